What follows belongs to an exercise in optimizing a design on an open flow for small area; a production flow would make more cautious choices.
Where RTL was checked, it was by simulation tests only, not by an equivalence proof against the original.
Runs are listed by start time; runs that overlapped did not see each other's results, and the first one shown may already differ from the original design.
Not every run is shown, and edits may drop behaviour that the tests do not exercise.
Only the layout flow was run in run 1; the RTL was not checked for function there.

==> design.v <==
`timescale 1ns / 1ps
module clockDivider(clk, rst, maxValue, clk_out, rise);
	input clk, rst;
	input [25:0] maxValue;
	output reg clk_out;
	output wire rise;
	reg [25:0] counter;
	assign rise = ~rst & ~clk_out & (counter == maxValue);
	always @(posedge clk) begin
		if (rst) begin
			counter <= 1;
			clk_out <= 1'b0;
		end
		else begin
			counter <= counter + 1'b1;
			if (counter == maxValue) begin
				clk_out <= ~clk_out;
				counter <= 1;
			end
		end
	end
endmodule
`timescale 1ns / 1ps
module clockPulser(clk, rst, maxValue, clk_out);
	input clk, rst;
	input [31:0] maxValue;
	output reg clk_out;
	reg [31:0] counter;
	always @(posedge clk) begin
		if (rst) begin
			counter <= 1;
			clk_out <= 1'b0;
		end
		else begin
			counter <= counter + 1'b1;
			if (counter == maxValue) begin
				clk_out <= 1;
				counter <= 1;
			end
			else
				clk_out <= 0;
		end
	end
endmodule
`timescale 1ns / 1ps
module debouncer(clk, rst, btnInput, btn_signal
    );
	parameter DIV_BITS = 17;
	input clk, rst, btnInput;
	output reg btn_signal;
	wire [DIV_BITS:0] clk_dv_inc;
	reg [DIV_BITS-1:0] clk_dv;
	reg clk_en;
	reg clk_en_d;
	reg [2:0] step_btn;
    assign clk_dv_inc = clk_dv + 1;
    always @ (posedge clk)
      if (rst)
        begin
           clk_dv   <= 0;
           clk_en   <= 1'b0;
           clk_en_d <= 1'b0;
        end
      else
        begin
           clk_dv   <= clk_dv_inc[DIV_BITS-1:0];
           clk_en   <= clk_dv_inc[DIV_BITS];
           clk_en_d <= clk_en;
        end
   always @ (posedge clk)
     if (rst)
       begin
		  step_btn[2:0]  <= 0;
       end
     else if (clk_en)  
       begin
		  step_btn[2:0] <= {btnInput, step_btn[2:1]};
       end
	wire is_btn_posedge;
    assign is_btn_posedge = ~ step_btn[0] & step_btn[1];
	always @ (posedge clk)
		if (rst)
			begin
				btn_signal <= 1'b0;
			end
		else if (clk_en_d) 
			begin
				btn_signal <= is_btn_posedge;
			end
		else
			begin
				btn_signal <= 1'b0;
			end
endmodule
`timescale 1ns / 1ps
module immuneController(
	clk, pulse_immune, immune, display_player
    );
	input clk,pulse_immune, immune;
	output reg display_player;
	always@(posedge clk)
	begin
		if(immune)
		begin
			if(pulse_immune)
				display_player <= ~display_player;
		end
		else
			display_player <= 1;
	end
endmodule
`timescale 1ns / 1ps
module gameStateHandler(clk, rst, bossHP, playerHP, gameState
    );
	input clk, rst;
	input [9:0] bossHP;
	input [1:0] playerHP;
	output reg [1:0] gameState;
	always @ (posedge clk) begin
		if (rst)
			gameState <= 2'b00;
		else if (bossHP <= 0)
			gameState <= 2'b01;
		else if (playerHP <= 0)
			gameState <= 2'b10;
		else
			gameState <= 2'b00;
	end
endmodule
`timescale 1ns / 1ps
module sevenSegmentDisplayController(
	playerHealth, clk, rst, en_display,
	seg, an
    );
	input [1:0] playerHealth;
	input clk, rst, en_display;
	output reg [7:0] seg;
	output reg [3:0] an;
	parameter stFirst = 2'b00;
	parameter stSecond = 2'b01;
	parameter stThird = 2'b10;
	parameter stFourth = 2'b11;
	parameter fstSeg = 4'b0111;
	parameter sndSeg = 4'b1011;
	parameter thrdSeg = 4'b1101;
	parameter frthSeg = 4'b1110;
	reg [1:0] state;
	function [7:0] getSegment;
		input [3:0] digit;
		begin
			case (digit)
				4'b0000: getSegment = 8'b11000000;
				4'b0001: getSegment = 8'b11111001;
				4'b0010: getSegment = 8'b10100100;
				4'b0011: getSegment = 8'b10110000;
				4'b0100: getSegment = 8'b10011001;
				4'b0101: getSegment = 8'b10010010;
				4'b0110: getSegment = 8'b10000010;
				4'b0111: getSegment = 8'b11111000;
				4'b1000: getSegment = 8'b10000000;
				4'b1001: getSegment = 8'b10010000;
				default: getSegment = 8'b11111111;
			endcase
		end
	endfunction
	always @ (posedge clk) begin
		if (rst)
			state <= stFirst;
		else if (en_display)
		case (state)
			stFirst:
				state <= state + 1;
			stSecond:
				state <= state + 1;
			stThird:
				state <= state + 1;
			stFourth:
				state <= stFirst;
		endcase
	end
	always @ (*) begin
		case (state)
			stFirst: begin
				an = fstSeg;
				seg = getSegment(4'b1111);
				end
			stSecond: begin
				an = sndSeg;
				seg = getSegment(4'b1111);
				end
			stThird: begin
				an = thrdSeg;
				seg = getSegment(4'b1111);
				end
			stFourth: begin
				an = frthSeg;
				seg = getSegment(playerHealth);
				end
		endcase
	end
endmodule
`timescale 1ns / 1ps
module bossController(clk_master, pulse_cycleStep, rst, bossHit, delay,
	bossLocX, bossLocY, bossWidth, bossHeight,
	proj1X, proj1Y,
	proj2X, proj2Y,
	proj3X, proj3Y,
	proj4X, proj4Y,
	proj5X, proj5Y,
	projW, projH,
	bossHP, bossShoot, attackType,
	indicate1, indicate2
    );
	parameter BOSS_HP = 540;
	parameter HIT_DMG = 20;
	input clk_master, pulse_cycleStep, rst, bossHit;
	input [31:0] delay;
	output wire [9:0] bossLocX, bossWidth;
	output wire [8:0] bossLocY, bossHeight;
	output reg [9:0] proj1X, proj2X, proj3X, proj4X, proj5X,
		projW;
	output reg [8:0] proj1Y, proj2Y, proj3Y, proj4Y, proj5Y,
		projH;
	output reg bossShoot;
	output reg [1:0] attackType;
	output reg [9:0] bossHP;
	output reg indicate1, indicate2;
	parameter projAtk = 2'b00;
	parameter beamAtk = 2'b01;
	parameter diagAtk = 2'b10;
	parameter BOSS_X = 264;
	parameter BOSS_Y = 121;
	parameter BOSS_W = 400;
	parameter BOSS_H = 110;
	assign bossLocX = BOSS_X;
	assign bossLocY = BOSS_Y;
	assign bossWidth = BOSS_W;
	assign bossHeight = BOSS_H;
	parameter PROJ_OFFSET = BOSS_W / 4;
	parameter PROJ_Y = BOSS_Y + BOSS_H;
	parameter PROJ_W = 20;
	parameter PROJ_H = 25;
	parameter ATK1_PROJ1_X = BOSS_X - (PROJ_W / 2);
	parameter ATK1_PROJ2_X = ATK1_PROJ1_X + PROJ_OFFSET;
	parameter ATK1_PROJ3_X = ATK1_PROJ2_X + PROJ_OFFSET;
	parameter ATK1_PROJ4_X = ATK1_PROJ3_X + PROJ_OFFSET;
	parameter ATK1_PROJ5_X = ATK1_PROJ4_X + PROJ_OFFSET;
	parameter ATK2_PROJ1_X = BOSS_X + (PROJ_OFFSET / 2) - (PROJ_W / 2);
	parameter ATK2_PROJ2_X = ATK2_PROJ1_X + PROJ_OFFSET;
	parameter ATK2_PROJ3_X = ATK2_PROJ2_X + PROJ_OFFSET;
	parameter ATK2_PROJ4_X = ATK2_PROJ3_X + PROJ_OFFSET;
	parameter BEAM_W = 100;
	parameter BEAM_H = 280;
	parameter ATK3_PROJ1_X = BOSS_X - (BEAM_W / 2);
	parameter ATK3_PROJ2_X = BOSS_X + BOSS_W - (BEAM_W / 2);
	parameter ATK4_PROJ1_X = 144;
	parameter ATK4_PROJ2_X = 464 - (BEAM_W / 2);
	parameter ATK4_PROJ3_X = 783 - BEAM_W;
	parameter ATK5_PROJ_W = 20;
	parameter ATK5_PROJ_H = 20;
	parameter ATK5_PROJ1_X = BOSS_X - ATK5_PROJ_W;
	parameter ATK5_PROJ2_X = BOSS_X + BOSS_W + ATK5_PROJ_W;
	parameter ATK5_PROJ3_X = BOSS_X + BOSS_W/2 - PROJ_W/2;
	reg [2:0] state;
	reg [31:0] timer;
	reg waitSignal;
	always @ (posedge clk_master) begin
		if (rst) begin
			state <= 0;
			bossShoot <= 0;
			waitSignal <= 0;
			indicate1 <= 0;
			indicate2 <= 0;
			bossHP <= BOSS_HP;
			proj1X <= 0;
			proj1Y <= 0;
			proj2X <= 0;
			proj2Y <= 0;
			proj3X <= 0;
			proj3Y <= 0;
			proj4X <= 0;
			proj4Y <= 0;
			proj5X <= 0;
			proj5Y <= 0;
			projW <= 0;
			projH <= 0;
			attackType <= 0;
		end
		else begin
			if (bossHit) begin
				if (bossHP > HIT_DMG)
					bossHP <= bossHP - HIT_DMG;
				else
					bossHP <= 0;
			end
            if (waitSignal) begin
                timer <= timer + 1;
                if (timer == delay) begin
                    indicate1 <= 0;
                    indicate2 <= 0;
                    bossShoot <= 1;
                    waitSignal <= 0;
                end
                else
                    bossShoot <= 0;
            end
			else if (pulse_cycleStep) begin
				case (state)
					0: begin
						waitSignal <= 0;
						state <= state + 1;
					end
					1, 3: begin
						proj1X <= ATK1_PROJ1_X;
						proj1Y <= PROJ_Y;
						proj2X <= ATK1_PROJ2_X;
						proj2Y <= PROJ_Y;
						proj3X <= ATK1_PROJ3_X;
						proj3Y <= PROJ_Y;
						proj4X <= ATK1_PROJ4_X;
						proj4Y <= PROJ_Y;
						proj5X <= ATK1_PROJ5_X;
						proj5Y <= PROJ_Y;
						projW <= PROJ_W;
						projH <= PROJ_H;
						attackType <= projAtk;
						bossShoot <= 1;
						state <= state + 1;
					end
					2, 4: begin
						proj1X <= ATK2_PROJ1_X;
						proj1Y <= PROJ_Y;
						proj2X <= ATK2_PROJ2_X;
						proj2Y <= PROJ_Y;
						proj3X <= ATK2_PROJ3_X;
						proj3Y <= PROJ_Y;
						proj4X <= ATK2_PROJ4_X;
						proj4Y <= PROJ_Y;
						proj5X <= 0;
						proj5Y <= 0;
						projW <= PROJ_W;
						projH <= PROJ_H;
						attackType <= projAtk;
						bossShoot <= 1;
						state <= state + 1;
					end
					5: begin
						proj1X <= ATK3_PROJ1_X;
						proj1Y <= PROJ_Y;
						proj2X <= ATK3_PROJ2_X;
						proj2Y <= PROJ_Y;
						proj3X <= 0;
						proj3Y <= 0;
						proj4X <= 0;
						proj4Y <= 0;
						proj5X <= 0;
						proj5Y <= 0;
						projW <= BEAM_W;
						projH <= BEAM_H;
						attackType <= beamAtk;
						indicate1 <= 1;
						timer <= 1;
						waitSignal <= 1;
						state <= state + 1;
					end
					6: begin
						proj1X <= ATK4_PROJ1_X;
						proj1Y <= PROJ_Y;
						proj2X <= ATK4_PROJ2_X;
						proj2Y <= PROJ_Y;
						proj3X <= ATK4_PROJ3_X;
						proj3Y <= PROJ_Y;
						proj4X <= 0;
						proj4Y <= 0;
						proj5X <= 0;
						proj5Y <= 0;
						projW <= BEAM_W;
						projH <= BEAM_H;
						attackType <= beamAtk;
						indicate2 <= 1;
						timer <= 1;
						waitSignal <= 1;
						state <= state + 1;
					end
					7: begin
						proj1X <= ATK5_PROJ1_X;
						proj1Y <= PROJ_Y;
						proj2X <= ATK5_PROJ2_X;
						proj2Y <= PROJ_Y;
						proj3X <= ATK5_PROJ3_X;
						proj3Y <= PROJ_Y;
						proj4X <= ATK5_PROJ3_X;
						proj4Y <= PROJ_Y;
						proj5X <= 0;
						proj5Y <= 0;
						projW <= ATK5_PROJ_W;
						projH <= ATK5_PROJ_H;
						attackType <= diagAtk;
						bossShoot <= 1;
						state <= 1;
					end
				endcase
			end
			else
				bossShoot <= 0;
		end
	end
endmodule
`timescale 1ns / 1ps
module bossProjHandler(clk, rst, pulse_projSpeed, bossShoot, projHit, collidedProj, attackType, delay,
	proj1X_start, proj1Y_start, proj2X_start, proj2Y_start, proj3X_start, proj3Y_start,
	proj4X_start, proj4Y_start, proj5X_start, proj5Y_start,
	proj1X_out, proj1Y_out, proj2X_out, proj2Y_out, proj3X_out, proj3Y_out,
	proj4X_out, proj4Y_out, proj5X_out, proj5Y_out
    );
	input clk, rst, pulse_projSpeed, bossShoot, projHit;
	input [1:0] attackType;
	input [31:0] delay;
	input [2:0] collidedProj;
	input [9:0] proj1X_start, proj2X_start, proj3X_start, proj4X_start, proj5X_start;
	input [8:0] proj1Y_start, proj2Y_start, proj3Y_start, proj4Y_start, proj5Y_start;
	output reg [9:0] proj1X_out, proj2X_out, proj3X_out, proj4X_out, proj5X_out;
	output reg [8:0] proj1Y_out, proj2Y_out, proj3Y_out, proj4Y_out, proj5Y_out;
	parameter STEP = 1'b1;
	reg [31:0] timer;
    reg waitSignal;
    reg turnOffBeam;
	always @ (posedge clk) begin
		if (rst || turnOffBeam) begin
            if (turnOffBeam == 1)
                turnOffBeam <= 0;
            if (rst)
                timer <= 1;
			proj1X_out <= 0;
			proj1Y_out <= 0;
			proj2X_out <= 0;
			proj2Y_out <= 0;
			proj3X_out <= 0;
			proj3Y_out <= 0;
			proj4X_out <= 0;
			proj4Y_out <= 0;
			proj5X_out <= 0;
			proj5Y_out <= 0;
			waitSignal <= 0;
		end
        else if (waitSignal) begin
			timer <= timer + 1;
			if (timer == delay) begin
				turnOffBeam <= 1;
				waitSignal <= 0;
                timer <= 1;
			end
			else
				turnOffBeam <= 0;
		end
		else if (bossShoot) begin
			if (attackType == 2'b01) begin
				waitSignal <= 1;
			end
			proj1X_out <= proj1X_start;
			proj1Y_out <= proj1Y_start;
			proj2X_out <= proj2X_start;
			proj2Y_out <= proj2Y_start;
			proj3X_out <= proj3X_start;
			proj3Y_out <= proj3Y_start;
			proj4X_out <= proj4X_start;
			proj4Y_out <= proj4Y_start;
			proj5X_out <= proj5X_start;
			proj5Y_out <= proj5Y_start;		
		end
		else if (pulse_projSpeed && attackType == 2'b00) begin
			if (proj1Y_out > 0) proj1Y_out <= proj1Y_out + STEP;
			if (proj2Y_out > 0) proj2Y_out <= proj2Y_out + STEP;
			if (proj3Y_out > 0) proj3Y_out <= proj3Y_out + STEP;
			if (proj4Y_out > 0) proj4Y_out <= proj4Y_out + STEP;
			if (proj5Y_out > 0) proj5Y_out <= proj5Y_out + STEP;
		end
		else if (pulse_projSpeed && attackType == 2'b10) begin
			if (proj1X_out > 0) proj1X_out <= proj1X_out + STEP;
			if (proj1Y_out > 0) proj1Y_out <= proj1Y_out + STEP;
			if (proj2X_out > 0) proj2X_out <= proj2X_out - STEP;
			if (proj2Y_out > 0) proj2Y_out <= proj2Y_out + STEP;
			if (proj3X_out > 0) proj3X_out <= proj3X_out + STEP;
			if (proj3Y_out > 0) proj3Y_out <= proj3Y_out + STEP;
			if (proj4X_out > 0) proj4X_out <= proj4X_out - STEP;
			if (proj4Y_out > 0) proj4Y_out <= proj4Y_out + STEP;
		end
		else if (projHit && (attackType == 2'b00 || attackType == 2'b10)) begin
			if (collidedProj == 1) begin
				proj1X_out <= 0;
				proj1Y_out <= 0;
			end
			if (collidedProj == 2) begin
				proj2X_out <= 0;
				proj2Y_out <= 0;
			end
			if (collidedProj == 3) begin
				proj3X_out <= 0;
				proj3Y_out <= 0;
			end
			if (collidedProj == 4) begin
				proj4X_out <= 0;
				proj4Y_out <= 0;
			end
			if (collidedProj == 5) begin
				proj5X_out <= 0;
				proj5Y_out <= 0;
			end
		end
	end
endmodule
`timescale 1ns / 1ps
module playerController(clk_master, pulse_stepCycle, rst, mvLeft, mvRight, playerHit, delay,
	playerX, playerY, playerW, playerH,
	projW, projH,
	playerHP, immune
    );
	input clk_master, pulse_stepCycle, rst, mvLeft, mvRight, playerHit;
	input [31:0] delay;
	parameter PLAYER_START_X = 449;
	parameter PLAYER_Y = 450;
	parameter PLAYER_W = 30;
	parameter PLAYER_H = 30;
	parameter PROJ_W = 10;
	parameter PROJ_H = 10;
	parameter STEP = 15;
	parameter LEFT_BOUNDARY = 144;
	parameter RIGHT_BOUNDARY = 784;
	parameter MAX_HEALTH = 2'b11;
	parameter MIN_HEALTH = 0;
	parameter HEALTH_LOSS = 1'b1;
	output reg [9:0] playerX;
	output wire [8:0] playerY;
	output wire [9:0] playerW, projW;
	output wire [8:0] playerH, projH;
	output reg [1:0] playerHP;
	output reg immune;
	assign playerW = PLAYER_W;
	assign playerH = PLAYER_H;
	assign playerY = PLAYER_Y;
	assign projW = PROJ_W;
	assign projH = PROJ_H;
	reg [31:0] timer;
	always @(posedge clk_master)
	begin
		if (rst)
		begin
			playerX <= PLAYER_START_X;
			playerHP <= MAX_HEALTH;  
			immune <= 0;
		end
		else
		begin
			if (immune) begin
                timer <= timer + 1;
                if (timer == delay) begin
                    immune <= 0;
                end
            end
			else if(playerHit)
			begin
				if(playerHP > MIN_HEALTH)
				begin
					playerHP <= playerHP-HEALTH_LOSS;
					timer <= 1;
					immune <= 1;
				end
				else
				begin
					playerHP <= MIN_HEALTH;  
				end
			end
			if(mvLeft || mvRight)  
			begin
				if(mvLeft && playerX > (STEP+LEFT_BOUNDARY))
				begin
					playerX <= playerX - STEP;
				end
				else if(mvRight && playerX < (RIGHT_BOUNDARY-STEP-PLAYER_W))
				begin
					playerX <= playerX + STEP;
				end
			end
			else
			begin
				playerX <= playerX;
			end
		end
	end
endmodule
`timescale 1ns / 1ps
module playerProjHandler(clk, rst, pulse_projSpeed, shoot, projHit, collidedProj,
	playerX, playerY, playerW,
	o_proj1X, o_proj1Y, o_proj2X, o_proj2Y, o_proj3X, o_proj3Y
    );
	input clk, rst, pulse_projSpeed, shoot, projHit;
	input [1:0] collidedProj;
	input [9:0] playerX, playerW;
	input [8:0] playerY;
	output reg [9:0] o_proj1X, o_proj2X, o_proj3X;
	output reg [8:0] o_proj1Y, o_proj2Y, o_proj3Y;
	parameter TOP_BOUNDARY = 31;
	parameter STEP = 1;
	always @(posedge clk)
	begin
		if(rst)
		begin
			o_proj1X <= 0;
			o_proj1Y <= 0;
			o_proj2X <= 0;
			o_proj2Y <= 0;
			o_proj3X <= 0;
			o_proj3Y <= 0;
		end
		else if(shoot)  
		begin
			if(o_proj1X==0 && o_proj1Y ==0)
			begin
				o_proj1X <= playerX + playerW/4;
				o_proj1Y <= playerY - playerW;
			end
			else if(o_proj2X==0 && o_proj2Y ==0)
			begin
				o_proj2X <= playerX + playerW/4;
				o_proj2Y <= playerY - playerW;
			end
			else if(o_proj3X==0 && o_proj3Y ==0)
			begin
				o_proj3X <= playerX + playerW/4;
				o_proj3Y <= playerY - playerW;
			end
		end
		if(pulse_projSpeed)  
		begin
			if(((o_proj1Y+STEP)<=TOP_BOUNDARY || (o_proj1X==0 && o_proj1Y==0))) 
			begin
				o_proj1X <= 0;
				o_proj1Y <= 0;
			end
			else
			begin
				o_proj1X <= o_proj1X;
				o_proj1Y <= o_proj1Y-STEP;
			end 
			if(((o_proj2Y+STEP)<=TOP_BOUNDARY || (o_proj2X==0 && o_proj2Y==0))) 
			begin
				o_proj2X <= 0;
				o_proj2Y <= 0;
			end
			else
			begin
				o_proj2X <= o_proj2X;
				o_proj2Y <= o_proj2Y-STEP;
			end
			if(((o_proj3Y+STEP)<=TOP_BOUNDARY || (o_proj3X==0 && o_proj3Y==0))) 
			begin
				o_proj3X <= 0;
				o_proj3Y <= 0;
			end
			else
			begin
				o_proj3X <= o_proj3X;
				o_proj3Y <= o_proj3Y-STEP;
			end
		end
		if (projHit) begin
			case (collidedProj)
				2'b01:
					begin
						o_proj1X <= 0;
						o_proj1Y <= 0;
					end
				2'b10:
					begin
						o_proj2X <= 0;
						o_proj2Y <= 0;
					end
				2'b11:
					begin
						o_proj3X <= 0;
						o_proj3Y <= 0;
					end
			endcase
		end
	end
endmodule
`timescale 1ns / 1ps
module playerCollisionDetector(clk, playerX, playerY, playerW, playerH,
	bossProj1X, bossProj1Y, bossProj2X, bossProj2Y, bossProj3X, bossProj3Y,bossProj4X, bossProj4Y,bossProj5X, bossProj5Y,
	projW, projH,
	playerHit, projHit, collidedProj
    );
	input clk;
	input [9:0] playerX, playerW, bossProj1X, bossProj2X, bossProj3X, bossProj4X, bossProj5X, projW;
	input [8:0] playerY, playerH, bossProj1Y, bossProj2Y, bossProj3Y, bossProj4Y, bossProj5Y, projH;
	output reg playerHit, projHit;
	output reg [2:0] collidedProj;
	always @ (posedge clk) begin
		if ((bossProj1Y + projH > playerY) &&
			(((playerX >= bossProj1X) && (playerX < (bossProj1X + projW))) ||
			((bossProj1X > playerX) && (bossProj1X < (playerX + playerW))))) begin
			playerHit <= 1;
			projHit <= 1;
			collidedProj <= 1;
		end
		else if ((bossProj2Y + projH > playerY) &&
			(((playerX >= bossProj2X) && (playerX < (bossProj2X + projW))) ||
			((bossProj2X > playerX) && (bossProj2X < (playerX + playerW))))) begin
			playerHit <= 1;
			projHit <= 1;
			collidedProj <= 2;
		end
		else if ((bossProj3Y + projH > playerY) &&
			(((playerX >= bossProj3X) && (playerX < (bossProj3X + projW))) ||
			((bossProj3X > playerX) && (bossProj3X < (playerX + playerW))))) begin
			playerHit <= 1;
			projHit <= 1;
			collidedProj <= 3;
		end
		else if ((bossProj4Y + projH > playerY) &&
			(((playerX >= bossProj4X) && (playerX < (bossProj4X + projW))) ||
			((bossProj4X > playerX) && (bossProj4X < (playerX + playerW))))) begin
			playerHit <= 1;
			projHit <= 1;
			collidedProj <= 4;
		end
		else if ((bossProj5Y + projH > playerY) &&
			(((playerX >= bossProj5X) && (playerX < (bossProj5X + projW))) ||
			((bossProj5X > playerX) && (bossProj5X < (playerX + playerW))))) begin
			playerHit <= 1;
			projHit <= 1;
			collidedProj <= 5;
		end
		else begin
			playerHit <= 0;
			projHit <= 0;
		end
	end
endmodule
`timescale 1ns / 1ps
module bossCollisionDetector(clk, rst, bossX, bossY, bossW, bossH,
	playerProj1X, playerProj1Y, playerProj2X, playerProj2Y, playerProj3X, playerProj3Y,
	projW, 
	bossHit, projHit, collidedProj
    );
	input clk,rst;
	input [9:0] bossX, bossW, playerProj1X, playerProj2X, playerProj3X, projW;
	input [8:0] bossY, bossH, playerProj1Y, playerProj2Y, playerProj3Y;
	output reg bossHit, projHit;
	output reg [1:0] collidedProj;
	parameter BORDER = 31;
	always @ (posedge clk) begin
		if (rst)
		begin
			bossHit <= 0;
			projHit <= 0;
			collidedProj <= 0;
		end
		if ((playerProj1Y < (bossY + bossH)) &&
			(((bossX >= playerProj1X) && (bossX < (playerProj1X + projW))) ||
			((playerProj1X >= bossX) && (playerProj1X < (bossX + bossW))))) begin
			bossHit <= 1;
			projHit <= 1;
			collidedProj <= 1;
		end
		else if ((playerProj2Y < (bossY + bossH)) &&
				(((bossX >= playerProj2X) && (bossX < (playerProj2X + projW))) ||
				((playerProj2X >= bossX) && (playerProj2X < (bossX + bossW))))) begin
			bossHit <= 1;
			projHit <= 1;
			collidedProj <= 2;
		end
		else if ((playerProj3Y < (bossY + bossH)) &&
				(((bossX >= playerProj3X) && (bossX < (playerProj3X + projW))) ||
				((playerProj3X >= bossX) && (playerProj3X < (bossX + bossW))))) begin
			bossHit <= 1;
			projHit <= 1;
			collidedProj <= 3;
		end
		else begin
			bossHit <= 0;
			projHit <= 0;
			collidedProj <= 0;
		end
	end
endmodule
`timescale 1ns / 1ps
module vga640x480(
	input wire clk,			 
	input wire dclk_en,		 
	input wire display_player,
	input wire rst,			 
	input wire [9:0] bossX,
	input wire [8:0] bossY,
	input wire [9:0] bossW,
	input wire [8:0] bossH,
	input wire playerImmune,
	input wire indicate1,
	input wire indicate2,
	input wire [9:0] bossProj1X,
	input wire [8:0] bossProj1Y,
	input wire [9:0] bossProj2X,
	input wire [8:0] bossProj2Y,
	input wire [9:0] bossProj3X,
	input wire [8:0] bossProj3Y,
	input wire [9:0] bossProj4X,
	input wire [8:0] bossProj4Y,
	input wire [9:0] bossProj5X,
	input wire [8:0] bossProj5Y,
	input wire [9:0] bossProjW,
	input wire [8:0] bossProjH,
	input wire [9:0] bossHP,
	input wire [9:0] playerX,
	input wire [8:0] playerY,
	input wire [9:0] playerW,
	input wire [8:0] playerH,
	input wire [9:0] playerProj1X,
	input wire [8:0] playerProj1Y,
	input wire [9:0] playerProj2X,
	input wire [8:0] playerProj2Y,
	input wire [9:0] playerProj3X,
	input wire [8:0] playerProj3Y,
	input wire [9:0] playerProjW,
	input wire [8:0] playerProjH,
	input wire [1:0] gameState,
	output wire hsync,		 
	output wire vsync,		 
	output reg [2:0] red,	 
	output reg [2:0] green,  
	output reg [1:0] blue	 
	);
parameter hpixels = 800; 
parameter vlines = 521;  
parameter hpulse = 96; 	 
parameter vpulse = 2; 	 
parameter hbp = 144; 	 
parameter hfp = 784; 	 
parameter vbp = 31; 		 
parameter vfp = 511; 	 
parameter bossHP_Y = 56;
parameter bossHP_H = 40;
parameter bossHP_X = 144 + 50;
parameter PX_PER_BLOCK = 15;
parameter EYE_PX_PER_BLOCK = 10;
parameter VICTORY_Y = 233;
parameter VICTORY_X = 179;
parameter GAMEOVER_X = 314;
parameter GAMEOVER_Y = 189;
parameter LEFT_EYE_X = 334;
parameter LEFT_EYE_Y = 151;
parameter RIGHT_EYE_X = 264+230;
parameter RIGHT_EYE_Y = 151;
parameter INDIC_W = 10;
parameter INDIC_H = 15;
parameter INDIC_Y = 231;
parameter INDIC1_1X = 254;
parameter INDIC1_2X = 664;
parameter INDIC2_1X = 144 + 30;
parameter INDIC2_2X = 464;
parameter INDIC2_3X = 783 - 30;
reg [9:0] hc;
reg [9:0] vc;
always @(posedge clk)
begin
	if (rst == 1)
	begin
		hc <= 0;
		vc <= 0;
	end
	else if (dclk_en)
	begin
		if (hc < hpixels - 1)
			hc <= hc + 1;
		else
		begin
			hc <= 0;
			if (vc < vlines - 1)
				vc <= vc + 1;
			else
				vc <= 0;
		end
	end
end
assign hsync = (hc < hpulse) ? 0:1;
assign vsync = (vc < vpulse) ? 0:1;
always @(*)
begin
	red = 3'b000;
	green = 3'b000;
	blue = 2'b00;
	if (vc >= vbp && vc < vfp)
	begin
		if (gameState == 2'b00) begin
			if (vc >= LEFT_EYE_Y + (2*EYE_PX_PER_BLOCK) && vc <= LEFT_EYE_Y + (4*EYE_PX_PER_BLOCK) &&
				hc >= LEFT_EYE_X + (5*EYE_PX_PER_BLOCK) && hc <= LEFT_EYE_X + (7*EYE_PX_PER_BLOCK))
			begin
				red = 3'b000;
				green = 3'b000;
				blue = 2'b00;
			end
			else if (vc >= LEFT_EYE_Y + EYE_PX_PER_BLOCK && vc <= LEFT_EYE_Y + (2*EYE_PX_PER_BLOCK) &&
				hc >= LEFT_EYE_X + (5*EYE_PX_PER_BLOCK) && hc <= LEFT_EYE_X + (6*EYE_PX_PER_BLOCK))
			begin
				red = 3'b000;
				green = 3'b000;
				blue = 2'b00;
			end
			else if (vc >= LEFT_EYE_Y && vc <= LEFT_EYE_Y + EYE_PX_PER_BLOCK &&
				hc >= LEFT_EYE_X && hc <= LEFT_EYE_X + (3*EYE_PX_PER_BLOCK))
			begin
				red = 3'b111;
				green = 3'b111;
				blue = 2'b11;
			end
			else if (vc >= LEFT_EYE_Y + EYE_PX_PER_BLOCK && vc <= LEFT_EYE_Y + (2*EYE_PX_PER_BLOCK) &&
				hc >= LEFT_EYE_X + EYE_PX_PER_BLOCK && hc <= LEFT_EYE_X + (6*EYE_PX_PER_BLOCK))
			begin
				red = 3'b111;
				green = 3'b111;
				blue = 2'b11;
			end
			else if (vc >= LEFT_EYE_Y + (2*EYE_PX_PER_BLOCK) && vc <= LEFT_EYE_Y + (3*EYE_PX_PER_BLOCK) &&
				hc >= LEFT_EYE_X + EYE_PX_PER_BLOCK && hc <= LEFT_EYE_X + (9*EYE_PX_PER_BLOCK))
			begin
				red = 3'b111;
				green = 3'b111;
				blue = 2'b11;
			end
			else if (vc >= LEFT_EYE_Y + (3*EYE_PX_PER_BLOCK) && vc <= LEFT_EYE_Y + (4*EYE_PX_PER_BLOCK) &&
				hc >= LEFT_EYE_X + (2*EYE_PX_PER_BLOCK) && hc <= LEFT_EYE_X + (9*EYE_PX_PER_BLOCK))
			begin
				red = 3'b111;
				green = 3'b111;
				blue = 2'b11;
			end
			else if (vc >= LEFT_EYE_Y + (4*EYE_PX_PER_BLOCK) && vc <= LEFT_EYE_Y + (5*EYE_PX_PER_BLOCK) &&
				hc >= LEFT_EYE_X + (3*EYE_PX_PER_BLOCK) && hc <= LEFT_EYE_X + (9*EYE_PX_PER_BLOCK))
			begin
				red = 3'b111;
				green = 3'b111;
				blue = 2'b11;
			end
			else if (vc >= LEFT_EYE_Y + (5*EYE_PX_PER_BLOCK) && vc <= LEFT_EYE_Y + (6*EYE_PX_PER_BLOCK) &&
				hc >= LEFT_EYE_X + (4*EYE_PX_PER_BLOCK) && hc <= LEFT_EYE_X + (8*EYE_PX_PER_BLOCK))
			begin
				red = 3'b111;
				green = 3'b111;
				blue = 2'b11;
			end
			else if (vc >= LEFT_EYE_Y - (2*EYE_PX_PER_BLOCK) && vc <= LEFT_EYE_Y - EYE_PX_PER_BLOCK &&
				hc >= LEFT_EYE_X + (3*EYE_PX_PER_BLOCK) && hc <= LEFT_EYE_X + (6*EYE_PX_PER_BLOCK))
			begin
				red = 3'b000;
				green = 3'b000;
				blue = 2'b00;
			end
			else if (vc >= LEFT_EYE_Y - EYE_PX_PER_BLOCK && vc <= LEFT_EYE_Y &&
				hc >= LEFT_EYE_X + (5*EYE_PX_PER_BLOCK) && hc <= LEFT_EYE_X + (8*EYE_PX_PER_BLOCK))
			begin
				red = 3'b000;
				green = 3'b000;
				blue = 2'b00;
			end
			else if (vc >= LEFT_EYE_Y && vc <= LEFT_EYE_Y + EYE_PX_PER_BLOCK &&
				hc >= LEFT_EYE_X + (7*EYE_PX_PER_BLOCK) && hc <= LEFT_EYE_X + (10*EYE_PX_PER_BLOCK))
			begin
				red = 3'b000;
				green = 3'b000;
				blue = 2'b00;
			end
			else if (vc >= RIGHT_EYE_Y + (2*EYE_PX_PER_BLOCK) && vc <= RIGHT_EYE_Y + (4*EYE_PX_PER_BLOCK) &&
				hc >= RIGHT_EYE_X + (2*EYE_PX_PER_BLOCK) && hc <= RIGHT_EYE_X + (4*EYE_PX_PER_BLOCK))
			begin
				red = 3'b000;
				green = 3'b000;
				blue = 2'b00;
			end
			else if (vc >= RIGHT_EYE_Y + EYE_PX_PER_BLOCK && vc <= RIGHT_EYE_Y + (2*EYE_PX_PER_BLOCK) &&
				hc >= RIGHT_EYE_X + (3*EYE_PX_PER_BLOCK) && hc <= RIGHT_EYE_X + (4*EYE_PX_PER_BLOCK))
			begin
				red = 3'b000;
				green = 3'b000;
				blue = 2'b00;
			end
			else if (vc >= RIGHT_EYE_Y && vc <= RIGHT_EYE_Y + EYE_PX_PER_BLOCK &&
				hc >= RIGHT_EYE_X + (6*EYE_PX_PER_BLOCK) && hc <= RIGHT_EYE_X + (9*EYE_PX_PER_BLOCK))
			begin
				red = 3'b111;
				green = 3'b111;
				blue = 2'b11;
			end
			else if (vc >= RIGHT_EYE_Y + EYE_PX_PER_BLOCK && vc <= RIGHT_EYE_Y + (2*EYE_PX_PER_BLOCK) &&
				hc >= RIGHT_EYE_X + (3*EYE_PX_PER_BLOCK) && hc <= RIGHT_EYE_X + (8*EYE_PX_PER_BLOCK))
			begin
				red = 3'b111;
				green = 3'b111;
				blue = 2'b11;
			end
			else if (vc >= RIGHT_EYE_Y + (2*EYE_PX_PER_BLOCK) && vc <= RIGHT_EYE_Y + (3*EYE_PX_PER_BLOCK) &&
				hc >= RIGHT_EYE_X && hc <= RIGHT_EYE_X + (8*EYE_PX_PER_BLOCK))
			begin
				red = 3'b111;
				green = 3'b111;
				blue = 2'b11;
			end
			else if (vc >= RIGHT_EYE_Y + (3*EYE_PX_PER_BLOCK) && vc <= RIGHT_EYE_Y + (4*EYE_PX_PER_BLOCK) &&
				hc >= RIGHT_EYE_X && hc <= RIGHT_EYE_X + (7*EYE_PX_PER_BLOCK))
			begin
				red = 3'b111;
				green = 3'b111;
				blue = 2'b11;
			end
			else if (vc >= RIGHT_EYE_Y + (4*EYE_PX_PER_BLOCK) && vc <= RIGHT_EYE_Y + (5*EYE_PX_PER_BLOCK) &&
				hc >= RIGHT_EYE_X && hc <= RIGHT_EYE_X + (6*EYE_PX_PER_BLOCK))
			begin
				red = 3'b111;
				green = 3'b111;
				blue = 2'b11;
			end
			else if (vc >= RIGHT_EYE_Y + (5*EYE_PX_PER_BLOCK) && vc <= RIGHT_EYE_Y + (6*EYE_PX_PER_BLOCK) &&
				hc >= RIGHT_EYE_X + EYE_PX_PER_BLOCK && hc <= RIGHT_EYE_X + (5*EYE_PX_PER_BLOCK))
			begin
				red = 3'b111;
				green = 3'b111;
				blue = 2'b11;
			end
			else if (vc >= RIGHT_EYE_Y - (2*EYE_PX_PER_BLOCK) && vc <= RIGHT_EYE_Y - EYE_PX_PER_BLOCK &&
				hc >= RIGHT_EYE_X + (3*EYE_PX_PER_BLOCK) && hc <= RIGHT_EYE_X + (6*EYE_PX_PER_BLOCK))
			begin
				red = 3'b000;
				green = 3'b000;
				blue = 2'b00;
			end
			else if (vc >= RIGHT_EYE_Y - EYE_PX_PER_BLOCK && vc <= RIGHT_EYE_Y &&
				hc >= RIGHT_EYE_X + EYE_PX_PER_BLOCK && hc <= RIGHT_EYE_X + (4*EYE_PX_PER_BLOCK))
			begin
				red = 3'b000;
				green = 3'b000;
				blue = 2'b00;
			end
			else if (vc >= RIGHT_EYE_Y && vc <= RIGHT_EYE_Y + EYE_PX_PER_BLOCK &&
				hc >= RIGHT_EYE_X - EYE_PX_PER_BLOCK && hc <= RIGHT_EYE_X + (2*EYE_PX_PER_BLOCK))
			begin
				red = 3'b000;
				green = 3'b000;
				blue = 2'b00;
			end
			else if (vc >= bossY && vc <= bossY + bossH &&
				hc >= bossX && hc <= bossX + bossW)
			begin
				red = 3'b111;
				green = 3'b000;
				blue = 2'b00;
			end
			else if (vc >= bossHP_Y && vc <= (bossHP_Y + bossHP_H) &&
				hc >= bossHP_X && hc <= (bossHP_X + bossHP))
			begin
				if (bossHP > 360) begin
					red = 3'b000;
					green = 3'b111;
					blue = 2'b00;
				end
				else if (bossHP > 180) begin
					red = 3'b111;
					green = 3'b111;
					blue = 2'b00;
				end
				else begin
					red = 3'b111;
					green = 3'b000;
					blue = 2'b00;
				end
			end
			else if (indicate1 && vc >= INDIC_Y && vc <= INDIC_Y + INDIC_H &&
					((hc >= INDIC1_1X && hc <= INDIC1_1X + INDIC_W) ||
					(hc >= INDIC1_2X && hc <= INDIC1_2X + INDIC_W)))
			begin
				red = 3'b111;
				green = 3'b111;
				blue = 2'b00;
			end
			else if (indicate2 && vc >= INDIC_Y && vc <= INDIC_Y + INDIC_H &&
					((hc >= INDIC2_1X && hc <= INDIC2_1X + INDIC_W) ||
					(hc >= INDIC2_2X && hc <= INDIC2_2X + INDIC_W) ||
					(hc >= INDIC2_3X && hc <= INDIC2_3X + INDIC_W)))
			begin
				red = 3'b111;
				green = 3'b111;
				blue = 2'b00;
			end
			else if (bossProj1X >= 144 && bossProj1Y >= 31 &&
				vc >= bossProj1Y && vc <= bossProj1Y + bossProjH &&
				hc >= bossProj1X && hc <= bossProj1X + bossProjW)
			begin
				red = 3'b111;
				green = 3'b000;
				blue = 2'b11;
			end
			else if (bossProj2X >= 144 && bossProj2Y >= 31 &&
				vc >= bossProj2Y && vc <= bossProj2Y + bossProjH &&
				hc >= bossProj2X && hc <= bossProj2X + bossProjW)
			begin
				red = 3'b111;
				green = 3'b000;
				blue = 2'b11;
			end
			else if (bossProj3X >= 144 && bossProj3Y >= 31 &&
				vc >= bossProj3Y && vc <= bossProj3Y + bossProjH &&
				hc >= bossProj3X && hc <= bossProj3X + bossProjW)
			begin
				red = 3'b111;
				green = 3'b000;
				blue = 2'b11;
			end
			else if (bossProj4X >= 144 && bossProj4Y >= 31 &&
				vc >= bossProj4Y && vc <= bossProj4Y + bossProjH &&
				hc >= bossProj4X && hc <= bossProj4X + bossProjW)
			begin
				red = 3'b111;
				green = 3'b000;
				blue = 2'b11;
			end
			else if (bossProj5X >= 144 && bossProj5Y >= 31 &&
				vc >= bossProj5Y && vc <= bossProj5Y + bossProjH &&
				hc >= bossProj5X && hc <= bossProj5X + bossProjW)
			begin
				red = 3'b111;
				green = 3'b000;
				blue = 2'b11;
			end
			else if (  display_player && vc >= playerY && vc <= playerY + playerH &&
				hc >= playerX && hc <= playerX + playerW)
			begin
				red = 3'b000;
				green = 3'b000;
				blue = 2'b11;
			end
			else if (playerProj1X >= 144 && playerProj1Y >= 31 &&
				vc >= playerProj1Y && vc <= playerProj1Y + playerProjH &&
				hc >= playerProj1X && hc <= playerProj1X + playerProjW)
			begin
				red = 3'b000;
				green = 3'b111;
				blue = 2'b11;
			end
			else if (playerProj2X >= 144 && playerProj2Y >= 31 &&
				vc >= playerProj2Y && vc <= playerProj2Y + playerProjH &&
				hc >= playerProj2X && hc <= playerProj2X + playerProjW)
			begin
				red = 3'b000;
				green = 3'b111;
				blue = 2'b11;
			end
			else if (playerProj3X >= 144 && playerProj3Y >= 31 &&
				vc >= playerProj3Y && vc <= playerProj3Y + playerProjH &&
				hc >= playerProj3X && hc <= playerProj3X + playerProjW)
			begin
				red = 3'b000;
				green = 3'b111;
				blue = 2'b11;
			end
			else
			begin
				red = 0;
				green = 0;
				blue = 0;
			end
		end
		else if (gameState == 2'b01) begin
			if (vc >= VICTORY_Y && vc <= VICTORY_Y + (3*PX_PER_BLOCK) &&
				hc >= VICTORY_X && hc <= VICTORY_X + PX_PER_BLOCK)
			begin
				red = 3'b000;
				green = 3'b111;
				blue = 2'b00;
			end
			else if (vc >= VICTORY_Y && vc <= VICTORY_Y + (3*PX_PER_BLOCK) &&
				hc >= VICTORY_X + (4*PX_PER_BLOCK) && hc <= VICTORY_X + (5*PX_PER_BLOCK))
			begin
				red = 3'b000;
				green = 3'b111;
				blue = 2'b00;
			end
			else if (vc >= VICTORY_Y + (3*PX_PER_BLOCK) && vc <= VICTORY_Y + (4*PX_PER_BLOCK) &&
				((hc >= VICTORY_X + PX_PER_BLOCK && hc <= VICTORY_X + (2*PX_PER_BLOCK)) ||
				(hc >= VICTORY_X + (3*PX_PER_BLOCK) && hc <= VICTORY_X + (4*PX_PER_BLOCK))))
			begin
				red = 3'b000;
				green = 3'b111;
				blue = 2'b00;
			end
			else if (vc >= VICTORY_Y + (4*PX_PER_BLOCK) && vc <= VICTORY_Y + (5*PX_PER_BLOCK) &&
				hc >= VICTORY_X + (2*PX_PER_BLOCK) && hc <= VICTORY_X + (3*PX_PER_BLOCK))
			begin
				red = 3'b000;
				green = 3'b111;
				blue = 2'b00;
			end
			else if (vc >= VICTORY_Y && vc <= VICTORY_Y + (5*PX_PER_BLOCK) &&
				hc >= VICTORY_X + (6*PX_PER_BLOCK) && hc <= VICTORY_X + (7*PX_PER_BLOCK))
			begin
				red = 3'b000;
				green = 3'b111;
				blue = 2'b00;
			end
			else if (vc >= VICTORY_Y && vc <= VICTORY_Y + PX_PER_BLOCK &&
				hc >= VICTORY_X + (8*PX_PER_BLOCK) && hc <= VICTORY_X + (12*PX_PER_BLOCK))
			begin
				red = 3'b000;
				green = 3'b111;
				blue = 2'b00;
			end
			else if (vc >= VICTORY_Y && vc <= VICTORY_Y + (5*PX_PER_BLOCK) &&
				hc >= VICTORY_X + (8*PX_PER_BLOCK) && hc <= VICTORY_X + (9*PX_PER_BLOCK))
			begin
				red = 3'b000;
				green = 3'b111;
				blue = 2'b00;
			end
			else if (vc >= VICTORY_Y + (4*PX_PER_BLOCK) && vc <= VICTORY_Y + (5*PX_PER_BLOCK) &&
				hc >= VICTORY_X + (8*PX_PER_BLOCK) && hc <= VICTORY_X + (12*PX_PER_BLOCK))
			begin
				red = 3'b000;
				green = 3'b111;
				blue = 2'b00;
			end
			else if (vc >= VICTORY_Y && vc <= VICTORY_Y + PX_PER_BLOCK &&
				hc >= VICTORY_X + (13*PX_PER_BLOCK) && hc <= VICTORY_X + (18*PX_PER_BLOCK))
			begin
				red = 3'b000;
				green = 3'b111;
				blue = 2'b00;
			end
			else if (vc >= VICTORY_Y && vc <= VICTORY_Y + (5*PX_PER_BLOCK) &&
				hc >= VICTORY_X + (15*PX_PER_BLOCK) && hc <= VICTORY_X + (16*PX_PER_BLOCK))
			begin
				red = 3'b000;
				green = 3'b111;
				blue = 2'b00;
			end
			else if (vc >= VICTORY_Y && vc <= VICTORY_Y + PX_PER_BLOCK &&
				hc >= VICTORY_X + (20*PX_PER_BLOCK) && hc <= VICTORY_X + (22*PX_PER_BLOCK))
			begin
				red = 3'b000;
				green = 3'b111;
				blue = 2'b00;
			end
			else if (vc >= VICTORY_Y + PX_PER_BLOCK && vc <= VICTORY_Y + (4*PX_PER_BLOCK) &&
				hc >= VICTORY_X + (19*PX_PER_BLOCK) && hc <= VICTORY_X + (20*PX_PER_BLOCK))
			begin
				red = 3'b000;
				green = 3'b111;
				blue = 2'b00;
			end
			else if (vc >= VICTORY_Y + PX_PER_BLOCK && vc <= VICTORY_Y + (4*PX_PER_BLOCK) &&
				hc >= VICTORY_X + (22*PX_PER_BLOCK) && hc <= VICTORY_X + (23*PX_PER_BLOCK))
			begin
				red = 3'b000;
				green = 3'b111;
				blue = 2'b00;
			end
			else if (vc >= VICTORY_Y + (4*PX_PER_BLOCK) && vc <= VICTORY_Y + (5*PX_PER_BLOCK) &&
				hc >= VICTORY_X + (20*PX_PER_BLOCK) && hc <= VICTORY_X + (22*PX_PER_BLOCK))
			begin
				red = 3'b000;
				green = 3'b111;
				blue = 2'b00;
			end
			else if (vc >= VICTORY_Y && vc <= VICTORY_Y + PX_PER_BLOCK &&
				hc >= VICTORY_X + (24*PX_PER_BLOCK) && hc <= VICTORY_X + (27*PX_PER_BLOCK))
			begin
				red = 3'b000;
				green = 3'b111;
				blue = 2'b00;
			end
			else if (vc >= VICTORY_Y && vc <= VICTORY_Y + (5*PX_PER_BLOCK) &&
				hc >= VICTORY_X + (24*PX_PER_BLOCK) && hc <= VICTORY_X + (25*PX_PER_BLOCK))
			begin
				red = 3'b000;
				green = 3'b111;
				blue = 2'b00;
			end
			else if (vc >= VICTORY_Y + (2*PX_PER_BLOCK) && vc <= VICTORY_Y + (3*PX_PER_BLOCK) &&
				hc >= VICTORY_X + (24*PX_PER_BLOCK) && hc <= VICTORY_X + (28*PX_PER_BLOCK))
			begin
				red = 3'b000;
				green = 3'b111;
				blue = 2'b00;
			end
			else if (vc >= VICTORY_Y + PX_PER_BLOCK && vc <= VICTORY_Y + (2*PX_PER_BLOCK) &&
				hc >= VICTORY_X + (27*PX_PER_BLOCK) && hc <= VICTORY_X + (28*PX_PER_BLOCK))
			begin
				red = 3'b000;
				green = 3'b111;
				blue = 2'b00;
			end
			else if (vc >= VICTORY_Y + (3*PX_PER_BLOCK) && vc <= VICTORY_Y + (4*PX_PER_BLOCK) &&
				hc >= VICTORY_X + (26*PX_PER_BLOCK) && hc <= VICTORY_X + (27*PX_PER_BLOCK))
			begin
				red = 3'b000;
				green = 3'b111;
				blue = 2'b00;
			end
			else if (vc >= VICTORY_Y + (4*PX_PER_BLOCK) && vc <= VICTORY_Y + (5*PX_PER_BLOCK) &&
				hc >= VICTORY_X + (27*PX_PER_BLOCK) && hc <= VICTORY_X + (28*PX_PER_BLOCK))
			begin
				red = 3'b000;
				green = 3'b111;
				blue = 2'b00;
			end
			else if (vc >= VICTORY_Y && vc <= VICTORY_Y + PX_PER_BLOCK &&
				((hc >= VICTORY_X + (29*PX_PER_BLOCK) && hc <= VICTORY_X + (30*PX_PER_BLOCK)) ||
				(hc >= VICTORY_X + (33*PX_PER_BLOCK) && hc <= VICTORY_X + (34*PX_PER_BLOCK))))
			begin
				red = 3'b000;
				green = 3'b111;
				blue = 2'b00;
			end
			else if (vc >= VICTORY_Y + PX_PER_BLOCK && vc <= VICTORY_Y + (2*PX_PER_BLOCK) &&
				((hc >= VICTORY_X + (30*PX_PER_BLOCK) && hc <= VICTORY_X + (31*PX_PER_BLOCK)) ||
				(hc >= VICTORY_X + (32*PX_PER_BLOCK) && hc <= VICTORY_X + (33*PX_PER_BLOCK))))
			begin
				red = 3'b000;
				green = 3'b111;
				blue = 2'b00;
			end
			else if (vc >= VICTORY_Y + (2*PX_PER_BLOCK) && vc <= VICTORY_Y + (5*PX_PER_BLOCK) &&
				hc >= VICTORY_X + (31*PX_PER_BLOCK) && hc <= VICTORY_X + (32*PX_PER_BLOCK))
			begin
				red = 3'b000;
				green = 3'b111;
				blue = 2'b00;
			end
			else if (vc >= VICTORY_Y && vc <= VICTORY_Y + (3*PX_PER_BLOCK) &&
				hc >= VICTORY_X + (35*PX_PER_BLOCK) && hc <= VICTORY_X + (36*PX_PER_BLOCK))
			begin
				red = 3'b000;
				green = 3'b111;
				blue = 2'b00;
			end
            else if (vc >= VICTORY_Y + (4*PX_PER_BLOCK) && vc <= VICTORY_Y + (5*PX_PER_BLOCK) &&
                hc >= VICTORY_X + (35*PX_PER_BLOCK) && hc <= VICTORY_X + (36*PX_PER_BLOCK))
            begin
                red = 3'b000;
                green = 3'b111;
                blue = 2'b00;
            end
			else
			begin
				red = 0;
				green = 0;
				blue = 0;
			end
		end
		else if (gameState == 2'b10)
		begin
			if (vc >= GAMEOVER_Y && vc <= GAMEOVER_Y + PX_PER_BLOCK &&
				hc >= GAMEOVER_X + PX_PER_BLOCK && hc <= GAMEOVER_X + (4*PX_PER_BLOCK))
			begin
				red = 3'b111;
				green = 3'b111;
				blue = 2'b11;
			end
			else if (vc >= GAMEOVER_Y + PX_PER_BLOCK && vc <= GAMEOVER_Y + (4*PX_PER_BLOCK) &&
				hc >= GAMEOVER_X && hc <= GAMEOVER_X + PX_PER_BLOCK)
			begin
				red = 3'b111;
				green = 3'b111;
				blue = 2'b11;
			end
			else if (vc >= GAMEOVER_Y + (4*PX_PER_BLOCK) && vc <= GAMEOVER_Y + (5*PX_PER_BLOCK) &&
				hc >= GAMEOVER_X + PX_PER_BLOCK && hc <= GAMEOVER_X + (4*PX_PER_BLOCK))
			begin
				red = 3'b111;
				green = 3'b111;
				blue = 2'b11;
			end
			else if (vc >= GAMEOVER_Y + (2*PX_PER_BLOCK) && vc <= GAMEOVER_Y + (5*PX_PER_BLOCK) &&
				hc >= GAMEOVER_X + (3*PX_PER_BLOCK) && hc <= GAMEOVER_X + (4*PX_PER_BLOCK))
			begin
				red = 3'b111;
				green = 3'b111;
				blue = 2'b11;
			end
			else if (vc >= GAMEOVER_Y + (2*PX_PER_BLOCK) && vc <= GAMEOVER_Y + (3*PX_PER_BLOCK) &&
				hc >= GAMEOVER_X + (2*PX_PER_BLOCK) && hc <= GAMEOVER_X + (3*PX_PER_BLOCK))
			begin
				red = 3'b111;
				green = 3'b111;
				blue = 2'b11;
			end
			else if (vc >= GAMEOVER_Y && vc <= GAMEOVER_Y + PX_PER_BLOCK &&
				hc >= GAMEOVER_X + (6*PX_PER_BLOCK) && hc <= GAMEOVER_X + (8*PX_PER_BLOCK))
			begin
				red = 3'b111;
				green = 3'b111;
				blue = 2'b11;
			end
			else if (vc >= GAMEOVER_Y + PX_PER_BLOCK && vc <= GAMEOVER_Y + (5*PX_PER_BLOCK) &&
				hc >= GAMEOVER_X + (5*PX_PER_BLOCK) && hc <= GAMEOVER_X + (6*PX_PER_BLOCK))
			begin
				red = 3'b111;
				green = 3'b111;
				blue = 2'b11;
			end
			else if (vc >= GAMEOVER_Y + PX_PER_BLOCK && vc <= GAMEOVER_Y + (5*PX_PER_BLOCK) &&
				hc >= GAMEOVER_X + (8*PX_PER_BLOCK) && hc <= GAMEOVER_X + (9*PX_PER_BLOCK))
			begin
				red = 3'b111;
				green = 3'b111;
				blue = 2'b11;
			end
			else if (vc >= GAMEOVER_Y + (2*PX_PER_BLOCK) && vc <= GAMEOVER_Y + (3*PX_PER_BLOCK) &&
				hc >= GAMEOVER_X + (6*PX_PER_BLOCK) && hc <= GAMEOVER_X + (8*PX_PER_BLOCK))
			begin
				red = 3'b111;
				green = 3'b111;
				blue = 2'b11;
			end
			else if (vc >= GAMEOVER_Y && vc <= GAMEOVER_Y + (5*PX_PER_BLOCK) &&
				hc >= GAMEOVER_X + (10*PX_PER_BLOCK) && hc <= GAMEOVER_X + (11*PX_PER_BLOCK))
			begin
				red = 3'b111;
				green = 3'b111;
				blue = 2'b11;
			end
			else if (vc >= GAMEOVER_Y + PX_PER_BLOCK && vc <= GAMEOVER_Y + (2*PX_PER_BLOCK) &&
				hc >= GAMEOVER_X + (11*PX_PER_BLOCK) && hc <= GAMEOVER_X + (12*PX_PER_BLOCK))
			begin
				red = 3'b111;
				green = 3'b111;
				blue = 2'b11;
			end
			else if (vc >= GAMEOVER_Y + (2*PX_PER_BLOCK) && vc <= GAMEOVER_Y + (3*PX_PER_BLOCK) &&
				hc >= GAMEOVER_X + (12*PX_PER_BLOCK) && hc <= GAMEOVER_X + (13*PX_PER_BLOCK))
			begin
				red = 3'b111;
				green = 3'b111;
				blue = 2'b11;
			end
			else if (vc >= GAMEOVER_Y + PX_PER_BLOCK && vc <= GAMEOVER_Y + (2*PX_PER_BLOCK) &&
				hc >= GAMEOVER_X + (13*PX_PER_BLOCK) && hc <= GAMEOVER_X + (14*PX_PER_BLOCK))
			begin
				red = 3'b111;
				green = 3'b111;
				blue = 2'b11;
			end
			else if (vc >= GAMEOVER_Y && vc <= GAMEOVER_Y + (5*PX_PER_BLOCK) &&
				hc >= GAMEOVER_X + (14*PX_PER_BLOCK) && hc <= GAMEOVER_X + (15*PX_PER_BLOCK))
			begin
				red = 3'b111;
				green = 3'b111;
				blue = 2'b11;
			end
			else if (vc >= GAMEOVER_Y && vc <= GAMEOVER_Y + PX_PER_BLOCK &&
				hc >= GAMEOVER_X + (17*PX_PER_BLOCK) && hc <= GAMEOVER_X + (20*PX_PER_BLOCK))
			begin
				red = 3'b111;
				green = 3'b111;
				blue = 2'b11;
			end
			else if (vc >= GAMEOVER_Y + (2*PX_PER_BLOCK) && vc <= GAMEOVER_Y + (3*PX_PER_BLOCK) &&
				hc >= GAMEOVER_X + (17*PX_PER_BLOCK) && hc <= GAMEOVER_X + (19*PX_PER_BLOCK))
			begin
				red = 3'b111;
				green = 3'b111;
				blue = 2'b11;
			end
			else if (vc >= GAMEOVER_Y + (4*PX_PER_BLOCK) && vc <= GAMEOVER_Y + (5*PX_PER_BLOCK) &&
				hc >= GAMEOVER_X + (17*PX_PER_BLOCK) && hc <= GAMEOVER_X + (20*PX_PER_BLOCK))
			begin
				red = 3'b111;
				green = 3'b111;
				blue = 2'b11;
			end
			else if (vc >= GAMEOVER_Y && vc <= GAMEOVER_Y + (5*PX_PER_BLOCK) &&
				hc >= GAMEOVER_X + (16*PX_PER_BLOCK) && hc <= GAMEOVER_X + (17*PX_PER_BLOCK))
			begin
				red = 3'b111;
				green = 3'b111;
				blue = 2'b11;
			end
			else if (vc >= GAMEOVER_Y + (6*PX_PER_BLOCK) && vc <= GAMEOVER_Y + (7*PX_PER_BLOCK) &&
				hc >= GAMEOVER_X + PX_PER_BLOCK && hc <= GAMEOVER_X + (3*PX_PER_BLOCK))
			begin
				red = 3'b111;
				green = 3'b111;
				blue = 2'b11;
			end
			else if (vc >= GAMEOVER_Y + (7*PX_PER_BLOCK) && vc <= GAMEOVER_Y + (10*PX_PER_BLOCK) &&
				hc >= GAMEOVER_X && hc <= GAMEOVER_X + PX_PER_BLOCK)
			begin
				red = 3'b111;
				green = 3'b111;
				blue = 2'b11;
			end
			else if (vc >= GAMEOVER_Y + (7*PX_PER_BLOCK) && vc <= GAMEOVER_Y + (10*PX_PER_BLOCK) &&
				hc >= GAMEOVER_X + (3*PX_PER_BLOCK) && hc <= GAMEOVER_X + (4*PX_PER_BLOCK))
			begin
				red = 3'b111;
				green = 3'b111;
				blue = 2'b11;
			end
			else if (vc >= GAMEOVER_Y + (10*PX_PER_BLOCK) && vc <= GAMEOVER_Y + (11*PX_PER_BLOCK) &&
				hc >= GAMEOVER_X + PX_PER_BLOCK && hc <= GAMEOVER_X + (3*PX_PER_BLOCK))
			begin
				red = 3'b111;
				green = 3'b111;
				blue = 2'b11;
			end
			else if (vc >= GAMEOVER_Y + (6*PX_PER_BLOCK) && vc <= GAMEOVER_Y + (9*PX_PER_BLOCK) &&
				hc >= GAMEOVER_X + (5*PX_PER_BLOCK) && hc <= GAMEOVER_X + (6*PX_PER_BLOCK))
			begin
				red = 3'b111;
				green = 3'b111;
				blue = 2'b11;
			end
			else if (vc >= GAMEOVER_Y + (6*PX_PER_BLOCK) && vc <= GAMEOVER_Y + (9*PX_PER_BLOCK) &&
				hc >= GAMEOVER_X + (9*PX_PER_BLOCK) && hc <= GAMEOVER_X + (10*PX_PER_BLOCK))
			begin
				red = 3'b111;
				green = 3'b111;
				blue = 2'b11;
			end
			else if (vc >= GAMEOVER_Y + (9*PX_PER_BLOCK) && vc <= GAMEOVER_Y + (10*PX_PER_BLOCK) &&
				hc >= GAMEOVER_X + (6*PX_PER_BLOCK) && hc <= GAMEOVER_X + (7*PX_PER_BLOCK))
			begin
				red = 3'b111;
				green = 3'b111;
				blue = 2'b11;
			end
			else if (vc >= GAMEOVER_Y + (10*PX_PER_BLOCK) && vc <= GAMEOVER_Y + (11*PX_PER_BLOCK) &&
				hc >= GAMEOVER_X + (7*PX_PER_BLOCK) && hc <= GAMEOVER_X + (8*PX_PER_BLOCK))
			begin
				red = 3'b111;
				green = 3'b111;
				blue = 2'b11;
			end
			else if (vc >= GAMEOVER_Y + (9*PX_PER_BLOCK) && vc <= GAMEOVER_Y + (10*PX_PER_BLOCK) &&
				hc >= GAMEOVER_X + (8*PX_PER_BLOCK) && hc <= GAMEOVER_X + (9*PX_PER_BLOCK))
			begin
				red = 3'b111;
				green = 3'b111;
				blue = 2'b11;
			end
			else if (vc >= GAMEOVER_Y + (6*PX_PER_BLOCK) && vc <= GAMEOVER_Y + (11*PX_PER_BLOCK) &&
				hc >= GAMEOVER_X + (11*PX_PER_BLOCK) && hc <= GAMEOVER_X + (12*PX_PER_BLOCK))
			begin
				red = 3'b111;
				green = 3'b111;
				blue = 2'b11;
			end
			else if (vc >= GAMEOVER_Y + (6*PX_PER_BLOCK) && vc <= GAMEOVER_Y + (7*PX_PER_BLOCK) &&
				hc >= GAMEOVER_X + (12*PX_PER_BLOCK) && hc <= GAMEOVER_X + (15*PX_PER_BLOCK))
			begin
				red = 3'b111;
				green = 3'b111;
				blue = 2'b11;
			end
			else if (vc >= GAMEOVER_Y + (8*PX_PER_BLOCK) && vc <= GAMEOVER_Y + (9*PX_PER_BLOCK) &&
				hc >= GAMEOVER_X + (12*PX_PER_BLOCK) && hc <= GAMEOVER_X + (14*PX_PER_BLOCK))
			begin
				red = 3'b111;
				green = 3'b111;
				blue = 2'b11;
			end
			else if (vc >= GAMEOVER_Y + (10*PX_PER_BLOCK) && vc <= GAMEOVER_Y + (11*PX_PER_BLOCK) &&
				hc >= GAMEOVER_X + (12*PX_PER_BLOCK) && hc <= GAMEOVER_X + (15*PX_PER_BLOCK))
			begin
				red = 3'b111;
				green = 3'b111;
				blue = 2'b11;
			end
			else if (vc >= GAMEOVER_Y + (6*PX_PER_BLOCK) && vc <= GAMEOVER_Y + (11*PX_PER_BLOCK) &&
				hc >= GAMEOVER_X + (16*PX_PER_BLOCK) && hc <= GAMEOVER_X + (17*PX_PER_BLOCK))
			begin
				red = 3'b111;
				green = 3'b111;
				blue = 2'b11;
			end
			else if (vc >= GAMEOVER_Y + (6*PX_PER_BLOCK) && vc <= GAMEOVER_Y + (7*PX_PER_BLOCK) &&
				hc >= GAMEOVER_X + (17*PX_PER_BLOCK) && hc <= GAMEOVER_X + (19*PX_PER_BLOCK))
			begin
				red = 3'b111;
				green = 3'b111;
				blue = 2'b11;
			end
			else if (vc >= GAMEOVER_Y + (8*PX_PER_BLOCK) && vc <= GAMEOVER_Y + (9*PX_PER_BLOCK) &&
				hc >= GAMEOVER_X + (17*PX_PER_BLOCK) && hc <= GAMEOVER_X + (20*PX_PER_BLOCK))
			begin
				red = 3'b111;
				green = 3'b111;
				blue = 2'b11;
			end
			else if (vc >= GAMEOVER_Y + (7*PX_PER_BLOCK) && vc <= GAMEOVER_Y + (8*PX_PER_BLOCK) &&
				hc >= GAMEOVER_X + (19*PX_PER_BLOCK) && hc <= GAMEOVER_X + (20*PX_PER_BLOCK))
			begin
				red = 3'b111;
				green = 3'b111;
				blue = 2'b11;
			end
			else if (vc >= GAMEOVER_Y + (9*PX_PER_BLOCK) && vc <= GAMEOVER_Y + (10*PX_PER_BLOCK) &&
				hc >= GAMEOVER_X + (18*PX_PER_BLOCK) && hc <= GAMEOVER_X + (19*PX_PER_BLOCK))
			begin
				red = 3'b111;
				green = 3'b111;
				blue = 2'b11;
			end
			else if (vc >= GAMEOVER_Y + (10*PX_PER_BLOCK) && vc <= GAMEOVER_Y + (11*PX_PER_BLOCK) &&
				hc >= GAMEOVER_X + (19*PX_PER_BLOCK) && hc <= GAMEOVER_X + (20*PX_PER_BLOCK))
			begin
				red = 3'b111;
				green = 3'b111;
				blue = 2'b11;
			end
			else
			begin
				red = 0;
				green = 0;
				blue = 0;
			end
		end
	end
	else
	begin
		red = 0;
		green = 0;
		blue = 0;
	end
end
endmodule
`timescale 1ns / 1ps
module bossBattleTop(clk, btnRst, btnLeft, btnRight, btnShoot,
	seg, an, vgaRed, vgaGreen, vgaBlue, Hsync, Vsync
    );
	input clk, btnRst, btnLeft, btnRight, btnShoot;
	output [7:0] seg;
	output [3:0] an;
	output [2:0] vgaRed, vgaGreen;
	output [1:0] vgaBlue;
	output Hsync, Vsync;
	wire rst;
	reg [1:0] arst_ff;
	wire arst_i;
	assign arst_i = btnRst;
	assign rst = arst_ff[0];
    always @ (posedge clk or posedge arst_i)
      if (arst_i)
        arst_ff <= 2'b11;
      else
        arst_ff <= {1'b0, arst_ff[1]};
	parameter CYCLES_PER_BOSS_ATTACK = 300000;
	parameter IMMUNE_CYCLES = 150000;
	parameter IMMUNE_BLINK_CYCLES = IMMUNE_CYCLES/10;
	parameter BOSS_PROJ_CYCLES = 400;
	parameter PLAYER_PROJ_CYCLES = 500;
	parameter DISPLAY_HALF_CYCLES = 1000;
	parameter DEBOUNCE_BITS = 8;
	wire clk_vga, en_vga;
	clockDivider gen_clkVga(clk, rst, 26'b0000000000000000000000010, clk_vga, en_vga);
	wire pulse_bossProjSpeed;
	clockPulser gen_pulseBossProjSpeed(clk, rst, BOSS_PROJ_CYCLES, pulse_bossProjSpeed);
	wire pulse_playerProjSpeed;
	clockPulser gen_pulsePlayerProjSpeed(clk, rst, PLAYER_PROJ_CYCLES, pulse_playerProjSpeed);
	wire pulse_cycleStep;
	clockPulser gen_pulseCycleStep(clk, rst, CYCLES_PER_BOSS_ATTACK, pulse_cycleStep);
	wire pulse_immune;
	clockPulser gen_pulseImmune(clk,rst,IMMUNE_BLINK_CYCLES,pulse_immune);
	wire mvLeft;
	wire mvRight;
	wire shoot;
	debouncer #(.DIV_BITS(DEBOUNCE_BITS)) db_btnL(clk, rst, btnLeft, mvLeft);
	debouncer #(.DIV_BITS(DEBOUNCE_BITS)) db_btnR(clk, rst, btnRight, mvRight);
	debouncer #(.DIV_BITS(DEBOUNCE_BITS)) db_btnS(clk, rst, btnShoot, shoot);
	wire [9:0] bossX, bossW, bossProj1X, bossProj2X, bossProj3X, bossProj4X, bossProj5X, bossProjW;
	wire [8:0] bossY, bossH, bossProj1Y, bossProj2Y, bossProj3Y, bossProj4Y, bossProj5Y, bossProjH;
	wire bossHit, bossShoot;
    wire [1:0] atkType;
	wire [9:0] bossHP;
	wire indicate1, indicate2;
	bossController bossCtrl(clk, pulse_cycleStep, rst, bossHit, (CYCLES_PER_BOSS_ATTACK / 2),
		bossX, bossY, bossW, bossH,
		bossProj1X, bossProj1Y, bossProj2X, bossProj2Y, bossProj3X, bossProj3Y, bossProj4X, bossProj4Y,
		bossProj5X, bossProj5Y, bossProjW, bossProjH, bossHP, bossShoot, atkType, indicate1, indicate2);
    wire bossProjHit;
    wire [2:0] bossCollidedProj;
    wire [9:0] bossProj1X_out, bossProj2X_out, bossProj3X_out, bossProj4X_out, bossProj5X_out;
    wire [8:0] bossProj1Y_out, bossProj2Y_out, bossProj3Y_out, bossProj4Y_out, bossProj5Y_out;
    bossProjHandler bossProj(clk, rst, pulse_bossProjSpeed, bossShoot, bossProjHit, bossCollidedProj, atkType,
        (CYCLES_PER_BOSS_ATTACK / 3), bossProj1X, bossProj1Y, bossProj2X, bossProj2Y, bossProj3X, bossProj3Y,
        bossProj4X, bossProj4Y,	bossProj5X, bossProj5Y, bossProj1X_out, bossProj1Y_out, bossProj2X_out,
        bossProj2Y_out, bossProj3X_out, bossProj3Y_out, bossProj4X_out, bossProj4Y_out, bossProj5X_out,
        bossProj5Y_out);
	wire [9:0] playerX, playerW, playerProjW;
	wire [8:0] playerY, playerH, playerProjH;
	wire playerHit;
	wire playerImmune;
	wire [1:0] playerHP;
	playerController playerCtrl(clk, pulse_cycleStep, rst, mvLeft, mvRight, playerHit, IMMUNE_CYCLES,
								playerX, playerY, playerW, playerH, playerProjW, playerProjH,
								playerHP, playerImmune);
	wire playerProjHit;
    wire [1:0] playerCollidedProj;
    wire [9:0] playerProj1X_out, playerProj2X_out, playerProj3X_out;
    wire [8:0] playerProj1Y_out, playerProj2Y_out, playerProj3Y_out;
	playerProjHandler playerProj(clk,rst, pulse_playerProjSpeed, shoot, playerProjHit, playerCollidedProj,
								playerX, playerY, playerW,
								playerProj1X_out, playerProj1Y_out, playerProj2X_out, playerProj2Y_out, playerProj3X_out, playerProj3Y_out
								);
	playerCollisionDetector playerCollisions(clk, playerX, playerY, playerW, playerH,
								bossProj1X_out, bossProj1Y_out, bossProj2X_out, bossProj2Y_out, 
								bossProj3X_out, bossProj3Y_out, bossProj4X_out, bossProj4Y_out, bossProj5X_out, bossProj5Y_out,
								bossProjW, bossProjH, playerHit, bossProjHit, bossCollidedProj);
	bossCollisionDetector bossCollisions(clk, rst, bossX, bossY, bossW, bossH,
	playerProj1X_out, playerProj1Y_out, playerProj2X_out, playerProj2Y_out, playerProj3X_out, playerProj3Y_out,
	playerProjW, bossHit, playerProjHit, playerCollidedProj);
	wire clk_display, en_display;
	clockDivider clkDisplay(clk, rst, DISPLAY_HALF_CYCLES, clk_display, en_display);
	sevenSegmentDisplayController playerHealthDisplay(playerHP,clk,rst,en_display,seg,an);
	wire display_player;
	immuneController immuneHandler(clk,pulse_immune,playerImmune,display_player);
	wire [1:0] gameState;
	gameStateHandler state(clk, rst, bossHP, playerHP, gameState);
    vga640x480 vgaController(clk, en_vga, display_player, rst, bossX, bossY, bossW, bossH,playerImmune, indicate1, indicate2, bossProj1X_out,
        bossProj1Y_out, bossProj2X_out, bossProj2Y_out, bossProj3X_out, bossProj3Y_out, bossProj4X_out,
        bossProj4Y_out,	bossProj5X_out, bossProj5Y_out, bossProjW, bossProjH, bossHP,
        playerX, playerY, playerW, playerH, playerProj1X_out, playerProj1Y_out, playerProj2X_out, playerProj2Y_out, playerProj3X_out, playerProj3Y_out,
		  playerProjW, playerProjH, gameState,
        Hsync, Vsync, vgaRed, vgaGreen, vgaBlue);
endmodule
==> run.sh <==
#!/bin/bash
# synth_recipe.tcl (not shown) runs the flow's synth.tcl, then flattens the netlist and writes it again
# the make line also repeats each setting of config.mk as NAME=value (left out here)
make -C /OpenROAD-flow-scripts/flow DESIGN_CONFIG=/design/flow/config.mk WORK_HOME=/design/flow/orfs CLKGATE_MAP_FILE= SYNTH_SCRIPT=/design/flow/synth_recipe.tcl finish
==> config.mk <==
export PLATFORM = sky130hd
export DESIGN_NAME = bossBattleTop
export DESIGN_NICKNAME = bossBattleTop
export VERILOG_FILES = /design/flow/design.v
export SDC_FILE = /design/flow/constraint.sdc
export NUM_CORES = 4
export LEC_CHECK = 0
export CAP_MARGIN = 20
export CORE_MARGIN = 2
export CORE_UTILIZATION = 40
export SLEW_MARGIN = 20
==> constraint.sdc <==
create_clock -name core_clock -period 10.0 [get_ports {clk}]
set_input_delay 2.0000 -clock core_clock [delete_from_list [all_inputs] [get_ports {clk}]]
set_output_delay 2.0000 -clock core_clock [all_outputs]
set_load 0.01 [all_outputs]
==> results of run 1 <==
## kinds of logic after synthesis
logic type,Yosys count,share of synthesized area (%)
muxes,17,0.395
xor gates and xnor gates,388,7.72
other,2,0.0171
DFF,568,28.0
AOI/OAI and AO/OA,1291,18.8
buffers and inverters,473,4.44
and+or+nand+nor,2091,23.7
adders and majority gates,591,16.8
## layout make-up
cell class	count	area share, %
Multi-Input combinational cell	4380	62.2
Clock inverter	34	0.726
Tap cell	1414	3.69
Clock buffer	90	3.87
Timing Repair Buffer	91	1.57
Sequential cell	568	25.8
Inverter	273	2.14
## Yosys cell counts, types with 36 or more instances
cell	instances
nand2_1	398
nor4_1	72
a31oi_1	42
dfxtp_1	470
xor2_1	182
nor2b_1	78
buf_2	37
nor3_1	131
ha_1	590
o21a_1	36
a22oi_1	59
nand2b_1	44
edfxtp_1	96
nand3_1	217
or3_1	72
inv_1	271
clkbuf_1	129
nand4_1	142
nor2_1	641
and2_1	53
o21ai_0	309
a21oi_1	372
a21o_1	79
and3_1	78
a211oi_1	70
xnor2_1	206
## worst reg2reg max path: stages (launching register included)
cell and delay, ns:
dfxtp_1 0.56, ha_1 0.35, a31o_2 0.26, a21o_1 0.18, a21oi_1 0.24, nor3_1 0.09, xnor2_1 0.28, ha_1 0.30
o2111ai_1 0.11, a21oi_1 0.08, a2111oi_1 0.80, o2111ai_1 0.46, a31o_2 0.35
## layer usage
layer,track usage (%),share of wire [%],up-vias
met4,9.43,4.1,0
met5,0,0,-
li1,-,-,19700
met2,39.2,45,1315
met1,31.3,45,19200
met3,3.65,6.3,306
## final timing paths
path,startpoint,cells past startpoint,endpoint
worst max-delay path,bossCtrl.projH[2],17,vgaGreen[2]
worst min-delay path,arst_ff[1],0,arst_ff[0]
worst max register to register,bossProj.proj1X_out[4],12,playerCollisions.collidedProj[1]
worst min register to register,arst_ff[1],0,arst_ff[0]
max in group asynchronous,btnRst,2,arst_ff[1]
min in group asynchronous,btnRst,2,arst_ff[1]
## registers in the layout (all words and copies together) (netlist names), 10 cells and up
name	count
bossProj.proj3X_out	10
playerProj.o_proj2X	10
bossCtrl.timer	32
playerCtrl.playerX	10
gen_pulseCycleStep.counter	32
bossProj.proj2X_out	10
bossProj.proj4X_out	10
playerCtrl.timer	32
vgaController.vc	10
vgaController.hc	10
bossProj.timer	32
gen_pulseImmune.counter	32
gen_pulseBossProjSpeed.counter	32
playerProj.o_proj1X	10
gen_pulsePlayerProjSpeed.counter	32
gen_clkVga.counter	26
bossProj.proj1X_out	10
clkDisplay.counter	26
playerProj.o_proj3X	10
## metrics by stage
stage	worst slack (ns)	hold slack (ns)
final	1.95	0.357
after global routing	1.83	0.369
after floorplan	4.22	0.345
after global placement	2.91	0.348
after CTS	2.12	0.358
after detailed placement	2.86	0.349
==> flow_metrics.env, run 1 <==
export IMPL_cp_end_kind="output pin"
export IMPL_synth_area_um2=44000
export IMPL_rows=121
export IMPL_cts_made_buffers=69
export IMPL_min_period_over_period_pct=80.5
export IMPL_finalSetupViolCount=0
export IMPL_synth_top_area_cell="dfxtp_1"
export IMPL_final_hold_viol_count=0
export IMPL_drive_above_1_share_pct=5.04
export IMPL_routedWlPerCell_um=20.0
export IMPL_tns_ns=0
export IMPL_synth_distinct_cells=109
export IMPL_cts_resized=0
export IMPL_die_h_um=336
export IMPL_cts_setup_buffers=0
export IMPL_die_area_um2=113000
export IMPL_multiInputGateArea_um2=29800
export IMPL_antenna_left=0
export IMPL_worstSetupStartpointType="register"
export IMPL_worst_pin_slew_ns=1.10
export IMPL_reg2reg_setup_slack_ns=5.84
export IMPL_globalplace_congestion=1.01
export IMPL_ctsLongestPathBuffers=3
export IMPL_routed_via_count=40500
export IMPL_port_buffers=25
export IMPL_clk_latency_ns=0.65
export IMPL_grt_pass1_vias=38400
export IMPL_run_status="complete, no violations"
export IMPL_cp_slowest_stage_delay_ns=0.67
export IMPL_synth_ff_type="dfxtp_1"
export IMPL_syn_avg_cell_area_um2=8.12
export IMPL_rsz0062_at_grt="false"
export IMPL_antenna_cells=0
export IMPL_grt_ovfl_total=0
export IMPL_timing_fmax_mhz=124
export IMPL_drt_iter0_markers=3247
export IMPL_maxCapViolCount=0
export IMPL_cp_arrival_ns=6.05
export IMPL_syn_num_nets=6017
export IMPL_crit_slowest_cell="clkdlybuf4s50_1"
export IMPL_drc_errors=0
export IMPL_cts_reportedPaths_clkPinSlew_ns=0.06
export IMPL_synth_async_sr_flop_share_pct=0.352
export IMPL_core_um2=109000
export IMPL_final_min_clock_period_ns=8.05
export IMPL_final_cell_mix="nor2_1, ha_1, dfxtp_1"
export IMPL_die_w_um=336
export IMPL_yosys_top_cells_area="dfxtp_1, ha_1, edfxtp_1, nor2_1, a21oi_1"
export IMPL_cp_max_fo=11
export IMPL_hold_path_class="reg2reg"
export IMPL_synthCells=5421
export IMPL_cts_tree="built"
export IMPL_ff_latch_area_um2=12400
export IMPL_dpl_instance_area_um2=45700
export IMPL_finalNonFillerCells=6850
export IMPL_crit_chain="buf_4 -> ha_1 -> a31oi_1 -> o21ai_0 -> nand3_1 -> xnor2_1 -> ha_1 -> a21oi_1 -> o21ai_0 -> nand2b_1 -> or3b_2 -> nand4_1 -> o2111ai_1 -> nor3_1 -> a21bo_2 -> a211oi_1 -> clkdlybuf4s50_1"
export IMPL_grt_usage_pct=23.9
export IMPL_area_growth_synth_to_final_pct=8.85
export IMPL_wl_um=137000
export IMPL_nets=5979
export IMPL_n_fill_cell=10900
export IMPL_seq_area_frac_synth_pct=28.0
export IMPL_grt_start_max_net_pins=70
export IMPL_cts_sinks=568
export IMPL_cp_top_family="compound AO/OA/AOI/OAI gates"
export IMPL_fin_area_um2=47900
export IMPL_relSlewSlack_pct=25.6
export IMPL_cts_root_buf="clkbuf_16"
export IMPL_clock_skew_ns=0.0379
export IMPL_yosysWarnings=15
export IMPL_synth_seq_cells=568
export IMPL_postCtsHoldBufs=0
export IMPL_final_common_cell="nor2_1"
export IMPL_synth_edf_count=96
export IMPL_ios=27
export IMPL_antenna_found_initial=1
export IMPL_synth_top_area_share_pct=21.4
export IMPL_dp_cells=6724
export IMPL_cts_htree_levels=3
export IMPL_setup_worst_path_class="reg2out"
export IMPL_worst_ep_required_time_ns=8.00
export IMPL_fin_util_pct=44.0
export IMPL_crit_buf_inv=2
export IMPL_hpwl_um=98800
export IMPL_via_per_inst=5.92
export IMPL_first_pass_iters=6
export IMPL_initial_utilization_pct=40.4
export IMPL_maxSlewViolCount=0
export IMPL_grt_pass1_wl_um=216000
Power of run 1 is not shown: the default activity estimate is doubtful for this run.
==> inputs of run 2 (changes only) <==
==> design.v (replaced) <==
`timescale 1ns / 1ps
module vga640x480(
	input wire clk,
	input wire dclk_en,		 
	input wire rst,			 
	input wire display_player,
	input wire indicate1,
	input wire indicate2,
	input wire [4:0] bossHPk,	 
	input wire [2:0] bossState,	 
	input wire [5:1] bossAlive,	 
	input wire [8:0] bossProjY,	 
	input wire [9:0] playerX,
	input wire [5:0] pq1, pq2, pq3,	 
	input wire [8:0] py1, py2, py3,	 
	input wire [1:0] gameState,
	output wire hsync,
	output wire vsync,
	output reg [2:0] red,
	output reg [2:0] green,
	output reg [1:0] blue
	);
parameter hpixels = 800;
parameter vlines = 521;
parameter hpulse = 96;
parameter vpulse = 2;
parameter vbp = 31;
parameter vfp = 511;
parameter bossHP_Y = 56;
parameter bossHP_H = 40;
parameter bossHP_X = 144 + 50;
parameter PX_PER_BLOCK = 15;
parameter EYE_PX_PER_BLOCK = 10;
parameter VICTORY_Y = 233;
parameter VICTORY_X = 179;
parameter GAMEOVER_X = 314;
parameter GAMEOVER_Y = 189;
parameter LEFT_EYE_X = 334;
parameter LEFT_EYE_Y = 151;
parameter RIGHT_EYE_X = 264+230;
parameter RIGHT_EYE_Y = 151;
parameter INDIC_W = 10;
parameter INDIC_H = 15;
parameter INDIC_Y = 231;
parameter INDIC1_1X = 254;
parameter INDIC1_2X = 664;
parameter INDIC2_1X = 144 + 30;
parameter INDIC2_2X = 464;
parameter INDIC2_3X = 783 - 30;
parameter bossX = 264;
parameter bossY = 121;
parameter bossW = 400;
parameter bossH = 110;
reg [9:0] hc;
reg [9:0] vc;
always @(posedge clk)
begin
	if (rst == 1)
	begin
		hc <= 0;
		vc <= 0;
	end
	else if (dclk_en)
	begin
		if (hc < hpixels - 1)
			hc <= hc + 1;
		else
		begin
			hc <= 0;
			if (vc < vlines - 1)
				vc <= vc + 1;
			else
				vc <= 0;
		end
	end
end
assign hsync = (hc < hpulse) ? 0:1;
assign vsync = (vc < vpulse) ? 0:1;
reg [9:0] bx1, bx2, bx3, bx4, bx5, bw;
reg [8:0] bh;
always @(*) begin
	bx1 = 0; bx2 = 0; bx3 = 0; bx4 = 0; bx5 = 0;
	bw = 20; bh = 25;
	case (bossState)
		3'd2, 3'd4: begin bx1 = 254; bx2 = 354; bx3 = 454; bx4 = 554; bx5 = 654; end
		3'd3, 3'd5: begin bx1 = 304; bx2 = 404; bx3 = 504; bx4 = 604; end
		3'd6: begin bx1 = 214; bx2 = 614; bw = 100; bh = 280; end
		3'd7: begin bx1 = 144; bx2 = 414; bx3 = 683; bw = 100; bh = 280; end
		3'd1: begin
			bx1 = bossProjY + 10'd13;
			bx2 = 10'd915 - bossProjY;
			bx3 = bossProjY + 10'd223;
			bx4 = 10'd685 - bossProjY;
			bh = 20;
		end
		default: ;
	endcase
end
wire [9:0] bossHP = {bossHPk, 4'b0} + {bossHPk, 2'b0};
wire [9:0] ppx1 = 10'd141 + {pq1, 4'b0} - pq1;
wire [9:0] ppx2 = 10'd141 + {pq2, 4'b0} - pq2;
wire [9:0] ppx3 = 10'd141 + {pq3, 4'b0} - pq3;
wire bvy = vc >= bossProjY && vc <= bossProjY + bh;
wire bd1 = bossAlive[1] && bvy && hc >= bx1 && hc <= bx1 + bw;
wire bd2 = bossAlive[2] && bvy && hc >= bx2 && hc <= bx2 + bw;
wire bd3 = bossAlive[3] && bvy && hc >= bx3 && hc <= bx3 + bw;
wire bd4 = bossAlive[4] && bvy && hc >= bx4 && hc <= bx4 + bw;
wire bd5 = bossAlive[5] && bvy && hc >= bx5 && hc <= bx5 + bw;
wire pd1 = pq1 != 0 && py1 >= 31 && vc >= py1 && vc <= py1 + 10 && hc >= ppx1 && hc <= ppx1 + 10;
wire pd2 = pq2 != 0 && py2 >= 31 && vc >= py2 && vc <= py2 + 10 && hc >= ppx2 && hc <= ppx2 + 10;
wire pd3 = pq3 != 0 && py3 >= 31 && vc >= py3 && vc <= py3 + 10 && hc >= ppx3 && hc <= ppx3 + 10;
always @(*)
begin
	red = 3'b000;
	green = 3'b000;
	blue = 2'b00;
	if (vc >= vbp && vc < vfp)
	begin
		if (gameState == 2'b00) begin
			if (vc >= LEFT_EYE_Y + (2*EYE_PX_PER_BLOCK) && vc <= LEFT_EYE_Y + (4*EYE_PX_PER_BLOCK) &&
				hc >= LEFT_EYE_X + (5*EYE_PX_PER_BLOCK) && hc <= LEFT_EYE_X + (7*EYE_PX_PER_BLOCK))
			begin
				red = 3'b000;
				green = 3'b000;
				blue = 2'b00;
			end
			else if (vc >= LEFT_EYE_Y + EYE_PX_PER_BLOCK && vc <= LEFT_EYE_Y + (2*EYE_PX_PER_BLOCK) &&
				hc >= LEFT_EYE_X + (5*EYE_PX_PER_BLOCK) && hc <= LEFT_EYE_X + (6*EYE_PX_PER_BLOCK))
			begin
				red = 3'b000;
				green = 3'b000;
				blue = 2'b00;
			end
			else if (vc >= LEFT_EYE_Y && vc <= LEFT_EYE_Y + EYE_PX_PER_BLOCK &&
				hc >= LEFT_EYE_X && hc <= LEFT_EYE_X + (3*EYE_PX_PER_BLOCK))
			begin
				red = 3'b111;
				green = 3'b111;
				blue = 2'b11;
			end
			else if (vc >= LEFT_EYE_Y + EYE_PX_PER_BLOCK && vc <= LEFT_EYE_Y + (2*EYE_PX_PER_BLOCK) &&
				hc >= LEFT_EYE_X + EYE_PX_PER_BLOCK && hc <= LEFT_EYE_X + (6*EYE_PX_PER_BLOCK))
			begin
				red = 3'b111;
				green = 3'b111;
				blue = 2'b11;
			end
			else if (vc >= LEFT_EYE_Y + (2*EYE_PX_PER_BLOCK) && vc <= LEFT_EYE_Y + (3*EYE_PX_PER_BLOCK) &&
				hc >= LEFT_EYE_X + EYE_PX_PER_BLOCK && hc <= LEFT_EYE_X + (9*EYE_PX_PER_BLOCK))
			begin
				red = 3'b111;
				green = 3'b111;
				blue = 2'b11;
			end
			else if (vc >= LEFT_EYE_Y + (3*EYE_PX_PER_BLOCK) && vc <= LEFT_EYE_Y + (4*EYE_PX_PER_BLOCK) &&
				hc >= LEFT_EYE_X + (2*EYE_PX_PER_BLOCK) && hc <= LEFT_EYE_X + (9*EYE_PX_PER_BLOCK))
			begin
				red = 3'b111;
				green = 3'b111;
				blue = 2'b11;
			end
			else if (vc >= LEFT_EYE_Y + (4*EYE_PX_PER_BLOCK) && vc <= LEFT_EYE_Y + (5*EYE_PX_PER_BLOCK) &&
				hc >= LEFT_EYE_X + (3*EYE_PX_PER_BLOCK) && hc <= LEFT_EYE_X + (9*EYE_PX_PER_BLOCK))
			begin
				red = 3'b111;
				green = 3'b111;
				blue = 2'b11;
			end
			else if (vc >= LEFT_EYE_Y + (5*EYE_PX_PER_BLOCK) && vc <= LEFT_EYE_Y + (6*EYE_PX_PER_BLOCK) &&
				hc >= LEFT_EYE_X + (4*EYE_PX_PER_BLOCK) && hc <= LEFT_EYE_X + (8*EYE_PX_PER_BLOCK))
			begin
				red = 3'b111;
				green = 3'b111;
				blue = 2'b11;
			end
			else if (vc >= LEFT_EYE_Y - (2*EYE_PX_PER_BLOCK) && vc <= LEFT_EYE_Y - EYE_PX_PER_BLOCK &&
				hc >= LEFT_EYE_X + (3*EYE_PX_PER_BLOCK) && hc <= LEFT_EYE_X + (6*EYE_PX_PER_BLOCK))
			begin
				red = 3'b000;
				green = 3'b000;
				blue = 2'b00;
			end
			else if (vc >= LEFT_EYE_Y - EYE_PX_PER_BLOCK && vc <= LEFT_EYE_Y &&
				hc >= LEFT_EYE_X + (5*EYE_PX_PER_BLOCK) && hc <= LEFT_EYE_X + (8*EYE_PX_PER_BLOCK))
			begin
				red = 3'b000;
				green = 3'b000;
				blue = 2'b00;
			end
			else if (vc >= LEFT_EYE_Y && vc <= LEFT_EYE_Y + EYE_PX_PER_BLOCK &&
				hc >= LEFT_EYE_X + (7*EYE_PX_PER_BLOCK) && hc <= LEFT_EYE_X + (10*EYE_PX_PER_BLOCK))
			begin
				red = 3'b000;
				green = 3'b000;
				blue = 2'b00;
			end
			else if (vc >= RIGHT_EYE_Y + (2*EYE_PX_PER_BLOCK) && vc <= RIGHT_EYE_Y + (4*EYE_PX_PER_BLOCK) &&
				hc >= RIGHT_EYE_X + (2*EYE_PX_PER_BLOCK) && hc <= RIGHT_EYE_X + (4*EYE_PX_PER_BLOCK))
			begin
				red = 3'b000;
				green = 3'b000;
				blue = 2'b00;
			end
			else if (vc >= RIGHT_EYE_Y + EYE_PX_PER_BLOCK && vc <= RIGHT_EYE_Y + (2*EYE_PX_PER_BLOCK) &&
				hc >= RIGHT_EYE_X + (3*EYE_PX_PER_BLOCK) && hc <= RIGHT_EYE_X + (4*EYE_PX_PER_BLOCK))
			begin
				red = 3'b000;
				green = 3'b000;
				blue = 2'b00;
			end
			else if (vc >= RIGHT_EYE_Y && vc <= RIGHT_EYE_Y + EYE_PX_PER_BLOCK &&
				hc >= RIGHT_EYE_X + (6*EYE_PX_PER_BLOCK) && hc <= RIGHT_EYE_X + (9*EYE_PX_PER_BLOCK))
			begin
				red = 3'b111;
				green = 3'b111;
				blue = 2'b11;
			end
			else if (vc >= RIGHT_EYE_Y + EYE_PX_PER_BLOCK && vc <= RIGHT_EYE_Y + (2*EYE_PX_PER_BLOCK) &&
				hc >= RIGHT_EYE_X + (3*EYE_PX_PER_BLOCK) && hc <= RIGHT_EYE_X + (8*EYE_PX_PER_BLOCK))
			begin
				red = 3'b111;
				green = 3'b111;
				blue = 2'b11;
			end
			else if (vc >= RIGHT_EYE_Y + (2*EYE_PX_PER_BLOCK) && vc <= RIGHT_EYE_Y + (3*EYE_PX_PER_BLOCK) &&
				hc >= RIGHT_EYE_X && hc <= RIGHT_EYE_X + (8*EYE_PX_PER_BLOCK))
			begin
				red = 3'b111;
				green = 3'b111;
				blue = 2'b11;
			end
			else if (vc >= RIGHT_EYE_Y + (3*EYE_PX_PER_BLOCK) && vc <= RIGHT_EYE_Y + (4*EYE_PX_PER_BLOCK) &&
				hc >= RIGHT_EYE_X && hc <= RIGHT_EYE_X + (7*EYE_PX_PER_BLOCK))
			begin
				red = 3'b111;
				green = 3'b111;
				blue = 2'b11;
			end
			else if (vc >= RIGHT_EYE_Y + (4*EYE_PX_PER_BLOCK) && vc <= RIGHT_EYE_Y + (5*EYE_PX_PER_BLOCK) &&
				hc >= RIGHT_EYE_X && hc <= RIGHT_EYE_X + (6*EYE_PX_PER_BLOCK))
			begin
				red = 3'b111;
				green = 3'b111;
				blue = 2'b11;
			end
			else if (vc >= RIGHT_EYE_Y + (5*EYE_PX_PER_BLOCK) && vc <= RIGHT_EYE_Y + (6*EYE_PX_PER_BLOCK) &&
				hc >= RIGHT_EYE_X + EYE_PX_PER_BLOCK && hc <= RIGHT_EYE_X + (5*EYE_PX_PER_BLOCK))
			begin
				red = 3'b111;
				green = 3'b111;
				blue = 2'b11;
			end
			else if (vc >= RIGHT_EYE_Y - (2*EYE_PX_PER_BLOCK) && vc <= RIGHT_EYE_Y - EYE_PX_PER_BLOCK &&
				hc >= RIGHT_EYE_X + (3*EYE_PX_PER_BLOCK) && hc <= RIGHT_EYE_X + (6*EYE_PX_PER_BLOCK))
			begin
				red = 3'b000;
				green = 3'b000;
				blue = 2'b00;
			end
			else if (vc >= RIGHT_EYE_Y - EYE_PX_PER_BLOCK && vc <= RIGHT_EYE_Y &&
				hc >= RIGHT_EYE_X + EYE_PX_PER_BLOCK && hc <= RIGHT_EYE_X + (4*EYE_PX_PER_BLOCK))
			begin
				red = 3'b000;
				green = 3'b000;
				blue = 2'b00;
			end
			else if (vc >= RIGHT_EYE_Y && vc <= RIGHT_EYE_Y + EYE_PX_PER_BLOCK &&
				hc >= RIGHT_EYE_X - EYE_PX_PER_BLOCK && hc <= RIGHT_EYE_X + (2*EYE_PX_PER_BLOCK))
			begin
				red = 3'b000;
				green = 3'b000;
				blue = 2'b00;
			end
			else if (vc >= bossY && vc <= bossY + bossH &&
				hc >= bossX && hc <= bossX + bossW)
			begin
				red = 3'b111;
				green = 3'b000;
				blue = 2'b00;
			end
			else if (vc >= bossHP_Y && vc <= (bossHP_Y + bossHP_H) &&
				hc >= bossHP_X && hc <= (bossHP_X + bossHP))
			begin
				if (bossHPk > 18) begin
					red = 3'b000;
					green = 3'b111;
					blue = 2'b00;
				end
				else if (bossHPk > 9) begin
					red = 3'b111;
					green = 3'b111;
					blue = 2'b00;
				end
				else begin
					red = 3'b111;
					green = 3'b000;
					blue = 2'b00;
				end
			end
			else if (indicate1 && vc >= INDIC_Y && vc <= INDIC_Y + INDIC_H &&
					((hc >= INDIC1_1X && hc <= INDIC1_1X + INDIC_W) ||
					(hc >= INDIC1_2X && hc <= INDIC1_2X + INDIC_W)))
			begin
				red = 3'b111;
				green = 3'b111;
				blue = 2'b00;
			end
			else if (indicate2 && vc >= INDIC_Y && vc <= INDIC_Y + INDIC_H &&
					((hc >= INDIC2_1X && hc <= INDIC2_1X + INDIC_W) ||
					(hc >= INDIC2_2X && hc <= INDIC2_2X + INDIC_W) ||
					(hc >= INDIC2_3X && hc <= INDIC2_3X + INDIC_W)))
			begin
				red = 3'b111;
				green = 3'b111;
				blue = 2'b00;
			end
			else if (bd1 || bd2 || bd3 || bd4 || bd5)
			begin
				red = 3'b111;
				green = 3'b000;
				blue = 2'b11;
			end
			else if (display_player && vc >= 450 && vc <= 480 &&
				hc >= playerX && hc <= playerX + 30)
			begin
				red = 3'b000;
				green = 3'b000;
				blue = 2'b11;
			end
			else if (pd1 || pd2 || pd3)
			begin
				red = 3'b000;
				green = 3'b111;
				blue = 2'b11;
			end
			else
			begin
				red = 0;
				green = 0;
				blue = 0;
			end
		end
		else if (gameState == 2'b01) begin
			if (vc >= VICTORY_Y && vc <= VICTORY_Y + (3*PX_PER_BLOCK) &&
				hc >= VICTORY_X && hc <= VICTORY_X + PX_PER_BLOCK)
			begin
				red = 3'b000;
				green = 3'b111;
				blue = 2'b00;
			end
			else if (vc >= VICTORY_Y && vc <= VICTORY_Y + (3*PX_PER_BLOCK) &&
				hc >= VICTORY_X + (4*PX_PER_BLOCK) && hc <= VICTORY_X + (5*PX_PER_BLOCK))
			begin
				red = 3'b000;
				green = 3'b111;
				blue = 2'b00;
			end
			else if (vc >= VICTORY_Y + (3*PX_PER_BLOCK) && vc <= VICTORY_Y + (4*PX_PER_BLOCK) &&
				((hc >= VICTORY_X + PX_PER_BLOCK && hc <= VICTORY_X + (2*PX_PER_BLOCK)) ||
				(hc >= VICTORY_X + (3*PX_PER_BLOCK) && hc <= VICTORY_X + (4*PX_PER_BLOCK))))
			begin
				red = 3'b000;
				green = 3'b111;
				blue = 2'b00;
			end
			else if (vc >= VICTORY_Y + (4*PX_PER_BLOCK) && vc <= VICTORY_Y + (5*PX_PER_BLOCK) &&
				hc >= VICTORY_X + (2*PX_PER_BLOCK) && hc <= VICTORY_X + (3*PX_PER_BLOCK))
			begin
				red = 3'b000;
				green = 3'b111;
				blue = 2'b00;
			end
			else if (vc >= VICTORY_Y && vc <= VICTORY_Y + (5*PX_PER_BLOCK) &&
				hc >= VICTORY_X + (6*PX_PER_BLOCK) && hc <= VICTORY_X + (7*PX_PER_BLOCK))
			begin
				red = 3'b000;
				green = 3'b111;
				blue = 2'b00;
			end
			else if (vc >= VICTORY_Y && vc <= VICTORY_Y + PX_PER_BLOCK &&
				hc >= VICTORY_X + (8*PX_PER_BLOCK) && hc <= VICTORY_X + (12*PX_PER_BLOCK))
			begin
				red = 3'b000;
				green = 3'b111;
				blue = 2'b00;
			end
			else if (vc >= VICTORY_Y && vc <= VICTORY_Y + (5*PX_PER_BLOCK) &&
				hc >= VICTORY_X + (8*PX_PER_BLOCK) && hc <= VICTORY_X + (9*PX_PER_BLOCK))
			begin
				red = 3'b000;
				green = 3'b111;
				blue = 2'b00;
			end
			else if (vc >= VICTORY_Y + (4*PX_PER_BLOCK) && vc <= VICTORY_Y + (5*PX_PER_BLOCK) &&
				hc >= VICTORY_X + (8*PX_PER_BLOCK) && hc <= VICTORY_X + (12*PX_PER_BLOCK))
			begin
				red = 3'b000;
				green = 3'b111;
				blue = 2'b00;
			end
			else if (vc >= VICTORY_Y && vc <= VICTORY_Y + PX_PER_BLOCK &&
				hc >= VICTORY_X + (13*PX_PER_BLOCK) && hc <= VICTORY_X + (18*PX_PER_BLOCK))
			begin
				red = 3'b000;
				green = 3'b111;
				blue = 2'b00;
			end
			else if (vc >= VICTORY_Y && vc <= VICTORY_Y + (5*PX_PER_BLOCK) &&
				hc >= VICTORY_X + (15*PX_PER_BLOCK) && hc <= VICTORY_X + (16*PX_PER_BLOCK))
			begin
				red = 3'b000;
				green = 3'b111;
				blue = 2'b00;
			end
			else if (vc >= VICTORY_Y && vc <= VICTORY_Y + PX_PER_BLOCK &&
				hc >= VICTORY_X + (20*PX_PER_BLOCK) && hc <= VICTORY_X + (22*PX_PER_BLOCK))
			begin
				red = 3'b000;
				green = 3'b111;
				blue = 2'b00;
			end
			else if (vc >= VICTORY_Y + PX_PER_BLOCK && vc <= VICTORY_Y + (4*PX_PER_BLOCK) &&
				hc >= VICTORY_X + (19*PX_PER_BLOCK) && hc <= VICTORY_X + (20*PX_PER_BLOCK))
			begin
				red = 3'b000;
				green = 3'b111;
				blue = 2'b00;
			end
			else if (vc >= VICTORY_Y + PX_PER_BLOCK && vc <= VICTORY_Y + (4*PX_PER_BLOCK) &&
				hc >= VICTORY_X + (22*PX_PER_BLOCK) && hc <= VICTORY_X + (23*PX_PER_BLOCK))
			begin
				red = 3'b000;
				green = 3'b111;
				blue = 2'b00;
			end
			else if (vc >= VICTORY_Y + (4*PX_PER_BLOCK) && vc <= VICTORY_Y + (5*PX_PER_BLOCK) &&
				hc >= VICTORY_X + (20*PX_PER_BLOCK) && hc <= VICTORY_X + (22*PX_PER_BLOCK))
			begin
				red = 3'b000;
				green = 3'b111;
				blue = 2'b00;
			end
			else if (vc >= VICTORY_Y && vc <= VICTORY_Y + PX_PER_BLOCK &&
				hc >= VICTORY_X + (24*PX_PER_BLOCK) && hc <= VICTORY_X + (27*PX_PER_BLOCK))
			begin
				red = 3'b000;
				green = 3'b111;
				blue = 2'b00;
			end
			else if (vc >= VICTORY_Y && vc <= VICTORY_Y + (5*PX_PER_BLOCK) &&
				hc >= VICTORY_X + (24*PX_PER_BLOCK) && hc <= VICTORY_X + (25*PX_PER_BLOCK))
			begin
				red = 3'b000;
				green = 3'b111;
				blue = 2'b00;
			end
			else if (vc >= VICTORY_Y + (2*PX_PER_BLOCK) && vc <= VICTORY_Y + (3*PX_PER_BLOCK) &&
				hc >= VICTORY_X + (24*PX_PER_BLOCK) && hc <= VICTORY_X + (28*PX_PER_BLOCK))
			begin
				red = 3'b000;
				green = 3'b111;
				blue = 2'b00;
			end
			else if (vc >= VICTORY_Y + PX_PER_BLOCK && vc <= VICTORY_Y + (2*PX_PER_BLOCK) &&
				hc >= VICTORY_X + (27*PX_PER_BLOCK) && hc <= VICTORY_X + (28*PX_PER_BLOCK))
			begin
				red = 3'b000;
				green = 3'b111;
				blue = 2'b00;
			end
			else if (vc >= VICTORY_Y + (3*PX_PER_BLOCK) && vc <= VICTORY_Y + (4*PX_PER_BLOCK) &&
				hc >= VICTORY_X + (26*PX_PER_BLOCK) && hc <= VICTORY_X + (27*PX_PER_BLOCK))
			begin
				red = 3'b000;
				green = 3'b111;
				blue = 2'b00;
			end
			else if (vc >= VICTORY_Y + (4*PX_PER_BLOCK) && vc <= VICTORY_Y + (5*PX_PER_BLOCK) &&
				hc >= VICTORY_X + (27*PX_PER_BLOCK) && hc <= VICTORY_X + (28*PX_PER_BLOCK))
			begin
				red = 3'b000;
				green = 3'b111;
				blue = 2'b00;
			end
			else if (vc >= VICTORY_Y && vc <= VICTORY_Y + PX_PER_BLOCK &&
				((hc >= VICTORY_X + (29*PX_PER_BLOCK) && hc <= VICTORY_X + (30*PX_PER_BLOCK)) ||
				(hc >= VICTORY_X + (33*PX_PER_BLOCK) && hc <= VICTORY_X + (34*PX_PER_BLOCK))))
			begin
				red = 3'b000;
				green = 3'b111;
				blue = 2'b00;
			end
			else if (vc >= VICTORY_Y + PX_PER_BLOCK && vc <= VICTORY_Y + (2*PX_PER_BLOCK) &&
				((hc >= VICTORY_X + (30*PX_PER_BLOCK) && hc <= VICTORY_X + (31*PX_PER_BLOCK)) ||
				(hc >= VICTORY_X + (32*PX_PER_BLOCK) && hc <= VICTORY_X + (33*PX_PER_BLOCK))))
			begin
				red = 3'b000;
				green = 3'b111;
				blue = 2'b00;
			end
			else if (vc >= VICTORY_Y + (2*PX_PER_BLOCK) && vc <= VICTORY_Y + (5*PX_PER_BLOCK) &&
				hc >= VICTORY_X + (31*PX_PER_BLOCK) && hc <= VICTORY_X + (32*PX_PER_BLOCK))
			begin
				red = 3'b000;
				green = 3'b111;
				blue = 2'b00;
			end
			else if (vc >= VICTORY_Y && vc <= VICTORY_Y + (3*PX_PER_BLOCK) &&
				hc >= VICTORY_X + (35*PX_PER_BLOCK) && hc <= VICTORY_X + (36*PX_PER_BLOCK))
			begin
				red = 3'b000;
				green = 3'b111;
				blue = 2'b00;
			end
            else if (vc >= VICTORY_Y + (4*PX_PER_BLOCK) && vc <= VICTORY_Y + (5*PX_PER_BLOCK) &&
                hc >= VICTORY_X + (35*PX_PER_BLOCK) && hc <= VICTORY_X + (36*PX_PER_BLOCK))
            begin
                red = 3'b000;
                green = 3'b111;
                blue = 2'b00;
            end
			else
			begin
				red = 0;
				green = 0;
				blue = 0;
			end
		end
		else if (gameState == 2'b10)
		begin
			if (vc >= GAMEOVER_Y && vc <= GAMEOVER_Y + PX_PER_BLOCK &&
				hc >= GAMEOVER_X + PX_PER_BLOCK && hc <= GAMEOVER_X + (4*PX_PER_BLOCK))
			begin
				red = 3'b111;
				green = 3'b111;
				blue = 2'b11;
			end
			else if (vc >= GAMEOVER_Y + PX_PER_BLOCK && vc <= GAMEOVER_Y + (4*PX_PER_BLOCK) &&
				hc >= GAMEOVER_X && hc <= GAMEOVER_X + PX_PER_BLOCK)
			begin
				red = 3'b111;
				green = 3'b111;
				blue = 2'b11;
			end
			else if (vc >= GAMEOVER_Y + (4*PX_PER_BLOCK) && vc <= GAMEOVER_Y + (5*PX_PER_BLOCK) &&
				hc >= GAMEOVER_X + PX_PER_BLOCK && hc <= GAMEOVER_X + (4*PX_PER_BLOCK))
			begin
				red = 3'b111;
				green = 3'b111;
				blue = 2'b11;
			end
			else if (vc >= GAMEOVER_Y + (2*PX_PER_BLOCK) && vc <= GAMEOVER_Y + (5*PX_PER_BLOCK) &&
				hc >= GAMEOVER_X + (3*PX_PER_BLOCK) && hc <= GAMEOVER_X + (4*PX_PER_BLOCK))
			begin
				red = 3'b111;
				green = 3'b111;
				blue = 2'b11;
			end
			else if (vc >= GAMEOVER_Y + (2*PX_PER_BLOCK) && vc <= GAMEOVER_Y + (3*PX_PER_BLOCK) &&
				hc >= GAMEOVER_X + (2*PX_PER_BLOCK) && hc <= GAMEOVER_X + (3*PX_PER_BLOCK))
			begin
				red = 3'b111;
				green = 3'b111;
				blue = 2'b11;
			end
			else if (vc >= GAMEOVER_Y && vc <= GAMEOVER_Y + PX_PER_BLOCK &&
				hc >= GAMEOVER_X + (6*PX_PER_BLOCK) && hc <= GAMEOVER_X + (8*PX_PER_BLOCK))
			begin
				red = 3'b111;
				green = 3'b111;
				blue = 2'b11;
			end
			else if (vc >= GAMEOVER_Y + PX_PER_BLOCK && vc <= GAMEOVER_Y + (5*PX_PER_BLOCK) &&
				hc >= GAMEOVER_X + (5*PX_PER_BLOCK) && hc <= GAMEOVER_X + (6*PX_PER_BLOCK))
			begin
				red = 3'b111;
				green = 3'b111;
				blue = 2'b11;
			end
			else if (vc >= GAMEOVER_Y + PX_PER_BLOCK && vc <= GAMEOVER_Y + (5*PX_PER_BLOCK) &&
				hc >= GAMEOVER_X + (8*PX_PER_BLOCK) && hc <= GAMEOVER_X + (9*PX_PER_BLOCK))
			begin
				red = 3'b111;
				green = 3'b111;
				blue = 2'b11;
			end
			else if (vc >= GAMEOVER_Y + (2*PX_PER_BLOCK) && vc <= GAMEOVER_Y + (3*PX_PER_BLOCK) &&
				hc >= GAMEOVER_X + (6*PX_PER_BLOCK) && hc <= GAMEOVER_X + (8*PX_PER_BLOCK))
			begin
				red = 3'b111;
				green = 3'b111;
				blue = 2'b11;
			end
			else if (vc >= GAMEOVER_Y && vc <= GAMEOVER_Y + (5*PX_PER_BLOCK) &&
				hc >= GAMEOVER_X + (10*PX_PER_BLOCK) && hc <= GAMEOVER_X + (11*PX_PER_BLOCK))
			begin
				red = 3'b111;
				green = 3'b111;
				blue = 2'b11;
			end
			else if (vc >= GAMEOVER_Y + PX_PER_BLOCK && vc <= GAMEOVER_Y + (2*PX_PER_BLOCK) &&
				hc >= GAMEOVER_X + (11*PX_PER_BLOCK) && hc <= GAMEOVER_X + (12*PX_PER_BLOCK))
			begin
				red = 3'b111;
				green = 3'b111;
				blue = 2'b11;
			end
			else if (vc >= GAMEOVER_Y + (2*PX_PER_BLOCK) && vc <= GAMEOVER_Y + (3*PX_PER_BLOCK) &&
				hc >= GAMEOVER_X + (12*PX_PER_BLOCK) && hc <= GAMEOVER_X + (13*PX_PER_BLOCK))
			begin
				red = 3'b111;
				green = 3'b111;
				blue = 2'b11;
			end
			else if (vc >= GAMEOVER_Y + PX_PER_BLOCK && vc <= GAMEOVER_Y + (2*PX_PER_BLOCK) &&
				hc >= GAMEOVER_X + (13*PX_PER_BLOCK) && hc <= GAMEOVER_X + (14*PX_PER_BLOCK))
			begin
				red = 3'b111;
				green = 3'b111;
				blue = 2'b11;
			end
			else if (vc >= GAMEOVER_Y && vc <= GAMEOVER_Y + (5*PX_PER_BLOCK) &&
				hc >= GAMEOVER_X + (14*PX_PER_BLOCK) && hc <= GAMEOVER_X + (15*PX_PER_BLOCK))
			begin
				red = 3'b111;
				green = 3'b111;
				blue = 2'b11;
			end
			else if (vc >= GAMEOVER_Y && vc <= GAMEOVER_Y + PX_PER_BLOCK &&
				hc >= GAMEOVER_X + (17*PX_PER_BLOCK) && hc <= GAMEOVER_X + (20*PX_PER_BLOCK))
			begin
				red = 3'b111;
				green = 3'b111;
				blue = 2'b11;
			end
			else if (vc >= GAMEOVER_Y + (2*PX_PER_BLOCK) && vc <= GAMEOVER_Y + (3*PX_PER_BLOCK) &&
				hc >= GAMEOVER_X + (17*PX_PER_BLOCK) && hc <= GAMEOVER_X + (19*PX_PER_BLOCK))
			begin
				red = 3'b111;
				green = 3'b111;
				blue = 2'b11;
			end
			else if (vc >= GAMEOVER_Y + (4*PX_PER_BLOCK) && vc <= GAMEOVER_Y + (5*PX_PER_BLOCK) &&
				hc >= GAMEOVER_X + (17*PX_PER_BLOCK) && hc <= GAMEOVER_X + (20*PX_PER_BLOCK))
			begin
				red = 3'b111;
				green = 3'b111;
				blue = 2'b11;
			end
			else if (vc >= GAMEOVER_Y && vc <= GAMEOVER_Y + (5*PX_PER_BLOCK) &&
				hc >= GAMEOVER_X + (16*PX_PER_BLOCK) && hc <= GAMEOVER_X + (17*PX_PER_BLOCK))
			begin
				red = 3'b111;
				green = 3'b111;
				blue = 2'b11;
			end
			else if (vc >= GAMEOVER_Y + (6*PX_PER_BLOCK) && vc <= GAMEOVER_Y + (7*PX_PER_BLOCK) &&
				hc >= GAMEOVER_X + PX_PER_BLOCK && hc <= GAMEOVER_X + (3*PX_PER_BLOCK))
			begin
				red = 3'b111;
				green = 3'b111;
				blue = 2'b11;
			end
			else if (vc >= GAMEOVER_Y + (7*PX_PER_BLOCK) && vc <= GAMEOVER_Y + (10*PX_PER_BLOCK) &&
				hc >= GAMEOVER_X && hc <= GAMEOVER_X + PX_PER_BLOCK)
			begin
				red = 3'b111;
				green = 3'b111;
				blue = 2'b11;
			end
			else if (vc >= GAMEOVER_Y + (7*PX_PER_BLOCK) && vc <= GAMEOVER_Y + (10*PX_PER_BLOCK) &&
				hc >= GAMEOVER_X + (3*PX_PER_BLOCK) && hc <= GAMEOVER_X + (4*PX_PER_BLOCK))
			begin
				red = 3'b111;
				green = 3'b111;
				blue = 2'b11;
			end
			else if (vc >= GAMEOVER_Y + (10*PX_PER_BLOCK) && vc <= GAMEOVER_Y + (11*PX_PER_BLOCK) &&
				hc >= GAMEOVER_X + PX_PER_BLOCK && hc <= GAMEOVER_X + (3*PX_PER_BLOCK))
			begin
				red = 3'b111;
				green = 3'b111;
				blue = 2'b11;
			end
			else if (vc >= GAMEOVER_Y + (6*PX_PER_BLOCK) && vc <= GAMEOVER_Y + (9*PX_PER_BLOCK) &&
				hc >= GAMEOVER_X + (5*PX_PER_BLOCK) && hc <= GAMEOVER_X + (6*PX_PER_BLOCK))
			begin
				red = 3'b111;
				green = 3'b111;
				blue = 2'b11;
			end
			else if (vc >= GAMEOVER_Y + (6*PX_PER_BLOCK) && vc <= GAMEOVER_Y + (9*PX_PER_BLOCK) &&
				hc >= GAMEOVER_X + (9*PX_PER_BLOCK) && hc <= GAMEOVER_X + (10*PX_PER_BLOCK))
			begin
				red = 3'b111;
				green = 3'b111;
				blue = 2'b11;
			end
			else if (vc >= GAMEOVER_Y + (9*PX_PER_BLOCK) && vc <= GAMEOVER_Y + (10*PX_PER_BLOCK) &&
				hc >= GAMEOVER_X + (6*PX_PER_BLOCK) && hc <= GAMEOVER_X + (7*PX_PER_BLOCK))
			begin
				red = 3'b111;
				green = 3'b111;
				blue = 2'b11;
			end
			else if (vc >= GAMEOVER_Y + (10*PX_PER_BLOCK) && vc <= GAMEOVER_Y + (11*PX_PER_BLOCK) &&
				hc >= GAMEOVER_X + (7*PX_PER_BLOCK) && hc <= GAMEOVER_X + (8*PX_PER_BLOCK))
			begin
				red = 3'b111;
				green = 3'b111;
				blue = 2'b11;
			end
			else if (vc >= GAMEOVER_Y + (9*PX_PER_BLOCK) && vc <= GAMEOVER_Y + (10*PX_PER_BLOCK) &&
				hc >= GAMEOVER_X + (8*PX_PER_BLOCK) && hc <= GAMEOVER_X + (9*PX_PER_BLOCK))
			begin
				red = 3'b111;
				green = 3'b111;
				blue = 2'b11;
			end
			else if (vc >= GAMEOVER_Y + (6*PX_PER_BLOCK) && vc <= GAMEOVER_Y + (11*PX_PER_BLOCK) &&
				hc >= GAMEOVER_X + (11*PX_PER_BLOCK) && hc <= GAMEOVER_X + (12*PX_PER_BLOCK))
			begin
				red = 3'b111;
				green = 3'b111;
				blue = 2'b11;
			end
			else if (vc >= GAMEOVER_Y + (6*PX_PER_BLOCK) && vc <= GAMEOVER_Y + (7*PX_PER_BLOCK) &&
				hc >= GAMEOVER_X + (12*PX_PER_BLOCK) && hc <= GAMEOVER_X + (15*PX_PER_BLOCK))
			begin
				red = 3'b111;
				green = 3'b111;
				blue = 2'b11;
			end
			else if (vc >= GAMEOVER_Y + (8*PX_PER_BLOCK) && vc <= GAMEOVER_Y + (9*PX_PER_BLOCK) &&
				hc >= GAMEOVER_X + (12*PX_PER_BLOCK) && hc <= GAMEOVER_X + (14*PX_PER_BLOCK))
			begin
				red = 3'b111;
				green = 3'b111;
				blue = 2'b11;
			end
			else if (vc >= GAMEOVER_Y + (10*PX_PER_BLOCK) && vc <= GAMEOVER_Y + (11*PX_PER_BLOCK) &&
				hc >= GAMEOVER_X + (12*PX_PER_BLOCK) && hc <= GAMEOVER_X + (15*PX_PER_BLOCK))
			begin
				red = 3'b111;
				green = 3'b111;
				blue = 2'b11;
			end
			else if (vc >= GAMEOVER_Y + (6*PX_PER_BLOCK) && vc <= GAMEOVER_Y + (11*PX_PER_BLOCK) &&
				hc >= GAMEOVER_X + (16*PX_PER_BLOCK) && hc <= GAMEOVER_X + (17*PX_PER_BLOCK))
			begin
				red = 3'b111;
				green = 3'b111;
				blue = 2'b11;
			end
			else if (vc >= GAMEOVER_Y + (6*PX_PER_BLOCK) && vc <= GAMEOVER_Y + (7*PX_PER_BLOCK) &&
				hc >= GAMEOVER_X + (17*PX_PER_BLOCK) && hc <= GAMEOVER_X + (19*PX_PER_BLOCK))
			begin
				red = 3'b111;
				green = 3'b111;
				blue = 2'b11;
			end
			else if (vc >= GAMEOVER_Y + (8*PX_PER_BLOCK) && vc <= GAMEOVER_Y + (9*PX_PER_BLOCK) &&
				hc >= GAMEOVER_X + (17*PX_PER_BLOCK) && hc <= GAMEOVER_X + (20*PX_PER_BLOCK))
			begin
				red = 3'b111;
				green = 3'b111;
				blue = 2'b11;
			end
			else if (vc >= GAMEOVER_Y + (7*PX_PER_BLOCK) && vc <= GAMEOVER_Y + (8*PX_PER_BLOCK) &&
				hc >= GAMEOVER_X + (19*PX_PER_BLOCK) && hc <= GAMEOVER_X + (20*PX_PER_BLOCK))
			begin
				red = 3'b111;
				green = 3'b111;
				blue = 2'b11;
			end
			else if (vc >= GAMEOVER_Y + (9*PX_PER_BLOCK) && vc <= GAMEOVER_Y + (10*PX_PER_BLOCK) &&
				hc >= GAMEOVER_X + (18*PX_PER_BLOCK) && hc <= GAMEOVER_X + (19*PX_PER_BLOCK))
			begin
				red = 3'b111;
				green = 3'b111;
				blue = 2'b11;
			end
			else if (vc >= GAMEOVER_Y + (10*PX_PER_BLOCK) && vc <= GAMEOVER_Y + (11*PX_PER_BLOCK) &&
				hc >= GAMEOVER_X + (19*PX_PER_BLOCK) && hc <= GAMEOVER_X + (20*PX_PER_BLOCK))
			begin
				red = 3'b111;
				green = 3'b111;
				blue = 2'b11;
			end
			else
			begin
				red = 0;
				green = 0;
				blue = 0;
			end
		end
	end
	else
	begin
		red = 0;
		green = 0;
		blue = 0;
	end
end
endmodule
`timescale 1ns / 1ps
module bossBattleTop(clk, btnRst, btnLeft, btnRight, btnShoot,
	seg, an, vgaRed, vgaGreen, vgaBlue, Hsync, Vsync
    );
	input clk, btnRst, btnLeft, btnRight, btnShoot;
	output reg [7:0] seg;
	output [3:0] an;
	output [2:0] vgaRed, vgaGreen;
	output [1:0] vgaBlue;
	output Hsync, Vsync;
	reg [1:0] arst_ff;
	wire rst = arst_ff[0];
	always @ (posedge clk or posedge btnRst)
		if (btnRst)
			arst_ff <= 2'b11;
		else
			arst_ff <= {1'b0, arst_ff[1]};
	reg first;
	always @(posedge clk)
		first <= rst;
	reg [1:0] c4;
	reg [6:0] a;
	reg [1:0] b4;
	reg [4:0] b30;
	reg [4:0] d;
	reg [5:0] e;
	wire c4end = c4 == 2'd3;
	wire aend = c4end && a == 7'd124;
	wire b30end = aend && b30 == 5'd29;
	always @(posedge clk) begin
		if (rst) begin
			c4 <= 0; a <= 0; b4 <= 0; b30 <= 0; d <= 0; e <= 0;
		end
		else begin
			c4 <= c4 + 1'b1;
			if (c4end) begin
				a <= (a == 7'd124) ? 7'd0 : a + 1'b1;
				e <= e + 1'b1;
			end
			if (aend) begin
				b4 <= b4 + 1'b1;
				b30 <= (b30 == 5'd29) ? 5'd0 : b30 + 1'b1;
			end
			if (b30end)
				d <= (d == 5'd19) ? 5'd0 : d + 1'b1;
		end
	end
	wire c0 = c4 == 2'd0;
	wire t500 = c0 && a == 7'd0;				 
	wire pulse_playerProj = t500 && !first;			 
	wire pulse_bossProj = c0 && (					 
		(b4 == 2'd0 && (a == 7'd0 || a == 7'd100)) ||
		(b4 == 2'd1 && a == 7'd75) ||
		(b4 == 2'd2 && a == 7'd50) ||
		(b4 == 2'd3 && a == 7'd25));
	wire pulse_immune = t500 && b30 == 5'd0;		 
	wire phi0 = pulse_immune && d == 5'd0;
	wire pulse_cycleStep = phi0 && !first;			 
	wire phi150000 = pulse_immune && d == 5'd10;		 
	wire phi250002 = c4 == 2'd2 && a == 7'd0 && b30 == 5'd20 && d == 5'd16;
	wire en_vga = c4 == 2'd1;				 
	wire en_display = aend && b4 == 2'd1;			 
	wire deb_en = c0 && e == 6'd0 && !first;		 
	wire deb_out = c4 == 2'd2 && e == 6'd0;			 
	reg [2:0] stepL, stepR, stepS;
	always @(posedge clk)
		if (rst) begin
			stepL <= 0; stepR <= 0; stepS <= 0;
		end
		else if (deb_en) begin
			stepL <= {btnLeft, stepL[2:1]};
			stepR <= {btnRight, stepR[2:1]};
			stepS <= {btnShoot, stepS[2:1]};
		end
	wire mvLeft = deb_out && !stepL[0] && stepL[1];
	wire mvRight = deb_out && !stepR[0] && stepR[1];
	wire shoot = deb_out && !stepS[0] && stepS[1];
	reg [5:0] pj;
	reg [1:0] playerHP;
	reg immune;
	reg [17:0] itimer;
	reg playerHit;
	always @(posedge clk)
		if (rst) begin
			pj <= 6'd20;
			playerHP <= 2'd3;
			immune <= 0;
		end
		else begin
			if (immune) begin
				itimer <= itimer + 1'b1;
				if (itimer == 18'd150000)
					immune <= 0;
			end
			else if (playerHit && playerHP != 0) begin
				playerHP <= playerHP - 1'b1;
				itimer <= 1;
				immune <= 1;
			end
			if (mvLeft && pj != 0)
				pj <= pj - 1'b1;
			else if (mvRight && pj < 6'd40)
				pj <= pj + 1'b1;
		end
	wire [9:0] playerX = 10'd149 + {pj, 4'b0} - pj;
	reg display_player;
	always @(posedge clk)
		if (immune) begin
			if (pulse_immune)
				display_player <= ~display_player;
		end
		else
			display_player <= 1;
	reg [5:0] pq1, pq2, pq3;
	reg [8:0] py1, py2, py3;
	reg bossHit;
	reg [1:0] bossCollided;
	always @(posedge clk) begin
		if (rst) begin
			pq1 <= 0; pq2 <= 0; pq3 <= 0;
		end
		else if (shoot) begin
			if (pq1 == 0) begin
				pq1 <= pj + 1'b1; py1 <= 9'd420;
			end
			else if (pq2 == 0) begin
				pq2 <= pj + 1'b1; py2 <= 9'd420;
			end
			else if (pq3 == 0) begin
				pq3 <= pj + 1'b1; py3 <= 9'd420;
			end
		end
		if (pulse_playerProj) begin
			pq1 <= (pq1 == 0 || py1 <= 9'd30) ? 6'd0 : pq1;
			pq2 <= (pq2 == 0 || py2 <= 9'd30) ? 6'd0 : pq2;
			pq3 <= (pq3 == 0 || py3 <= 9'd30) ? 6'd0 : pq3;
			py1 <= py1 - 1'b1;
			py2 <= py2 - 1'b1;
			py3 <= py3 - 1'b1;
		end
		if (bossHit) begin
			case (bossCollided)
				2'd1: pq1 <= 0;
				2'd2: pq2 <= 0;
				2'd3: pq3 <= 0;
				default: ;
			endcase
		end
	end
	wire bh1 = py1 < 9'd231 && pq1 >= 6'd8 && pq1 <= 6'd34;
	wire bh2 = py2 < 9'd231 && pq2 >= 6'd8 && pq2 <= 6'd34;
	wire bh3 = py3 < 9'd231 && pq3 >= 6'd8 && pq3 <= 6'd34;
	always @(posedge clk) begin
		bossHit <= bh1 || bh2 || bh3;
		bossCollided <= bh1 ? 2'd1 : bh2 ? 2'd2 : 2'd3;
	end
	reg [4:0] bossHPk;
	reg [2:0] bst;
	reg bwait;
	reg bossShoot;
	always @(posedge clk)
		if (rst) begin
			bossHPk <= 5'd27;
			bst <= 0;
			bwait <= 0;
			bossShoot <= 0;
		end
		else begin
			if (bossHit)
				bossHPk <= (bossHPk > 5'd1) ? bossHPk - 1'b1 : 5'd0;
			bossShoot <= (pulse_cycleStep && (bst == 3'd1 || bst == 3'd2 || bst == 3'd3 || bst == 3'd4 || bst == 3'd7)) ||
				(bwait && phi150000);
			if (bwait && phi150000)
				bwait <= 0;
			else if (pulse_cycleStep && (bst == 3'd5 || bst == 3'd6))
				bwait <= 1;
			if (pulse_cycleStep)
				bst <= (bst == 3'd7) ? 3'd1 : bst + 1'b1;
		end
	wire indicate1 = bwait && bst == 3'd6;
	wire indicate2 = bwait && bst == 3'd7;
	wire beamState = bst == 3'd6 || bst == 3'd7;
	reg [5:1] bossAlive;
	reg [8:0] bossProjY;
	reg projHit;
	reg [2:0] projCollided;
	always @(posedge clk)
		if (rst || (beamState && phi250002))
			bossAlive <= 0;
		else if (bossShoot) begin
			bossProjY <= 9'd231;
			case (bst)
				3'd2, 3'd4: bossAlive <= 5'b11111;
				3'd6: bossAlive <= 5'b00011;
				3'd7: bossAlive <= 5'b00111;
				default: bossAlive <= 5'b01111;
			endcase
		end
		else if (pulse_bossProj && !beamState) begin
			bossProjY <= bossProjY + 1'b1;
			if (bossProjY == 9'd511)
				bossAlive <= 0;
		end
		else if (projHit && !beamState) begin
			case (projCollided)
				3'd1: bossAlive[1] <= 0;
				3'd2: bossAlive[2] <= 0;
				3'd3: bossAlive[3] <= 0;
				3'd4: bossAlive[4] <= 0;
				3'd5: bossAlive[5] <= 0;
				default: ;
			endcase
		end
	reg [9:0] bx1, bx2, bx3, bx4, bx5, bw;
	reg [8:0] bh;
	always @(*) begin
		bx1 = 0; bx2 = 0; bx3 = 0; bx4 = 0; bx5 = 0;
		bw = 20; bh = 25;
		case (bst)
			3'd2, 3'd4: begin bx1 = 254; bx2 = 354; bx3 = 454; bx4 = 554; bx5 = 654; end
			3'd3, 3'd5: begin bx1 = 304; bx2 = 404; bx3 = 504; bx4 = 604; end
			3'd6: begin bx1 = 214; bx2 = 614; bw = 100; bh = 280; end
			3'd7: begin bx1 = 144; bx2 = 414; bx3 = 683; bw = 100; bh = 280; end
			3'd1: begin
				bx1 = bossProjY + 10'd13;
				bx2 = 10'd915 - bossProjY;
				bx3 = bossProjY + 10'd223;
				bx4 = 10'd685 - bossProjY;
				bh = 20;
			end
			default: ;
		endcase
	end
	wire [8:0] ybot = bossProjY + bh;
	wire yhit = ybot > 9'd450;
	wire ph1 = bossAlive[1] && yhit && ((playerX >= bx1 && playerX < bx1 + bw) || (bx1 > playerX && bx1 < playerX + 10'd30));
	wire ph2 = bossAlive[2] && yhit && ((playerX >= bx2 && playerX < bx2 + bw) || (bx2 > playerX && bx2 < playerX + 10'd30));
	wire ph3 = bossAlive[3] && yhit && ((playerX >= bx3 && playerX < bx3 + bw) || (bx3 > playerX && bx3 < playerX + 10'd30));
	wire ph4 = bossAlive[4] && yhit && ((playerX >= bx4 && playerX < bx4 + bw) || (bx4 > playerX && bx4 < playerX + 10'd30));
	wire ph5 = bossAlive[5] && yhit && ((playerX >= bx5 && playerX < bx5 + bw) || (bx5 > playerX && bx5 < playerX + 10'd30));
	always @(posedge clk) begin
		playerHit <= ph1 || ph2 || ph3 || ph4 || ph5;
		projHit <= ph1 || ph2 || ph3 || ph4 || ph5;
		projCollided <= ph1 ? 3'd1 : ph2 ? 3'd2 : ph3 ? 3'd3 : ph4 ? 3'd4 : 3'd5;
	end
	reg [1:0] gameState;
	always @(posedge clk)
		if (rst)
			gameState <= 2'b00;
		else if (bossHPk == 0)
			gameState <= 2'b01;
		else if (playerHP == 0)
			gameState <= 2'b10;
		else
			gameState <= 2'b00;
	reg [1:0] digit;
	always @(posedge clk)
		if (rst)
			digit <= 0;
		else if (en_display)
			digit <= digit + 1'b1;
	assign an = ~(4'b1000 >> digit);
	always @(*)
		if (digit != 2'd3)
			seg = 8'b11111111;
		else
			case (playerHP)
				2'd0: seg = 8'b11000000;
				2'd1: seg = 8'b11111001;
				2'd2: seg = 8'b10100100;
				default: seg = 8'b10110000;
			endcase
	vga640x480 vgaController(
		.clk(clk), .dclk_en(en_vga), .rst(rst), .display_player(display_player),
		.indicate1(indicate1), .indicate2(indicate2), .bossHPk(bossHPk),
		.bossState(bst), .bossAlive(bossAlive), .bossProjY(bossProjY),
		.playerX(playerX), .pq1(pq1), .pq2(pq2), .pq3(pq3),
		.py1(py1), .py2(py2), .py3(py3), .gameState(gameState),
		.hsync(Hsync), .vsync(Vsync), .red(vgaRed), .green(vgaGreen), .blue(vgaBlue));
endmodule
==> run 2 against run 1 <==
Compared with the run above: register-to-register slack worse by 1.7 ns; clock-buffer cell count down 73; cell area down 44%; non-clock buffer count down 17.
==> flow_metrics.env, run 2 <==
export IMPL_routedWlPerCell_um=21.0
export IMPL_final_min_clock_period_ns=8.83
export IMPL_cp_max_fo=26
export IMPL_cts_reportedPaths_clkPinSlew_ns=0.09
export IMPL_use_met2_pct=41.1
export IMPL_n_fill_cell=6319
export IMPL_synth_most_common_cell="ha_1"
export IMPL_hpwl_um=63600
export IMPL_rsz0062_at_grt="false"
export IMPL_worst_ep_required_time_ns=8.00
export IMPL_grt_pass1_vias=22600
export IMPL_grt_usage_pct=26.0
export IMPL_globalplace_congestion=1.03
export IMPL_maxCapViolCount=0
export IMPL_first_pass_iters=9
export IMPL_cp_arrival_ns=6.83
export IMPL_routed_via_count=24000
export IMPL_worstSetupStartpointType="register"
export IMPL_grt_use_met1_pct=35.5
export IMPL_tns_ns=0
export IMPL_relSlewSlack_pct=18.5
export IMPL_drc_errors=0
export IMPL_synth_ff_type="dfxtp_1"
export IMPL_busiest_layer="met2"
export IMPL_cts_root_buf="clkbuf_16"
export IMPL_postCtsHoldBufs=0
export IMPL_run_status="complete, no violations"
export IMPL_antenna_cells=0
export IMPL_cts_sinks=167
export IMPL_via_per_inst=6.00
export IMPL_seq_area_frac_synth_pct=15.6
export IMPL_die_h_um=254
export IMPL_synth_async_sr_flop_share_pct=1.20
export IMPL_cp_slowest_stage_delay_ns=0.64
export IMPL_clock_skew_ns=0.0142
export IMPL_wl_um=84100
export IMPL_rows=91
export IMPL_synth_seq_cells=167
export IMPL_yosys_top_cells_area="ha_1, dfxtp_1, edfxtp_1, xnor2_1, a21oi_1"
export IMPL_syn_avg_cell_area_um2=7.84
export IMPL_largest_register_ffs=18
export IMPL_final_common_cell="ha_1"
export IMPL_antenna_left=0
export IMPL_synth_top_area_share_pct=26.8
export IMPL_cts_setup_buffers=0
export IMPL_antenna_found_initial=2
export IMPL_use_met3_pct=3.84
export IMPL_worst_pin_slew_ns=1.21
export IMPL_final_cell_mix="ha_1, nor2_1, inv_1"
export IMPL_port_buffers=25
export IMPL_min_period_over_period_pct=88.3
export IMPL_drive_above_1_share_pct=4.32
export IMPL_hold_path_class="reg2reg"
export IMPL_ctsLongestPathBuffers=2
export IMPL_die_w_um=254
export IMPL_cp_startpoint="bst[1]"
export IMPL_maxSlewViolCount=0
export IMPL_synth_top_area_cell="ha_1"
export IMPL_cp_end_kind="output pin"
export IMPL_area_growth_synth_to_final_pct=7.37
export IMPL_synth_area_um2=25000
export IMPL_die_area_um2=64400
export IMPL_timing_fmax_mhz=113
export IMPL_crit_slowest_cell="inv_1"
export IMPL_core_um2=61700
export IMPL_cts_made_buffers=17
export IMPL_ios=27
export IMPL_r2r_start="pj[1]"
export IMPL_synthCells=3183
export IMPL_clk_latency_ns=0.50
export IMPL_synth_commonest_cells="ha_1, nor2_1, inv_1"
export IMPL_synth_edf_count=54
export IMPL_syn_num_nets=3727
export IMPL_grt_ovfl_total=0
export IMPL_cts_htree_levels=4
export IMPL_nets=3700
export IMPL_cts_tree="built"
export IMPL_max_flop_register="itimer"
export IMPL_final_hold_viol_count=0
export IMPL_grt_start_max_net_pins=50
export IMPL_grt_pass1_wl_um=131000
export IMPL_initial_utilization_pct=40.4
export IMPL_drt_iter0_markers=2421
export IMPL_setup_worst_path_class="reg2out"
export IMPL_hold_start="arst_ff[1]"
export IMPL_largest_registers="itimer: 18 flops, vgaController.hc: 10 flops, vgaController.vc: 10 flops"
export IMPL_yosysWarnings=2
export IMPL_finalSetupViolCount=0
export IMPL_synth_distinct_cells=91
export IMPL_cts_resized=0
run 2: cell types whose count changed in the layout (fill, tap and decap cells not counted), moves of 56 or more:
cell and delta:
nor2_1 -389, dfxtp_1 -350, nand2_1 -171, a21oi_1 -157, xor2_1 -138, o21ai_0 -121, nand3_1 -112, nand4_1 -82
xnor2_1 -63, ha_1 -56
run 2: kinds of logic after synthesis:
logic type	count (synthesis)	synth area share (%)
compound gates	864	22.7
flops	167	15.6
mux	25	1.02
fa+ha+maj	543	27.3
xor+xnor	186	6.58
other cells	2	0.0301
simple gates	1042	21.2
buf+inv	354	5.50
run 2: metal layers:
layer  wire, um  part of all wire, %
met1      38300                   46
met2      37000                   44
met3       5820                  6.9
met4       2930                  3.5
met5         22                0.026
run 2: through the flow:
stage | hold WS [ns] | utilization [%] | setup slack (ns) | area (um^2) | cells
floorplan | 0.345 | - | 2.84 | 25000 | 3183
global placement | 0.351 | 42.4 | 2.08 | 26100 | 3974
global route | 0.366 | 43.4 | 0.795 | 26800 | 4006
detailed placement | 0.347 | 42.4 | 1.96 | 26100 | 3974
CTS | 0.363 | 43.4 | 1.38 | 26800 | 4006
finish | 0.362 | 43.4 | 1.17 | 26800 | 4006
run 2: critical path: cells and delay by family (launching register included):
family                     cells  cell delay (ns)
buffers and inverters          5             1.63
DFF                            1             0.38
and+or+nand+nor                8             1.04
xor gates and xnor gates       1             0.12
adders and majority gates      3             0.96
AOI/OAI and AO/OA              9             2.20
run 2: cell type report:
type / count / area, um^2 / share of cell area, %
multi-input combinational: 2662 / 19700 / 73.5
tap: 837 / 1050 / 3.91
clock buffer: 17 / 425 / 1.59
sequential: 167 / 3910 / 14.6
clock inverter: 15 / 228 / 0.850
timing repair buffer: 74 / 618 / 2.31
inverter: 234 / 878 / 3.28
run 2: path summary, 6_finish.rpt:
kind	end	slack, ns	cells past startpoint
max	vgaGreen[1]	1.17	26
min	arst_ff[0]	0.36	0
max reg2reg	projHit	4.13	20
min reg2reg	arst_ff[0]	0.36	0
max in group asynchronous	arst_ff[0]	8.13	2
min in group asynchronous	arst_ff[1]	1.85	2
Power of run 2 is not shown: the default activity estimate is doubtful for this run.
==> inputs of run 3 (changes only) <==
==> design.v (replaced) <==
`timescale 1ns / 1ps
module vga640x480(
	input wire clk,
	input wire dclk_en,		 
	input wire rst,			 
	input wire display_player,
	input wire indicate1,
	input wire indicate2,
	input wire [4:0] bossHPk,	 
	input wire [2:0] bossState,	 
	input wire [5:1] bossAlive,	 
	input wire [8:0] bossProjY,	 
	input wire [5:0] playerJ,	 
	input wire [9:0] playerX,
	input wire [5:0] pq1, pq2, pq3,	 
	input wire [8:0] py1, py2, py3,	 
	input wire [1:0] gameState,
	output wire hsync,
	output wire vsync,
	output reg [2:0] red,
	output reg [2:0] green,
	output reg [1:0] blue
	);
parameter hpixels = 800;
parameter vlines = 521;
parameter hpulse = 96;
parameter vpulse = 2;
parameter vbp = 31;
parameter vfp = 511;
parameter bossHP_Y = 56;
parameter bossHP_H = 40;
parameter bossHP_X = 144 + 50;
parameter PX_PER_BLOCK = 15;
parameter EYE_PX_PER_BLOCK = 10;
parameter VICTORY_Y = 233;
parameter VICTORY_X = 179;
parameter GAMEOVER_X = 314;
parameter GAMEOVER_Y = 189;
parameter LEFT_EYE_X = 334;
parameter LEFT_EYE_Y = 151;
parameter RIGHT_EYE_X = 264+230;
parameter RIGHT_EYE_Y = 151;
parameter INDIC_W = 10;
parameter INDIC_H = 15;
parameter INDIC_Y = 231;
parameter INDIC1_1X = 254;
parameter INDIC1_2X = 664;
parameter INDIC2_1X = 144 + 30;
parameter INDIC2_2X = 464;
parameter INDIC2_3X = 783 - 30;
parameter bossX = 264;
parameter bossY = 121;
parameter bossW = 400;
parameter bossH = 110;
reg [9:0] hc;
reg [9:0] vc;
reg [5:0] gq;
reg [3:0] gr;
wire hend = hc == hpixels - 1;
always @(posedge clk)
begin
	if (rst == 1)
	begin
		hc <= 0;
		vc <= 0;
		gq <= 1;
		gr <= 9;
	end
	else if (dclk_en)
	begin
		if (!hend)
		begin
			hc <= hc + 1;
			if (gr == 14) begin
				gr <= 0;
				gq <= gq + 1;
			end
			else
				gr <= gr + 1;
		end
		else
		begin
			hc <= 0;
			gq <= 1;
			gr <= 9;
			if (vc < vlines - 1)
				vc <= vc + 1;
			else
				vc <= 0;
		end
	end
end
assign hsync = (hc < hpulse) ? 0:1;
assign vsync = (vc < vpulse) ? 0:1;
function GEc(input [10:0] x, input [10:0] c);
	integer i;
	reg r;
	begin
		r = 1'b1;
		for (i = 0; i < 11; i = i + 1)
			r = c[i] ? (x[i] & r) : (x[i] | r);
		GEc = r;
	end
endfunction
function LEc(input [10:0] x, input [10:0] c);
	integer i;
	reg r;
	begin
		r = 1'b1;
		for (i = 0; i < 11; i = i + 1)
			r = c[i] ? (~x[i] | r) : (~x[i] & r);
		LEc = r;
	end
endfunction
wire [10:0] dv = {1'b0, vc} - {2'b0, bossProjY};		 
wire [10:0] ds = {1'b0, hc} - {2'b0, bossProjY};		 
wire [10:0] dt = {1'b0, hc} + {2'b0, bossProjY};		 
reg bvy;
reg [5:1] bcol;
always @(*) begin
	bvy = LEc(dv, 25);
	bcol = 0;
	case (bossState)
		3'd2, 3'd4: bcol = {GEc(hc, 654) && LEc(hc, 674), GEc(hc, 554) && LEc(hc, 574), GEc(hc, 454) && LEc(hc, 474),
			GEc(hc, 354) && LEc(hc, 374), GEc(hc, 254) && LEc(hc, 274)};
		3'd3, 3'd5: bcol = {1'b0, GEc(hc, 604) && LEc(hc, 624), GEc(hc, 504) && LEc(hc, 524),
			GEc(hc, 404) && LEc(hc, 424), GEc(hc, 304) && LEc(hc, 324)};
		3'd6: begin
			bcol = {3'b0, GEc(hc, 614) && LEc(hc, 714), GEc(hc, 214) && LEc(hc, 314)};
			bvy = LEc(dv, 280);
		end
		3'd7: begin
			bcol = {2'b0, GEc(hc, 683) && LEc(hc, 783), GEc(hc, 414) && LEc(hc, 514), GEc(hc, 144) && LEc(hc, 244)};
			bvy = LEc(dv, 280);
		end
		3'd1: begin
			bcol = {1'b0, GEc(dt, 685) && LEc(dt, 705), GEc(ds, 223) && LEc(ds, 243), GEc(dt, 915) && LEc(dt, 935), GEc(ds, 13) && LEc(ds, 33)};
			bvy = LEc(dv, 20);
		end
		default: ;
	endcase
end
wire bossProjDraw = bvy && |(bcol & bossAlive);
wire [5:0] dq = gq - playerJ;
wire playerDraw = display_player && GEc(vc, 450) && LEc(vc, 480) &&
	((dq == 0 && gr >= 8) || dq == 1 || (dq == 2 && gr <= 8));
wire [9:0] dv1 = vc - py1;
wire [9:0] dv2 = vc - py2;
wire [9:0] dv3 = vc - py3;
wire pcol = gr <= 10;
wire pd1 = pcol && gq == pq1 && GEc(py1, 31) && LEc(dv1, 10);
wire pd2 = pcol && gq == pq2 && GEc(py2, 31) && LEc(dv2, 10);
wire pd3 = pcol && gq == pq3 && GEc(py3, 31) && LEc(dv3, 10);
wire [9:0] bossHP = {bossHPk, 4'b0} + {bossHPk, 2'b0};
always @(*)
begin
	red = 3'b000;
	green = 3'b000;
	blue = 2'b00;
	if (GEc(vc, vbp) && LEc(vc, (vfp) - 1))
	begin
		if (gameState == 2'b00) begin
			if (GEc(vc, LEFT_EYE_Y + (2*EYE_PX_PER_BLOCK)) && LEc(vc, LEFT_EYE_Y + (4*EYE_PX_PER_BLOCK)) &&
				GEc(hc, LEFT_EYE_X + (5*EYE_PX_PER_BLOCK)) && LEc(hc, LEFT_EYE_X + (7*EYE_PX_PER_BLOCK)))
			begin
				red = 3'b000;
				green = 3'b000;
				blue = 2'b00;
			end
			else if (GEc(vc, LEFT_EYE_Y + EYE_PX_PER_BLOCK) && LEc(vc, LEFT_EYE_Y + (2*EYE_PX_PER_BLOCK)) &&
				GEc(hc, LEFT_EYE_X + (5*EYE_PX_PER_BLOCK)) && LEc(hc, LEFT_EYE_X + (6*EYE_PX_PER_BLOCK)))
			begin
				red = 3'b000;
				green = 3'b000;
				blue = 2'b00;
			end
			else if (GEc(vc, LEFT_EYE_Y) && LEc(vc, LEFT_EYE_Y + EYE_PX_PER_BLOCK) &&
				GEc(hc, LEFT_EYE_X) && LEc(hc, LEFT_EYE_X + (3*EYE_PX_PER_BLOCK)))
			begin
				red = 3'b111;
				green = 3'b111;
				blue = 2'b11;
			end
			else if (GEc(vc, LEFT_EYE_Y + EYE_PX_PER_BLOCK) && LEc(vc, LEFT_EYE_Y + (2*EYE_PX_PER_BLOCK)) &&
				GEc(hc, LEFT_EYE_X + EYE_PX_PER_BLOCK) && LEc(hc, LEFT_EYE_X + (6*EYE_PX_PER_BLOCK)))
			begin
				red = 3'b111;
				green = 3'b111;
				blue = 2'b11;
			end
			else if (GEc(vc, LEFT_EYE_Y + (2*EYE_PX_PER_BLOCK)) && LEc(vc, LEFT_EYE_Y + (3*EYE_PX_PER_BLOCK)) &&
				GEc(hc, LEFT_EYE_X + EYE_PX_PER_BLOCK) && LEc(hc, LEFT_EYE_X + (9*EYE_PX_PER_BLOCK)))
			begin
				red = 3'b111;
				green = 3'b111;
				blue = 2'b11;
			end
			else if (GEc(vc, LEFT_EYE_Y + (3*EYE_PX_PER_BLOCK)) && LEc(vc, LEFT_EYE_Y + (4*EYE_PX_PER_BLOCK)) &&
				GEc(hc, LEFT_EYE_X + (2*EYE_PX_PER_BLOCK)) && LEc(hc, LEFT_EYE_X + (9*EYE_PX_PER_BLOCK)))
			begin
				red = 3'b111;
				green = 3'b111;
				blue = 2'b11;
			end
			else if (GEc(vc, LEFT_EYE_Y + (4*EYE_PX_PER_BLOCK)) && LEc(vc, LEFT_EYE_Y + (5*EYE_PX_PER_BLOCK)) &&
				GEc(hc, LEFT_EYE_X + (3*EYE_PX_PER_BLOCK)) && LEc(hc, LEFT_EYE_X + (9*EYE_PX_PER_BLOCK)))
			begin
				red = 3'b111;
				green = 3'b111;
				blue = 2'b11;
			end
			else if (GEc(vc, LEFT_EYE_Y + (5*EYE_PX_PER_BLOCK)) && LEc(vc, LEFT_EYE_Y + (6*EYE_PX_PER_BLOCK)) &&
				GEc(hc, LEFT_EYE_X + (4*EYE_PX_PER_BLOCK)) && LEc(hc, LEFT_EYE_X + (8*EYE_PX_PER_BLOCK)))
			begin
				red = 3'b111;
				green = 3'b111;
				blue = 2'b11;
			end
			else if (GEc(vc, LEFT_EYE_Y - (2*EYE_PX_PER_BLOCK)) && LEc(vc, LEFT_EYE_Y - EYE_PX_PER_BLOCK) &&
				GEc(hc, LEFT_EYE_X + (3*EYE_PX_PER_BLOCK)) && LEc(hc, LEFT_EYE_X + (6*EYE_PX_PER_BLOCK)))
			begin
				red = 3'b000;
				green = 3'b000;
				blue = 2'b00;
			end
			else if (GEc(vc, LEFT_EYE_Y - EYE_PX_PER_BLOCK) && LEc(vc, LEFT_EYE_Y) &&
				GEc(hc, LEFT_EYE_X + (5*EYE_PX_PER_BLOCK)) && LEc(hc, LEFT_EYE_X + (8*EYE_PX_PER_BLOCK)))
			begin
				red = 3'b000;
				green = 3'b000;
				blue = 2'b00;
			end
			else if (GEc(vc, LEFT_EYE_Y) && LEc(vc, LEFT_EYE_Y + EYE_PX_PER_BLOCK) &&
				GEc(hc, LEFT_EYE_X + (7*EYE_PX_PER_BLOCK)) && LEc(hc, LEFT_EYE_X + (10*EYE_PX_PER_BLOCK)))
			begin
				red = 3'b000;
				green = 3'b000;
				blue = 2'b00;
			end
			else if (GEc(vc, RIGHT_EYE_Y + (2*EYE_PX_PER_BLOCK)) && LEc(vc, RIGHT_EYE_Y + (4*EYE_PX_PER_BLOCK)) &&
				GEc(hc, RIGHT_EYE_X + (2*EYE_PX_PER_BLOCK)) && LEc(hc, RIGHT_EYE_X + (4*EYE_PX_PER_BLOCK)))
			begin
				red = 3'b000;
				green = 3'b000;
				blue = 2'b00;
			end
			else if (GEc(vc, RIGHT_EYE_Y + EYE_PX_PER_BLOCK) && LEc(vc, RIGHT_EYE_Y + (2*EYE_PX_PER_BLOCK)) &&
				GEc(hc, RIGHT_EYE_X + (3*EYE_PX_PER_BLOCK)) && LEc(hc, RIGHT_EYE_X + (4*EYE_PX_PER_BLOCK)))
			begin
				red = 3'b000;
				green = 3'b000;
				blue = 2'b00;
			end
			else if (GEc(vc, RIGHT_EYE_Y) && LEc(vc, RIGHT_EYE_Y + EYE_PX_PER_BLOCK) &&
				GEc(hc, RIGHT_EYE_X + (6*EYE_PX_PER_BLOCK)) && LEc(hc, RIGHT_EYE_X + (9*EYE_PX_PER_BLOCK)))
			begin
				red = 3'b111;
				green = 3'b111;
				blue = 2'b11;
			end
			else if (GEc(vc, RIGHT_EYE_Y + EYE_PX_PER_BLOCK) && LEc(vc, RIGHT_EYE_Y + (2*EYE_PX_PER_BLOCK)) &&
				GEc(hc, RIGHT_EYE_X + (3*EYE_PX_PER_BLOCK)) && LEc(hc, RIGHT_EYE_X + (8*EYE_PX_PER_BLOCK)))
			begin
				red = 3'b111;
				green = 3'b111;
				blue = 2'b11;
			end
			else if (GEc(vc, RIGHT_EYE_Y + (2*EYE_PX_PER_BLOCK)) && LEc(vc, RIGHT_EYE_Y + (3*EYE_PX_PER_BLOCK)) &&
				GEc(hc, RIGHT_EYE_X) && LEc(hc, RIGHT_EYE_X + (8*EYE_PX_PER_BLOCK)))
			begin
				red = 3'b111;
				green = 3'b111;
				blue = 2'b11;
			end
			else if (GEc(vc, RIGHT_EYE_Y + (3*EYE_PX_PER_BLOCK)) && LEc(vc, RIGHT_EYE_Y + (4*EYE_PX_PER_BLOCK)) &&
				GEc(hc, RIGHT_EYE_X) && LEc(hc, RIGHT_EYE_X + (7*EYE_PX_PER_BLOCK)))
			begin
				red = 3'b111;
				green = 3'b111;
				blue = 2'b11;
			end
			else if (GEc(vc, RIGHT_EYE_Y + (4*EYE_PX_PER_BLOCK)) && LEc(vc, RIGHT_EYE_Y + (5*EYE_PX_PER_BLOCK)) &&
				GEc(hc, RIGHT_EYE_X) && LEc(hc, RIGHT_EYE_X + (6*EYE_PX_PER_BLOCK)))
			begin
				red = 3'b111;
				green = 3'b111;
				blue = 2'b11;
			end
			else if (GEc(vc, RIGHT_EYE_Y + (5*EYE_PX_PER_BLOCK)) && LEc(vc, RIGHT_EYE_Y + (6*EYE_PX_PER_BLOCK)) &&
				GEc(hc, RIGHT_EYE_X + EYE_PX_PER_BLOCK) && LEc(hc, RIGHT_EYE_X + (5*EYE_PX_PER_BLOCK)))
			begin
				red = 3'b111;
				green = 3'b111;
				blue = 2'b11;
			end
			else if (GEc(vc, RIGHT_EYE_Y - (2*EYE_PX_PER_BLOCK)) && LEc(vc, RIGHT_EYE_Y - EYE_PX_PER_BLOCK) &&
				GEc(hc, RIGHT_EYE_X + (3*EYE_PX_PER_BLOCK)) && LEc(hc, RIGHT_EYE_X + (6*EYE_PX_PER_BLOCK)))
			begin
				red = 3'b000;
				green = 3'b000;
				blue = 2'b00;
			end
			else if (GEc(vc, RIGHT_EYE_Y - EYE_PX_PER_BLOCK) && LEc(vc, RIGHT_EYE_Y) &&
				GEc(hc, RIGHT_EYE_X + EYE_PX_PER_BLOCK) && LEc(hc, RIGHT_EYE_X + (4*EYE_PX_PER_BLOCK)))
			begin
				red = 3'b000;
				green = 3'b000;
				blue = 2'b00;
			end
			else if (GEc(vc, RIGHT_EYE_Y) && LEc(vc, RIGHT_EYE_Y + EYE_PX_PER_BLOCK) &&
				GEc(hc, RIGHT_EYE_X - EYE_PX_PER_BLOCK) && LEc(hc, RIGHT_EYE_X + (2*EYE_PX_PER_BLOCK)))
			begin
				red = 3'b000;
				green = 3'b000;
				blue = 2'b00;
			end
			else if (GEc(vc, bossY) && LEc(vc, bossY + bossH) &&
				GEc(hc, bossX) && LEc(hc, bossX + bossW))
			begin
				red = 3'b111;
				green = 3'b000;
				blue = 2'b00;
			end
			else if (GEc(vc, bossHP_Y) && LEc(vc, (bossHP_Y + bossHP_H)) &&
				GEc(hc, bossHP_X) && LEc(hc, (bossHP_X + bossHP)))
			begin
				if (GEc(bossHPk, (18) + 1)) begin
					red = 3'b000;
					green = 3'b111;
					blue = 2'b00;
				end
				else if (GEc(bossHPk, (9) + 1)) begin
					red = 3'b111;
					green = 3'b111;
					blue = 2'b00;
				end
				else begin
					red = 3'b111;
					green = 3'b000;
					blue = 2'b00;
				end
			end
			else if (indicate1 && GEc(vc, INDIC_Y) && LEc(vc, INDIC_Y + INDIC_H) &&
					((GEc(hc, INDIC1_1X) && LEc(hc, INDIC1_1X + INDIC_W)) ||
					(GEc(hc, INDIC1_2X) && LEc(hc, INDIC1_2X + INDIC_W))))
			begin
				red = 3'b111;
				green = 3'b111;
				blue = 2'b00;
			end
			else if (indicate2 && GEc(vc, INDIC_Y) && LEc(vc, INDIC_Y + INDIC_H) &&
					((GEc(hc, INDIC2_1X) && LEc(hc, INDIC2_1X + INDIC_W)) ||
					(GEc(hc, INDIC2_2X) && LEc(hc, INDIC2_2X + INDIC_W)) ||
					(GEc(hc, INDIC2_3X) && LEc(hc, INDIC2_3X + INDIC_W))))
			begin
				red = 3'b111;
				green = 3'b111;
				blue = 2'b00;
			end
			else if (bossProjDraw)
			begin
				red = 3'b111;
				green = 3'b000;
				blue = 2'b11;
			end
			else if (playerDraw)
			begin
				red = 3'b000;
				green = 3'b000;
				blue = 2'b11;
			end
			else if (pd1 || pd2 || pd3)
			begin
				red = 3'b000;
				green = 3'b111;
				blue = 2'b11;
			end
			else
			begin
				red = 0;
				green = 0;
				blue = 0;
			end
		end
		else if (gameState == 2'b01) begin
			if (GEc(vc, VICTORY_Y) && LEc(vc, VICTORY_Y + (3*PX_PER_BLOCK)) &&
				(GEc(gq, 14) || (gq == 13 && GEc(gr, 8))) && (LEc(gq, 13) || (gq == 14 && LEc(gr, 8))))
			begin
				red = 3'b000;
				green = 3'b111;
				blue = 2'b00;
			end
			else if (GEc(vc, VICTORY_Y) && LEc(vc, VICTORY_Y + (3*PX_PER_BLOCK)) &&
				(GEc(gq, 18) || (gq == 17 && GEc(gr, 8))) && (LEc(gq, 17) || (gq == 18 && LEc(gr, 8))))
			begin
				red = 3'b000;
				green = 3'b111;
				blue = 2'b00;
			end
			else if (GEc(vc, VICTORY_Y + (3*PX_PER_BLOCK)) && LEc(vc, VICTORY_Y + (4*PX_PER_BLOCK)) &&
				(((GEc(gq, 15) || (gq == 14 && GEc(gr, 8))) && (LEc(gq, 14) || (gq == 15 && LEc(gr, 8)))) ||
				((GEc(gq, 17) || (gq == 16 && GEc(gr, 8))) && (LEc(gq, 16) || (gq == 17 && LEc(gr, 8))))))
			begin
				red = 3'b000;
				green = 3'b111;
				blue = 2'b00;
			end
			else if (GEc(vc, VICTORY_Y + (4*PX_PER_BLOCK)) && LEc(vc, VICTORY_Y + (5*PX_PER_BLOCK)) &&
				(GEc(gq, 16) || (gq == 15 && GEc(gr, 8))) && (LEc(gq, 15) || (gq == 16 && LEc(gr, 8))))
			begin
				red = 3'b000;
				green = 3'b111;
				blue = 2'b00;
			end
			else if (GEc(vc, VICTORY_Y) && LEc(vc, VICTORY_Y + (5*PX_PER_BLOCK)) &&
				(GEc(gq, 20) || (gq == 19 && GEc(gr, 8))) && (LEc(gq, 19) || (gq == 20 && LEc(gr, 8))))
			begin
				red = 3'b000;
				green = 3'b111;
				blue = 2'b00;
			end
			else if (GEc(vc, VICTORY_Y) && LEc(vc, VICTORY_Y + PX_PER_BLOCK) &&
				(GEc(gq, 22) || (gq == 21 && GEc(gr, 8))) && (LEc(gq, 24) || (gq == 25 && LEc(gr, 8))))
			begin
				red = 3'b000;
				green = 3'b111;
				blue = 2'b00;
			end
			else if (GEc(vc, VICTORY_Y) && LEc(vc, VICTORY_Y + (5*PX_PER_BLOCK)) &&
				(GEc(gq, 22) || (gq == 21 && GEc(gr, 8))) && (LEc(gq, 21) || (gq == 22 && LEc(gr, 8))))
			begin
				red = 3'b000;
				green = 3'b111;
				blue = 2'b00;
			end
			else if (GEc(vc, VICTORY_Y + (4*PX_PER_BLOCK)) && LEc(vc, VICTORY_Y + (5*PX_PER_BLOCK)) &&
				(GEc(gq, 22) || (gq == 21 && GEc(gr, 8))) && (LEc(gq, 24) || (gq == 25 && LEc(gr, 8))))
			begin
				red = 3'b000;
				green = 3'b111;
				blue = 2'b00;
			end
			else if (GEc(vc, VICTORY_Y) && LEc(vc, VICTORY_Y + PX_PER_BLOCK) &&
				(GEc(gq, 27) || (gq == 26 && GEc(gr, 8))) && (LEc(gq, 30) || (gq == 31 && LEc(gr, 8))))
			begin
				red = 3'b000;
				green = 3'b111;
				blue = 2'b00;
			end
			else if (GEc(vc, VICTORY_Y) && LEc(vc, VICTORY_Y + (5*PX_PER_BLOCK)) &&
				(GEc(gq, 29) || (gq == 28 && GEc(gr, 8))) && (LEc(gq, 28) || (gq == 29 && LEc(gr, 8))))
			begin
				red = 3'b000;
				green = 3'b111;
				blue = 2'b00;
			end
			else if (GEc(vc, VICTORY_Y) && LEc(vc, VICTORY_Y + PX_PER_BLOCK) &&
				(GEc(gq, 34) || (gq == 33 && GEc(gr, 8))) && (LEc(gq, 34) || (gq == 35 && LEc(gr, 8))))
			begin
				red = 3'b000;
				green = 3'b111;
				blue = 2'b00;
			end
			else if (GEc(vc, VICTORY_Y + PX_PER_BLOCK) && LEc(vc, VICTORY_Y + (4*PX_PER_BLOCK)) &&
				(GEc(gq, 33) || (gq == 32 && GEc(gr, 8))) && (LEc(gq, 32) || (gq == 33 && LEc(gr, 8))))
			begin
				red = 3'b000;
				green = 3'b111;
				blue = 2'b00;
			end
			else if (GEc(vc, VICTORY_Y + PX_PER_BLOCK) && LEc(vc, VICTORY_Y + (4*PX_PER_BLOCK)) &&
				(GEc(gq, 36) || (gq == 35 && GEc(gr, 8))) && (LEc(gq, 35) || (gq == 36 && LEc(gr, 8))))
			begin
				red = 3'b000;
				green = 3'b111;
				blue = 2'b00;
			end
			else if (GEc(vc, VICTORY_Y + (4*PX_PER_BLOCK)) && LEc(vc, VICTORY_Y + (5*PX_PER_BLOCK)) &&
				(GEc(gq, 34) || (gq == 33 && GEc(gr, 8))) && (LEc(gq, 34) || (gq == 35 && LEc(gr, 8))))
			begin
				red = 3'b000;
				green = 3'b111;
				blue = 2'b00;
			end
			else if (GEc(vc, VICTORY_Y) && LEc(vc, VICTORY_Y + PX_PER_BLOCK) &&
				(GEc(gq, 38) || (gq == 37 && GEc(gr, 8))) && (LEc(gq, 39) || (gq == 40 && LEc(gr, 8))))
			begin
				red = 3'b000;
				green = 3'b111;
				blue = 2'b00;
			end
			else if (GEc(vc, VICTORY_Y) && LEc(vc, VICTORY_Y + (5*PX_PER_BLOCK)) &&
				(GEc(gq, 38) || (gq == 37 && GEc(gr, 8))) && (LEc(gq, 37) || (gq == 38 && LEc(gr, 8))))
			begin
				red = 3'b000;
				green = 3'b111;
				blue = 2'b00;
			end
			else if (GEc(vc, VICTORY_Y + (2*PX_PER_BLOCK)) && LEc(vc, VICTORY_Y + (3*PX_PER_BLOCK)) &&
				(GEc(gq, 38) || (gq == 37 && GEc(gr, 8))) && (LEc(gq, 40) || (gq == 41 && LEc(gr, 8))))
			begin
				red = 3'b000;
				green = 3'b111;
				blue = 2'b00;
			end
			else if (GEc(vc, VICTORY_Y + PX_PER_BLOCK) && LEc(vc, VICTORY_Y + (2*PX_PER_BLOCK)) &&
				(GEc(gq, 41) || (gq == 40 && GEc(gr, 8))) && (LEc(gq, 40) || (gq == 41 && LEc(gr, 8))))
			begin
				red = 3'b000;
				green = 3'b111;
				blue = 2'b00;
			end
			else if (GEc(vc, VICTORY_Y + (3*PX_PER_BLOCK)) && LEc(vc, VICTORY_Y + (4*PX_PER_BLOCK)) &&
				(GEc(gq, 40) || (gq == 39 && GEc(gr, 8))) && (LEc(gq, 39) || (gq == 40 && LEc(gr, 8))))
			begin
				red = 3'b000;
				green = 3'b111;
				blue = 2'b00;
			end
			else if (GEc(vc, VICTORY_Y + (4*PX_PER_BLOCK)) && LEc(vc, VICTORY_Y + (5*PX_PER_BLOCK)) &&
				(GEc(gq, 41) || (gq == 40 && GEc(gr, 8))) && (LEc(gq, 40) || (gq == 41 && LEc(gr, 8))))
			begin
				red = 3'b000;
				green = 3'b111;
				blue = 2'b00;
			end
			else if (GEc(vc, VICTORY_Y) && LEc(vc, VICTORY_Y + PX_PER_BLOCK) &&
				(((GEc(gq, 43) || (gq == 42 && GEc(gr, 8))) && (LEc(gq, 42) || (gq == 43 && LEc(gr, 8)))) ||
				((GEc(gq, 47) || (gq == 46 && GEc(gr, 8))) && (LEc(gq, 46) || (gq == 47 && LEc(gr, 8))))))
			begin
				red = 3'b000;
				green = 3'b111;
				blue = 2'b00;
			end
			else if (GEc(vc, VICTORY_Y + PX_PER_BLOCK) && LEc(vc, VICTORY_Y + (2*PX_PER_BLOCK)) &&
				(((GEc(gq, 44) || (gq == 43 && GEc(gr, 8))) && (LEc(gq, 43) || (gq == 44 && LEc(gr, 8)))) ||
				((GEc(gq, 46) || (gq == 45 && GEc(gr, 8))) && (LEc(gq, 45) || (gq == 46 && LEc(gr, 8))))))
			begin
				red = 3'b000;
				green = 3'b111;
				blue = 2'b00;
			end
			else if (GEc(vc, VICTORY_Y + (2*PX_PER_BLOCK)) && LEc(vc, VICTORY_Y + (5*PX_PER_BLOCK)) &&
				(GEc(gq, 45) || (gq == 44 && GEc(gr, 8))) && (LEc(gq, 44) || (gq == 45 && LEc(gr, 8))))
			begin
				red = 3'b000;
				green = 3'b111;
				blue = 2'b00;
			end
			else if (GEc(vc, VICTORY_Y) && LEc(vc, VICTORY_Y + (3*PX_PER_BLOCK)) &&
				(GEc(gq, 49) || (gq == 48 && GEc(gr, 8))) && (LEc(gq, 48) || (gq == 49 && LEc(gr, 8))))
			begin
				red = 3'b000;
				green = 3'b111;
				blue = 2'b00;
			end
            else if (GEc(vc, VICTORY_Y + (4*PX_PER_BLOCK)) && LEc(vc, VICTORY_Y + (5*PX_PER_BLOCK)) &&
                (GEc(gq, 49) || (gq == 48 && GEc(gr, 8))) && (LEc(gq, 48) || (gq == 49 && LEc(gr, 8))))
            begin
                red = 3'b000;
                green = 3'b111;
                blue = 2'b00;
            end
			else
			begin
				red = 0;
				green = 0;
				blue = 0;
			end
		end
		else if (gameState == 2'b10)
		begin
			if (GEc(vc, GAMEOVER_Y) && LEc(vc, GAMEOVER_Y + PX_PER_BLOCK) &&
				(GEc(gq, 24) || (gq == 23 && GEc(gr, 8))) && (LEc(gq, 25) || (gq == 26 && LEc(gr, 8))))
			begin
				red = 3'b111;
				green = 3'b111;
				blue = 2'b11;
			end
			else if (GEc(vc, GAMEOVER_Y + PX_PER_BLOCK) && LEc(vc, GAMEOVER_Y + (4*PX_PER_BLOCK)) &&
				(GEc(gq, 23) || (gq == 22 && GEc(gr, 8))) && (LEc(gq, 22) || (gq == 23 && LEc(gr, 8))))
			begin
				red = 3'b111;
				green = 3'b111;
				blue = 2'b11;
			end
			else if (GEc(vc, GAMEOVER_Y + (4*PX_PER_BLOCK)) && LEc(vc, GAMEOVER_Y + (5*PX_PER_BLOCK)) &&
				(GEc(gq, 24) || (gq == 23 && GEc(gr, 8))) && (LEc(gq, 25) || (gq == 26 && LEc(gr, 8))))
			begin
				red = 3'b111;
				green = 3'b111;
				blue = 2'b11;
			end
			else if (GEc(vc, GAMEOVER_Y + (2*PX_PER_BLOCK)) && LEc(vc, GAMEOVER_Y + (5*PX_PER_BLOCK)) &&
				(GEc(gq, 26) || (gq == 25 && GEc(gr, 8))) && (LEc(gq, 25) || (gq == 26 && LEc(gr, 8))))
			begin
				red = 3'b111;
				green = 3'b111;
				blue = 2'b11;
			end
			else if (GEc(vc, GAMEOVER_Y + (2*PX_PER_BLOCK)) && LEc(vc, GAMEOVER_Y + (3*PX_PER_BLOCK)) &&
				(GEc(gq, 25) || (gq == 24 && GEc(gr, 8))) && (LEc(gq, 24) || (gq == 25 && LEc(gr, 8))))
			begin
				red = 3'b111;
				green = 3'b111;
				blue = 2'b11;
			end
			else if (GEc(vc, GAMEOVER_Y) && LEc(vc, GAMEOVER_Y + PX_PER_BLOCK) &&
				(GEc(gq, 29) || (gq == 28 && GEc(gr, 8))) && (LEc(gq, 29) || (gq == 30 && LEc(gr, 8))))
			begin
				red = 3'b111;
				green = 3'b111;
				blue = 2'b11;
			end
			else if (GEc(vc, GAMEOVER_Y + PX_PER_BLOCK) && LEc(vc, GAMEOVER_Y + (5*PX_PER_BLOCK)) &&
				(GEc(gq, 28) || (gq == 27 && GEc(gr, 8))) && (LEc(gq, 27) || (gq == 28 && LEc(gr, 8))))
			begin
				red = 3'b111;
				green = 3'b111;
				blue = 2'b11;
			end
			else if (GEc(vc, GAMEOVER_Y + PX_PER_BLOCK) && LEc(vc, GAMEOVER_Y + (5*PX_PER_BLOCK)) &&
				(GEc(gq, 31) || (gq == 30 && GEc(gr, 8))) && (LEc(gq, 30) || (gq == 31 && LEc(gr, 8))))
			begin
				red = 3'b111;
				green = 3'b111;
				blue = 2'b11;
			end
			else if (GEc(vc, GAMEOVER_Y + (2*PX_PER_BLOCK)) && LEc(vc, GAMEOVER_Y + (3*PX_PER_BLOCK)) &&
				(GEc(gq, 29) || (gq == 28 && GEc(gr, 8))) && (LEc(gq, 29) || (gq == 30 && LEc(gr, 8))))
			begin
				red = 3'b111;
				green = 3'b111;
				blue = 2'b11;
			end
			else if (GEc(vc, GAMEOVER_Y) && LEc(vc, GAMEOVER_Y + (5*PX_PER_BLOCK)) &&
				(GEc(gq, 33) || (gq == 32 && GEc(gr, 8))) && (LEc(gq, 32) || (gq == 33 && LEc(gr, 8))))
			begin
				red = 3'b111;
				green = 3'b111;
				blue = 2'b11;
			end
			else if (GEc(vc, GAMEOVER_Y + PX_PER_BLOCK) && LEc(vc, GAMEOVER_Y + (2*PX_PER_BLOCK)) &&
				(GEc(gq, 34) || (gq == 33 && GEc(gr, 8))) && (LEc(gq, 33) || (gq == 34 && LEc(gr, 8))))
			begin
				red = 3'b111;
				green = 3'b111;
				blue = 2'b11;
			end
			else if (GEc(vc, GAMEOVER_Y + (2*PX_PER_BLOCK)) && LEc(vc, GAMEOVER_Y + (3*PX_PER_BLOCK)) &&
				(GEc(gq, 35) || (gq == 34 && GEc(gr, 8))) && (LEc(gq, 34) || (gq == 35 && LEc(gr, 8))))
			begin
				red = 3'b111;
				green = 3'b111;
				blue = 2'b11;
			end
			else if (GEc(vc, GAMEOVER_Y + PX_PER_BLOCK) && LEc(vc, GAMEOVER_Y + (2*PX_PER_BLOCK)) &&
				(GEc(gq, 36) || (gq == 35 && GEc(gr, 8))) && (LEc(gq, 35) || (gq == 36 && LEc(gr, 8))))
			begin
				red = 3'b111;
				green = 3'b111;
				blue = 2'b11;
			end
			else if (GEc(vc, GAMEOVER_Y) && LEc(vc, GAMEOVER_Y + (5*PX_PER_BLOCK)) &&
				(GEc(gq, 37) || (gq == 36 && GEc(gr, 8))) && (LEc(gq, 36) || (gq == 37 && LEc(gr, 8))))
			begin
				red = 3'b111;
				green = 3'b111;
				blue = 2'b11;
			end
			else if (GEc(vc, GAMEOVER_Y) && LEc(vc, GAMEOVER_Y + PX_PER_BLOCK) &&
				(GEc(gq, 40) || (gq == 39 && GEc(gr, 8))) && (LEc(gq, 41) || (gq == 42 && LEc(gr, 8))))
			begin
				red = 3'b111;
				green = 3'b111;
				blue = 2'b11;
			end
			else if (GEc(vc, GAMEOVER_Y + (2*PX_PER_BLOCK)) && LEc(vc, GAMEOVER_Y + (3*PX_PER_BLOCK)) &&
				(GEc(gq, 40) || (gq == 39 && GEc(gr, 8))) && (LEc(gq, 40) || (gq == 41 && LEc(gr, 8))))
			begin
				red = 3'b111;
				green = 3'b111;
				blue = 2'b11;
			end
			else if (GEc(vc, GAMEOVER_Y + (4*PX_PER_BLOCK)) && LEc(vc, GAMEOVER_Y + (5*PX_PER_BLOCK)) &&
				(GEc(gq, 40) || (gq == 39 && GEc(gr, 8))) && (LEc(gq, 41) || (gq == 42 && LEc(gr, 8))))
			begin
				red = 3'b111;
				green = 3'b111;
				blue = 2'b11;
			end
			else if (GEc(vc, GAMEOVER_Y) && LEc(vc, GAMEOVER_Y + (5*PX_PER_BLOCK)) &&
				(GEc(gq, 39) || (gq == 38 && GEc(gr, 8))) && (LEc(gq, 38) || (gq == 39 && LEc(gr, 8))))
			begin
				red = 3'b111;
				green = 3'b111;
				blue = 2'b11;
			end
			else if (GEc(vc, GAMEOVER_Y + (6*PX_PER_BLOCK)) && LEc(vc, GAMEOVER_Y + (7*PX_PER_BLOCK)) &&
				(GEc(gq, 24) || (gq == 23 && GEc(gr, 8))) && (LEc(gq, 24) || (gq == 25 && LEc(gr, 8))))
			begin
				red = 3'b111;
				green = 3'b111;
				blue = 2'b11;
			end
			else if (GEc(vc, GAMEOVER_Y + (7*PX_PER_BLOCK)) && LEc(vc, GAMEOVER_Y + (10*PX_PER_BLOCK)) &&
				(GEc(gq, 23) || (gq == 22 && GEc(gr, 8))) && (LEc(gq, 22) || (gq == 23 && LEc(gr, 8))))
			begin
				red = 3'b111;
				green = 3'b111;
				blue = 2'b11;
			end
			else if (GEc(vc, GAMEOVER_Y + (7*PX_PER_BLOCK)) && LEc(vc, GAMEOVER_Y + (10*PX_PER_BLOCK)) &&
				(GEc(gq, 26) || (gq == 25 && GEc(gr, 8))) && (LEc(gq, 25) || (gq == 26 && LEc(gr, 8))))
			begin
				red = 3'b111;
				green = 3'b111;
				blue = 2'b11;
			end
			else if (GEc(vc, GAMEOVER_Y + (10*PX_PER_BLOCK)) && LEc(vc, GAMEOVER_Y + (11*PX_PER_BLOCK)) &&
				(GEc(gq, 24) || (gq == 23 && GEc(gr, 8))) && (LEc(gq, 24) || (gq == 25 && LEc(gr, 8))))
			begin
				red = 3'b111;
				green = 3'b111;
				blue = 2'b11;
			end
			else if (GEc(vc, GAMEOVER_Y + (6*PX_PER_BLOCK)) && LEc(vc, GAMEOVER_Y + (9*PX_PER_BLOCK)) &&
				(GEc(gq, 28) || (gq == 27 && GEc(gr, 8))) && (LEc(gq, 27) || (gq == 28 && LEc(gr, 8))))
			begin
				red = 3'b111;
				green = 3'b111;
				blue = 2'b11;
			end
			else if (GEc(vc, GAMEOVER_Y + (6*PX_PER_BLOCK)) && LEc(vc, GAMEOVER_Y + (9*PX_PER_BLOCK)) &&
				(GEc(gq, 32) || (gq == 31 && GEc(gr, 8))) && (LEc(gq, 31) || (gq == 32 && LEc(gr, 8))))
			begin
				red = 3'b111;
				green = 3'b111;
				blue = 2'b11;
			end
			else if (GEc(vc, GAMEOVER_Y + (9*PX_PER_BLOCK)) && LEc(vc, GAMEOVER_Y + (10*PX_PER_BLOCK)) &&
				(GEc(gq, 29) || (gq == 28 && GEc(gr, 8))) && (LEc(gq, 28) || (gq == 29 && LEc(gr, 8))))
			begin
				red = 3'b111;
				green = 3'b111;
				blue = 2'b11;
			end
			else if (GEc(vc, GAMEOVER_Y + (10*PX_PER_BLOCK)) && LEc(vc, GAMEOVER_Y + (11*PX_PER_BLOCK)) &&
				(GEc(gq, 30) || (gq == 29 && GEc(gr, 8))) && (LEc(gq, 29) || (gq == 30 && LEc(gr, 8))))
			begin
				red = 3'b111;
				green = 3'b111;
				blue = 2'b11;
			end
			else if (GEc(vc, GAMEOVER_Y + (9*PX_PER_BLOCK)) && LEc(vc, GAMEOVER_Y + (10*PX_PER_BLOCK)) &&
				(GEc(gq, 31) || (gq == 30 && GEc(gr, 8))) && (LEc(gq, 30) || (gq == 31 && LEc(gr, 8))))
			begin
				red = 3'b111;
				green = 3'b111;
				blue = 2'b11;
			end
			else if (GEc(vc, GAMEOVER_Y + (6*PX_PER_BLOCK)) && LEc(vc, GAMEOVER_Y + (11*PX_PER_BLOCK)) &&
				(GEc(gq, 34) || (gq == 33 && GEc(gr, 8))) && (LEc(gq, 33) || (gq == 34 && LEc(gr, 8))))
			begin
				red = 3'b111;
				green = 3'b111;
				blue = 2'b11;
			end
			else if (GEc(vc, GAMEOVER_Y + (6*PX_PER_BLOCK)) && LEc(vc, GAMEOVER_Y + (7*PX_PER_BLOCK)) &&
				(GEc(gq, 35) || (gq == 34 && GEc(gr, 8))) && (LEc(gq, 36) || (gq == 37 && LEc(gr, 8))))
			begin
				red = 3'b111;
				green = 3'b111;
				blue = 2'b11;
			end
			else if (GEc(vc, GAMEOVER_Y + (8*PX_PER_BLOCK)) && LEc(vc, GAMEOVER_Y + (9*PX_PER_BLOCK)) &&
				(GEc(gq, 35) || (gq == 34 && GEc(gr, 8))) && (LEc(gq, 35) || (gq == 36 && LEc(gr, 8))))
			begin
				red = 3'b111;
				green = 3'b111;
				blue = 2'b11;
			end
			else if (GEc(vc, GAMEOVER_Y + (10*PX_PER_BLOCK)) && LEc(vc, GAMEOVER_Y + (11*PX_PER_BLOCK)) &&
				(GEc(gq, 35) || (gq == 34 && GEc(gr, 8))) && (LEc(gq, 36) || (gq == 37 && LEc(gr, 8))))
			begin
				red = 3'b111;
				green = 3'b111;
				blue = 2'b11;
			end
			else if (GEc(vc, GAMEOVER_Y + (6*PX_PER_BLOCK)) && LEc(vc, GAMEOVER_Y + (11*PX_PER_BLOCK)) &&
				(GEc(gq, 39) || (gq == 38 && GEc(gr, 8))) && (LEc(gq, 38) || (gq == 39 && LEc(gr, 8))))
			begin
				red = 3'b111;
				green = 3'b111;
				blue = 2'b11;
			end
			else if (GEc(vc, GAMEOVER_Y + (6*PX_PER_BLOCK)) && LEc(vc, GAMEOVER_Y + (7*PX_PER_BLOCK)) &&
				(GEc(gq, 40) || (gq == 39 && GEc(gr, 8))) && (LEc(gq, 40) || (gq == 41 && LEc(gr, 8))))
			begin
				red = 3'b111;
				green = 3'b111;
				blue = 2'b11;
			end
			else if (GEc(vc, GAMEOVER_Y + (8*PX_PER_BLOCK)) && LEc(vc, GAMEOVER_Y + (9*PX_PER_BLOCK)) &&
				(GEc(gq, 40) || (gq == 39 && GEc(gr, 8))) && (LEc(gq, 41) || (gq == 42 && LEc(gr, 8))))
			begin
				red = 3'b111;
				green = 3'b111;
				blue = 2'b11;
			end
			else if (GEc(vc, GAMEOVER_Y + (7*PX_PER_BLOCK)) && LEc(vc, GAMEOVER_Y + (8*PX_PER_BLOCK)) &&
				(GEc(gq, 42) || (gq == 41 && GEc(gr, 8))) && (LEc(gq, 41) || (gq == 42 && LEc(gr, 8))))
			begin
				red = 3'b111;
				green = 3'b111;
				blue = 2'b11;
			end
			else if (GEc(vc, GAMEOVER_Y + (9*PX_PER_BLOCK)) && LEc(vc, GAMEOVER_Y + (10*PX_PER_BLOCK)) &&
				(GEc(gq, 41) || (gq == 40 && GEc(gr, 8))) && (LEc(gq, 40) || (gq == 41 && LEc(gr, 8))))
			begin
				red = 3'b111;
				green = 3'b111;
				blue = 2'b11;
			end
			else if (GEc(vc, GAMEOVER_Y + (10*PX_PER_BLOCK)) && LEc(vc, GAMEOVER_Y + (11*PX_PER_BLOCK)) &&
				(GEc(gq, 42) || (gq == 41 && GEc(gr, 8))) && (LEc(gq, 41) || (gq == 42 && LEc(gr, 8))))
			begin
				red = 3'b111;
				green = 3'b111;
				blue = 2'b11;
			end
			else
			begin
				red = 0;
				green = 0;
				blue = 0;
			end
		end
	end
	else
	begin
		red = 0;
		green = 0;
		blue = 0;
	end
end
endmodule
`timescale 1ns / 1ps
module bossBattleTop(clk, btnRst, btnLeft, btnRight, btnShoot,
	seg, an, vgaRed, vgaGreen, vgaBlue, Hsync, Vsync
    );
	input clk, btnRst, btnLeft, btnRight, btnShoot;
	output reg [7:0] seg;
	output [3:0] an;
	output [2:0] vgaRed, vgaGreen;
	output [1:0] vgaBlue;
	output Hsync, Vsync;
	reg [1:0] arst_ff;
	wire rst = arst_ff[0];
	always @ (posedge clk or posedge btnRst)
		if (btnRst)
			arst_ff <= 2'b11;
		else
			arst_ff <= {1'b0, arst_ff[1]};
	reg first;
	always @(posedge clk)
		first <= rst;
	reg [1:0] c4;
	reg [6:0] a;
	reg [1:0] b4;
	reg [4:0] b30;
	reg [4:0] d;
	reg [5:0] e;
	wire c4end = c4 == 2'd3;
	wire aend = c4end && a == 7'd124;
	wire b30end = aend && b30 == 5'd29;
	always @(posedge clk) begin
		if (rst) begin
			c4 <= 0; a <= 0; b4 <= 0; b30 <= 0; d <= 0; e <= 0;
		end
		else begin
			c4 <= c4 + 1'b1;
			if (c4end) begin
				a <= (a == 7'd124) ? 7'd0 : a + 1'b1;
				e <= e + 1'b1;
			end
			if (aend) begin
				b4 <= b4 + 1'b1;
				b30 <= (b30 == 5'd29) ? 5'd0 : b30 + 1'b1;
			end
			if (b30end)
				d <= (d == 5'd19) ? 5'd0 : d + 1'b1;
		end
	end
	wire c0 = c4 == 2'd0;
	wire t500 = c0 && a == 7'd0;				 
	wire pulse_playerProj = t500 && !first;			 
	wire pulse_bossProj = c0 && (					 
		(b4 == 2'd0 && (a == 7'd0 || a == 7'd100)) ||
		(b4 == 2'd1 && a == 7'd75) ||
		(b4 == 2'd2 && a == 7'd50) ||
		(b4 == 2'd3 && a == 7'd25));
	wire pulse_immune = t500 && b30 == 5'd0;		 
	wire phi0 = pulse_immune && d == 5'd0;
	wire pulse_cycleStep = phi0 && !first;			 
	wire phi150000 = pulse_immune && d == 5'd10;		 
	wire phi250002 = c4 == 2'd2 && a == 7'd0 && b30 == 5'd20 && d == 5'd16;
	wire en_vga = c4 == 2'd1;				 
	wire en_display = aend && b4 == 2'd1;			 
	wire deb_en = c0 && e == 6'd0 && !first;		 
	wire deb_out = c4 == 2'd2 && e == 6'd0;			 
	reg [2:0] stepL, stepR, stepS;
	always @(posedge clk)
		if (rst) begin
			stepL <= 0; stepR <= 0; stepS <= 0;
		end
		else if (deb_en) begin
			stepL <= {btnLeft, stepL[2:1]};
			stepR <= {btnRight, stepR[2:1]};
			stepS <= {btnShoot, stepS[2:1]};
		end
	wire mvLeft = deb_out && !stepL[0] && stepL[1];
	wire mvRight = deb_out && !stepR[0] && stepR[1];
	wire shoot = deb_out && !stepS[0] && stepS[1];
	reg [5:0] pJ;
	reg [1:0] playerHP;
	reg immune;
	reg [17:0] itimer;	 
	reg playerHit;
	always @(posedge clk)
		if (rst) begin
			pJ <= 6'd31;
			playerHP <= 2'd3;
			immune <= 0;
		end
		else begin
			if (immune) begin
				itimer <= {itimer[16:0], itimer[17] ^ itimer[10]};
				if (itimer == 18'h08d32)
					immune <= 0;
			end
			else if (playerHit && playerHP != 0) begin
				playerHP <= playerHP - 1'b1;
				itimer <= 18'd1;
				immune <= 1;
			end
			if (mvLeft && pJ != 6'd11)
				pJ <= pJ - 1'b1;
			else if (mvRight && pJ != 6'd51)
				pJ <= pJ + 1'b1;
		end
	wire [9:0] playerX = {pJ, 4'b0} - pJ - 10'd16;
	reg display_player;
	always @(posedge clk)
		if (immune) begin
			if (pulse_immune)
				display_player <= ~display_player;
		end
		else
			display_player <= 1;
	reg [5:0] pq1, pq2, pq3;
	reg [8:0] py1, py2, py3;
	reg bossHit;
	reg [1:0] bossCollided;
	always @(posedge clk) begin
		if (rst) begin
			pq1 <= 0; pq2 <= 0; pq3 <= 0;
		end
		else if (shoot) begin
			if (pq1 == 0) begin
				pq1 <= pJ + 1'b1; py1 <= 9'd420;
			end
			else if (pq2 == 0) begin
				pq2 <= pJ + 1'b1; py2 <= 9'd420;
			end
			else if (pq3 == 0) begin
				pq3 <= pJ + 1'b1; py3 <= 9'd420;
			end
		end
		if (pulse_playerProj) begin
			pq1 <= (pq1 == 0 || py1 <= 9'd30) ? 6'd0 : pq1;
			pq2 <= (pq2 == 0 || py2 <= 9'd30) ? 6'd0 : pq2;
			pq3 <= (pq3 == 0 || py3 <= 9'd30) ? 6'd0 : pq3;
			py1 <= py1 - 1'b1;
			py2 <= py2 - 1'b1;
			py3 <= py3 - 1'b1;
		end
		if (bossHit) begin
			case (bossCollided)
				2'd1: pq1 <= 0;
				2'd2: pq2 <= 0;
				2'd3: pq3 <= 0;
				default: ;
			endcase
		end
	end
	wire bh1 = py1 < 9'd231 && pq1 >= 6'd19 && pq1 <= 6'd45;
	wire bh2 = py2 < 9'd231 && pq2 >= 6'd19 && pq2 <= 6'd45;
	wire bh3 = py3 < 9'd231 && pq3 >= 6'd19 && pq3 <= 6'd45;
	always @(posedge clk) begin
		bossHit <= bh1 || bh2 || bh3;
		bossCollided <= bh1 ? 2'd1 : bh2 ? 2'd2 : 2'd3;
	end
	reg [4:0] bossHPk;
	reg [2:0] bst;
	reg bwait;
	reg bossShoot;
	always @(posedge clk)
		if (rst) begin
			bossHPk <= 5'd27;
			bst <= 0;
			bwait <= 0;
			bossShoot <= 0;
		end
		else begin
			if (bossHit)
				bossHPk <= (bossHPk > 5'd1) ? bossHPk - 1'b1 : 5'd0;
			bossShoot <= (pulse_cycleStep && (bst == 3'd1 || bst == 3'd2 || bst == 3'd3 || bst == 3'd4 || bst == 3'd7)) ||
				(bwait && phi150000);
			if (bwait && phi150000)
				bwait <= 0;
			else if (pulse_cycleStep && (bst == 3'd5 || bst == 3'd6))
				bwait <= 1;
			if (pulse_cycleStep)
				bst <= (bst == 3'd7) ? 3'd1 : bst + 1'b1;
		end
	wire indicate1 = bwait && bst == 3'd6;
	wire indicate2 = bwait && bst == 3'd7;
	wire beamState = bst == 3'd6 || bst == 3'd7;
	reg [5:1] bossAlive;
	reg [8:0] bossProjY;
	reg projHit;
	reg [2:0] projCollided;
	always @(posedge clk)
		if (rst || (beamState && phi250002))
			bossAlive <= 0;
		else if (bossShoot) begin
			bossProjY <= 9'd231;
			case (bst)
				3'd2, 3'd4: bossAlive <= 5'b11111;
				3'd6: bossAlive <= 5'b00011;
				3'd7: bossAlive <= 5'b00111;
				default: bossAlive <= 5'b01111;
			endcase
		end
		else if (pulse_bossProj && !beamState) begin
			bossProjY <= bossProjY + 1'b1;
			if (bossProjY == 9'd511)
				bossAlive <= 0;
		end
		else if (projHit && !beamState) begin
			case (projCollided)
				3'd1: bossAlive[1] <= 0;
				3'd2: bossAlive[2] <= 0;
				3'd3: bossAlive[3] <= 0;
				3'd4: bossAlive[4] <= 0;
				3'd5: bossAlive[5] <= 0;
				default: ;
			endcase
		end
	wire [10:0] cm = {1'b0, playerX} - {2'b0, bossProjY};	 
	wire [10:0] cp = {1'b0, playerX} + {2'b0, bossProjY};	 
	reg [5:1] ccol;
	reg yhit;
	always @(*) begin
		ccol = 0;
		yhit = bossProjY >= 9'd426 && bossProjY <= 9'd486;
		case (bst)
			3'd2, 3'd4: ccol = {pJ >= 43 && pJ <= 45, pJ >= 37 && pJ <= 39, pJ >= 30 && pJ <= 32,
				pJ >= 23 && pJ <= 25, pJ >= 17 && pJ <= 19};
			3'd3, 3'd5: ccol = {1'b0, pJ >= 40 && pJ <= 42, pJ >= 33 && pJ <= 35,
				pJ >= 27 && pJ <= 29, pJ >= 20 && pJ <= 22};
			3'd6: begin
				ccol = {3'b0, pJ >= 41 && pJ <= 48, pJ >= 14 && pJ <= 21};
				yhit = bossProjY >= 9'd171 && bossProjY <= 9'd231;
			end
			3'd7: begin
				ccol = {2'b0, pJ >= 45 && pJ <= 51, pJ >= 27 && pJ <= 35, pJ >= 11 && pJ <= 17};
				yhit = bossProjY >= 9'd171 && bossProjY <= 9'd231;
			end
			3'd1: begin
				ccol = {1'b0, cp >= 656 && cp <= 704, cm >= 194 && cm <= 242,
					cp >= 886 && cp <= 934, cm <= 32 || cm >= 11'h7f0};
				yhit = bossProjY >= 9'd431 && bossProjY <= 9'd491;
			end
			default: ;
		endcase
	end
	wire [5:1] ph = (yhit ? ccol : 5'b0) & bossAlive;
	always @(posedge clk) begin
		playerHit <= |ph;
		projHit <= |ph;
		projCollided <= ph[1] ? 3'd1 : ph[2] ? 3'd2 : ph[3] ? 3'd3 : ph[4] ? 3'd4 : 3'd5;
	end
	reg [1:0] gameState;
	always @(posedge clk)
		if (rst)
			gameState <= 2'b00;
		else if (bossHPk == 0)
			gameState <= 2'b01;
		else if (playerHP == 0)
			gameState <= 2'b10;
		else
			gameState <= 2'b00;
	reg [1:0] digit;
	always @(posedge clk)
		if (rst)
			digit <= 0;
		else if (en_display)
			digit <= digit + 1'b1;
	assign an = ~(4'b1000 >> digit);
	always @(*)
		if (digit != 2'd3)
			seg = 8'b11111111;
		else
			case (playerHP)
				2'd0: seg = 8'b11000000;
				2'd1: seg = 8'b11111001;
				2'd2: seg = 8'b10100100;
				default: seg = 8'b10110000;
			endcase
	vga640x480 vgaController(
		.clk(clk), .dclk_en(en_vga), .rst(rst), .display_player(display_player),
		.indicate1(indicate1), .indicate2(indicate2), .bossHPk(bossHPk),
		.bossState(bst), .bossAlive(bossAlive), .bossProjY(bossProjY),
		.playerJ(pJ), .playerX(playerX), .pq1(pq1), .pq2(pq2), .pq3(pq3),
		.py1(py1), .py2(py2), .py3(py3), .gameState(gameState),
		.hsync(Hsync), .vsync(Vsync), .red(vgaRed), .green(vgaGreen), .blue(vgaBlue));
endmodule
==> run 3 against run 2 <==
Compared with the run above: register-to-register slack better by 0.83 ns; sequential share of layout area is 6.9 points higher; maximum frequency is 24% higher; final cell count is 28% lower; first-iteration DRC count is 29% lower; critical path depth is 13 lower; clock-buffer cell count is 1 higher; global-route usage is 1.9 points lower.
==> flow_metrics.env, run 3 <==
export IMPL_final_hold_viol_count=0
export IMPL_ctsLongestPathBuffers=2
export IMPL_reg2reg_setup_slack_ns=4.96
export IMPL_routedWlPerCell_um=19.7
export IMPL_syn_avg_cell_area_um2=7.72
export IMPL_die_area_um2=46400
export IMPL_max_flop_register="itimer"
export IMPL_finalNonFillerCells=2872
export IMPL_yosysWarnings=2
export IMPL_fin_area_um2=19100
export IMPL_min_period_over_period_pct=71.1
export IMPL_die_h_um=215
export IMPL_timing_rr_end="projCollided[0]"
export IMPL_syn_num_nets=2496
export IMPL_initial_utilization_pct=40.5
export IMPL_rr_worst_depth=18
export IMPL_synth_ff_type="dfxtp_1"
export IMPL_cp_top_family="compound AO/OA/AOI/OAI gates"
export IMPL_nets=2447
export IMPL_cts_tree="built"
export IMPL_antenna_left=0
export IMPL_hpwl_um=42000
export IMPL_synth_top_area_cell="dfxtp_1"
export IMPL_run_status="complete, no violations"
export IMPL_drive_above_1_share_pct=5.09
export IMPL_yosys_top_cells_area="dfxtp_1, ha_1, edfxtp_1, nor2_1, xnor2_1"
export IMPL_hold_depth=0
export IMPL_grt_usage_pct=24.1
export IMPL_hold_start="arst_ff[1]"
export IMPL_cp_slowest_stage_delay_ns=0.68
export IMPL_via_per_inst=6.08
export IMPL_final_min_clock_period_ns=7.11
export IMPL_synth_area_um2=17900
export IMPL_hold_end="arst_ff[0]"
export IMPL_clock_skew_ns=0.0171
export IMPL_finalSetupViolCount=0
export IMPL_routed_via_count=17500
export IMPL_synth_async_sr_flop_share_pct=1.13
export IMPL_relSlewSlack_pct=28.2
export IMPL_rows=77
export IMPL_largest_register_ffs=18
export IMPL_cts_setup_buffers=0
export IMPL_tns_ns=0
export IMPL_grt_pass1_vias=16400
export IMPL_worstSetupStartpointType="register"
export IMPL_setup_worst_path_class="reg2out"
export IMPL_area_growth_synth_to_final_pct=6.75
export IMPL_grt_start_max_net_pins=52
export IMPL_synthCells=2316
export IMPL_timing_fmax_mhz=141
export IMPL_globalplace_congestion=1.01
export IMPL_crit_chain="inv_1 -> ha_1 -> nand2b_4 -> nor2b_1 -> o41ai_1 -> o2111ai_1 -> and4_1 -> o2111a_1 -> o21ai_1 -> a311o_1 -> nand4_1 -> a211oi_1 -> clkdlybuf4s50_1"
export IMPL_cts_made_buffers=17
export IMPL_antenna_cells=0
export IMPL_core_um2=44100
export IMPL_postCtsHoldBufs=0
export IMPL_cp_arrival_ns=5.11
export IMPL_grt_ovfl_total=0
export IMPL_cts_sinks=177
export IMPL_drt_iter0_markers=1729
export IMPL_ios=27
export IMPL_final_common_cell="nor2_1"
export IMPL_dpl_instance_area_um2=18500
export IMPL_cp_end_kind="output pin"
export IMPL_first_pass_iters=8
export IMPL_cts_htree_levels=4
export IMPL_synth_commonest_cells="nor2_1, nand2_1, ha_1"
export IMPL_synth_top_area_share_pct=13.5
export IMPL_port_buffers=25
export IMPL_fin_util_pct=43.3
export IMPL_antenna_found_initial=0
export IMPL_die_w_um=215
export IMPL_wl_um=56400
export IMPL_crit_slowest_cell="clkdlybuf4s50_1"
export IMPL_synth_seq_cells=177
export IMPL_seq_area_frac_synth_pct=22.9
export IMPL_cp_max_fo=11
export IMPL_hold_path_class="reg2reg"
export IMPL_cts_resized=0
export IMPL_cts_reportedPaths_clkPinSlew_ns=0.08
export IMPL_maxSlewViolCount=0
export IMPL_clk_latency_ns=0.47
export IMPL_worst_ep_required_time_ns=8.00
export IMPL_maxCapViolCount=0
export IMPL_cts_root_buf="clkbuf_16"
export IMPL_crit_buf_inv=2
export IMPL_synth_edf_count=54
export IMPL_grt_pass1_wl_um=90500
export IMPL_rsz0062_at_grt="false"
export IMPL_final_cell_mix="nor2_1, nand2_1, ha_1"
export IMPL_largest_registers="itimer: 18 flops, vgaController.hc: 10 flops, vgaController.vc: 10 flops"
export IMPL_dp_cells=2840
export IMPL_r2r_start="pJ[1]"
export IMPL_drc_errors=0
export IMPL_synth_most_common_cell="nor2_1"
export IMPL_synth_distinct_cells=104
export IMPL_worst_pin_slew_ns=1.07
run 3: kinds of logic after synthesis:
group | Yosys count | share of synthesized area, %
fa+ha+maj | 176 | 12.7
buf+inv | 262 | 6.43
other cells | 2 | 0.0420
flops | 177 | 22.9
compound gates | 606 | 22.9
mux | 33 | 1.88
xor+xnor | 140 | 6.90
simple gates | 920 | 26.2
run 3: worst max-delay path by stage:
stage                       from  depth (start not counted)          end
floorplan           bossProjY[2]                         15   vgaBlue[1]
global placement    bossProjY[2]                         13   vgaBlue[0]
detailed placement  bossProjY[2]                         13    vgaRed[1]
CTS                 bossProjY[2]                         13    vgaRed[1]
global route        bossProjY[1]                         13    vgaRed[0]
finish              bossProjY[2]                         13  vgaGreen[1]
run 3: layout make-up:
| class | count | area (um^2) |
|---|---|---|
| clock buffer | 18 | 450 |
| clock inverter | 14 | 168 |
| fill | 4513 | 25000 |
| inverter | 140 | 526 |
| multi-input combinational | 1877 | 12600 |
| sequential | 177 | 4100 |
| tap | 592 | 741 |
| timing repair buffer | 54 | 468 |
run 3: worst reg2reg max path, stage by stage (launching register included):
cell	delay [ns]
dfxtp_1	0.57
inv_1	0.30
ha_1	0.36
inv_1	0.04
ha_1	0.32
nor3b_1	0.24
nor2_1	0.08
xnor2_1	0.20
ha_1	0.26
or2_2	0.31
a2111oi_2	0.44
o21ai_0	0.14
or3_1	0.34
a2111oi_2	0.31
a31oi_1	0.10
nor4b_1	0.45
o211a_1	0.25
o2bb2ai_1	0.13
nand2_1	0.08
run 3: routing by layer:
| metal | GRT usage, % | share of wire, % | vias to the layer above |
|---|---|---|---|
| met3 | 2.99 | 6.9 | 124 |
| li1 | - | - | 8322 |
| met5 | 0 | 0 | - |
| met2 | 38.1 | 44 | 754 |
| met1 | 33.6 | 46 | 8256 |
| met4 | 8.67 | 2.8 | 0 |
run 3: per-stage QoR:
stage          hold WS, ns  setup slack (ns)
2_1_floorplan        0.345              4.30
3_3_place_gp         0.347              3.46
3_5_place_dp         0.349              3.39
4_1_cts              0.361              2.86
5_1_grt              0.367              2.55
6_report             0.360              2.89
Power of run 3 is not shown: the default activity estimate is doubtful for this run.
==> inputs of run 4 (changes only) <==
--- a/design.v
+++ b/design.v
@@ -57,5 +57,5 @@
 reg [5:0] gq;
 reg [3:0] gr;
-wire hend = hc == hpixels - 1;
+wire hend = GEc(hc, hpixels - 1);
 always @(posedge clk)
 begin
@@ -71,11 +71,11 @@
 		if (!hend)
 		begin
-			hc <= hc + 1;
+			hc <= INCr(hc);
 			if (gr == 14) begin
 				gr <= 0;
-				gq <= gq + 1;
+				gq <= INCr(gq);
 			end
 			else
-				gr <= gr + 1;
+				gr <= INCr(gr);
 		end
 		else
@@ -84,6 +84,6 @@
 			gq <= 1;
 			gr <= 9;
-			if (vc < vlines - 1)
-				vc <= vc + 1;
+			if (LEc(vc, vlines - 2))
+				vc <= INCr(vc);
 			else
 				vc <= 0;
@@ -91,6 +91,50 @@
 	end
 end
-assign hsync = (hc < hpulse) ? 0:1;
-assign vsync = (vc < vpulse) ? 0:1;
+assign hsync = GEc(hc, hpulse);
+assign vsync = GEc(vc, vpulse);
+function [10:0] ADDr(input [10:0] a, input [10:0] b);
+	integer i;
+	reg c;
+	begin
+		c = 1'b0;
+		for (i = 0; i < 11; i = i + 1) begin
+			ADDr[i] = a[i] ^ b[i] ^ c;
+			c = (a[i] & b[i]) | (c & (a[i] ^ b[i]));
+		end
+	end
+endfunction
+function [10:0] SUBr(input [10:0] a, input [10:0] b);
+	integer i;
+	reg c;
+	begin
+		c = 1'b1;
+		for (i = 0; i < 11; i = i + 1) begin
+			SUBr[i] = a[i] ^ ~b[i] ^ c;
+			c = (a[i] & ~b[i]) | (c & (a[i] ^ ~b[i]));
+		end
+	end
+endfunction
+function [10:0] INCr(input [10:0] a);
+	integer i;
+	reg c;
+	begin
+		c = 1'b1;
+		for (i = 0; i < 11; i = i + 1) begin
+			INCr[i] = a[i] ^ c;
+			c = c & a[i];
+		end
+	end
+endfunction
+function [10:0] DECr(input [10:0] a);
+	integer i;
+	reg c;
+	begin
+		c = 1'b1;
+		for (i = 0; i < 11; i = i + 1) begin
+			DECr[i] = a[i] ^ c;
+			c = c & ~a[i];
+		end
+	end
+endfunction
 function GEc(input [10:0] x, input [10:0] c);
 	integer i;
@@ -113,7 +157,7 @@
 	end
 endfunction
-wire [10:0] dv = {1'b0, vc} - {2'b0, bossProjY};		 
-wire [10:0] ds = {1'b0, hc} - {2'b0, bossProjY};		 
-wire [10:0] dt = {1'b0, hc} + {2'b0, bossProjY};		 
+wire [10:0] dv = SUBr(vc, bossProjY);		 
+wire [10:0] ds = SUBr(hc, bossProjY);		 
+wire [10:0] dt = ADDr(hc, bossProjY);		 
 reg bvy;
 reg [5:1] bcol;
@@ -142,15 +186,15 @@
 end
 wire bossProjDraw = bvy && |(bcol & bossAlive);
-wire [5:0] dq = gq - playerJ;
+wire [5:0] dq = SUBr(gq, playerJ);
 wire playerDraw = display_player && GEc(vc, 450) && LEc(vc, 480) &&
-	((dq == 0 && gr >= 8) || dq == 1 || (dq == 2 && gr <= 8));
-wire [9:0] dv1 = vc - py1;
-wire [9:0] dv2 = vc - py2;
-wire [9:0] dv3 = vc - py3;
-wire pcol = gr <= 10;
+	((dq == 0 && GEc(gr, 8)) || dq == 1 || (dq == 2 && LEc(gr, 8)));
+wire [9:0] dv1 = SUBr(vc, py1);
+wire [9:0] dv2 = SUBr(vc, py2);
+wire [9:0] dv3 = SUBr(vc, py3);
+wire pcol = LEc(gr, 10);
 wire pd1 = pcol && gq == pq1 && GEc(py1, 31) && LEc(dv1, 10);
 wire pd2 = pcol && gq == pq2 && GEc(py2, 31) && LEc(dv2, 10);
 wire pd3 = pcol && gq == pq3 && GEc(py3, 31) && LEc(dv3, 10);
-wire [9:0] bossHP = {bossHPk, 4'b0} + {bossHPk, 2'b0};
+wire [9:0] bossHPend = ADDr(ADDr({bossHPk, 4'b0}, {bossHPk, 2'b0}), bossHP_X);
 always @(*)
 begin
@@ -323,5 +367,5 @@
 			end
 			else if (GEc(vc, bossHP_Y) && LEc(vc, (bossHP_Y + bossHP_H)) &&
-				GEc(hc, bossHP_X) && LEc(hc, (bossHP_X + bossHP)))
+				GEc(hc, bossHP_X) && LEc(hc, bossHPend))
 			begin
 				if (GEc(bossHPk, (18) + 1)) begin
@@ -856,4 +900,68 @@
 	output [1:0] vgaBlue;
 	output Hsync, Vsync;
+	function [10:0] ADDr(input [10:0] a, input [10:0] b);
+		integer i;
+		reg c;
+		begin
+			c = 1'b0;
+			for (i = 0; i < 11; i = i + 1) begin
+				ADDr[i] = a[i] ^ b[i] ^ c;
+				c = (a[i] & b[i]) | (c & (a[i] ^ b[i]));
+			end
+		end
+	endfunction
+	function [10:0] SUBr(input [10:0] a, input [10:0] b);
+		integer i;
+		reg c;
+		begin
+			c = 1'b1;
+			for (i = 0; i < 11; i = i + 1) begin
+				SUBr[i] = a[i] ^ ~b[i] ^ c;
+				c = (a[i] & ~b[i]) | (c & (a[i] ^ ~b[i]));
+			end
+		end
+	endfunction
+	function [10:0] INCr(input [10:0] a);
+		integer i;
+		reg c;
+		begin
+			c = 1'b1;
+			for (i = 0; i < 11; i = i + 1) begin
+				INCr[i] = a[i] ^ c;
+				c = c & a[i];
+			end
+		end
+	endfunction
+	function [10:0] DECr(input [10:0] a);
+		integer i;
+		reg c;
+		begin
+			c = 1'b1;
+			for (i = 0; i < 11; i = i + 1) begin
+				DECr[i] = a[i] ^ c;
+				c = c & ~a[i];
+			end
+		end
+	endfunction
+	function GEc(input [10:0] x, input [10:0] c);
+		integer i;
+		reg r;
+		begin
+			r = 1'b1;
+			for (i = 0; i < 11; i = i + 1)
+				r = c[i] ? (x[i] & r) : (x[i] | r);
+			GEc = r;
+		end
+	endfunction
+	function LEc(input [10:0] x, input [10:0] c);
+		integer i;
+		reg r;
+		begin
+			r = 1'b1;
+			for (i = 0; i < 11; i = i + 1)
+				r = c[i] ? (~x[i] | r) : (~x[i] & r);
+			LEc = r;
+		end
+	endfunction
 	reg [1:0] arst_ff;
 	wire rst = arst_ff[0];
@@ -880,15 +988,15 @@
 		end
 		else begin
-			c4 <= c4 + 1'b1;
+			c4 <= INCr(c4);
 			if (c4end) begin
-				a <= (a == 7'd124) ? 7'd0 : a + 1'b1;
-				e <= e + 1'b1;
+				a <= (a == 7'd124) ? 7'd0 : INCr(a);
+				e <= INCr(e);
 			end
 			if (aend) begin
-				b4 <= b4 + 1'b1;
-				b30 <= (b30 == 5'd29) ? 5'd0 : b30 + 1'b1;
+				b4 <= INCr(b4);
+				b30 <= (b30 == 5'd29) ? 5'd0 : INCr(b30);
 			end
 			if (b30end)
-				d <= (d == 5'd19) ? 5'd0 : d + 1'b1;
+				d <= (d == 5'd19) ? 5'd0 : INCr(d);
 		end
 	end
@@ -941,14 +1049,14 @@
 			end
 			else if (playerHit && playerHP != 0) begin
-				playerHP <= playerHP - 1'b1;
+				playerHP <= DECr(playerHP);
 				itimer <= 18'd1;
 				immune <= 1;
 			end
 			if (mvLeft && pJ != 6'd11)
-				pJ <= pJ - 1'b1;
+				pJ <= DECr(pJ);
 			else if (mvRight && pJ != 6'd51)
-				pJ <= pJ + 1'b1;
+				pJ <= INCr(pJ);
 		end
-	wire [9:0] playerX = {pJ, 4'b0} - pJ - 10'd16;
+	wire [9:0] playerX = SUBr(SUBr({pJ, 4'b0}, pJ), 16);
 	reg display_player;
 	always @(posedge clk)
@@ -969,20 +1077,20 @@
 		else if (shoot) begin
 			if (pq1 == 0) begin
-				pq1 <= pJ + 1'b1; py1 <= 9'd420;
+				pq1 <= INCr(pJ); py1 <= 9'd420;
 			end
 			else if (pq2 == 0) begin
-				pq2 <= pJ + 1'b1; py2 <= 9'd420;
+				pq2 <= INCr(pJ); py2 <= 9'd420;
 			end
 			else if (pq3 == 0) begin
-				pq3 <= pJ + 1'b1; py3 <= 9'd420;
+				pq3 <= INCr(pJ); py3 <= 9'd420;
 			end
 		end
 		if (pulse_playerProj) begin
-			pq1 <= (pq1 == 0 || py1 <= 9'd30) ? 6'd0 : pq1;
-			pq2 <= (pq2 == 0 || py2 <= 9'd30) ? 6'd0 : pq2;
-			pq3 <= (pq3 == 0 || py3 <= 9'd30) ? 6'd0 : pq3;
-			py1 <= py1 - 1'b1;
-			py2 <= py2 - 1'b1;
-			py3 <= py3 - 1'b1;
+			pq1 <= (pq1 == 0 || LEc(py1, 9'd30)) ? 6'd0 : pq1;
+			pq2 <= (pq2 == 0 || LEc(py2, 9'd30)) ? 6'd0 : pq2;
+			pq3 <= (pq3 == 0 || LEc(py3, 9'd30)) ? 6'd0 : pq3;
+			py1 <= DECr(py1);
+			py2 <= DECr(py2);
+			py3 <= DECr(py3);
 		end
 		if (bossHit) begin
@@ -995,7 +1103,7 @@
 		end
 	end
-	wire bh1 = py1 < 9'd231 && pq1 >= 6'd19 && pq1 <= 6'd45;
-	wire bh2 = py2 < 9'd231 && pq2 >= 6'd19 && pq2 <= 6'd45;
-	wire bh3 = py3 < 9'd231 && pq3 >= 6'd19 && pq3 <= 6'd45;
+	wire bh1 = LEc(py1, (9'd231) - 1) && GEc(pq1, 6'd19) && LEc(pq1, 6'd45);
+	wire bh2 = LEc(py2, (9'd231) - 1) && GEc(pq2, 6'd19) && LEc(pq2, 6'd45);
+	wire bh3 = LEc(py3, (9'd231) - 1) && GEc(pq3, 6'd19) && LEc(pq3, 6'd45);
 	always @(posedge clk) begin
 		bossHit <= bh1 || bh2 || bh3;
@@ -1015,5 +1123,5 @@
 		else begin
 			if (bossHit)
-				bossHPk <= (bossHPk > 5'd1) ? bossHPk - 1'b1 : 5'd0;
+				bossHPk <= GEc(bossHPk, 2) ? DECr(bossHPk) : 5'd0;
 			bossShoot <= (pulse_cycleStep && (bst == 3'd1 || bst == 3'd2 || bst == 3'd3 || bst == 3'd4 || bst == 3'd7)) ||
 				(bwait && phi150000);
@@ -1023,5 +1131,5 @@
 				bwait <= 1;
 			if (pulse_cycleStep)
-				bst <= (bst == 3'd7) ? 3'd1 : bst + 1'b1;
+				bst <= (bst == 3'd7) ? 3'd1 : INCr(bst);
 		end
 	wire indicate1 = bwait && bst == 3'd6;
@@ -1045,5 +1153,5 @@
 		end
 		else if (pulse_bossProj && !beamState) begin
-			bossProjY <= bossProjY + 1'b1;
+			bossProjY <= INCr(bossProjY);
 			if (bossProjY == 9'd511)
 				bossAlive <= 0;
@@ -1059,28 +1167,28 @@
 			endcase
 		end
-	wire [10:0] cm = {1'b0, playerX} - {2'b0, bossProjY};	 
-	wire [10:0] cp = {1'b0, playerX} + {2'b0, bossProjY};	 
+	wire [10:0] cm = SUBr(playerX, bossProjY);	 
+	wire [10:0] cp = ADDr(playerX, bossProjY);	 
 	reg [5:1] ccol;
 	reg yhit;
 	always @(*) begin
 		ccol = 0;
-		yhit = bossProjY >= 9'd426 && bossProjY <= 9'd486;
+		yhit = GEc(bossProjY, 9'd426) && LEc(bossProjY, 9'd486);
 		case (bst)
-			3'd2, 3'd4: ccol = {pJ >= 43 && pJ <= 45, pJ >= 37 && pJ <= 39, pJ >= 30 && pJ <= 32,
-				pJ >= 23 && pJ <= 25, pJ >= 17 && pJ <= 19};
-			3'd3, 3'd5: ccol = {1'b0, pJ >= 40 && pJ <= 42, pJ >= 33 && pJ <= 35,
-				pJ >= 27 && pJ <= 29, pJ >= 20 && pJ <= 22};
+			3'd2, 3'd4: ccol = {GEc(pJ, 43) && LEc(pJ, 45), GEc(pJ, 37) && LEc(pJ, 39), GEc(pJ, 30) && LEc(pJ, 32),
+				GEc(pJ, 23) && LEc(pJ, 25), GEc(pJ, 17) && LEc(pJ, 19)};
+			3'd3, 3'd5: ccol = {1'b0, GEc(pJ, 40) && LEc(pJ, 42), GEc(pJ, 33) && LEc(pJ, 35),
+				GEc(pJ, 27) && LEc(pJ, 29), GEc(pJ, 20) && LEc(pJ, 22)};
 			3'd6: begin
-				ccol = {3'b0, pJ >= 41 && pJ <= 48, pJ >= 14 && pJ <= 21};
-				yhit = bossProjY >= 9'd171 && bossProjY <= 9'd231;
+				ccol = {3'b0, GEc(pJ, 41) && LEc(pJ, 48), GEc(pJ, 14) && LEc(pJ, 21)};
+				yhit = GEc(bossProjY, 9'd171) && LEc(bossProjY, 9'd231);
 			end
 			3'd7: begin
-				ccol = {2'b0, pJ >= 45 && pJ <= 51, pJ >= 27 && pJ <= 35, pJ >= 11 && pJ <= 17};
-				yhit = bossProjY >= 9'd171 && bossProjY <= 9'd231;
+				ccol = {2'b0, GEc(pJ, 45) && LEc(pJ, 51), GEc(pJ, 27) && LEc(pJ, 35), GEc(pJ, 11) && LEc(pJ, 17)};
+				yhit = GEc(bossProjY, 9'd171) && LEc(bossProjY, 9'd231);
 			end
 			3'd1: begin
-				ccol = {1'b0, cp >= 656 && cp <= 704, cm >= 194 && cm <= 242,
-					cp >= 886 && cp <= 934, cm <= 32 || cm >= 11'h7f0};
-				yhit = bossProjY >= 9'd431 && bossProjY <= 9'd491;
+				ccol = {1'b0, GEc(cp, 656) && LEc(cp, 704), GEc(cm, 194) && LEc(cm, 242),
+					GEc(cp, 886) && LEc(cp, 934), LEc(cm, 32) || GEc(cm, 11'h7f0)};
+				yhit = GEc(bossProjY, 9'd431) && LEc(bossProjY, 9'd491);
 			end
 			default: ;
@@ -1108,5 +1216,5 @@
 			digit <= 0;
 		else if (en_display)
-			digit <= digit + 1'b1;
+			digit <= INCr(digit);
 	assign an = ~(4'b1000 >> digit);
 	always @(*)
==> run 4 against run 3 <==
Compared with the run above: still clean on timing, DRC and antenna; sequential share of layout area grew 2.0 points; sequential cell count is the same; critical path depth is 9 higher; global-route usage fell by 0.51 points; clock skew down 0.0043 ns; synthesized area shrank 9.2%; highest routed layer is now met5; hold slack worse by 0.00083 ns; synthesized cell count down 17%; largest cell class unchanged; register-to-register slack worse by 0.94 ns; worst setup slack got worse by 2.3 ns; non-clock buffer count shrank 3.
==> flow_metrics.env, run 4 <==
export IMPL_synthCells=1929
export IMPL_max_flop_register="itimer"
export IMPL_cp_arrival_ns=7.37
export IMPL_antenna_cells=0
export IMPL_synth_adder_area_share_pct=21.6
export IMPL_setup_worst_path_class="reg2out"
export IMPL_clock_skew_ns=0.0128
export IMPL_cts_sinks=177
export IMPL_crit_slowest_cell="clkdlybuf4s50_1"
export IMPL_largest_register_ffs=18
export IMPL_globalplace_congestion=0.924
export IMPL_run_status="complete, no violations"
export IMPL_synth_most_common_cell="inv_1"
export IMPL_ctsLongestPathBuffers=2
export IMPL_antenna_left=0
export IMPL_die_h_um=205
export IMPL_synth_commonest_cells="inv_1, nor2_1, ha_1"
export IMPL_hold_ws_ns=0.359
export IMPL_initial_utilization_pct=40.7
export IMPL_ios=27
export IMPL_cp_slowest_stage_delay_ns=0.66
export IMPL_grt_ovfl_total=0
export IMPL_largest_registers="itimer: 18 flops, vgaController.hc: 10 flops, vgaController.vc: 10 flops"
export IMPL_fin_ws_ns=0.635
export IMPL_yosysWarnings=2
export IMPL_yosys_top_cells_area="dfxtp_1, ha_1, edfxtp_1, fa_1, inv_1"
export IMPL_synth_seq_cells=177
export IMPL_postCtsHoldBufs=0
export IMPL_timing_fmax_mhz=107
export IMPL_via_per_inst=5.96
export IMPL_synth_top_area_share_pct=14.9
export IMPL_yosys_area_share_simple_pct=22.4
export IMPL_finalSetupViolCount=0
export IMPL_grt_pass1_vias=14000
export IMPL_final_common_cell="inv_1"
export IMPL_crit_chain="inv_1 -> fa_1 -> fa_1 -> fa_1 -> fa_1 -> inv_1 -> fa_1 -> inv_1 -> fa_1 -> fa_1 -> inv_1 -> fa_1 -> ha_1 -> nor2b_1 -> a31oi_1 -> a2111oi_0 -> nor4_1 -> a21boi_1 -> o41ai_2 -> a41oi_1 -> a211oi_2 -> clkdlybuf4s50_1"
export IMPL_cts_made_buffers=17
export IMPL_antenna_found_initial=1
export IMPL_final_cell_mix="inv_1, nor2_1, ha_1"
export IMPL_cts_setup_buffers=0
export IMPL_maxCapViolCount=0
export IMPL_seq_area_frac_synth_pct=25.2
export IMPL_port_buffers=25
export IMPL_synth_async_sr_flop_share_pct=1.13
export IMPL_dpl_instance_area_um2=16900
export IMPL_cts_root_buf="clkbuf_16"
export IMPL_synth_compound_area_share_pct=19.3
export IMPL_cp_end_kind="output pin"
export IMPL_worst_pin_slew_ns=0.918
export IMPL_hpwl_um=36900
export IMPL_first_pass_iters=6
export IMPL_routed_via_count=14500
export IMPL_dp_slack_ns=1.12
export IMPL_drive_above_1_share_pct=5.25
export IMPL_synthXorXnorAreaFrac_pct=2.54
export IMPL_routedWlPerCell_um=19.9
export IMPL_worst_ep_required_time_ns=8.00
export IMPL_cts_tree="built"
export IMPL_drt_iter0_markers=1297
export IMPL_final_min_clock_period_ns=9.37
export IMPL_rsz0062_at_grt="false"
export IMPL_cpMostUsedCell="fa_1"
export IMPL_syn_num_nets=2171
export IMPL_cts_reportedPaths_clkPinSlew_ns=0.08
export IMPL_grt_start_max_net_pins=49
export IMPL_final_hold_viol_count=0
export IMPL_synth_mux_area_fraction_pct=1.77
export IMPL_nets=2135
export IMPL_synth_area_um2=16200
export IMPL_syn_avg_cell_area_um2=8.42
export IMPL_clk_latency_ns=0.46
export IMPL_area_growth_synth_to_final_pct=7.72
export IMPL_tns_ns=0
export IMPL_core_um2=39900
export IMPL_hold_path_class="reg2reg"
export IMPL_cts_htree_levels=4
export IMPL_die_area_um2=42200
export IMPL_fin_area_um2=17500
export IMPL_synth_top_family_by_area="simple AND/OR/NAND/NOR gates"
export IMPL_drc_errors=0
export IMPL_min_period_over_period_pct=93.7
export IMPL_n_fill_cell=3951
export IMPL_worstSetupStartpointType="register"
export IMPL_synth_ff_type="dfxtp_1"
export IMPL_cts_resized=0
export IMPL_maxSlewViolCount=0
export IMPL_rows=73
export IMPL_relSlewSlack_pct=38.0
export IMPL_synth_top_area_cell="dfxtp_1"
export IMPL_wl_um=48300
export IMPL_synth_distinct_cells=95
export IMPL_die_w_um=205
export IMPL_grt_pass1_wl_um=77900
export IMPL_synth_edf_count=54
export IMPL_grt_usage_pct=23.6
export IMPL_cp_max_fo=13
[run 4: layer usage]
metal / track usage, % / routed length [um] / vias up
met4: 7.58 / 1030 / 2
li1: - / - / 6860
met3: 4.10 / 2620 / 78
met2: 38.2 / 22500 / 470
met1: 31.8 / 22200 / 7071
met5: 0 / 9 / -
[run 4: cell type report]
type                            instances  area (um^2)  area share, %
Tap cell                              525          657           3.76
Clock buffer                           20          462           2.64
Clock inverter                         12          138          0.787
Timing Repair Buffer                   51          445           2.55
Multi-Input combinational cell       1461        11000           62.9
Sequential cell                       177         4100           23.4
Inverter                              185          694           3.97
[run 4: cell families (layout without fill, tap and decap cells)]
logic type	Yosys count	after routing
fa+ha+maj	237	237
compound gates	455	455
xor+xnor	47	47
simple gates	692	692
mux	28	28
buf+inv	291	268
other cells	2	2
flops	177	177
[run 4: critical path, delay by kind of cell (launching register included)]
kind	cells	cell delay, ns
fa+ha+maj	9	2.97
flops	1	0.61
buf+inv	5	1.03
compound gates	6	1.79
simple gates	2	0.53
[run 4: stage by stage]
stage	cells	utilization, %
after CTS	2431	43.8
final	2431	43.8
after global placement	2399	42.3
after floorplan	1929	-
after detailed placement	2399	42.3
after global routing	2431	43.8
[run 4: path summary, 6_finish.rpt]
path                                      from     endpoint  slack (ns)  cells after the start
min reg2reg                         arst_ff[1]   arst_ff[0]        0.36                      0
min                                 arst_ff[1]   arst_ff[0]        0.36                      0
max                        vgaController.hc[1]  vgaGreen[0]        0.63                     22
max in group asynchronous               btnRst   arst_ff[0]        8.13                      2
max reg2reg                              pJ[0]    playerHit        4.02                     22
min in group asynchronous               btnRst   arst_ff[1]        1.85                      2
Power of run 4 is not shown: the default activity estimate is doubtful for this run.
==> inputs of run 5 (changes only) <==
==> design.v (replaced) <==
`timescale 1ns / 1ps
module vga640x480(
	input wire clk,
	input wire dclk_en,		 
	input wire rst,			 
	input wire display_player,
	input wire indicate1,
	input wire indicate2,
	input wire [4:0] bossHPk,	 
	input wire [2:0] bossState,	 
	input wire [5:1] bossAlive,	 
	input wire [8:0] bossProjY,	 
	input wire [5:0] playerJ,	 
	input wire [9:0] playerX,
	input wire [5:0] pq1, pq2, pq3,	 
	input wire [8:0] py1, py2, py3,	 
	input wire [1:0] gameState,
	output wire hsync,
	output wire vsync,
	output reg [2:0] red,
	output reg [2:0] green,
	output reg [1:0] blue
	);
parameter hpixels = 800;
parameter vlines = 521;
parameter hpulse = 96;
parameter vpulse = 2;
parameter vbp = 31;
parameter vfp = 511;
parameter bossHP_Y = 56;
parameter bossHP_H = 40;
parameter bossHP_X = 144 + 50;
parameter PX_PER_BLOCK = 15;
parameter EYE_PX_PER_BLOCK = 10;
parameter VICTORY_Y = 233;
parameter VICTORY_X = 179;
parameter GAMEOVER_X = 314;
parameter GAMEOVER_Y = 189;
parameter LEFT_EYE_X = 334;
parameter LEFT_EYE_Y = 151;
parameter RIGHT_EYE_X = 264+230;
parameter RIGHT_EYE_Y = 151;
parameter INDIC_W = 10;
parameter INDIC_H = 15;
parameter INDIC_Y = 231;
parameter INDIC1_1X = 254;
parameter INDIC1_2X = 664;
parameter INDIC2_1X = 144 + 30;
parameter INDIC2_2X = 464;
parameter INDIC2_3X = 783 - 30;
parameter bossX = 264;
parameter bossY = 121;
parameter bossW = 400;
parameter bossH = 110;
reg [9:0] hc;
reg [9:0] vc;
reg [5:0] gq;
reg [3:0] gr;
wire hend = GEc(hc, hpixels - 1);
always @(posedge clk)
begin
	if (rst == 1)
	begin
		hc <= 0;
		vc <= 0;
		gq <= 1;
		gr <= 9;
	end
	else if (dclk_en)
	begin
		if (!hend)
		begin
			hc <= INCr(hc);
			if (gr == 14) begin
				gr <= 0;
				gq <= INCr(gq);
			end
			else
				gr <= INCr(gr);
		end
		else
		begin
			hc <= 0;
			gq <= 1;
			gr <= 9;
			if (LEc(vc, vlines - 2))
				vc <= INCr(vc);
			else
				vc <= 0;
		end
	end
end
assign hsync = GEc(hc, hpulse);
assign vsync = GEc(vc, vpulse);
function [10:0] ADDr(input [10:0] a, input [10:0] b);
	integer i;
	reg c;
	begin
		c = 1'b0;
		for (i = 0; i < 11; i = i + 1) begin
			ADDr[i] = a[i] ^ b[i] ^ c;
			c = (a[i] & b[i]) | (c & (a[i] ^ b[i]));
		end
	end
endfunction
function [10:0] SUBr(input [10:0] a, input [10:0] b);
	integer i;
	reg c;
	begin
		c = 1'b1;
		for (i = 0; i < 11; i = i + 1) begin
			SUBr[i] = a[i] ^ ~b[i] ^ c;
			c = (a[i] & ~b[i]) | (c & (a[i] ^ ~b[i]));
		end
	end
endfunction
function [10:0] INCr(input [10:0] a);
	integer i;
	reg c;
	begin
		c = 1'b1;
		for (i = 0; i < 11; i = i + 1) begin
			INCr[i] = a[i] ^ c;
			c = c & a[i];
		end
	end
endfunction
function [10:0] DECr(input [10:0] a);
	integer i;
	reg c;
	begin
		c = 1'b1;
		for (i = 0; i < 11; i = i + 1) begin
			DECr[i] = a[i] ^ c;
			c = c & ~a[i];
		end
	end
endfunction
function GEc(input [10:0] x, input [10:0] c);
	integer i;
	reg r;
	begin
		r = 1'b1;
		for (i = 0; i < 11; i = i + 1)
			r = c[i] ? (x[i] & r) : (x[i] | r);
		GEc = r;
	end
endfunction
function LEc(input [10:0] x, input [10:0] c);
	integer i;
	reg r;
	begin
		r = 1'b1;
		for (i = 0; i < 11; i = i + 1)
			r = c[i] ? (~x[i] | r) : (~x[i] & r);
		LEc = r;
	end
endfunction
wire [10:0] dv = SUBr(vc, bossProjY);		 
wire [10:0] ds = SUBr(hc, bossProjY);		 
wire [10:0] dt = ADDr(hc, bossProjY);		 
reg bvy;
reg [5:1] bcol;
always @(*) begin
	bvy = LEc(dv, 25);
	bcol = 0;
	case (bossState)
		3'd2, 3'd4: bcol = {GEc(hc, 654) && LEc(hc, 674), GEc(hc, 554) && LEc(hc, 574), GEc(hc, 454) && LEc(hc, 474),
			GEc(hc, 354) && LEc(hc, 374), GEc(hc, 254) && LEc(hc, 274)};
		3'd3, 3'd5: bcol = {1'b0, GEc(hc, 604) && LEc(hc, 624), GEc(hc, 504) && LEc(hc, 524),
			GEc(hc, 404) && LEc(hc, 424), GEc(hc, 304) && LEc(hc, 324)};
		3'd6: begin
			bcol = {3'b0, GEc(hc, 614) && LEc(hc, 714), GEc(hc, 214) && LEc(hc, 314)};
			bvy = LEc(dv, 280);
		end
		3'd7: begin
			bcol = {2'b0, GEc(hc, 683) && LEc(hc, 783), GEc(hc, 414) && LEc(hc, 514), GEc(hc, 144) && LEc(hc, 244)};
			bvy = LEc(dv, 280);
		end
		3'd1: begin
			bcol = {1'b0, GEc(dt, 685) && LEc(dt, 705), GEc(ds, 223) && LEc(ds, 243), GEc(dt, 915) && LEc(dt, 935), GEc(ds, 13) && LEc(ds, 33)};
			bvy = LEc(dv, 20);
		end
		default: ;
	endcase
end
wire bossProjDraw = bvy && |(bcol & bossAlive);
wire [5:0] dq = SUBr(gq, playerJ);
wire playerDraw = display_player && GEc(vc, 450) && LEc(vc, 480) &&
	((dq == 0 && GEc(gr, 8)) || dq == 1 || (dq == 2 && LEc(gr, 8)));
wire [9:0] dv1 = SUBr(vc, py1);
wire [9:0] dv2 = SUBr(vc, py2);
wire [9:0] dv3 = SUBr(vc, py3);
wire pcol = LEc(gr, 10);
wire pd1 = pcol && gq == pq1 && GEc(py1, 31) && LEc(dv1, 10);
wire pd2 = pcol && gq == pq2 && GEc(py2, 31) && LEc(dv2, 10);
wire pd3 = pcol && gq == pq3 && GEc(py3, 31) && LEc(dv3, 10);
wire [9:0] bossHPend = ADDr(ADDr({bossHPk, 4'b0}, {bossHPk, 2'b0}), bossHP_X);
wire dc0 = GEc(vc, vbp) && LEc(vc, (vfp) - 1);
wire dc1 = GEc(vc, LEFT_EYE_Y + (2*EYE_PX_PER_BLOCK)) && LEc(vc, LEFT_EYE_Y + (4*EYE_PX_PER_BLOCK)) && GEc(hc, LEFT_EYE_X + (5*EYE_PX_PER_BLOCK)) && LEc(hc, LEFT_EYE_X + (7*EYE_PX_PER_BLOCK));
wire dc2 = GEc(vc, LEFT_EYE_Y + EYE_PX_PER_BLOCK) && LEc(vc, LEFT_EYE_Y + (2*EYE_PX_PER_BLOCK)) && GEc(hc, LEFT_EYE_X + (5*EYE_PX_PER_BLOCK)) && LEc(hc, LEFT_EYE_X + (6*EYE_PX_PER_BLOCK));
wire dc3 = GEc(vc, LEFT_EYE_Y) && LEc(vc, LEFT_EYE_Y + EYE_PX_PER_BLOCK) && GEc(hc, LEFT_EYE_X) && LEc(hc, LEFT_EYE_X + (3*EYE_PX_PER_BLOCK));
wire dc4 = GEc(vc, LEFT_EYE_Y + EYE_PX_PER_BLOCK) && LEc(vc, LEFT_EYE_Y + (2*EYE_PX_PER_BLOCK)) && GEc(hc, LEFT_EYE_X + EYE_PX_PER_BLOCK) && LEc(hc, LEFT_EYE_X + (6*EYE_PX_PER_BLOCK));
wire dc5 = GEc(vc, LEFT_EYE_Y + (2*EYE_PX_PER_BLOCK)) && LEc(vc, LEFT_EYE_Y + (3*EYE_PX_PER_BLOCK)) && GEc(hc, LEFT_EYE_X + EYE_PX_PER_BLOCK) && LEc(hc, LEFT_EYE_X + (9*EYE_PX_PER_BLOCK));
wire dc6 = GEc(vc, LEFT_EYE_Y + (3*EYE_PX_PER_BLOCK)) && LEc(vc, LEFT_EYE_Y + (4*EYE_PX_PER_BLOCK)) && GEc(hc, LEFT_EYE_X + (2*EYE_PX_PER_BLOCK)) && LEc(hc, LEFT_EYE_X + (9*EYE_PX_PER_BLOCK));
wire dc7 = GEc(vc, LEFT_EYE_Y + (4*EYE_PX_PER_BLOCK)) && LEc(vc, LEFT_EYE_Y + (5*EYE_PX_PER_BLOCK)) && GEc(hc, LEFT_EYE_X + (3*EYE_PX_PER_BLOCK)) && LEc(hc, LEFT_EYE_X + (9*EYE_PX_PER_BLOCK));
wire dc8 = GEc(vc, LEFT_EYE_Y + (5*EYE_PX_PER_BLOCK)) && LEc(vc, LEFT_EYE_Y + (6*EYE_PX_PER_BLOCK)) && GEc(hc, LEFT_EYE_X + (4*EYE_PX_PER_BLOCK)) && LEc(hc, LEFT_EYE_X + (8*EYE_PX_PER_BLOCK));
wire dc9 = GEc(vc, LEFT_EYE_Y - (2*EYE_PX_PER_BLOCK)) && LEc(vc, LEFT_EYE_Y - EYE_PX_PER_BLOCK) && GEc(hc, LEFT_EYE_X + (3*EYE_PX_PER_BLOCK)) && LEc(hc, LEFT_EYE_X + (6*EYE_PX_PER_BLOCK));
wire dc10 = GEc(vc, LEFT_EYE_Y - EYE_PX_PER_BLOCK) && LEc(vc, LEFT_EYE_Y) && GEc(hc, LEFT_EYE_X + (5*EYE_PX_PER_BLOCK)) && LEc(hc, LEFT_EYE_X + (8*EYE_PX_PER_BLOCK));
wire dc11 = GEc(vc, LEFT_EYE_Y) && LEc(vc, LEFT_EYE_Y + EYE_PX_PER_BLOCK) && GEc(hc, LEFT_EYE_X + (7*EYE_PX_PER_BLOCK)) && LEc(hc, LEFT_EYE_X + (10*EYE_PX_PER_BLOCK));
wire dc12 = GEc(vc, RIGHT_EYE_Y + (2*EYE_PX_PER_BLOCK)) && LEc(vc, RIGHT_EYE_Y + (4*EYE_PX_PER_BLOCK)) && GEc(hc, RIGHT_EYE_X + (2*EYE_PX_PER_BLOCK)) && LEc(hc, RIGHT_EYE_X + (4*EYE_PX_PER_BLOCK));
wire dc13 = GEc(vc, RIGHT_EYE_Y + EYE_PX_PER_BLOCK) && LEc(vc, RIGHT_EYE_Y + (2*EYE_PX_PER_BLOCK)) && GEc(hc, RIGHT_EYE_X + (3*EYE_PX_PER_BLOCK)) && LEc(hc, RIGHT_EYE_X + (4*EYE_PX_PER_BLOCK));
wire dc14 = GEc(vc, RIGHT_EYE_Y) && LEc(vc, RIGHT_EYE_Y + EYE_PX_PER_BLOCK) && GEc(hc, RIGHT_EYE_X + (6*EYE_PX_PER_BLOCK)) && LEc(hc, RIGHT_EYE_X + (9*EYE_PX_PER_BLOCK));
wire dc15 = GEc(vc, RIGHT_EYE_Y + EYE_PX_PER_BLOCK) && LEc(vc, RIGHT_EYE_Y + (2*EYE_PX_PER_BLOCK)) && GEc(hc, RIGHT_EYE_X + (3*EYE_PX_PER_BLOCK)) && LEc(hc, RIGHT_EYE_X + (8*EYE_PX_PER_BLOCK));
wire dc16 = GEc(vc, RIGHT_EYE_Y + (2*EYE_PX_PER_BLOCK)) && LEc(vc, RIGHT_EYE_Y + (3*EYE_PX_PER_BLOCK)) && GEc(hc, RIGHT_EYE_X) && LEc(hc, RIGHT_EYE_X + (8*EYE_PX_PER_BLOCK));
wire dc17 = GEc(vc, RIGHT_EYE_Y + (3*EYE_PX_PER_BLOCK)) && LEc(vc, RIGHT_EYE_Y + (4*EYE_PX_PER_BLOCK)) && GEc(hc, RIGHT_EYE_X) && LEc(hc, RIGHT_EYE_X + (7*EYE_PX_PER_BLOCK));
wire dc18 = GEc(vc, RIGHT_EYE_Y + (4*EYE_PX_PER_BLOCK)) && LEc(vc, RIGHT_EYE_Y + (5*EYE_PX_PER_BLOCK)) && GEc(hc, RIGHT_EYE_X) && LEc(hc, RIGHT_EYE_X + (6*EYE_PX_PER_BLOCK));
wire dc19 = GEc(vc, RIGHT_EYE_Y + (5*EYE_PX_PER_BLOCK)) && LEc(vc, RIGHT_EYE_Y + (6*EYE_PX_PER_BLOCK)) && GEc(hc, RIGHT_EYE_X + EYE_PX_PER_BLOCK) && LEc(hc, RIGHT_EYE_X + (5*EYE_PX_PER_BLOCK));
wire dc20 = GEc(vc, RIGHT_EYE_Y - (2*EYE_PX_PER_BLOCK)) && LEc(vc, RIGHT_EYE_Y - EYE_PX_PER_BLOCK) && GEc(hc, RIGHT_EYE_X + (3*EYE_PX_PER_BLOCK)) && LEc(hc, RIGHT_EYE_X + (6*EYE_PX_PER_BLOCK));
wire dc21 = GEc(vc, RIGHT_EYE_Y - EYE_PX_PER_BLOCK) && LEc(vc, RIGHT_EYE_Y) && GEc(hc, RIGHT_EYE_X + EYE_PX_PER_BLOCK) && LEc(hc, RIGHT_EYE_X + (4*EYE_PX_PER_BLOCK));
wire dc22 = GEc(vc, RIGHT_EYE_Y) && LEc(vc, RIGHT_EYE_Y + EYE_PX_PER_BLOCK) && GEc(hc, RIGHT_EYE_X - EYE_PX_PER_BLOCK) && LEc(hc, RIGHT_EYE_X + (2*EYE_PX_PER_BLOCK));
wire dc23 = GEc(vc, bossY) && LEc(vc, bossY + bossH) && GEc(hc, bossX) && LEc(hc, bossX + bossW);
wire dc24 = GEc(vc, bossHP_Y) && LEc(vc, (bossHP_Y + bossHP_H)) && GEc(hc, bossHP_X) && LEc(hc, bossHPend);
wire dc25 = GEc(bossHPk, (18) + 1);
wire dc26 = GEc(bossHPk, (9) + 1);
wire dc27 = indicate1 && GEc(vc, INDIC_Y) && LEc(vc, INDIC_Y + INDIC_H) && ((GEc(hc, INDIC1_1X) && LEc(hc, INDIC1_1X + INDIC_W)) || (GEc(hc, INDIC1_2X) && LEc(hc, INDIC1_2X + INDIC_W)));
wire dc28 = indicate2 && GEc(vc, INDIC_Y) && LEc(vc, INDIC_Y + INDIC_H) && ((GEc(hc, INDIC2_1X) && LEc(hc, INDIC2_1X + INDIC_W)) || (GEc(hc, INDIC2_2X) && LEc(hc, INDIC2_2X + INDIC_W)) || (GEc(hc, INDIC2_3X) && LEc(hc, INDIC2_3X + INDIC_W)));
wire dc29 = GEc(vc, VICTORY_Y) && LEc(vc, VICTORY_Y + (3*PX_PER_BLOCK)) && (GEc(gq, 14) || (gq == 13 && GEc(gr, 8))) && (LEc(gq, 13) || (gq == 14 && LEc(gr, 8)));
wire dc30 = GEc(vc, VICTORY_Y) && LEc(vc, VICTORY_Y + (3*PX_PER_BLOCK)) && (GEc(gq, 18) || (gq == 17 && GEc(gr, 8))) && (LEc(gq, 17) || (gq == 18 && LEc(gr, 8)));
wire dc31 = GEc(vc, VICTORY_Y + (3*PX_PER_BLOCK)) && LEc(vc, VICTORY_Y + (4*PX_PER_BLOCK)) && (((GEc(gq, 15) || (gq == 14 && GEc(gr, 8))) && (LEc(gq, 14) || (gq == 15 && LEc(gr, 8)))) || ((GEc(gq, 17) || (gq == 16 && GEc(gr, 8))) && (LEc(gq, 16) || (gq == 17 && LEc(gr, 8)))));
wire dc32 = GEc(vc, VICTORY_Y + (4*PX_PER_BLOCK)) && LEc(vc, VICTORY_Y + (5*PX_PER_BLOCK)) && (GEc(gq, 16) || (gq == 15 && GEc(gr, 8))) && (LEc(gq, 15) || (gq == 16 && LEc(gr, 8)));
wire dc33 = GEc(vc, VICTORY_Y) && LEc(vc, VICTORY_Y + (5*PX_PER_BLOCK)) && (GEc(gq, 20) || (gq == 19 && GEc(gr, 8))) && (LEc(gq, 19) || (gq == 20 && LEc(gr, 8)));
wire dc34 = GEc(vc, VICTORY_Y) && LEc(vc, VICTORY_Y + PX_PER_BLOCK) && (GEc(gq, 22) || (gq == 21 && GEc(gr, 8))) && (LEc(gq, 24) || (gq == 25 && LEc(gr, 8)));
wire dc35 = GEc(vc, VICTORY_Y) && LEc(vc, VICTORY_Y + (5*PX_PER_BLOCK)) && (GEc(gq, 22) || (gq == 21 && GEc(gr, 8))) && (LEc(gq, 21) || (gq == 22 && LEc(gr, 8)));
wire dc36 = GEc(vc, VICTORY_Y + (4*PX_PER_BLOCK)) && LEc(vc, VICTORY_Y + (5*PX_PER_BLOCK)) && (GEc(gq, 22) || (gq == 21 && GEc(gr, 8))) && (LEc(gq, 24) || (gq == 25 && LEc(gr, 8)));
wire dc37 = GEc(vc, VICTORY_Y) && LEc(vc, VICTORY_Y + PX_PER_BLOCK) && (GEc(gq, 27) || (gq == 26 && GEc(gr, 8))) && (LEc(gq, 30) || (gq == 31 && LEc(gr, 8)));
wire dc38 = GEc(vc, VICTORY_Y) && LEc(vc, VICTORY_Y + (5*PX_PER_BLOCK)) && (GEc(gq, 29) || (gq == 28 && GEc(gr, 8))) && (LEc(gq, 28) || (gq == 29 && LEc(gr, 8)));
wire dc39 = GEc(vc, VICTORY_Y) && LEc(vc, VICTORY_Y + PX_PER_BLOCK) && (GEc(gq, 34) || (gq == 33 && GEc(gr, 8))) && (LEc(gq, 34) || (gq == 35 && LEc(gr, 8)));
wire dc40 = GEc(vc, VICTORY_Y + PX_PER_BLOCK) && LEc(vc, VICTORY_Y + (4*PX_PER_BLOCK)) && (GEc(gq, 33) || (gq == 32 && GEc(gr, 8))) && (LEc(gq, 32) || (gq == 33 && LEc(gr, 8)));
wire dc41 = GEc(vc, VICTORY_Y + PX_PER_BLOCK) && LEc(vc, VICTORY_Y + (4*PX_PER_BLOCK)) && (GEc(gq, 36) || (gq == 35 && GEc(gr, 8))) && (LEc(gq, 35) || (gq == 36 && LEc(gr, 8)));
wire dc42 = GEc(vc, VICTORY_Y + (4*PX_PER_BLOCK)) && LEc(vc, VICTORY_Y + (5*PX_PER_BLOCK)) && (GEc(gq, 34) || (gq == 33 && GEc(gr, 8))) && (LEc(gq, 34) || (gq == 35 && LEc(gr, 8)));
wire dc43 = GEc(vc, VICTORY_Y) && LEc(vc, VICTORY_Y + PX_PER_BLOCK) && (GEc(gq, 38) || (gq == 37 && GEc(gr, 8))) && (LEc(gq, 39) || (gq == 40 && LEc(gr, 8)));
wire dc44 = GEc(vc, VICTORY_Y) && LEc(vc, VICTORY_Y + (5*PX_PER_BLOCK)) && (GEc(gq, 38) || (gq == 37 && GEc(gr, 8))) && (LEc(gq, 37) || (gq == 38 && LEc(gr, 8)));
wire dc45 = GEc(vc, VICTORY_Y + (2*PX_PER_BLOCK)) && LEc(vc, VICTORY_Y + (3*PX_PER_BLOCK)) && (GEc(gq, 38) || (gq == 37 && GEc(gr, 8))) && (LEc(gq, 40) || (gq == 41 && LEc(gr, 8)));
wire dc46 = GEc(vc, VICTORY_Y + PX_PER_BLOCK) && LEc(vc, VICTORY_Y + (2*PX_PER_BLOCK)) && (GEc(gq, 41) || (gq == 40 && GEc(gr, 8))) && (LEc(gq, 40) || (gq == 41 && LEc(gr, 8)));
wire dc47 = GEc(vc, VICTORY_Y + (3*PX_PER_BLOCK)) && LEc(vc, VICTORY_Y + (4*PX_PER_BLOCK)) && (GEc(gq, 40) || (gq == 39 && GEc(gr, 8))) && (LEc(gq, 39) || (gq == 40 && LEc(gr, 8)));
wire dc48 = GEc(vc, VICTORY_Y + (4*PX_PER_BLOCK)) && LEc(vc, VICTORY_Y + (5*PX_PER_BLOCK)) && (GEc(gq, 41) || (gq == 40 && GEc(gr, 8))) && (LEc(gq, 40) || (gq == 41 && LEc(gr, 8)));
wire dc49 = GEc(vc, VICTORY_Y) && LEc(vc, VICTORY_Y + PX_PER_BLOCK) && (((GEc(gq, 43) || (gq == 42 && GEc(gr, 8))) && (LEc(gq, 42) || (gq == 43 && LEc(gr, 8)))) || ((GEc(gq, 47) || (gq == 46 && GEc(gr, 8))) && (LEc(gq, 46) || (gq == 47 && LEc(gr, 8)))));
wire dc50 = GEc(vc, VICTORY_Y + PX_PER_BLOCK) && LEc(vc, VICTORY_Y + (2*PX_PER_BLOCK)) && (((GEc(gq, 44) || (gq == 43 && GEc(gr, 8))) && (LEc(gq, 43) || (gq == 44 && LEc(gr, 8)))) || ((GEc(gq, 46) || (gq == 45 && GEc(gr, 8))) && (LEc(gq, 45) || (gq == 46 && LEc(gr, 8)))));
wire dc51 = GEc(vc, VICTORY_Y + (2*PX_PER_BLOCK)) && LEc(vc, VICTORY_Y + (5*PX_PER_BLOCK)) && (GEc(gq, 45) || (gq == 44 && GEc(gr, 8))) && (LEc(gq, 44) || (gq == 45 && LEc(gr, 8)));
wire dc52 = GEc(vc, VICTORY_Y) && LEc(vc, VICTORY_Y + (3*PX_PER_BLOCK)) && (GEc(gq, 49) || (gq == 48 && GEc(gr, 8))) && (LEc(gq, 48) || (gq == 49 && LEc(gr, 8)));
wire dc53 = GEc(vc, VICTORY_Y + (4*PX_PER_BLOCK)) && LEc(vc, VICTORY_Y + (5*PX_PER_BLOCK)) && (GEc(gq, 49) || (gq == 48 && GEc(gr, 8))) && (LEc(gq, 48) || (gq == 49 && LEc(gr, 8)));
wire dc54 = GEc(vc, GAMEOVER_Y) && LEc(vc, GAMEOVER_Y + PX_PER_BLOCK) && (GEc(gq, 24) || (gq == 23 && GEc(gr, 8))) && (LEc(gq, 25) || (gq == 26 && LEc(gr, 8)));
wire dc55 = GEc(vc, GAMEOVER_Y + PX_PER_BLOCK) && LEc(vc, GAMEOVER_Y + (4*PX_PER_BLOCK)) && (GEc(gq, 23) || (gq == 22 && GEc(gr, 8))) && (LEc(gq, 22) || (gq == 23 && LEc(gr, 8)));
wire dc56 = GEc(vc, GAMEOVER_Y + (4*PX_PER_BLOCK)) && LEc(vc, GAMEOVER_Y + (5*PX_PER_BLOCK)) && (GEc(gq, 24) || (gq == 23 && GEc(gr, 8))) && (LEc(gq, 25) || (gq == 26 && LEc(gr, 8)));
wire dc57 = GEc(vc, GAMEOVER_Y + (2*PX_PER_BLOCK)) && LEc(vc, GAMEOVER_Y + (5*PX_PER_BLOCK)) && (GEc(gq, 26) || (gq == 25 && GEc(gr, 8))) && (LEc(gq, 25) || (gq == 26 && LEc(gr, 8)));
wire dc58 = GEc(vc, GAMEOVER_Y + (2*PX_PER_BLOCK)) && LEc(vc, GAMEOVER_Y + (3*PX_PER_BLOCK)) && (GEc(gq, 25) || (gq == 24 && GEc(gr, 8))) && (LEc(gq, 24) || (gq == 25 && LEc(gr, 8)));
wire dc59 = GEc(vc, GAMEOVER_Y) && LEc(vc, GAMEOVER_Y + PX_PER_BLOCK) && (GEc(gq, 29) || (gq == 28 && GEc(gr, 8))) && (LEc(gq, 29) || (gq == 30 && LEc(gr, 8)));
wire dc60 = GEc(vc, GAMEOVER_Y + PX_PER_BLOCK) && LEc(vc, GAMEOVER_Y + (5*PX_PER_BLOCK)) && (GEc(gq, 28) || (gq == 27 && GEc(gr, 8))) && (LEc(gq, 27) || (gq == 28 && LEc(gr, 8)));
wire dc61 = GEc(vc, GAMEOVER_Y + PX_PER_BLOCK) && LEc(vc, GAMEOVER_Y + (5*PX_PER_BLOCK)) && (GEc(gq, 31) || (gq == 30 && GEc(gr, 8))) && (LEc(gq, 30) || (gq == 31 && LEc(gr, 8)));
wire dc62 = GEc(vc, GAMEOVER_Y + (2*PX_PER_BLOCK)) && LEc(vc, GAMEOVER_Y + (3*PX_PER_BLOCK)) && (GEc(gq, 29) || (gq == 28 && GEc(gr, 8))) && (LEc(gq, 29) || (gq == 30 && LEc(gr, 8)));
wire dc63 = GEc(vc, GAMEOVER_Y) && LEc(vc, GAMEOVER_Y + (5*PX_PER_BLOCK)) && (GEc(gq, 33) || (gq == 32 && GEc(gr, 8))) && (LEc(gq, 32) || (gq == 33 && LEc(gr, 8)));
wire dc64 = GEc(vc, GAMEOVER_Y + PX_PER_BLOCK) && LEc(vc, GAMEOVER_Y + (2*PX_PER_BLOCK)) && (GEc(gq, 34) || (gq == 33 && GEc(gr, 8))) && (LEc(gq, 33) || (gq == 34 && LEc(gr, 8)));
wire dc65 = GEc(vc, GAMEOVER_Y + (2*PX_PER_BLOCK)) && LEc(vc, GAMEOVER_Y + (3*PX_PER_BLOCK)) && (GEc(gq, 35) || (gq == 34 && GEc(gr, 8))) && (LEc(gq, 34) || (gq == 35 && LEc(gr, 8)));
wire dc66 = GEc(vc, GAMEOVER_Y + PX_PER_BLOCK) && LEc(vc, GAMEOVER_Y + (2*PX_PER_BLOCK)) && (GEc(gq, 36) || (gq == 35 && GEc(gr, 8))) && (LEc(gq, 35) || (gq == 36 && LEc(gr, 8)));
wire dc67 = GEc(vc, GAMEOVER_Y) && LEc(vc, GAMEOVER_Y + (5*PX_PER_BLOCK)) && (GEc(gq, 37) || (gq == 36 && GEc(gr, 8))) && (LEc(gq, 36) || (gq == 37 && LEc(gr, 8)));
wire dc68 = GEc(vc, GAMEOVER_Y) && LEc(vc, GAMEOVER_Y + PX_PER_BLOCK) && (GEc(gq, 40) || (gq == 39 && GEc(gr, 8))) && (LEc(gq, 41) || (gq == 42 && LEc(gr, 8)));
wire dc69 = GEc(vc, GAMEOVER_Y + (2*PX_PER_BLOCK)) && LEc(vc, GAMEOVER_Y + (3*PX_PER_BLOCK)) && (GEc(gq, 40) || (gq == 39 && GEc(gr, 8))) && (LEc(gq, 40) || (gq == 41 && LEc(gr, 8)));
wire dc70 = GEc(vc, GAMEOVER_Y + (4*PX_PER_BLOCK)) && LEc(vc, GAMEOVER_Y + (5*PX_PER_BLOCK)) && (GEc(gq, 40) || (gq == 39 && GEc(gr, 8))) && (LEc(gq, 41) || (gq == 42 && LEc(gr, 8)));
wire dc71 = GEc(vc, GAMEOVER_Y) && LEc(vc, GAMEOVER_Y + (5*PX_PER_BLOCK)) && (GEc(gq, 39) || (gq == 38 && GEc(gr, 8))) && (LEc(gq, 38) || (gq == 39 && LEc(gr, 8)));
wire dc72 = GEc(vc, GAMEOVER_Y + (6*PX_PER_BLOCK)) && LEc(vc, GAMEOVER_Y + (7*PX_PER_BLOCK)) && (GEc(gq, 24) || (gq == 23 && GEc(gr, 8))) && (LEc(gq, 24) || (gq == 25 && LEc(gr, 8)));
wire dc73 = GEc(vc, GAMEOVER_Y + (7*PX_PER_BLOCK)) && LEc(vc, GAMEOVER_Y + (10*PX_PER_BLOCK)) && (GEc(gq, 23) || (gq == 22 && GEc(gr, 8))) && (LEc(gq, 22) || (gq == 23 && LEc(gr, 8)));
wire dc74 = GEc(vc, GAMEOVER_Y + (7*PX_PER_BLOCK)) && LEc(vc, GAMEOVER_Y + (10*PX_PER_BLOCK)) && (GEc(gq, 26) || (gq == 25 && GEc(gr, 8))) && (LEc(gq, 25) || (gq == 26 && LEc(gr, 8)));
wire dc75 = GEc(vc, GAMEOVER_Y + (10*PX_PER_BLOCK)) && LEc(vc, GAMEOVER_Y + (11*PX_PER_BLOCK)) && (GEc(gq, 24) || (gq == 23 && GEc(gr, 8))) && (LEc(gq, 24) || (gq == 25 && LEc(gr, 8)));
wire dc76 = GEc(vc, GAMEOVER_Y + (6*PX_PER_BLOCK)) && LEc(vc, GAMEOVER_Y + (9*PX_PER_BLOCK)) && (GEc(gq, 28) || (gq == 27 && GEc(gr, 8))) && (LEc(gq, 27) || (gq == 28 && LEc(gr, 8)));
wire dc77 = GEc(vc, GAMEOVER_Y + (6*PX_PER_BLOCK)) && LEc(vc, GAMEOVER_Y + (9*PX_PER_BLOCK)) && (GEc(gq, 32) || (gq == 31 && GEc(gr, 8))) && (LEc(gq, 31) || (gq == 32 && LEc(gr, 8)));
wire dc78 = GEc(vc, GAMEOVER_Y + (9*PX_PER_BLOCK)) && LEc(vc, GAMEOVER_Y + (10*PX_PER_BLOCK)) && (GEc(gq, 29) || (gq == 28 && GEc(gr, 8))) && (LEc(gq, 28) || (gq == 29 && LEc(gr, 8)));
wire dc79 = GEc(vc, GAMEOVER_Y + (10*PX_PER_BLOCK)) && LEc(vc, GAMEOVER_Y + (11*PX_PER_BLOCK)) && (GEc(gq, 30) || (gq == 29 && GEc(gr, 8))) && (LEc(gq, 29) || (gq == 30 && LEc(gr, 8)));
wire dc80 = GEc(vc, GAMEOVER_Y + (9*PX_PER_BLOCK)) && LEc(vc, GAMEOVER_Y + (10*PX_PER_BLOCK)) && (GEc(gq, 31) || (gq == 30 && GEc(gr, 8))) && (LEc(gq, 30) || (gq == 31 && LEc(gr, 8)));
wire dc81 = GEc(vc, GAMEOVER_Y + (6*PX_PER_BLOCK)) && LEc(vc, GAMEOVER_Y + (11*PX_PER_BLOCK)) && (GEc(gq, 34) || (gq == 33 && GEc(gr, 8))) && (LEc(gq, 33) || (gq == 34 && LEc(gr, 8)));
wire dc82 = GEc(vc, GAMEOVER_Y + (6*PX_PER_BLOCK)) && LEc(vc, GAMEOVER_Y + (7*PX_PER_BLOCK)) && (GEc(gq, 35) || (gq == 34 && GEc(gr, 8))) && (LEc(gq, 36) || (gq == 37 && LEc(gr, 8)));
wire dc83 = GEc(vc, GAMEOVER_Y + (8*PX_PER_BLOCK)) && LEc(vc, GAMEOVER_Y + (9*PX_PER_BLOCK)) && (GEc(gq, 35) || (gq == 34 && GEc(gr, 8))) && (LEc(gq, 35) || (gq == 36 && LEc(gr, 8)));
wire dc84 = GEc(vc, GAMEOVER_Y + (10*PX_PER_BLOCK)) && LEc(vc, GAMEOVER_Y + (11*PX_PER_BLOCK)) && (GEc(gq, 35) || (gq == 34 && GEc(gr, 8))) && (LEc(gq, 36) || (gq == 37 && LEc(gr, 8)));
wire dc85 = GEc(vc, GAMEOVER_Y + (6*PX_PER_BLOCK)) && LEc(vc, GAMEOVER_Y + (11*PX_PER_BLOCK)) && (GEc(gq, 39) || (gq == 38 && GEc(gr, 8))) && (LEc(gq, 38) || (gq == 39 && LEc(gr, 8)));
wire dc86 = GEc(vc, GAMEOVER_Y + (6*PX_PER_BLOCK)) && LEc(vc, GAMEOVER_Y + (7*PX_PER_BLOCK)) && (GEc(gq, 40) || (gq == 39 && GEc(gr, 8))) && (LEc(gq, 40) || (gq == 41 && LEc(gr, 8)));
wire dc87 = GEc(vc, GAMEOVER_Y + (8*PX_PER_BLOCK)) && LEc(vc, GAMEOVER_Y + (9*PX_PER_BLOCK)) && (GEc(gq, 40) || (gq == 39 && GEc(gr, 8))) && (LEc(gq, 41) || (gq == 42 && LEc(gr, 8)));
wire dc88 = GEc(vc, GAMEOVER_Y + (7*PX_PER_BLOCK)) && LEc(vc, GAMEOVER_Y + (8*PX_PER_BLOCK)) && (GEc(gq, 42) || (gq == 41 && GEc(gr, 8))) && (LEc(gq, 41) || (gq == 42 && LEc(gr, 8)));
wire dc89 = GEc(vc, GAMEOVER_Y + (9*PX_PER_BLOCK)) && LEc(vc, GAMEOVER_Y + (10*PX_PER_BLOCK)) && (GEc(gq, 41) || (gq == 40 && GEc(gr, 8))) && (LEc(gq, 40) || (gq == 41 && LEc(gr, 8)));
wire dc90 = GEc(vc, GAMEOVER_Y + (10*PX_PER_BLOCK)) && LEc(vc, GAMEOVER_Y + (11*PX_PER_BLOCK)) && (GEc(gq, 42) || (gq == 41 && GEc(gr, 8))) && (LEc(gq, 41) || (gq == 42 && LEc(gr, 8)));
always @(*)
begin
	red = 3'b000;
	green = 3'b000;
	blue = 2'b00;
	if (dc0)
	begin
		if (gameState == 2'b00) begin
			if (dc1)
			begin
				red = 3'b000;
				green = 3'b000;
				blue = 2'b00;
			end
			else if (dc2)
			begin
				red = 3'b000;
				green = 3'b000;
				blue = 2'b00;
			end
			else if (dc3)
			begin
				red = 3'b111;
				green = 3'b111;
				blue = 2'b11;
			end
			else if (dc4)
			begin
				red = 3'b111;
				green = 3'b111;
				blue = 2'b11;
			end
			else if (dc5)
			begin
				red = 3'b111;
				green = 3'b111;
				blue = 2'b11;
			end
			else if (dc6)
			begin
				red = 3'b111;
				green = 3'b111;
				blue = 2'b11;
			end
			else if (dc7)
			begin
				red = 3'b111;
				green = 3'b111;
				blue = 2'b11;
			end
			else if (dc8)
			begin
				red = 3'b111;
				green = 3'b111;
				blue = 2'b11;
			end
			else if (dc9)
			begin
				red = 3'b000;
				green = 3'b000;
				blue = 2'b00;
			end
			else if (dc10)
			begin
				red = 3'b000;
				green = 3'b000;
				blue = 2'b00;
			end
			else if (dc11)
			begin
				red = 3'b000;
				green = 3'b000;
				blue = 2'b00;
			end
			else if (dc12)
			begin
				red = 3'b000;
				green = 3'b000;
				blue = 2'b00;
			end
			else if (dc13)
			begin
				red = 3'b000;
				green = 3'b000;
				blue = 2'b00;
			end
			else if (dc14)
			begin
				red = 3'b111;
				green = 3'b111;
				blue = 2'b11;
			end
			else if (dc15)
			begin
				red = 3'b111;
				green = 3'b111;
				blue = 2'b11;
			end
			else if (dc16)
			begin
				red = 3'b111;
				green = 3'b111;
				blue = 2'b11;
			end
			else if (dc17)
			begin
				red = 3'b111;
				green = 3'b111;
				blue = 2'b11;
			end
			else if (dc18)
			begin
				red = 3'b111;
				green = 3'b111;
				blue = 2'b11;
			end
			else if (dc19)
			begin
				red = 3'b111;
				green = 3'b111;
				blue = 2'b11;
			end
			else if (dc20)
			begin
				red = 3'b000;
				green = 3'b000;
				blue = 2'b00;
			end
			else if (dc21)
			begin
				red = 3'b000;
				green = 3'b000;
				blue = 2'b00;
			end
			else if (dc22)
			begin
				red = 3'b000;
				green = 3'b000;
				blue = 2'b00;
			end
			else if (dc23)
			begin
				red = 3'b111;
				green = 3'b000;
				blue = 2'b00;
			end
			else if (dc24)
			begin
				if (dc25) begin
					red = 3'b000;
					green = 3'b111;
					blue = 2'b00;
				end
				else if (dc26) begin
					red = 3'b111;
					green = 3'b111;
					blue = 2'b00;
				end
				else begin
					red = 3'b111;
					green = 3'b000;
					blue = 2'b00;
				end
			end
			else if (dc27)
			begin
				red = 3'b111;
				green = 3'b111;
				blue = 2'b00;
			end
			else if (dc28)
			begin
				red = 3'b111;
				green = 3'b111;
				blue = 2'b00;
			end
			else if (bossProjDraw)
			begin
				red = 3'b111;
				green = 3'b000;
				blue = 2'b11;
			end
			else if (playerDraw)
			begin
				red = 3'b000;
				green = 3'b000;
				blue = 2'b11;
			end
			else if (pd1 || pd2 || pd3)
			begin
				red = 3'b000;
				green = 3'b111;
				blue = 2'b11;
			end
			else
			begin
				red = 0;
				green = 0;
				blue = 0;
			end
		end
		else if (gameState == 2'b01) begin
			if (dc29)
			begin
				red = 3'b000;
				green = 3'b111;
				blue = 2'b00;
			end
			else if (dc30)
			begin
				red = 3'b000;
				green = 3'b111;
				blue = 2'b00;
			end
			else if (dc31)
			begin
				red = 3'b000;
				green = 3'b111;
				blue = 2'b00;
			end
			else if (dc32)
			begin
				red = 3'b000;
				green = 3'b111;
				blue = 2'b00;
			end
			else if (dc33)
			begin
				red = 3'b000;
				green = 3'b111;
				blue = 2'b00;
			end
			else if (dc34)
			begin
				red = 3'b000;
				green = 3'b111;
				blue = 2'b00;
			end
			else if (dc35)
			begin
				red = 3'b000;
				green = 3'b111;
				blue = 2'b00;
			end
			else if (dc36)
			begin
				red = 3'b000;
				green = 3'b111;
				blue = 2'b00;
			end
			else if (dc37)
			begin
				red = 3'b000;
				green = 3'b111;
				blue = 2'b00;
			end
			else if (dc38)
			begin
				red = 3'b000;
				green = 3'b111;
				blue = 2'b00;
			end
			else if (dc39)
			begin
				red = 3'b000;
				green = 3'b111;
				blue = 2'b00;
			end
			else if (dc40)
			begin
				red = 3'b000;
				green = 3'b111;
				blue = 2'b00;
			end
			else if (dc41)
			begin
				red = 3'b000;
				green = 3'b111;
				blue = 2'b00;
			end
			else if (dc42)
			begin
				red = 3'b000;
				green = 3'b111;
				blue = 2'b00;
			end
			else if (dc43)
			begin
				red = 3'b000;
				green = 3'b111;
				blue = 2'b00;
			end
			else if (dc44)
			begin
				red = 3'b000;
				green = 3'b111;
				blue = 2'b00;
			end
			else if (dc45)
			begin
				red = 3'b000;
				green = 3'b111;
				blue = 2'b00;
			end
			else if (dc46)
			begin
				red = 3'b000;
				green = 3'b111;
				blue = 2'b00;
			end
			else if (dc47)
			begin
				red = 3'b000;
				green = 3'b111;
				blue = 2'b00;
			end
			else if (dc48)
			begin
				red = 3'b000;
				green = 3'b111;
				blue = 2'b00;
			end
			else if (dc49)
			begin
				red = 3'b000;
				green = 3'b111;
				blue = 2'b00;
			end
			else if (dc50)
			begin
				red = 3'b000;
				green = 3'b111;
				blue = 2'b00;
			end
			else if (dc51)
			begin
				red = 3'b000;
				green = 3'b111;
				blue = 2'b00;
			end
			else if (dc52)
			begin
				red = 3'b000;
				green = 3'b111;
				blue = 2'b00;
			end
            else if (dc53)
            begin
                red = 3'b000;
                green = 3'b111;
                blue = 2'b00;
            end
			else
			begin
				red = 0;
				green = 0;
				blue = 0;
			end
		end
		else if (gameState == 2'b10)
		begin
			if (dc54)
			begin
				red = 3'b111;
				green = 3'b111;
				blue = 2'b11;
			end
			else if (dc55)
			begin
				red = 3'b111;
				green = 3'b111;
				blue = 2'b11;
			end
			else if (dc56)
			begin
				red = 3'b111;
				green = 3'b111;
				blue = 2'b11;
			end
			else if (dc57)
			begin
				red = 3'b111;
				green = 3'b111;
				blue = 2'b11;
			end
			else if (dc58)
			begin
				red = 3'b111;
				green = 3'b111;
				blue = 2'b11;
			end
			else if (dc59)
			begin
				red = 3'b111;
				green = 3'b111;
				blue = 2'b11;
			end
			else if (dc60)
			begin
				red = 3'b111;
				green = 3'b111;
				blue = 2'b11;
			end
			else if (dc61)
			begin
				red = 3'b111;
				green = 3'b111;
				blue = 2'b11;
			end
			else if (dc62)
			begin
				red = 3'b111;
				green = 3'b111;
				blue = 2'b11;
			end
			else if (dc63)
			begin
				red = 3'b111;
				green = 3'b111;
				blue = 2'b11;
			end
			else if (dc64)
			begin
				red = 3'b111;
				green = 3'b111;
				blue = 2'b11;
			end
			else if (dc65)
			begin
				red = 3'b111;
				green = 3'b111;
				blue = 2'b11;
			end
			else if (dc66)
			begin
				red = 3'b111;
				green = 3'b111;
				blue = 2'b11;
			end
			else if (dc67)
			begin
				red = 3'b111;
				green = 3'b111;
				blue = 2'b11;
			end
			else if (dc68)
			begin
				red = 3'b111;
				green = 3'b111;
				blue = 2'b11;
			end
			else if (dc69)
			begin
				red = 3'b111;
				green = 3'b111;
				blue = 2'b11;
			end
			else if (dc70)
			begin
				red = 3'b111;
				green = 3'b111;
				blue = 2'b11;
			end
			else if (dc71)
			begin
				red = 3'b111;
				green = 3'b111;
				blue = 2'b11;
			end
			else if (dc72)
			begin
				red = 3'b111;
				green = 3'b111;
				blue = 2'b11;
			end
			else if (dc73)
			begin
				red = 3'b111;
				green = 3'b111;
				blue = 2'b11;
			end
			else if (dc74)
			begin
				red = 3'b111;
				green = 3'b111;
				blue = 2'b11;
			end
			else if (dc75)
			begin
				red = 3'b111;
				green = 3'b111;
				blue = 2'b11;
			end
			else if (dc76)
			begin
				red = 3'b111;
				green = 3'b111;
				blue = 2'b11;
			end
			else if (dc77)
			begin
				red = 3'b111;
				green = 3'b111;
				blue = 2'b11;
			end
			else if (dc78)
			begin
				red = 3'b111;
				green = 3'b111;
				blue = 2'b11;
			end
			else if (dc79)
			begin
				red = 3'b111;
				green = 3'b111;
				blue = 2'b11;
			end
			else if (dc80)
			begin
				red = 3'b111;
				green = 3'b111;
				blue = 2'b11;
			end
			else if (dc81)
			begin
				red = 3'b111;
				green = 3'b111;
				blue = 2'b11;
			end
			else if (dc82)
			begin
				red = 3'b111;
				green = 3'b111;
				blue = 2'b11;
			end
			else if (dc83)
			begin
				red = 3'b111;
				green = 3'b111;
				blue = 2'b11;
			end
			else if (dc84)
			begin
				red = 3'b111;
				green = 3'b111;
				blue = 2'b11;
			end
			else if (dc85)
			begin
				red = 3'b111;
				green = 3'b111;
				blue = 2'b11;
			end
			else if (dc86)
			begin
				red = 3'b111;
				green = 3'b111;
				blue = 2'b11;
			end
			else if (dc87)
			begin
				red = 3'b111;
				green = 3'b111;
				blue = 2'b11;
			end
			else if (dc88)
			begin
				red = 3'b111;
				green = 3'b111;
				blue = 2'b11;
			end
			else if (dc89)
			begin
				red = 3'b111;
				green = 3'b111;
				blue = 2'b11;
			end
			else if (dc90)
			begin
				red = 3'b111;
				green = 3'b111;
				blue = 2'b11;
			end
			else
			begin
				red = 0;
				green = 0;
				blue = 0;
			end
		end
	end
	else
	begin
		red = 0;
		green = 0;
		blue = 0;
	end
end
endmodule
`timescale 1ns / 1ps
module bossBattleTop(clk, btnRst, btnLeft, btnRight, btnShoot,
	seg, an, vgaRed, vgaGreen, vgaBlue, Hsync, Vsync
    );
	input clk, btnRst, btnLeft, btnRight, btnShoot;
	output reg [7:0] seg;
	output [3:0] an;
	output [2:0] vgaRed, vgaGreen;
	output [1:0] vgaBlue;
	output Hsync, Vsync;
	function [10:0] ADDr(input [10:0] a, input [10:0] b);
		integer i;
		reg c;
		begin
			c = 1'b0;
			for (i = 0; i < 11; i = i + 1) begin
				ADDr[i] = a[i] ^ b[i] ^ c;
				c = (a[i] & b[i]) | (c & (a[i] ^ b[i]));
			end
		end
	endfunction
	function [10:0] SUBr(input [10:0] a, input [10:0] b);
		integer i;
		reg c;
		begin
			c = 1'b1;
			for (i = 0; i < 11; i = i + 1) begin
				SUBr[i] = a[i] ^ ~b[i] ^ c;
				c = (a[i] & ~b[i]) | (c & (a[i] ^ ~b[i]));
			end
		end
	endfunction
	function [10:0] INCr(input [10:0] a);
		integer i;
		reg c;
		begin
			c = 1'b1;
			for (i = 0; i < 11; i = i + 1) begin
				INCr[i] = a[i] ^ c;
				c = c & a[i];
			end
		end
	endfunction
	function [10:0] DECr(input [10:0] a);
		integer i;
		reg c;
		begin
			c = 1'b1;
			for (i = 0; i < 11; i = i + 1) begin
				DECr[i] = a[i] ^ c;
				c = c & ~a[i];
			end
		end
	endfunction
	function GEc(input [10:0] x, input [10:0] c);
		integer i;
		reg r;
		begin
			r = 1'b1;
			for (i = 0; i < 11; i = i + 1)
				r = c[i] ? (x[i] & r) : (x[i] | r);
			GEc = r;
		end
	endfunction
	function LEc(input [10:0] x, input [10:0] c);
		integer i;
		reg r;
		begin
			r = 1'b1;
			for (i = 0; i < 11; i = i + 1)
				r = c[i] ? (~x[i] | r) : (~x[i] & r);
			LEc = r;
		end
	endfunction
	reg [1:0] arst_ff;
	wire rst = arst_ff[0];
	always @ (posedge clk or posedge btnRst)
		if (btnRst)
			arst_ff <= 2'b11;
		else
			arst_ff <= {1'b0, arst_ff[1]};
	reg first;
	always @(posedge clk)
		first <= rst;
	reg [1:0] c4;
	reg [6:0] a;
	reg [1:0] b4;
	reg [4:0] b30;
	reg [4:0] d;
	reg [5:0] e;
	wire c0 = c4 == 2'b00;
	wire c1 = c4 == 2'b01;
	wire c2 = c4 == 2'b11;
	wire c3 = c4 == 2'b10;
	wire a0 = a == 7'b0000000;
	wire a25 = a == 7'b0101110;
	wire a50 = a == 7'b1010110;
	wire a75 = a == 7'b1011001;
	wire a100 = a == 7'b0010110;
	wire a124 = a == 7'b1010000;
	wire b30_0 = b30 == 5'b00000;
	wire b30_20 = b30 == 5'b11011;
	wire b30_29 = b30 == 5'b11000;
	wire d0 = d == 5'b00000;
	wire d10 = d == 5'b10001;
	wire d16 = d == 5'b10111;
	wire d19 = d == 5'b11101;
	wire e0 = e == 6'b000000;
	wire aend = c3 && a124;
	wire b30end = aend && b30_29;
	always @(posedge clk) begin
		if (rst) begin
			c4 <= 0; a <= 0; b4 <= 0; b30 <= 0; d <= 0; e <= 0;
		end
		else begin
			c4 <= {c4[0], ~c4[1]};
			if (c3) begin
				a <= a124 ? 7'd0 : {a[5:0], ~(a[6] ^ a[5])};
				e <= {e[4:0], e[5] ^ e[4] ^ (e[4:0] == 5'b00000)};
			end
			if (aend) begin
				b4 <= {b4[0], ~b4[1]};
				b30 <= b30_29 ? 5'd0 : {b30[3:0], ~(b30[4] ^ b30[2])};
			end
			if (b30end)
				d <= d19 ? 5'd0 : {d[3:0], ~(d[4] ^ d[2])};
		end
	end
	wire t500 = c0 && a0;					 
	wire pulse_playerProj = t500 && !first;			 
	wire pulse_bossProj = c0 && (					 
		(b4 == 2'b00 && (a0 || a100)) ||
		(b4 == 2'b01 && a75) ||
		(b4 == 2'b11 && a50) ||
		(b4 == 2'b10 && a25));
	wire pulse_immune = t500 && b30_0;			 
	wire phi0 = pulse_immune && d0;
	wire pulse_cycleStep = phi0 && !first;			 
	wire phi150000 = pulse_immune && d10;			 
	wire phi250002 = c2 && a0 && b30_20 && d16;		 
	wire en_vga = c1;					 
	wire en_display = aend && b4 == 2'b01;			 
	wire deb_en = c0 && e0 && !first;			 
	wire deb_out = c2 && e0;				 
	reg [2:0] stepL, stepR, stepS;
	always @(posedge clk)
		if (rst) begin
			stepL <= 0; stepR <= 0; stepS <= 0;
		end
		else if (deb_en) begin
			stepL <= {btnLeft, stepL[2:1]};
			stepR <= {btnRight, stepR[2:1]};
			stepS <= {btnShoot, stepS[2:1]};
		end
	wire mvLeft = deb_out && !stepL[0] && stepL[1];
	wire mvRight = deb_out && !stepR[0] && stepR[1];
	wire shoot = deb_out && !stepS[0] && stepS[1];
	reg [5:0] pJ;
	reg [1:0] playerHP;
	reg immune;
	reg [17:0] itimer;	 
	reg playerHit;
	always @(posedge clk)
		if (rst) begin
			pJ <= 6'd31;
			playerHP <= 2'd3;
			immune <= 0;
		end
		else begin
			if (immune) begin
				itimer <= {itimer[16:0], itimer[17] ^ itimer[10]};
				if (itimer == 18'h08d32)
					immune <= 0;
			end
			else if (playerHit && playerHP != 0) begin
				playerHP <= DECr(playerHP);
				itimer <= 18'd1;
				immune <= 1;
			end
			if (mvLeft && pJ != 6'd11)
				pJ <= DECr(pJ);
			else if (mvRight && pJ != 6'd51)
				pJ <= INCr(pJ);
		end
	wire [9:0] playerX = SUBr(SUBr({pJ, 4'b0}, pJ), 16);
	reg display_player;
	always @(posedge clk)
		if (immune) begin
			if (pulse_immune)
				display_player <= ~display_player;
		end
		else
			display_player <= 1;
	reg [5:0] pq1, pq2, pq3;
	reg [8:0] py1, py2, py3;
	reg bossHit;
	reg [1:0] bossCollided;
	always @(posedge clk) begin
		if (rst) begin
			pq1 <= 0; pq2 <= 0; pq3 <= 0;
		end
		else if (shoot) begin
			if (pq1 == 0) begin
				pq1 <= INCr(pJ); py1 <= 9'd420;
			end
			else if (pq2 == 0) begin
				pq2 <= INCr(pJ); py2 <= 9'd420;
			end
			else if (pq3 == 0) begin
				pq3 <= INCr(pJ); py3 <= 9'd420;
			end
		end
		if (pulse_playerProj) begin
			pq1 <= (pq1 == 0 || LEc(py1, 9'd30)) ? 6'd0 : pq1;
			pq2 <= (pq2 == 0 || LEc(py2, 9'd30)) ? 6'd0 : pq2;
			pq3 <= (pq3 == 0 || LEc(py3, 9'd30)) ? 6'd0 : pq3;
			py1 <= DECr(py1);
			py2 <= DECr(py2);
			py3 <= DECr(py3);
		end
		if (bossHit) begin
			case (bossCollided)
				2'd1: pq1 <= 0;
				2'd2: pq2 <= 0;
				2'd3: pq3 <= 0;
				default: ;
			endcase
		end
	end
	wire bh1 = LEc(py1, (9'd231) - 1) && GEc(pq1, 6'd19) && LEc(pq1, 6'd45);
	wire bh2 = LEc(py2, (9'd231) - 1) && GEc(pq2, 6'd19) && LEc(pq2, 6'd45);
	wire bh3 = LEc(py3, (9'd231) - 1) && GEc(pq3, 6'd19) && LEc(pq3, 6'd45);
	always @(posedge clk) begin
		bossHit <= bh1 || bh2 || bh3;
		bossCollided <= bh1 ? 2'd1 : bh2 ? 2'd2 : 2'd3;
	end
	reg [4:0] bossHPk;
	reg [2:0] bst;
	reg bwait;
	reg bossShoot;
	always @(posedge clk)
		if (rst) begin
			bossHPk <= 5'd27;
			bst <= 0;
			bwait <= 0;
			bossShoot <= 0;
		end
		else begin
			if (bossHit)
				bossHPk <= GEc(bossHPk, 2) ? DECr(bossHPk) : 5'd0;
			bossShoot <= (pulse_cycleStep && (bst == 3'd1 || bst == 3'd2 || bst == 3'd3 || bst == 3'd4 || bst == 3'd7)) ||
				(bwait && phi150000);
			if (bwait && phi150000)
				bwait <= 0;
			else if (pulse_cycleStep && (bst == 3'd5 || bst == 3'd6))
				bwait <= 1;
			if (pulse_cycleStep)
				bst <= (bst == 3'd7) ? 3'd1 : INCr(bst);
		end
	wire indicate1 = bwait && bst == 3'd6;
	wire indicate2 = bwait && bst == 3'd7;
	wire beamState = bst == 3'd6 || bst == 3'd7;
	reg [5:1] bossAlive;
	reg [8:0] bossProjY;
	wire projHit = playerHit;
	reg [2:0] projCollided;
	always @(posedge clk)
		if (rst || (beamState && phi250002))
			bossAlive <= 0;
		else if (bossShoot) begin
			bossProjY <= 9'd231;
			case (bst)
				3'd2, 3'd4: bossAlive <= 5'b11111;
				3'd6: bossAlive <= 5'b00011;
				3'd7: bossAlive <= 5'b00111;
				default: bossAlive <= 5'b01111;
			endcase
		end
		else if (pulse_bossProj && !beamState) begin
			bossProjY <= INCr(bossProjY);
			if (bossProjY == 9'd511)
				bossAlive <= 0;
		end
		else if (projHit && !beamState) begin
			case (projCollided)
				3'd1: bossAlive[1] <= 0;
				3'd2: bossAlive[2] <= 0;
				3'd3: bossAlive[3] <= 0;
				3'd4: bossAlive[4] <= 0;
				3'd5: bossAlive[5] <= 0;
				default: ;
			endcase
		end
	wire [10:0] cm = SUBr(playerX, bossProjY);	 
	wire [10:0] cp = ADDr(playerX, bossProjY);	 
	reg [5:1] ccol;
	reg yhit;
	always @(*) begin
		ccol = 0;
		yhit = GEc(bossProjY, 9'd426) && LEc(bossProjY, 9'd486);
		case (bst)
			3'd2, 3'd4: ccol = {GEc(pJ, 43) && LEc(pJ, 45), GEc(pJ, 37) && LEc(pJ, 39), GEc(pJ, 30) && LEc(pJ, 32),
				GEc(pJ, 23) && LEc(pJ, 25), GEc(pJ, 17) && LEc(pJ, 19)};
			3'd3, 3'd5: ccol = {1'b0, GEc(pJ, 40) && LEc(pJ, 42), GEc(pJ, 33) && LEc(pJ, 35),
				GEc(pJ, 27) && LEc(pJ, 29), GEc(pJ, 20) && LEc(pJ, 22)};
			3'd6: begin
				ccol = {3'b0, GEc(pJ, 41) && LEc(pJ, 48), GEc(pJ, 14) && LEc(pJ, 21)};
				yhit = GEc(bossProjY, 9'd171) && LEc(bossProjY, 9'd231);
			end
			3'd7: begin
				ccol = {2'b0, GEc(pJ, 45) && LEc(pJ, 51), GEc(pJ, 27) && LEc(pJ, 35), GEc(pJ, 11) && LEc(pJ, 17)};
				yhit = GEc(bossProjY, 9'd171) && LEc(bossProjY, 9'd231);
			end
			3'd1: begin
				ccol = {1'b0, GEc(cp, 656) && LEc(cp, 704), GEc(cm, 194) && LEc(cm, 242),
					GEc(cp, 886) && LEc(cp, 934), LEc(cm, 32) || GEc(cm, 11'h7f0)};
				yhit = GEc(bossProjY, 9'd431) && LEc(bossProjY, 9'd491);
			end
			default: ;
		endcase
	end
	wire [5:1] ph = (yhit ? ccol : 5'b0) & bossAlive;
	always @(posedge clk) begin
		playerHit <= |ph;
		projCollided <= ph[1] ? 3'd1 : ph[2] ? 3'd2 : ph[3] ? 3'd3 : ph[4] ? 3'd4 : 3'd5;
	end
	reg [1:0] gameState;
	always @(posedge clk)
		if (rst)
			gameState <= 2'b00;
		else if (bossHPk == 0)
			gameState <= 2'b01;
		else if (playerHP == 0)
			gameState <= 2'b10;
		else
			gameState <= 2'b00;
	reg [1:0] digit;
	always @(posedge clk)
		if (rst)
			digit <= 0;
		else if (en_display)
			digit <= {digit[0], ~digit[1]};
	assign an = {digit != 2'b00, digit != 2'b01, digit != 2'b11, digit != 2'b10};
	always @(*)
		if (digit != 2'b10)
			seg = 8'b11111111;
		else
			case (playerHP)
				2'd0: seg = 8'b11000000;
				2'd1: seg = 8'b11111001;
				2'd2: seg = 8'b10100100;
				default: seg = 8'b10110000;
			endcase
	vga640x480 vgaController(
		.clk(clk), .dclk_en(en_vga), .rst(rst), .display_player(display_player),
		.indicate1(indicate1), .indicate2(indicate2), .bossHPk(bossHPk),
		.bossState(bst), .bossAlive(bossAlive), .bossProjY(bossProjY),
		.playerJ(pJ), .playerX(playerX), .pq1(pq1), .pq2(pq2), .pq3(pq3),
		.py1(py1), .py2(py2), .py3(py3), .gameState(gameState),
		.hsync(Hsync), .vsync(Vsync), .red(vgaRed), .green(vgaGreen), .blue(vgaBlue));
endmodule
==> run 5 against run 4 <==
Compared with the run above: largest cell class unchanged; via count decreased by 1.2%; still clean; sequential cell count unchanged; register-to-register slack got worse by 0.08 ns; non-clock buffer count decreased by 7; die area decreased by 3.7%; synthesized area decreased by 3.8%; clock skew decreased by 0.0011 ns; critical path depth increased by 2; sequential share of layout area increased by 0.91 points; maximum frequency increased by 7.1%; clock-buffer cell count decreased by 2.
==> flow_metrics.env, run 5 <==
export IMPL_run_status="complete, no violations"
export IMPL_grt_pass1_vias=13900
export IMPL_via_per_inst=5.93
export IMPL_setup_worst_path_class="reg2out"
export IMPL_largest_registers="itimer: 18 flops, vgaController.hc: 10 flops, vgaController.vc: 10 flops"
export IMPL_synth_ff_type="dfxtp_1"
export IMPL_max_flop_register="itimer"
export IMPL_timing_fmax_mhz=114
export IMPL_antenna_cells=0
export IMPL_yosysWarnings=2
export IMPL_drt_iter0_markers=1162
export IMPL_routed_via_count=14300
export IMPL_use_met3_pct=3.21
export IMPL_busiest_layer="met2"
export IMPL_first_pass_iters=5
export IMPL_ios=27
export IMPL_syn_avg_cell_area_um2=8.14
export IMPL_nets=2093
export IMPL_antenna_found_initial=0
export IMPL_initial_utilization_pct=40.5
export IMPL_syn_num_nets=2131
export IMPL_drc_errors=0
export IMPL_dp_cells=2381
export IMPL_use_met2_pct=38.1
export IMPL_synth_async_sr_flop_share_pct=1.13
export IMPL_area_growth_synth_to_final_pct=7.75
export IMPL_wl_um=47600
export IMPL_worst_pin_slew_ns=1.13
export IMPL_tns_ns=0
export IMPL_die_area_um2=40600
export IMPL_hpwl_um=35700
export IMPL_cp_end_kind="output pin"
export IMPL_port_buffers=25
export IMPL_cts_made_buffers=17
export IMPL_largest_register_ffs=18
export IMPL_cts_resized=0
export IMPL_cts_setup_buffers=0
export IMPL_drive_above_1_share_pct=4.96
export IMPL_clk_latency_ns=0.45
export IMPL_routedWlPerCell_um=19.7
export IMPL_cp_max_fo=7
export IMPL_final_hold_viol_count=0
export IMPL_grt_usage_pct=23.5
export IMPL_ctsLongestPathBuffers=2
export IMPL_seq_area_frac_synth_pct=26.2
export IMPL_die_h_um=202
export IMPL_grt_start_max_net_pins=68
export IMPL_worst_ep_required_time_ns=8.00
export IMPL_synth_area_um2=15600
export IMPL_globalplace_congestion=0.942
export IMPL_synth_commonest_cells="nand2_1, inv_1, nor2_1"
export IMPL_die_w_um=202
export IMPL_grt_ovfl_total=0
export IMPL_synth_top_area_share_pct=15.5
export IMPL_synth_top_area_cell="dfxtp_1"
export IMPL_postCtsHoldBufs=0
export IMPL_rsz0062_at_grt="false"
export IMPL_rows=72
export IMPL_grt_use_met1_pct=31.8
export IMPL_maxSlewViolCount=0
export IMPL_synthCells=1920
export IMPL_hold_ws_ns=0.361
export IMPL_cts_root_buf="clkbuf_16"
export IMPL_synth_seq_cells=177
export IMPL_worstSetupStartpointType="register"
export IMPL_min_period_over_period_pct=87.4
export IMPL_final_cell_mix="nand2_1, inv_1, nor2_1"
export IMPL_core_um2=38600
export IMPL_final_min_clock_period_ns=8.74
export IMPL_finalSetupViolCount=0
export IMPL_grt_pass1_wl_um=76300
export IMPL_cts_htree_levels=4
export IMPL_maxCapViolCount=0
export IMPL_yosys_top_cells_area="dfxtp_1, ha_1, edfxtp_1, fa_1, nand2_1"
export IMPL_antenna_left=0
export IMPL_cts_tree="built"
export IMPL_synth_edf_count=54
export IMPL_relSlewSlack_pct=22.7
export IMPL_cp_arrival_ns=6.74
export IMPL_reg2reg_setup_slack_ns=3.94
export IMPL_clock_skew_ns=0.0117
export IMPL_synth_most_common_cell="nand2_1"
export IMPL_finalNonFillerCells=2413
export IMPL_hold_path_class="reg2reg"
export IMPL_cts_reportedPaths_clkPinSlew_ns=0.08
export IMPL_cts_sinks=177
export IMPL_synth_distinct_cells=89
export IMPL_final_common_cell="nand2_1"
## run 5: kinds of logic after synthesis
group / share of synthesized area, %
AND/OR/NAND/NOR: 23.0
AO/OA/AOI/OAI: 19.6
buffers and inverters: 7.15
adder cells (fa/ha/maj): 20.0
flip-flops: 26.2
XOR/XNOR: 2.24
multiplexers: 1.76
other: 0.0481
## run 5: path summary, 6_finish.rpt
kind,depth (start not counted),endpoint,from
max in group asynchronous,2,arst_ff[0],btnRst
worst max register to register,22,projCollided[1],pJ[0]
worst max-delay path,24,vgaGreen[1],bossProjY[0]
worst min-delay path,0,arst_ff[0],arst_ff[1]
worst min register to register,0,arst_ff[0],arst_ff[1]
min in group asynchronous,2,arst_ff[1],btnRst
## run 5: per-layer routing
layer / vias to the layer above / wire length [um]
li1: 6750 / -
met1: 6860 / 20900
met2: 600 / 22100
met3: 104 / 3210
met4: 0 / 1430
met5: - / 0
## run 5: layout make-up
class / instances / area [um^2]
clock buffers: 18 / 450
clock inverters: 14 / 156
fillers: 3925 / 21700
inverters: 180 / 676
multi-input cells: 1462 / 10400
flip-flops and latches: 177 / 4100
well taps: 518 / 648
repair buffers: 44 / 393
## run 5: per-stage QoR
step | instance area (um^2) | util (%) | worst slack (ns)
after floorplan | 15600 | - | 2.55
after global placement | 16200 | 42.1 | 1.84
after detailed placement | 16200 | 42.1 | 1.79
after CTS | 16800 | 43.6 | 1.26
after global routing | 16800 | 43.7 | 0.945
final | 16800 | 43.7 | 1.26
## run 5: critical path: stages (launching register included)
cell and delay [ns]:
edfxtp_1 0.52, ha_1 0.19, inv_1 0.04, fa_1 0.37, fa_1 0.40, fa_1 0.39, fa_1 0.38, inv_1 0.08
fa_1 0.16, inv_1 0.05, fa_1 0.39, fa_1 0.38, inv_1 0.08, fa_1 0.20, ha_1 0.26, nor2b_1 0.15
nand2_1 0.08, o21bai_1 0.07, nor4b_1 0.15, o41a_1 0.41, a31oi_1 0.17, a41o_1 0.31, a311oi_1 0.12, nor3b_1 0.31
clkdlybuf4s50_1 0.61
Power of run 5 is not shown: the default activity estimate is doubtful for this run.
==> inputs of run 6 (changes only) <==
--- a/design.v
+++ b/design.v
@@ -3,4 +3,6 @@
 	input wire clk,
 	input wire dclk_en,		 
+	input wire [9:0] hc,		 
+	input wire hend,		 
 	input wire rst,			 
 	input wire display_player,
@@ -53,50 +55,42 @@
 parameter bossW = 400;
 parameter bossH = 110;
-reg [9:0] hc;
 reg [9:0] vc;
 reg [5:0] gq;
 reg [3:0] gr;
-wire hend = GEc(hc, hpixels - 1);
 always @(posedge clk)
 begin
 	if (rst == 1)
 	begin
-		hc <= 0;
 		vc <= 0;
 		gq <= 1;
 		gr <= 9;
 	end
+	else if (hend)
+	begin
+		gq <= 1;
+		gr <= 9;
+		if (LEc(vc, vlines - 2))
+			vc <= INCr(vc);
+		else
+			vc <= 0;
+	end
 	else if (dclk_en)
 	begin
-		if (!hend)
-		begin
-			hc <= INCr(hc);
-			if (gr == 14) begin
-				gr <= 0;
-				gq <= INCr(gq);
-			end
-			else
-				gr <= INCr(gr);
+		if (gr == 14) begin
+			gr <= 0;
+			gq <= INCr(gq);
 		end
 		else
-		begin
-			hc <= 0;
-			gq <= 1;
-			gr <= 9;
-			if (LEc(vc, vlines - 2))
-				vc <= INCr(vc);
-			else
-				vc <= 0;
-		end
+			gr <= INCr(gr);
 	end
 end
 assign hsync = GEc(hc, hpulse);
 assign vsync = GEc(vc, vpulse);
-function [10:0] ADDr(input [10:0] a, input [10:0] b);
+function [11:0] ADDr(input [11:0] a, input [11:0] b);
 	integer i;
 	reg c;
 	begin
 		c = 1'b0;
-		for (i = 0; i < 11; i = i + 1) begin
+		for (i = 0; i < 12; i = i + 1) begin
 			ADDr[i] = a[i] ^ b[i] ^ c;
 			c = (a[i] & b[i]) | (c & (a[i] ^ b[i]));
@@ -104,10 +98,10 @@
 	end
 endfunction
-function [10:0] SUBr(input [10:0] a, input [10:0] b);
+function [11:0] SUBr(input [11:0] a, input [11:0] b);
 	integer i;
 	reg c;
 	begin
 		c = 1'b1;
-		for (i = 0; i < 11; i = i + 1) begin
+		for (i = 0; i < 12; i = i + 1) begin
 			SUBr[i] = a[i] ^ ~b[i] ^ c;
 			c = (a[i] & ~b[i]) | (c & (a[i] ^ ~b[i]));
@@ -115,10 +109,10 @@
 	end
 endfunction
-function [10:0] INCr(input [10:0] a);
+function [11:0] INCr(input [11:0] a);
 	integer i;
 	reg c;
 	begin
 		c = 1'b1;
-		for (i = 0; i < 11; i = i + 1) begin
+		for (i = 0; i < 12; i = i + 1) begin
 			INCr[i] = a[i] ^ c;
 			c = c & a[i];
@@ -126,10 +120,10 @@
 	end
 endfunction
-function [10:0] DECr(input [10:0] a);
+function [11:0] DECr(input [11:0] a);
 	integer i;
 	reg c;
 	begin
 		c = 1'b1;
-		for (i = 0; i < 11; i = i + 1) begin
+		for (i = 0; i < 12; i = i + 1) begin
 			DECr[i] = a[i] ^ c;
 			c = c & ~a[i];
@@ -137,20 +131,20 @@
 	end
 endfunction
-function GEc(input [10:0] x, input [10:0] c);
+function GEc(input [11:0] x, input [11:0] c);
 	integer i;
 	reg r;
 	begin
 		r = 1'b1;
-		for (i = 0; i < 11; i = i + 1)
+		for (i = 0; i < 12; i = i + 1)
 			r = c[i] ? (x[i] & r) : (x[i] | r);
 		GEc = r;
 	end
 endfunction
-function LEc(input [10:0] x, input [10:0] c);
+function LEc(input [11:0] x, input [11:0] c);
 	integer i;
 	reg r;
 	begin
 		r = 1'b1;
-		for (i = 0; i < 11; i = i + 1)
+		for (i = 0; i < 12; i = i + 1)
 			r = c[i] ? (~x[i] | r) : (~x[i] & r);
 		LEc = r;
@@ -897,10 +891,10 @@
 	output [1:0] vgaBlue;
 	output Hsync, Vsync;
-	function [10:0] ADDr(input [10:0] a, input [10:0] b);
+	function [11:0] ADDr(input [11:0] a, input [11:0] b);
 		integer i;
 		reg c;
 		begin
 			c = 1'b0;
-			for (i = 0; i < 11; i = i + 1) begin
+			for (i = 0; i < 12; i = i + 1) begin
 				ADDr[i] = a[i] ^ b[i] ^ c;
 				c = (a[i] & b[i]) | (c & (a[i] ^ b[i]));
@@ -908,10 +902,10 @@
 		end
 	endfunction
-	function [10:0] SUBr(input [10:0] a, input [10:0] b);
+	function [11:0] SUBr(input [11:0] a, input [11:0] b);
 		integer i;
 		reg c;
 		begin
 			c = 1'b1;
-			for (i = 0; i < 11; i = i + 1) begin
+			for (i = 0; i < 12; i = i + 1) begin
 				SUBr[i] = a[i] ^ ~b[i] ^ c;
 				c = (a[i] & ~b[i]) | (c & (a[i] ^ ~b[i]));
@@ -919,10 +913,10 @@
 		end
 	endfunction
-	function [10:0] INCr(input [10:0] a);
+	function [11:0] INCr(input [11:0] a);
 		integer i;
 		reg c;
 		begin
 			c = 1'b1;
-			for (i = 0; i < 11; i = i + 1) begin
+			for (i = 0; i < 12; i = i + 1) begin
 				INCr[i] = a[i] ^ c;
 				c = c & a[i];
@@ -930,10 +924,10 @@
 		end
 	endfunction
-	function [10:0] DECr(input [10:0] a);
+	function [11:0] DECr(input [11:0] a);
 		integer i;
 		reg c;
 		begin
 			c = 1'b1;
-			for (i = 0; i < 11; i = i + 1) begin
+			for (i = 0; i < 12; i = i + 1) begin
 				DECr[i] = a[i] ^ c;
 				c = c & ~a[i];
@@ -941,20 +935,20 @@
 		end
 	endfunction
-	function GEc(input [10:0] x, input [10:0] c);
+	function GEc(input [11:0] x, input [11:0] c);
 		integer i;
 		reg r;
 		begin
 			r = 1'b1;
-			for (i = 0; i < 11; i = i + 1)
+			for (i = 0; i < 12; i = i + 1)
 				r = c[i] ? (x[i] & r) : (x[i] | r);
 			GEc = r;
 		end
 	endfunction
-	function LEc(input [10:0] x, input [10:0] c);
+	function LEc(input [11:0] x, input [11:0] c);
 		integer i;
 		reg r;
 		begin
 			r = 1'b1;
-			for (i = 0; i < 11; i = i + 1)
+			for (i = 0; i < 12; i = i + 1)
 				r = c[i] ? (~x[i] | r) : (~x[i] & r);
 			LEc = r;
@@ -971,20 +965,22 @@
 	always @(posedge clk)
 		first <= rst;
-	reg [1:0] c4;
-	reg [6:0] a;
+	reg [11:0] u;
+	reg [8:0] a;
 	reg [1:0] b4;
 	reg [4:0] b30;
 	reg [4:0] d;
 	reg [5:0] e;
-	wire c0 = c4 == 2'b00;
-	wire c1 = c4 == 2'b01;
-	wire c2 = c4 == 2'b11;
-	wire c3 = c4 == 2'b10;
-	wire a0 = a == 7'b0000000;
-	wire a25 = a == 7'b0101110;
-	wire a50 = a == 7'b1010110;
-	wire a75 = a == 7'b1011001;
-	wire a100 = a == 7'b0010110;
-	wire a124 = a == 7'b1010000;
+	wire c0 = u[1:0] == 2'd2;				 
+	wire c1 = u[1:0] == 2'd3;
+	wire c2 = u[1:0] == 2'd0;
+	wire c3 = u[1:0] == 2'd1;
+	wire uend = u == 12'd3199;
+	wire a0 = a == 9'b000000000;
+	wire a2 = a == 9'b000000011;
+	wire a100 = a == 9'b100100101;
+	wire a200 = a == 9'b111010100;
+	wire a300 = a == 9'b110100111;
+	wire a400 = a == 9'b101010000;
+	wire aend = a == 9'b000100001;				 
 	wire b30_0 = b30 == 5'b00000;
 	wire b30_20 = b30 == 5'b11011;
@@ -995,16 +991,14 @@
 	wire d19 = d == 5'b11101;
 	wire e0 = e == 6'b000000;
-	wire aend = c3 && a124;
 	wire b30end = aend && b30_29;
 	always @(posedge clk) begin
 		if (rst) begin
-			c4 <= 0; a <= 0; b4 <= 0; b30 <= 0; d <= 0; e <= 0;
+			u <= 12'd2; a <= 0; b4 <= 0; b30 <= 0; d <= 0; e <= 0;
 		end
 		else begin
-			c4 <= {c4[0], ~c4[1]};
-			if (c3) begin
-				a <= a124 ? 7'd0 : {a[5:0], ~(a[6] ^ a[5])};
+			u <= uend ? 12'd0 : INCr(u);
+			a <= aend ? 9'd0 : {a[7:0], ~(a[8] ^ a[4])};
+			if (c3)
 				e <= {e[4:0], e[5] ^ e[4] ^ (e[4:0] == 5'b00000)};
-			end
 			if (aend) begin
 				b4 <= {b4[0], ~b4[1]};
@@ -1015,16 +1009,16 @@
 		end
 	end
-	wire t500 = c0 && a0;					 
+	wire t500 = a0;						 
 	wire pulse_playerProj = t500 && !first;			 
-	wire pulse_bossProj = c0 && (					 
-		(b4 == 2'b00 && (a0 || a100)) ||
-		(b4 == 2'b01 && a75) ||
-		(b4 == 2'b11 && a50) ||
-		(b4 == 2'b10 && a25));
+	wire pulse_bossProj =					 
+		(b4 == 2'b00 && (a0 || a400)) ||
+		(b4 == 2'b01 && a300) ||
+		(b4 == 2'b11 && a200) ||
+		(b4 == 2'b10 && a100);
 	wire pulse_immune = t500 && b30_0;			 
 	wire phi0 = pulse_immune && d0;
 	wire pulse_cycleStep = phi0 && !first;			 
 	wire phi150000 = pulse_immune && d10;			 
-	wire phi250002 = c2 && a0 && b30_20 && d16;		 
+	wire phi250002 = a2 && b30_20 && d16;			 
 	wire en_vga = c1;					 
 	wire en_display = aend && b4 == 2'b01;			 
@@ -1057,5 +1051,4 @@
 		else begin
 			if (immune) begin
-				itimer <= {itimer[16:0], itimer[17] ^ itimer[10]};
 				if (itimer == 18'h08d32)
 					immune <= 0;
@@ -1063,5 +1056,4 @@
 			else if (playerHit && playerHP != 0) begin
 				playerHP <= DECr(playerHP);
-				itimer <= 18'd1;
 				immune <= 1;
 			end
@@ -1071,4 +1063,9 @@
 				pJ <= INCr(pJ);
 		end
+	always @(posedge clk)
+		if (!immune && playerHit && playerHP != 0)
+			itimer <= 18'd1;
+		else
+			itimer <= {itimer[16:0], itimer[17] ^ itimer[10]};
 	wire [9:0] playerX = SUBr(SUBr({pJ, 4'b0}, pJ), 16);
 	reg display_player;
@@ -1241,5 +1238,5 @@
 			endcase
 	vga640x480 vgaController(
-		.clk(clk), .dclk_en(en_vga), .rst(rst), .display_player(display_player),
+		.clk(clk), .dclk_en(en_vga), .hc(u[11:2]), .hend(uend), .rst(rst), .display_player(display_player),
 		.indicate1(indicate1), .indicate2(indicate2), .bossHPk(bossHPk),
 		.bossState(bst), .bossAlive(bossAlive), .bossProjY(bossProjY),
==> run 6 against run 5 <==
Compared with the run above: still clean on timing, DRC and antenna; clock-buffer cell count did not move; final cell count shrank 3.7%; hold slack got worse by 0.0025 ns; worst setup slack better by 0.0090 ns; maximum frequency grew 0.10%; clock skew is 0.0018 ns higher; sequential share of layout area fell by 0.43 points; critical path depth shrank 3; global-route usage up 0.51 points; critical path type unchanged.
==> flow_metrics.env, run 6 <==
export IMPL_cts_setup_buffers=0
export IMPL_grt_ovfl_total=0
export IMPL_fin_ws_ns=1.27
export IMPL_cts_htree_levels=4
export IMPL_maxSlewViolCount=0
export IMPL_crit_buf_inv=5
export IMPL_port_buffers=25
export IMPL_synth_ff_type="dfxtp_1"
export IMPL_yosysWarnings=2
export IMPL_cts_tree="built"
export IMPL_cp_slowest_stage_delay_ns=0.77
export IMPL_cts_made_buffers=17
export IMPL_clk_latency_ns=0.46
export IMPL_grt_usage_pct=24.0
export IMPL_ctsLongestPathBuffers=2
export IMPL_fin_area_um2=16500
export IMPL_antenna_left=0
export IMPL_max_flop_register="itimer"
export IMPL_cp_top_family="adder cells"
export IMPL_first_pass_iters=6
export IMPL_syn_avg_cell_area_um2=8.40
export IMPL_synth_most_common_cell="inv_1"
export IMPL_synth_area_um2=15300
export IMPL_timing_fmax_mhz=114
export IMPL_grt_pass1_vias=12900
export IMPL_maxCapViolCount=0
export IMPL_syn_num_nets=2031
export IMPL_rsz0062_at_grt="false"
export IMPL_synth_commonest_cells="inv_1, nor2_1, dfxtp_1"
export IMPL_synth_async_sr_flop_share_pct=1.12
export IMPL_wl_um=46700
export IMPL_dpl_instance_area_um2=16000
export IMPL_antenna_found_initial=0
export IMPL_globalplace_congestion=0.949
export IMPL_drc_errors=0
export IMPL_synth_top_area_cell="dfxtp_1"
export IMPL_tns_ns=0
export IMPL_final_hold_viol_count=0
export IMPL_area_growth_synth_to_final_pct=8.08
export IMPL_largest_register_ffs=18
export IMPL_final_common_cell="inv_1"
export IMPL_dp_slack_ns=1.75
export IMPL_routed_via_count=13600
export IMPL_crit_slowest_cell="dfxtp_1"
export IMPL_synth_distinct_cells=95
export IMPL_synth_top_area_share_pct=18.4
export IMPL_dp_cells=2291
export IMPL_via_per_inst=5.87
export IMPL_core_um2=37700
export IMPL_cts_root_buf="clkbuf_16"
export IMPL_cp_arrival_ns=6.73
export IMPL_relSlewSlack_pct=30.4
export IMPL_largest_registers="itimer: 18 flops, u: 12 flops, vgaController.vc: 10 flops"
export IMPL_initial_utilization_pct=40.6
export IMPL_synthCells=1823
export IMPL_setup_worst_path_class="reg2out"
export IMPL_cts_resized=0
export IMPL_final_min_clock_period_ns=8.73
export IMPL_final_cell_mix="inv_1, nor2_1, dfxtp_1"
export IMPL_crit_chain="inv_1 -> fa_1 -> fa_1 -> fa_1 -> fa_1 -> inv_1 -> fa_1 -> inv_1 -> fa_1 -> fa_1 -> inv_1 -> fa_1 -> ha_1 -> nand2b_1 -> o31a_1 -> a32oi_1 -> a41oi_1 -> o31a_1 -> nand4b_1 -> a211oi_1 -> clkdlybuf4s50_1"
export IMPL_finalSetupViolCount=0
export IMPL_rows=71
export IMPL_yosys_top_cells_area="dfxtp_1, ha_1, fa_1, edfxtp_1, inv_1"
export IMPL_die_h_um=200
export IMPL_worst_ep_required_time_ns=8.00
export IMPL_worstSetupStartpointType="register"
export IMPL_seq_area_frac_synth_pct=25.8
export IMPL_antenna_cells=0
export IMPL_worst_pin_slew_ns=1.03
export IMPL_hold_path_class="reg2reg"
export IMPL_cts_sinks=179
export IMPL_die_area_um2=39800
export IMPL_run_status="complete, no violations"
export IMPL_hpwl_um=35200
export IMPL_die_w_um=200
export IMPL_cpMostUsedCell="fa_1"
export IMPL_cp_max_fo=18
export IMPL_min_period_over_period_pct=87.3
export IMPL_drive_above_1_share_pct=5.68
export IMPL_synth_seq_cells=179
export IMPL_nets=2007
export IMPL_ios=27
export IMPL_drt_iter0_markers=1317
export IMPL_finalNonFillerCells=2323
export IMPL_grt_pass1_wl_um=74100
export IMPL_synth_edf_count=36
export IMPL_routedWlPerCell_um=20.1
export IMPL_postCtsHoldBufs=0
export IMPL_cp_end_kind="output pin"
export IMPL_cts_reportedPaths_clkPinSlew_ns=0.08
export IMPL_clock_skew_ns=0.0135
export IMPL_grt_start_max_net_pins=50
run 6: cell types whose count changed after synthesis, moves of 18 or more:
cell,previous run,this run
a21oi_1,120,78
clkbuf_1,65,40
dfxtp_1,121,141
edfxtp_1,54,36
nand2_1,201,140
nor2b_1,24,47
run 6: worst paths after layout:
check	endpoint	cells after the start	from	slack (ns)
setup / recovery	vgaGreen[1]	21	u[3]	1.27
hold / removal	arst_ff[0]	0	arst_ff[1]	0.36
setup reg to reg	playerHit	22	pJ[0]	3.86
hold reg to reg	arst_ff[0]	0	arst_ff[1]	0.36
max in group asynchronous	arst_ff[0]	2	btnRst	8.12
min in group asynchronous	arst_ff[1]	2	btnRst	1.86
run 6: logic make-up after synthesis:
logic type / Yosys count / synth area share, %
other: 2 / 0.0491
buffers and inverters: 266 / 6.96
and+or+nand+nor: 682 / 23.5
xor gates and xnor gates: 43 / 2.46
muxes: 35 / 2.32
adders and majority gates: 203 / 20.2
DFF: 179 / 25.8
AOI/OAI and AO/OA: 413 / 18.6
run 6: per-stage QoR:
step	hold WS, ns	util [%]
floorplan	0.345	-
global placement	0.347	42.3
detailed placement	0.349	42.3
CTS	0.360	43.9
global route	0.366	43.9
finish	0.359	43.9
run 6: cell type report:
type / instances / area [um^2]
Clock inverter: 14 / 164
Inverter: 180 / 676
Tap cell: 511 / 639
Multi-Input combinational cell: 1378 / 10300
Sequential cell: 179 / 3960
Clock buffer: 18 / 429
Fill cell: 3804 / 21100
Timing Repair Buffer: 43 / 385
run 6: routing by layer:
layer / vias up / global-route usage [%] / share of wire, %
li1: 6466 / - / -
met1: 6516 / 33.5 / 46
met2: 563 / 37.7 / 45
met3: 98 / 2.89 / 6.0
met4: 0 / 9.14 / 3.3
met5: - / 0 / 0
Power of run 6 is not shown: the default activity estimate is doubtful for this run.
==> inputs of run 7 (changes only) <==
==> flow/run.sh (new file) <==
#!/bin/bash
# Layout flow: the standard flow (standard.sh, unchanged synthesis and steps), with one
# change: clock tree synthesis adds no dummy loads to balance the tree.
set -euo pipefail
export CTS_ARGS="-sink_clustering_enable -repair_clock_nets -dont_use_dummy_load"
bash standard.sh 2>&1 | tee standard.log
==> standard.sh (new file) <==
#!/bin/bash
# synth_recipe.tcl (not shown) runs the flow's synth.tcl, then flattens the netlist and writes it again
# the make line also repeats each setting of config.mk as NAME=value (left out here)
make -C /OpenROAD-flow-scripts/flow DESIGN_CONFIG=/design/flow/config.mk WORK_HOME=/design/flow/orfs CLKGATE_MAP_FILE= SYNTH_SCRIPT=/design/flow/synth_recipe.tcl "${@:-finish}"
removed: run.sh
==> run 7 against run 6 <==
Compared with the run above: still clean on timing, DRC and antenna; sequential share of layout area increased by 0.24 points; critical path depth is the same; clock skew increased by 0.014 ns; register-to-register slack got worse by 0.05 ns; maximum frequency increased by 0.15%; hold slack lost 0.0014 ns; critical path type unchanged.
==> flow_metrics.env, run 7 <==
export IMPL_final_hold_viol_count=0
export IMPL_final_cell_mix="inv_1, nor2_1, dfxtp_1"
export IMPL_synth_area_um2=15300
export IMPL_top_layer="met4"
export IMPL_via_per_inst=5.91
export IMPL_cts_setup_buffers=0
export IMPL_synth_most_common_cell="inv_1"
export IMPL_ctsLongestPathBuffers=2
export IMPL_grt_pass1_wl_um=74000
export IMPL_cts_reportedPaths_clkPinSlew_ns=0.06
export IMPL_rows=71
export IMPL_run_status="complete, no violations"
export IMPL_drc_errors=0
export IMPL_synth_distinct_cells=95
export IMPL_seq_area_frac_synth_pct=25.8
export IMPL_synth_edf_count=36
export IMPL_synth_commonest_cells="inv_1, nor2_1, dfxtp_1"
export IMPL_largest_register_ffs=18
export IMPL_clk_latency_ns=0.46
export IMPL_antenna_cells=0
export IMPL_worstSetupStartpointType="register"
export IMPL_synth_top_area_cell="dfxtp_1"
export IMPL_maxSlewViolCount=0
export IMPL_worst_pin_slew_ns=1.02
export IMPL_grt_usage_pct=24.0
export IMPL_cts_tree="built"
export IMPL_setup_worst_path_class="reg2out"
export IMPL_drive_above_1_share_pct=4.95
export IMPL_die_h_um=200
export IMPL_dp_slack_ns=1.75
export IMPL_final_common_cell="inv_1"
export IMPL_clock_skew_ns=0.0279
export IMPL_grt_ovfl_total=0
export IMPL_ios=27
export IMPL_synth_top_area_share_pct=18.4
export IMPL_min_period_over_period_pct=87.2
export IMPL_finalSetupViolCount=0
export IMPL_hpwl_um=35200
export IMPL_hold_ws_ns=0.357
export IMPL_crit_chain="inv_1 -> fa_1 -> fa_1 -> fa_1 -> fa_1 -> inv_1 -> fa_1 -> inv_1 -> fa_1 -> fa_1 -> inv_1 -> fa_1 -> ha_1 -> nand2b_1 -> o31a_1 -> a32oi_1 -> a41oi_1 -> o31a_1 -> nand4b_1 -> a211oi_1 -> clkdlybuf4s50_1"
export IMPL_rsz0062_at_grt="false"
export IMPL_syn_num_nets=2031
export IMPL_drt_iter0_markers=1336
export IMPL_cpMostUsedCell="fa_1"
export IMPL_timing_fmax_mhz=115
export IMPL_cts_sinks=179
export IMPL_core_um2=37700
export IMPL_cp_slowest_stage_delay_ns=0.75
export IMPL_final_min_clock_period_ns=8.72
export IMPL_die_w_um=200
export IMPL_antenna_found_initial=0
export IMPL_wl_met3_um=2840
export IMPL_route_met2_wl_um=21100
export IMPL_die_area_um2=39800
export IMPL_grt_start_max_net_pins=50
export IMPL_largest_registers="itimer: 18 flops, u: 12 flops, vgaController.vc: 10 flops"
export IMPL_max_flop_register="itimer"
export IMPL_postCtsHoldBufs=0
export IMPL_synthCells=1823
export IMPL_antenna_left=0
export IMPL_initial_utilization_pct=40.6
export IMPL_multiInputGateArea_um2=10300
export IMPL_grt_pass1_vias=12900
export IMPL_port_buffers=25
export IMPL_cp_max_fo=18
export IMPL_relSlewSlack_pct=32.0
export IMPL_first_pass_iters=5
export IMPL_fin_ws_ns=1.28
export IMPL_routedWlPerCell_um=20.2
export IMPL_syn_avg_cell_area_um2=8.40
export IMPL_n_fill_cell=3820
export IMPL_cts_htree_levels=4
export IMPL_cts_root_buf="clkbuf_16"
export IMPL_worst_ep_required_time_ns=8.00
export IMPL_wl_um=46700
export IMPL_crit_slowest_cell="dfxtp_1"
export IMPL_met1Wirelength_um=21300
export IMPL_globalplace_congestion=0.949
export IMPL_yosysWarnings=2
export IMPL_cp_arrival_ns=6.72
export IMPL_synth_async_sr_flop_share_pct=1.12
export IMPL_cp_end_kind="output pin"
export IMPL_cts_resized=0
export IMPL_nets=2007
export IMPL_cts_made_buffers=17
export IMPL_maxCapViolCount=0
export IMPL_tns_ns=0
export IMPL_hold_path_class="reg2reg"
export IMPL_area_growth_synth_to_final_pct=6.99
export IMPL_synth_seq_cells=179
export IMPL_synth_ff_type="dfxtp_1"
export IMPL_routed_via_count=13600
export IMPL_yosys_top_cells_area="dfxtp_1, ha_1, fa_1, edfxtp_1, inv_1"
export IMPL_ff_latch_area_um2=3960
-- run 7: through the flow --
stage               area [um^2]  utilization [%]  instances
floorplan                 15300                -       1823
global placement          16000             42.3       2291
detailed placement        16000             42.3       2291
CTS                       16400             43.5       2308
global route              16400             43.5       2308
finish                    16400             43.5       2308
-- run 7: final cells by class --
cell class              count  share of cell area (%)
repair buffers             43                    2.35
flip-flops and latches    179                    24.2
clock buffers              17                    2.60
inverters                 180                    4.13
multi-input cells        1378                    62.9
well taps                 511                    3.90
-- run 7: cells by family after synthesis --
logic type	count (synthesis)	synth area share, %
AND/OR/NAND/NOR	682	23.5
AO/OA/AOI/OAI	413	18.6
buffers and inverters	266	6.96
adder cells (fa/ha/maj)	203	20.2
flip-flops	179	25.8
XOR/XNOR	43	2.46
multiplexers	35	2.32
other	2	0.0491
-- run 7: path summary, 6_finish.rpt --
path                                 start     endpoint  slack, ns  cells past startpoint
min in group asynchronous           btnRst   arst_ff[0]       1.87                      2
worst max register to register       pJ[0]    playerHit       3.81                     22
worst min-delay path            arst_ff[1]   arst_ff[0]       0.36                      0
max in group asynchronous           btnRst   arst_ff[1]       8.11                      2
worst max-delay path                  u[3]  vgaGreen[1]       1.28                     21
worst min register to register  arst_ff[1]   arst_ff[0]       0.36                      0
-- run 7: per-layer routing --
| metal | up-vias | global-route usage [%] |
|---|---|---|
| met3 | 93 | 3.43 |
| met5 | - | 0 |
| met1 | 6560 | 33.4 |
| met2 | 546 | 37.8 |
| met4 | 0 | 8.78 |
| li1 | 6450 | - |
-- run 7: worst max-delay path, delay by kind of cell, from the launching register on --
family	cells	cell delay, ns
adders and majority gates	9	2.84
AOI/OAI and AO/OA	5	1.35
buffers and inverters	5	0.98
DFF	1	0.75
and+or+nand+nor	2	0.30
Power of run 7 is not shown: the default activity estimate is doubtful for this run.
==> inputs of run 8 (changes only) <==
--- a/design.v
+++ b/design.v
@@ -166,9 +166,9 @@
 		3'd6: begin
 			bcol = {3'b0, GEc(hc, 614) && LEc(hc, 714), GEc(hc, 214) && LEc(hc, 314)};
-			bvy = LEc(dv, 280);
+			bvy = GEc(vc, 231) && LEc(vc, 511);	 
 		end
 		3'd7: begin
 			bcol = {2'b0, GEc(hc, 683) && LEc(hc, 783), GEc(hc, 414) && LEc(hc, 514), GEc(hc, 144) && LEc(hc, 244)};
-			bvy = LEc(dv, 280);
+			bvy = GEc(vc, 231) && LEc(vc, 511);	 
 		end
 		3'd1: begin
@@ -1191,9 +1191,9 @@
 			3'd6: begin
 				ccol = {3'b0, GEc(pJ, 41) && LEc(pJ, 48), GEc(pJ, 14) && LEc(pJ, 21)};
-				yhit = GEc(bossProjY, 9'd171) && LEc(bossProjY, 9'd231);
+				yhit = 1'b1;	 
 			end
 			3'd7: begin
 				ccol = {2'b0, GEc(pJ, 45) && LEc(pJ, 51), GEc(pJ, 27) && LEc(pJ, 35), GEc(pJ, 11) && LEc(pJ, 17)};
-				yhit = GEc(bossProjY, 9'd171) && LEc(bossProjY, 9'd231);
+				yhit = 1'b1;	 
 			end
 			3'd1: begin
==> run 8 against run 7 <==
Compared with the run above: clock skew is 0.0081 ns lower; sequential cell count stayed put; hold slack gained 0.0024 ns; still clean; wire length is 4.6% lower.
==> flow_metrics.env, run 8 <==
export IMPL_postCtsHoldBufs=0
export IMPL_drc_errors=0
export IMPL_largest_registers="itimer: 18 flops, u: 12 flops, vgaController.vc: 10 flops"
export IMPL_die_h_um=201
export IMPL_synth_edf_count=36
export IMPL_routedWlPerCell_um=19.1
export IMPL_globalplace_congestion=0.997
export IMPL_synth_top_area_share_pct=18.3
export IMPL_seq_area_frac_synth_pct=25.6
export IMPL_final_hold_viol_count=0
export IMPL_cts_setup_buffers=0
export IMPL_clock_skew_ns=0.0197
export IMPL_fin_area_um2=16500
export IMPL_yosys_top_cells_area="dfxtp_1, ha_1, fa_1, edfxtp_1, nor2_1"
export IMPL_die_area_um2=40300
export IMPL_ctsLongestPathBuffers=2
export IMPL_maxSlewViolCount=0
export IMPL_grt_pass1_wl_um=71800
export IMPL_rows=72
export IMPL_cts_root_buf="clkbuf_16"
export IMPL_initial_utilization_pct=40.3
export IMPL_yosys_area_share_simple_pct=24.3
export IMPL_synth_compound_area_share_pct=17.5
export IMPL_cts_made_buffers=17
export IMPL_synth_most_common_cell="nor2_1"
export IMPL_die_w_um=201
export IMPL_cts_reportedPaths_clkPinSlew_ns=0.07
export IMPL_max_flop_register="itimer"
export IMPL_antenna_found_initial=1
export IMPL_worst_pin_slew_ns=1.13
export IMPL_nets=2023
export IMPL_final_min_clock_period_ns=9.01
export IMPL_hold_path_class="reg2reg"
export IMPL_cp_max_fo=18
export IMPL_synth_mux_area_fraction_pct=2.65
export IMPL_cts_tree="built"
export IMPL_worstSetupStartpointType="register"
export IMPL_grt_usage_pct=22.0
export IMPL_largest_register_ffs=18
export IMPL_rsz0062_at_grt="false"
export IMPL_synth_async_sr_flop_share_pct=1.12
export IMPL_antenna_cells=0
export IMPL_grt_start_max_net_pins=65
export IMPL_maxCapViolCount=0
export IMPL_cp_end_kind="output pin"
export IMPL_synthCells=1847
export IMPL_dpl_instance_area_um2=16100
export IMPL_cts_resized=0
export IMPL_synth_seq_cells=179
export IMPL_routed_via_count=13700
export IMPL_port_buffers=25
export IMPL_grt_ovfl_total=0
export IMPL_n_fill_cell=3837
export IMPL_timing_fmax_mhz=111
export IMPL_final_common_cell="nor2_1"
export IMPL_final_cell_mix="nor2_1, inv_1, nand2_1"
export IMPL_worst_ep_required_time_ns=8.00
export IMPL_synthXorXnorAreaFrac_pct=2.49
export IMPL_first_pass_iters=5
export IMPL_tns_ns=0
export IMPL_wl_um=44500
export IMPL_syn_avg_cell_area_um2=8.37
export IMPL_finalSetupViolCount=0
export IMPL_min_period_over_period_pct=90.1
export IMPL_synth_top_area_cell="dfxtp_1"
export IMPL_synth_ff_type="dfxtp_1"
export IMPL_via_per_inst=5.89
export IMPL_synth_adder_area_share_pct=20.1
export IMPL_run_status="complete, no violations"
export IMPL_syn_num_nets=2054
export IMPL_drive_above_1_share_pct=5.07
export IMPL_grt_pass1_vias=13000
export IMPL_synth_area_um2=15500
export IMPL_cp_arrival_ns=7.01
export IMPL_synth_commonest_cells="nor2_1, inv_1, nand2_1"
export IMPL_antenna_left=0
export IMPL_drt_iter0_markers=1300
export IMPL_clk_latency_ns=0.43
export IMPL_core_um2=38400
export IMPL_area_growth_synth_to_final_pct=6.59
export IMPL_cts_htree_levels=4
export IMPL_setup_worst_path_class="reg2out"
export IMPL_hpwl_um=33400
export IMPL_yosysWarnings=2
export IMPL_synth_distinct_cells=101
export IMPL_ios=27
export IMPL_synth_top_family_by_area="simple AND/OR/NAND/NOR gates"
export IMPL_cts_sinks=179
export IMPL_relSlewSlack_pct=24.8
## run 8: cell types whose count changed after synthesis, moves of 8 or more
cell	delta
a22oi_1	+9
nand2_1	+9
buf_2	+11
nor3_1	+10
nand4_1	+14
inv_1	-12
o22ai_1	+9
o21ai_1	+8
nor2b_1	+10
o31ai_1	-10
and3_1	+10
a21oi_1	+10
o21ai_0	-13
## run 8: worst paths after layout
path | from | to | slack (ns) | depth (start not counted)
max in group asynchronous | btnRst | arst_ff[0] | 8.10 | 2
min reg2reg | arst_ff[1] | arst_ff[0] | 0.36 | 0
max | u[3] | vgaRed[0] | 0.99 | 21
min in group asynchronous | btnRst | arst_ff[1] | 1.88 | 2
max reg2reg | pJ[0] | playerHit | 4.00 | 22
min | arst_ff[1] | arst_ff[0] | 0.36 | 0
## run 8: area by class of cell
class / count / area, um^2 / area share (%)
clock buffer: 17 / 425 / 2.58
sequential: 179 / 3960 / 24.0
multi-input combinational: 1401 / 10400 / 63.0
tap: 518 / 648 / 3.93
timing repair buffer: 50 / 438 / 2.66
inverter: 167 / 627 / 3.80
## run 8: routing by layer
| metal | vias up | GRT usage (%) | routed length [um] |
|---|---|---|---|
| met1 | 6487 | 31.1 | 20200 |
| met3 | 101 | 2.35 | 3180 |
| li1 | 6519 | - | - |
| met2 | 619 | 35.0 | 19900 |
| met5 | - | 0 | 0 |
| met4 | 0 | 7.75 | 1270 |
## run 8: cells by family (layout without fill, tap and decap cells)
| logic type | after synthesis | in the layout |
|---|---|---|
| DFF | 179 | 179 |
| buffers and inverters | 267 | 234 |
| and+or+nand+nor | 713 | 713 |
| adders and majority gates | 205 | 205 |
| muxes | 40 | 40 |
| xor gates and xnor gates | 44 | 44 |
| AOI/OAI and AO/OA | 397 | 397 |
| other | 2 | 2 |
## run 8: worst max-delay path, stage by stage, from the launching register on
cell and delay [ns]:
dfxtp_1 0.79, inv_2 0.12, fa_1 0.46, fa_1 0.39
fa_1 0.40, fa_1 0.37, inv_1 0.07, fa_1 0.15
inv_1 0.05, fa_1 0.37, fa_1 0.37, inv_1 0.08
fa_1 0.20, ha_1 0.15, nand2b_1 0.10, o31a_1 0.29
nor4_1 0.30, o41a_1 0.26, o31ai_4 0.10, a221o_1 0.37
a2111oi_1 0.55, clkdlybuf4s50_1 0.64
## run 8: per-stage QoR
| stage | hold WS (ns) | instances | utilization [%] | setup slack, ns |
|---|---|---|---|---|
| 3_5_place_dp | 0.350 | 2315 | 41.8 | 1.43 |
| 3_3_place_gp | 0.347 | 2315 | 41.8 | 1.63 |
| 5_1_grt | 0.361 | 2332 | 43.0 | 0.470 |
| 6_report | 0.359 | 2332 | 43.0 | 0.995 |
| 4_1_cts | 0.360 | 2332 | 43.0 | 0.966 |
| 2_1_floorplan | 0.345 | 1847 | - | 2.15 |
Power of run 8 is not shown: the default activity estimate is doubtful for this run.
==> inputs of run 9 (changes only) <==
--- a/design.v
+++ b/design.v
@@ -14,5 +14,4 @@
 	input wire [8:0] bossProjY,	 
 	input wire [5:0] playerJ,	 
-	input wire [9:0] playerX,
 	input wire [5:0] pq1, pq2, pq3,	 
 	input wire [8:0] py1, py2, py3,	 
@@ -1068,5 +1067,5 @@
 		else
 			itimer <= {itimer[16:0], itimer[17] ^ itimer[10]};
-	wire [9:0] playerX = SUBr(SUBr({pJ, 4'b0}, pJ), 16);
+	wire [9:0] pJ15 = SUBr({pJ, 4'b0}, pJ);	 
 	reg display_player;
 	always @(posedge clk)
@@ -1177,6 +1176,6 @@
 			endcase
 		end
-	wire [10:0] cm = SUBr(playerX, bossProjY);	 
-	wire [10:0] cp = ADDr(playerX, bossProjY);	 
+	wire [9:0] cm = SUBr(pJ15, bossProjY[6:0]);
+	wire [9:0] cp = ADDr(pJ15, bossProjY[6:0]);
 	reg [5:1] ccol;
 	reg yhit;
@@ -1198,6 +1197,6 @@
 			end
 			3'd1: begin
-				ccol = {1'b0, GEc(cp, 656) && LEc(cp, 704), GEc(cm, 194) && LEc(cm, 242),
-					GEc(cp, 886) && LEc(cp, 934), LEc(cm, 32) || GEc(cm, 11'h7f0)};
+				ccol = {1'b0, GEc(cp, 288) && LEc(cp, 336), GEc(cm, 594) && LEc(cm, 642),
+					GEc(cp, 518) && LEc(cp, 566), GEc(cm, 384) && LEc(cm, 432)};
 				yhit = GEc(bossProjY, 9'd431) && LEc(bossProjY, 9'd491);
 			end
@@ -1241,5 +1240,5 @@
 		.indicate1(indicate1), .indicate2(indicate2), .bossHPk(bossHPk),
 		.bossState(bst), .bossAlive(bossAlive), .bossProjY(bossProjY),
-		.playerJ(pJ), .playerX(playerX), .pq1(pq1), .pq2(pq2), .pq3(pq3),
+		.playerJ(pJ), .pq1(pq1), .pq2(pq2), .pq3(pq3),
 		.py1(py1), .py2(py2), .py3(py3), .gameState(gameState),
 		.hsync(Hsync), .vsync(Vsync), .red(vgaRed), .green(vgaGreen), .blue(vgaBlue));
==> run 9 against run 8 <==
Compared with the run above: worst setup slack worse by 0.20 ns; highest routed layer unchanged; synthesized area down 1.1%; clock skew down 0.0027 ns; sequential share of layout area up 0.21 points; core utilization up 0.44 points; first-iteration DRC count down 1.9%; wire length up 6.6%; non-clock buffer count down 4; die area down 1.1%; synthesized cell count up 0.87%; hold slack worse by 0.0027 ns; final cell count up 0.13%.
==> flow_metrics.env, run 9 <==
export IMPL_grt_pass1_vias=13500
export IMPL_timing_fmax_mhz=109
export IMPL_dp_cells=2318
export IMPL_postCtsHoldBufs=0
export IMPL_final_common_cell="nand2_1"
export IMPL_clk_latency_ns=0.45
export IMPL_final_min_clock_period_ns=9.20
export IMPL_yosys_top_cells_area="dfxtp_1, ha_1, fa_1, edfxtp_1, nand2_1"
export IMPL_tns_ns=0
export IMPL_setup_worst_path_class="reg2out"
export IMPL_wl_um=47500
export IMPL_largest_register_ffs=18
export IMPL_syn_num_nets=2064
export IMPL_maxSlewViolCount=0
export IMPL_fin_area_um2=16300
export IMPL_synth_async_sr_flop_share_pct=1.12
export IMPL_fin_ws_ns=0.795
export IMPL_seq_area_frac_synth_pct=25.9
export IMPL_synth_distinct_cells=91
export IMPL_globalplace_congestion=1.00
export IMPL_via_per_inst=5.96
export IMPL_clock_skew_ns=0.0171
export IMPL_n_fill_cell=3834
export IMPL_synthCells=1863
export IMPL_synth_ff_type="dfxtp_1"
export IMPL_first_pass_iters=6
export IMPL_ff_latch_area_um2=3960
export IMPL_synth_most_common_cell="nand2_1"
export IMPL_cp_max_fo=16
export IMPL_cts_root_buf="clkbuf_16"
export IMPL_max_flop_register="itimer"
export IMPL_drt_iter0_markers=1275
export IMPL_min_period_over_period_pct=92.0
export IMPL_worstSetupStartpointType="register"
export IMPL_final_hold_viol_count=0
export IMPL_cts_reportedPaths_clkPinSlew_ns=0.07
export IMPL_grt_pass1_wl_um=75100
export IMPL_hpwl_um=35700
export IMPL_grt_ovfl_total=0
export IMPL_port_buffers=25
export IMPL_dp_slack_ns=1.31
export IMPL_finalNonFillerCells=2335
export IMPL_antenna_left=0
export IMPL_antenna_cells=0
export IMPL_syn_avg_cell_area_um2=8.21
export IMPL_dpl_instance_area_um2=15900
export IMPL_cp_arrival_ns=7.20
export IMPL_cts_htree_levels=4
export IMPL_ios=27
export IMPL_die_h_um=200
export IMPL_synth_edf_count=36
export IMPL_core_um2=37700
export IMPL_finalSetupViolCount=0
export IMPL_synth_top_area_share_pct=18.5
export IMPL_die_area_um2=39800
export IMPL_rsz0062_at_grt="false"
export IMPL_cts_made_buffers=17
export IMPL_antenna_found_initial=0
export IMPL_grt_start_max_net_pins=62
export IMPL_synth_top_area_cell="dfxtp_1"
export IMPL_worst_ep_required_time_ns=8.00
export IMPL_hold_path_class="reg2reg"
export IMPL_multiInputGateArea_um2=10300
export IMPL_rows=71
export IMPL_yosysWarnings=2
export IMPL_drc_errors=0
export IMPL_cts_setup_buffers=0
export IMPL_area_growth_synth_to_final_pct=6.83
export IMPL_grt_usage_pct=24.4
export IMPL_worst_pin_slew_ns=1.03
export IMPL_final_cell_mix="nand2_1, inv_1, nor2_1"
export IMPL_routed_via_count=13900
export IMPL_cts_resized=0
export IMPL_synth_commonest_cells="nand2_1, inv_1, nor2_1"
export IMPL_run_status="complete, no violations"
export IMPL_largest_registers="itimer: 18 flops, u: 12 flops, vgaController.vc: 10 flops"
export IMPL_die_w_um=200
export IMPL_synth_area_um2=15300
export IMPL_cts_tree="built"
export IMPL_cts_sinks=179
export IMPL_relSlewSlack_pct=31.2
export IMPL_nets=2027
export IMPL_maxCapViolCount=0
export IMPL_ctsLongestPathBuffers=2
export IMPL_reg2reg_setup_slack_ns=4.07
export IMPL_cp_end_kind="output pin"
export IMPL_initial_utilization_pct=40.6
export IMPL_routedWlPerCell_um=20.3
export IMPL_synth_seq_cells=179
export IMPL_drive_above_1_share_pct=4.55
==> run 9: cell count changes in the layout (fill, tap and decap cells not counted), moves of 6 or more <==
cell       before  now
nand2_1       149  174
mux2i_1        35   22
o21a_1          5   17
o21ai_0        75   87
nor2_1        163  153
nor2b_1        57   48
o21bai_1        1    9
a2111oi_0       3   10
and2_1         19   12
a21oi_1        88   94
nand3b_1        6   12
nand4_1        42   36
==> run 9: through the flow <==
step                hold slack [ns]  util [%]
detailed placement            0.348      42.3
global route                  0.363      43.4
global placement              0.347      42.3
floorplan                     0.345         -
finish                        0.357      43.4
CTS                           0.357      43.4
==> run 9: critical path, stage by stage, from the launching register on <==
cell             delay [ns]
dfxtp_1                0.68
inv_1                  0.14
fa_1                   0.45
fa_1                   0.38
fa_1                   0.39
fa_1                   0.36
inv_1                  0.07
fa_1                   0.15
inv_1                  0.05
fa_1                   0.37
fa_1                   0.37
inv_1                  0.07
fa_1                   0.45
and4b_1                0.22
a311o_1                0.31
o211ai_1               0.10
o41ai_1                0.10
o31ai_1                0.34
a41oi_1                0.37
nor4bb_1               0.40
nor3b_1                0.08
o21ai_0                0.29
clkdlybuf4s50_1        0.60
==> run 9: path summary, 6_finish.rpt <==
check	start	endpoint	depth (start not counted)
setup / recovery	u[3]	vgaGreen[1]	22
hold / removal	arst_ff[1]	arst_ff[0]	0
setup reg to reg	pJ[0]	playerHit	20
hold reg to reg	arst_ff[1]	arst_ff[0]	0
max in group asynchronous	btnRst	arst_ff[0]	2
min in group asynchronous	btnRst	arst_ff[1]	2
==> run 9: cell families after synthesis <==
| family | after synthesis | synth area share (%) |
|---|---|---|
| flip-flops | 179 | 25.9 |
| adder cells (fa/ha/maj) | 196 | 19.4 |
| multiplexers | 26 | 1.73 |
| buffers and inverters | 259 | 6.68 |
| AO/OA/AOI/OAI | 441 | 19.5 |
| other | 2 | 0.0491 |
| AND/OR/NAND/NOR | 716 | 24.3 |
| XOR/XNOR | 44 | 2.52 |
==> run 9: area by class of cell <==
cell class / count / share of cell area [%]
clock buffer: 17 / 2.60
inverter: 157 / 3.61
multi-input combinational: 1425 / 63.2
sequential: 179 / 24.2
tap: 511 / 3.91
timing repair buffer: 46 / 2.50
==> run 9: per-layer routing <==
layer | GRT usage, % | share of wire [%] | vias up
met4 | 8.72 | 2.8 | 0
met1 | 32.3 | 44 | 6730
li1 | - | - | 6585
met3 | 4.02 | 6.4 | 94
met5 | 0 | 0 | -
met2 | 40.1 | 47 | 505
Power of run 9 is not shown: the default activity estimate is doubtful for this run.
==> inputs of run 10 (changes only) <==
--- a/config.mk
+++ b/config.mk
@@ -9,3 +9,4 @@
 export CORE_MARGIN = 2
 export CORE_UTILIZATION = 40
+export GPL_TIMING_DRIVEN = 0
 export SLEW_MARGIN = 20
==> run 10 against run 9 <==
Compared with the run above: cell area up 1.7%; sequential cell count is the same; critical path depth increased by 2; synthesized area unchanged; clock skew up 0.0050 ns; global-route usage up 1.5 points; clock-buffer cell count unchanged; non-clock buffer count increased by 81; register-to-register slack gained 0.05 ns; final cell count is 3.5% higher; hold slack worse by 0.0012 ns; synthesized cell count unchanged; critical endpoint unchanged; largest cell class unchanged.
==> flow_metrics.env, run 10 <==
export IMPL_final_hold_viol_count=0
export IMPL_min_period_over_period_pct=94.4
export IMPL_final_common_cell="nand2_1"
export IMPL_maxSlewViolCount=0
export IMPL_antenna_found_initial=0
export IMPL_rsz0062_at_grt="false"
export IMPL_antenna_cells=0
export IMPL_grt_ovfl_total=0
export IMPL_yosysWarnings=2
export IMPL_seq_area_frac_synth_pct=25.9
export IMPL_cp_max_fo=10
export IMPL_area_growth_synth_to_final_pct=8.60
export IMPL_drc_errors=0
export IMPL_grt_start_max_net_pins=18
export IMPL_routed_via_count=14500
export IMPL_crit_chain="buf_2 -> inv_1 -> fa_1 -> fa_1 -> fa_1 -> fa_1 -> inv_1 -> fa_1 -> inv_1 -> fa_1 -> fa_1 -> inv_1 -> fa_1 -> and4b_1 -> a311o_1 -> o211ai_1 -> o41ai_1 -> o31ai_1 -> a41oi_1 -> nor4bb_1 -> nor3b_1 -> o21ai_0 -> buf_4 -> clkdlybuf4s50_1"
export IMPL_synth_distinct_cells=91
export IMPL_wl_um=50500
export IMPL_dp_slack_ns=1.07
export IMPL_die_area_um2=39800
export IMPL_largest_register_ffs=18
export IMPL_synth_most_common_cell="nand2_1"
export IMPL_worst_ep_required_time_ns=8.00
export IMPL_syn_num_nets=2064
export IMPL_cts_root_buf="clkbuf_16"
export IMPL_cpMostUsedCell="fa_1"
export IMPL_synth_commonest_cells="nand2_1, inv_1, nor2_1"
export IMPL_nets=2108
export IMPL_relSlewSlack_pct=25.2
export IMPL_rows=71
export IMPL_synth_ff_type="dfxtp_1"
export IMPL_crit_buf_inv=7
export IMPL_synthCells=1863
export IMPL_cts_reportedPaths_clkPinSlew_ns=0.06
export IMPL_grt_pass1_vias=14000
export IMPL_maxCapViolCount=0
export IMPL_clk_latency_ns=0.44
export IMPL_tns_ns=0
export IMPL_fin_ws_ns=0.558
export IMPL_cts_made_buffers=17
export IMPL_cts_tree="built"
export IMPL_finalSetupViolCount=0
export IMPL_yosys_top_cells_area="dfxtp_1, ha_1, fa_1, edfxtp_1, nand2_1"
export IMPL_die_w_um=200
export IMPL_cp_end_kind="output pin"
export IMPL_synth_async_sr_flop_share_pct=1.12
export IMPL_synth_edf_count=36
export IMPL_synth_top_area_cell="dfxtp_1"
export IMPL_timing_fmax_mhz=106
export IMPL_synth_top_area_share_pct=18.5
export IMPL_via_per_inst=5.99
export IMPL_final_cell_mix="nand2_1, inv_1, nor2_1"
export IMPL_final_min_clock_period_ns=9.44
export IMPL_core_um2=37700
export IMPL_cts_htree_levels=4
export IMPL_hold_ws_ns=0.356
export IMPL_clock_skew_ns=0.0221
export IMPL_synth_area_um2=15300
export IMPL_run_status="complete, no violations"
export IMPL_syn_avg_cell_area_um2=8.21
export IMPL_worst_pin_slew_ns=1.11
export IMPL_max_flop_register="itimer"
export IMPL_port_buffers=25
export IMPL_cp_arrival_ns=7.44
export IMPL_drive_above_1_share_pct=4.46
export IMPL_cp_top_family="adder cells"
export IMPL_crit_slowest_cell="dfxtp_1"
export IMPL_cts_resized=0
export IMPL_grt_usage_pct=25.9
export IMPL_first_pass_iters=8
export IMPL_largest_registers="itimer: 18 flops, u: 12 flops, vgaController.vc: 10 flops"
export IMPL_grt_pass1_wl_um=79200
export IMPL_die_h_um=200
export IMPL_antenna_left=0
export IMPL_hold_path_class="reg2reg"
export IMPL_cp_slowest_stage_delay_ns=0.52
export IMPL_routedWlPerCell_um=20.9
export IMPL_ctsLongestPathBuffers=2
export IMPL_synth_seq_cells=179
export IMPL_cts_sinks=179
export IMPL_ios=27
export IMPL_setup_worst_path_class="reg2out"
export IMPL_cts_setup_buffers=0
export IMPL_drt_iter0_markers=1539
export IMPL_postCtsHoldBufs=0
export IMPL_globalplace_congestion=0.977
export IMPL_worstSetupStartpointType="register"
export IMPL_initial_utilization_pct=40.6
export IMPL_hpwl_um=39100
run 10: cell counts after synthesis:
No cell type changed its count.
run 10: kinds of logic (layout without fill, tap and decap cells):
group	count (synthesis)	after routing	share of synthesized area [%]
AOI/OAI and AO/OA	441	441	19.5
muxes	26	26	1.73
DFF	179	179	25.9
xor gates and xnor gates	44	44	2.52
adders and majority gates	196	196	19.4
buffers and inverters	259	301	6.68
other	2	2	0.0491
and+or+nand+nor	716	716	24.3
run 10: layout make-up:
class	instances	area [um^2]
repair buffers	25	250
inverters	157	589
well taps	511	639
plain buffers	102	433
flip-flops and latches	179	3960
multi-input cells	1425	10300
clock buffers	17	425
fillers	3805	21100
run 10: layer usage:
metal	track usage, %	wire, um
met2	42.3	23200
met1	35.3	22000
met3	3.58	3960
met4	8.04	1260
met5	0	0
run 10: path summary, 6_finish.rpt:
check	end	slack [ns]	depth (start not counted)	startpoint
worst max-delay path	vgaGreen[1]	0.56	24	u[3]
worst min-delay path	arst_ff[0]	0.36	0	arst_ff[1]
worst max register to register	playerHit	4.12	20	pJ[0]
worst min register to register	arst_ff[0]	0.36	0	arst_ff[1]
max in group asynchronous	arst_ff[0]	8.05	2	btnRst
min in group asynchronous	arst_ff[1]	1.93	2	btnRst
run 10: per-stage QoR:
stage / util, % / cells / instance area, um^2
3_5_place_dp: 43.0 / 2399 / 16200
3_3_place_gp: 43.0 / 2399 / 16200
5_1_grt: 44.1 / 2416 / 16600
2_1_floorplan: - / 1863 / 15300
6_report: 44.1 / 2416 / 16600
4_1_cts: 44.1 / 2416 / 16600
Power of run 10 is not shown: the default activity estimate is doubtful for this run.
==> inputs of run 11 (changes only) <==
==> flow/run.sh (replaced) <==
#!/bin/bash
# Layout flow: the standard flow (standard.sh, unchanged synthesis and steps), with two
# changes: the port buffers are the smallest buffer cell, and clock tree synthesis adds no
# dummy loads to balance the tree.
set -euo pipefail
export BUFFER_PORTS_ARGS="-buffer_cell sky130_fd_sc_hd__buf_1"
export CTS_ARGS="-sink_clustering_enable -repair_clock_nets -dont_use_dummy_load"
bash standard.sh 2>&1 | tee standard.log
==> run 11 against run 10 <==
Compared with the run above: maximum frequency increased by 3.8%; still clean on timing, DRC and antenna; cell area decreased by 0.94%; core utilization shrank 0.42 points; wire length down 0.15%; sequential share of layout area increased by 0.23 points; global-route usage decreased by 0.17 points; critical path type unchanged; critical path depth unchanged; synthesized cell count stayed put; clock-buffer cell count is the same.
==> flow_metrics.env, run 11 <==
export IMPL_max_flop_register="itimer"
export IMPL_cts_reportedPaths_clkPinSlew_ns=0.06
export IMPL_grt_ovfl_total=0
export IMPL_routed_via_count=14500
export IMPL_grt_start_max_net_pins=17
export IMPL_antenna_found_initial=0
export IMPL_synth_distinct_cells=91
export IMPL_largest_register_ffs=18
export IMPL_drc_errors=0
export IMPL_run_status="complete, no violations"
export IMPL_routedWlPerCell_um=20.9
export IMPL_antenna_left=0
export IMPL_grt_pass1_vias=13700
export IMPL_yosysWarnings=2
export IMPL_postCtsHoldBufs=0
export IMPL_nets=2108
export IMPL_synth_top_area_cell="dfxtp_1"
export IMPL_ios=27
export IMPL_min_period_over_period_pct=91.0
export IMPL_tns_ns=0
export IMPL_relSlewSlack_pct=27.8
export IMPL_synth_top_area_share_pct=18.5
export IMPL_synth_area_um2=15300
export IMPL_syn_avg_cell_area_um2=8.21
export IMPL_die_area_um2=39800
export IMPL_first_pass_iters=6
export IMPL_maxSlewViolCount=0
export IMPL_die_w_um=200
export IMPL_syn_num_nets=2064
export IMPL_area_growth_synth_to_final_pct=7.57
export IMPL_worstSetupStartpointType="register"
export IMPL_hpwl_um=39100
export IMPL_core_um2=37700
export IMPL_yosys_top_cells_area="dfxtp_1, ha_1, fa_1, edfxtp_1, nand2_1"
export IMPL_synthCells=1863
export IMPL_synth_seq_cells=179
export IMPL_globalplace_congestion=0.967
export IMPL_cts_root_buf="clkbuf_16"
export IMPL_final_min_clock_period_ns=9.10
export IMPL_cp_arrival_ns=7.10
export IMPL_setup_worst_path_class="reg2out"
export IMPL_rr_worst_depth=20
export IMPL_hold_path_class="reg2reg"
export IMPL_largest_registers="itimer: 18 flops, u: 12 flops, vgaController.vc: 10 flops"
export IMPL_die_h_um=200
export IMPL_synth_commonest_cells="nand2_1, inv_1, nor2_1"
export IMPL_initial_utilization_pct=40.6
export IMPL_drt_iter0_markers=1696
export IMPL_drive_above_1_share_pct=4.46
export IMPL_timing_fmax_mhz=110
export IMPL_hold_depth=0
export IMPL_cts_made_buffers=17
export IMPL_final_cell_mix="nand2_1, inv_1, nor2_1"
export IMPL_final_common_cell="nand2_1"
export IMPL_worst_pin_slew_ns=1.07
export IMPL_synth_most_common_cell="nand2_1"
export IMPL_finalSetupViolCount=0
export IMPL_final_hold_viol_count=0
export IMPL_rows=71
export IMPL_cp_max_fo=10
export IMPL_via_per_inst=5.98
export IMPL_seq_area_frac_synth_pct=25.9
export IMPL_worst_ep_required_time_ns=8.00
export IMPL_synth_ff_type="dfxtp_1"
export IMPL_rsz0062_at_grt="false"
export IMPL_maxCapViolCount=0
export IMPL_clock_skew_ns=0.0194
export IMPL_antenna_cells=0
export IMPL_port_buffers=25
export IMPL_cp_end_kind="output pin"
export IMPL_cts_tree="built"
export IMPL_synth_async_sr_flop_share_pct=1.12
export IMPL_cts_resized=0
export IMPL_ctsLongestPathBuffers=2
export IMPL_grt_usage_pct=25.7
export IMPL_cts_htree_levels=4
export IMPL_cts_sinks=179
export IMPL_synth_edf_count=36
export IMPL_grt_pass1_wl_um=78700
export IMPL_clk_latency_ns=0.44
export IMPL_cts_setup_buffers=0
export IMPL_wl_um=50400
-- run 11: path summary, 6_finish.rpt --
kind / slack, ns / to / startpoint
worst min register to register: 0.35 / arst_ff[0] / arst_ff[1]
worst min-delay path: 0.35 / arst_ff[0] / arst_ff[1]
min in group asynchronous: 1.58 / arst_ff[1] / btnRst
max in group asynchronous: 8.40 / arst_ff[0] / btnRst
worst max-delay path: 0.90 / vgaGreen[1] / u[3]
worst max register to register: 4.05 / playerHit / pJ[0]
-- run 11: cells by family (layout without fill, tap and decap cells) --
group	after synthesis	count (layout)	share of synthesized area, %
other	2	2	0.0491
XOR/XNOR	44	44	2.52
multiplexers	26	26	1.73
buffers and inverters	259	301	6.68
flip-flops	179	179	25.9
AO/OA/AOI/OAI	441	441	19.5
adder cells (fa/ha/maj)	196	196	19.4
AND/OR/NAND/NOR	716	716	24.3
-- run 11: layout make-up --
| cell class | instances | area (um^2) |
|---|---|---|
| sequential | 179 | 3960 |
| timing repair buffer | 25 | 93.8 |
| tap | 511 | 639 |
| clock buffer | 17 | 425 |
| inverter | 157 | 589 |
| buffer | 102 | 433 |
| fill | 3798 | 21200 |
| multi-input combinational | 1425 | 10300 |
-- run 11: layer usage --
layer  track usage [%]  part of all wire [%]  wire length (um)
met4              8.89                   2.8              1410
met5                 0                     0                 0
met3              2.65                   7.0              3530
met1              36.5                    45             22900
met2              40.5                    45             22600
-- run 11: metrics by stage --
stage,hold WS (ns),instances,utilization (%),setup slack (ns),instance area [um^2]
finish,0.353,2416,43.7,0.901,16500
global route,0.358,2416,43.7,0.440,16500
CTS,0.355,2416,43.7,0.901,16500
detailed placement,0.347,2399,42.6,1.38,16000
floorplan,0.345,1863,-,2.25,15300
global placement,0.346,2399,42.6,1.46,16000
-- run 11: worst max-delay path, cell delays in order, from the launching register on --
cell      delay (ns)
dfxtp_1         0.55
buf_2           0.30
inv_1           0.09
fa_1            0.44
fa_1            0.39
fa_1            0.39
fa_1            0.37
inv_1           0.07
fa_1            0.15
inv_1           0.05
fa_1            0.37
fa_1            0.36
inv_1           0.08
fa_1            0.45
and4b_1         0.21
a311o_1         0.31
o211ai_1        0.17
o41ai_1         0.16
o31ai_1         0.32
a41oi_1         0.27
nor4bb_1        0.34
nor3b_1         0.12
o21ai_0         0.38
buf_4           0.18
buf_1           0.14
Power of run 11 is not shown: the default activity estimate is doubtful for this run.
==> inputs of run 12 (changes only) <==
--- a/config.mk
+++ b/config.mk
@@ -9,4 +9,3 @@
 export CORE_MARGIN = 2
 export CORE_UTILIZATION = 40
-export GPL_TIMING_DRIVEN = 0
 export SLEW_MARGIN = 20
==> run 12 against run 11 <==
Compared with the run above: wire length fell by 8.0%; worst setup slack improved by 0.33 ns; clock skew increased by 0.00077 ns; via count shrank 4.4%; sequential cell count unchanged; hold slack gained 0.0027 ns; register-to-register slack better by 0.08 ns.
==> flow_metrics.env, run 12 <==
export IMPL_yosys_top_cells_area="dfxtp_1, ha_1, fa_1, edfxtp_1, nand2_1"
export IMPL_r2r_start="pJ[0]"
export IMPL_rows=71
export IMPL_finalSetupViolCount=0
export IMPL_clk_latency_ns=0.45
export IMPL_drt_iter0_markers=1322
export IMPL_grt_start_max_net_pins=62
export IMPL_antenna_left=0
export IMPL_dpl_instance_area_um2=15800
export IMPL_initial_utilization_pct=40.6
export IMPL_synth_async_sr_flop_share_pct=1.12
export IMPL_synth_commonest_cells="nand2_1, inv_1, nor2_1"
export IMPL_die_area_um2=39800
export IMPL_syn_avg_cell_area_um2=8.21
export IMPL_final_min_clock_period_ns=8.77
export IMPL_area_growth_synth_to_final_pct=5.92
export IMPL_antenna_found_initial=1
export IMPL_n_fill_cell=3837
export IMPL_cts_tree="built"
export IMPL_tns_ns=0
export IMPL_run_status="complete, no violations"
export IMPL_fin_util_pct=43.0
export IMPL_ff_latch_area_um2=3960
export IMPL_synth_seq_cells=179
export IMPL_hpwl_um=34700
export IMPL_drc_errors=0
export IMPL_hold_end="arst_ff[0]"
export IMPL_final_hold_viol_count=0
export IMPL_largest_registers="itimer: 18 flops, u: 12 flops, vgaController.vc: 10 flops"
export IMPL_cts_sinks=179
export IMPL_cts_made_buffers=17
export IMPL_relSlewSlack_pct=34.3
export IMPL_clock_skew_ns=0.0202
export IMPL_cts_setup_buffers=0
export IMPL_maxCapViolCount=0
export IMPL_cts_root_buf="clkbuf_16"
export IMPL_cp_end_kind="output pin"
export IMPL_final_common_cell="nand2_1"
export IMPL_ctsLongestPathBuffers=2
export IMPL_worst_pin_slew_ns=0.984
export IMPL_cts_htree_levels=4
export IMPL_routed_via_count=13800
export IMPL_largest_register_ffs=18
export IMPL_timing_fmax_mhz=114
export IMPL_min_period_over_period_pct=87.7
export IMPL_grt_pass1_vias=13300
export IMPL_cp_max_fo=16
export IMPL_grt_ovfl_total=0
export IMPL_synth_ff_type="dfxtp_1"
export IMPL_synth_top_area_cell="dfxtp_1"
export IMPL_reg2reg_setup_slack_ns=4.13
export IMPL_setup_worst_path_class="reg2out"
export IMPL_final_cell_mix="nand2_1, inv_1, nor2_1"
export IMPL_grt_pass1_wl_um=74400
export IMPL_hold_path_class="reg2reg"
export IMPL_rr_worst_depth=20
export IMPL_synth_distinct_cells=91
export IMPL_synth_most_common_cell="nand2_1"
export IMPL_cp_arrival_ns=6.77
export IMPL_wl_um=46400
export IMPL_max_flop_register="itimer"
export IMPL_worstSetupStartpointType="register"
export IMPL_rsz0062_at_grt="false"
export IMPL_worst_ep_required_time_ns=8.00
export IMPL_yosysWarnings=2
export IMPL_first_pass_iters=6
export IMPL_port_buffers=25
export IMPL_die_h_um=200
export IMPL_multiInputGateArea_um2=10300
export IMPL_timing_rr_end="playerHit"
export IMPL_fin_area_um2=16200
export IMPL_cts_resized=0
export IMPL_synthCells=1863
export IMPL_globalplace_congestion=0.956
export IMPL_maxSlewViolCount=0
export IMPL_synth_top_area_share_pct=18.5
export IMPL_hold_depth=0
export IMPL_synth_area_um2=15300
export IMPL_syn_num_nets=2064
export IMPL_hold_start="arst_ff[1]"
export IMPL_via_per_inst=5.91
export IMPL_nets=2029
export IMPL_drive_above_1_share_pct=4.65
export IMPL_grt_usage_pct=23.9
export IMPL_core_um2=37700
export IMPL_postCtsHoldBufs=0
export IMPL_seq_area_frac_synth_pct=25.9
export IMPL_cts_reportedPaths_clkPinSlew_ns=0.07
export IMPL_ios=27
export IMPL_routedWlPerCell_um=19.8
export IMPL_die_w_um=200
export IMPL_hold_ws_ns=0.356
export IMPL_synth_edf_count=36
[run 12: cell families (layout without fill, tap and decap cells)]
| logic type | after synthesis | after routing | synth area share (%) |
|---|---|---|---|
| AO/OA/AOI/OAI | 441 | 441 | 19.5 |
| other | 2 | 3 | 0.0491 |
| adder cells (fa/ha/maj) | 196 | 196 | 19.4 |
| XOR/XNOR | 44 | 44 | 2.52 |
| buffers and inverters | 259 | 222 | 6.68 |
| AND/OR/NAND/NOR | 716 | 716 | 24.3 |
| multiplexers | 26 | 26 | 1.73 |
| flip-flops | 179 | 179 | 25.9 |
[run 12: final cells by class]
class	instances	share of cell area [%]
Sequential cell	179	24.4
Inverter	157	3.64
Multi-Input combinational cell	1425	63.7
Antenna cell	1	0.0154
Timing Repair Buffer	48	1.64
Tap cell	511	3.95
Clock buffer	17	2.63
[run 12: metal layers]
layer	GRT usage, %	wire, um
met5	0	0
met4	7.93	1250
met3	3.97	2980
met2	39.2	21500
met1	32.1	20700
[run 12: worst max-delay path by stage]
stage / end / startpoint / cells after the start / slack (ns)
final: vgaGreen[0] / u[3] / 22 / 1.23
after global routing: vgaGreen[2] / u[3] / 22 / 0.82
after CTS: vgaGreen[2] / u[3] / 22 / 1.29
after detailed placement: vgaGreen[2] / u[3] / 22 / 1.79
after global placement: vgaGreen[0] / u[3] / 22 / 1.97
after floorplan: vgaGreen[1] / u[3] / 23 / 2.25
[run 12: stage by stage]
stage / setup slack, ns / std cells
2_1_floorplan: 2.25 / 1863
6_report: 1.23 / 2338
4_1_cts: 1.29 / 2337
3_3_place_gp: 1.97 / 2320
3_5_place_dp: 1.79 / 2320
5_1_grt: 0.822 / 2337
[run 12: critical path, cell delays in order (launching register included)]
cell and delay, ns:
dfxtp_1 0.68, inv_1 0.13, fa_1 0.45, fa_1 0.39, fa_1 0.39, fa_1 0.37
inv_1 0.08, fa_1 0.15, inv_1 0.05, fa_1 0.37, fa_1 0.36, inv_1 0.08
fa_1 0.45, and4b_1 0.22, a311o_1 0.32, o211ai_1 0.15, o41ai_1 0.13, o31ai_1 0.29
a41oi_1 0.32, nor4bb_1 0.36, nor3b_1 0.08, o21ai_0 0.30, buf_1 0.19
Power of run 12 is not shown: the default activity estimate is doubtful for this run.
==> inputs of run 13 (changes only) <==
--- a/config.mk
+++ b/config.mk
@@ -8,4 +8,4 @@
 export CAP_MARGIN = 20
 export CORE_MARGIN = 2
-export CORE_UTILIZATION = 40
+export CORE_UTILIZATION = 60
 export SLEW_MARGIN = 20
==> run 13 against run 12 <==
Compared with the run above: highest routed layer unchanged; still clean on timing, DRC and antenna; first-iteration DRC count rose by 5.9%; critical path depth stayed put; clock skew increased by 0.017 ns; core utilization increased by 20 points; clock-buffer cell count stayed put; worst setup slack improved by 0.11 ns; global-route usage rose by 9.9 points; sequential share of layout area rose by 0.39 points; wire length decreased by 3.4%; non-clock buffer count shrank 7.
==> flow_metrics.env, run 13 <==
export IMPL_run_status="complete, no violations"
export IMPL_worst_pin_slew_ns=0.893
export IMPL_syn_avg_cell_area_um2=8.21
export IMPL_maxSlewViolCount=0
export IMPL_synth_seq_cells=179
export IMPL_via_per_inst=6.49
export IMPL_final_hold_viol_count=0
export IMPL_synth_commonest_cells="nand2_1, inv_1, nor2_1"
export IMPL_dp_cells=2132
export IMPL_clk_latency_ns=0.44
export IMPL_wl_um=44800
export IMPL_setup_worst_path_class="reg2out"
export IMPL_synth_async_sr_flop_share_pct=1.12
export IMPL_tns_ns=0
export IMPL_largest_registers="itimer: 18 flops, u: 12 flops, vgaController.vc: 10 flops"
export IMPL_synth_distinct_cells=91
export IMPL_syn_num_nets=2064
export IMPL_worstSetupStartpointType="register"
export IMPL_largest_register_ffs=18
export IMPL_cp_max_fo=16
export IMPL_cpMostUsedCell="fa_1"
export IMPL_final_common_cell="nand2_1"
export IMPL_drt_iter0_markers=1400
export IMPL_grt_start_max_net_pins=61
export IMPL_globalplace_congestion=0.955
export IMPL_die_w_um=164
export IMPL_hpwl_um=33400
export IMPL_die_area_um2=26800
export IMPL_cts_reportedPaths_clkPinSlew_ns=0.07
export IMPL_synth_most_common_cell="nand2_1"
export IMPL_ctsLongestPathBuffers=2
export IMPL_rows=58
export IMPL_grt_pass1_wl_um=71400
export IMPL_cts_htree_levels=4
export IMPL_cp_end_kind="output pin"
export IMPL_n_fill_cell=2246
export IMPL_synth_edf_count=36
export IMPL_crit_chain="inv_1 -> fa_1 -> fa_1 -> fa_1 -> fa_1 -> inv_1 -> fa_1 -> inv_1 -> fa_1 -> fa_1 -> inv_1 -> fa_1 -> and4b_1 -> a311o_1 -> o211ai_1 -> o41ai_1 -> o31ai_1 -> a41oi_1 -> nor4bb_1 -> nor3b_1 -> o21ai_0 -> buf_1"
export IMPL_routedWlPerCell_um=20.8
export IMPL_synth_top_area_share_pct=18.5
export IMPL_cts_tree="built"
export IMPL_rsz0062_at_grt="false"
export IMPL_dpl_instance_area_um2=15500
export IMPL_clock_skew_ns=0.0367
export IMPL_yosys_top_cells_area="dfxtp_1, ha_1, fa_1, edfxtp_1, nand2_1"
export IMPL_min_period_over_period_pct=86.5
export IMPL_final_min_clock_period_ns=8.65
export IMPL_initial_utilization_pct=60.9
export IMPL_core_um2=25100
export IMPL_seq_area_frac_synth_pct=25.9
export IMPL_synth_area_um2=15300
export IMPL_nets=2022
export IMPL_hold_path_class="reg2reg"
export IMPL_fin_area_um2=15900
export IMPL_cts_resized=0
export IMPL_cts_sinks=179
export IMPL_ios=27
export IMPL_cts_made_buffers=17
export IMPL_cp_arrival_ns=6.65
export IMPL_port_buffers=25
export IMPL_cts_setup_buffers=0
export IMPL_finalSetupViolCount=0
export IMPL_crit_slowest_cell="dfxtp_1"
export IMPL_timing_fmax_mhz=116
export IMPL_relSlewSlack_pct=38.9
export IMPL_cp_slowest_stage_delay_ns=0.65
export IMPL_antenna_found_initial=1
export IMPL_yosysWarnings=2
export IMPL_grt_ovfl_total=0
export IMPL_routed_via_count=13900
export IMPL_drive_above_1_share_pct=4.40
export IMPL_max_flop_register="itimer"
export IMPL_maxCapViolCount=0
export IMPL_final_cell_mix="nand2_1, inv_1, nor2_1"
export IMPL_synth_ff_type="dfxtp_1"
export IMPL_die_h_um=164
export IMPL_area_growth_synth_to_final_pct=4.24
export IMPL_synthCells=1863
export IMPL_grt_usage_pct=33.8
export IMPL_grt_pass1_vias=13100
export IMPL_first_pass_iters=8
export IMPL_postCtsHoldBufs=0
export IMPL_synth_top_area_cell="dfxtp_1"
export IMPL_antenna_left=0
export IMPL_finalNonFillerCells=2150
export IMPL_worst_ep_required_time_ns=8.00
export IMPL_cts_root_buf="clkbuf_16"
export IMPL_drc_errors=0
==> run 13: cell type report <==
class,instances,area (um^2),area share (%)
Sequential cell,179,3960,24.8
Tap cell,330,413,2.59
Antenna cell,1,2.50,0.0157
Inverter,157,589,3.70
Timing Repair Buffer,41,214,1.34
Multi-Input combinational cell,1425,10300,64.9
Clock buffer,17,425,2.67
==> run 13: cells by family (layout without fill, tap and decap cells) <==
logic type                 count (synthesis)  count (layout)  synth area share (%)
AOI/OAI and AO/OA                        441             441                  19.5
xor gates and xnor gates                  44              44                  2.52
adders and majority gates                196             196                  19.4
buffers and inverters                    259             215                  6.68
DFF                                      179             179                  25.9
muxes                                     26              26                  1.73
other                                      2               3                0.0491
and+or+nand+nor                          716             716                  24.3
==> run 13: worst max-delay path: cells and delay by family, from the launching register on <==
family	cells	cell delay, ns
DFF	1	0.65
buffers and inverters	5	0.51
adders and majority gates	8	2.96
AOI/OAI and AO/OA	6	1.44
and+or+nand+nor	3	0.68
==> run 13: routing by layer <==
| metal | routed length, um | GRT usage, % |
|---|---|---|
| met1 | 19400 | 46.2 |
| met2 | 20700 | 54.4 |
| met3 | 3430 | 5.15 |
| met4 | 1340 | 12.4 |
| met5 | 0 | 0 |
==> run 13: worst paths after layout <==
check | cells after the start | slack [ns] | endpoint | startpoint
min in group asynchronous | 2 | 1.55 | arst_ff[1] | btnRst
worst min-delay path | 0 | 0.37 | arst_ff[0] | arst_ff[1]
worst min register to register | 0 | 0.37 | arst_ff[0] | arst_ff[1]
worst max-delay path | 22 | 1.35 | vgaGreen[2] | u[3]
worst max register to register | 20 | 4.08 | playerHit | pJ[0]
max in group asynchronous | 2 | 8.43 | arst_ff[0] | btnRst
==> run 13: stage by stage <==
step                      utilization [%]  setup WS, ns  hold WS [ns]
final                                63.5          1.35         0.368
after global routing                 63.5         0.963         0.373
after CTS                            63.4          1.40         0.367
after detailed placement             61.7          1.83         0.352
after global placement               61.7          1.96         0.350
after floorplan                         -          2.25         0.345
Power of run 13 is not shown: the default activity estimate is doubtful for this run.
==> inputs of run 14 (changes only) <==
--- a/design.v
+++ b/design.v
@@ -190,4 +190,53 @@
 wire pd3 = pcol && gq == pq3 && GEc(py3, 31) && LEc(dv3, 10);
 wire [9:0] bossHPend = ADDr(ADDr({bossHPk, 4'b0}, {bossHPk, 2'b0}), bossHP_X);
+wire gr_ge8 = GEc(gr, 8);
+wire gr_le8 = LEc(gr, 8);
+localparam [63:0] vic_A0 = 64'h000144e67dea2000;
+localparam [63:0] vic_B0 = 64'h000289ccfbd44000;
+wire vic_r0 = GEc(vc, 233) && LEc(vc, 248) && ((gr_ge8 && vic_A0[gq]) || (gr_le8 && vic_B0[gq]));
+localparam [63:0] vic_A1 = 64'h00012929102a2000;
+localparam [63:0] vic_B1 = 64'h0002525220544000;
+wire vic_r1 = GEc(vc, 248) && LEc(vc, 263) && ((gr_ge8 && vic_A1[gq]) || (gr_le8 && vic_B1[gq]));
+localparam [63:0] vic_A2 = 64'h000111e9102a2000;
+localparam [63:0] vic_B2 = 64'h000223d220544000;
+wire vic_r2 = GEc(vc, 263) && LEc(vc, 278) && ((gr_ge8 && vic_A2[gq]) || (gr_le8 && vic_B2[gq]));
+localparam [63:0] vic_A3 = 64'h000010a910294000;
+localparam [63:0] vic_B3 = 64'h0000215220528000;
+wire vic_r3 = GEc(vc, 278) && LEc(vc, 293) && ((gr_ge8 && vic_A3[gq]) || (gr_le8 && vic_B3[gq]));
+localparam [63:0] vic_A4 = 64'h0001112611e88000;
+localparam [63:0] vic_B4 = 64'h0002224c23d10000;
+wire vic_r4 = GEc(vc, 293) && LEc(vc, 308) && ((gr_ge8 && vic_A4[gq]) || (gr_le8 && vic_B4[gq]));
+localparam [63:0] gov_A0 = 64'h000003d133800000;
+localparam [63:0] gov_B0 = 64'h000007a267000000;
+wire gov_r0 = GEc(vc, 189) && LEc(vc, 204) && ((gr_ge8 && gov_A0[gq]) || (gr_le8 && gov_B0[gq]));
+localparam [63:0] gov_A1 = 64'h0000005b48400000;
+localparam [63:0] gov_B1 = 64'h000000b690800000;
+wire gov_r1 = GEc(vc, 204) && LEc(vc, 219) && ((gr_ge8 && gov_A1[gq]) || (gr_le8 && gov_B1[gq]));
+localparam [63:0] gov_A2 = 64'h000001d57b400000;
+localparam [63:0] gov_B2 = 64'h000003aaf6800000;
+wire gov_r2 = GEc(vc, 219) && LEc(vc, 234) && ((gr_ge8 && gov_A2[gq]) || (gr_le8 && gov_B2[gq]));
+localparam [63:0] gov_A3 = 64'h000000514a400000;
+localparam [63:0] gov_B3 = 64'h000000a294800000;
+wire gov_r3 = GEc(vc, 234) && LEc(vc, 249) && ((gr_ge8 && gov_A3[gq]) || (gr_le8 && gov_B3[gq]));
+localparam [63:0] gov_A4 = 64'h000003d14b800000;
+localparam [63:0] gov_B4 = 64'h000007a297000000;
+wire gov_r4 = GEc(vc, 249) && LEc(vc, 264) && ((gr_ge8 && gov_A4[gq]) || (gr_le8 && gov_B4[gq]));
+localparam [63:0] gov_A6 = 64'h000001de89800000;
+localparam [63:0] gov_B6 = 64'h000003bd13000000;
+wire gov_r6 = GEc(vc, 279) && LEc(vc, 294) && ((gr_ge8 && gov_A6[gq]) || (gr_le8 && gov_B6[gq]));
+localparam [63:0] gov_A7 = 64'h000002428a400000;
+localparam [63:0] gov_B7 = 64'h0000048514800000;
+wire gov_r7 = GEc(vc, 294) && LEc(vc, 309) && ((gr_ge8 && gov_A7[gq]) || (gr_le8 && gov_B7[gq]));
+localparam [63:0] gov_A8 = 64'h000003ce8a400000;
+localparam [63:0] gov_B8 = 64'h0000079d14800000;
+wire gov_r8 = GEc(vc, 309) && LEc(vc, 324) && ((gr_ge8 && gov_A8[gq]) || (gr_le8 && gov_B8[gq]));
+localparam [63:0] gov_A9 = 64'h0000014252400000;
+localparam [63:0] gov_B9 = 64'h00000284a4800000;
+wire gov_r9 = GEc(vc, 324) && LEc(vc, 339) && ((gr_ge8 && gov_A9[gq]) || (gr_le8 && gov_B9[gq]));
+localparam [63:0] gov_A10 = 64'h0000025e21800000;
+localparam [63:0] gov_B10 = 64'h000004bc43000000;
+wire gov_r10 = GEc(vc, 339) && LEc(vc, 354) && ((gr_ge8 && gov_A10[gq]) || (gr_le8 && gov_B10[gq]));
+wire victoryLit = vic_r0 || vic_r1 || vic_r2 || vic_r3 || vic_r4;
+wire gameoverLit = gov_r0 || gov_r1 || gov_r2 || gov_r3 || gov_r4 || gov_r6 || gov_r7 || gov_r8 || gov_r9 || gov_r10;
 wire dc0 = GEc(vc, vbp) && LEc(vc, (vfp) - 1);
 wire dc1 = GEc(vc, LEFT_EYE_Y + (2*EYE_PX_PER_BLOCK)) && LEc(vc, LEFT_EYE_Y + (4*EYE_PX_PER_BLOCK)) && GEc(hc, LEFT_EYE_X + (5*EYE_PX_PER_BLOCK)) && LEc(hc, LEFT_EYE_X + (7*EYE_PX_PER_BLOCK));
@@ -483,5 +532,5 @@
 		end
 		else if (gameState == 2'b01) begin
-			if (dc29)
+			if (victoryLit)
 			begin
 				red = 3'b000;
@@ -489,182 +538,8 @@
 				blue = 2'b00;
 			end
-			else if (dc30)
-			begin
-				red = 3'b000;
-				green = 3'b111;
-				blue = 2'b00;
-			end
-			else if (dc31)
-			begin
-				red = 3'b000;
-				green = 3'b111;
-				blue = 2'b00;
-			end
-			else if (dc32)
-			begin
-				red = 3'b000;
-				green = 3'b111;
-				blue = 2'b00;
-			end
-			else if (dc33)
-			begin
-				red = 3'b000;
-				green = 3'b111;
-				blue = 2'b00;
-			end
-			else if (dc34)
-			begin
-				red = 3'b000;
-				green = 3'b111;
-				blue = 2'b00;
-			end
-			else if (dc35)
-			begin
-				red = 3'b000;
-				green = 3'b111;
-				blue = 2'b00;
-			end
-			else if (dc36)
-			begin
-				red = 3'b000;
-				green = 3'b111;
-				blue = 2'b00;
-			end
-			else if (dc37)
-			begin
-				red = 3'b000;
-				green = 3'b111;
-				blue = 2'b00;
-			end
-			else if (dc38)
-			begin
-				red = 3'b000;
-				green = 3'b111;
-				blue = 2'b00;
-			end
-			else if (dc39)
-			begin
-				red = 3'b000;
-				green = 3'b111;
-				blue = 2'b00;
-			end
-			else if (dc40)
-			begin
-				red = 3'b000;
-				green = 3'b111;
-				blue = 2'b00;
-			end
-			else if (dc41)
-			begin
-				red = 3'b000;
-				green = 3'b111;
-				blue = 2'b00;
-			end
-			else if (dc42)
-			begin
-				red = 3'b000;
-				green = 3'b111;
-				blue = 2'b00;
-			end
-			else if (dc43)
-			begin
-				red = 3'b000;
-				green = 3'b111;
-				blue = 2'b00;
-			end
-			else if (dc44)
-			begin
-				red = 3'b000;
-				green = 3'b111;
-				blue = 2'b00;
-			end
-			else if (dc45)
-			begin
-				red = 3'b000;
-				green = 3'b111;
-				blue = 2'b00;
-			end
-			else if (dc46)
-			begin
-				red = 3'b000;
-				green = 3'b111;
-				blue = 2'b00;
-			end
-			else if (dc47)
-			begin
-				red = 3'b000;
-				green = 3'b111;
-				blue = 2'b00;
-			end
-			else if (dc48)
-			begin
-				red = 3'b000;
-				green = 3'b111;
-				blue = 2'b00;
-			end
-			else if (dc49)
-			begin
-				red = 3'b000;
-				green = 3'b111;
-				blue = 2'b00;
-			end
-			else if (dc50)
-			begin
-				red = 3'b000;
-				green = 3'b111;
-				blue = 2'b00;
-			end
-			else if (dc51)
-			begin
-				red = 3'b000;
-				green = 3'b111;
-				blue = 2'b00;
-			end
-			else if (dc52)
-			begin
-				red = 3'b000;
-				green = 3'b111;
-				blue = 2'b00;
-			end
-            else if (dc53)
-            begin
-                red = 3'b000;
-                green = 3'b111;
-                blue = 2'b00;
-            end
-			else
-			begin
-				red = 0;
-				green = 0;
-				blue = 0;
-			end
 		end
 		else if (gameState == 2'b10)
 		begin
-			if (dc54)
-			begin
-				red = 3'b111;
-				green = 3'b111;
-				blue = 2'b11;
-			end
-			else if (dc55)
-			begin
-				red = 3'b111;
-				green = 3'b111;
-				blue = 2'b11;
-			end
-			else if (dc56)
-			begin
-				red = 3'b111;
-				green = 3'b111;
-				blue = 2'b11;
-			end
-			else if (dc57)
-			begin
-				red = 3'b111;
-				green = 3'b111;
-				blue = 2'b11;
-			end
-			else if (dc58)
+			if (gameoverLit)
 			begin
 				red = 3'b111;
@@ -672,202 +547,4 @@
 				blue = 2'b11;
 			end
-			else if (dc59)
-			begin
-				red = 3'b111;
-				green = 3'b111;
-				blue = 2'b11;
-			end
-			else if (dc60)
-			begin
-				red = 3'b111;
-				green = 3'b111;
-				blue = 2'b11;
-			end
-			else if (dc61)
-			begin
-				red = 3'b111;
-				green = 3'b111;
-				blue = 2'b11;
-			end
-			else if (dc62)
-			begin
-				red = 3'b111;
-				green = 3'b111;
-				blue = 2'b11;
-			end
-			else if (dc63)
-			begin
-				red = 3'b111;
-				green = 3'b111;
-				blue = 2'b11;
-			end
-			else if (dc64)
-			begin
-				red = 3'b111;
-				green = 3'b111;
-				blue = 2'b11;
-			end
-			else if (dc65)
-			begin
-				red = 3'b111;
-				green = 3'b111;
-				blue = 2'b11;
-			end
-			else if (dc66)
-			begin
-				red = 3'b111;
-				green = 3'b111;
-				blue = 2'b11;
-			end
-			else if (dc67)
-			begin
-				red = 3'b111;
-				green = 3'b111;
-				blue = 2'b11;
-			end
-			else if (dc68)
-			begin
-				red = 3'b111;
-				green = 3'b111;
-				blue = 2'b11;
-			end
-			else if (dc69)
-			begin
-				red = 3'b111;
-				green = 3'b111;
-				blue = 2'b11;
-			end
-			else if (dc70)
-			begin
-				red = 3'b111;
-				green = 3'b111;
-				blue = 2'b11;
-			end
-			else if (dc71)
-			begin
-				red = 3'b111;
-				green = 3'b111;
-				blue = 2'b11;
-			end
-			else if (dc72)
-			begin
-				red = 3'b111;
-				green = 3'b111;
-				blue = 2'b11;
-			end
-			else if (dc73)
-			begin
-				red = 3'b111;
-				green = 3'b111;
-				blue = 2'b11;
-			end
-			else if (dc74)
-			begin
-				red = 3'b111;
-				green = 3'b111;
-				blue = 2'b11;
-			end
-			else if (dc75)
-			begin
-				red = 3'b111;
-				green = 3'b111;
-				blue = 2'b11;
-			end
-			else if (dc76)
-			begin
-				red = 3'b111;
-				green = 3'b111;
-				blue = 2'b11;
-			end
-			else if (dc77)
-			begin
-				red = 3'b111;
-				green = 3'b111;
-				blue = 2'b11;
-			end
-			else if (dc78)
-			begin
-				red = 3'b111;
-				green = 3'b111;
-				blue = 2'b11;
-			end
-			else if (dc79)
-			begin
-				red = 3'b111;
-				green = 3'b111;
-				blue = 2'b11;
-			end
-			else if (dc80)
-			begin
-				red = 3'b111;
-				green = 3'b111;
-				blue = 2'b11;
-			end
-			else if (dc81)
-			begin
-				red = 3'b111;
-				green = 3'b111;
-				blue = 2'b11;
-			end
-			else if (dc82)
-			begin
-				red = 3'b111;
-				green = 3'b111;
-				blue = 2'b11;
-			end
-			else if (dc83)
-			begin
-				red = 3'b111;
-				green = 3'b111;
-				blue = 2'b11;
-			end
-			else if (dc84)
-			begin
-				red = 3'b111;
-				green = 3'b111;
-				blue = 2'b11;
-			end
-			else if (dc85)
-			begin
-				red = 3'b111;
-				green = 3'b111;
-				blue = 2'b11;
-			end
-			else if (dc86)
-			begin
-				red = 3'b111;
-				green = 3'b111;
-				blue = 2'b11;
-			end
-			else if (dc87)
-			begin
-				red = 3'b111;
-				green = 3'b111;
-				blue = 2'b11;
-			end
-			else if (dc88)
-			begin
-				red = 3'b111;
-				green = 3'b111;
-				blue = 2'b11;
-			end
-			else if (dc89)
-			begin
-				red = 3'b111;
-				green = 3'b111;
-				blue = 2'b11;
-			end
-			else if (dc90)
-			begin
-				red = 3'b111;
-				green = 3'b111;
-				blue = 2'b11;
-			end
-			else
-			begin
-				red = 0;
-				green = 0;
-				blue = 0;
-			end
 		end
 	end
--- a/config.mk
+++ b/config.mk
@@ -8,4 +8,4 @@
 export CAP_MARGIN = 20
 export CORE_MARGIN = 2
-export CORE_UTILIZATION = 60
+export CORE_UTILIZATION = 40
 export SLEW_MARGIN = 20
==> run 14 against run 13 <==
Compared with the run above: clock-buffer cell count stayed put; register-to-register slack better by 0.33 ns; core utilization is 20 points lower; first-iteration DRC count is 12% higher; still clean on timing, DRC and antenna; global-route usage is 11 points lower; clock skew is 0.011 ns lower; non-clock buffer count is 3 higher; maximum frequency hardly changed; sequential cell count stayed put; largest cell class unchanged.
==> flow_metrics.env, run 14 <==
export IMPL_worst_pin_slew_ns=1.10
export IMPL_synth_commonest_cells="nor2_1, inv_1, dfxtp_1, nand2_1, ha_1"
export IMPL_relSlewSlack_pct=26.5
export IMPL_worstSetupStartpointType="register"
export IMPL_cp_top_family="adder cells"
export IMPL_drive_above_1_share_pct=4.58
export IMPL_clk_latency_ns=0.45
export IMPL_wl_um=45100
export IMPL_synth_most_common_cell="nor2_1"
export IMPL_crit_buf_inv=5
export IMPL_maxCapViolCount=0
export IMPL_seq_area_frac_synth_pct=25.7
export IMPL_globalplace_congestion=0.919
export IMPL_yosys_top_cells_area="dfxtp_1, ha_1, fa_1, edfxtp_1, nor2_1"
export IMPL_synth_edf_count=36
export IMPL_cts_resized=0
export IMPL_synth_top_area_share_pct=18.4
export IMPL_drc_errors=0
export IMPL_cp_slowest_stage_delay_ns=0.83
export IMPL_finalSetupViolCount=0
export IMPL_synth_ff_type="dfxtp_1"
export IMPL_postCtsHoldBufs=0
export IMPL_tns_ns=0
export IMPL_hold_ws_ns=0.358
export IMPL_synth_area_um2=15400
export IMPL_synth_distinct_cells=94
export IMPL_cp_end_kind="output pin"
export IMPL_setup_worst_path_class="reg2out"
export IMPL_crit_chain="inv_1 -> fa_1 -> fa_1 -> fa_1 -> fa_1 -> inv_1 -> fa_1 -> inv_1 -> fa_1 -> fa_1 -> inv_1 -> fa_1 -> ha_1 -> nand3b_1 -> nor2_1 -> o2111ai_1 -> nand4_1 -> o31a_1 -> or4b_1 -> a211oi_2 -> buf_1"
export IMPL_cp_max_fo=21
export IMPL_max_flop_register="itimer"
export IMPL_grt_start_max_net_pins=72
export IMPL_cts_tree="built"
export IMPL_clock_skew_ns=0.0252
export IMPL_final_common_cell="nor2_1"
export IMPL_hpwl_um=33600
export IMPL_grt_pass1_wl_um=72500
export IMPL_timing_fmax_mhz=116
export IMPL_rsz0062_at_grt="false"
export IMPL_hold_depth=0
export IMPL_via_per_inst=5.94
export IMPL_run_status="complete, no violations"
export IMPL_maxSlewViolCount=0
export IMPL_cts_root_buf="clkbuf_16"
export IMPL_final_hold_viol_count=0
export IMPL_die_h_um=200
export IMPL_final_min_clock_period_ns=8.65
export IMPL_cts_setup_buffers=0
export IMPL_antenna_found_initial=0
export IMPL_initial_utilization_pct=40.7
export IMPL_min_period_over_period_pct=86.5
export IMPL_rr_worst_depth=20
export IMPL_fin_area_um2=16300
export IMPL_path_depth=21
export IMPL_synth_async_sr_flop_share_pct=1.12
export IMPL_die_w_um=200
export IMPL_ios=27
export IMPL_drt_iter0_markers=1566
export IMPL_fin_util_pct=43.1
export IMPL_cts_made_buffers=17
export IMPL_crit_slowest_cell="dfxtp_1"
export IMPL_ctsLongestPathBuffers=2
export IMPL_core_um2=37800
export IMPL_routed_via_count=13800
export IMPL_dpl_instance_area_um2=15800
export IMPL_hold_path_class="reg2reg"
export IMPL_final_cell_mix="nor2_1, inv_1, nand2_1"
export IMPL_syn_avg_cell_area_um2=8.29
export IMPL_largest_registers="itimer: 18 flops, u: 12 flops, vgaController.vc: 10 flops"
export IMPL_rows=71
export IMPL_port_buffers=25
export IMPL_cp_arrival_ns=6.65
export IMPL_syn_num_nets=2057
export IMPL_die_area_um2=40000
export IMPL_synth_seq_cells=179
export IMPL_worst_ep_required_time_ns=8.00
export IMPL_routedWlPerCell_um=19.4
export IMPL_largest_register_ffs=18
export IMPL_yosysWarnings=2
export IMPL_synth_top_area_cell="dfxtp_1"
export IMPL_grt_usage_pct=22.5
export IMPL_cts_sinks=179
export IMPL_cpMostUsedCell="fa_1"
export IMPL_antenna_left=0
export IMPL_cts_htree_levels=4
export IMPL_grt_pass1_vias=13200
export IMPL_antenna_cells=0
export IMPL_first_pass_iters=6
export IMPL_area_growth_synth_to_final_pct=5.74
export IMPL_cts_reportedPaths_clkPinSlew_ns=0.06
export IMPL_grt_ovfl_total=0
export IMPL_nets=2014
export IMPL_synthCells=1856
## run 14: worst paths after layout
kind                       slack, ns       start          end
setup / recovery                1.35        u[3]  vgaGreen[1]
hold / removal                  0.36  arst_ff[1]   arst_ff[0]
setup reg to reg                4.41       pJ[0]    playerHit
hold reg to reg                 0.36  arst_ff[1]   arst_ff[0]
max in group asynchronous       8.43      btnRst   arst_ff[0]
min in group asynchronous       1.55      btnRst   arst_ff[1]
## run 14: cell type report
class                   count  area (um^2)
multi-input cells        1423        10500
well taps                 511          639
inverters                 148          556
repair buffers             44          236
fillers                  3802        21500
flip-flops and latches    179         3960
clock buffers              17          425
## run 14: cells by family (layout without fill, tap and decap cells)
group	Yosys count	count (layout)	synth area share, %
and+or+nand+nor	714	714	24.5
AOI/OAI and AO/OA	428	428	18.8
buffers and inverters	254	209	6.53
adders and majority gates	198	198	19.4
DFF	179	179	25.7
xor gates and xnor gates	47	47	2.68
muxes	34	34	2.28
other	2	2	0.0488
## run 14: routing by layer
metal  vias to the layer above  part of all wire, %  global-route usage [%]
li1                       6519                    -                       -
met1                      6674                   46                    30.9
met2                       508                   45                    35.7
met3                        82                  6.0                    3.25
met4                         0                  2.9                    8.64
met5                         -                    0                       0
## run 14: through the flow
step           setup slack (ns)  std cells
2_1_floorplan              2.28       1856
3_3_place_gp               2.05       2305
3_5_place_dp               1.86       2305
4_1_cts                    1.37       2322
5_1_grt                    1.01       2322
6_report                   1.35       2322
Power of run 14 is not shown: the default activity estimate is doubtful for this run.

==> separate check: timing with driven ports <==
The flow's constraints put no driver on any port. The routed layouts listed below were extracted and timed again, unchanged, in two steps. Step 1: set_driving_cell puts a clkbuf_16 on clk and a buf_2 on each other input, an assumption about the parent block. Step 2 also shifts input and output timing later by t, the mid clock arrival at the registers, as if the neighbouring blocks saw the same clock. Slacks: no drivers / after step 1 / after step 2; pairs: no drivers / after step 1.
| run | t (ns) | slack for setup (ns) | worst setup path at the end | pins driven straight from the clock port |
|---|---|---|---|---|
| run 1 | 0.715 | 1.950 / 1.871 / 2.586 | register to output | 1 |
| run 2 | 0.551 | 1.174 / 1.115 / 1.666 | register to output | 1 |
| run 3 | 0.515 | 2.885 / 2.831 / 3.346 | register to output | 1 |
| run 4 | 0.505 | 0.635 / 0.583 / 1.088 | register to output | 1 |
| run 5 | 0.498 | 1.257 / 1.206 / 1.704 | register to output | 1 |
| run 6 | 0.506 | 1.266 / 1.215 / 1.722 | register to output | 1 |
| run 7 | 0.497 | 1.279 / 1.226 / 1.723 | register to output | 1 |
| run 8 | 0.472 | 0.995 / 0.946 / 1.418 | register to output | 1 |
| run 9 | 0.491 | 0.795 / 0.743 / 1.234 | register to output | 1 |
| run 10 | 0.481 | 0.558 / 0.511 / 0.992 | register to output | 1 |
| run 11 | 0.485 | 0.901 / 0.851 / 1.336 | register to output | 1 |
| run 12 | 0.491 | 1.235 / 1.179 / 1.670 | register to output | 1 |
| run 13 | 0.476 | 1.346 / 1.295 / 1.771 | register to output | 1 |
| run 14 | 0.491 | 1.349 / 1.297 / 1.788 | register to output | 1 |
After both steps every run listed still meets setup and hold.
